Context: an optimization exercise on an open-source flow, tuned for small area, a short achievable clock period and few clock cycles per item. The choices shown serve that exercise and are no tape-out recipe.
Where RTL was checked, it was by simulation tests only, not by an equivalence proof against the original.
The runs stand in the order in which they began. Some may have run side by side, so a run need not build on the results above it, and the first need not be the original design.
The series may have gaps, and a smaller design here may also do less where the tests do not look.
Function not checked in runs 4 to 10, 12, 15, 16, 24 to 26, 29, 31 and 35: the RTL went through the layout flow alone.

--- design/flow/run.sh ---
#!/bin/bash
# synth_recipe.tcl (not shown) runs the flow's synth.tcl, then flattens the netlist and writes it again
# the make line also repeats each setting of config.mk as NAME=value (left out here)
make -C /OpenROAD-flow-scripts/flow DESIGN_CONFIG=/design/flow/config.mk WORK_HOME=/design/flow/orfs CLKGATE_MAP_FILE= SYNTH_SCRIPT=/design/flow/synth_recipe.tcl finish
--- design/flow/config.mk ---
export PLATFORM = sky130hd
export DESIGN_NAME = mul_unit
export DESIGN_NICKNAME = mul_unit
export VERILOG_FILES = /design/flow/design.v
export SDC_FILE = /design/flow/constraint.sdc
export NUM_CORES = 4
export LEC_CHECK = 0
export CAP_MARGIN = 20
export CORE_MARGIN = 2
export CORE_UTILIZATION = 40
export SLEW_MARGIN = 20
--- design/flow/design.v ---
module mul_unit
(
    input  logic                  clk,
    input  logic                  rst,
    input  logic                  start,
    input  logic [1:0]            mul_type,
    input  logic [31:0]           a,
    input  logic [31:0]           b,
    input  logic [4:0]            arch_reg,
    input  logic [5:0]   phys_reg,
    input  logic [2:0]  rob,
    input  logic                  cdb_mul_ack,
    input  logic                  branch,
    output logic                  cdb_valid,
    output logic [2:0]  cdb_rob,
    output logic [4:0]            cdb_arch_reg,
    output logic [5:0]   cdb_phys_reg,
    output logic [31:0]           cdb_data,
    output logic [31:0]           cdb_ps1_rdata,
    output logic [31:0]           cdb_ps2_rdata,
    output logic                  done
);
    logic [249:0] cdb;
    shift_add_multiplier #(.OPERAND_WIDTH(32)) u_mul (
        .clk            (clk),
        .rst            (rst),
        .start          (start),
        .mul_type       (mul_type),
        .a              (a),
        .b              (b),
        .arch_reg       (arch_reg),
        .phys_reg       (phys_reg),
        .rob            (rob),
        .cdb_mul_ack    (cdb_mul_ack),
        .branch         (branch),
        .mul_cdb_output (cdb),
        .done           (done)
    );
    assign cdb_valid     = cdb[249];
    assign cdb_rob       = cdb[248:246];
    assign cdb_arch_reg  = cdb[245:241];
    assign cdb_phys_reg  = cdb[240:235];
    assign cdb_data      = cdb[234:203];
    assign cdb_ps1_rdata = cdb[202:171];
    assign cdb_ps2_rdata = cdb[170:139];
endmodule

package rv32i_types;
    localparam int PR_WIDTH = 6;                                         
    localparam int ROB_WIDTH = 3;                                        
    localparam int RS_WIDTH = 3;                                         
    localparam int PHYS_REG_NUM = 2**PR_WIDTH;                           
    localparam int RAT_NUM = 32;
    localparam int RRF_NUM = 32;
    localparam int RS_NUM = 2**RS_WIDTH;                                 
    localparam int ROB_NUM = 2**ROB_WIDTH;                               
    localparam logic [RS_WIDTH:0] RS_NUM_LOGIC = 2**RS_WIDTH;       
    localparam logic [ROB_WIDTH:0] ROB_NUM_LOGIC = 2**ROB_WIDTH; 
    localparam logic [ROB_WIDTH-1:0] ROB_IDX_LOGIC = 2**ROB_WIDTH;    
    localparam logic [PR_WIDTH-1:0] PR_NUM_LOGIC = 2**PR_WIDTH;
    localparam int GHR_WIDTH = 32;
    localparam int WEIGHTS_WIDTH = 8;
    localparam int P_TABLE_SIZE = 256;
    typedef enum logic [6:0] {
        op_b_lui    = 7'b0110111,  
        op_b_auipc  = 7'b0010111,  
        op_b_jal    = 7'b1101111,  
        op_b_jalr   = 7'b1100111,  
        op_b_br     = 7'b1100011,  
        op_b_load   = 7'b0000011,  
        op_b_store  = 7'b0100011,  
        op_b_imm    = 7'b0010011,  
        op_b_reg    = 7'b0110011   
    } rv32i_op_b_t;
    typedef enum bit [2:0] {
        mul     = 3'b000,
        mulh    = 3'b001,
        mulhsu  = 3'b010,
        mulhu   = 3'b011, 
        div     = 3'b100,
        divu    = 3'b101, 
        rem     = 3'b110, 
        remu    = 3'b111
    } M_ext_funct3_t;
    typedef enum bit [2:0] {
        beq  = 3'b000,
        bne  = 3'b001,
        blt  = 3'b100,
        bge  = 3'b101,
        bltu = 3'b110,
        bgeu = 3'b111
    } branch_funct3_t;
    typedef enum bit [2:0] {
        lb  = 3'b000,
        lh  = 3'b001,
        lw  = 3'b010,
        lbu = 3'b100,
        lhu = 3'b101
    } load_funct3_t;
    typedef enum bit [2:0] {
        sb = 3'b000,
        sh = 3'b001,
        sw = 3'b010
    } store_funct3_t;
    typedef enum bit [2:0] {
        alu_add = 3'b000,
        alu_sll = 3'b001,
        alu_sra = 3'b010,
        alu_sub = 3'b011,
        alu_xor = 3'b100,
        alu_srl = 3'b101,
        alu_or  = 3'b110,
        alu_and = 3'b111
    } alu_ops;
    typedef enum bit [2:0] {
        add  = 3'b000,  
        sll  = 3'b001,
        slt  = 3'b010,
        sltu = 3'b011,
        axor = 3'b100,
        sr   = 3'b101,  
        aor  = 3'b110,
        aand = 3'b111
    } arith_funct3_t;
    typedef struct packed {
        logic                       valid;
        logic   [31:0]              inst;
        logic   [4:0]               rs1_addr;
        logic   [4:0]               rs2_addr;
        logic   [31:0]              rs1_rdata;
        logic   [31:0]              rs2_rdata;
        logic   [4:0]               rd_addr;
        logic   [31:0]              rd_wdata;
        logic   [31:0]              pc_rdata, pc_wdata;
        logic   [31:0]              mem_addr;
        logic   [3:0]               mem_rmask, mem_wmask;
        logic   [31:0]              mem_rdata, mem_wdata;
    } RVFI;
    typedef struct packed {
        logic   [31:0]  pc;
        logic   [31:0]  pc_next;
        logic   [31:0]  out_inst;
        logic           prediction;
    } if_id_stage_reg_t;
    typedef struct packed {
        logic   [31:0]  pc;
        logic   [31:0]  pc_next;
        logic           valid;
        logic   [31:0]  inst;
        logic           decoded;
        logic   [6:0]   opcode;
        logic   [6:0]   funct7;
        logic   [2:0]   funct3;
        logic   [3:0]   mem_rmask;
        logic   [3:0]   mem_wmask;
        logic           RegWrite;
        logic           MemtoReg;
        logic   [4:0]   rs1_addr;
        logic   [4:0]   rs2_addr;
        logic   [4:0]   rd;
        logic   [31:0]  imm_gen;
        logic           prediction;
        logic   [1:0]   reservation_choice;
        RVFI            rvfi_sig;
    } id_ex_stage_reg_t;
    typedef struct packed {
        logic                   cdb_valid;
        logic   [ROB_WIDTH-1:0] rob;
        logic   [4:0]           arch_reg;
        logic   [PR_WIDTH-1:0]  phys_reg;
        logic   [31:0]          data;            
        logic   [31:0]          ps1_rdata;
        logic   [31:0]          ps2_rdata;
        logic                   is_store;
        logic                   is_branch;
        logic                   is_jalr;
        logic   [31:0]          branch_imm;
        logic   [31:0]          mem_addr;
        logic   [31:0]          mem_wdata;
        logic   [31:0]          mem_rdata;
        logic   [3:0]           mem_rmask;
        logic   [3:0]           mem_wmask;
    } cdb_t;
    typedef struct packed {
        logic                   rob_valid;   
        logic   [ROB_WIDTH-1:0] idx;         
        logic   [PR_WIDTH-1:0]  pReg;       
        logic   [4:0]           archReg;     
        logic                   br;          
        logic   [31:0]          br_imm;      
        logic   [31:0]          pc;          
        logic                   st;          
        logic                   jmp;         
        logic                   prediction;  
        logic                   is_branch;
        RVFI                    rvfi_sig;
    } ROBEntry_t;
    typedef struct packed {
        logic                       valid;                   
        logic   [31:0]              imm_gen;                 
        logic   [6:0]               opcode;                  
        logic   [3:0]               Op;                      
        logic   [PR_WIDTH-1:0]      prs1;                    
        logic   [PR_WIDTH-1:0]      prs2;                    
        logic                       prs1Ready;               
        logic                       prs2Ready;               
        logic   [PR_WIDTH-1:0]      pDest;                   
        logic   [4:0]               archDest;                
        logic   [ROB_WIDTH-1:0]     Wrob;                    
    } ReservationEntry_t;
    typedef struct packed {
        logic                       ls_valid;                
        logic                       operation;               
        logic   [PR_WIDTH-1:0]      addr;                    
        logic                       addrReady;               
        logic   [PR_WIDTH-1:0]      data;                    
        logic                       dataReady;               
        logic   [31:0]              offset;                  
        logic   [PR_WIDTH-1:0]      pDest;                   
        logic   [4:0]               archDest;                
        logic   [ROB_WIDTH-1:0]     Wrob;                    
        logic                       inProgress;              
        logic                       commit;                  
        logic   [2:0]               funct3;                  
    } loadStoreReservationEntry_t;
endpackage
module shift_add_multiplier
#(
    parameter int OPERAND_WIDTH = 32
)
(
    input logic clk,
    input logic rst,
    input logic start,
    input logic [1:0] mul_type,
    input logic [OPERAND_WIDTH-1:0] a,
    input logic [OPERAND_WIDTH-1:0] b,
    input logic [4:0] arch_reg, 
    input logic [rv32i_types::PR_WIDTH-1:0] phys_reg, 
    input logic [rv32i_types::ROB_WIDTH-1:0] rob, 
    input logic cdb_mul_ack, 
    input logic branch,          
    output rv32i_types::cdb_t mul_cdb_output, 
    output logic done
);
    enum int unsigned {IDLE, SHIFT, ADD, DONE} curr_state, next_state;
    localparam int OP_WIDTH_LOG = $clog2(OPERAND_WIDTH);
    logic [OP_WIDTH_LOG-1:0] counter;
    logic [OPERAND_WIDTH-1:0] b_reg;
    logic [2*OPERAND_WIDTH-1:0] accumulator, a_reg;  
    logic neg_result;
    logic   [2*OPERAND_WIDTH-1:0]   p;
    logic                           local_cdb_valid;
    logic   [rv32i_types::ROB_WIDTH-1:0] local_rob;
    logic   [4:0]                   local_arch_reg;
    logic   [rv32i_types::PR_WIDTH-1:0]  local_phys_reg;
    logic   [31:0]                  local_op1;
    logic   [31:0]                  local_op2;
    always_comb
    begin : state_transition
        next_state = curr_state;
        unique case (curr_state)
            IDLE:    next_state = start ? ADD : IDLE;
            ADD:     next_state = SHIFT;
            SHIFT:   next_state = ({27'b0, counter} == OPERAND_WIDTH-1'b1) ? DONE : ADD;
            DONE:    next_state = ((start == 0) && cdb_mul_ack) ? IDLE : DONE;
            default: next_state = curr_state;
        endcase
    end : state_transition
    always_comb
    begin : state_outputs
        p = '0;
        done = '0;
        mul_cdb_output.cdb_valid = '0;
        mul_cdb_output.rob = '0;
        mul_cdb_output.arch_reg = '0;
        mul_cdb_output.phys_reg = '0;
        mul_cdb_output.data = '0;
        mul_cdb_output.ps1_rdata = '0;
        mul_cdb_output.ps2_rdata = '0;
        mul_cdb_output.is_store = '0;
        mul_cdb_output.is_branch = '0;
        mul_cdb_output.is_jalr = '0;
        mul_cdb_output.branch_imm = '0;
        mul_cdb_output.mem_addr = '0;
        mul_cdb_output.mem_wdata = '0;
        mul_cdb_output.mem_rdata = '0;
        mul_cdb_output.mem_rmask = '0;
        mul_cdb_output.mem_wmask = '0;
        unique case (curr_state)
            DONE:
            begin
                unique case (mul_type)
                    2'b11: p = accumulator[2*OPERAND_WIDTH-1:0];
                    2'b00,
                    2'b10: p = neg_result ? (~accumulator[2*OPERAND_WIDTH-1-1:0])+1'b1 : accumulator;
                    default: ;
                endcase
                if ( cdb_mul_ack ) begin
                    done = 1'b1;
                    mul_cdb_output.cdb_valid = local_cdb_valid;
                    mul_cdb_output.rob = local_rob;
                    mul_cdb_output.arch_reg = local_arch_reg;
                    mul_cdb_output.phys_reg = local_phys_reg;
                    mul_cdb_output.data = p;
                    mul_cdb_output.ps1_rdata = local_op1;
                    mul_cdb_output.ps2_rdata = local_op2;
                end
            end
            IDLE: 
            begin
                if ( start ) done = 1'b0;
                else done = 1'b1;
            end
            default: ;
        endcase
    end : state_outputs
    always_ff @ (posedge clk)
    begin
        if (rst || branch)
        begin
            curr_state <= IDLE;
            a_reg <= '0;
            b_reg <= '0;
            accumulator <= '0;
            counter <= '0;
            neg_result <= '0;
            local_cdb_valid <= '0;
            local_rob <= '0;
            local_arch_reg <= '0;
            local_phys_reg <= '0;
            local_op1 <= '0;
            local_op2 <= '0;
        end
        else
        begin
            curr_state <= next_state;
            unique case (curr_state)
                IDLE:
                begin
                    if (start)
                    begin
                        accumulator <= '0;
                        unique case (mul_type)
                            2'b11:
                            begin
                                neg_result <= '0;    
                                a_reg <= {{OPERAND_WIDTH{1'b0}}, a};
                                b_reg <= b;
                            end
                            2'b00:
                            begin
                                neg_result <= (a[OPERAND_WIDTH-1] ^ b[OPERAND_WIDTH-1]) && ((a != '0) && (b != '0));
                                a_reg <= (a[OPERAND_WIDTH-1]) ? {OPERAND_WIDTH*{1'b0}, (~a + 1'b1)} : a;
                                b_reg <= (b[OPERAND_WIDTH-1]) ? {(~b + 1'b1)} : b;
                            end
                            2'b10:
                            begin
                                neg_result <= a[OPERAND_WIDTH-1];
                                a_reg <= (a[OPERAND_WIDTH-1]) ? {OPERAND_WIDTH*{1'b0}, (~a + 1'b1)} : a;
                                b_reg <= b;
                            end
                            default:;
                        endcase
                        local_cdb_valid <= start;
                        local_rob <= rob;
                        local_arch_reg <= arch_reg;
                        local_phys_reg <= phys_reg;
                        local_op1 <= a;
                        local_op2 <= b;
                    end
                end
                ADD:
                begin
                    if (b_reg[0]) accumulator <= accumulator + a_reg;
                    local_cdb_valid <= local_cdb_valid;
                    local_rob <= local_rob;
                    local_arch_reg <= local_arch_reg;
                    local_phys_reg <= local_phys_reg;
                    local_op1 <= local_op1;
                    local_op2 <= local_op2;
                end
                SHIFT:
                begin
                    a_reg <= a_reg<<1;
                    b_reg <= b_reg>>1;
                    counter <= counter + 1'b1;
                    local_cdb_valid <= local_cdb_valid;
                    local_rob <= local_rob;
                    local_arch_reg <= local_arch_reg;
                    local_phys_reg <= local_phys_reg;
                    local_op1 <= local_op1;
                    local_op2 <= local_op2;
                end
                DONE: 
                begin
                    counter <= '0;
                    local_cdb_valid <= local_cdb_valid;
                    local_rob <= local_rob;
                    local_arch_reg <= local_arch_reg;
                    local_phys_reg <= local_phys_reg;
                    local_op1 <= local_op1;
                    local_op2 <= local_op2;
                end
                default: ;
            endcase
        end
    end
endmodule
--- design/flow/constraint.sdc ---
create_clock -name core_clock -period 5.0 [get_ports {clk}]
set_input_delay 1.0000 -clock core_clock [delete_from_list [all_inputs] [get_ports {clk}]]
set_output_delay 1.0000 -clock core_clock [all_outputs]
set_load 0.01 [all_outputs]
==> results of run 1 <==
==> per-layer routing <==
metal  up-vias  share of wire (%)  global-route usage [%]
li1       5775                  -                       -
met1      5342                 49                    34.8
met2       347                 41                    34.0
met3        20                8.2                    6.24
met4         0               0.90                    4.67
met5         -                  0                       0
==> cells by family after synthesis <==
family	Yosys count	share of synthesized area [%]
simple gates	699	28.2
compound gates	432	22.9
flops	183	32.2
buf+inv	129	4.27
xor+xnor	87	6.70
fa+ha+maj	41	4.58
mux	12	1.14
==> layout by cell type, fill, tap and decap left out, types with 33 or more instances in the layout <==
cell type	n
and3_1	83
nor2_1	100
a21oi_1	219
dfxtp_1	183
nand3_1	39
ha_1	38
nand2_1	360
o21ai_0	68
clkdlybuf4s50_1	195
xnor2_1	54
xor2_1	33
==> worst register-to-register path, stage by stage, from the launching register on <==
cell	delay [ns]
dfxtp_1	0.45
ha_1	0.35
a21oi_1	0.17
o21ai_0	0.14
nor2_1	0.17
a21oi_1	0.11
nor4_1	0.56
nor2_1	0.21
o311ai_0	0.62
mux2_2	0.40
a21oi_1	0.13
==> cell type report <==
class	count	area, um^2
clock buffers	18	439
clock inverters	14	161
fillers	2763	13700
inverters	24	90.1
multi-input cells	1271	7250
flip-flops and latches	183	3660
well taps	378	473
repair buffers	213	2110
==> per-stage QoR <==
stage | instance area (um^2) | utilization [%] | hold WS [ns]
floorplan | 11400 | - | 0.432
global placement | 13600 | 48.8 | 0.437
detailed placement | 13600 | 48.8 | 0.443
CTS | 14200 | 50.9 | 0.453
global route | 14200 | 50.9 | 0.466
finish | 14200 | 50.9 | 0.451
==> worst paths after layout <==
kind / cells past startpoint / endpoint / start / slack (ns)
worst max register to register: 10 / u_mul.accumulator[31] / u_mul.accumulator[8] / 1.61
worst max-delay path: 10 / cdb_data[31] / u_mul.accumulator[6] / 0.53
worst min register to register: 2 / u_mul.local_op1[13] / u_mul.local_op1[13] / 0.45
worst min-delay path: 2 / u_mul.local_op1[13] / u_mul.local_op1[13] / 0.45
==> impl_results.md, run 1 <==
* Status: finished clean
* Fin worst setup slack at 0.525 ns
* WL final at 36,000 um
* FMAX at 0.223 GHz
* Crit share post-route at 89.5%
* Boundary pin count at 197
* Synth cell count leaders: nand2_1, a21oi_1, dfxtp_1
* Sequential area share after synthesis at 32.2%
* Setup TNS at 0 ns
* Non-Filler Instances at 2,101
* Placed insts at 2,069
* Netlist cell types at 68
* Average via count per standard cell at 5.47
* All-layer global routing usage at 23.5%
* Layout area overhead at 24.7%
* Crit path DAT at 3.47 ns
* Critical path data required time at 4.00 ns
* Post-CTS setup repair buffer count at 0
* Ordered list of cells on the worst path: or4_4 > nor2_2 > nand3_2 > or2_4 > nor2_4 > nand2_2 > o31ai_1 > mux2_1 > nor2_1 > clkdlybuf4s50_1
* Hold_buf cts at 0
* Grt total ovfl at 0
* Clk Latency, worst-skew pair at 0.43 ns
* CP max FO at 8
* DRT Pass-1 Iters at 5
* Die W at 173 um
* Die height at 173 um
* Normalized max-slew margin at 27.4%
* CTS tree: yes
* Cts repair resizes at 0
* Asr flop ratio synth at 0%
* Via count at 11,500
* WS Path Type: reg2out
* Count leader, synth: nand2_1
* Num CTS Buffers at 17
* Mapped Cells at 1,583
* Reg clk slew, reported paths at 0.08 ns
* Root buf cell: clkbuf_16
* CORE AREA at 27,900 um^2
* Area leader, netlist: dfxtp_1
* Drt drc at 0
* H-tree depth at 4
* Worst-Margin Slew at 1.09 ns
* CP endpoint kind: output pin
* HP Class: reg2reg
* Largest stage delay, worst path at 0.58 ns
* Number of enable flip-flop cells after synthesis at 0
* CTS Buffer Depth at 2
* CP max-delay cell: or4_4
* Top cells by area, synth: dfxtp_1, nand2_1, a21oi_1
* Pin count of the biggest net entering global routing at 153
* RSZ-0062 raised after global routing: false
* Setup crit start kind: flop
* Antenna viol nets, final at 0
* Cell Area, Synth at 11,400 um^2
* Antenna Cells at 0
* Post-DP HPWL at 25,400 um
* Initial antenna violation count at 0
* Slew Viols, Final at 0
* Starting DRT DRC Count at 661
* Mean post-synth cell area at 7.18 um^2
* CP delay by family, top: simple AND/OR/NAND/NOR gates
* Max capacitance violation total at 0
* Fraction of layout cells with a size suffix above 1 at 5.46%
* Clk sinks at 183
* CP Buf/Inv Count at 1
* Dpl ws at 0.633 ns
* Initial Utilization at 40.8%
* First-pass GRT wire length at 57,500 um
* Period minus WS final at 4.47 ns
* Nets at 1,836
* Final Hold Vio Count at 0
* Post-synth top area share at 32.2%
* WL/cell at 17.2 um
* Overall die area at 29,800 um^2
* YS warnings at 1
* Top_reg_cell synth: dfxtp_1
* Row count at 61
* Final Skew at 0.0141 ns
* Final Setup Violations at 0
* GPL Wtd Cong at 0.899
* PortBufs at 196
* #FFs+latches synth at 183
* Vias in the first global route at 10,600
Testbench counts, summed over its fixed seeds: cycles 158,408, ops 2,400.
Power of run 1 is not shown: the default activity estimate is doubtful for this run.
==> inputs of run 2 (changes only) <==
--- a/design/flow/design.v
+++ b/design/flow/design.v
@@ -235,175 +235,1656 @@
     input logic [1:0] mul_type,
     input logic [OPERAND_WIDTH-1:0] a,
     input logic [OPERAND_WIDTH-1:0] b,
-    input logic [4:0] arch_reg, 
-    input logic [rv32i_types::PR_WIDTH-1:0] phys_reg, 
-    input logic [rv32i_types::ROB_WIDTH-1:0] rob, 
-    input logic cdb_mul_ack, 
-    input logic branch,          
-    output rv32i_types::cdb_t mul_cdb_output, 
+    input logic [4:0] arch_reg,
+    input logic [rv32i_types::PR_WIDTH-1:0] phys_reg,
+    input logic [rv32i_types::ROB_WIDTH-1:0] rob,
+    input logic cdb_mul_ack,
+    input logic branch,
+    output rv32i_types::cdb_t mul_cdb_output,
     output logic done
 );
-    enum int unsigned {IDLE, SHIFT, ADD, DONE} curr_state, next_state;
-    localparam int OP_WIDTH_LOG = $clog2(OPERAND_WIDTH);
-    logic [OP_WIDTH_LOG-1:0] counter;
-    logic [OPERAND_WIDTH-1:0] b_reg;
-    logic [2*OPERAND_WIDTH-1:0] accumulator, a_reg;  
-    logic neg_result;
-    logic   [2*OPERAND_WIDTH-1:0]   p;
-    logic                           local_cdb_valid;
-    logic   [rv32i_types::ROB_WIDTH-1:0] local_rob;
-    logic   [4:0]                   local_arch_reg;
-    logic   [rv32i_types::PR_WIDTH-1:0]  local_phys_reg;
-    logic   [31:0]                  local_op1;
-    logic   [31:0]                  local_op2;
-    always_comb
-    begin : state_transition
-        next_state = curr_state;
-        unique case (curr_state)
-            IDLE:    next_state = start ? ADD : IDLE;
-            ADD:     next_state = SHIFT;
-            SHIFT:   next_state = ({27'b0, counter} == OPERAND_WIDTH-1'b1) ? DONE : ADD;
-            DONE:    next_state = ((start == 0) && cdb_mul_ack) ? IDLE : DONE;
-            default: next_state = curr_state;
-        endcase
-    end : state_transition
-    always_comb
-    begin : state_outputs
-        p = '0;
-        done = '0;
-        mul_cdb_output.cdb_valid = '0;
-        mul_cdb_output.rob = '0;
-        mul_cdb_output.arch_reg = '0;
-        mul_cdb_output.phys_reg = '0;
-        mul_cdb_output.data = '0;
-        mul_cdb_output.ps1_rdata = '0;
-        mul_cdb_output.ps2_rdata = '0;
-        mul_cdb_output.is_store = '0;
-        mul_cdb_output.is_branch = '0;
-        mul_cdb_output.is_jalr = '0;
-        mul_cdb_output.branch_imm = '0;
-        mul_cdb_output.mem_addr = '0;
-        mul_cdb_output.mem_wdata = '0;
-        mul_cdb_output.mem_rdata = '0;
-        mul_cdb_output.mem_rmask = '0;
-        mul_cdb_output.mem_wmask = '0;
-        unique case (curr_state)
-            DONE:
-            begin
-                unique case (mul_type)
-                    2'b11: p = accumulator[2*OPERAND_WIDTH-1:0];
-                    2'b00,
-                    2'b10: p = neg_result ? (~accumulator[2*OPERAND_WIDTH-1-1:0])+1'b1 : accumulator;
-                    default: ;
-                endcase
-                if ( cdb_mul_ack ) begin
-                    done = 1'b1;
-                    mul_cdb_output.cdb_valid = local_cdb_valid;
-                    mul_cdb_output.rob = local_rob;
-                    mul_cdb_output.arch_reg = local_arch_reg;
-                    mul_cdb_output.phys_reg = local_phys_reg;
-                    mul_cdb_output.data = p;
-                    mul_cdb_output.ps1_rdata = local_op1;
-                    mul_cdb_output.ps2_rdata = local_op2;
-                end
-            end
-            IDLE: 
-            begin
-                if ( start ) done = 1'b0;
-                else done = 1'b1;
-            end
-            default: ;
-        endcase
-    end : state_outputs
-    always_ff @ (posedge clk)
-    begin
-        if (rst || branch)
-        begin
-            curr_state <= IDLE;
-            a_reg <= '0;
-            b_reg <= '0;
-            accumulator <= '0;
-            counter <= '0;
-            neg_result <= '0;
-            local_cdb_valid <= '0;
-            local_rob <= '0;
-            local_arch_reg <= '0;
-            local_phys_reg <= '0;
-            local_op1 <= '0;
-            local_op2 <= '0;
+    logic busy;       
+    logic rdy;        
+    logic zero_q;     
+    logic [31:0] a_q, b_q;
+    logic [rv32i_types::ROB_WIDTH-1:0] rob_q;
+    logic [4:0] arch_q;
+    logic [rv32i_types::PR_WIDTH-1:0] phys_q;
+    logic deliver;
+    assign deliver = rdy & cdb_mul_ack;
+    always_ff @(posedge clk) begin
+        if (rst || branch) begin
+            busy <= 1'b0;
+            rdy  <= 1'b0;
+        end else begin
+            busy <= busy ? ~deliver : start;
+            rdy  <= busy & ~deliver;
         end
-        else
-        begin
-            curr_state <= next_state;
-            unique case (curr_state)
-                IDLE:
-                begin
-                    if (start)
-                    begin
-                        accumulator <= '0;
-                        unique case (mul_type)
-                            2'b11:
-                            begin
-                                neg_result <= '0;    
-                                a_reg <= {{OPERAND_WIDTH{1'b0}}, a};
-                                b_reg <= b;
-                            end
-                            2'b00:
-                            begin
-                                neg_result <= (a[OPERAND_WIDTH-1] ^ b[OPERAND_WIDTH-1]) && ((a != '0) && (b != '0));
-                                a_reg <= (a[OPERAND_WIDTH-1]) ? {OPERAND_WIDTH*{1'b0}, (~a + 1'b1)} : a;
-                                b_reg <= (b[OPERAND_WIDTH-1]) ? {(~b + 1'b1)} : b;
-                            end
-                            2'b10:
-                            begin
-                                neg_result <= a[OPERAND_WIDTH-1];
-                                a_reg <= (a[OPERAND_WIDTH-1]) ? {OPERAND_WIDTH*{1'b0}, (~a + 1'b1)} : a;
-                                b_reg <= b;
-                            end
-                            default:;
-                        endcase
-                        local_cdb_valid <= start;
-                        local_rob <= rob;
-                        local_arch_reg <= arch_reg;
-                        local_phys_reg <= phys_reg;
-                        local_op1 <= a;
-                        local_op2 <= b;
-                    end
-                end
-                ADD:
-                begin
-                    if (b_reg[0]) accumulator <= accumulator + a_reg;
-                    local_cdb_valid <= local_cdb_valid;
-                    local_rob <= local_rob;
-                    local_arch_reg <= local_arch_reg;
-                    local_phys_reg <= local_phys_reg;
-                    local_op1 <= local_op1;
-                    local_op2 <= local_op2;
-                end
-                SHIFT:
-                begin
-                    a_reg <= a_reg<<1;
-                    b_reg <= b_reg>>1;
-                    counter <= counter + 1'b1;
-                    local_cdb_valid <= local_cdb_valid;
-                    local_rob <= local_rob;
-                    local_arch_reg <= local_arch_reg;
-                    local_phys_reg <= local_phys_reg;
-                    local_op1 <= local_op1;
-                    local_op2 <= local_op2;
-                end
-                DONE: 
-                begin
-                    counter <= '0;
-                    local_cdb_valid <= local_cdb_valid;
-                    local_rob <= local_rob;
-                    local_arch_reg <= local_arch_reg;
-                    local_phys_reg <= local_phys_reg;
-                    local_op1 <= local_op1;
-                    local_op2 <= local_op2;
-                end
-                default: ;
-            endcase
+    end
+    always_ff @(posedge clk) begin
+        if (!busy) begin
+            a_q    <= a[31:0];
+            b_q    <= b[31:0];
+            rob_q  <= rob;
+            arch_q <= arch_reg;
+            phys_q <= phys_reg;
+            zero_q <= (mul_type == 2'b01);
         end
     end
+    logic bo0;
+    logic bt0;
+    logic bn0;
+    logic pp0;
+    logic pp2;
+    logic pp4;
+    logic pp6;
+    logic pp8;
+    logic pp10;
+    logic pp12;
+    logic pp14;
+    logic pp16;
+    logic pp18;
+    logic pp20;
+    logic pp22;
+    logic pp24;
+    logic pp26;
+    logic pp28;
+    logic pp30;
+    logic pp32;
+    logic pp34;
+    logic pp36;
+    logic pp38;
+    logic pp40;
+    logic pp42;
+    logic pp44;
+    logic pp46;
+    logic pp48;
+    logic pp50;
+    logic pp52;
+    logic pp54;
+    logic pp56;
+    logic pp58;
+    logic pp60;
+    logic pp62;
+    logic bo1;
+    logic bt1;
+    logic bn1;
+    logic pp65;
+    logic pp67;
+    logic pp69;
+    logic pp71;
+    logic pp73;
+    logic pp75;
+    logic pp77;
+    logic pp79;
+    logic pp81;
+    logic pp83;
+    logic pp85;
+    logic pp87;
+    logic pp89;
+    logic pp91;
+    logic pp93;
+    logic pp95;
+    logic pp97;
+    logic pp99;
+    logic pp101;
+    logic pp103;
+    logic pp105;
+    logic pp107;
+    logic pp109;
+    logic pp111;
+    logic pp113;
+    logic pp115;
+    logic pp117;
+    logic pp119;
+    logic pp121;
+    logic pp123;
+    logic bo2;
+    logic bt2;
+    logic bn2;
+    logic pp126;
+    logic pp128;
+    logic pp130;
+    logic pp132;
+    logic pp134;
+    logic pp136;
+    logic pp138;
+    logic pp140;
+    logic pp142;
+    logic pp144;
+    logic pp146;
+    logic pp148;
+    logic pp150;
+    logic pp152;
+    logic pp154;
+    logic pp156;
+    logic pp158;
+    logic pp160;
+    logic pp162;
+    logic pp164;
+    logic pp166;
+    logic pp168;
+    logic pp170;
+    logic pp172;
+    logic pp174;
+    logic pp176;
+    logic pp178;
+    logic pp180;
+    logic bo3;
+    logic bt3;
+    logic bn3;
+    logic pp183;
+    logic pp185;
+    logic pp187;
+    logic pp189;
+    logic pp191;
+    logic pp193;
+    logic pp195;
+    logic pp197;
+    logic pp199;
+    logic pp201;
+    logic pp203;
+    logic pp205;
+    logic pp207;
+    logic pp209;
+    logic pp211;
+    logic pp213;
+    logic pp215;
+    logic pp217;
+    logic pp219;
+    logic pp221;
+    logic pp223;
+    logic pp225;
+    logic pp227;
+    logic pp229;
+    logic pp231;
+    logic pp233;
+    logic bo4;
+    logic bt4;
+    logic bn4;
+    logic pp236;
+    logic pp238;
+    logic pp240;
+    logic pp242;
+    logic pp244;
+    logic pp246;
+    logic pp248;
+    logic pp250;
+    logic pp252;
+    logic pp254;
+    logic pp256;
+    logic pp258;
+    logic pp260;
+    logic pp262;
+    logic pp264;
+    logic pp266;
+    logic pp268;
+    logic pp270;
+    logic pp272;
+    logic pp274;
+    logic pp276;
+    logic pp278;
+    logic pp280;
+    logic pp282;
+    logic bo5;
+    logic bt5;
+    logic bn5;
+    logic pp285;
+    logic pp287;
+    logic pp289;
+    logic pp291;
+    logic pp293;
+    logic pp295;
+    logic pp297;
+    logic pp299;
+    logic pp301;
+    logic pp303;
+    logic pp305;
+    logic pp307;
+    logic pp309;
+    logic pp311;
+    logic pp313;
+    logic pp315;
+    logic pp317;
+    logic pp319;
+    logic pp321;
+    logic pp323;
+    logic pp325;
+    logic pp327;
+    logic bo6;
+    logic bt6;
+    logic bn6;
+    logic pp330;
+    logic pp332;
+    logic pp334;
+    logic pp336;
+    logic pp338;
+    logic pp340;
+    logic pp342;
+    logic pp344;
+    logic pp346;
+    logic pp348;
+    logic pp350;
+    logic pp352;
+    logic pp354;
+    logic pp356;
+    logic pp358;
+    logic pp360;
+    logic pp362;
+    logic pp364;
+    logic pp366;
+    logic pp368;
+    logic bo7;
+    logic bt7;
+    logic bn7;
+    logic pp371;
+    logic pp373;
+    logic pp375;
+    logic pp377;
+    logic pp379;
+    logic pp381;
+    logic pp383;
+    logic pp385;
+    logic pp387;
+    logic pp389;
+    logic pp391;
+    logic pp393;
+    logic pp395;
+    logic pp397;
+    logic pp399;
+    logic pp401;
+    logic pp403;
+    logic pp405;
+    logic bo8;
+    logic bt8;
+    logic bn8;
+    logic pp408;
+    logic pp410;
+    logic pp412;
+    logic pp414;
+    logic pp416;
+    logic pp418;
+    logic pp420;
+    logic pp422;
+    logic pp424;
+    logic pp426;
+    logic pp428;
+    logic pp430;
+    logic pp432;
+    logic pp434;
+    logic pp436;
+    logic pp438;
+    logic bo9;
+    logic bt9;
+    logic bn9;
+    logic pp441;
+    logic pp443;
+    logic pp445;
+    logic pp447;
+    logic pp449;
+    logic pp451;
+    logic pp453;
+    logic pp455;
+    logic pp457;
+    logic pp459;
+    logic pp461;
+    logic pp463;
+    logic pp465;
+    logic pp467;
+    logic bo10;
+    logic bt10;
+    logic bn10;
+    logic pp470;
+    logic pp472;
+    logic pp474;
+    logic pp476;
+    logic pp478;
+    logic pp480;
+    logic pp482;
+    logic pp484;
+    logic pp486;
+    logic pp488;
+    logic pp490;
+    logic pp492;
+    logic bo11;
+    logic bt11;
+    logic bn11;
+    logic pp495;
+    logic pp497;
+    logic pp499;
+    logic pp501;
+    logic pp503;
+    logic pp505;
+    logic pp507;
+    logic pp509;
+    logic pp511;
+    logic pp513;
+    logic bo12;
+    logic bt12;
+    logic bn12;
+    logic pp516;
+    logic pp518;
+    logic pp520;
+    logic pp522;
+    logic pp524;
+    logic pp526;
+    logic pp528;
+    logic pp530;
+    logic bo13;
+    logic bt13;
+    logic bn13;
+    logic pp533;
+    logic pp535;
+    logic pp537;
+    logic pp539;
+    logic pp541;
+    logic pp543;
+    logic bo14;
+    logic bt14;
+    logic bn14;
+    logic pp546;
+    logic pp548;
+    logic pp550;
+    logic pp552;
+    logic bo15;
+    logic bt15;
+    logic bn15;
+    logic pp555;
+    logic pp556;
+    logic s559;
+    logic c560;
+    logic s563;
+    logic c564;
+    logic s567;
+    logic c568;
+    logic s571;
+    logic c572;
+    logic s575;
+    logic c576;
+    logic s579;
+    logic c580;
+    logic s583;
+    logic c584;
+    logic s587;
+    logic c588;
+    logic s591;
+    logic c592;
+    logic s595;
+    logic c596;
+    logic s599;
+    logic c600;
+    logic s603;
+    logic c604;
+    logic s607;
+    logic c608;
+    logic s611;
+    logic c612;
+    logic s615;
+    logic c616;
+    logic s619;
+    logic c620;
+    logic s623;
+    logic c624;
+    logic s627;
+    logic c628;
+    logic s631;
+    logic c632;
+    logic s635;
+    logic c636;
+    logic s639;
+    logic c640;
+    logic s643;
+    logic c644;
+    logic s647;
+    logic c648;
+    logic s651;
+    logic c652;
+    logic s655;
+    logic c656;
+    logic s659;
+    logic c660;
+    logic s663;
+    logic c664;
+    logic s667;
+    logic c668;
+    logic s671;
+    logic c672;
+    logic s675;
+    logic c676;
+    logic s679;
+    logic c680;
+    logic s683;
+    logic c684;
+    logic s687;
+    logic c688;
+    logic s691;
+    logic c692;
+    logic s695;
+    logic c696;
+    logic s699;
+    logic c700;
+    logic s703;
+    logic c704;
+    logic s707;
+    logic c708;
+    logic s711;
+    logic c712;
+    logic s715;
+    logic c716;
+    logic s719;
+    logic c720;
+    logic s723;
+    logic c724;
+    logic s727;
+    logic c728;
+    logic s731;
+    logic c732;
+    logic s735;
+    logic c736;
+    logic s739;
+    logic c740;
+    logic s743;
+    logic c744;
+    logic s747;
+    logic c748;
+    logic s751;
+    logic c752;
+    logic s755;
+    logic c756;
+    logic s759;
+    logic c760;
+    logic s763;
+    logic c764;
+    logic s767;
+    logic c768;
+    logic s771;
+    logic c772;
+    logic s775;
+    logic c776;
+    logic s779;
+    logic c780;
+    logic s783;
+    logic c784;
+    logic s787;
+    logic c788;
+    logic s791;
+    logic c792;
+    logic s795;
+    logic c796;
+    logic s799;
+    logic c800;
+    logic s803;
+    logic c804;
+    logic s807;
+    logic c808;
+    logic s811;
+    logic c812;
+    logic s815;
+    logic c816;
+    logic s819;
+    logic c820;
+    logic s823;
+    logic c824;
+    logic s827;
+    logic c828;
+    logic s831;
+    logic c832;
+    logic s835;
+    logic c836;
+    logic s839;
+    logic c840;
+    logic s843;
+    logic c844;
+    logic s847;
+    logic c848;
+    logic s851;
+    logic c852;
+    logic s855;
+    logic c856;
+    logic s859;
+    logic c860;
+    logic s863;
+    logic c864;
+    logic s867;
+    logic c868;
+    logic s871;
+    logic c872;
+    logic s875;
+    logic c876;
+    logic s879;
+    logic c880;
+    logic s883;
+    logic c884;
+    logic s887;
+    logic c888;
+    logic s891;
+    logic c892;
+    logic s895;
+    logic c896;
+    logic s899;
+    logic c900;
+    logic s903;
+    logic c904;
+    logic s907;
+    logic c908;
+    logic s911;
+    logic c912;
+    logic s915;
+    logic c916;
+    logic s919;
+    logic c920;
+    logic s923;
+    logic c924;
+    logic s927;
+    logic c928;
+    logic s931;
+    logic c932;
+    logic s935;
+    logic c936;
+    logic s939;
+    logic c940;
+    logic s943;
+    logic c944;
+    logic s947;
+    logic c948;
+    logic s951;
+    logic c952;
+    logic s955;
+    logic c956;
+    logic s959;
+    logic c960;
+    logic s963;
+    logic c964;
+    logic s967;
+    logic c968;
+    logic s971;
+    logic c972;
+    logic s975;
+    logic c976;
+    logic s979;
+    logic c980;
+    logic s983;
+    logic c984;
+    logic s987;
+    logic c988;
+    logic s991;
+    logic c992;
+    logic s995;
+    logic c996;
+    logic s999;
+    logic c1000;
+    logic s1003;
+    logic c1004;
+    logic s1007;
+    logic c1008;
+    logic s1011;
+    logic c1012;
+    logic s1015;
+    logic c1016;
+    logic s1019;
+    logic c1020;
+    logic s1023;
+    logic c1024;
+    logic s1027;
+    logic c1028;
+    logic s1031;
+    logic c1032;
+    logic s1035;
+    logic c1036;
+    logic s1039;
+    logic c1040;
+    logic s1043;
+    logic c1044;
+    logic s1047;
+    logic c1048;
+    logic s1051;
+    logic c1052;
+    logic s1055;
+    logic c1056;
+    logic s1059;
+    logic c1060;
+    logic s1063;
+    logic c1064;
+    logic s1067;
+    logic c1068;
+    logic s1071;
+    logic c1072;
+    logic s1075;
+    logic c1076;
+    logic s1079;
+    logic c1080;
+    logic s1083;
+    logic c1084;
+    logic s1087;
+    logic c1088;
+    logic s1091;
+    logic c1092;
+    logic s1095;
+    logic c1096;
+    logic s1099;
+    logic c1100;
+    logic s1103;
+    logic c1104;
+    logic s1107;
+    logic c1108;
+    logic s1111;
+    logic c1112;
+    logic s1115;
+    logic c1116;
+    logic s1119;
+    logic c1120;
+    logic s1123;
+    logic c1124;
+    logic s1127;
+    logic c1128;
+    logic s1131;
+    logic c1132;
+    logic s1135;
+    logic c1136;
+    logic s1139;
+    logic c1140;
+    logic s1143;
+    logic c1144;
+    logic s1147;
+    logic c1148;
+    logic s1151;
+    logic c1152;
+    logic s1155;
+    logic c1156;
+    logic s1159;
+    logic c1160;
+    logic s1163;
+    logic c1164;
+    logic s1167;
+    logic c1168;
+    logic s1171;
+    logic c1172;
+    logic s1175;
+    logic c1176;
+    logic s1179;
+    logic c1180;
+    logic s1183;
+    logic c1184;
+    logic s1187;
+    logic c1188;
+    logic s1191;
+    logic c1192;
+    logic s1195;
+    logic c1196;
+    logic s1199;
+    logic c1200;
+    logic s1203;
+    logic c1204;
+    logic s1207;
+    logic c1208;
+    logic s1211;
+    logic c1212;
+    logic s1215;
+    logic c1216;
+    logic s1219;
+    logic c1220;
+    logic s1223;
+    logic c1224;
+    logic s1227;
+    logic c1228;
+    logic s1231;
+    logic c1232;
+    logic s1235;
+    logic c1236;
+    logic s1239;
+    logic c1240;
+    logic s1243;
+    logic c1244;
+    logic s1247;
+    logic c1248;
+    logic s1251;
+    logic c1252;
+    logic s1255;
+    logic c1256;
+    logic s1259;
+    logic c1260;
+    logic s1263;
+    logic c1264;
+    logic s1267;
+    logic c1268;
+    logic s1271;
+    logic c1272;
+    logic s1275;
+    logic c1276;
+    logic s1279;
+    logic c1280;
+    logic s1283;
+    logic c1284;
+    logic s1287;
+    logic c1288;
+    logic s1291;
+    logic c1292;
+    logic s1295;
+    logic c1296;
+    logic s1299;
+    logic c1300;
+    logic s1303;
+    logic c1304;
+    logic s1307;
+    logic c1308;
+    logic s1311;
+    logic c1312;
+    logic s1315;
+    logic c1316;
+    logic s1319;
+    logic c1320;
+    logic s1323;
+    logic c1324;
+    logic s1327;
+    logic c1328;
+    logic s1331;
+    logic c1332;
+    logic s1335;
+    logic c1336;
+    logic s1339;
+    logic c1340;
+    logic s1343;
+    logic c1344;
+    logic s1347;
+    logic c1348;
+    logic s1351;
+    logic c1352;
+    logic s1355;
+    logic c1356;
+    logic s1359;
+    logic c1360;
+    logic s1363;
+    logic c1364;
+    logic s1367;
+    logic c1368;
+    logic s1371;
+    logic c1372;
+    logic s1375;
+    logic c1376;
+    logic s1379;
+    logic c1380;
+    logic s1383;
+    logic c1384;
+    logic s1387;
+    logic c1388;
+    logic s1391;
+    logic c1392;
+    logic s1395;
+    logic c1396;
+    logic s1399;
+    logic c1400;
+    logic s1403;
+    logic c1404;
+    logic s1407;
+    logic c1408;
+    logic s1411;
+    logic c1412;
+    logic s1415;
+    logic c1416;
+    logic s1419;
+    logic c1420;
+    logic s1423;
+    logic c1424;
+    logic s1427;
+    logic c1428;
+    logic s1431;
+    logic c1432;
+    logic s1435;
+    logic c1436;
+    logic s1439;
+    logic c1440;
+    logic s1443;
+    logic c1444;
+    logic s1447;
+    logic c1448;
+    logic s1451;
+    logic c1452;
+    logic s1455;
+    logic c1456;
+    logic s1458;
+    logic c1459;
+    logic s1461;
+    logic c1462;
+    logic s1464;
+    logic c1465;
+    logic s1467;
+    logic c1468;
+    logic s1470;
+    logic c1471;
+    logic s1473;
+    logic c1474;
+    logic s1476;
+    logic c1477;
+    logic s1479;
+    logic c1480;
+    logic s1482;
+    logic c1483;
+    logic s1485;
+    logic c1486;
+    logic s1488;
+    logic c1489;
+    logic s1491;
+    logic c1492;
+    logic s1494;
+    logic c1495;
+    assign bo0 = b_q[0] ^ 1'b0;
+    assign bt0 = (b_q[1] & ~b_q[0] & ~1'b0) | (~b_q[1] & b_q[0] & 1'b0);
+    assign bn0 = b_q[1];
+    assign pp0 = (bo0 & a_q[0]) ^ bn0;
+    assign pp2 = ((bo0 & a_q[1]) | (bt0 & a_q[0])) ^ bn0;
+    assign pp4 = ((bo0 & a_q[2]) | (bt0 & a_q[1])) ^ bn0;
+    assign pp6 = ((bo0 & a_q[3]) | (bt0 & a_q[2])) ^ bn0;
+    assign pp8 = ((bo0 & a_q[4]) | (bt0 & a_q[3])) ^ bn0;
+    assign pp10 = ((bo0 & a_q[5]) | (bt0 & a_q[4])) ^ bn0;
+    assign pp12 = ((bo0 & a_q[6]) | (bt0 & a_q[5])) ^ bn0;
+    assign pp14 = ((bo0 & a_q[7]) | (bt0 & a_q[6])) ^ bn0;
+    assign pp16 = ((bo0 & a_q[8]) | (bt0 & a_q[7])) ^ bn0;
+    assign pp18 = ((bo0 & a_q[9]) | (bt0 & a_q[8])) ^ bn0;
+    assign pp20 = ((bo0 & a_q[10]) | (bt0 & a_q[9])) ^ bn0;
+    assign pp22 = ((bo0 & a_q[11]) | (bt0 & a_q[10])) ^ bn0;
+    assign pp24 = ((bo0 & a_q[12]) | (bt0 & a_q[11])) ^ bn0;
+    assign pp26 = ((bo0 & a_q[13]) | (bt0 & a_q[12])) ^ bn0;
+    assign pp28 = ((bo0 & a_q[14]) | (bt0 & a_q[13])) ^ bn0;
+    assign pp30 = ((bo0 & a_q[15]) | (bt0 & a_q[14])) ^ bn0;
+    assign pp32 = ((bo0 & a_q[16]) | (bt0 & a_q[15])) ^ bn0;
+    assign pp34 = ((bo0 & a_q[17]) | (bt0 & a_q[16])) ^ bn0;
+    assign pp36 = ((bo0 & a_q[18]) | (bt0 & a_q[17])) ^ bn0;
+    assign pp38 = ((bo0 & a_q[19]) | (bt0 & a_q[18])) ^ bn0;
+    assign pp40 = ((bo0 & a_q[20]) | (bt0 & a_q[19])) ^ bn0;
+    assign pp42 = ((bo0 & a_q[21]) | (bt0 & a_q[20])) ^ bn0;
+    assign pp44 = ((bo0 & a_q[22]) | (bt0 & a_q[21])) ^ bn0;
+    assign pp46 = ((bo0 & a_q[23]) | (bt0 & a_q[22])) ^ bn0;
+    assign pp48 = ((bo0 & a_q[24]) | (bt0 & a_q[23])) ^ bn0;
+    assign pp50 = ((bo0 & a_q[25]) | (bt0 & a_q[24])) ^ bn0;
+    assign pp52 = ((bo0 & a_q[26]) | (bt0 & a_q[25])) ^ bn0;
+    assign pp54 = ((bo0 & a_q[27]) | (bt0 & a_q[26])) ^ bn0;
+    assign pp56 = ((bo0 & a_q[28]) | (bt0 & a_q[27])) ^ bn0;
+    assign pp58 = ((bo0 & a_q[29]) | (bt0 & a_q[28])) ^ bn0;
+    assign pp60 = ((bo0 & a_q[30]) | (bt0 & a_q[29])) ^ bn0;
+    assign pp62 = ((bo0 & a_q[31]) | (bt0 & a_q[30])) ^ bn0;
+    assign bo1 = b_q[2] ^ b_q[1];
+    assign bt1 = (b_q[3] & ~b_q[2] & ~b_q[1]) | (~b_q[3] & b_q[2] & b_q[1]);
+    assign bn1 = b_q[3];
+    assign pp65 = (bo1 & a_q[0]) ^ bn1;
+    assign pp67 = ((bo1 & a_q[1]) | (bt1 & a_q[0])) ^ bn1;
+    assign pp69 = ((bo1 & a_q[2]) | (bt1 & a_q[1])) ^ bn1;
+    assign pp71 = ((bo1 & a_q[3]) | (bt1 & a_q[2])) ^ bn1;
+    assign pp73 = ((bo1 & a_q[4]) | (bt1 & a_q[3])) ^ bn1;
+    assign pp75 = ((bo1 & a_q[5]) | (bt1 & a_q[4])) ^ bn1;
+    assign pp77 = ((bo1 & a_q[6]) | (bt1 & a_q[5])) ^ bn1;
+    assign pp79 = ((bo1 & a_q[7]) | (bt1 & a_q[6])) ^ bn1;
+    assign pp81 = ((bo1 & a_q[8]) | (bt1 & a_q[7])) ^ bn1;
+    assign pp83 = ((bo1 & a_q[9]) | (bt1 & a_q[8])) ^ bn1;
+    assign pp85 = ((bo1 & a_q[10]) | (bt1 & a_q[9])) ^ bn1;
+    assign pp87 = ((bo1 & a_q[11]) | (bt1 & a_q[10])) ^ bn1;
+    assign pp89 = ((bo1 & a_q[12]) | (bt1 & a_q[11])) ^ bn1;
+    assign pp91 = ((bo1 & a_q[13]) | (bt1 & a_q[12])) ^ bn1;
+    assign pp93 = ((bo1 & a_q[14]) | (bt1 & a_q[13])) ^ bn1;
+    assign pp95 = ((bo1 & a_q[15]) | (bt1 & a_q[14])) ^ bn1;
+    assign pp97 = ((bo1 & a_q[16]) | (bt1 & a_q[15])) ^ bn1;
+    assign pp99 = ((bo1 & a_q[17]) | (bt1 & a_q[16])) ^ bn1;
+    assign pp101 = ((bo1 & a_q[18]) | (bt1 & a_q[17])) ^ bn1;
+    assign pp103 = ((bo1 & a_q[19]) | (bt1 & a_q[18])) ^ bn1;
+    assign pp105 = ((bo1 & a_q[20]) | (bt1 & a_q[19])) ^ bn1;
+    assign pp107 = ((bo1 & a_q[21]) | (bt1 & a_q[20])) ^ bn1;
+    assign pp109 = ((bo1 & a_q[22]) | (bt1 & a_q[21])) ^ bn1;
+    assign pp111 = ((bo1 & a_q[23]) | (bt1 & a_q[22])) ^ bn1;
+    assign pp113 = ((bo1 & a_q[24]) | (bt1 & a_q[23])) ^ bn1;
+    assign pp115 = ((bo1 & a_q[25]) | (bt1 & a_q[24])) ^ bn1;
+    assign pp117 = ((bo1 & a_q[26]) | (bt1 & a_q[25])) ^ bn1;
+    assign pp119 = ((bo1 & a_q[27]) | (bt1 & a_q[26])) ^ bn1;
+    assign pp121 = ((bo1 & a_q[28]) | (bt1 & a_q[27])) ^ bn1;
+    assign pp123 = ((bo1 & a_q[29]) | (bt1 & a_q[28])) ^ bn1;
+    assign bo2 = b_q[4] ^ b_q[3];
+    assign bt2 = (b_q[5] & ~b_q[4] & ~b_q[3]) | (~b_q[5] & b_q[4] & b_q[3]);
+    assign bn2 = b_q[5];
+    assign pp126 = (bo2 & a_q[0]) ^ bn2;
+    assign pp128 = ((bo2 & a_q[1]) | (bt2 & a_q[0])) ^ bn2;
+    assign pp130 = ((bo2 & a_q[2]) | (bt2 & a_q[1])) ^ bn2;
+    assign pp132 = ((bo2 & a_q[3]) | (bt2 & a_q[2])) ^ bn2;
+    assign pp134 = ((bo2 & a_q[4]) | (bt2 & a_q[3])) ^ bn2;
+    assign pp136 = ((bo2 & a_q[5]) | (bt2 & a_q[4])) ^ bn2;
+    assign pp138 = ((bo2 & a_q[6]) | (bt2 & a_q[5])) ^ bn2;
+    assign pp140 = ((bo2 & a_q[7]) | (bt2 & a_q[6])) ^ bn2;
+    assign pp142 = ((bo2 & a_q[8]) | (bt2 & a_q[7])) ^ bn2;
+    assign pp144 = ((bo2 & a_q[9]) | (bt2 & a_q[8])) ^ bn2;
+    assign pp146 = ((bo2 & a_q[10]) | (bt2 & a_q[9])) ^ bn2;
+    assign pp148 = ((bo2 & a_q[11]) | (bt2 & a_q[10])) ^ bn2;
+    assign pp150 = ((bo2 & a_q[12]) | (bt2 & a_q[11])) ^ bn2;
+    assign pp152 = ((bo2 & a_q[13]) | (bt2 & a_q[12])) ^ bn2;
+    assign pp154 = ((bo2 & a_q[14]) | (bt2 & a_q[13])) ^ bn2;
+    assign pp156 = ((bo2 & a_q[15]) | (bt2 & a_q[14])) ^ bn2;
+    assign pp158 = ((bo2 & a_q[16]) | (bt2 & a_q[15])) ^ bn2;
+    assign pp160 = ((bo2 & a_q[17]) | (bt2 & a_q[16])) ^ bn2;
+    assign pp162 = ((bo2 & a_q[18]) | (bt2 & a_q[17])) ^ bn2;
+    assign pp164 = ((bo2 & a_q[19]) | (bt2 & a_q[18])) ^ bn2;
+    assign pp166 = ((bo2 & a_q[20]) | (bt2 & a_q[19])) ^ bn2;
+    assign pp168 = ((bo2 & a_q[21]) | (bt2 & a_q[20])) ^ bn2;
+    assign pp170 = ((bo2 & a_q[22]) | (bt2 & a_q[21])) ^ bn2;
+    assign pp172 = ((bo2 & a_q[23]) | (bt2 & a_q[22])) ^ bn2;
+    assign pp174 = ((bo2 & a_q[24]) | (bt2 & a_q[23])) ^ bn2;
+    assign pp176 = ((bo2 & a_q[25]) | (bt2 & a_q[24])) ^ bn2;
+    assign pp178 = ((bo2 & a_q[26]) | (bt2 & a_q[25])) ^ bn2;
+    assign pp180 = ((bo2 & a_q[27]) | (bt2 & a_q[26])) ^ bn2;
+    assign bo3 = b_q[6] ^ b_q[5];
+    assign bt3 = (b_q[7] & ~b_q[6] & ~b_q[5]) | (~b_q[7] & b_q[6] & b_q[5]);
+    assign bn3 = b_q[7];
+    assign pp183 = (bo3 & a_q[0]) ^ bn3;
+    assign pp185 = ((bo3 & a_q[1]) | (bt3 & a_q[0])) ^ bn3;
+    assign pp187 = ((bo3 & a_q[2]) | (bt3 & a_q[1])) ^ bn3;
+    assign pp189 = ((bo3 & a_q[3]) | (bt3 & a_q[2])) ^ bn3;
+    assign pp191 = ((bo3 & a_q[4]) | (bt3 & a_q[3])) ^ bn3;
+    assign pp193 = ((bo3 & a_q[5]) | (bt3 & a_q[4])) ^ bn3;
+    assign pp195 = ((bo3 & a_q[6]) | (bt3 & a_q[5])) ^ bn3;
+    assign pp197 = ((bo3 & a_q[7]) | (bt3 & a_q[6])) ^ bn3;
+    assign pp199 = ((bo3 & a_q[8]) | (bt3 & a_q[7])) ^ bn3;
+    assign pp201 = ((bo3 & a_q[9]) | (bt3 & a_q[8])) ^ bn3;
+    assign pp203 = ((bo3 & a_q[10]) | (bt3 & a_q[9])) ^ bn3;
+    assign pp205 = ((bo3 & a_q[11]) | (bt3 & a_q[10])) ^ bn3;
+    assign pp207 = ((bo3 & a_q[12]) | (bt3 & a_q[11])) ^ bn3;
+    assign pp209 = ((bo3 & a_q[13]) | (bt3 & a_q[12])) ^ bn3;
+    assign pp211 = ((bo3 & a_q[14]) | (bt3 & a_q[13])) ^ bn3;
+    assign pp213 = ((bo3 & a_q[15]) | (bt3 & a_q[14])) ^ bn3;
+    assign pp215 = ((bo3 & a_q[16]) | (bt3 & a_q[15])) ^ bn3;
+    assign pp217 = ((bo3 & a_q[17]) | (bt3 & a_q[16])) ^ bn3;
+    assign pp219 = ((bo3 & a_q[18]) | (bt3 & a_q[17])) ^ bn3;
+    assign pp221 = ((bo3 & a_q[19]) | (bt3 & a_q[18])) ^ bn3;
+    assign pp223 = ((bo3 & a_q[20]) | (bt3 & a_q[19])) ^ bn3;
+    assign pp225 = ((bo3 & a_q[21]) | (bt3 & a_q[20])) ^ bn3;
+    assign pp227 = ((bo3 & a_q[22]) | (bt3 & a_q[21])) ^ bn3;
+    assign pp229 = ((bo3 & a_q[23]) | (bt3 & a_q[22])) ^ bn3;
+    assign pp231 = ((bo3 & a_q[24]) | (bt3 & a_q[23])) ^ bn3;
+    assign pp233 = ((bo3 & a_q[25]) | (bt3 & a_q[24])) ^ bn3;
+    assign bo4 = b_q[8] ^ b_q[7];
+    assign bt4 = (b_q[9] & ~b_q[8] & ~b_q[7]) | (~b_q[9] & b_q[8] & b_q[7]);
+    assign bn4 = b_q[9];
+    assign pp236 = (bo4 & a_q[0]) ^ bn4;
+    assign pp238 = ((bo4 & a_q[1]) | (bt4 & a_q[0])) ^ bn4;
+    assign pp240 = ((bo4 & a_q[2]) | (bt4 & a_q[1])) ^ bn4;
+    assign pp242 = ((bo4 & a_q[3]) | (bt4 & a_q[2])) ^ bn4;
+    assign pp244 = ((bo4 & a_q[4]) | (bt4 & a_q[3])) ^ bn4;
+    assign pp246 = ((bo4 & a_q[5]) | (bt4 & a_q[4])) ^ bn4;
+    assign pp248 = ((bo4 & a_q[6]) | (bt4 & a_q[5])) ^ bn4;
+    assign pp250 = ((bo4 & a_q[7]) | (bt4 & a_q[6])) ^ bn4;
+    assign pp252 = ((bo4 & a_q[8]) | (bt4 & a_q[7])) ^ bn4;
+    assign pp254 = ((bo4 & a_q[9]) | (bt4 & a_q[8])) ^ bn4;
+    assign pp256 = ((bo4 & a_q[10]) | (bt4 & a_q[9])) ^ bn4;
+    assign pp258 = ((bo4 & a_q[11]) | (bt4 & a_q[10])) ^ bn4;
+    assign pp260 = ((bo4 & a_q[12]) | (bt4 & a_q[11])) ^ bn4;
+    assign pp262 = ((bo4 & a_q[13]) | (bt4 & a_q[12])) ^ bn4;
+    assign pp264 = ((bo4 & a_q[14]) | (bt4 & a_q[13])) ^ bn4;
+    assign pp266 = ((bo4 & a_q[15]) | (bt4 & a_q[14])) ^ bn4;
+    assign pp268 = ((bo4 & a_q[16]) | (bt4 & a_q[15])) ^ bn4;
+    assign pp270 = ((bo4 & a_q[17]) | (bt4 & a_q[16])) ^ bn4;
+    assign pp272 = ((bo4 & a_q[18]) | (bt4 & a_q[17])) ^ bn4;
+    assign pp274 = ((bo4 & a_q[19]) | (bt4 & a_q[18])) ^ bn4;
+    assign pp276 = ((bo4 & a_q[20]) | (bt4 & a_q[19])) ^ bn4;
+    assign pp278 = ((bo4 & a_q[21]) | (bt4 & a_q[20])) ^ bn4;
+    assign pp280 = ((bo4 & a_q[22]) | (bt4 & a_q[21])) ^ bn4;
+    assign pp282 = ((bo4 & a_q[23]) | (bt4 & a_q[22])) ^ bn4;
+    assign bo5 = b_q[10] ^ b_q[9];
+    assign bt5 = (b_q[11] & ~b_q[10] & ~b_q[9]) | (~b_q[11] & b_q[10] & b_q[9]);
+    assign bn5 = b_q[11];
+    assign pp285 = (bo5 & a_q[0]) ^ bn5;
+    assign pp287 = ((bo5 & a_q[1]) | (bt5 & a_q[0])) ^ bn5;
+    assign pp289 = ((bo5 & a_q[2]) | (bt5 & a_q[1])) ^ bn5;
+    assign pp291 = ((bo5 & a_q[3]) | (bt5 & a_q[2])) ^ bn5;
+    assign pp293 = ((bo5 & a_q[4]) | (bt5 & a_q[3])) ^ bn5;
+    assign pp295 = ((bo5 & a_q[5]) | (bt5 & a_q[4])) ^ bn5;
+    assign pp297 = ((bo5 & a_q[6]) | (bt5 & a_q[5])) ^ bn5;
+    assign pp299 = ((bo5 & a_q[7]) | (bt5 & a_q[6])) ^ bn5;
+    assign pp301 = ((bo5 & a_q[8]) | (bt5 & a_q[7])) ^ bn5;
+    assign pp303 = ((bo5 & a_q[9]) | (bt5 & a_q[8])) ^ bn5;
+    assign pp305 = ((bo5 & a_q[10]) | (bt5 & a_q[9])) ^ bn5;
+    assign pp307 = ((bo5 & a_q[11]) | (bt5 & a_q[10])) ^ bn5;
+    assign pp309 = ((bo5 & a_q[12]) | (bt5 & a_q[11])) ^ bn5;
+    assign pp311 = ((bo5 & a_q[13]) | (bt5 & a_q[12])) ^ bn5;
+    assign pp313 = ((bo5 & a_q[14]) | (bt5 & a_q[13])) ^ bn5;
+    assign pp315 = ((bo5 & a_q[15]) | (bt5 & a_q[14])) ^ bn5;
+    assign pp317 = ((bo5 & a_q[16]) | (bt5 & a_q[15])) ^ bn5;
+    assign pp319 = ((bo5 & a_q[17]) | (bt5 & a_q[16])) ^ bn5;
+    assign pp321 = ((bo5 & a_q[18]) | (bt5 & a_q[17])) ^ bn5;
+    assign pp323 = ((bo5 & a_q[19]) | (bt5 & a_q[18])) ^ bn5;
+    assign pp325 = ((bo5 & a_q[20]) | (bt5 & a_q[19])) ^ bn5;
+    assign pp327 = ((bo5 & a_q[21]) | (bt5 & a_q[20])) ^ bn5;
+    assign bo6 = b_q[12] ^ b_q[11];
+    assign bt6 = (b_q[13] & ~b_q[12] & ~b_q[11]) | (~b_q[13] & b_q[12] & b_q[11]);
+    assign bn6 = b_q[13];
+    assign pp330 = (bo6 & a_q[0]) ^ bn6;
+    assign pp332 = ((bo6 & a_q[1]) | (bt6 & a_q[0])) ^ bn6;
+    assign pp334 = ((bo6 & a_q[2]) | (bt6 & a_q[1])) ^ bn6;
+    assign pp336 = ((bo6 & a_q[3]) | (bt6 & a_q[2])) ^ bn6;
+    assign pp338 = ((bo6 & a_q[4]) | (bt6 & a_q[3])) ^ bn6;
+    assign pp340 = ((bo6 & a_q[5]) | (bt6 & a_q[4])) ^ bn6;
+    assign pp342 = ((bo6 & a_q[6]) | (bt6 & a_q[5])) ^ bn6;
+    assign pp344 = ((bo6 & a_q[7]) | (bt6 & a_q[6])) ^ bn6;
+    assign pp346 = ((bo6 & a_q[8]) | (bt6 & a_q[7])) ^ bn6;
+    assign pp348 = ((bo6 & a_q[9]) | (bt6 & a_q[8])) ^ bn6;
+    assign pp350 = ((bo6 & a_q[10]) | (bt6 & a_q[9])) ^ bn6;
+    assign pp352 = ((bo6 & a_q[11]) | (bt6 & a_q[10])) ^ bn6;
+    assign pp354 = ((bo6 & a_q[12]) | (bt6 & a_q[11])) ^ bn6;
+    assign pp356 = ((bo6 & a_q[13]) | (bt6 & a_q[12])) ^ bn6;
+    assign pp358 = ((bo6 & a_q[14]) | (bt6 & a_q[13])) ^ bn6;
+    assign pp360 = ((bo6 & a_q[15]) | (bt6 & a_q[14])) ^ bn6;
+    assign pp362 = ((bo6 & a_q[16]) | (bt6 & a_q[15])) ^ bn6;
+    assign pp364 = ((bo6 & a_q[17]) | (bt6 & a_q[16])) ^ bn6;
+    assign pp366 = ((bo6 & a_q[18]) | (bt6 & a_q[17])) ^ bn6;
+    assign pp368 = ((bo6 & a_q[19]) | (bt6 & a_q[18])) ^ bn6;
+    assign bo7 = b_q[14] ^ b_q[13];
+    assign bt7 = (b_q[15] & ~b_q[14] & ~b_q[13]) | (~b_q[15] & b_q[14] & b_q[13]);
+    assign bn7 = b_q[15];
+    assign pp371 = (bo7 & a_q[0]) ^ bn7;
+    assign pp373 = ((bo7 & a_q[1]) | (bt7 & a_q[0])) ^ bn7;
+    assign pp375 = ((bo7 & a_q[2]) | (bt7 & a_q[1])) ^ bn7;
+    assign pp377 = ((bo7 & a_q[3]) | (bt7 & a_q[2])) ^ bn7;
+    assign pp379 = ((bo7 & a_q[4]) | (bt7 & a_q[3])) ^ bn7;
+    assign pp381 = ((bo7 & a_q[5]) | (bt7 & a_q[4])) ^ bn7;
+    assign pp383 = ((bo7 & a_q[6]) | (bt7 & a_q[5])) ^ bn7;
+    assign pp385 = ((bo7 & a_q[7]) | (bt7 & a_q[6])) ^ bn7;
+    assign pp387 = ((bo7 & a_q[8]) | (bt7 & a_q[7])) ^ bn7;
+    assign pp389 = ((bo7 & a_q[9]) | (bt7 & a_q[8])) ^ bn7;
+    assign pp391 = ((bo7 & a_q[10]) | (bt7 & a_q[9])) ^ bn7;
+    assign pp393 = ((bo7 & a_q[11]) | (bt7 & a_q[10])) ^ bn7;
+    assign pp395 = ((bo7 & a_q[12]) | (bt7 & a_q[11])) ^ bn7;
+    assign pp397 = ((bo7 & a_q[13]) | (bt7 & a_q[12])) ^ bn7;
+    assign pp399 = ((bo7 & a_q[14]) | (bt7 & a_q[13])) ^ bn7;
+    assign pp401 = ((bo7 & a_q[15]) | (bt7 & a_q[14])) ^ bn7;
+    assign pp403 = ((bo7 & a_q[16]) | (bt7 & a_q[15])) ^ bn7;
+    assign pp405 = ((bo7 & a_q[17]) | (bt7 & a_q[16])) ^ bn7;
+    assign bo8 = b_q[16] ^ b_q[15];
+    assign bt8 = (b_q[17] & ~b_q[16] & ~b_q[15]) | (~b_q[17] & b_q[16] & b_q[15]);
+    assign bn8 = b_q[17];
+    assign pp408 = (bo8 & a_q[0]) ^ bn8;
+    assign pp410 = ((bo8 & a_q[1]) | (bt8 & a_q[0])) ^ bn8;
+    assign pp412 = ((bo8 & a_q[2]) | (bt8 & a_q[1])) ^ bn8;
+    assign pp414 = ((bo8 & a_q[3]) | (bt8 & a_q[2])) ^ bn8;
+    assign pp416 = ((bo8 & a_q[4]) | (bt8 & a_q[3])) ^ bn8;
+    assign pp418 = ((bo8 & a_q[5]) | (bt8 & a_q[4])) ^ bn8;
+    assign pp420 = ((bo8 & a_q[6]) | (bt8 & a_q[5])) ^ bn8;
+    assign pp422 = ((bo8 & a_q[7]) | (bt8 & a_q[6])) ^ bn8;
+    assign pp424 = ((bo8 & a_q[8]) | (bt8 & a_q[7])) ^ bn8;
+    assign pp426 = ((bo8 & a_q[9]) | (bt8 & a_q[8])) ^ bn8;
+    assign pp428 = ((bo8 & a_q[10]) | (bt8 & a_q[9])) ^ bn8;
+    assign pp430 = ((bo8 & a_q[11]) | (bt8 & a_q[10])) ^ bn8;
+    assign pp432 = ((bo8 & a_q[12]) | (bt8 & a_q[11])) ^ bn8;
+    assign pp434 = ((bo8 & a_q[13]) | (bt8 & a_q[12])) ^ bn8;
+    assign pp436 = ((bo8 & a_q[14]) | (bt8 & a_q[13])) ^ bn8;
+    assign pp438 = ((bo8 & a_q[15]) | (bt8 & a_q[14])) ^ bn8;
+    assign bo9 = b_q[18] ^ b_q[17];
+    assign bt9 = (b_q[19] & ~b_q[18] & ~b_q[17]) | (~b_q[19] & b_q[18] & b_q[17]);
+    assign bn9 = b_q[19];
+    assign pp441 = (bo9 & a_q[0]) ^ bn9;
+    assign pp443 = ((bo9 & a_q[1]) | (bt9 & a_q[0])) ^ bn9;
+    assign pp445 = ((bo9 & a_q[2]) | (bt9 & a_q[1])) ^ bn9;
+    assign pp447 = ((bo9 & a_q[3]) | (bt9 & a_q[2])) ^ bn9;
+    assign pp449 = ((bo9 & a_q[4]) | (bt9 & a_q[3])) ^ bn9;
+    assign pp451 = ((bo9 & a_q[5]) | (bt9 & a_q[4])) ^ bn9;
+    assign pp453 = ((bo9 & a_q[6]) | (bt9 & a_q[5])) ^ bn9;
+    assign pp455 = ((bo9 & a_q[7]) | (bt9 & a_q[6])) ^ bn9;
+    assign pp457 = ((bo9 & a_q[8]) | (bt9 & a_q[7])) ^ bn9;
+    assign pp459 = ((bo9 & a_q[9]) | (bt9 & a_q[8])) ^ bn9;
+    assign pp461 = ((bo9 & a_q[10]) | (bt9 & a_q[9])) ^ bn9;
+    assign pp463 = ((bo9 & a_q[11]) | (bt9 & a_q[10])) ^ bn9;
+    assign pp465 = ((bo9 & a_q[12]) | (bt9 & a_q[11])) ^ bn9;
+    assign pp467 = ((bo9 & a_q[13]) | (bt9 & a_q[12])) ^ bn9;
+    assign bo10 = b_q[20] ^ b_q[19];
+    assign bt10 = (b_q[21] & ~b_q[20] & ~b_q[19]) | (~b_q[21] & b_q[20] & b_q[19]);
+    assign bn10 = b_q[21];
+    assign pp470 = (bo10 & a_q[0]) ^ bn10;
+    assign pp472 = ((bo10 & a_q[1]) | (bt10 & a_q[0])) ^ bn10;
+    assign pp474 = ((bo10 & a_q[2]) | (bt10 & a_q[1])) ^ bn10;
+    assign pp476 = ((bo10 & a_q[3]) | (bt10 & a_q[2])) ^ bn10;
+    assign pp478 = ((bo10 & a_q[4]) | (bt10 & a_q[3])) ^ bn10;
+    assign pp480 = ((bo10 & a_q[5]) | (bt10 & a_q[4])) ^ bn10;
+    assign pp482 = ((bo10 & a_q[6]) | (bt10 & a_q[5])) ^ bn10;
+    assign pp484 = ((bo10 & a_q[7]) | (bt10 & a_q[6])) ^ bn10;
+    assign pp486 = ((bo10 & a_q[8]) | (bt10 & a_q[7])) ^ bn10;
+    assign pp488 = ((bo10 & a_q[9]) | (bt10 & a_q[8])) ^ bn10;
+    assign pp490 = ((bo10 & a_q[10]) | (bt10 & a_q[9])) ^ bn10;
+    assign pp492 = ((bo10 & a_q[11]) | (bt10 & a_q[10])) ^ bn10;
+    assign bo11 = b_q[22] ^ b_q[21];
+    assign bt11 = (b_q[23] & ~b_q[22] & ~b_q[21]) | (~b_q[23] & b_q[22] & b_q[21]);
+    assign bn11 = b_q[23];
+    assign pp495 = (bo11 & a_q[0]) ^ bn11;
+    assign pp497 = ((bo11 & a_q[1]) | (bt11 & a_q[0])) ^ bn11;
+    assign pp499 = ((bo11 & a_q[2]) | (bt11 & a_q[1])) ^ bn11;
+    assign pp501 = ((bo11 & a_q[3]) | (bt11 & a_q[2])) ^ bn11;
+    assign pp503 = ((bo11 & a_q[4]) | (bt11 & a_q[3])) ^ bn11;
+    assign pp505 = ((bo11 & a_q[5]) | (bt11 & a_q[4])) ^ bn11;
+    assign pp507 = ((bo11 & a_q[6]) | (bt11 & a_q[5])) ^ bn11;
+    assign pp509 = ((bo11 & a_q[7]) | (bt11 & a_q[6])) ^ bn11;
+    assign pp511 = ((bo11 & a_q[8]) | (bt11 & a_q[7])) ^ bn11;
+    assign pp513 = ((bo11 & a_q[9]) | (bt11 & a_q[8])) ^ bn11;
+    assign bo12 = b_q[24] ^ b_q[23];
+    assign bt12 = (b_q[25] & ~b_q[24] & ~b_q[23]) | (~b_q[25] & b_q[24] & b_q[23]);
+    assign bn12 = b_q[25];
+    assign pp516 = (bo12 & a_q[0]) ^ bn12;
+    assign pp518 = ((bo12 & a_q[1]) | (bt12 & a_q[0])) ^ bn12;
+    assign pp520 = ((bo12 & a_q[2]) | (bt12 & a_q[1])) ^ bn12;
+    assign pp522 = ((bo12 & a_q[3]) | (bt12 & a_q[2])) ^ bn12;
+    assign pp524 = ((bo12 & a_q[4]) | (bt12 & a_q[3])) ^ bn12;
+    assign pp526 = ((bo12 & a_q[5]) | (bt12 & a_q[4])) ^ bn12;
+    assign pp528 = ((bo12 & a_q[6]) | (bt12 & a_q[5])) ^ bn12;
+    assign pp530 = ((bo12 & a_q[7]) | (bt12 & a_q[6])) ^ bn12;
+    assign bo13 = b_q[26] ^ b_q[25];
+    assign bt13 = (b_q[27] & ~b_q[26] & ~b_q[25]) | (~b_q[27] & b_q[26] & b_q[25]);
+    assign bn13 = b_q[27];
+    assign pp533 = (bo13 & a_q[0]) ^ bn13;
+    assign pp535 = ((bo13 & a_q[1]) | (bt13 & a_q[0])) ^ bn13;
+    assign pp537 = ((bo13 & a_q[2]) | (bt13 & a_q[1])) ^ bn13;
+    assign pp539 = ((bo13 & a_q[3]) | (bt13 & a_q[2])) ^ bn13;
+    assign pp541 = ((bo13 & a_q[4]) | (bt13 & a_q[3])) ^ bn13;
+    assign pp543 = ((bo13 & a_q[5]) | (bt13 & a_q[4])) ^ bn13;
+    assign bo14 = b_q[28] ^ b_q[27];
+    assign bt14 = (b_q[29] & ~b_q[28] & ~b_q[27]) | (~b_q[29] & b_q[28] & b_q[27]);
+    assign bn14 = b_q[29];
+    assign pp546 = (bo14 & a_q[0]) ^ bn14;
+    assign pp548 = ((bo14 & a_q[1]) | (bt14 & a_q[0])) ^ bn14;
+    assign pp550 = ((bo14 & a_q[2]) | (bt14 & a_q[1])) ^ bn14;
+    assign pp552 = ((bo14 & a_q[3]) | (bt14 & a_q[2])) ^ bn14;
+    assign bo15 = b_q[30] ^ b_q[29];
+    assign bt15 = (b_q[31] & ~b_q[30] & ~b_q[29]) | (~b_q[31] & b_q[30] & b_q[29]);
+    assign bn15 = b_q[31];
+    assign pp555 = bo15 & a_q[0];
+    assign pp556 = (bo15 & (a_q[1] ^ (bn15 & a_q[0]))) | (bt15 & a_q[0]);
+    assign s559 = bn1 ^ pp4;
+    assign c560 = bn1 & pp4;
+    assign s563 = pp6 ^ pp67;
+    assign c564 = pp6 & pp67;
+    assign s567 = bn2 ^ pp8 ^ pp69;
+    assign c568 = (bn2 & pp8) | (bn2 & pp69) | (pp8 & pp69);
+    assign s571 = pp126 ^ c564;
+    assign c572 = pp126 & c564;
+    assign s575 = pp10 ^ pp71 ^ pp128;
+    assign c576 = (pp10 & pp71) | (pp10 & pp128) | (pp71 & pp128);
+    assign s579 = c568 ^ c572;
+    assign c580 = c568 & c572;
+    assign s583 = bn3 ^ pp12 ^ pp73;
+    assign c584 = (bn3 & pp12) | (bn3 & pp73) | (pp12 & pp73);
+    assign s587 = pp130 ^ pp183 ^ c576;
+    assign c588 = (pp130 & pp183) | (pp130 & c576) | (pp183 & c576);
+    assign s591 = s583 ^ c580;
+    assign c592 = s583 & c580;
+    assign s595 = pp14 ^ pp75 ^ pp132;
+    assign c596 = (pp14 & pp75) | (pp14 & pp132) | (pp75 & pp132);
+    assign s599 = pp185 ^ c584 ^ s595;
+    assign c600 = (pp185 & c584) | (pp185 & s595) | (c584 & s595);
+    assign s603 = c588 ^ c592;
+    assign c604 = c588 & c592;
+    assign s607 = bn4 ^ pp16 ^ pp77;
+    assign c608 = (bn4 & pp16) | (bn4 & pp77) | (pp16 & pp77);
+    assign s611 = pp134 ^ pp187 ^ pp236;
+    assign c612 = (pp134 & pp187) | (pp134 & pp236) | (pp187 & pp236);
+    assign s615 = c596 ^ s607 ^ s611;
+    assign c616 = (c596 & s607) | (c596 & s611) | (s607 & s611);
+    assign s619 = c600 ^ s615;
+    assign c620 = c600 & s615;
+    assign s623 = pp18 ^ pp79 ^ pp136;
+    assign c624 = (pp18 & pp79) | (pp18 & pp136) | (pp79 & pp136);
+    assign s627 = pp189 ^ pp238 ^ c608;
+    assign c628 = (pp189 & pp238) | (pp189 & c608) | (pp238 & c608);
+    assign s631 = c612 ^ s623 ^ s627;
+    assign c632 = (c612 & s623) | (c612 & s627) | (s623 & s627);
+    assign s635 = c616 ^ c620;
+    assign c636 = c616 & c620;
+    assign s639 = bn5 ^ pp20 ^ pp81;
+    assign c640 = (bn5 & pp20) | (bn5 & pp81) | (pp20 & pp81);
+    assign s643 = pp138 ^ pp191 ^ pp240;
+    assign c644 = (pp138 & pp191) | (pp138 & pp240) | (pp191 & pp240);
+    assign s647 = pp285 ^ c624 ^ s639;
+    assign c648 = (pp285 & c624) | (pp285 & s639) | (c624 & s639);
+    assign s651 = s643 ^ c628 ^ s647;
+    assign c652 = (s643 & c628) | (s643 & s647) | (c628 & s647);
+    assign s655 = c632 ^ c636;
+    assign c656 = c632 & c636;
+    assign s659 = pp22 ^ pp83 ^ pp140;
+    assign c660 = (pp22 & pp83) | (pp22 & pp140) | (pp83 & pp140);
+    assign s663 = pp193 ^ pp242 ^ pp287;
+    assign c664 = (pp193 & pp242) | (pp193 & pp287) | (pp242 & pp287);
+    assign s667 = c640 ^ c644 ^ s659;
+    assign c668 = (c640 & c644) | (c640 & s659) | (c644 & s659);
+    assign s671 = s663 ^ c648 ^ s667;
+    assign c672 = (s663 & c648) | (s663 & s667) | (c648 & s667);
+    assign s675 = c652 ^ s671;
+    assign c676 = c652 & s671;
+    assign s679 = bn6 ^ pp24 ^ pp85;
+    assign c680 = (bn6 & pp24) | (bn6 & pp85) | (pp24 & pp85);
+    assign s683 = pp142 ^ pp195 ^ pp244;
+    assign c684 = (pp142 & pp195) | (pp142 & pp244) | (pp195 & pp244);
+    assign s687 = pp289 ^ pp330 ^ c660;
+    assign c688 = (pp289 & pp330) | (pp289 & c660) | (pp330 & c660);
+    assign s691 = c664 ^ s679 ^ s683;
+    assign c692 = (c664 & s679) | (c664 & s683) | (s679 & s683);
+    assign s695 = s687 ^ c668 ^ s691;
+    assign c696 = (s687 & c668) | (s687 & s691) | (c668 & s691);
+    assign s699 = c672 ^ s695;
+    assign c700 = c672 & s695;
+    assign s703 = pp26 ^ pp87 ^ pp144;
+    assign c704 = (pp26 & pp87) | (pp26 & pp144) | (pp87 & pp144);
+    assign s707 = pp197 ^ pp246 ^ pp291;
+    assign c708 = (pp197 & pp246) | (pp197 & pp291) | (pp246 & pp291);
+    assign s711 = pp332 ^ c680 ^ c684;
+    assign c712 = (pp332 & c680) | (pp332 & c684) | (c680 & c684);
+    assign s715 = s703 ^ s707 ^ c688;
+    assign c716 = (s703 & s707) | (s703 & c688) | (s707 & c688);
+    assign s719 = s711 ^ c692 ^ s715;
+    assign c720 = (s711 & c692) | (s711 & s715) | (c692 & s715);
+    assign s723 = c696 ^ c700;
+    assign c724 = c696 & c700;
+    assign s727 = bn7 ^ pp28 ^ pp89;
+    assign c728 = (bn7 & pp28) | (bn7 & pp89) | (pp28 & pp89);
+    assign s731 = pp146 ^ pp199 ^ pp248;
+    assign c732 = (pp146 & pp199) | (pp146 & pp248) | (pp199 & pp248);
+    assign s735 = pp293 ^ pp334 ^ pp371;
+    assign c736 = (pp293 & pp334) | (pp293 & pp371) | (pp334 & pp371);
+    assign s739 = c704 ^ c708 ^ s727;
+    assign c740 = (c704 & c708) | (c704 & s727) | (c708 & s727);
+    assign s743 = s731 ^ s735 ^ c712;
+    assign c744 = (s731 & s735) | (s731 & c712) | (s735 & c712);
+    assign s747 = s739 ^ c716 ^ s743;
+    assign c748 = (s739 & c716) | (s739 & s743) | (c716 & s743);
+    assign s751 = c720 ^ s747;
+    assign c752 = c720 & s747;
+    assign s755 = pp30 ^ pp91 ^ pp148;
+    assign c756 = (pp30 & pp91) | (pp30 & pp148) | (pp91 & pp148);
+    assign s759 = pp201 ^ pp250 ^ pp295;
+    assign c760 = (pp201 & pp250) | (pp201 & pp295) | (pp250 & pp295);
+    assign s763 = pp336 ^ pp373 ^ c728;
+    assign c764 = (pp336 & pp373) | (pp336 & c728) | (pp373 & c728);
+    assign s767 = c732 ^ c736 ^ s755;
+    assign c768 = (c732 & c736) | (c732 & s755) | (c736 & s755);
+    assign s771 = s759 ^ s763 ^ c740;
+    assign c772 = (s759 & s763) | (s759 & c740) | (s763 & c740);
+    assign s775 = s767 ^ c744 ^ s771;
+    assign c776 = (s767 & c744) | (s767 & s771) | (c744 & s771);
+    assign s779 = c748 ^ s775;
+    assign c780 = c748 & s775;
+    assign s783 = bn8 ^ pp32 ^ pp93;
+    assign c784 = (bn8 & pp32) | (bn8 & pp93) | (pp32 & pp93);
+    assign s787 = pp150 ^ pp203 ^ pp252;
+    assign c788 = (pp150 & pp203) | (pp150 & pp252) | (pp203 & pp252);
+    assign s791 = pp297 ^ pp338 ^ pp375;
+    assign c792 = (pp297 & pp338) | (pp297 & pp375) | (pp338 & pp375);
+    assign s795 = pp408 ^ c756 ^ c760;
+    assign c796 = (pp408 & c756) | (pp408 & c760) | (c756 & c760);
+    assign s799 = s783 ^ s787 ^ s791;
+    assign c800 = (s783 & s787) | (s783 & s791) | (s787 & s791);
+    assign s803 = c764 ^ s795 ^ c768;
+    assign c804 = (c764 & s795) | (c764 & c768) | (s795 & c768);
+    assign s807 = s799 ^ c772 ^ s803;
+    assign c808 = (s799 & c772) | (s799 & s803) | (c772 & s803);
+    assign s811 = c776 ^ s807;
+    assign c812 = c776 & s807;
+    assign s815 = pp34 ^ pp95 ^ pp152;
+    assign c816 = (pp34 & pp95) | (pp34 & pp152) | (pp95 & pp152);
+    assign s819 = pp205 ^ pp254 ^ pp299;
+    assign c820 = (pp205 & pp254) | (pp205 & pp299) | (pp254 & pp299);
+    assign s823 = pp340 ^ pp377 ^ pp410;
+    assign c824 = (pp340 & pp377) | (pp340 & pp410) | (pp377 & pp410);
+    assign s827 = c784 ^ c788 ^ c792;
+    assign c828 = (c784 & c788) | (c784 & c792) | (c788 & c792);
+    assign s831 = s815 ^ s819 ^ s823;
+    assign c832 = (s815 & s819) | (s815 & s823) | (s819 & s823);
+    assign s835 = c796 ^ s827 ^ c800;
+    assign c836 = (c796 & s827) | (c796 & c800) | (s827 & c800);
+    assign s839 = s831 ^ c804 ^ s835;
+    assign c840 = (s831 & c804) | (s831 & s835) | (c804 & s835);
+    assign s843 = c808 ^ s839;
+    assign c844 = c808 & s839;
+    assign s847 = bn9 ^ pp36 ^ pp97;
+    assign c848 = (bn9 & pp36) | (bn9 & pp97) | (pp36 & pp97);
+    assign s851 = pp154 ^ pp207 ^ pp256;
+    assign c852 = (pp154 & pp207) | (pp154 & pp256) | (pp207 & pp256);
+    assign s855 = pp301 ^ pp342 ^ pp379;
+    assign c856 = (pp301 & pp342) | (pp301 & pp379) | (pp342 & pp379);
+    assign s859 = pp412 ^ pp441 ^ c816;
+    assign c860 = (pp412 & pp441) | (pp412 & c816) | (pp441 & c816);
+    assign s863 = c820 ^ c824 ^ s847;
+    assign c864 = (c820 & c824) | (c820 & s847) | (c824 & s847);
+    assign s867 = s851 ^ s855 ^ c828;
+    assign c868 = (s851 & s855) | (s851 & c828) | (s855 & c828);
+    assign s871 = s859 ^ c832 ^ s863;
+    assign c872 = (s859 & c832) | (s859 & s863) | (c832 & s863);
+    assign s875 = s867 ^ c836 ^ s871;
+    assign c876 = (s867 & c836) | (s867 & s871) | (c836 & s871);
+    assign s879 = c840 ^ s875;
+    assign c880 = c840 & s875;
+    assign s883 = pp38 ^ pp99 ^ pp156;
+    assign c884 = (pp38 & pp99) | (pp38 & pp156) | (pp99 & pp156);
+    assign s887 = pp209 ^ pp258 ^ pp303;
+    assign c888 = (pp209 & pp258) | (pp209 & pp303) | (pp258 & pp303);
+    assign s891 = pp344 ^ pp381 ^ pp414;
+    assign c892 = (pp344 & pp381) | (pp344 & pp414) | (pp381 & pp414);
+    assign s895 = pp443 ^ c848 ^ c852;
+    assign c896 = (pp443 & c848) | (pp443 & c852) | (c848 & c852);
+    assign s899 = c856 ^ s883 ^ s887;
+    assign c900 = (c856 & s883) | (c856 & s887) | (s883 & s887);
+    assign s903 = s891 ^ c860 ^ s895;
+    assign c904 = (s891 & c860) | (s891 & s895) | (c860 & s895);
+    assign s907 = c864 ^ s899 ^ c868;
+    assign c908 = (c864 & s899) | (c864 & c868) | (s899 & c868);
+    assign s911 = c872 ^ s903 ^ s907;
+    assign c912 = (c872 & s903) | (c872 & s907) | (s903 & s907);
+    assign s915 = c876 ^ c880;
+    assign c916 = c876 & c880;
+    assign s919 = bn10 ^ pp40 ^ pp101;
+    assign c920 = (bn10 & pp40) | (bn10 & pp101) | (pp40 & pp101);
+    assign s923 = pp158 ^ pp211 ^ pp260;
+    assign c924 = (pp158 & pp211) | (pp158 & pp260) | (pp211 & pp260);
+    assign s927 = pp305 ^ pp346 ^ pp383;
+    assign c928 = (pp305 & pp346) | (pp305 & pp383) | (pp346 & pp383);
+    assign s931 = pp416 ^ pp445 ^ pp470;
+    assign c932 = (pp416 & pp445) | (pp416 & pp470) | (pp445 & pp470);
+    assign s935 = c884 ^ c888 ^ c892;
+    assign c936 = (c884 & c888) | (c884 & c892) | (c888 & c892);
+    assign s939 = s919 ^ s923 ^ s927;
+    assign c940 = (s919 & s923) | (s919 & s927) | (s923 & s927);
+    assign s943 = s931 ^ c896 ^ s935;
+    assign c944 = (s931 & c896) | (s931 & s935) | (c896 & s935);
+    assign s947 = c900 ^ s939 ^ c904;
+    assign c948 = (c900 & s939) | (c900 & c904) | (s939 & c904);
+    assign s951 = s943 ^ c908 ^ s947;
+    assign c952 = (s943 & c908) | (s943 & s947) | (c908 & s947);
+    assign s955 = c912 ^ s951;
+    assign c956 = c912 & s951;
+    assign s959 = pp42 ^ pp103 ^ pp160;
+    assign c960 = (pp42 & pp103) | (pp42 & pp160) | (pp103 & pp160);
+    assign s963 = pp213 ^ pp262 ^ pp307;
+    assign c964 = (pp213 & pp262) | (pp213 & pp307) | (pp262 & pp307);
+    assign s967 = pp348 ^ pp385 ^ pp418;
+    assign c968 = (pp348 & pp385) | (pp348 & pp418) | (pp385 & pp418);
+    assign s971 = pp447 ^ pp472 ^ c920;
+    assign c972 = (pp447 & pp472) | (pp447 & c920) | (pp472 & c920);
+    assign s975 = c924 ^ c928 ^ c932;
+    assign c976 = (c924 & c928) | (c924 & c932) | (c928 & c932);
+    assign s979 = s959 ^ s963 ^ s967;
+    assign c980 = (s959 & s963) | (s959 & s967) | (s963 & s967);
+    assign s983 = c936 ^ s971 ^ s975;
+    assign c984 = (c936 & s971) | (c936 & s975) | (s971 & s975);
+    assign s987 = c940 ^ s979 ^ c944;
+    assign c988 = (c940 & s979) | (c940 & c944) | (s979 & c944);
+    assign s991 = s983 ^ c948 ^ s987;
+    assign c992 = (s983 & c948) | (s983 & s987) | (c948 & s987);
+    assign s995 = c952 ^ s991;
+    assign c996 = c952 & s991;
+    assign s999 = bn11 ^ pp44 ^ pp105;
+    assign c1000 = (bn11 & pp44) | (bn11 & pp105) | (pp44 & pp105);
+    assign s1003 = pp162 ^ pp215 ^ pp264;
+    assign c1004 = (pp162 & pp215) | (pp162 & pp264) | (pp215 & pp264);
+    assign s1007 = pp309 ^ pp350 ^ pp387;
+    assign c1008 = (pp309 & pp350) | (pp309 & pp387) | (pp350 & pp387);
+    assign s1011 = pp420 ^ pp449 ^ pp474;
+    assign c1012 = (pp420 & pp449) | (pp420 & pp474) | (pp449 & pp474);
+    assign s1015 = pp495 ^ c960 ^ c964;
+    assign c1016 = (pp495 & c960) | (pp495 & c964) | (c960 & c964);
+    assign s1019 = c968 ^ s999 ^ s1003;
+    assign c1020 = (c968 & s999) | (c968 & s1003) | (s999 & s1003);
+    assign s1023 = s1007 ^ s1011 ^ c972;
+    assign c1024 = (s1007 & s1011) | (s1007 & c972) | (s1011 & c972);
+    assign s1027 = c976 ^ s1015 ^ c980;
+    assign c1028 = (c976 & s1015) | (c976 & c980) | (s1015 & c980);
+    assign s1031 = s1019 ^ s1023 ^ c984;
+    assign c1032 = (s1019 & s1023) | (s1019 & c984) | (s1023 & c984);
+    assign s1035 = s1027 ^ c988 ^ s1031;
+    assign c1036 = (s1027 & c988) | (s1027 & s1031) | (c988 & s1031);
+    assign s1039 = c992 ^ s1035;
+    assign c1040 = c992 & s1035;
+    assign s1043 = pp46 ^ pp107 ^ pp164;
+    assign c1044 = (pp46 & pp107) | (pp46 & pp164) | (pp107 & pp164);
+    assign s1047 = pp217 ^ pp266 ^ pp311;
+    assign c1048 = (pp217 & pp266) | (pp217 & pp311) | (pp266 & pp311);
+    assign s1051 = pp352 ^ pp389 ^ pp422;
+    assign c1052 = (pp352 & pp389) | (pp352 & pp422) | (pp389 & pp422);
+    assign s1055 = pp451 ^ pp476 ^ pp497;
+    assign c1056 = (pp451 & pp476) | (pp451 & pp497) | (pp476 & pp497);
+    assign s1059 = c1000 ^ c1004 ^ c1008;
+    assign c1060 = (c1000 & c1004) | (c1000 & c1008) | (c1004 & c1008);
+    assign s1063 = c1012 ^ s1043 ^ s1047;
+    assign c1064 = (c1012 & s1043) | (c1012 & s1047) | (s1043 & s1047);
+    assign s1067 = s1051 ^ s1055 ^ c1016;
+    assign c1068 = (s1051 & s1055) | (s1051 & c1016) | (s1055 & c1016);
+    assign s1071 = s1059 ^ c1020 ^ s1063;
+    assign c1072 = (s1059 & c1020) | (s1059 & s1063) | (c1020 & s1063);
+    assign s1075 = c1024 ^ s1067 ^ c1028;
+    assign c1076 = (c1024 & s1067) | (c1024 & c1028) | (s1067 & c1028);
+    assign s1079 = s1071 ^ c1032 ^ s1075;
+    assign c1080 = (s1071 & c1032) | (s1071 & s1075) | (c1032 & s1075);
+    assign s1083 = c1036 ^ s1079;
+    assign c1084 = c1036 & s1079;
+    assign s1087 = bn12 ^ pp48 ^ pp109;
+    assign c1088 = (bn12 & pp48) | (bn12 & pp109) | (pp48 & pp109);
+    assign s1091 = pp166 ^ pp219 ^ pp268;
+    assign c1092 = (pp166 & pp219) | (pp166 & pp268) | (pp219 & pp268);
+    assign s1095 = pp313 ^ pp354 ^ pp391;
+    assign c1096 = (pp313 & pp354) | (pp313 & pp391) | (pp354 & pp391);
+    assign s1099 = pp424 ^ pp453 ^ pp478;
+    assign c1100 = (pp424 & pp453) | (pp424 & pp478) | (pp453 & pp478);
+    assign s1103 = pp499 ^ pp516 ^ c1044;
+    assign c1104 = (pp499 & pp516) | (pp499 & c1044) | (pp516 & c1044);
+    assign s1107 = c1048 ^ c1052 ^ c1056;
+    assign c1108 = (c1048 & c1052) | (c1048 & c1056) | (c1052 & c1056);
+    assign s1111 = s1087 ^ s1091 ^ s1095;
+    assign c1112 = (s1087 & s1091) | (s1087 & s1095) | (s1091 & s1095);
+    assign s1115 = s1099 ^ c1060 ^ s1103;
+    assign c1116 = (s1099 & c1060) | (s1099 & s1103) | (c1060 & s1103);
+    assign s1119 = s1107 ^ c1064 ^ s1111;
+    assign c1120 = (s1107 & c1064) | (s1107 & s1111) | (c1064 & s1111);
+    assign s1123 = c1068 ^ c1072 ^ s1115;
+    assign c1124 = (c1068 & c1072) | (c1068 & s1115) | (c1072 & s1115);
+    assign s1127 = s1119 ^ c1076 ^ s1123;
+    assign c1128 = (s1119 & c1076) | (s1119 & s1123) | (c1076 & s1123);
+    assign s1131 = c1080 ^ s1127;
+    assign c1132 = c1080 & s1127;
+    assign s1135 = pp50 ^ pp111 ^ pp168;
+    assign c1136 = (pp50 & pp111) | (pp50 & pp168) | (pp111 & pp168);
+    assign s1139 = pp221 ^ pp270 ^ pp315;
+    assign c1140 = (pp221 & pp270) | (pp221 & pp315) | (pp270 & pp315);
+    assign s1143 = pp356 ^ pp393 ^ pp426;
+    assign c1144 = (pp356 & pp393) | (pp356 & pp426) | (pp393 & pp426);
+    assign s1147 = pp455 ^ pp480 ^ pp501;
+    assign c1148 = (pp455 & pp480) | (pp455 & pp501) | (pp480 & pp501);
+    assign s1151 = pp518 ^ c1088 ^ c1092;
+    assign c1152 = (pp518 & c1088) | (pp518 & c1092) | (c1088 & c1092);
+    assign s1155 = c1096 ^ c1100 ^ s1135;
+    assign c1156 = (c1096 & c1100) | (c1096 & s1135) | (c1100 & s1135);
+    assign s1159 = s1139 ^ s1143 ^ s1147;
+    assign c1160 = (s1139 & s1143) | (s1139 & s1147) | (s1143 & s1147);
+    assign s1163 = c1104 ^ c1108 ^ s1151;
+    assign c1164 = (c1104 & c1108) | (c1104 & s1151) | (c1108 & s1151);
+    assign s1167 = c1112 ^ s1155 ^ s1159;
+    assign c1168 = (c1112 & s1155) | (c1112 & s1159) | (s1155 & s1159);
+    assign s1171 = c1116 ^ c1120 ^ s1163;
+    assign c1172 = (c1116 & c1120) | (c1116 & s1163) | (c1120 & s1163);
+    assign s1175 = s1167 ^ c1124 ^ s1171;
+    assign c1176 = (s1167 & c1124) | (s1167 & s1171) | (c1124 & s1171);
+    assign s1179 = c1128 ^ s1175;
+    assign c1180 = c1128 & s1175;
+    assign s1183 = bn13 ^ pp52 ^ pp113;
+    assign c1184 = (bn13 & pp52) | (bn13 & pp113) | (pp52 & pp113);
+    assign s1187 = pp170 ^ pp223 ^ pp272;
+    assign c1188 = (pp170 & pp223) | (pp170 & pp272) | (pp223 & pp272);
+    assign s1191 = pp317 ^ pp358 ^ pp395;
+    assign c1192 = (pp317 & pp358) | (pp317 & pp395) | (pp358 & pp395);
+    assign s1195 = pp428 ^ pp457 ^ pp482;
+    assign c1196 = (pp428 & pp457) | (pp428 & pp482) | (pp457 & pp482);
+    assign s1199 = pp503 ^ pp520 ^ pp533;
+    assign c1200 = (pp503 & pp520) | (pp503 & pp533) | (pp520 & pp533);
+    assign s1203 = c1136 ^ c1140 ^ c1144;
+    assign c1204 = (c1136 & c1140) | (c1136 & c1144) | (c1140 & c1144);
+    assign s1207 = c1148 ^ s1183 ^ s1187;
+    assign c1208 = (c1148 & s1183) | (c1148 & s1187) | (s1183 & s1187);
+    assign s1211 = s1191 ^ s1195 ^ s1199;
+    assign c1212 = (s1191 & s1195) | (s1191 & s1199) | (s1195 & s1199);
+    assign s1215 = c1152 ^ s1203 ^ c1156;
+    assign c1216 = (c1152 & s1203) | (c1152 & c1156) | (s1203 & c1156);
+    assign s1219 = c1160 ^ s1207 ^ s1211;
+    assign c1220 = (c1160 & s1207) | (c1160 & s1211) | (s1207 & s1211);
+    assign s1223 = c1164 ^ c1168 ^ s1215;
+    assign c1224 = (c1164 & c1168) | (c1164 & s1215) | (c1168 & s1215);
+    assign s1227 = s1219 ^ c1172 ^ s1223;
+    assign c1228 = (s1219 & c1172) | (s1219 & s1223) | (c1172 & s1223);
+    assign s1231 = c1176 ^ s1227;
+    assign c1232 = c1176 & s1227;
+    assign s1235 = pp54 ^ pp115 ^ pp172;
+    assign c1236 = (pp54 & pp115) | (pp54 & pp172) | (pp115 & pp172);
+    assign s1239 = pp225 ^ pp274 ^ pp319;
+    assign c1240 = (pp225 & pp274) | (pp225 & pp319) | (pp274 & pp319);
+    assign s1243 = pp360 ^ pp397 ^ pp430;
+    assign c1244 = (pp360 & pp397) | (pp360 & pp430) | (pp397 & pp430);
+    assign s1247 = pp459 ^ pp484 ^ pp505;
+    assign c1248 = (pp459 & pp484) | (pp459 & pp505) | (pp484 & pp505);
+    assign s1251 = pp522 ^ pp535 ^ c1184;
+    assign c1252 = (pp522 & pp535) | (pp522 & c1184) | (pp535 & c1184);
+    assign s1255 = c1188 ^ c1192 ^ c1196;
+    assign c1256 = (c1188 & c1192) | (c1188 & c1196) | (c1192 & c1196);
+    assign s1259 = c1200 ^ s1235 ^ s1239;
+    assign c1260 = (c1200 & s1235) | (c1200 & s1239) | (s1235 & s1239);
+    assign s1263 = s1243 ^ s1247 ^ c1204;
+    assign c1264 = (s1243 & s1247) | (s1243 & c1204) | (s1247 & c1204);
+    assign s1267 = s1251 ^ s1255 ^ c1208;
+    assign c1268 = (s1251 & s1255) | (s1251 & c1208) | (s1255 & c1208);
+    assign s1271 = c1212 ^ s1259 ^ s1263;
+    assign c1272 = (c1212 & s1259) | (c1212 & s1263) | (s1259 & s1263);
+    assign s1275 = c1216 ^ c1220 ^ s1267;
+    assign c1276 = (c1216 & c1220) | (c1216 & s1267) | (c1220 & s1267);
+    assign s1279 = s1271 ^ c1224 ^ s1275;
+    assign c1280 = (s1271 & c1224) | (s1271 & s1275) | (c1224 & s1275);
+    assign s1283 = c1228 ^ s1279;
+    assign c1284 = c1228 & s1279;
+    assign s1287 = bn14 ^ pp56 ^ pp117;
+    assign c1288 = (bn14 & pp56) | (bn14 & pp117) | (pp56 & pp117);
+    assign s1291 = pp174 ^ pp227 ^ pp276;
+    assign c1292 = (pp174 & pp227) | (pp174 & pp276) | (pp227 & pp276);
+    assign s1295 = pp321 ^ pp362 ^ pp399;
+    assign c1296 = (pp321 & pp362) | (pp321 & pp399) | (pp362 & pp399);
+    assign s1299 = pp432 ^ pp461 ^ pp486;
+    assign c1300 = (pp432 & pp461) | (pp432 & pp486) | (pp461 & pp486);
+    assign s1303 = pp507 ^ pp524 ^ pp537;
+    assign c1304 = (pp507 & pp524) | (pp507 & pp537) | (pp524 & pp537);
+    assign s1307 = pp546 ^ c1236 ^ c1240;
+    assign c1308 = (pp546 & c1236) | (pp546 & c1240) | (c1236 & c1240);
+    assign s1311 = c1244 ^ c1248 ^ s1287;
+    assign c1312 = (c1244 & c1248) | (c1244 & s1287) | (c1248 & s1287);
+    assign s1315 = s1291 ^ s1295 ^ s1299;
+    assign c1316 = (s1291 & s1295) | (s1291 & s1299) | (s1295 & s1299);
+    assign s1319 = s1303 ^ c1252 ^ c1256;
+    assign c1320 = (s1303 & c1252) | (s1303 & c1256) | (c1252 & c1256);
+    assign s1323 = s1307 ^ c1260 ^ s1311;
+    assign c1324 = (s1307 & c1260) | (s1307 & s1311) | (c1260 & s1311);
+    assign s1327 = s1315 ^ c1264 ^ s1319;
+    assign c1328 = (s1315 & c1264) | (s1315 & s1319) | (c1264 & s1319);
+    assign s1331 = c1268 ^ s1323 ^ c1272;
+    assign c1332 = (c1268 & s1323) | (c1268 & c1272) | (s1323 & c1272);
+    assign s1335 = s1327 ^ c1276 ^ s1331;
+    assign c1336 = (s1327 & c1276) | (s1327 & s1331) | (c1276 & s1331);
+    assign s1339 = c1280 ^ c1284;
+    assign c1340 = c1280 & c1284;
+    assign s1343 = pp58 ^ pp119 ^ pp176;
+    assign c1344 = (pp58 & pp119) | (pp58 & pp176) | (pp119 & pp176);
+    assign s1347 = pp229 ^ pp278 ^ pp323;
+    assign c1348 = (pp229 & pp278) | (pp229 & pp323) | (pp278 & pp323);
+    assign s1351 = pp364 ^ pp401 ^ pp434;
+    assign c1352 = (pp364 & pp401) | (pp364 & pp434) | (pp401 & pp434);
+    assign s1355 = pp463 ^ pp488 ^ pp509;
+    assign c1356 = (pp463 & pp488) | (pp463 & pp509) | (pp488 & pp509);
+    assign s1359 = pp526 ^ pp539 ^ pp548;
+    assign c1360 = (pp526 & pp539) | (pp526 & pp548) | (pp539 & pp548);
+    assign s1363 = c1288 ^ c1292 ^ c1296;
+    assign c1364 = (c1288 & c1292) | (c1288 & c1296) | (c1292 & c1296);
+    assign s1367 = c1300 ^ c1304 ^ s1343;
+    assign c1368 = (c1300 & c1304) | (c1300 & s1343) | (c1304 & s1343);
+    assign s1371 = s1347 ^ s1351 ^ s1355;
+    assign c1372 = (s1347 & s1351) | (s1347 & s1355) | (s1351 & s1355);
+    assign s1375 = s1359 ^ c1308 ^ s1363;
+    assign c1376 = (s1359 & c1308) | (s1359 & s1363) | (c1308 & s1363);
+    assign s1379 = c1312 ^ c1316 ^ s1367;
+    assign c1380 = (c1312 & c1316) | (c1312 & s1367) | (c1316 & s1367);
+    assign s1383 = s1371 ^ c1320 ^ c1324;
+    assign c1384 = (s1371 & c1320) | (s1371 & c1324) | (c1320 & c1324);
+    assign s1387 = s1375 ^ s1379 ^ c1328;
+    assign c1388 = (s1375 & s1379) | (s1375 & c1328) | (s1379 & c1328);
+    assign s1391 = s1383 ^ c1332 ^ s1387;
+    assign c1392 = (s1383 & c1332) | (s1383 & s1387) | (c1332 & s1387);
+    assign s1395 = c1336 ^ s1391;
+    assign c1396 = c1336 & s1391;
+    assign s1399 = pp555 ^ pp60 ^ pp121;
+    assign c1400 = (pp555 & pp60) | (pp555 & pp121) | (pp60 & pp121);
+    assign s1403 = pp178 ^ pp231 ^ pp280;
+    assign c1404 = (pp178 & pp231) | (pp178 & pp280) | (pp231 & pp280);
+    assign s1407 = pp325 ^ pp366 ^ pp403;
+    assign c1408 = (pp325 & pp366) | (pp325 & pp403) | (pp366 & pp403);
+    assign s1411 = pp436 ^ pp465 ^ pp490;
+    assign c1412 = (pp436 & pp465) | (pp436 & pp490) | (pp465 & pp490);
+    assign s1415 = pp511 ^ pp528 ^ pp541;
+    assign c1416 = (pp511 & pp528) | (pp511 & pp541) | (pp528 & pp541);
+    assign s1419 = pp550 ^ c1344 ^ c1348;
+    assign c1420 = (pp550 & c1344) | (pp550 & c1348) | (c1344 & c1348);
+    assign s1423 = c1352 ^ c1356 ^ c1360;
+    assign c1424 = (c1352 & c1356) | (c1352 & c1360) | (c1356 & c1360);
+    assign s1427 = s1399 ^ s1403 ^ s1407;
+    assign c1428 = (s1399 & s1403) | (s1399 & s1407) | (s1403 & s1407);
+    assign s1431 = s1411 ^ s1415 ^ c1364;
+    assign c1432 = (s1411 & s1415) | (s1411 & c1364) | (s1415 & c1364);
+    assign s1435 = s1419 ^ s1423 ^ c1368;
+    assign c1436 = (s1419 & s1423) | (s1419 & c1368) | (s1423 & c1368);
+    assign s1439 = c1372 ^ s1427 ^ s1431;
+    assign c1440 = (c1372 & s1427) | (c1372 & s1431) | (s1427 & s1431);
+    assign s1443 = c1376 ^ c1380 ^ s1435;
+    assign c1444 = (c1376 & c1380) | (c1376 & s1435) | (c1380 & s1435);
+    assign s1447 = c1384 ^ s1439 ^ s1443;
+    assign c1448 = (c1384 & s1439) | (c1384 & s1443) | (s1439 & s1443);
+    assign s1451 = c1388 ^ s1447 ^ c1392;
+    assign c1452 = (c1388 & s1447) | (c1388 & c1392) | (s1447 & c1392);
+    assign s1455 = pp556 ^ pp62 ^ pp123;
+    assign c1456 = (pp556 & pp62) | (pp556 & pp123) | (pp62 & pp123);
+    assign s1458 = pp180 ^ pp233 ^ pp282;
+    assign c1459 = (pp180 & pp233) | (pp180 & pp282) | (pp233 & pp282);
+    assign s1461 = pp327 ^ pp368 ^ pp405;
+    assign c1462 = (pp327 & pp368) | (pp327 & pp405) | (pp368 & pp405);
+    assign s1464 = pp438 ^ pp467 ^ pp492;
+    assign c1465 = (pp438 & pp467) | (pp438 & pp492) | (pp467 & pp492);
+    assign s1467 = pp513 ^ pp530 ^ pp543;
+    assign c1468 = (pp513 & pp530) | (pp513 & pp543) | (pp530 & pp543);
+    assign s1470 = pp552 ^ c1400 ^ c1404;
+    assign c1471 = (pp552 & c1400) | (pp552 & c1404) | (c1400 & c1404);
+    assign s1473 = c1408 ^ c1412 ^ c1416;
+    assign c1474 = (c1408 & c1412) | (c1408 & c1416) | (c1412 & c1416);
+    assign s1476 = s1455 ^ s1458 ^ s1461;
+    assign c1477 = (s1455 & s1458) | (s1455 & s1461) | (s1458 & s1461);
+    assign s1479 = s1464 ^ s1467 ^ c1420;
+    assign c1480 = (s1464 & s1467) | (s1464 & c1420) | (s1467 & c1420);
+    assign s1482 = c1424 ^ s1470 ^ s1473;
+    assign c1483 = (c1424 & s1470) | (c1424 & s1473) | (s1470 & s1473);
+    assign s1485 = c1428 ^ s1476 ^ c1432;
+    assign c1486 = (c1428 & s1476) | (c1428 & c1432) | (s1476 & c1432);
+    assign s1488 = s1479 ^ c1436 ^ s1482;
+    assign c1489 = (s1479 & c1436) | (s1479 & s1482) | (c1436 & s1482);
+    assign s1491 = c1440 ^ s1485 ^ c1444;
+    assign c1492 = (c1440 & s1485) | (c1440 & c1444) | (s1485 & c1444);
+    assign s1494 = s1488 ^ c1448 ^ s1491;
+    assign c1495 = (s1488 & c1448) | (s1488 & s1491) | (c1448 & s1491);
+    logic [31:0] cs0_d, cs0_q;
+    assign cs0_d = {s1494, c1396, c1340, s1335, c1232, c1180, c1132, c1084, c1040, c996, c956, c916, s911, c844, c812, c780, c752, c724, s719, c676, c656, s651, s631, c604, s599, s587, s575, s567, c560, pp65, pp2, bn0};
+    logic [31:0] cs1_d, cs1_q;
+    assign cs1_d = {c1452, s1451, s1395, s1339, s1283, s1231, s1179, s1131, s1083, s1039, s995, s955, s915, s879, s843, s811, s779, s751, s723, s699, s675, s655, s635, s619, s603, s591, s579, s571, s563, s559, 1'b0, pp0};
+    always_ff @(posedge clk) begin
+        cs0_q <= cs0_d;
+        cs1_q <= cs1_d;
+    end
+    logic [31:0] prod;
+    assign prod = cs0_q + cs1_q;
+    logic g, gd;
+    assign g  = deliver;
+    assign gd = deliver & ~zero_q;
+    always_comb begin
+        mul_cdb_output = '0;
+        mul_cdb_output.cdb_valid = g;
+        mul_cdb_output.rob       = {rv32i_types::ROB_WIDTH{g}} & rob_q;
+        mul_cdb_output.arch_reg  = {5{g}} & arch_q;
+        mul_cdb_output.phys_reg  = {rv32i_types::PR_WIDTH{g}} & phys_q;
+        mul_cdb_output.data      = {32{gd}} & prod;
+        mul_cdb_output.ps1_rdata = {32{g}} & a_q;
+        mul_cdb_output.ps2_rdata = {32{g}} & b_q;
+    end
+    assign done = ~start & (~busy | deliver);
 endmodule
==> impl_results.md, run 2 <==
* Status: finished clean
* Final Skew at 0.0153 ns
* Boundary pin count at 197
* Count leader, synth: nand2_1
* Placed insts at 3,492
* Worst reg-to-reg path cell count at 15
* Normalized max-slew margin at 43.2%
* Reg clk slew, reported paths at 0.07 ns
* CP max-delay cell: fa_1
* Post-DP HPWL at 59,000 um
* Worst-Margin Slew at 0.849 ns
* Row count at 84
* R2R Path End: u_mul.cs0_q[31]
* #FFs+latches synth at 144
* Commonest non-fill, non-tap cell in the layout: nand2_1
* Min-delay src: u_mul.busy
* WL final at 77,400 um
* Final Hold Vio Count at 0
* Clk Latency, worst-skew pair at 0.49 ns
* Post-synth top area share at 18.3%
* Number of enable flip-flop cells after synthesis at 79
* CTS tree: yes
* Mapped Cells at 2,760
* Biggest registers after layout: u_mul.a_q (32), u_mul.b_q (32), u_mul.cs0_q (32)
* Crit path DAT at 5.22 ns
* Sequential area share after synthesis at 17.1%
* Clk sinks at 144
* Crit share post-route at 96.0%
* Pin count of the biggest net entering global routing at 86
* CP max FO at 6
* Hold_buf cts at 0
* Mean post-synth cell area at 7.77 um^2
* Area leader, netlist: fa_1
* First-pass GRT wire length at 118,000 um
* Cell Area, Synth at 21,400 um^2
* R2R setup slack at 0.20 ns
* Root buf cell: clkbuf_16
* Overall die area at 55,500 um^2
* DRT Pass-1 Iters at 6
* CP endpoint kind: flop
* Fill cells at 5,212
* Top_reg_cell synth: edfxtp_1
* Setup TNS at 0 ns
* WL/cell at 21.9 um
* Via count at 20,800
* CP startpoint: u_mul.b_q[20]
* Layout area overhead at 17.2%
* Die W at 235 um
* Asr flop ratio synth at 0%
* Most frequent CP cell: xnor2_1
* Synth cell count leaders: nand2_1, clkbuf_1, a21oi_1
* Antenna viol nets, final at 0
* Fraction of layout cells with a size suffix above 1 at 8.45%
* Slew Viols, Final at 0
* FMAX at 0.208 GHz
* Initial antenna violation count at 0
* GPL Wtd Cong at 0.928
* Period minus WS final at 4.80 ns
* YS warnings at 1
* H-tree depth at 4
* Average via count per standard cell at 5.90
* WS Path Type: reg2reg
* Fin util at 47.6%
* Antenna Cells at 0
* Largest stage delay, worst path at 0.54 ns
* Critical path data required time at 5.43 ns
* CTS Buffer Depth at 2
* HP Class: reg2reg
* FF-to-FF Start: u_mul.b_q[20]
* Nets at 3,168
* Netlist cell types at 71
* Grt total ovfl at 0
* Drt drc at 0
* Non-Filler Instances at 3,529
* PortBufs at 196
* Vias in the first global route at 19,500
* Most frequent cells in the layout: nand2_1, a21oi_1, inv_1
* Final Setup Violations at 0
* Num CTS Buffers at 17
* All-layer global routing usage at 27.6%
* Max capacitance violation total at 0
* Starting DRT DRC Count at 2,012
* Hold-critical path endpoint: u_mul.busy
* Top cells by area, synth: fa_1, edfxtp_1, nand2_1
* Initial Utilization at 40.6%
* Ordered list of cells on the worst path: xor2_1 > and2_1 > a22oi_1 > o21ai_0 > fa_1 > fa_1 > fa_1 > fa_1 > fa_1 > xnor2_1 > xnor2_1 > xnor2_1 > xnor2_1 > xnor2_1 > xnor2_1
* CORE AREA at 52,800 um^2
* Setup crit start kind: flop
* Die height at 235 um
* Hold Crit Depth at 2
run 2: changes by cell type after synthesis, sizes merged, moves of 42 or more:
cell	before	now
fa	1	196
inv	23	205
clkbuf	97	246
dfxtp	183	65
maj3	0	105
o22ai	0	87
edfxtp	0	79
a22oi	15	91
buf	8	81
nor2b	5	75
o21ai	75	132
a221oi	2	52
o311a	1	43
run 2: layout make-up:
| cell class | instances | area [um^2] | area share [%] |
|---|---|---|---|
| sequential | 144 | 3670 | 14.6 |
| clock inverter | 14 | 203 | 0.807 |
| multi-input combinational | 2083 | 15700 | 62.6 |
| tap | 688 | 861 | 3.43 |
| inverter | 206 | 776 | 3.09 |
| timing repair buffer | 376 | 3460 | 13.8 |
| clock buffer | 18 | 429 | 1.71 |
run 2: logic make-up after synthesis:
| group | synth area share, % |
|---|---|
| flip-flops | 17.1 |
| AND/OR/NAND/NOR | 17.0 |
| adder cells (fa/ha/maj) | 26.7 |
| XOR/XNOR | 3.96 |
| multiplexers | 0.724 |
| buffers and inverters | 9.51 |
| AO/OA/AOI/OAI | 25.0 |
run 2: through the flow:
step / hold WS (ns) / instance area (um^2) / setup slack [ns]
floorplan: 0.425 / 21400 / 0.179
global placement: 0.543 / 24500 / 0.269
detailed placement: 0.584 / 24500 / 0.258
CTS: 0.597 / 25100 / 0.226
global route: 0.648 / 25100 / -0.0123
finish: 0.590 / 25100 / 0.201
run 2: timing repair:
item                       CTS  global route
resized for setup            0             2
setup buffers                0             5
setup endpoints to repair    0             1
run 2: critical path: cells and delay by family (launching register included):
kind / cells / cell delay [ns]
xor gates and xnor gates: 7 / 1.23
AOI/OAI and AO/OA: 2 / 0.38
and+or+nand+nor: 1 / 0.21
adders and majority gates: 5 / 2.42
DFF: 1 / 0.49
run 2: worst max-delay path by stage:
stage	endpoint	slack [ns]	depth (start not counted)
after floorplan	u_mul.cs0_q[31]	0.18	18
after global placement	u_mul.cs1_q[30]	0.27	15
after detailed placement	u_mul.cs1_q[30]	0.26	15
after CTS	u_mul.cs0_q[31]	0.23	17
after global routing	u_mul.cs0_q[31]	-0.01	16
final	u_mul.cs0_q[31]	0.20	15
run 2: routing by layer:
| layer | global-route usage [%] | wire, um | up-vias |
|---|---|---|---|
| li1 | - | - | 9730 |
| met4 | 13.8 | 3870 | 0 |
| met5 | 0 | 0 | - |
| met2 | 44.5 | 35800 | 905 |
| met1 | 36.5 | 33000 | 10000 |
| met3 | 3.51 | 4740 | 149 |
Testbench counts for the RTL of run 2, summed over its fixed seeds: cycles 7,208, ops 2,400.
Power of run 2 is not shown: the default activity estimate is doubtful for this run.
--- run 3: outline of the changes from run 2 ---
design/flow/design.v: 1890 -> 3214 lines; modules unchanged: 1
  shift_add_multiplier: edited, 1664 -> 2988 lines, shown in part
==> module shift_add_multiplier, changes in run 3, first 102 of 4279 lines <==
@@ -45,9 +45,6 @@
             zero_q <= (mul_type == 2'b01);
         end
     end
-    logic bo0;
-    logic bt0;
-    logic bn0;
     logic pp0;
     logic pp2;
     logic pp4;
@@ -80,42 +77,37 @@
     logic pp58;
     logic pp60;
     logic pp62;
-    logic bo1;
-    logic bt1;
-    logic bn1;
-    logic pp65;
-    logic pp67;
-    logic pp69;
-    logic pp71;
-    logic pp73;
-    logic pp75;
-    logic pp77;
-    logic pp79;
-    logic pp81;
-    logic pp83;
-    logic pp85;
-    logic pp87;
-    logic pp89;
-    logic pp91;
-    logic pp93;
-    logic pp95;
-    logic pp97;
-    logic pp99;
-    logic pp101;
-    logic pp103;
-    logic pp105;
-    logic pp107;
-    logic pp109;
-    logic pp111;
-    logic pp113;
-    logic pp115;
-    logic pp117;
-    logic pp119;
-    logic pp121;
-    logic pp123;
-    logic bo2;
-    logic bt2;
-    logic bn2;
+    logic pp64;
+    logic pp66;
+    logic pp68;
+    logic pp70;
+    logic pp72;
+    logic pp74;
+    logic pp76;
+    logic pp78;
+    logic pp80;
+    logic pp82;
+    logic pp84;
+    logic pp86;
+    logic pp88;
+    logic pp90;
+    logic pp92;
+    logic pp94;
+    logic pp96;
+    logic pp98;
+    logic pp100;
+    logic pp102;
+    logic pp104;
+    logic pp106;
+    logic pp108;
+    logic pp110;
+    logic pp112;
+    logic pp114;
+    logic pp116;
+    logic pp118;
+    logic pp120;
+    logic pp122;
+    logic pp124;
     logic pp126;
     logic pp128;
     logic pp130;
@@ -144,38 +136,33 @@
     logic pp176;
     logic pp178;
     logic pp180;
-    logic bo3;
-    logic bt3;
-    logic bn3;
-    logic pp183;
-    logic pp185;
-    logic pp187;
-    logic pp189;
-    logic pp191;
-    logic pp193;
-    logic pp195;
-    logic pp197;
-    logic pp199;
-    logic pp201;
-    logic pp203;
==> impl_results.md, run 3 <==
* Status: finished with violations
* SO Faults: setup timing
* GPL Wtd Cong at 0.957
* Clk sinks at 144
* Starting DRT DRC Count at 910
* Worst reg-to-reg path cell count at 19
* CTS tree: yes
* Non-Filler Instances at 2,911
* WL final at 63,400 um
* Period minus WS final at 5.18 ns
* Critical path data required time at 5.36 ns
* First-pass GRT wire length at 98,700 um
* Post-DP HPWL at 51,500 um
* Synth cell count leaders: fa_1, inv_1, nand2_1
* Initial Utilization at 40.2%
* Crit path depth at 19
* CP delay by family, top: adder cells
* Post-synth top area share at 41.6%
* Hold Crit Depth at 1
* Num CTS Buffers at 17
* Sequential area share after synthesis at 18.8%
* HP Class: reg2reg
* Die W at 225 um
* Netlist cell types at 61
* Cell Area, Synth at 19,600 um^2
* Worst-Margin Slew at 1.17 ns
* Normalized max-slew margin at 21.6%
* PortBufs at 196
* Nets at 2,826
* Asr flop ratio synth at 0%
* DRT Pass-1 Iters at 5
* Final Skew at 0.0151 ns
* Final hold slack at 0.542 ns
* CP max-delay cell: fa_2
* Clk Latency, worst-skew pair at 0.50 ns
* Layout area overhead at 22.2%
* Fin worst setup slack at -0.183 ns
* Final Setup Violations at 1
* Row count at 81
* Top cells by area, synth: fa_1, edfxtp_1, and2_1
* WS Path Type: reg2reg
* Most frequent cells in the layout: inv_1, fa_1, nand2_1
* YS warnings at 1
* Largest stage delay, worst path at 0.57 ns
* Overall die area at 50,700 um^2
* Mean post-synth cell area at 9.76 um^2
* Area leader, netlist: fa_1
* Drt drc at 0
* Via count at 14,600
* H-tree depth at 4
* Count leader, synth: fa_1
* Grt total ovfl at 0
* Average via count per standard cell at 5.01
* CP max FO at 3
* Antenna viol nets, final at 0
* RSZ-0062 raised after global routing: true
* CP Buf/Inv Count at 4
* Biggest registers after layout: u_mul.a_q (32), u_mul.b_q (32), u_mul.cs0_q (32)
* Setup crit start kind: flop
* Max capacitance violation total at 0
* #FFs+latches synth at 144
* Boundary pin count at 197
* Dpl ws at -0.333 ns
* Commonest non-fill, non-tap cell in the layout: inv_1
* Placed insts at 2,861
* Vias in the first global route at 16,400
* CP endpoint kind: flop
* Slew Viols, Final at 0
* Crit path DAT at 5.55 ns
* Most frequent CP cell: xnor2_1
* CORE AREA at 48,600 um^2
* CTS Buffer Depth at 2
* Ordered list of cells on the worst path: buf_4 > and2_1 > fa_1 > inv_2 > fa_2 > fa_1 > inv_1 > fa_2 > inv_2 > fa_2 > fa_2 > fa_2 > xnor2_2 > xnor2_1 > xnor2_1 > xnor2_1 > xnor2_1 > xnor2_1 > xnor2_1
* Initial antenna violation count at 3
* Final Hold Vio Count at 0
* Mapped Cells at 2,006
* Pin count of the biggest net entering global routing at 79
* FMAX at 0.193 GHz
* Root buf cell: clkbuf_16
* Reg clk slew, reported paths at 0.07 ns
* Fraction of layout cells with a size suffix above 1 at 11.6%
* All-layer global routing usage at 26.7%
* Die height at 225 um
* Top_reg_cell synth: edfxtp_1
* Fill cells at 4,569
* WL/cell at 21.8 um
* Crit share post-route at 104%
* Number of enable flip-flop cells after synthesis at 79
==> run 3: cell count changes in the layout (fill, tap and decap cells not counted), sizes merged, moves of 105 or more <==
| cell | change |
|---|---|
| o21ai | -114 |
| nand2 | -114 |
| nor2 | -108 |
| a21oi | -215 |
| inv | +202 |
| fa | +211 |
| maj3 | -105 |
| and2 | +249 |
==> run 3: kinds of logic after synthesis <==
kind of cell,synth area share (%)
xor+xnor,3.53
fa+ha+maj,45.4
buf+inv,10.1
flops,18.8
simple gates,18.4
mux,0.0511
compound gates,3.77
==> run 3: worst register-to-register path: stages, from the launching register on <==
cell and delay (ns):
edfxtp_1 0.44, buf_4 0.18, and2_1 0.15, fa_1 0.56
inv_2 0.06, fa_2 0.37, fa_1 0.48, inv_1 0.06
fa_2 0.57, inv_2 0.04, fa_2 0.38, fa_2 0.36
fa_2 0.38, xnor2_2 0.17, xnor2_1 0.15, xnor2_1 0.15
xnor2_1 0.15, xnor2_1 0.15, xnor2_1 0.15, xnor2_1 0.10
==> run 3: through the flow <==
stage / instance area, um^2 / setup TNS (ns) / util [%]
floorplan: 19700 / -0.0870 / -
global placement: 23000 / -0.352 / 47.4
detailed placement: 23000 / -0.333 / 47.4
CTS: 23800 / -0.220 / 48.9
global route: 23900 / -0.354 / 49.2
finish: 23900 / -0.183 / 49.2
==> run 3: area by class of cell <==
cell class | count | area (um^2) | area share, %
multi-input cells | 1344 | 14000 | 58.6
flip-flops and latches | 144 | 3670 | 15.4
repair buffers | 365 | 3320 | 13.9
inverters | 403 | 1510 | 6.33
well taps | 622 | 778 | 3.25
clock buffers | 17 | 425 | 1.78
clock inverters | 15 | 180 | 0.753
diodes | 1 | 2.50 | 0.0105
==> run 3: layer usage <==
metal | vias to the layer above | GRT usage [%] | routed length [um]
met2 | 565 | 44.6 | 30500
met3 | 149 | 4.71 | 3620
met5 | - | 0 | 0
met4 | 0 | 15.4 | 3820
met1 | 7405 | 32.7 | 25400
li1 | 6472 | - | -
==> run 3: timing repair <==
action	in CTS	in global routing
resized for setup	22	30
buffers inserted	12	5
pin swaps	17	22
hold buffers	0	0
setup endpoints to repair	3	12
==> run 3: final timing paths <==
path | slack (ns) | end | start
setup / recovery | -0.18 | u_mul.cs1_q[31] | u_mul.b_q[2]
hold / removal | 0.54 | u_mul.busy | u_mul.busy
setup reg to reg | -0.18 | u_mul.cs1_q[31] | u_mul.b_q[2]
hold reg to reg | 0.54 | u_mul.busy | u_mul.busy
Testbench counts for the RTL of run 3, summed over its fixed seeds: cycles 7,208, ops 2,400.
Power of run 3 is not shown: the default activity estimate is doubtful for this run.
## Run 4: large edit since run 3, in outline
design/flow/design.v: 3214 -> 1591 lines; modules unchanged: 1
  mul_fa: new, 4 lines
  mul_bsel: new, 3 lines
  mul_x2: new, 3 lines
  mul_ha: new, 4 lines
  shift_add_multiplier: edited, 2988 -> 1351 lines, shown in part
==> module mul_fa as of run 4 <==
module mul_fa (input logic a, input logic b, input logic ci, output logic s, output logic co);
    assign s  = a ^ b ^ ci;
    assign co = (a & b) | (ci & (a ^ b));
endmodule
==> module mul_bsel as of run 4 <==
module mul_bsel (input logic one, input logic two, input logic neg, input logic a0, input logic a1, output logic pp);
    assign pp = ((one & a0) | (two & a1)) ^ neg;
endmodule
==> module mul_x2 as of run 4 <==
module mul_x2 (input logic a, input logic b, output logic s);
    assign s = a ^ b;
endmodule
==> module mul_ha as of run 4 <==
module mul_ha (input logic a, input logic b, output logic s, output logic co);
    assign s  = a ^ b;
    assign co = a & b;
endmodule
==> module shift_add_multiplier, changes in run 4, first 56 of 4009 lines <==
@@ -45,2932 +45,1295 @@
             zero_q <= (mul_type == 2'b01);
         end
     end
+    logic bo0;
+    logic bt0;
+    logic bn0;
     logic pp0;
-    logic pp2;
-    logic pp4;
+    logic pp3;
     logic pp6;
-    logic pp8;
-    logic pp10;
+    logic pp9;
     logic pp12;
-    logic pp14;
-    logic pp16;
+    logic pp15;
     logic pp18;
-    logic pp20;
-    logic pp22;
+    logic pp21;
     logic pp24;
-    logic pp26;
-    logic pp28;
+    logic pp27;
     logic pp30;
-    logic pp32;
-    logic pp34;
+    logic pp33;
     logic pp36;
-    logic pp38;
-    logic pp40;
+    logic pp39;
     logic pp42;
-    logic pp44;
-    logic pp46;
+    logic pp45;
     logic pp48;
-    logic pp50;
-    logic pp52;
+    logic pp51;
     logic pp54;
-    logic pp56;
-    logic pp58;
+    logic pp57;
     logic pp60;
-    logic pp62;
-    logic pp64;
+    logic pp63;
     logic pp66;
-    logic pp68;
-    logic pp70;
+    logic pp69;
     logic pp72;
--- a/design/flow/config.mk
+++ b/design/flow/config.mk
@@ -9,3 +9,5 @@
 export CORE_MARGIN = 2
 export CORE_UTILIZATION = 40
 export SLEW_MARGIN = 20
+export SYNTH_HIERARCHICAL = 1
+export SYNTH_MINIMUM_KEEP_SIZE = 0
==> impl_results.md, run 4 <==
* Overall die area at 45,100 um^2
* Final Hold Vio Count at 0
* Most frequent cells in the layout: xnor2_1, a22oi_2, clkdlybuf4s50_1
* Fill cells at 3,951
* HP Class: reg2reg
* CP max FO at 4
* RSZ-0062 raised after global routing: false
* PortBufs at 196
* Final Skew at 0.0102 ns
* Row count at 76
* WL final at 54,600 um
* Initial Utilization at 40.4%
* Die W at 212 um
* Root buf cell: clkbuf_16
* Area of the multi-input gates at 13,300 um^2
* Crit path DAT at 3.84 ns
* Status: finished clean
* Worst-Margin Slew at 1.04 ns
* Starting DRT DRC Count at 802
* GPL Wtd Cong at 0.877
* Vias in the first global route at 13,600
* All-layer global routing usage at 24.9%
* Nets at 2,058
* Biggest registers after layout: u_mul.a_q (32), u_mul.b_q (32), u_mul.cs0_q (31)
* Fin worst setup slack at 0.157 ns
* Num CTS Buffers at 17
* Initial antenna violation count at 1
* Area occupied by registers at 4260 um^2
* Average via count per standard cell at 5.46
* DRT Pass-1 Iters at 5
* Cell Area, Synth at 17,300 um^2
* Critical path data required time at 4.00 ns
* Slew Viols, Final at 0
* CORE AREA at 43,000 um^2
* Drt drc at 0
* Boundary pin count at 197
* CTS Buffer Depth at 2
* Clk Latency, worst-skew pair at 0.47 ns
* Setup crit start kind: flop
* Mapped Cells at 1,435
* Crit share post-route at 96.9%
* CP endpoint kind: output pin
* FMAX at 0.206 GHz
* Fraction of layout cells with a size suffix above 1 at 26.4%
* Reg clk slew, reported paths at 0.07 ns
* WL/cell at 23.6 um
* Dpl ws at 0.232 ns
* WS Path Type: reg2out
* Pin count of the biggest net entering global routing at 79
* Final Setup Violations at 0
* Layout area overhead at 24.0%
* Die height at 212 um
* Grt total ovfl at 0
* Post-DP HPWL at 41,800 um
* Period minus WS final at 4.84 ns
* CTS tree: yes
* Antenna viol nets, final at 0
* Fin util at 50.0%
* Max capacitance violation total at 0
* Via count at 12,700
* Mean post-synth cell area at 12.1 um^2
* Clk sinks at 173
* Antenna Cells at 0
* YS warnings at 7
* Commonest non-fill, non-tap cell in the layout: xnor2_1
* First-pass GRT wire length at 83,600 um
* Normalized max-slew margin at 30.5%
* H-tree depth at 4
run 4: metal layers:
layer  global-route usage (%)  wire length (um)  up-vias
met1                     31.6             23200     6404
met2                     42.9             27300      367
met5                        0                16        -
li1                         -                 -     5792
met3                     3.62              2310       89
met4                     9.60              1800        2
run 4: worst max-delay path, stage by stage (launching register included):
cell and delay, ns:
dfxtp_1 0.32, fa_1 0.48, ha_1 0.35, and2_1 0.20, a221oi_2 0.35, a21boi_4 0.12, nor3b_2 0.30, o41a_1 0.30
o21ai_1 0.11, mux2i_1 0.26, clkdlybuf4s50_1 0.59
run 4: worst paths after layout:
path         cells after the start            from  slack [ns]         endpoint
max                             10  u_mul.cs0_q[5]        0.16     cdb_data[27]
min                              1      u_mul.busy        0.56       u_mul.busy
max reg2reg                      9    u_mul.b_q[5]        0.67  u_mul.cs2_q[30]
min reg2reg                      1      u_mul.busy        0.56       u_mul.busy
run 4: repair_timing:
action,CTS,global route
hold buffers,0,0
gates resized for setup,5,7
buffers inserted,0,0
endpoints found under the setup margin,1,4
pin swaps,2,2
run 4: layout make-up:
cell class / count / share of cell area [%]
repair buffers: 282 / 12.2
inverters: 16 / 0.285
flip-flops and latches: 173 / 19.8
clock buffers: 17 / 1.98
multi-input cells: 1228 / 61.7
well taps: 585 / 3.40
clock inverters: 15 / 0.721
run 4: per-stage QoR:
step	area, um^2	hold WS, ns	TNS, ns	cells
floorplan	17600	0.471	-1.26	1449
global placement	20900	0.514	0	2284
detailed placement	20900	0.528	0	2284
CTS	21500	0.539	0	2316
global route	21500	0.567	0	2316
finish	21500	0.557	0	2316
Power of run 4 is not shown: the default activity estimate is doubtful for this run.
--- run 5: outline of the changes from run 4 ---
design/flow/design.v: 1591 -> 2699 lines; modules unchanged: 4
  shift_add_multiplier: edited, 1351 -> 2462 lines, shown in part
  removed: mul_bsel
==> module shift_add_multiplier, changes in run 5, first 103 of 3549 lines <==
@@ -45,1292 +45,2403 @@
             zero_q <= (mul_type == 2'b01);
         end
     end
-    logic bo0;
-    logic bt0;
-    logic bn0;
     logic pp0;
-    logic pp3;
+    logic pp2;
+    logic pp4;
     logic pp6;
-    logic pp9;
+    logic pp8;
+    logic pp10;
     logic pp12;
-    logic pp15;
+    logic pp14;
+    logic pp16;
     logic pp18;
-    logic pp21;
+    logic pp20;
+    logic pp22;
     logic pp24;
-    logic pp27;
+    logic pp26;
+    logic pp28;
     logic pp30;
-    logic pp33;
+    logic pp32;
+    logic pp34;
     logic pp36;
-    logic pp39;
+    logic pp38;
+    logic pp40;
     logic pp42;
-    logic pp45;
+    logic pp44;
+    logic pp46;
     logic pp48;
-    logic pp51;
+    logic pp50;
+    logic pp52;
     logic pp54;
-    logic pp57;
+    logic pp56;
+    logic pp58;
     logic pp60;
-    logic pp63;
+    logic pp62;
+    logic pp64;
     logic pp66;
-    logic pp69;
+    logic pp68;
+    logic pp70;
     logic pp72;
-    logic pp75;
+    logic pp74;
+    logic pp76;
     logic pp78;
-    logic pp81;
+    logic pp80;
+    logic pp82;
     logic pp84;
-    logic pp87;
+    logic pp86;
+    logic pp88;
     logic pp90;
-    logic pp93;
-    logic bo1;
-    logic bt1;
-    logic bn1;
-    logic pp97;
+    logic pp92;
+    logic pp94;
+    logic pp96;
+    logic pp98;
     logic pp100;
-    logic pp103;
+    logic pp102;
+    logic pp104;
     logic pp106;
-    logic pp109;
+    logic pp108;
+    logic pp110;
     logic pp112;
-    logic pp115;
+    logic pp114;
+    logic pp116;
     logic pp118;
-    logic pp121;
+    logic pp120;
+    logic pp122;
     logic pp124;
-    logic pp127;
+    logic pp126;
+    logic pp128;
     logic pp130;
-    logic pp133;
+    logic pp132;
+    logic pp134;
     logic pp136;
-    logic pp139;
==> impl_results.md, run 5 <==
* YS warnings at 7
* Hold_buf cts at 0
* Pin count of the biggest net entering global routing at 79
* Critical path data required time at 4.00 ns
* Starting DRT DRC Count at 906
* Ordered list of cells on the worst path: fa_1 > ha_2 > a21oi_4 > nand2_2 > o2111ai_4 > a31oi_1 > o2111a_1 > o31a_1 > nor3_2 > clkdlybuf4s50_1
* CP endpoint kind: output pin
* Largest stage delay, worst path at 0.58 ns
* Row count at 80
* Status: finished clean
* Reg clk slew, reported paths at 0.07 ns
* Setup crit start kind: flop
* First-pass GRT wire length at 92,600 um
* Crit share post-route at 96.7%
* Period minus WS final at 4.84 ns
* Average via count per standard cell at 5.42
* Mapped Cells at 1,663
* Num CTS Buffers at 17
* Post-DP HPWL at 45,000 um
* H-tree depth at 4
* Initial Utilization at 40.5%
* Overall die area at 50,200 um^2
* RSZ-0062 raised after global routing: false
* Initial antenna violation count at 2
* Layout area overhead at 17.4%
* DRT Pass-1 Iters at 7
* GPL Wtd Cong at 0.908
* Normalized max-slew margin at 33.9%
* CP max FO at 5
* Fill cells at 4,313
* Cell Area, Synth at 19,400 um^2
* Root buf cell: clkbuf_16
* Final Skew at 0.0141 ns
* Crit path DAT at 3.84 ns
* Die height at 224 um
* Final Setup Violations at 0
* Commonest non-fill, non-tap cell in the layout: and2_1
* Mean post-synth cell area at 11.6 um^2
* Antenna viol nets, final at 0
* All-layer global routing usage at 25.1%
* CORE AREA at 47,700 um^2
* Clk Latency, worst-skew pair at 0.48 ns
* Slew Viols, Final at 0
* Nets at 2,378
* Area occupied by registers at 4280 um^2
* Fraction of layout cells with a size suffix above 1 at 6.14%
* Biggest registers after layout: u_mul.a_q (32), u_mul.b_q (32), u_mul.cs0_q (31)
* PortBufs at 196
* CP max-delay cell: clkdlybuf4s50_1
* Die W at 224 um
* Clk sinks at 174
* Worst-Margin Slew at 0.991 ns
* WS Path Type: reg2out
* FMAX at 0.207 GHz
* Via count at 13,300
* WL/cell at 24.7 um
* Max capacitance violation total at 0
* Vias in the first global route at 14,900
* CTS tree: yes
* Drt drc at 0
* HP Class: reg2reg
* Final Hold Vio Count at 0
* Area of the multi-input gates at 14,700 um^2
* WL final at 60,600 um
* CTS Buffer Depth at 2
* Boundary pin count at 197
* Setup TNS at 0 ns
* Most frequent cells in the layout: and2_1, fa_1, clkdlybuf4s50_1
* Grt total ovfl at 0
run 5: path summary, 6_finish.rpt:
kind | cells past startpoint | slack (ns) | end | from
hold reg to reg | 2 | 0.57 | u_mul.busy | u_mul.busy
setup / recovery | 10 | 0.16 | cdb_data[29] | u_mul.cs0_q[6]
setup reg to reg | 9 | 0.55 | u_mul.cs2_q[26] | u_mul.b_q[12]
hold / removal | 2 | 0.57 | u_mul.busy | u_mul.busy
run 5: metal layers:
layer | global-route usage, % | vias up | share of wire [%]
li1 | - | 5642 | -
met1 | 34.1 | 6967 | 43
met2 | 41.0 | 610 | 47
met3 | 4.58 | 96 | 6.8
met4 | 7.85 | 2 | 2.5
met5 | 0 | - | 0.016
run 5: final cells by class:
type                            count  area share [%]
Antenna cell                        1          0.0110
Clock buffer                       19            1.95
Clock inverter                     13           0.391
Inverter                           14           0.237
Multi-Input combinational cell   1365            64.6
Sequential cell                   174            18.8
Tap cell                          615            3.39
Timing Repair Buffer              255            10.6
run 5: critical path, delay by kind of cell, from the launching register on:
| family | cells | cell delay [ns] |
|---|---|---|
| AO/OA/AOI/OAI | 5 | 1.25 |
| adder cells (fa/ha/maj) | 2 | 0.87 |
| buffers and inverters | 1 | 0.58 |
| AND/OR/NAND/NOR | 2 | 0.34 |
| flip-flops | 1 | 0.31 |
run 5: what timing repair did:
| action | CTS | global route |
|---|---|---|
| buffers inserted | 2 | 0 |
| gates resized for setup | 8 | 9 |
| pin swaps | 3 | 4 |
| endpoints found under the setup margin | 6 | 8 |
run 5: metrics by stage:
| stage | setup slack [ns] | utilization [%] | cell area, um^2 | hold WS (ns) | std cells |
|---|---|---|---|---|---|
| 2_1_floorplan | 1.16 | - | 19400 | 0.471 | 1663 |
| 3_3_place_gp | 0.307 | 46.3 | 22100 | 0.512 | 2421 |
| 3_5_place_dp | 0.226 | 46.3 | 22100 | 0.564 | 2421 |
| 4_1_cts | 0.00378 | 47.5 | 22700 | 0.574 | 2455 |
| 5_1_grt | 0.00469 | 47.6 | 22700 | 0.583 | 2455 |
| 6_report | 0.164 | 47.6 | 22700 | 0.570 | 2456 |
Power of run 5 is not shown: the default activity estimate is doubtful for this run.
==> inputs of run 6 (changes only) <==
==> design/flow/design.v: back to that of run 4 <==
==> design/flow/flow/run.sh (new file) <==
#!/bin/bash
# Standard ORFS layout (standard.sh), except that the port buffers
# are sky130_fd_sc_hd__buf_2 rather than the cell buffer_ports picks itself.
set -euo pipefail
export BUFFER_PORTS_ARGS="-buffer_cell sky130_fd_sc_hd__buf_2"
bash standard.sh > standard.log 2>&1
==> design/flow/standard.sh (new file) <==
#!/bin/bash
# synth_recipe.tcl (not shown) runs the flow's synth.tcl, then flattens the netlist and writes it again
# the make line also repeats each setting of config.mk as NAME=value (left out here)
make -C /OpenROAD-flow-scripts/flow DESIGN_CONFIG=/design/flow/config.mk WORK_HOME=/design/flow/orfs CLKGATE_MAP_FILE= SYNTH_SCRIPT=/design/flow/synth_recipe.tcl "${@:-finish}"
removed: design/flow/run.sh
==> impl_results.md, run 6 <==
* Status: finished clean
* GPL Wtd Cong at 0.892
* Slew Viols, Final at 0
* First-pass GRT wire length at 83,600 um
* Commonest non-fill, non-tap cell in the layout: xnor2_1
* FMAX at 0.209 GHz
* Die height at 212 um
* YS warnings at 7
* Hold Crit Depth at 1
* Mapped Cells at 1,435
* Layout area overhead at 18.1%
* Row count at 76
* WL final at 55,100 um
* Worst reg-to-reg path cell count at 10
* Reg clk slew, reported paths at 0.08 ns
* Final Setup Violations at 0
* Hold_buf cts at 0
* Area occupied by registers at 4260 um^2
* Area of the multi-input gates at 13,200 um^2
* Critical path data required time at 4.00 ns
* Final Skew at 0.0117 ns
* Clk sinks at 173
* Overall die area at 45,100 um^2
* Cts repair resizes at 0
* CORE AREA at 43,000 um^2
* CP max FO at 6
* R2R Path End: u_mul.cs2_q[29]
* Hold-critical path endpoint: u_mul.busy
* Boundary pin count at 197
* Antenna Cells at 0
* Period minus WS final at 4.79 ns
* Pin count of the biggest net entering global routing at 79
* RSZ-0062 raised after global routing: false
* H-tree depth at 4
* Post-CTS setup repair buffer count at 0
* Average via count per standard cell at 5.52
* CP max-delay cell: o41a_1
* Antenna viol nets, final at 0
* Worst-Margin Slew at 0.966 ns
* Fin area at 20,500 um^2
* WS Path Type: reg2out
* Mean post-synth cell area at 12.1 um^2
* Final Hold Vio Count at 0
* Initial antenna violation count at 0
* Via count at 12,800
* Post-DP HPWL at 42,800 um
* PortBufs at 196
* Clk Latency, worst-skew pair at 0.47 ns
* Nets at 2,058
* Ordered list of cells on the worst path: fa_1 > ha_1 > and2_1 > nand3_1 > a21boi_2 > nor3b_2 > o41a_1 > o41ai_2 > mux2i_1 > buf_2
* Setup TNS at 0 ns
* Grt total ovfl at 0
* R2R setup slack at 0.73 ns
* Largest stage delay, worst path at 0.50 ns
* HP Class: reg2reg
* DRT Pass-1 Iters at 5
* Fill cells at 4,022
* Setup crit start kind: flop
* Initial Utilization at 40.4%
* Crit path DAT at 3.79 ns
* Die W at 212 um
* Biggest registers after layout: u_mul.a_q (32), u_mul.b_q (32), u_mul.cs0_q (31)
* Normalized max-slew margin at 34.9%
* CTS Buffer Depth at 2
* Max capacitance violation total at 0
* Root buf cell: clkbuf_16
* FF-to-FF Start: u_mul.b_q[9]
* DP Area at 19,900 um^2
* All-layer global routing usage at 25.0%
* Vias in the first global route at 13,700
* WL/cell at 23.8 um
* Min-delay src: u_mul.busy
* CTS tree: yes
* Starting DRT DRC Count at 736
* Most frequent cells in the layout: xnor2_1, a22oi_2, buf_2
* Drt drc at 0
* Num CTS Buffers at 17
* Crit share post-route at 95.8%
* Fraction of layout cells with a size suffix above 1 at 37.3%
* Cell Area, Synth at 17,300 um^2
* CP endpoint kind: output pin
==> run 6: worst max-delay path by stage <==
stage,startpoint,to,slack [ns],cells past startpoint
final,u_mul.cs0_q[6],cdb_data[31],0.21,10
after global routing,u_mul.cs0_q[6],cdb_data[31],0.02,10
after CTS,u_mul.cs0_q[6],cdb_data[31],0.17,10
after detailed placement,u_mul.cs0_q[6],cdb_data[31],0.70,10
after global placement,u_mul.cs0_q[6],cdb_data[31],0.72,10
after floorplan,u_mul.b_q[1],u_mul.cs2_q[30],-0.33,8
==> run 6: per-layer routing <==
layer,track usage [%],share of wire [%],vias up
li1,-,-,5785
met1,31.9,43,6544
met2,43.3,50,377
met3,2.98,3.8,89
met4,9.72,3.3,0
met5,0,0,-
==> run 6: critical path, delay by kind of cell (launching register included) <==
kind            cells  cell delay (ns)
mux                 1             0.36
buf+inv             1             0.19
fa+ha+maj           2             0.87
flops               1             0.32
compound gates      3             1.18
simple gates        3             0.41
==> run 6: stage by stage <==
step	setup WS, ns	util, %	instances	hold slack, ns
floorplan	-0.333	-	1449	0.471
global placement	0.719	46.3	2284	0.516
detailed placement	0.695	46.3	2284	0.523
CTS	0.166	47.6	2316	0.534
global route	0.0156	47.7	2316	0.571
finish	0.212	47.7	2316	0.541
==> run 6: area by class of cell <==
cell class / count / share of cell area [%]
Timing Repair Buffer: 282 / 7.94
Sequential cell: 173 / 20.8
Clock inverter: 13 / 0.715
Tap cell: 585 / 3.57
Multi-Input combinational cell: 1228 / 64.5
Inverter: 16 / 0.299
Clock buffer: 19 / 2.21
Power of run 6 is not shown: the default activity estimate is doubtful for this run.
==> inputs of run 7 (changes only) <==
--- a/design/flow/config.mk
+++ b/design/flow/config.mk
@@ -8,6 +8,7 @@
 export CAP_MARGIN = 20
 export CORE_MARGIN = 2
 export CORE_UTILIZATION = 40
+export SETUP_SLACK_MARGIN = 0.8
 export SLEW_MARGIN = 20
 export SYNTH_HIERARCHICAL = 1
 export SYNTH_MINIMUM_KEEP_SIZE = 0
==> impl_results.md, run 7 <==
* CP max FO at 4
* Drt drc at 0
* Final Skew at 0.00815 ns
* FMAX at 0.232 GHz
* Clk sinks at 173
* PortBufs at 196
* Die height at 212 um
* Antenna viol nets, final at 0
* First-pass GRT wire length at 83,000 um
* Antenna Cells at 0
* CTS tree: yes
* Grt total ovfl at 0
* Fin area at 21,400 um^2
* Worst-Margin Slew at 0.867 ns
* Die W at 212 um
* Mean post-synth cell area at 12.1 um^2
* DP Area at 19,900 um^2
* Period minus WS final at 4.30 ns
* Pin count of the biggest net entering global routing at 79
* Crit path DAT at 3.30 ns
* Boundary pin count at 197
* Final hold slack at 0.558 ns
* WS Path Type: reg2out
* Via count at 13,100
* Slew Viols, Final at 0
* Most frequent cells in the layout: xnor2_1, a22oi_2, buf_2
* Mapped Cells at 1,435
* Initial Utilization at 40.4%
* Fill cells at 3,934
* Commonest non-fill, non-tap cell in the layout: xnor2_1
* Crit share post-route at 86.1%
* Layout area overhead at 23.3%
* Vias in the first global route at 13,900
* CORE AREA at 43,000 um^2
* GPL Wtd Cong at 0.918
* Fraction of layout cells with a size suffix above 1 at 46.0%
* YS warnings at 7
* Normalized max-slew margin at 42.2%
* Row count at 76
* Area occupied by registers at 4260 um^2
* All-layer global routing usage at 24.6%
* H-tree depth at 4
* WL final at 54,400 um
* Hold_buf cts at 0
* RSZ-0062 raised after global routing: true
* Biggest registers after layout: u_mul.a_q (32), u_mul.b_q (32), u_mul.cs0_q (31)
* Final Hold Vio Count at 0
* Clk Latency, worst-skew pair at 0.46 ns
* Nets at 2,083
* HP Class: reg2reg
* Status: finished clean
* Post-DP HPWL at 40,500 um
* Average via count per standard cell at 5.61
* Initial antenna violation count at 0
* Area of the multi-input gates at 13,900 um^2
* R2R setup slack at 0.93 ns
* Overall die area at 45,100 um^2
* Num CTS Buffers at 17
* Root buf cell: clkbuf_16
* WL/cell at 23.2 um
* CTS Buffer Depth at 2
* Reg clk slew, reported paths at 0.07 ns
* Final Setup Violations at 0
* Max capacitance violation total at 0
* CP endpoint kind: output pin
* Starting DRT DRC Count at 823
* Setup crit start kind: flop
* Cell Area, Synth at 17,300 um^2
* DRT Pass-1 Iters at 5
* Critical path data required time at 4.00 ns
## run 7: cell types whose count changed in the layout (fill, tap and decap cells not counted), moves of 8 or more
| cell | previous run | this run |
|---|---|---|
| a21oi_1 | 35 | 24 |
| a21oi_2 | 0 | 8 |
| buf_4 | 86 | 103 |
| fa_1 | 163 | 123 |
| fa_2 | 34 | 74 |
| ha_1 | 56 | 17 |
| ha_2 | 1 | 26 |
| ha_4 | 1 | 15 |
| nor3_1 | 10 | 2 |
| o21ai_0 | 26 | 14 |
## run 7: worst paths after layout
path	endpoint	startpoint	depth (start not counted)
setup reg to reg	u_mul.cs2_q[30]	u_mul.b_q[3]	9
hold reg to reg	u_mul.busy	u_mul.busy	2
hold / removal	u_mul.busy	u_mul.busy	2
setup / recovery	cdb_data[27]	u_mul.cs0_q[11]	10
## run 7: per-stage QoR
step | std cells | util (%) | worst slack (ns) | setup TNS [ns]
after floorplan | 1449 | - | -0.320 | -1.21
after global placement | 2271 | 46.4 | 0.500 | 0
after detailed placement | 2271 | 46.4 | 0.567 | 0
after CTS | 2331 | 49.1 | 0.655 | 0
after global routing | 2341 | 49.8 | 0.556 | 0
final | 2341 | 49.8 | 0.696 | 0
## run 7: timing repair
action                                  4_1_cts  5_1_grt
hold endpoints to repair                      0        0
gates resized for setup                      73       58
buffers inserted                             28       10
endpoints found under the setup margin       22       23
pin swaps                                    37       24
## run 7: layout make-up
class                           count  area share [%]
Multi-Input combinational cell   1228            65.1
Sequential cell                   173            19.9
Timing Repair Buffer              307            8.64
Tap cell                          585            3.42
Clock buffer                       17            1.99
Clock inverter                     15           0.684
Inverter                           16           0.287
## run 7: metal layers
metal	GRT usage, %	part of all wire [%]	up-vias
met4	10.3	3.9	0
met2	42.0	50	452
li1	-	-	5846
met3	4.06	4.7	101
met5	0	0	-
met1	31.0	41	6732
## run 7: worst max-delay path, cell delays in order (launching register included)
cell     delay [ns]
dfxtp_2        0.32
fa_1           0.54
ha_4           0.32
o21a_1         0.14
o21ai_2        0.06
o21a_1         0.20
o41a_1         0.49
buf_4          0.18
o21ai_2        0.15
mux2i_2        0.26
buf_2          0.17
Power of run 7 is not shown: the default activity estimate is doubtful for this run.
## Run 8: large edit since run 7, in outline
design/flow/design.v: 1591 -> 1514 lines; modules unchanged: 4
  mul_bsel: edited, 3 -> 5 lines, not shown
  mul_aoi22: new, 3 lines
  mul_xnor2: new, 3 lines
  shift_add_multiplier: edited, 1351 -> 1266 lines, shown in part
==> module mul_aoi22 as of run 8 <==
module mul_aoi22 (input logic a, input logic b, input logic c, input logic d, output logic y);
    assign y = ~((a & b) | (c & d));
endmodule
==> module mul_xnor2 as of run 8 <==
module mul_xnor2 (input logic a, input logic b, output logic y);
    assign y = ~(a ^ b);
endmodule
==> module shift_add_multiplier, changes in run 8, first 14 of 886 lines <==
@@ -45,9 +45,17 @@
             zero_q <= (mul_type == 2'b01);
         end
     end
-    logic bo0;
-    logic bt0;
-    logic bn0;
+    logic [15:0] bo_q, bt_q;
+    logic [32:0] bx;
+    assign bx = {b[31:0], 1'b0};
+    always_ff @(posedge clk) begin
+        if (!busy) begin
+            for (int i = 0; i < 16; i++) begin
+                bo_q[i] <= bx[2*i+1] ^ bx[2*i];
==> design/flow/flow/run.sh (replaced) <==
#!/bin/bash
# The standard ORFS layout (standard.sh) with two changes:
#  - the port buffers are sky130_fd_sc_hd__buf_2 instead of the cell
#    buffer_ports picks by itself (a slow delay cell);
#  - after the standard synthesis every combinational cell is set to its
#    drive-1 variant; floorplan/placement repair sizes up what timing needs.
set -euo pipefail
export BUFFER_PORTS_ARGS="-buffer_cell sky130_fd_sc_hd__buf_2"
RES=orfs/results/${FLOW_PLATFORM}/mul_unit/base
bash standard.sh synth > synth.log 2>&1
DS_ODB=$RES/1_synth.odb openroad -no_init -exit flow/downsize.tcl > downsize.log 2>&1
touch $RES/1_synth.sdc
bash standard.sh > standard.log 2>&1
==> design/flow/flow/downsize.tcl (new file) <==
# Set every combinational cell of the synthesized netlist to its drive-1
# variant; the resizer's repair steps size up what timing needs.
set odb_file $::env(DS_ODB)
read_db $odb_file
set db [ord::get_db]
set n 0
foreach inst [[ord::get_db_block] getInsts] {
  set m [[$inst getMaster] getName]
  if {[regexp {^(sky130_fd_sc_hd__[a-z0-9]+)_([0-9]+)$} $m -> base drive]} {
    if {$drive <= 1} continue
    if {[regexp {df|dl|sdf|edf|clk|conb|buf} $base]} continue
    set new [$db findMaster ${base}_1]
    if {$new == "NULL" || $new == ""} continue
    $inst swapMaster $new
    incr n
  }
}
puts "downsized $n cells"
write_db $odb_file
==> impl_results.md, run 8 <==
* Status: finished clean
* Crit share post-route at 85.8%
* Nets at 2,057
* WL final at 52,900 um
* CP max FO at 4
* Normalized max-slew margin at 34.0%
* Row count at 75
* All-layer global routing usage at 23.6%
* CORE AREA at 41,900 um^2
* GPL Wtd Cong at 0.883
* Final Hold Vio Count at 0
* CTS Buffer Depth at 3
* Biggest registers after layout: u_mul.a_q (32), u_mul.b_q (32), u_mul.cs0_q (31)
* Grt total ovfl at 0
* Wire length on met3 at 3690 um
* CP Buf/Inv Count at 3
* First-pass GRT wire length at 80,000 um
* Top layer in use: met5
* CP delay by family, top: compound AO/OA/AOI/OAI gates
* Worst-Margin Slew at 0.989 ns
* Final hold slack at 0.572 ns
* Boundary pin count at 197
* Reg clk slew, reported paths at 0.06 ns
* CP startpoint: u_mul.cs2_q[4]
* PortBufs at 196
* Average via count per standard cell at 5.79
* Drt drc at 0
* Largest stage delay, worst path at 0.55 ns
* Clk sinks at 204
* Hold_buf cts at 0
* Clk Latency, worst-skew pair at 0.55 ns
* Die height at 210 um
* HP Class: reg2reg
* Crit path DAT at 3.29 ns
* CP max-delay cell: fa_1
* Vias in the first global route at 13,600
* Starting DRT DRC Count at 1,152
* Ordered list of cells on the worst path: inv_2 > fa_1 > inv_2 > ha_4 > nand2_4 > o211ai_1 > o2111ai_2 > a21oi_4 > o2111ai_2 > a21o_1 > a21oi_1 > buf_2
* Root buf cell: clkbuf_16
* Slew Viols, Final at 0
* Antenna viol nets, final at 0
* Mapped Cells at 1,441
* Initial antenna violation count at 1
* Pin count of the biggest net entering global routing at 79
* CTS tree: yes
* FF-to-FF Start: u_mul.bo_q[1]
* Max capacitance violation total at 0
* DRT Pass-1 Iters at 6
* Cell Area, Synth at 16,900 um^2
* Fin worst setup slack at 0.709 ns
* Most frequent cells in the layout: xnor2_1, a22oi_1, fa_1
* Fill cells at 3,794
* Mean post-synth cell area at 11.8 um^2
* Dpl ws at 0.743 ns
* Commonest non-fill, non-tap cell in the layout: xnor2_1
* YS warnings at 7
* Die W at 210 um
* Via count at 13,200
* WL/cell at 23.3 um
* Period minus WS final at 4.29 ns
* Critical path data required time at 4.00 ns
* H-tree depth at 1
* Num CTS Buffers at 25
* CP endpoint kind: output pin
* Setup TNS at 0 ns
* Initial Utilization at 40.5%
* WS Path Type: reg2out
* RSZ-0062 raised after global routing: true
* WL met2 at 24,700 um
* WL met1 at 22,200 um
* Overall die area at 44,000 um^2
* Final Skew at 0.0169 ns
* FMAX at 0.233 GHz
* Antenna Cells at 0
* Layout area overhead at 18.9%
* Post-DP HPWL at 39,200 um
* Setup crit start kind: flop
* Min-delay src: u_mul.busy
* Fraction of layout cells with a size suffix above 1 at 20.5%
* Final Setup Violations at 0
[run 8: cell count changes in the layout (fill, tap and decap cells not counted), sizes merged, moves of 13 or more]
cell    before  now
buf        307  256
edfxtp      79  110
nand2       53   28
nor2        59   37
nand3b       0   15
nand2b       3   16
[run 8: layer usage]
| layer | track usage [%] | vias up |
|---|---|---|
| li1 | - | 5863 |
| met1 | 31.5 | 6565 |
| met2 | 38.4 | 619 |
| met3 | 3.67 | 124 |
| met4 | 10.1 | 2 |
| met5 | 0 | - |
[run 8: repair_timing]
item,4_1_cts,5_1_grt
buffers inserted,4,3
pin swaps,29,20
gates resized for setup,36,26
endpoints found under the setup margin,16,19
[run 8: worst reg2reg max path, cell delays in order, from the launching register on]
cell and delay [ns]:
edfxtp_1 0.79, a22oi_1 0.23, xnor2_1 0.42, fa_1 0.54, fa_1 0.43, fa_1 0.47
fa_1 0.48, ha_1 0.22, ha_1 0.28
[run 8: cell type report]
type	count	area (um^2)	area share, %
clock buffers	29	693	3.44
clock inverters	16	138	0.683
inverters	15	58.8	0.292
multi-input cells	1215	12000	59.4
flip-flops and latches	204	5190	25.8
well taps	539	674	3.35
repair buffers	256	1430	7.11
[run 8: worst paths after layout]
check        cells after the start  slack [ns]              end
min                              1        0.57       u_mul.busy
min reg2reg                      1        0.57       u_mul.busy
max reg2reg                      8        1.02  u_mul.cs2_q[29]
max                             12        0.71     cdb_data[27]
[run 8: metrics by stage]
stage	instances	util, %	instance area (um^2)
3_5_place_dp	2222	45.3	19000
2_1_floorplan	1455	-	17000
6_report	2274	48.1	20100
3_3_place_gp	2222	45.3	19000
4_1_cts	2271	47.8	20000
5_1_grt	2274	48.1	20100
Power of run 8 is not shown: the default activity estimate is doubtful for this run.
--- run 9: outline of the changes from run 8 ---
design/flow/design.v: 1514 -> 1601 lines; modules unchanged: 7
  shift_add_multiplier: edited, 1266 -> 1353 lines, shown in part
==> module shift_add_multiplier, changes in run 9, first 99 of 612 lines <==
@@ -718,32 +718,91 @@
     logic c1795;
     logic s1799;
     logic c1800;
-    logic x1804;
-    logic x1807;
-    logic x1810;
-    logic x1813;
-    logic x1816;
-    logic x1819;
-    logic x1822;
-    logic x1825;
-    logic x1828;
-    logic x1831;
-    logic x1834;
-    logic x1837;
-    logic x1840;
-    logic x1843;
-    logic x1846;
-    logic x1849;
-    logic x1852;
-    logic x1855;
-    logic x1858;
-    logic x1861;
-    logic x1864;
-    logic x1867;
-    logic x1870;
-    logic x1873;
-    logic x1876;
-    logic x1879;
+    logic s1804;
+    logic c1805;
+    logic s1809;
+    logic c1810;
+    logic s1814;
+    logic c1815;
+    logic s1819;
+    logic c1820;
+    logic s1824;
+    logic c1825;
+    logic s1829;
+    logic c1830;
+    logic s1834;
+    logic c1835;
+    logic s1839;
+    logic c1840;
+    logic s1844;
+    logic c1845;
+    logic s1849;
+    logic c1850;
+    logic s1854;
+    logic c1855;
+    logic s1859;
+    logic c1860;
+    logic s1864;
+    logic c1865;
+    logic s1869;
+    logic c1870;
+    logic s1874;
+    logic c1875;
+    logic s1879;
+    logic c1880;
+    logic s1884;
+    logic c1885;
+    logic s1889;
+    logic c1890;
+    logic s1894;
+    logic c1895;
+    logic s1899;
+    logic c1900;
+    logic s1904;
+    logic c1905;
+    logic s1909;
+    logic c1910;
+    logic s1914;
+    logic c1915;
+    logic s1919;
+    logic c1920;
+    logic s1924;
+    logic c1925;
+    logic s1929;
+    logic c1930;
+    logic s1934;
+    logic c1935;
+    logic s1939;
+    logic c1940;
+    logic s1944;
+    logic c1945;
+    logic x1949;
+    logic x1952;
+    logic x1955;
+    logic x1958;
+    logic x1961;
+    logic x1964;
+    logic x1967;
+    logic x1970;
+    logic x1973;
+    logic x1976;
+    logic x1979;
==> impl_results.md, run 9 <==
* Nets at 2,158
* Critical path data required time at 5.34 ns
* WL final at 54,200 um
* Post-DP HPWL at 39,300 um
* Setup TNS at 0 ns
* Mapped Cells at 1,424
* YS warnings at 7
* Normalized max-slew margin at 38.5%
* Final Setup Violations at 0
* CP endpoint kind: flop
* Period minus WS final at 4.11 ns
* Initial antenna violation count at 1
* Die height at 207 um
* First-pass GRT wire length at 80,400 um
* Crit path DAT at 4.45 ns
* Most frequent cells in the layout: xnor2_1, a22oi_1, buf_2
* Worst-Margin Slew at 0.922 ns
* Commonest non-fill, non-tap cell in the layout: xnor2_1
* Crit share post-route at 82.1%
* CP startpoint: u_mul.bo_q[7]
* Vias in the first global route at 13,400
* Hold_buf cts at 0
* Cell Area, Synth at 16,400 um^2
* Die W at 207 um
* Reg clk slew, reported paths at 0.07 ns
* Clk sinks at 176
* WL/cell at 22.9 um
* Starting DRT DRC Count at 1,408
* Slew Viols, Final at 0
* Antenna viol nets, final at 0
* H-tree depth at 4
* Fraction of layout cells with a size suffix above 1 at 24.8%
* Boundary pin count at 197
* Mean post-synth cell area at 11.6 um^2
* RSZ-0062 raised after global routing: false
* CP max FO at 3
* FMAX at 0.244 GHz
* Status: finished clean
* Layout area overhead at 24.5%
* Root buf cell: clkbuf_16
* Final Skew at 0.0119 ns
* Via count at 13,600
* Min-delay src: u_mul.busy
* Initial Utilization at 40.4%
* Final hold slack at 0.564 ns
* CTS Buffer Depth at 2
* WS Path Type: reg2reg
* FF-to-FF Start: u_mul.bo_q[7]
* HP Class: reg2reg
* Overall die area at 42,800 um^2
* Row count at 74
* Drt drc at 0
* CTS tree: yes
* All-layer global routing usage at 25.2%
* CORE AREA at 40,700 um^2
* PortBufs at 196
* Biggest registers after layout: u_mul.a_q (32), u_mul.b_q (32), u_mul.cs0_q (31)
* Clk Latency, worst-skew pair at 0.47 ns
* DRT Pass-1 Iters at 6
* Average via count per standard cell at 5.75
* Num CTS Buffers at 17
* Final Hold Vio Count at 0
* Pin count of the biggest net entering global routing at 79
* Setup crit start kind: flop
* Grt total ovfl at 0
* Max capacitance violation total at 0
* GPL Wtd Cong at 0.906
-- run 9: cell types whose count changed in the layout (fill, tap and decap cells not counted), moves of 7 or more --
cell and change:
buf_4 +105, o21ai_0 +7, o21a_1 +7, nand2_1 +8, xnor2_1 -7, dfxtp_1 -24, buf_12 +22, ha_1 +13
nor3_1 +17, clkbuf_16 -10, ha_4 -9, fa_1 -20, fa_2 +19
-- run 9: repair_timing --
item / 4_1_cts / 5_1_grt
resized for setup: 1 / 21
pin swaps: 0 / 6
endpoints found under the setup margin: 14 / 18
hold endpoints to repair: 0 / 0
buffers inserted: 52 / 79
-- run 9: path summary, 6_finish.rpt --
kind	end	cells past startpoint	slack (ns)
max	u_mul.cs1_q[30]	10	0.89
max reg2reg	u_mul.cs1_q[30]	10	0.89
min	u_mul.busy	2	0.56
min reg2reg	u_mul.busy	2	0.56
-- run 9: metal layers --
layer / share of wire [%] / GRT usage, %
met5: 0 / 0
met4: 4.1 / 11.9
met3: 8.5 / 5.59
met2: 46 / 39.5
met1: 41 / 33.3
-- run 9: stage by stage --
step	util, %	cell area (um^2)	setup WS, ns	instances
floorplan	-	16600	0.612	1438
global placement	45.6	18600	0.595	2200
detailed placement	45.6	18600	0.507	2200
CTS	48.2	19600	0.790	2284
global route	50.3	20500	0.786	2364
finish	50.3	20500	0.893	2364
-- run 9: worst max-delay path: stages, from the launching register on --
cell and delay [ns]:
edfxtp_1 0.45, buf_4 0.16, buf_4 0.13, a22oi_1 0.22, xnor2_1 0.20, fa_1 0.51
fa_2 0.38, fa_1 0.54, fa_1 0.43, fa_1 0.52, fa_1 0.43
-- run 9: area by class of cell --
class | count | area, um^2
clock buffer | 17 | 425
inverter | 11 | 43.8
multi-input combinational | 1226 | 11900
tap | 532 | 666
antenna | 1 | 2.50
clock inverter | 15 | 149
fill | 3750 | 20300
sequential | 176 | 4630
timing repair buffer | 386 | 2690
Power of run 9 is not shown: the default activity estimate is doubtful for this run.
==> inputs of run 10 (changes only) <==
--- a/design/flow/config.mk
+++ b/design/flow/config.mk
@@ -8,7 +8,7 @@
 export CAP_MARGIN = 20
 export CORE_MARGIN = 2
 export CORE_UTILIZATION = 40
-export SETUP_SLACK_MARGIN = 0.8
+export SETUP_SLACK_MARGIN = 1.2
 export SLEW_MARGIN = 20
 export SYNTH_HIERARCHICAL = 1
 export SYNTH_MINIMUM_KEEP_SIZE = 0
==> impl_results.md, run 10 <==
* WS Path Type: reg2reg
* Hold_buf cts at 0
* Initial Utilization at 40.4%
* Starting DRT DRC Count at 1,222
* DRT Pass-1 Iters at 6
* Normalized max-slew margin at 43.2%
* Min-delay src: u_mul.busy
* Commonest non-fill, non-tap cell in the layout: xnor2_1
* Via count at 14,000
* Pin count of the biggest net entering global routing at 79
* Nets at 2,218
* Period minus WS final at 4.03 ns
* CP endpoint kind: flop
* Mapped Cells at 1,424
* Worst-Margin Slew at 0.852 ns
* Reg clk slew, reported paths at 0.08 ns
* Largest stage delay, worst path at 0.66 ns
* Ordered list of cells on the worst path: buf_4 > buf_4 > buf_4 > a22oi_1 > xnor2_1 > fa_1 > fa_1 > fa_1 > fa_1 > fa_1
* YS warnings at 7
* Slew Viols, Final at 0
* Clk sinks at 176
* CTS Buffer Depth at 2
* Critical path data required time at 5.35 ns
* Average via count per standard cell at 5.79
* FF-to-FF Start: u_mul.a_q[20]
* Antenna viol nets, final at 0
* Biggest registers after layout: u_mul.a_q (32), u_mul.b_q (32), u_mul.cs0_q (31)
* PortBufs at 196
* Status: finished clean
* Row count at 74
* FMAX at 0.248 GHz
* CP Buf/Inv Count at 3
* CORE AREA at 40,700 um^2
* H-tree depth at 4
* Final Skew at 0.0257 ns
* Grt total ovfl at 0
* Root buf cell: clkbuf_16
* WL final at 57,600 um
* CP delay by family, top: adder cells
* Cell Area, Synth at 16,400 um^2
* Boundary pin count at 197
* GPL Wtd Cong at 0.911
* Vias in the first global route at 14,300
* Drt drc at 0
* Setup TNS at 0 ns
* HP Class: reg2reg
* Crit share post-route at 80.6%
* Die W at 207 um
* Final Setup Violations at 0
* All-layer global routing usage at 27.0%
* Setup crit start kind: flop
* Post-DP HPWL at 40,900 um
* Most frequent cells in the layout: xnor2_1, a22oi_1, buf_4
* WL/cell at 23.8 um
* Num CTS Buffers at 17
* CP max-delay cell: fa_1
* Die height at 207 um
* Layout area overhead at 33.9%
* First-pass GRT wire length at 85,500 um
* Initial antenna violation count at 1
* Mean post-synth cell area at 11.6 um^2
* Clk Latency, worst-skew pair at 0.48 ns
* Overall die area at 42,800 um^2
* CTS tree: yes
* Max capacitance violation total at 0
* CP startpoint: u_mul.a_q[20]
* Crit path DAT at 4.38 ns
* Fraction of layout cells with a size suffix above 1 at 37.8%
* Most frequent CP cell: fa_1
* CP max FO at 4
* Final Hold Vio Count at 0
* RSZ-0062 raised after global routing: true
[run 10: worst register-to-register path, delay by kind of cell, from the launching register on]
kind                     cells  cell delay, ns
AO/OA/AOI/OAI                1            0.22
buffers and inverters        3            0.46
adder cells (fa/ha/maj)      5            2.58
flip-flops                   1            0.47
XOR/XNOR                     1            0.16
[run 10: final cells by class]
class / count / area, um^2
fillers: 3536 / 18700
flip-flops and latches: 176 / 4630
clock buffers: 17 / 425
inverters: 11 / 43.8
repair buffers: 446 / 3240
well taps: 532 / 666
diodes: 1 / 2.50
multi-input cells: 1226 / 12800
clock inverters: 15 / 186
[run 10: timing repair]
item | CTS | global route
setup buffers | 161 | 22
endpoints found under the setup margin | 45 | 37
resized for setup | 126 | 105
endpoints found under the hold margin | 0 | 0
pin swaps | 61 | 67
[run 10: final timing paths]
| check | endpoint | slack (ns) | depth (start not counted) |
|---|---|---|---|
| worst max-delay path | u_mul.cs1_q[30] | 0.97 | 10 |
| worst min-delay path | u_mul.busy | 0.56 | 2 |
| worst max register to register | u_mul.cs1_q[30] | 0.97 | 10 |
| worst min register to register | u_mul.busy | 0.56 | 2 |
[run 10: per-layer routing]
layer	vias to the layer above	GRT usage (%)	wire, um
met5	-	0	0
met4	0	12.7	2830
met3	123	4.99	4520
met2	716	43.9	27100
met1	6985	34.8	23100
li1	6217	-	-
[run 10: stage by stage]
| stage | worst slack (ns) | hold slack [ns] | cell area [um^2] | util [%] | cells |
|---|---|---|---|---|---|
| after floorplan | 0.613 | 0.471 | 16700 | - | 1438 |
| after global placement | 0.674 | 0.544 | 18700 | 46.0 | 2208 |
| after detailed placement | 0.605 | 0.561 | 18700 | 46.0 | 2208 |
| after CTS | 1.01 | 0.572 | 21400 | 52.4 | 2401 |
| after global routing | 0.929 | 0.602 | 22000 | 54.1 | 2423 |
| final | 0.969 | 0.563 | 22000 | 54.1 | 2424 |
Power of run 10 is not shown: the default activity estimate is doubtful for this run.
==> inputs of run 11 (changes only) <==
--- a/design/flow/design.v
+++ b/design/flow/design.v
@@ -269,6 +269,7 @@
     logic rdy;        
     logic zero_q;     
     logic [31:0] a_q, b_q;
+    logic [15:0] bodd_q;
     logic [rv32i_types::ROB_WIDTH-1:0] rob_q;
     logic [4:0] arch_q;
     logic [rv32i_types::PR_WIDTH-1:0] phys_q;
@@ -286,7 +287,7 @@
     always_ff @(posedge clk) begin
         if (!busy) begin
             a_q    <= a[31:0];
-            b_q    <= b[31:0];
+            for (int i = 0; i < 16; i++) bodd_q[i] <= b[2*i+1];
             rob_q  <= rob;
             arch_q <= arch_reg;
             phys_q <= phys_reg;
@@ -304,6 +305,12 @@
             end
         end
     end
+    always_comb begin
+        for (int i = 0; i < 16; i++) begin
+            b_q[2*i+1] = bodd_q[i];
+            b_q[2*i]   = bo_q[i] ^ ((i == 0) ? 1'b0 : bodd_q[i-1]);
+        end
+    end
     logic pp0;
     logic pp3;
     logic pp6;
--- a/design/flow/config.mk
+++ b/design/flow/config.mk
@@ -8,7 +8,7 @@
 export CAP_MARGIN = 20
 export CORE_MARGIN = 2
 export CORE_UTILIZATION = 40
-export SETUP_SLACK_MARGIN = 1.2
+export SETUP_SLACK_MARGIN = 0.8
 export SLEW_MARGIN = 20
 export SYNTH_HIERARCHICAL = 1
 export SYNTH_MINIMUM_KEEP_SIZE = 0
==> impl_results.md, run 11 <==
* Placed insts at 2,190
* CP delay by family, top: adder cells
* Root buf cell: clkbuf_16
* Crit path DAT at 4.49 ns
* H-tree depth at 4
* Status: finished clean
* Most frequent cells in the layout: xnor2_1, a22oi_1, buf_2
* Max FFs per register at 32
* Max capacitance violation total at 0
* Overall die area at 41,800 um^2
* CTS Buffer Depth at 2
* Met1 GRT Util at 34.7%
* Largest stage delay, worst path at 0.56 ns
* Nets at 2,140
* Period minus WS final at 4.15 ns
* CP Buf/Inv Count at 1
* Initial antenna violation count at 0
* Met2 Use GR at 42.5%
* Die height at 205 um
* Initial Utilization at 40.5%
* Non-Filler Instances at 2,338
* WL final at 55,300 um
* Crit share post-route at 82.9%
* PortBufs at 196
* CORE AREA at 39,700 um^2
* Mean post-synth cell area at 11.3 um^2
* CP max-delay cell: edfxtp_1
* Ordered list of cells on the worst path: buf_4 > a22oi_1 > xnor2_1 > fa_1 > fa_1 > fa_1 > fa_1 > fa_1 > fa_1
* Vias in the first global route at 13,700
* Final Hold Vio Count at 0
* Mapped Cells at 1,423
* Setup TNS at 0 ns
* Critical path data required time at 5.34 ns
* Row count at 73
* YS warnings at 7
* Grt total ovfl at 0
* DRT Pass-1 Iters at 6
* WL/cell at 23.7 um
* Via count at 13,400
* Slew Viols, Final at 0
* Clk sinks at 161
* Antenna Cells at 0
* Met3 usage at 4.15%
* CP endpoint kind: flop
* CP max FO at 7
* Cell Area, Synth at 16,100 um^2
* Fraction of layout cells with a size suffix above 1 at 24.3%
* Drt drc at 0
* Most used routing layer: met2
* Most frequent CP cell: fa_1
* GPL Wtd Cong at 0.927
* Clk Latency, worst-skew pair at 0.46 ns
* Pin count of the biggest net entering global routing at 65
* Final Setup Violations at 0
* FMAX at 0.241 GHz
* Post-DP HPWL at 40,400 um
* RSZ-0062 raised after global routing: true
* Average via count per standard cell at 5.74
* HP Class: reg2reg
* Most flops, register: u_mul.a_q
* Layout area overhead at 24.5%
* Num CTS Buffers at 17
* Reg clk slew, reported paths at 0.07 ns
* CTS tree: yes
* Normalized max-slew margin at 47.9%
* Setup crit start kind: flop
* Final Skew at 0.0123 ns
* Worst-Margin Slew at 0.781 ns
* Commonest non-fill, non-tap cell in the layout: xnor2_1
* Biggest registers after layout: u_mul.a_q (32), u_mul.cs0_q (31), u_mul.cs1_q (30)
* Boundary pin count at 197
* All-layer global routing usage at 26.5%
* Starting DRT DRC Count at 1,205
* First-pass GRT wire length at 83,100 um
* Antenna viol nets, final at 0
* Die W at 205 um
* WS Path Type: reg2reg
-- run 11: path summary, 6_finish.rpt --
kind	cells past startpoint	endpoint	slack, ns	startpoint
max reg2reg	9	u_mul.cs1_q[30]	0.85	u_mul.a_q[10]
min	2	u_mul.busy	0.57	u_mul.busy
min reg2reg	2	u_mul.busy	0.57	u_mul.busy
max	9	u_mul.cs1_q[30]	0.85	u_mul.a_q[10]
-- run 11: worst min-delay path: stages (launching register included) --
cell and delay (ns):
dfxtp_1 0.36, nor2_1 0.11, a2111oi_0 0.06
-- run 11: through the flow --
step | instance area (um^2) | utilization [%] | setup slack, ns | hold WS [ns]
global placement | 18200 | 45.9 | 0.565 | 0.543
finish | 20000 | 50.4 | 0.853 | 0.572
CTS | 19500 | 49.1 | 0.797 | 0.575
global route | 20000 | 50.4 | 0.764 | 0.646
floorplan | 16300 | - | 0.583 | 0.471
detailed placement | 18200 | 45.9 | 0.590 | 0.567
-- run 11: layer usage --
metal,up-vias,share of wire [%]
li1,6020,-
met1,6664,42
met2,614,47
met3,115,6.4
met4,0,4.7
met5,-,0
-- run 11: final cells by class --
class                   instances  area, um^2
fillers                      3602       19700
flip-flops and latches        161        4170
well taps                     525         657
clock buffers                  18         429
multi-input cells            1241       12000
repair buffers                368        2540
clock inverters                14         178
inverters                      11        43.8
-- run 11: what timing repair did --
action	in CTS	in global routing
gates cloned	0	0
hold buffers	0	0
endpoints found under the hold margin	0	0
setup buffers	61	55
setup endpoints to repair	24	19
pin swaps	0	1
gates resized for setup	4	8
Testbench counts for the RTL of run 11, summed over its fixed seeds: cycles 7,208, ops 2,400.
Power of run 11 is not shown: the default activity estimate is doubtful for this run.
## Run 12: large edit since run 11, in outline
design/flow/design.v: 1608 -> 1192 lines; modules unchanged: 7
  mul_bsel8: new, 8 lines
  mul_nand2: new, 3 lines
  mul_xor2: new, 3 lines
  shift_add_multiplier: edited, 1360 -> 930 lines, shown in part
==> module mul_bsel8 as of run 12 <==
module mul_bsel8 (input logic s1, input logic s2, input logic s3, input logic s4, input logic neg,
                  input logic a0, input logic a1, input logic t0, input logic a2, output logic pp);
    logic n0, n1, p;
    mul_aoi22 u_0 (.a(s1), .b(a0), .c(s2), .d(a1), .y(n0));
    mul_aoi22 u_1 (.a(s3), .b(t0), .c(s4), .d(a2), .y(n1));
    mul_nand2 u_n (.a(n0), .b(n1), .y(p));
    mul_xor2 u_x (.a(p), .b(neg), .y(pp));
endmodule
==> module mul_nand2 as of run 12 <==
module mul_nand2 (input logic a, input logic b, output logic y);
    assign y = ~(a & b);
endmodule
==> module mul_xor2 as of run 12 <==
module mul_xor2 (input logic a, input logic b, output logic y);
    assign y = a ^ b;
endmodule
==> module shift_add_multiplier, changes in run 12, first 33 of 1951 lines <==
@@ -21,7 +21,6 @@
     logic rdy;        
     logic zero_q;     
     logic [31:0] a_q, b_q;
-    logic [15:0] bodd_q;
     logic [rv32i_types::ROB_WIDTH-1:0] rob_q;
     logic [4:0] arch_q;
     logic [rv32i_types::PR_WIDTH-1:0] phys_q;
@@ -39,30 +38,31 @@
     always_ff @(posedge clk) begin
         if (!busy) begin
             a_q    <= a[31:0];
-            for (int i = 0; i < 16; i++) bodd_q[i] <= b[2*i+1];
+            b_q    <= b[31:0];
             rob_q  <= rob;
             arch_q <= arch_reg;
             phys_q <= phys_reg;
             zero_q <= (mul_type == 2'b01);
         end
     end
-    logic [15:0] bo_q, bt_q;
-    logic [32:0] bx;
-    assign bx = {b[31:0], 1'b0};
+    logic [31:0] t_q;
+    logic [10:0] s1_q, s2_q, s3_q, s4_q;
+    logic [34:0] bx;
+    assign bx = {2'b00, b[31:0], 1'b0};
     always_ff @(posedge clk) begin
         if (!busy) begin
-            for (int i = 0; i < 16; i++) begin
-                bo_q[i] <= bx[2*i+1] ^ bx[2*i];
-                bt_q[i] <= (bx[2*i+2] & ~bx[2*i+1] & ~bx[2*i]) | (~bx[2*i+2] & bx[2*i+1] & bx[2*i]);
+            t_q <= a[31:0] + {a[30:0], 1'b0};
==> impl_results.md, run 12 <==
* YS warnings at 7
* WL/cell at 22.5 um
* Worst reg-to-reg path cell count at 10
* Grt total ovfl at 0
* Clk sinks at 219
* Status: finished clean
* Initial Utilization at 40.6%
* WL final at 61,000 um
* Die height at 219 um
* Most frequent cells in the layout: a22oi_1, nand2_1, xor2_1
* Setup TNS at 0 ns
* Antenna Cells at 0
* Post-DP HPWL at 46,700 um
* Initial antenna violation count at 1
* Starting DRT DRC Count at 1,814
* DRT Pass-1 Iters at 7
* Period minus WS final at 4.10 ns
* Mapped Cells at 1,825
* Worst-Margin Slew at 1.16 ns
* Pin count of the biggest net entering global routing at 156
* FF-to-FF Start: u_mul.s1_q[1]
* Final Hold Vio Count at 0
* All-layer global routing usage at 25.0%
* CTS Buffer Depth at 3
* Fraction of layout cells with a size suffix above 1 at 14.2%
* First-pass GRT wire length at 93,000 um
* CP endpoint kind: output pin
* Non-Filler Instances at 2,708
* Max capacitance violation total at 0
* CP max-delay cell: or4_4
* GPL Wtd Cong at 0.980
* Crit share post-route at 81.9%
* Final Setup Violations at 0
* Biggest registers after layout: u_mul.a_q (32), u_mul.b_q (32)
* PortBufs at 196
* Area occupied by registers at 5930 um^2
* Hold_buf cts at 0
* HP Class: reg2reg
* DP Area at 20,500 um^2
* Num CTS Buffers at 25
* Placed insts at 2,661
* Commonest non-fill, non-tap cell in the layout: a22oi_1
* Mean post-synth cell area at 10.1 um^2
* Slew Viols, Final at 0
* R2R setup slack at 0.97 ns
* Reg clk slew, reported paths at 0.06 ns
* R2R Path End: u_mul.cs1_q[30]
* CORE AREA at 45,500 um^2
* Clk Latency, worst-skew pair at 0.55 ns
* Root buf cell: clkbuf_16
* Area of the multi-input gates at 12,500 um^2
* Vias in the first global route at 15,500
* Hold-critical path endpoint: u_mul.busy
* Drt drc at 0
* Row count at 78
* Ordered list of cells on the worst path: ha_1 > and4_2 > and2_1 > nand2_1 > or4_4 > a211o_1 > nand3_1 > nor3b_2 > buf_2
* CTS tree: yes
* RSZ-0062 raised after global routing: false
* Boundary pin count at 197
* Min-delay src: u_mul.busy
* Fill cells at 4,331
* Overall die area at 47,900 um^2
* Largest stage delay, worst path at 0.46 ns
* CP max FO at 8
* Final Skew at 0.0155 ns
* Nets at 2,380
* Antenna viol nets, final at 0
* Crit path DAT at 3.10 ns
* Die W at 219 um
* Cell Area, Synth at 18,500 um^2
* Critical path data required time at 4.00 ns
* Normalized max-slew margin at 22.9%
* Average via count per standard cell at 5.92
* H-tree depth at 1
* Via count at 16,000
* WS Path Type: reg2out
* FMAX at 0.244 GHz
* Setup crit start kind: flop
* Layout area overhead at 16.6%
* Hold Crit Depth at 2
* Fin area at 21,500 um^2
-- run 12: metrics by stage --
step / setup slack (ns) / utilization, % / hold WS (ns)
after floorplan: 0.930 / - / 0.471
after global placement: 1.05 / 45.1 / 0.560
after detailed placement: 0.977 / 45.1 / 0.593
after CTS: 0.819 / 47.2 / 0.598
after global routing: 0.805 / 47.3 / 0.597
final: 0.903 / 47.3 / 0.591
-- run 12: cell type report --
class / count / area share, %
Multi-Input combinational cell: 1587 / 58.3
Sequential cell: 219 / 27.5
Timing Repair Buffer: 242 / 6.25
Clock buffer: 35 / 3.87
Tap cell: 600 / 3.49
Clock inverter: 10 / 0.296
Inverter: 15 / 0.285
-- run 12: critical path: cells and delay by family (launching register included) --
kind                       cells  cell delay, ns
buffers and inverters          1            0.16
AOI/OAI and AO/OA              1            0.33
and+or+nand+nor                6            1.33
adders and majority gates      1            0.43
DFF                            1            0.30
-- run 12: repair_timing --
| item | 4_1_cts | 5_1_grt |
|---|---|---|
| setup endpoints to repair | 9 | 12 |
| setup buffers | 0 | 2 |
| pin swaps | 1 | 1 |
| gates resized for setup | 6 | 10 |
-- run 12: how the worst max path moves through the flow --
| stage | startpoint | end | cells after the start |
|---|---|---|---|
| after floorplan | u_mul.b_q[2] | u_mul.cs1_q[30] | 7 |
| after global placement | u_mul.s3_q[3] | u_mul.cs1_q[30] | 9 |
| after detailed placement | u_mul.s1_q[1] | u_mul.cs1_q[30] | 10 |
| after CTS | u_mul.cs0_q[4] | cdb_data[25] | 9 |
| after global routing | u_mul.s3_q[1] | u_mul.cs1_q[30] | 10 |
| final | u_mul.cs0_q[14] | cdb_data[31] | 9 |
-- run 12: metal layers --
layer / vias to the layer above / wire (um) / GRT usage [%]
li1: 7407 / - / -
met1: 7790 / 26200 / 33.5
met2: 692 / 27800 / 40.5
met3: 142 / 4030 / 3.24
met4: 0 / 2970 / 11.3
met5: - / 0 / 0
Power of run 12 is not shown: the default activity estimate is doubtful for this run.
==> inputs of run 13 (changes only) <==
==> design/flow/design.v: back to that of run 11 <==
==> design/flow/flow/run.sh (replaced) <==
#!/bin/bash
# The standard ORFS layout (standard.sh) with two changes:
#  - the port buffers are sky130_fd_sc_hd__buf_1 instead of the cell
#    buffer_ports picks by itself (a slow delay cell);
#  - after the standard synthesis every combinational cell is set to its
#    drive-1 variant; floorplan/placement repair sizes up what timing needs.
set -euo pipefail
export BUFFER_PORTS_ARGS="-buffer_cell sky130_fd_sc_hd__buf_1"
RES=orfs/results/${FLOW_PLATFORM}/mul_unit/base
bash standard.sh synth > synth.log 2>&1
DS_ODB=$RES/1_synth.odb openroad -no_init -exit flow/downsize.tcl > downsize.log 2>&1
touch $RES/1_synth.sdc
bash standard.sh > standard.log 2>&1
--- a/design/flow/config.mk
+++ b/design/flow/config.mk
@@ -7,8 +7,8 @@
 export LEC_CHECK = 0
 export CAP_MARGIN = 20
 export CORE_MARGIN = 2
-export CORE_UTILIZATION = 40
-export SETUP_SLACK_MARGIN = 0.8
+export CORE_UTILIZATION = 60
+export SETUP_SLACK_MARGIN = 0.65
 export SLEW_MARGIN = 20
 export SYNTH_HIERARCHICAL = 1
 export SYNTH_MINIMUM_KEEP_SIZE = 0
==> impl_results.md, run 13 <==
* FMAX at 0.233 GHz
* Worst reg-to-reg path cell count at 10
* Hold_buf cts at 0
* Slew Viols, Final at 0
* Fraction of layout cells with a size suffix above 1 at 10.1%
* Mean post-synth cell area at 11.3 um^2
* Vias in the first global route at 13,600
* Min-delay src: u_mul.busy
* Setup TNS at 0 ns
* H-tree depth at 4
* Antenna viol nets, final at 0
* Final Setup Violations at 0
* Worst-Margin Slew at 1.01 ns
* Final Skew at 0.0218 ns
* YS warnings at 7
* CP endpoint kind: flop
* Critical path data required time at 5.31 ns
* Drt drc at 0
* CP max FO at 13
* Initial Utilization at 61.4%
* WL final at 51,800 um
* Commonest non-fill, non-tap cell in the layout: xnor2_1
* FF-to-FF Start: u_mul.a_q[14]
* Boundary pin count at 197
* First-pass GRT wire length at 78,200 um
* Final Hold Vio Count at 0
* Hold Crit Depth at 1
* Ordered list of cells on the worst path: buf_4 > a22oi_1 > xnor2_1 > fa_1 > fa_1 > fa_1 > fa_1 > fa_2 > fa_2 > fa_1
* RSZ-0062 raised after global routing: true
* WS Path Type: reg2reg
* Period minus WS final at 4.30 ns
* HP Class: reg2reg
* Post-DP HPWL at 37,700 um
* Biggest registers after layout: u_mul.a_q (32), u_mul.cs0_q (31), u_mul.cs1_q (30)
* Pin count of the biggest net entering global routing at 65
* CTS Buffer Depth at 2
* Initial antenna violation count at 0
* Overall die area at 28,100 um^2
* Clk sinks at 161
* Setup crit start kind: flop
* CORE AREA at 26,200 um^2
* Grt total ovfl at 0
* Nets at 2,089
* Starting DRT DRC Count at 1,606
* Root buf cell: clkbuf_16
* Layout area overhead at 17.4%
* Most flops, register: u_mul.a_q
* Most frequent CP cell: fa_1
* Average via count per standard cell at 6.57
* Hold-critical path endpoint: u_mul.busy
* Largest stage delay, worst path at 0.58 ns
* All-layer global routing usage at 36.5%
* Status: finished clean
* Max FFs per register at 32
* Clk Latency, worst-skew pair at 0.44 ns
* CP max-delay cell: edfxtp_1
* CTS tree: yes
* Via count at 13,800
* WL/cell at 24.7 um
* Die W at 168 um
* Max capacitance violation total at 0
* Crit path DAT at 4.61 ns
* Crit share post-route at 86.0%
* DRT Pass-1 Iters at 6
* R2R setup slack at 0.70 ns
* Mapped Cells at 1,423
* Row count at 59
* Die height at 168 um
* Antenna Cells at 0
* Reg clk slew, reported paths at 0.08 ns
* Normalized max-slew margin at 32.6%
* R2R Path End: u_mul.cs1_q[30]
* Cell Area, Synth at 16,100 um^2
* GPL Wtd Cong at 0.951
* PortBufs at 196
* Most frequent cells in the layout: xnor2_1, a22oi_1, buf_1
* Num CTS Buffers at 17
==> run 13: worst max path at each step <==
stage                          from              end  slack [ns]  cells after the start
CTS                   u_mul.a_q[15]  u_mul.cs1_q[30]        0.62                      9
detailed placement    u_mul.bo_q[6]  u_mul.cs1_q[30]        0.63                      9
floorplan           u_mul.bodd_q[2]  u_mul.cs1_q[30]        0.58                      8
global placement      u_mul.a_q[16]  u_mul.cs1_q[30]        0.60                      9
finish                u_mul.a_q[14]  u_mul.cs1_q[30]        0.70                     10
global route          u_mul.a_q[19]  u_mul.cs1_q[30]        0.63                     10
==> run 13: cell type report <==
type                    count  area, um^2
multi-input cells        1241       11900
fillers                  1966        7310
flip-flops and latches    161        4170
repair buffers            317        1750
clock buffers              18         439
well taps                 335         419
clock inverters            14         140
inverters                  11        42.5
==> run 13: through the flow <==
stage               std cells  util [%]  hold WS (ns)  cell area (um^2)  setup WS (ns)
floorplan                1437         -         0.471             16200          0.583
global placement         2014      68.0         0.524             17800          0.601
detailed placement       2014      68.0         0.536             17800          0.626
CTS                      2050      70.4         0.546             18500          0.619
global route             2097      72.1         0.576             18900          0.632
finish                   2097      72.1         0.551             18900          0.701
==> run 13: what timing repair did <==
| item | CTS | global route |
|---|---|---|
| buffers inserted | 4 | 47 |
| endpoints found under the setup margin | 4 | 14 |
| gates resized for setup | 2 | 1 |
==> run 13: per-layer routing <==
| layer | GRT usage [%] | vias to the layer above | share of wire (%) |
|---|---|---|---|
| met4 | 15.1 | 0 | 3.9 |
| met2 | 60.9 | 895 | 49 |
| li1 | - | 5926 | - |
| met5 | 0 | - | 0 |
| met1 | 47.1 | 6803 | 38 |
| met3 | 7.00 | 144 | 9.6 |
==> run 13: worst max-delay path: cells and delay by family (launching register included) <==
kind	cells	cell delay [ns]
flops	1	0.58
buf+inv	1	0.31
fa+ha+maj	7	2.88
xor+xnor	1	0.26
compound gates	1	0.13
Testbench counts for the RTL of run 13, summed over its fixed seeds: cycles 7,208, ops 2,400.
Power of run 13 is not shown: the default activity estimate is doubtful for this run.
==> inputs of run 14 (changes only) <==
==> design/flow/flow/run.sh (replaced) <==
#!/bin/bash
# The standard ORFS layout (standard.sh) with two changes:
#  - the port buffers are sky130_fd_sc_hd__buf_2 instead of the cell
#    buffer_ports picks by itself (a slow delay cell);
#  - after the standard synthesis every combinational cell is set to its
#    drive-1 variant; floorplan/placement repair sizes up what timing needs.
set -euo pipefail
export BUFFER_PORTS_ARGS="-buffer_cell sky130_fd_sc_hd__buf_2"
RES=orfs/results/${FLOW_PLATFORM}/mul_unit/base
bash standard.sh synth > synth.log 2>&1
DS_ODB=$RES/1_synth.odb openroad -no_init -exit flow/downsize.tcl > downsize.log 2>&1
touch $RES/1_synth.sdc
bash standard.sh > standard.log 2>&1
--- a/design/flow/config.mk
+++ b/design/flow/config.mk
@@ -7,8 +7,8 @@
 export LEC_CHECK = 0
 export CAP_MARGIN = 20
 export CORE_MARGIN = 2
-export CORE_UTILIZATION = 60
-export SETUP_SLACK_MARGIN = 0.65
+export CORE_UTILIZATION = 40
+export SETUP_SLACK_MARGIN = 0.5
 export SLEW_MARGIN = 20
 export SYNTH_HIERARCHICAL = 1
 export SYNTH_MINIMUM_KEEP_SIZE = 0
==> impl_results.md, run 14 <==
* HP Class: reg2reg
* Post-CTS setup repair buffer count at 0
* Hold_buf cts at 0
* Setup TNS at 0 ns
* Grt total ovfl at 0
* Worst reg-to-reg path cell count at 10
* CP max FO at 20
* Clk Latency, worst-skew pair at 0.46 ns
* Layout area overhead at 17.7%
* Met3 usage at 4.12%
* Biggest registers after layout: u_mul.a_q (32), u_mul.cs0_q (31), u_mul.cs1_q (30)
* Boundary pin count at 197
* CP endpoint kind: flop
* First-pass GRT wire length at 80,900 um
* Met1 GRT Util at 32.5%
* H-tree depth at 4
* Crit path depth at 10
* Drt drc at 0
* Die W at 205 um
* Average via count per standard cell at 5.84
* Vias in the first global route at 13,500
* Max capacitance violation total at 0
* RSZ-0062 raised after global routing: false
* Final Skew at 0.0142 ns
* Most frequent CP cell: fa_1
* WL/cell at 23.8 um
* Max FFs per register at 32
* YS warnings at 7
* CP delay by family, top: adder cells
* Critical path data required time at 5.33 ns
* Pin count of the biggest net entering global routing at 65
* Initial antenna violation count at 0
* Via count at 13,100
* Normalized max-slew margin at 42.4%
* Fraction of layout cells with a size suffix above 1 at 18.1%
* Reg clk slew, reported paths at 0.07 ns
* Most used routing layer: met2
* FMAX at 0.228 GHz
* Antenna viol nets, final at 0
* Clk sinks at 161
* Antenna Cells at 0
* Crit share post-route at 87.8%
* Status: finished clean
* Final Setup Violations at 0
* Overall die area at 41,800 um^2
* CP max-delay cell: edfxtp_1
* Initial Utilization at 40.5%
* Mean post-synth cell area at 11.3 um^2
* Row count at 73
* Nets at 2,041
* GPL Wtd Cong at 0.932
* WS Path Type: reg2reg
* WL final at 53,300 um
* Num CTS Buffers at 17
* Commonest non-fill, non-tap cell in the layout: xnor2_1
* Crit path DAT at 4.72 ns
* Ordered list of cells on the worst path: buf_4 > a22oi_1 > xnor2_1 > fa_1 > fa_1 > fa_1 > fa_1 > fa_2 > fa_2 > fa_1
* Worst-Margin Slew at 0.864 ns
* Met2 Use GR at 42.6%
* DRT Pass-1 Iters at 6
* CP Buf/Inv Count at 1
* Die height at 205 um
* Root buf cell: clkbuf_16
* PortBufs at 196
* Most frequent cells in the layout: xnor2_1, a22oi_1, buf_2
* Cell Area, Synth at 16,100 um^2
* All-layer global routing usage at 25.7%
* Post-DP HPWL at 39,800 um
* Most flops, register: u_mul.a_q
* Mapped Cells at 1,423
* Starting DRT DRC Count at 1,228
* Period minus WS final at 4.39 ns
* Final Hold Vio Count at 0
* CTS tree: yes
* CORE AREA at 39,700 um^2
* CTS Buffer Depth at 2
* Setup crit start kind: flop
* Largest stage delay, worst path at 0.66 ns
* Slew Viols, Final at 0
* Cts repair resizes at 0
* Hold Crit Depth at 1
## run 14: routing by layer
layer / wire (um) / vias up
met3: 3540 / 104
met5: 0 / -
li1: - / 5819
met1: 21700 / 6502
met2: 25600 / 645
met4: 2520 / 0
## run 14: per-stage QoR
| step | std cells | hold slack [ns] | cell area [um^2] | worst slack [ns] | utilization [%] |
|---|---|---|---|---|---|
| after global placement | 2197 | 0.542 | 18200 | 0.624 | 45.8 |
| after CTS | 2229 | 0.578 | 18900 | 0.560 | 47.4 |
| after detailed placement | 2197 | 0.569 | 18200 | 0.567 | 45.8 |
| final | 2239 | 0.585 | 18900 | 0.608 | 47.7 |
| after floorplan | 1437 | 0.471 | 16200 | 0.507 | - |
| after global routing | 2239 | 0.640 | 18900 | 0.502 | 47.7 |
## run 14: final timing paths
check,start,endpoint,slack (ns)
max,u_mul.a_q[5],u_mul.cs1_q[30],0.61
min,u_mul.busy,u_mul.busy,0.58
max reg2reg,u_mul.a_q[5],u_mul.cs1_q[30],0.61
min reg2reg,u_mul.busy,u_mul.busy,0.58
## run 14: area by class of cell
type                       instances  area (um^2)
sequential                       161         4170
inverter                          11         43.8
tap                              525          657
timing repair buffer             269         1550
multi-input combinational       1241        11900
clock buffer                      17          425
clock inverter                    15          220
fill                            3736        20800
Power of run 14 is not shown: the default activity estimate is doubtful for this run.
==> run 15: too many edits to list; what changed since run 14 <==
design/flow/design.v: 1608 -> 1821 lines; modules unchanged: 7
  mul_bsel8: new, 8 lines, not shown
  mul_nand2: new, 3 lines
  mul_xor2: new, 3 lines
  mul_x3: new, 3 lines
  mul_mj: new, 3 lines, not shown
  shift_add_multiplier: edited, 1360 -> 1553 lines, shown in part
==> module mul_nand2 as of run 15 <==
module mul_nand2 (input logic a, input logic b, output logic y);
    assign y = ~(a & b);
endmodule
==> module mul_xor2 as of run 15 <==
module mul_xor2 (input logic a, input logic b, output logic y);
    assign y = a ^ b;
endmodule
==> module mul_x3 as of run 15 <==
module mul_x3 (input logic a, input logic b, input logic c, output logic s);
    assign s = a ^ b ^ c;
endmodule
==> module shift_add_multiplier, changes in run 15, first 28 of 2484 lines <==
@@ -64,67 +64,68 @@
         end
     end
     logic pp0;
-    logic pp3;
-    logic pp6;
-    logic pp9;
-    logic pp12;
-    logic pp15;
-    logic pp18;
-    logic pp21;
-    logic pp24;
-    logic pp27;
-    logic pp30;
-    logic pp33;
-    logic pp36;
-    logic pp39;
-    logic pp42;
-    logic pp45;
-    logic pp48;
-    logic pp51;
-    logic pp54;
-    logic pp57;
-    logic pp60;
-    logic pp63;
-    logic pp66;
-    logic pp69;
-    logic pp72;
==> design/flow/flow/run.sh (replaced) <==
#!/bin/bash
# The standard ORFS layout (standard.sh) with two changes:
#  - the port buffers are sky130_fd_sc_hd__buf_1 instead of the cell
#    buffer_ports picks by itself (a slow delay cell);
#  - after the standard synthesis every combinational cell is set to its
#    drive-1 variant; floorplan/placement repair sizes up what timing needs.
set -euo pipefail
export BUFFER_PORTS_ARGS="-buffer_cell sky130_fd_sc_hd__buf_1"
RES=orfs/results/${FLOW_PLATFORM}/mul_unit/base
bash standard.sh synth > synth.log 2>&1
DS_ODB=$RES/1_synth.odb openroad -no_init -exit flow/downsize.tcl > downsize.log 2>&1
touch $RES/1_synth.sdc
bash standard.sh > standard.log 2>&1
--- a/design/flow/config.mk
+++ b/design/flow/config.mk
@@ -7,8 +7,8 @@
 export LEC_CHECK = 0
 export CAP_MARGIN = 20
 export CORE_MARGIN = 2
-export CORE_UTILIZATION = 40
-export SETUP_SLACK_MARGIN = 0.5
+export CORE_UTILIZATION = 60
+export SETUP_SLACK_MARGIN = 1.0
 export SLEW_MARGIN = 20
 export SYNTH_HIERARCHICAL = 1
 export SYNTH_MINIMUM_KEEP_SIZE = 0
==> impl_results.md, run 15 <==
* FMAX at 0.248 GHz
* Area occupied by registers at 4190 um^2
* First-pass GRT wire length at 81,500 um
* Mapped Cells at 1,569
* YS warnings at 7
* Worst-Margin Slew at 0.893 ns
* CP delay by family, top: XOR/XNOR gates
* Vias in the first global route at 14,300
* Largest stage delay, worst path at 0.63 ns
* Antenna viol nets, final at 0
* Fill cells at 1,962
* CP max FO at 8
* Via count at 14,900
* Overall die area at 29,100 um^2
* Biggest registers after layout: u_mul.a_q (32), u_mul.cs0_q (31), u_mul.cs1_q (30)
* Pin count of the biggest net entering global routing at 65
* Cell Area, Synth at 16,700 um^2
* Max capacitance violation total at 0
* Die height at 171 um
* All-layer global routing usage at 36.9%
* Period minus WS final at 4.04 ns
* FF-to-FF Start: u_mul.a_q[18]
* CP max-delay cell: edfxtp_1
* Final Hold Vio Count at 0
* Status: finished clean
* H-tree depth at 4
* Final Skew at 0.0275 ns
* Fin util at 74.3%
* Reg clk slew, reported paths at 0.10 ns
* Area of the multi-input gates at 12,500 um^2
* Setup crit start kind: flop
* Post-DP HPWL at 39,000 um
* Clk sinks at 162
* Initial Utilization at 61.5%
* Min-delay src: u_mul.busy
* Hold Crit Depth at 1
* Crit path DAT at 4.41 ns
* PortBufs at 196
* Most flops, register: u_mul.a_q
* Boundary pin count at 197
* WL/cell at 24.1 um
* Normalized max-slew margin at 40.4%
* CP endpoint kind: flop
* Crit share post-route at 80.8%
* CTS tree: yes
* Ordered list of cells on the worst path: buf_6 > a22oi_1 > xnor2_1 > fa_1 > fa_1 > xor2_1 > xor2_1 > xor2_1 > xor2_2 > xor2_1 > xor2_1 > xor2_1
* WS Path Type: reg2reg
* Fraction of layout cells with a size suffix above 1 at 12.3%
* HP Class: reg2reg
* Average via count per standard cell at 6.45
* Hold-critical path endpoint: u_mul.busy
* Worst reg-to-reg path cell count at 12
* Max FFs per register at 32
* Nets at 2,199
* CORE AREA at 27,100 um^2
* R2R Path End: u_mul.cs1_q[30]
* Final Setup Violations at 0
* Setup TNS at 0 ns
* Slew Viols, Final at 0
* Drt drc at 0
* Commonest non-fill, non-tap cell in the layout: xnor2_1
* R2R setup slack at 0.96 ns
* CTS Buffer Depth at 2
* Num CTS Buffers at 17
* RSZ-0062 raised after global routing: true
* WL final at 55,600 um
* Critical path data required time at 5.37 ns
* Non-Filler Instances at 2,310
* Grt total ovfl at 0
* Initial antenna violation count at 1
* Die W at 171 um
* Mean post-synth cell area at 10.6 um^2
* Placed insts at 2,182
* Starting DRT DRC Count at 1,882
* Most frequent cells in the layout: xnor2_1, a22oi_1, buf_1
* GPL Wtd Cong at 1.01
* Layout area overhead at 20.8%
* CP Buf/Inv Count at 1
* DRT Pass-1 Iters at 7
* Most frequent CP cell: xor2_1
* Root buf cell: clkbuf_16
* Clk Latency, worst-skew pair at 0.46 ns
* Row count at 60
==> run 15: changes by cell type in the layout (fill, tap and decap cells not counted), sizes merged, moves of 7 or more <==
cell / before / now
a21o: 9 / 20
a22oi: 270 / 256
buf: 269 / 365
conb: 15 / 0
fa: 196 / 131
maj3: 0 / 65
nand3: 5 / 19
o21ai: 36 / 29
xor2: 48 / 177
==> run 15: how the worst max path moves through the flow <==
stage	startpoint	to	slack [ns]	cells past startpoint
floorplan	u_mul.bodd_q[0]	u_mul.cs1_q[27]	0.96	7
global placement	u_mul.a_q[10]	u_mul.top_q[3]	1.07	8
detailed placement	u_mul.a_q[9]	u_mul.cs1_q[29]	0.98	12
CTS	u_mul.cs0_q[18]	cdb_data[23]	0.97	8
global route	u_mul.a_q[18]	u_mul.cs1_q[29]	0.87	13
finish	u_mul.a_q[18]	u_mul.cs1_q[30]	0.96	12
==> run 15: final cells by class <==
class / count / area share, %
Clock inverter: 14 / 0.814
Multi-Input combinational cell: 1369 / 62.0
Antenna cell: 1 / 0.0124
Inverter: 8 / 0.155
Clock buffer: 18 / 2.13
Tap cell: 372 / 2.31
Timing Repair Buffer: 366 / 11.7
Sequential cell: 162 / 20.8
==> run 15: routing by layer <==
metal	up-vias	track usage [%]	routed length, um
met5	-	0	0
met4	0	20.5	3100
met3	245	7.68	5510
met2	1077	59.8	26100
met1	7076	46.1	21000
li1	6501	-	-
==> run 15: repair_timing <==
item | 4_1_cts | 5_1_grt
hold buffers | 0 | 0
setup buffers | 12 | 83
endpoints found under the hold margin | 0 | 0
endpoints found under the setup margin | 10 | 24
resized for setup | 11 | 18
pin swaps | 0 | 11
==> run 15: metrics by stage <==
stage	worst slack [ns]	cell area (um^2)	hold slack, ns
2_1_floorplan	0.962	16700	0.471
3_3_place_gp	1.07	18400	0.523
3_5_place_dp	0.981	18400	0.530
4_1_cts	0.974	19100	0.539
5_1_grt	0.874	20100	0.580
6_report	0.962	20100	0.541
==> run 15: worst reg2reg max path: cells and delay by family, from the launching register on <==
kind | cells | cell delay (ns)
flip-flops | 1 | 0.63
adder cells (fa/ha/maj) | 2 | 1.00
XOR/XNOR | 8 | 1.82
buffers and inverters | 1 | 0.26
AO/OA/AOI/OAI | 1 | 0.25
Power of run 15 is not shown: the default activity estimate is doubtful for this run.
--- run 16: outline of the changes from run 15 ---
design/flow/design.v: 1821 -> 2214 lines; modules unchanged: 12
  shift_add_multiplier: edited, 1553 -> 1946 lines, shown in part
==> module shift_add_multiplier, changes in run 16, first 105 of 2172 lines <==
@@ -341,131 +341,126 @@
     logic c820;
     logic s824;
     logic c825;
-    logic s829;
-    logic c830;
-    logic s834;
-    logic c835;
-    logic s839;
-    logic c840;
-    logic s844;
-    logic c845;
-    logic s849;
-    logic c850;
-    logic s854;
-    logic c855;
-    logic s859;
-    logic c860;
-    logic s864;
-    logic c865;
-    logic s869;
-    logic c870;
-    logic s874;
-    logic c875;
+    logic p826;
+    logic s832;
+    logic c833;
+    logic s837;
+    logic c838;
+    logic p839;
+    logic s845;
+    logic c846;
+    logic s850;
+    logic c851;
+    logic p852;
+    logic s858;
+    logic c859;
+    logic p860;
+    logic s866;
+    logic c867;
+    logic s871;
+    logic c872;
+    logic p873;
     logic s879;
     logic c880;
-    logic s884;
-    logic c885;
-    logic s889;
-    logic c890;
-    logic s894;
-    logic c895;
-    logic s899;
-    logic c900;
-    logic s904;
-    logic c905;
-    logic p906;
-    logic s912;
-    logic c913;
-    logic s917;
-    logic c918;
-    logic s922;
-    logic c923;
-    logic s927;
-    logic c928;
-    logic s932;
-    logic c933;
-    logic p934;
-    logic s940;
-    logic c941;
+    logic p881;
+    logic s887;
+    logic c888;
+    logic s892;
+    logic c893;
+    logic p894;
+    logic s900;
+    logic c901;
+    logic p902;
+    logic s908;
+    logic c909;
+    logic p910;
+    logic s916;
+    logic c917;
+    logic s921;
+    logic c922;
+    logic p923;
+    logic s929;
+    logic c930;
+    logic p931;
+    logic s937;
+    logic c938;
+    logic p939;
     logic s945;
     logic c946;
     logic s950;
     logic c951;
-    logic s955;
-    logic c956;
-    logic s960;
-    logic c961;
-    logic p962;
-    logic s968;
-    logic c969;
-    logic s973;
-    logic c974;
==> impl_results.md, run 16 <==
* Dpl ws at 0.987 ns
* Fin util at 73.5%
* Fin worst setup slack at 1.06 ns
* Slew Viols, Final at 0
* Root buf cell: clkbuf_16
* Fin area at 21,200 um^2
* Normalized max-slew margin at 42.1%
* Max capacitance violation total at 0
* Overall die area at 30,800 um^2
* Critical path data required time at 4.00 ns
* Grt total ovfl at 0
* DRT Pass-1 Iters at 8
* Hold Crit Depth at 2
* CORE AREA at 28,900 um^2
* CTS tree: yes
* PortBufs at 196
* Hold_buf cts at 0
* Setup crit start kind: flop
* Row count at 62
* Fraction of layout cells with a size suffix above 1 at 11.2%
* Setup TNS at 0 ns
* First-pass GRT wire length at 87,000 um
* Vias in the first global route at 15,500
* Crit path DAT at 2.94 ns
* Most frequent cells in the layout: xor2_1, xnor2_1, a22oi_1
* Period minus WS final at 3.94 ns
* Mapped Cells at 1,831
* Cell Area, Synth at 17,600 um^2
* CTS Buffer Depth at 2
* Pin count of the biggest net entering global routing at 65
* Worst-Margin Slew at 0.868 ns
* CP max FO at 5
* HP Class: reg2reg
* H-tree depth at 4
* Final Setup Violations at 0
* Layout area overhead at 20.3%
* Antenna Cells at 0
* Reg clk slew, reported paths at 0.07 ns
* Nets at 2,347
* Most flops, register: u_mul.a_q
* Via count at 16,400
* Boundary pin count at 197
* Max FFs per register at 32
* CP endpoint kind: output pin
* Initial Utilization at 61.1%
* Biggest registers after layout: u_mul.a_q (32), u_mul.cs0_q (31), u_mul.cs1_q (30)
* Final Skew at 0.0198 ns
* DP Area at 19,200 um^2
* WL final at 58,900 um
* GPL Wtd Cong at 0.992
* FMAX at 0.254 GHz
* Die height at 175 um
* Worst reg-to-reg path cell count at 12
* WS Path Type: reg2out
* Die W at 175 um
* WL/cell at 22.7 um
* Average via count per standard cell at 6.31
* Status: finished clean
* RSZ-0062 raised after global routing: true
* Initial antenna violation count at 0
* Crit share post-route at 78.8%
* Num CTS Buffers at 17
* Antenna viol nets, final at 0
* Clk Latency, worst-skew pair at 0.46 ns
* Clk sinks at 162
* Mean post-synth cell area at 9.63 um^2
* Drt drc at 0
* Starting DRT DRC Count at 1,728
* YS warnings at 7
* Final Hold Vio Count at 0
* Post-DP HPWL at 42,100 um
* All-layer global routing usage at 36.4%
* Commonest non-fill, non-tap cell in the layout: xor2_1
[run 16: cell types whose count changed in the layout (fill, tap and decap cells not counted), moves of 6 or more]
cell    change
xor2_1    +259
maj3_1    +132
fa_1      -125
buf_4      +19
fa_2        -6
[run 16: metal layers]
layer,track usage (%),vias up,part of all wire (%)
met5,0,-,0
met4,17.9,0,4.7
met3,5.95,156,8.9
met2,61.1,916,47
met1,45.5,7896,40
li1,-,7450,-
[run 16: worst max-delay path: stages (launching register included)]
cell      delay, ns
dfxtp_1        0.31
ha_1           0.37
nand2_1        0.20
nor4_2         0.52
a211oi_4       0.15
buf_4          0.17
a211o_1        0.31
a21o_1         0.17
a21oi_1        0.13
buf_1          0.18
[run 16: cell type report]
| class | count | area, um^2 |
|---|---|---|
| multi-input combinational | 1631 | 13400 |
| sequential | 162 | 4190 |
| clock inverter | 15 | 184 |
| inverter | 8 | 32.5 |
| fill | 2197 | 7640 |
| clock buffer | 17 | 425 |
| timing repair buffer | 383 | 2460 |
| tap | 384 | 480 |
[run 16: path summary, 6_finish.rpt]
check	from	end	slack (ns)
min	u_mul.busy	u_mul.busy	0.58
max	u_mul.cs0_q[12]	cdb_data[26]	1.06
min reg2reg	u_mul.busy	u_mul.busy	0.58
max reg2reg	u_mul.bodd_q[3]	u_mul.cs1_q[27]	1.08
[run 16: timing repair]
item | CTS | global route
setup buffers | 3 | 122
pin swaps | 0 | 7
gates resized for setup | 3 | 30
setup endpoints to repair | 5 | 20
[run 16: through the flow]
step | hold WS (ns) | instances
after floorplan | 0.471 | 1831
after global placement | 0.547 | 2443
after detailed placement | 0.570 | 2443
after CTS | 0.579 | 2478
after global routing | 0.634 | 2600
final | 0.575 | 2600
Power of run 16 is not shown: the default activity estimate is doubtful for this run.
==> inputs of run 17 (changes only) <==
==> design/flow/design.v: back to that of run 11 <==
--- a/design/flow/config.mk
+++ b/design/flow/config.mk
@@ -7,8 +7,9 @@
 export LEC_CHECK = 0
 export CAP_MARGIN = 20
 export CORE_MARGIN = 2
-export CORE_UTILIZATION = 60
-export SETUP_SLACK_MARGIN = 1.0
+export CORE_UTILIZATION = 70
+export PLACE_DENSITY = 0.85
+export SETUP_SLACK_MARGIN = 0.65
 export SLEW_MARGIN = 20
 export SYNTH_HIERARCHICAL = 1
 export SYNTH_MINIMUM_KEEP_SIZE = 0
==> impl_results.md, run 17 <==
* Cell Area, Synth at 16,100 um^2
* WS Path Type: reg2reg
* Setup crit start kind: flop
* Setup TNS at 0 ns
* Final Setup Violations at 0
* Slew Viols, Final at 0
* RSZ-0062 raised after global routing: true
* Clk Latency, worst-skew pair at 0.45 ns
* Overall die area at 24,200 um^2
* Nets at 2,088
* R2R setup slack at 0.36 ns
* DRT Pass-1 Iters at 7
* Crit share post-route at 92.9%
* GPL Wtd Cong at 0.982
* Starting DRT DRC Count at 2,747
* Biggest registers after layout: u_mul.a_q (32), u_mul.cs0_q (31), u_mul.cs1_q (30)
* Max FFs per register at 32
* Mean post-synth cell area at 11.3 um^2
* CP startpoint: u_mul.bt_q[8]
* Worst reg-to-reg path cell count at 9
* Status: finished clean
* Initial Utilization at 71.3%
* Post-DP HPWL at 37,100 um
* Drt drc at 0
* Die height at 156 um
* Initial antenna violation count at 3
* Critical path capture point: u_mul.cs1_q[30]
* Pin count of the biggest net entering global routing at 65
* R2R Path End: u_mul.cs1_q[30]
* Reg clk slew, reported paths at 0.07 ns
* Final Hold Vio Count at 0
* Average via count per standard cell at 7.21
* CTS tree: yes
* Clk sinks at 161
* HP Class: reg2reg
* Max capacitance violation total at 0
* First-pass GRT wire length at 80,300 um
* Root buf cell: clkbuf_16
* CORE AREA at 22,600 um^2
* CP endpoint kind: flop
* Via count at 14,700
* WL/cell at 27.9 um
* FF-to-FF Start: u_mul.bt_q[8]
* Crit path DAT at 4.95 ns
* CTS Buffer Depth at 2
* PortBufs at 196
* Antenna viol nets, final at 0
* Fraction of layout cells with a size suffix above 1 at 9.94%
* All-layer global routing usage at 44.4%
* H-tree depth at 4
* Hold_buf cts at 0
* FMAX at 0.215 GHz
* Worst-Margin Slew at 0.907 ns
* CP max FO at 16
* Die W at 156 um
* Commonest non-fill, non-tap cell in the layout: xnor2_1
* Grt total ovfl at 0
* Boundary pin count at 197
* Layout area overhead at 17.4%
* Antenna Cells at 0
* Vias in the first global route at 14,200
* Final Skew at 0.0204 ns
* Most flops, register: u_mul.a_q
* Mapped Cells at 1,423
* Num CTS Buffers at 17
* YS warnings at 7
* Critical path data required time at 5.31 ns
* Most frequent cells in the layout: xnor2_1, a22oi_1, buf_1
* Row count at 55
* Normalized max-slew margin at 39.6%
* WL final at 57,000 um
* Period minus WS final at 4.64 ns
## run 17: area by class of cell
cell class / instances / area [um^2]
inverters: 11 / 42.5
multi-input cells: 1241 / 11900
well taps: 285 / 357
flip-flops and latches: 161 / 4170
fillers: 1299 / 3690
repair buffers: 316 / 1800
clock inverters: 14 / 141
clock buffers: 18 / 429
## run 17: timing repair
item / 4_1_cts / 5_1_grt
resized for setup: 1 / 3
endpoints found under the setup margin: 5 / 13
setup buffers: 8 / 53
## run 17: how the worst min path moves through the flow
stage	from	to	slack, ns	depth (start not counted)
after global routing	u_mul.busy	u_mul.busy	0.61	1
after CTS	u_mul.busy	u_mul.busy	0.57	1
after floorplan	u_mul.busy	u_mul.busy	0.47	1
after global placement	u_mul.busy	u_mul.busy	0.52	1
final	u_mul.busy	u_mul.busy	0.58	1
after detailed placement	u_mul.busy	u_mul.busy	0.56	1
## run 17: worst max-delay path: stages (launching register included)
cell,delay [ns]
edfxtp_1,0.87
a22oi_1,0.23
xnor2_1,0.24
fa_1,0.51
fa_1,0.55
fa_1,0.46
fa_1,0.44
fa_2,0.37
fa_2,0.38
fa_1,0.44
## run 17: stage by stage
step                setup WS, ns  cell area [um^2]  cells  hold WS, ns  util, %
CTS                        0.659             18300   1993        0.575     81.3
detailed placement         0.648             17700   1953        0.565     78.4
floorplan                  0.583             16200   1437        0.471        -
finish                     0.357             18900   2046        0.582     83.7
global route               0.370             18900   2046        0.612     83.7
global placement           0.746             17700   1953        0.519     78.4
## run 17: metal layers
| layer | part of all wire (%) | vias to the layer above | track usage [%] |
|---|---|---|---|
| li1 | - | 5923 | - |
| met1 | 33 | 6949 | 53.8 |
| met2 | 45 | 1450 | 71.0 |
| met3 | 13 | 419 | 11.7 |
| met4 | 8.4 | 6 | 28.0 |
| met5 | 0.072 | - | 0 |
Testbench counts for the RTL of run 17, summed over its fixed seeds: cycles 7,208, ops 2,400.
Power of run 17 is not shown: the default activity estimate is doubtful for this run.
==> inputs of run 18 (changes only) <==
--- a/design/flow/config.mk
+++ b/design/flow/config.mk
@@ -7,9 +7,9 @@
 export LEC_CHECK = 0
 export CAP_MARGIN = 20
 export CORE_MARGIN = 2
-export CORE_UTILIZATION = 70
-export PLACE_DENSITY = 0.85
-export SETUP_SLACK_MARGIN = 0.65
+export CORE_UTILIZATION = 60
+export PLACE_DENSITY = 0.75
+export SETUP_SLACK_MARGIN = 0.8
 export SLEW_MARGIN = 20
 export SYNTH_HIERARCHICAL = 1
 export SYNTH_MINIMUM_KEEP_SIZE = 0
==> impl_results.md, run 18 <==
* Initial antenna violation count at 1
* CP max FO at 17
* Crit share post-route at 83.1%
* Starting DRT DRC Count at 1,796
* Critical path data required time at 5.31 ns
* Fraction of layout cells with a size suffix above 1 at 14.6%
* Overall die area at 28,100 um^2
* FMAX at 0.241 GHz
* Final Skew at 0.0263 ns
* DRT Pass-1 Iters at 7
* Status: finished clean
* Die W at 168 um
* Commonest non-fill, non-tap cell in the layout: xnor2_1
* Worst reg-to-reg path cell count at 9
* Reg clk slew, reported paths at 0.08 ns
* Antenna viol nets, final at 0
* Most flops, register: u_mul.a_q
* Cell Area, Synth at 16,100 um^2
* WL final at 55,300 um
* WL/cell at 25.6 um
* Mapped Cells at 1,423
* GPL Wtd Cong at 0.970
* R2R setup slack at 0.84 ns
* Slew Viols, Final at 0
* Worst-Margin Slew at 0.715 ns
* Max FFs per register at 32
* YS warnings at 7
* Final Setup Violations at 0
* FF-to-FF Start: u_mul.a_q[7]
* Pin count of the biggest net entering global routing at 65
* Ordered list of cells on the worst path: buf_4 > a22oi_1 > xnor2_1 > fa_1 > fa_1 > fa_1 > fa_1 > fa_1 > ha_1
* Max capacitance violation total at 0
* All-layer global routing usage at 38.2%
* Hold_buf cts at 0
* RSZ-0062 raised after global routing: false
* Final Hold Vio Count at 0
* Antenna Cells at 0
* Fill cells at 1,832
* Crit path DAT at 4.47 ns
* Root buf cell: clkbuf_16
* Biggest registers after layout: u_mul.a_q (32), u_mul.cs0_q (31), u_mul.cs1_q (30)
* Average via count per standard cell at 6.54
* CTS tree: yes
* Period minus WS final at 4.16 ns
* CP endpoint kind: flop
* Setup TNS at 0 ns
* Normalized max-slew margin at 52.4%
* Via count at 14,200
* Mean post-synth cell area at 11.3 um^2
* Nets at 2,155
* Vias in the first global route at 14,200
* Hold Crit Depth at 1
* H-tree depth at 4
* Clk Latency, worst-skew pair at 0.44 ns
* Drt drc at 0
* Grt total ovfl at 0
* CORE AREA at 26,200 um^2
* Most frequent cells in the layout: xnor2_1, a22oi_1, buf_1
* CP max-delay cell: fa_1
* Clk sinks at 161
* Boundary pin count at 197
* HP Class: reg2reg
* First-pass GRT wire length at 81,900 um
* Row count at 59
* Most frequent CP cell: fa_1
* Largest stage delay, worst path at 0.56 ns
* R2R Path End: u_mul.cs1_q[22]
* WS Path Type: reg2reg
* Critical path capture point: u_mul.cs1_q[22]
* CP startpoint: u_mul.a_q[7]
* CTS Buffer Depth at 2
* Num CTS Buffers at 17
* Setup crit start kind: flop
* Die height at 168 um
* Layout area overhead at 22.2%
* PortBufs at 196
* Post-DP HPWL at 37,900 um
* Initial Utilization at 61.4%
[run 18: layer usage]
| layer | routed length (um) | GRT usage, % |
|---|---|---|
| met4 | 3470 | 22.1 |
| met2 | 25800 | 61.4 |
| met5 | 13 | 0 |
| met3 | 5510 | 7.71 |
| met1 | 20500 | 48.4 |
[run 18: timing repair]
action,CTS,global route
hold endpoints to repair,0,0
setup endpoints to repair,21,24
gates resized for setup,5,18
pin swaps,0,6
gates cloned,0,1
setup buffers,42,83
[run 18: critical path: cells and delay by family (launching register included)]
| kind | cells | cell delay (ns) |
|---|---|---|
| buf+inv | 1 | 0.28 |
| fa+ha+maj | 6 | 2.73 |
| flops | 1 | 0.52 |
| xor+xnor | 1 | 0.17 |
| compound gates | 1 | 0.32 |
[run 18: area by class of cell]
cell class | instances | area (um^2) | share of cell area [%]
clock buffer | 18 | 429 | 2.18
inverter | 11 | 43.8 | 0.223
clock inverter | 14 | 149 | 0.757
multi-input combinational | 1241 | 12100 | 61.3
sequential | 161 | 4170 | 21.2
tap | 335 | 419 | 2.13
timing repair buffer | 383 | 2390 | 12.2
[run 18: worst min-delay path by stage]
stage,startpoint,endpoint
2_1_floorplan,u_mul.busy,u_mul.busy
3_3_place_gp,u_mul.busy,u_mul.busy
3_5_place_dp,u_mul.busy,u_mul.busy
4_1_cts,u_mul.busy,u_mul.busy
5_1_grt,u_mul.busy,u_mul.busy
6_report,u_mul.busy,u_mul.busy
[run 18: stage by stage]
step | utilization (%) | setup WS [ns] | area, um^2 | hold WS, ns | std cells
3_3_place_gp | 67.9 | 0.668 | 17800 | 0.543 | 2005
3_5_place_dp | 67.9 | 0.584 | 17800 | 0.568 | 2005
2_1_floorplan | - | 0.583 | 16300 | 0.471 | 1437
4_1_cts | 71.9 | 0.765 | 18800 | 0.578 | 2079
6_report | 75.0 | 0.843 | 19700 | 0.602 | 2163
5_1_grt | 75.0 | 0.752 | 19700 | 0.632 | 2163
Power of run 18 is not shown: the default activity estimate is doubtful for this run.
## Run 19: large edit since run 18, in outline
design/flow/design.v: 1608 -> 1918 lines; modules unchanged: 7
  mul_bsel8: new, 8 lines, not shown
  mul_nand2: new, 3 lines
  mul_xor2: new, 3 lines
  mul_x3: new, 3 lines
  mul_mj: new, 3 lines
  mul_and2: new, 3 lines
  mul_ao21: new, 3 lines
  shift_add_multiplier: edited, 1360 -> 1644 lines, shown in part
==> module mul_nand2 as of run 19 <==
module mul_nand2 (input logic a, input logic b, output logic y);
    assign y = ~(a & b);
endmodule
==> module mul_xor2 as of run 19 <==
module mul_xor2 (input logic a, input logic b, output logic y);
    assign y = a ^ b;
endmodule
==> module mul_x3 as of run 19 <==
module mul_x3 (input logic a, input logic b, input logic c, output logic s);
    assign s = a ^ b ^ c;
endmodule
==> module mul_mj as of run 19 <==
module mul_mj (input logic a, input logic b, input logic c, output logic s);
    assign s = (a & b) | (c & (a | b));
endmodule
==> module mul_and2 as of run 19 <==
module mul_and2 (input logic a, input logic b, output logic y);
    assign y = a & b;
endmodule
==> module mul_ao21 as of run 19 <==
module mul_ao21 (input logic a, input logic b, input logic c, output logic y);
    assign y = (a & b) | c;
endmodule
==> module shift_add_multiplier, changes in run 19, first 39 of 1832 lines <==
@@ -64,67 +64,68 @@
         end
     end
     logic pp0;
-    logic pp3;
-    logic pp6;
-    logic pp9;
-    logic pp12;
-    logic pp15;
-    logic pp18;
-    logic pp21;
-    logic pp24;
-    logic pp27;
-    logic pp30;
-    logic pp33;
-    logic pp36;
-    logic pp39;
-    logic pp42;
-    logic pp45;
-    logic pp48;
-    logic pp51;
-    logic pp54;
-    logic pp57;
-    logic pp60;
-    logic pp63;
-    logic pp66;
-    logic pp69;
-    logic pp72;
-    logic pp75;
-    logic pp78;
-    logic pp81;
-    logic pp84;
-    logic pp87;
-    logic pp90;
-    logic pp93;
-    logic pp97;
-    logic pp100;
-    logic pp103;
-    logic pp106;
--- a/design/flow/config.mk
+++ b/design/flow/config.mk
@@ -8,8 +8,7 @@
 export CAP_MARGIN = 20
 export CORE_MARGIN = 2
 export CORE_UTILIZATION = 60
-export PLACE_DENSITY = 0.75
-export SETUP_SLACK_MARGIN = 0.8
+export SETUP_SLACK_MARGIN = 0.65
 export SLEW_MARGIN = 20
 export SYNTH_HIERARCHICAL = 1
 export SYNTH_MINIMUM_KEEP_SIZE = 0
==> impl_results.md, run 19 <==
* Most flops, register: u_mul.a_q
* Normalized max-slew margin at 32.8%
* Die W at 167 um
* Drt drc at 0
* WS Path Type: reg2reg
* Boundary pin count at 197
* Fraction of layout cells with a size suffix above 1 at 8.86%
* Clk Latency, worst-skew pair at 0.45 ns
* Most frequent cells in the layout: xnor2_1, a22oi_1, buf_1
* Critical path capture point: u_mul.cs1_q[30]
* WL/cell at 23.6 um
* Layout area overhead at 16.0%
* Period minus WS final at 4.22 ns
* Row count at 59
* Status: finished clean
* HP Class: reg2reg
* Overall die area at 27,800 um^2
* Worst-Margin Slew at 1.01 ns
* Commonest non-fill, non-tap cell in the layout: xnor2_1
* RSZ-0062 raised after global routing: false
* Average via count per standard cell at 6.24
* Initial antenna violation count at 1
* Slew Viols, Final at 0
* Placed insts at 1,925
* Max FFs per register at 32
* WL final at 46,700 um
* Vias in the first global route at 12,700
* Antenna viol nets, final at 0
* CTS Buffer Depth at 2
* Cell Area, Synth at 15,900 um^2
* FMAX at 0.237 GHz
* Grt total ovfl at 0
* CP max FO at 14
* R2R Path End: u_mul.cs1_q[30]
* Critical path data required time at 5.32 ns
* FF-to-FF Start: u_mul.bo_q[6]
* R2R setup slack at 0.78 ns
* Biggest registers after layout: u_mul.a_q (32), u_mul.cs0_q (31), u_mul.cs1_q (30)
* Final Hold Vio Count at 0
* First-pass GRT wire length at 72,000 um
* Max capacitance violation total at 0
* Pin count of the biggest net entering global routing at 79
* CP endpoint kind: flop
* Mean post-synth cell area at 11.9 um^2
* Crit share post-route at 84.5%
* DP Area at 17,600 um^2
* GPL Wtd Cong at 0.967
* Hold_buf cts at 0
* PortBufs at 196
* Worst reg-to-reg path cell count at 9
* Non-Filler Instances at 1,984
* Root buf cell: clkbuf_16
* Starting DRT DRC Count at 1,146
* Via count at 12,400
* CTS tree: yes
* CORE AREA at 26,100 um^2
* Fin area at 18,400 um^2
* Initial Utilization at 61.0%
* Clk sinks at 161
* Hold Crit Depth at 1
* Final hold slack at 0.579 ns
* Setup TNS at 0 ns
* CP startpoint: u_mul.bo_q[6]
* Final Skew at 0.0149 ns
* All-layer global routing usage at 33.8%
* DRT Pass-1 Iters at 8
* Final Setup Violations at 0
* H-tree depth at 4
* YS warnings at 7
* Die height at 167 um
* Setup crit start kind: flop
* Mapped Cells at 1,341
* Crit path DAT at 4.54 ns
* Reg clk slew, reported paths at 0.08 ns
* Post-DP HPWL at 33,900 um
* Num CTS Buffers at 17
* Nets at 1,975
[run 19: routing by layer]
| layer | track usage, % | up-vias | wire (um) |
|---|---|---|---|
| li1 | - | 5427 | - |
| met1 | 44.2 | 6085 | 18000 |
| met2 | 55.1 | 747 | 22600 |
| met3 | 7.30 | 112 | 4420 |
| met4 | 13.6 | 0 | 1650 |
| met5 | 0 | - | 0 |
[run 19: through the flow]
stage / setup slack, ns / util (%)
floorplan: 0.626 / -
global placement: 0.724 / 67.5
detailed placement: 0.676 / 67.5
CTS: 0.677 / 69.8
global route: 0.681 / 70.7
finish: 0.777 / 70.7
[run 19: cell type report]
cell class | instances | area [um^2]
Antenna cell | 1 | 2.50
Sequential cell | 161 | 4170
Timing Repair Buffer | 278 | 1400
Clock buffer | 17 | 425
Clock inverter | 15 | 171
Fill cell | 1949 | 7630
Inverter | 2 | 10.0
Tap cell | 335 | 419
Multi-Input combinational cell | 1175 | 11800
[run 19: worst max-delay path, stage by stage, from the launching register on]
cell and delay, ns:
edfxtp_1 0.73, a22oi_1 0.20, xnor2_1 0.19, fa_1 0.46, fa_1 0.43, fa_1 0.47
fa_2 0.36, fa_1 0.46, fa_2 0.35, fa_1 0.43
[run 19: how the worst min path moves through the flow]
stage | from | endpoint
final | u_mul.busy | u_mul.busy
after global routing | u_mul.busy | u_mul.busy
after global placement | u_mul.busy | u_mul.busy
after floorplan | u_mul.busy | u_mul.busy
after detailed placement | u_mul.busy | u_mul.busy
after CTS | u_mul.busy | u_mul.busy
[run 19: repair_timing]
| item | 4_1_cts | 5_1_grt |
|---|---|---|
| endpoints found under the hold margin | 0 | 0 |
| resized for setup | 0 | 1 |
| setup endpoints to repair | 0 | 8 |
| setup buffers | 0 | 26 |
Testbench counts for the RTL of run 19, summed over its fixed seeds: cycles 7,208, ops 2,400.
Power of run 19 is not shown: the default activity estimate is doubtful for this run.
==> inputs of run 20 (changes only) <==
--- a/design/flow/config.mk
+++ b/design/flow/config.mk
@@ -8,7 +8,7 @@
 export CAP_MARGIN = 20
 export CORE_MARGIN = 2
 export CORE_UTILIZATION = 60
-export SETUP_SLACK_MARGIN = 0.65
+export SETUP_SLACK_MARGIN = 0.9
 export SLEW_MARGIN = 20
 export SYNTH_HIERARCHICAL = 1
 export SYNTH_MINIMUM_KEEP_SIZE = 0
==> impl_results.md, run 20 <==
* YS warnings at 7
* WL/cell at 23.5 um
* Root buf cell: clkbuf_16
* R2R Path End: u_mul.cs1_q[28]
* CP max-delay cell: edfxtp_1
* Post-DP HPWL at 34,100 um
* CTS Buffer Depth at 2
* Slew Viols, Final at 0
* Max capacitance violation total at 0
* Period minus WS final at 4.08 ns
* Ordered list of cells on the worst path: a22oi_1 > xnor2_1 > fa_1 > fa_2 > fa_2 > fa_2 > fa_2 > fa_1 > ha_2
* Worst reg-to-reg path cell count at 9
* Mean post-synth cell area at 11.9 um^2
* Antenna Cells at 0
* Drt drc at 0
* Status: finished clean
* Final Skew at 0.0204 ns
* CP max FO at 9
* Hold Crit Depth at 1
* Hold_buf cts at 0
* CTS tree: yes
* R2R setup slack at 0.92 ns
* Die W at 167 um
* DRT Pass-1 Iters at 8
* Num CTS Buffers at 17
* Initial Utilization at 61.0%
* PortBufs at 196
* First-pass GRT wire length at 73,000 um
* Via count at 13,100
* H-tree depth at 4
* WS Path Type: reg2reg
* Boundary pin count at 197
* HP Class: reg2reg
* Row count at 59
* Die height at 167 um
* Min-delay src: u_mul.busy
* Clk Latency, worst-skew pair at 0.45 ns
* Final Hold Vio Count at 0
* CP delay by family, top: adder cells
* Mapped Cells at 1,341
* Crit path DAT at 4.47 ns
* Worst-Margin Slew at 0.945 ns
* Nets at 2,066
* Critical path data required time at 5.39 ns
* Most frequent cells in the layout: xnor2_1, a22oi_1, buf_1
* Grt total ovfl at 0
* Clk sinks at 161
* CP Buf/Inv Count at 0
* GPL Wtd Cong at 0.921
* Overall die area at 27,800 um^2
* Crit share post-route at 81.5%
* Hold-critical path endpoint: u_mul.busy
* Antenna viol nets, final at 0
* WL final at 48,700 um
* Normalized max-slew margin at 37.0%
* Most flops, register: u_mul.a_q
* Reg clk slew, reported paths at 0.08 ns
* Cell Area, Synth at 15,900 um^2
* All-layer global routing usage at 34.0%
* FMAX at 0.245 GHz
* Final Setup Violations at 0
* Biggest registers after layout: u_mul.a_q (32), u_mul.cs0_q (31), u_mul.cs1_q (30)
* Layout area overhead at 22.2%
* RSZ-0062 raised after global routing: true
* Starting DRT DRC Count at 1,516
* Largest stage delay, worst path at 0.65 ns
* Most frequent CP cell: fa_2
* Commonest non-fill, non-tap cell in the layout: xnor2_1
* Setup TNS at 0 ns
* Fraction of layout cells with a size suffix above 1 at 16.0%
* Pin count of the biggest net entering global routing at 82
* Average via count per standard cell at 6.29
* FF-to-FF Start: u_mul.a_q[11]
* Setup crit start kind: flop
* CP endpoint kind: flop
* Max FFs per register at 32
* Initial antenna violation count at 0
* Vias in the first global route at 13,200
* CORE AREA at 26,100 um^2
-- run 20: area by class of cell --
type	count	area (um^2)
multi-input cells	1175	12000
fillers	1872	6640
flip-flops and latches	161	4170
repair buffers	369	2210
clock buffers	17	425
well taps	335	419
clock inverters	15	199
inverters	2	10.0
-- run 20: worst max-delay path by stage --
stage               startpoint               to  cells past startpoint
2_1_floorplan  u_mul.bodd_q[1]  u_mul.cs1_q[30]                      7
5_1_grt          u_mul.bo_q[6]  u_mul.cs1_q[30]                      9
3_3_place_gp     u_mul.bo_q[4]  u_mul.cs1_q[28]                     10
6_report         u_mul.a_q[11]  u_mul.cs1_q[28]                      9
3_5_place_dp     u_mul.bo_q[4]  u_mul.cs1_q[28]                     10
4_1_cts         u_mul.bo_q[10]  u_mul.cs1_q[30]                      9
-- run 20: metal layers --
| layer | part of all wire [%] | GRT usage [%] | routed length, um | vias up |
|---|---|---|---|---|
| met3 | 8.3 | 5.68 | 4020 | 155 |
| met2 | 48 | 56.0 | 23400 | 786 |
| li1 | - | - | - | 5609 |
| met1 | 39 | 44.3 | 18900 | 6504 |
| met5 | 0 | 0 | 0 | - |
| met4 | 4.8 | 15.8 | 2320 | 0 |
-- run 20: per-stage QoR --
step	instances	hold slack [ns]	setup WS [ns]	util [%]	cell area [um^2]
2_1_floorplan	1341	0.461	0.627	-	16100
3_3_place_gp	1930	0.511	0.819	67.9	17700
3_5_place_dp	1930	0.561	0.807	67.9	17700
4_1_cts	2002	0.572	0.874	71.8	18700
5_1_grt	2074	0.587	0.787	74.5	19400
6_report	2074	0.571	0.924	74.5	19400
-- run 20: timing repair --
item,4_1_cts,5_1_grt
gates resized for setup,1,28
pin swaps,0,4
buffers inserted,40,72
endpoints found under the setup margin,18,23
Power of run 20 is not shown: the default activity estimate is doubtful for this run.
==> inputs of run 21 (changes only) <==
--- a/design/flow/config.mk
+++ b/design/flow/config.mk
@@ -8,7 +8,7 @@
 export CAP_MARGIN = 20
 export CORE_MARGIN = 2
 export CORE_UTILIZATION = 60
-export SETUP_SLACK_MARGIN = 0.9
+export SETUP_SLACK_MARGIN = 0.45
 export SLEW_MARGIN = 20
 export SYNTH_HIERARCHICAL = 1
 export SYNTH_MINIMUM_KEEP_SIZE = 0
==> impl_results.md, run 21 <==
* PortBufs at 196
* Nets at 1,947
* Overall die area at 27,800 um^2
* Hold_buf cts at 0
* WS Path Type: reg2reg
* CORE AREA at 26,100 um^2
* Critical path data required time at 5.31 ns
* CP delay by family, top: adder cells
* Setup TNS at 0 ns
* First-pass GRT wire length at 71,800 um
* Grt total ovfl at 0
* Slew Viols, Final at 0
* Commonest non-fill, non-tap cell in the layout: xnor2_1
* Fill cells at 2,039
* GPL Wtd Cong at 1.01
* Most flops, register: u_mul.a_q
* Pin count of the biggest net entering global routing at 82
* H-tree depth at 4
* Initial Utilization at 61.0%
* Normalized max-slew margin at 30.7%
* Post-DP HPWL at 34,300 um
* Clk Latency, worst-skew pair at 0.44 ns
* Mapped Cells at 1,341
* Ordered list of cells on the worst path: a22oi_1 > xnor2_1 > fa_1 > fa_1 > fa_1 > fa_1 > fa_1 > fa_1 > fa_1
* Biggest registers after layout: u_mul.a_q (32), u_mul.cs0_q (31), u_mul.cs1_q (30)
* Max capacitance violation total at 0
* Antenna viol nets, final at 0
* CP endpoint kind: flop
* Largest stage delay, worst path at 0.81 ns
* WL final at 46,500 um
* Num CTS Buffers at 17
* WL/cell at 23.8 um
* Fraction of layout cells with a size suffix above 1 at 5.62%
* Die W at 167 um
* Setup crit start kind: flop
* CP max-delay cell: edfxtp_1
* YS warnings at 7
* Most frequent CP cell: fa_1
* Crit share post-route at 87.9%
* Layout area overhead at 13.7%
* Worst-Margin Slew at 1.04 ns
* Vias in the first global route at 12,500
* Reg clk slew, reported paths at 0.08 ns
* HP Class: reg2reg
* CTS tree: yes
* RSZ-0062 raised after global routing: false
* Cell Area, Synth at 15,900 um^2
* R2R setup slack at 0.61 ns
* FMAX at 0.228 GHz
* Mean post-synth cell area at 11.9 um^2
* Period minus WS final at 4.39 ns
* Crit path DAT at 4.71 ns
* Area occupied by registers at 4170 um^2
* Boundary pin count at 197
* Root buf cell: clkbuf_16
* Drt drc at 0
* DRT Pass-1 Iters at 7
* Row count at 59
* Final Setup Violations at 0
* Initial antenna violation count at 1
* Most frequent cells in the layout: xnor2_1, a22oi_1, fa_1, buf_1, and2_1
* Die height at 167 um
* Max FFs per register at 32
* Average via count per standard cell at 6.25
* Final Skew at 0.0178 ns
* Final Hold Vio Count at 0
* Status: finished clean
* CTS Buffer Depth at 2
* Starting DRT DRC Count at 1,323
* CP max FO at 16
* Via count at 12,200
* Clk sinks at 161
* CP Buf/Inv Count at 0
* All-layer global routing usage at 33.9%
* Area of the multi-input gates at 11,700 um^2
run 21: worst reg2reg max path, delay by kind of cell (launching register included):
kind / cells / cell delay, ns
adders and majority gates: 7 / 3.06
DFF: 1 / 0.81
AOI/OAI and AO/OA: 1 / 0.23
xor gates and xnor gates: 1 / 0.19
run 21: worst paths after layout:
check                                  endpoint  cells past startpoint     startpoint
worst min register to register       u_mul.busy                      1     u_mul.busy
worst min-delay path                 u_mul.busy                      1     u_mul.busy
worst max-delay path            u_mul.cs1_q[30]                      9  u_mul.bo_q[3]
worst max register to register  u_mul.cs1_q[30]                      9  u_mul.bo_q[3]
run 21: stage by stage:
stage | hold slack (ns) | cells | worst slack [ns] | util, % | instance area [um^2]
finish | 0.558 | 1956 | 0.606 | 69.4 | 18100
CTS | 0.557 | 1952 | 0.515 | 69.2 | 18000
global route | 0.622 | 1955 | 0.482 | 69.3 | 18100
global placement | 0.539 | 1920 | 0.736 | 66.9 | 17400
floorplan | 0.461 | 1341 | 0.463 | - | 15900
detailed placement | 0.546 | 1920 | 0.652 | 66.9 | 17400
run 21: routing by layer:
layer | GRT usage, % | up-vias | wire length (um) | part of all wire, %
met3 | 7.77 | 113 | 4470 | 9.6
met5 | 0 | - | 13 | 0.028
met1 | 45.8 | 6035 | 18600 | 40
met4 | 13.0 | 2 | 1560 | 3.4
li1 | - | 5356 | - | -
met2 | 53.6 | 726 | 21900 | 47
run 21: layout make-up:
cell class / count / share of cell area, %
clock buffers: 17 / 2.35
repair buffers: 250 / 6.31
clock inverters: 15 / 1.07
diodes: 1 / 0.0138
multi-input cells: 1175 / 64.8
inverters: 2 / 0.0554
flip-flops and latches: 161 / 23.1
well taps: 335 / 2.32
run 21: repair_timing:
item | CTS | global route
setup endpoints to repair | 0 | 2
setup buffers | 0 | 3
resized for setup | 0 | 1
Power of run 21 is not shown: the default activity estimate is doubtful for this run.
==> inputs of run 22 (changes only) <==
--- a/design/flow/config.mk
+++ b/design/flow/config.mk
@@ -8,7 +8,8 @@
 export CAP_MARGIN = 20
 export CORE_MARGIN = 2
 export CORE_UTILIZATION = 60
-export SETUP_SLACK_MARGIN = 0.45
+export CTS_BUF_LIST = sky130_fd_sc_hd__clkbuf_4 sky130_fd_sc_hd__clkbuf_8
+export SETUP_SLACK_MARGIN = 0.65
 export SLEW_MARGIN = 20
 export SYNTH_HIERARCHICAL = 1
 export SYNTH_MINIMUM_KEEP_SIZE = 0
==> impl_results.md, run 22 <==
* Status: finished clean
* YS warnings at 7
* Drt drc at 0
* HP Class: reg2reg
* H-tree depth at 4
* First-pass GRT wire length at 71,500 um
* FMAX at 0.236 GHz
* Vias in the first global route at 12,600
* FF-to-FF Start: u_mul.a_q[6]
* Min-delay src: u_mul.busy
* Largest stage delay, worst path at 0.57 ns
* R2R Path End: u_mul.cs1_q[26]
* Worst reg-to-reg path cell count at 9
* Final Setup Violations at 0
* All-layer global routing usage at 33.5%
* Row count at 59
* Clk Latency, worst-skew pair at 0.49 ns
* CP max-delay cell: edfxtp_1
* WL/cell at 23.5 um
* WS Path Type: reg2reg
* CTS Buffer Depth at 2
* Antenna viol nets, final at 0
* Mean post-synth cell area at 11.9 um^2
* Most flops, register: u_mul.a_q
* Pin count of the biggest net entering global routing at 79
* Die W at 167 um
* Post-DP HPWL at 33,900 um
* Slew Viols, Final at 0
* Normalized max-slew margin at 32.9%
* Fraction of layout cells with a size suffix above 1 at 8.75%
* Crit share post-route at 84.6%
* CORE AREA at 26,100 um^2
* Commonest non-fill, non-tap cell in the layout: xnor2_1
* Worst-Margin Slew at 1.01 ns
* RSZ-0062 raised after global routing: true
* Setup crit start kind: flop
* CTS tree: yes
* Most frequent CP cell: fa_1
* Hold_buf cts at 0
* Grt total ovfl at 0
* Reg clk slew, reported paths at 0.12 ns
* Final Skew at 0.0267 ns
* Average via count per standard cell at 6.27
* CP max FO at 21
* Fill cells at 1,995
* Boundary pin count at 197
* Clk sinks at 161
* Initial Utilization at 61.0%
* Max capacitance violation total at 0
* Cell Area, Synth at 15,900 um^2
* Setup TNS at 0 ns
* GPL Wtd Cong at 0.967
* Layout area overhead at 14.7%
* R2R setup slack at 0.77 ns
* Crit path DAT at 4.61 ns
* Mapped Cells at 1,341
* WL final at 46,600 um
* Hold-critical path endpoint: u_mul.busy
* PortBufs at 196
* Period minus WS final at 4.23 ns
* Most frequent cells in the layout: xnor2_1, a22oi_1, buf_1
* Num CTS Buffers at 17
* Die height at 167 um
* Root buf cell: clkbuf_8
* Nets at 1,973
* Critical path data required time at 5.38 ns
* Via count at 12,400
* Starting DRT DRC Count at 1,333
* Max FFs per register at 32
* Initial antenna violation count at 1
* Ordered list of cells on the worst path: buf_4 > a22oi_1 > xnor2_1 > fa_1 > fa_1 > fa_1 > fa_1 > fa_1 > ha_1
* Final Hold Vio Count at 0
* Overall die area at 27,800 um^2
* DRT Pass-1 Iters at 9
* Hold Crit Depth at 1
* CP startpoint: u_mul.a_q[6]
* Biggest registers after layout: u_mul.a_q (32), u_mul.cs0_q (31), u_mul.cs1_q (30)
* CP endpoint kind: flop
run 22: cell types whose count changed in the layout (fill, tap and decap cells not counted), moves of 10 or more:
cell | before | now
buf_4 | 54 | 75
clkbuf_16 | 17 | 0
clkbuf_8 | 0 | 17
fa_1 | 196 | 180
fa_2 | 0 | 16
xnor2_1 | 270 | 260
xnor2_2 | 2 | 12
run 22: routing by layer:
metal	vias to the layer above	global-route usage, %	routed length, um
li1	5416	-	-
met1	6098	44.9	18000
met2	773	53.5	22200
met3	140	6.63	4550
met4	0	14.7	1790
met5	-	0	0
run 22: how the worst max path moves through the flow:
stage / end / slack [ns] / cells past startpoint
2_1_floorplan: u_mul.cs1_q[30] / 0.63 / 7
3_3_place_gp: u_mul.cs1_q[30] / 0.72 / 9
3_5_place_dp: u_mul.cs1_q[30] / 0.68 / 9
4_1_cts: cdb_data[31] / 0.65 / 10
5_1_grt: cdb_data[31] / 0.64 / 10
6_report: u_mul.cs1_q[26] / 0.77 / 9
run 22: stage by stage:
step	cell area (um^2)	setup slack, ns	util, %	hold WS [ns]	std cells
finish	18200	0.768	70.0	0.586	1982
global route	18200	0.635	70.0	0.626	1982
CTS	18000	0.653	69.1	0.578	1957
detailed placement	17600	0.676	67.5	0.560	1925
global placement	17600	0.724	67.5	0.540	1925
floorplan	16000	0.626	-	0.461	1341
run 22: critical path, delay by kind of cell, from the launching register on:
kind / cells / cell delay [ns]
fa+ha+maj: 6 / 2.71
flops: 1 / 0.57
buf+inv: 1 / 0.41
xor+xnor: 1 / 0.29
compound gates: 1 / 0.15
run 22: area by class of cell:
type	count	area [um^2]	area share [%]
Multi-Input combinational cell	1175	11800	64.8
Sequential cell	161	4170	22.9
Timing Repair Buffer	276	1400	7.67
Tap cell	335	419	2.30
Clock buffer	17	234	1.28
Clock inverter	15	171	0.940
Inverter	2	10.0	0.0549
Antenna cell	1	2.50	0.0137
run 22: repair_timing:
item | in CTS | in global routing
setup endpoints to repair | 0 | 9
gates resized for setup | 0 | 1
setup buffers | 0 | 24
Power of run 22 is not shown: the default activity estimate is doubtful for this run.
==> inputs of run 23 (changes only) <==
--- a/design/flow/config.mk
+++ b/design/flow/config.mk
@@ -8,7 +8,7 @@
 export CAP_MARGIN = 20
 export CORE_MARGIN = 2
 export CORE_UTILIZATION = 60
-export CTS_BUF_LIST = sky130_fd_sc_hd__clkbuf_4 sky130_fd_sc_hd__clkbuf_8
+export CTS_BUF_LIST = sky130_fd_sc_hd__clkbuf_8
 export SETUP_SLACK_MARGIN = 0.65
 export SLEW_MARGIN = 20
 export SYNTH_HIERARCHICAL = 1
==> impl_results.md, run 23 <==
* First-pass GRT wire length at 71,500 um
* FF-to-FF Start: u_mul.a_q[6]
* Biggest registers after layout: u_mul.a_q (32), u_mul.cs0_q (31), u_mul.cs1_q (30)
* Drt drc at 0
* CTS tree: yes
* CORE AREA at 26,100 um^2
* Max capacitance violation total at 0
* WL final at 46,600 um
* H-tree depth at 4
* Slew Viols, Final at 0
* GPL Wtd Cong at 0.967
* Fill cells at 1,995
* Post-DP HPWL at 33,900 um
* Mean post-synth cell area at 11.9 um^2
* Setup TNS at 0 ns
* Worst-Margin Slew at 1.01 ns
* DRT Pass-1 Iters at 9
* Period minus WS final at 4.23 ns
* WS Path Type: reg2reg
* Die height at 167 um
* Initial antenna violation count at 1
* Grt total ovfl at 0
* Antenna viol nets, final at 0
* Average via count per standard cell at 6.27
* Nets at 1,973
* Initial Utilization at 61.0%
* Most flops, register: u_mul.a_q
* HP Class: reg2reg
* Critical path capture point: u_mul.cs1_q[26]
* Final Setup Violations at 0
* CP endpoint kind: flop
* Cell Area, Synth at 15,900 um^2
* Num CTS Buffers at 17
* Mapped Cells at 1,341
* Final Hold Vio Count at 0
* Top layer in use: met4
* WL/cell at 23.5 um
* Reg clk slew, reported paths at 0.12 ns
* Clk sinks at 161
* Pin count of the biggest net entering global routing at 79
* Status: finished clean
* Most frequent cells in the layout: xnor2_1, a22oi_1, buf_1
* Worst reg-to-reg path cell count at 9
* Critical path data required time at 5.38 ns
* Boundary pin count at 197
* PortBufs at 196
* Row count at 59
* R2R Path End: u_mul.cs1_q[26]
* Crit share post-route at 84.6%
* WL met2 at 22,200 um
* Wire length on met3 at 4550 um
* Clk Latency, worst-skew pair at 0.49 ns
* Fraction of layout cells with a size suffix above 1 at 8.75%
* Via count at 12,400
* RSZ-0062 raised after global routing: true
* Starting DRT DRC Count at 1,333
* Vias in the first global route at 12,600
* Die W at 167 um
* Normalized max-slew margin at 32.9%
* WL met1 at 18,000 um
* Setup crit start kind: flop
* R2R setup slack at 0.77 ns
* All-layer global routing usage at 33.5%
* Final Skew at 0.0267 ns
* Crit path DAT at 4.61 ns
* Max FFs per register at 32
* CP max FO at 21
* Overall die area at 27,800 um^2
* Commonest non-fill, non-tap cell in the layout: xnor2_1
* Root buf cell: clkbuf_8
* YS warnings at 7
* Hold_buf cts at 0
* FMAX at 0.236 GHz
* CP startpoint: u_mul.a_q[6]
* CTS Buffer Depth at 2
* Layout area overhead at 14.7%
==> run 23: worst min-delay path by stage <==
stage	to	from	depth (start not counted)	slack, ns
2_1_floorplan	u_mul.busy	u_mul.busy	1	0.46
3_3_place_gp	u_mul.busy	u_mul.busy	1	0.54
3_5_place_dp	u_mul.busy	u_mul.busy	1	0.56
4_1_cts	u_mul.busy	u_mul.busy	1	0.58
5_1_grt	u_mul.busy	u_mul.busy	1	0.63
6_report	u_mul.busy	u_mul.busy	1	0.59
==> run 23: per-stage QoR <==
| step | hold slack (ns) | instances | cell area [um^2] | setup slack [ns] | utilization (%) |
|---|---|---|---|---|---|
| floorplan | 0.461 | 1341 | 16000 | 0.626 | - |
| global placement | 0.540 | 1925 | 17600 | 0.724 | 67.5 |
| detailed placement | 0.560 | 1925 | 17600 | 0.676 | 67.5 |
| CTS | 0.578 | 1957 | 18000 | 0.653 | 69.1 |
| global route | 0.626 | 1982 | 18200 | 0.635 | 70.0 |
| finish | 0.586 | 1982 | 18200 | 0.768 | 70.0 |
==> run 23: what timing repair did <==
action	CTS	global route
setup buffers	0	24
gates resized for setup	0	1
setup endpoints to repair	0	9
==> run 23: final cells by class <==
type / count / area [um^2] / share of cell area [%]
Antenna cell: 1 / 2.50 / 0.0137
Clock buffer: 17 / 234 / 1.28
Clock inverter: 15 / 171 / 0.940
Inverter: 2 / 10.0 / 0.0549
Multi-Input combinational cell: 1175 / 11800 / 64.8
Sequential cell: 161 / 4170 / 22.9
Tap cell: 335 / 419 / 2.30
Timing Repair Buffer: 276 / 1400 / 7.67
==> run 23: metal layers <==
layer / vias to the layer above / track usage (%)
met5: - / 0
met4: 0 / 14.7
met3: 140 / 6.63
met2: 773 / 53.5
met1: 6098 / 44.9
li1: 5416 / -
==> run 23: critical path, cell delays in order, from the launching register on <==
cell	delay (ns)
edfxtp_1	0.57
buf_4	0.41
a22oi_1	0.15
xnor2_1	0.29
fa_1	0.50
fa_1	0.42
fa_1	0.47
fa_1	0.57
fa_1	0.45
ha_1	0.30
Power of run 23 is not shown: the default activity estimate is doubtful for this run.
## Run 24: large edit since run 23, in outline
design/flow/design.v: 1918 -> 1893 lines; modules unchanged: 14
  shift_add_multiplier: edited, 1644 -> 1619 lines, shown in part
==> module shift_add_multiplier, changes in run 24, first 80 of 417 lines <==
@@ -761,55 +761,32 @@
     logic c1870;
     logic s1874;
     logic c1875;
-    logic s1879;
-    logic c1880;
-    logic s1884;
-    logic c1885;
-    logic s1889;
-    logic c1890;
-    logic s1894;
-    logic c1895;
-    logic s1899;
-    logic c1900;
-    logic s1904;
-    logic c1905;
-    logic s1909;
-    logic c1910;
-    logic s1914;
-    logic c1915;
-    logic s1919;
-    logic c1920;
-    logic s1924;
-    logic c1925;
-    logic s1929;
-    logic c1930;
-    logic x1934;
-    logic x1937;
-    logic x1940;
-    logic x1943;
-    logic x1946;
-    logic x1949;
-    logic x1952;
-    logic x1955;
-    logic x1958;
-    logic x1961;
-    logic x1964;
-    logic x1967;
-    logic x1970;
-    logic x1973;
-    logic x1976;
-    logic x1979;
-    logic x1982;
-    logic x1985;
-    logic x1988;
-    logic x1991;
-    logic x1994;
-    logic x1997;
-    logic x2000;
-    logic x2003;
-    logic x2006;
-    logic x2009;
-    logic x2012;
+    logic x1879;
+    logic x1882;
+    logic x1885;
+    logic x1888;
+    logic x1891;
+    logic x1894;
+    logic x1897;
+    logic x1900;
+    logic x1903;
+    logic x1906;
+    logic x1909;
+    logic x1912;
+    logic x1915;
+    logic x1918;
+    logic x1921;
+    logic x1924;
+    logic x1927;
+    logic x1930;
+    logic x1933;
+    logic x1936;
+    logic x1939;
+    logic x1942;
+    logic x1945;
+    logic x1948;
+    logic x1951;
+    logic x1954;
     assign pp0 = (bo_q[0] & a_q[0]) ^ b_q[1];
--- a/design/flow/config.mk
+++ b/design/flow/config.mk
@@ -8,7 +8,6 @@
 export CAP_MARGIN = 20
 export CORE_MARGIN = 2
 export CORE_UTILIZATION = 60
-export CTS_BUF_LIST = sky130_fd_sc_hd__clkbuf_8
 export SETUP_SLACK_MARGIN = 0.65
 export SLEW_MARGIN = 20
 export SYNTH_HIERARCHICAL = 1
==> impl_results.md, run 24 <==
* Status: finished clean
* Final Setup Violations at 0
* Antenna Cells at 0
* Critical path capture point: cdb_data[31]
* Clk sinks at 172
* GPL Wtd Cong at 0.890
* CTS Buffer Depth at 2
* YS warnings at 7
* R2R setup slack at 1.12 ns
* Most used routing layer: met2
* WS Path Type: reg2out
* Most frequent cells in the layout: xnor2_1, a22oi_1, fa_1
* Root buf cell: clkbuf_16
* CP startpoint: u_mul.cs2_q[25]
* Critical path data required time at 4.00 ns
* FF-to-FF Start: u_mul.a_q[3]
* Mapped Cells at 1,352
* WL final at 46,300 um
* Grt total ovfl at 0
* Drt drc at 0
* Antenna viol nets, final at 0
* Pin count of the biggest net entering global routing at 82
* Ordered list of cells on the worst path: fa_1 > ha_4 > a21o_1 > a21o_1 > a21o_1 > a21o_1 > a21o_1 > xnor2_2 > xnor2_1 > xnor2_1 > and2_1 > buf_2
* Overall die area at 28,200 um^2
* Num CTS Buffers at 17
* Layout area overhead at 15.7%
* Final Skew at 0.0143 ns
* R2R Path End: u_mul.cs2_q[30]
* All-layer global routing usage at 33.7%
* FMAX at 0.235 GHz
* CP max FO at 4
* Nets at 1,984
* Commonest non-fill, non-tap cell in the layout: xnor2_1
* Initial Utilization at 61.5%
* Worst reg-to-reg path cell count at 7
* Max FFs per register at 32
* Setup crit start kind: flop
* WL/cell at 23.2 um
* Vias in the first global route at 12,900
* Initial antenna violation count at 0
* Fill cells at 2,020
* CP max-delay cell: fa_1
* DRT Pass-1 Iters at 7
* Met3 usage at 5.83%
* Starting DRT DRC Count at 1,096
* Via count at 12,500
* Hold Crit Depth at 1
* Row count at 59
* Normalized max-slew margin at 34.4%
* CP endpoint kind: output pin
* PortBufs at 196
* Biggest registers after layout: u_mul.a_q (32), u_mul.cs0_q (31), u_mul.cs1_q (30)
* Die height at 168 um
* Crit path DAT at 3.25 ns
* Clk Latency, worst-skew pair at 0.45 ns
* Die W at 168 um
* Reg clk slew, reported paths at 0.08 ns
* RSZ-0062 raised after global routing: true
* Slew Viols, Final at 0
* Fraction of layout cells with a size suffix above 1 at 7.91%
* H-tree depth at 4
* Met1 GRT Util at 45.0%
* CTS tree: yes
* Most frequent CP cell: a21o_1
* Worst-Margin Slew at 0.985 ns
* Max capacitance violation total at 0
* First-pass GRT wire length at 72,500 um
* Mean post-synth cell area at 11.9 um^2
* CORE AREA at 26,200 um^2
* Period minus WS final at 4.25 ns
* Largest stage delay, worst path at 0.59 ns
* HP Class: reg2reg
* Setup TNS at 0 ns
* Average via count per standard cell at 6.27
* Cell Area, Synth at 16,100 um^2
* Post-DP HPWL at 33,100 um
* Met2 Use GR at 54.1%
* Most flops, register: u_mul.a_q
* Final Hold Vio Count at 0
* Boundary pin count at 197
* Crit share post-route at 85.1%
[run 24: final cells by class]
cell class | count | area, um^2 | share of cell area (%)
Clock buffer | 17 | 425 | 2.28
Tap cell | 335 | 419 | 2.25
Multi-Input combinational cell | 1176 | 11800 | 63.5
Timing Repair Buffer | 275 | 1370 | 7.34
Clock inverter | 15 | 183 | 0.980
Inverter | 2 | 11.3 | 0.0604
Sequential cell | 172 | 4390 | 23.6
[run 24: timing repair]
item                                    CTS  global route
setup buffers                             0             4
hold buffers                              0             0
pin swaps                                 2            11
resized for setup                         5            15
endpoints found under the setup margin    1             1
[run 24: worst max-delay path, delay by kind of cell (launching register included)]
family                     cells  cell delay, ns
AOI/OAI and AO/OA              5            0.95
adders and majority gates      2            0.81
and+or+nand+nor                1            0.14
xor gates and xnor gates       3            0.45
DFF                            1            0.32
buffers and inverters          1            0.14
[run 24: through the flow]
| step | hold WS [ns] | util, % | area (um^2) | instances | worst slack (ns) |
|---|---|---|---|---|---|
| final | 0.579 | 71.1 | 18600 | 1992 | 0.747 |
| after global routing | 0.616 | 71.1 | 18600 | 1992 | 0.591 |
| after CTS | 0.580 | 70.5 | 18500 | 1988 | 0.654 |
| after detailed placement | 0.568 | 68.1 | 17900 | 1956 | 1.06 |
| after global placement | 0.542 | 68.1 | 17900 | 1956 | 1.10 |
| after floorplan | 0.461 | - | 16100 | 1353 | 1.00 |
[run 24: worst min path at each step]
stage                          start          to  slack [ns]
after floorplan           u_mul.busy  u_mul.busy        0.46
after global placement    u_mul.busy  u_mul.busy        0.54
after detailed placement  u_mul.busy  u_mul.busy        0.57
after CTS                 u_mul.busy  u_mul.busy        0.58
after global routing      u_mul.busy  u_mul.busy        0.62
final                     u_mul.busy  u_mul.busy        0.58
[run 24: metal layers]
metal	routed length (um)	vias to the layer above
met3	3970	144
li1	-	5453
met4	2120	0
met2	21700	696
met1	18500	6198
met5	0	-
Power of run 24 is not shown: the default activity estimate is doubtful for this run.
==> inputs of run 25 (changes only) <==
--- a/design/flow/config.mk
+++ b/design/flow/config.mk
@@ -8,7 +8,7 @@
 export CAP_MARGIN = 20
 export CORE_MARGIN = 2
 export CORE_UTILIZATION = 60
-export SETUP_SLACK_MARGIN = 0.65
+export SETUP_SLACK_MARGIN = 0.9
 export SLEW_MARGIN = 20
 export SYNTH_HIERARCHICAL = 1
 export SYNTH_MINIMUM_KEEP_SIZE = 0
==> impl_results.md, run 25 <==
* Period minus WS final at 4.23 ns
* Most flops, register: u_mul.a_q
* PortBufs at 196
* CP endpoint kind: output pin
* Root buf cell: clkbuf_16
* Layout area overhead at 16.0%
* CTS tree: yes
* Crit path DAT at 3.23 ns
* Final Setup Violations at 0
* Commonest non-fill, non-tap cell in the layout: xnor2_1
* FF-to-FF Start: u_mul.a_q[3]
* Setup TNS at 0 ns
* Biggest registers after layout: u_mul.a_q (32), u_mul.cs0_q (31), u_mul.cs1_q (30)
* Average via count per standard cell at 6.23
* Overall die area at 28,200 um^2
* Reg clk slew, reported paths at 0.08 ns
* Status: finished clean
* Initial Utilization at 61.5%
* Fraction of layout cells with a size suffix above 1 at 8.80%
* Row count at 59
* Nets at 1,987
* GPL Wtd Cong at 0.890
* Min-delay src: u_mul.busy
* Crit share post-route at 84.6%
* Critical path data required time at 4.00 ns
* CORE AREA at 26,200 um^2
* HP Class: reg2reg
* R2R setup slack at 1.07 ns
* RSZ-0062 raised after global routing: true
* WL final at 46,500 um
* Worst-Margin Slew at 0.992 ns
* Hold Crit Depth at 1
* Vias in the first global route at 13,000
* Die height at 168 um
* Cell Area, Synth at 16,100 um^2
* Grt total ovfl at 0
* H-tree depth at 4
* Most frequent cells in the layout: xnor2_1, a22oi_1, fa_1
* Boundary pin count at 197
* Clk sinks at 172
* R2R Path End: u_mul.cs2_q[30]
* Antenna Cells at 0
* Normalized max-slew margin at 33.9%
* Drt drc at 0
* Pin count of the biggest net entering global routing at 82
* Final Hold Vio Count at 0
* Slew Viols, Final at 0
* YS warnings at 7
* Fin worst setup slack at 0.771 ns
* DRT Pass-1 Iters at 6
* Hold_buf cts at 0
* Fin util at 71.3%
* Via count at 12,400
* Setup crit start kind: flop
* Max FFs per register at 32
* Mapped Cells at 1,352
* Initial antenna violation count at 0
* Mean post-synth cell area at 11.9 um^2
* FMAX at 0.236 GHz
* Post-DP HPWL at 33,100 um
* Antenna viol nets, final at 0
* Hold-critical path endpoint: u_mul.busy
* CP max FO at 3
* Max capacitance violation total at 0
* WS Path Type: reg2out
* All-layer global routing usage at 33.9%
* CTS Buffer Depth at 2
* Die W at 168 um
* Num CTS Buffers at 17
* Final Skew at 0.0138 ns
* Starting DRT DRC Count at 1,141
* First-pass GRT wire length at 72,900 um
* Clk Latency, worst-skew pair at 0.45 ns
* WL/cell at 23.3 um
* Dpl ws at 1.06 ns
* Worst reg-to-reg path cell count at 7
## run 25: worst max-delay path by stage
stage               startpoint              end  slack [ns]  cells past startpoint
6_report       u_mul.cs2_q[23]     cdb_data[31]        0.77                     12
3_3_place_gp   u_mul.cs0_q[20]     cdb_data[31]        1.10                     12
5_1_grt        u_mul.cs0_q[24]     cdb_data[31]        0.65                     12
4_1_cts        u_mul.cs2_q[25]     cdb_data[31]        0.80                     12
3_5_place_dp   u_mul.cs0_q[21]     cdb_data[31]        1.06                     12
2_1_floorplan  u_mul.bodd_q[0]  u_mul.cs2_q[29]        1.00                      7
## run 25: metrics by stage
step | hold slack, ns | cell area (um^2) | cells
after floorplan | 0.461 | 16100 | 1353
after global placement | 0.542 | 17900 | 1956
after detailed placement | 0.568 | 17900 | 1956
after CTS | 0.580 | 18700 | 1995
after global routing | 0.616 | 18700 | 1995
final | 0.579 | 18700 | 1995
## run 25: what timing repair did
action / 4_1_cts / 5_1_grt
pin swaps: 17 / 4
setup endpoints to repair: 1 / 7
setup buffers: 7 / 0
gates resized for setup: 26 / 10
## run 25: per-layer routing
layer	vias up	wire length (um)	track usage [%]
met1	6194	18800	45.0
met2	663	22200	55.1
met3	120	3720	6.06
li1	5443	-	-
met4	0	1760	15.0
met5	-	0	0
## run 25: cell type report
cell class,count,area (um^2)
fillers,2013,7520
flip-flops and latches,172,4400
clock inverters,15,183
repair buffers,278,1400
multi-input cells,1176,11900
inverters,2,11.3
well taps,335,419
clock buffers,17,425
## run 25: worst max-delay path, stage by stage, from the launching register on
cell	delay, ns
dfxtp_2	0.32
fa_1	0.60
ha_4	0.22
a21o_1	0.18
a21o_1	0.17
a21o_4	0.19
a21o_1	0.15
a21o_1	0.20
xnor2_2	0.15
xnor2_1	0.18
xnor2_1	0.13
and2_1	0.14
buf_2	0.14
Power of run 25 is not shown: the default activity estimate is doubtful for this run.
==> inputs of run 26 (changes only) <==
--- a/design/flow/design.v
+++ b/design/flow/design.v
@@ -1035,32 +1035,40 @@
     logic c1870;
     logic s1874;
     logic c1875;
-    logic x1879;
-    logic x1882;
-    logic x1885;
-    logic x1888;
-    logic x1891;
-    logic x1894;
-    logic x1897;
-    logic x1900;
-    logic x1903;
-    logic x1906;
-    logic x1909;
-    logic x1912;
-    logic x1915;
-    logic x1918;
-    logic x1921;
-    logic x1924;
-    logic x1927;
-    logic x1930;
-    logic x1933;
-    logic x1936;
-    logic x1939;
-    logic x1942;
-    logic x1945;
-    logic x1948;
-    logic x1951;
-    logic x1954;
+    logic s1879;
+    logic c1880;
+    logic s1884;
+    logic c1885;
+    logic s1889;
+    logic c1890;
+    logic s1894;
+    logic c1895;
+    logic x1899;
+    logic x1902;
+    logic x1905;
+    logic x1908;
+    logic x1911;
+    logic x1914;
+    logic x1917;
+    logic x1920;
+    logic x1923;
+    logic x1926;
+    logic x1929;
+    logic x1932;
+    logic x1935;
+    logic x1938;
+    logic x1941;
+    logic x1944;
+    logic x1947;
+    logic x1950;
+    logic x1953;
+    logic x1956;
+    logic x1959;
+    logic x1962;
+    logic x1965;
+    logic x1968;
+    logic x1971;
+    logic x1974;
     assign pp0 = (bo_q[0] & a_q[0]) ^ b_q[1];
     mul_bsel u3 (.one(bo_q[0]), .two(bt_q[0]), .neg(b_q[1]), .a0(a_q[1]), .a1(a_q[0]), .pp(pp2));
     mul_bsel u6 (.one(bo_q[0]), .two(bt_q[0]), .neg(b_q[1]), .a0(a_q[2]), .a1(a_q[1]), .pp(pp5));
@@ -1432,166 +1440,170 @@
     mul_fa u1296 (.a(s1279), .b(c1235), .ci(c1240), .s(s1294), .co(c1295));
     mul_fa u1301 (.a(s1284), .b(s1289), .ci(c1245), .s(s1299), .co(c1300));
     mul_fa u1306 (.a(s1294), .b(c1250), .ci(s1299), .s(s1304), .co(c1305));
-    mul_fa u1311 (.a(pp62), .b(pp152), .ci(pp236), .s(s1309), .co(c1310));
-    mul_fa u1316 (.a(pp314), .b(pp386), .ci(pp452), .s(s1314), .co(c1315));
-    mul_fa u1321 (.a(pp512), .b(pp566), .ci(pp614), .s(s1319), .co(c1320));
-    mul_fa u1326 (.a(pp656), .b(pp692), .ci(c1265), .s(s1324), .co(c1325));
-    mul_fa u1331 (.a(c1270), .b(c1275), .ci(c1280), .s(s1329), .co(c1330));
-    mul_fa u1336 (.a(s1309), .b(s1314), .ci(s1319), .s(s1334), .co(c1335));
-    mul_fa u1341 (.a(c1285), .b(s1324), .ci(c1290), .s(s1339), .co(c1340));
-    mul_fa u1346 (.a(s1329), .b(s1334), .ci(c1295), .s(s1344), .co(c1345));
-    mul_ha u1351 (.a(s1339), .b(c1300), .s(s1349), .co(c1350));
-    mul_fa u1356 (.a(b_q[23]), .b(pp65), .ci(pp155), .s(s1354), .co(c1355));
-    mul_fa u1361 (.a(pp239), .b(pp317), .ci(pp389), .s(s1359), .co(c1360));
-    mul_fa u1366 (.a(pp455), .b(pp515), .ci(pp569), .s(s1364), .co(c1365));
-    mul_fa u1371 (.a(pp617), .b(pp659), .ci(pp695), .s(s1369), .co(c1370));
-    mul_fa u1376 (.a(pp726), .b(c1310), .ci(c1315), .s(s1374), .co(c1375));
-    mul_fa u1381 (.a(c1320), .b(s1354), .ci(s1359), .s(s1379), .co(c1380));
-    mul_fa u1386 (.a(s1364), .b(s1369), .ci(c1325), .s(s1384), .co(c1385));
-    mul_fa u1391 (.a(c1330), .b(s1374), .ci(c1335), .s(s1389), .co(c1390));
-    mul_fa u1396 (.a(s1379), .b(s1384), .ci(c1340), .s(s1394), .co(c1395));
-    mul_ha u1401 (.a(s1389), .b(c1345), .s(s1399), .co(c1400));
-    mul_fa u1406 (.a(pp68), .b(pp158), .ci(pp242), .s(s1404), .co(c1405));
-    mul_fa u1411 (.a(pp320), .b(pp392), .ci(pp458), .s(s1409), .co(c1410));
-    mul_fa u1416 (.a(pp518), .b(pp572), .ci(pp620), .s(s1414), .co(c1415));
-    mul_fa u1421 (.a(pp662), .b(pp698), .ci(pp728), .s(s1419), .co(c1420));
-    mul_fa u1426 (.a(c1355), .b(c1360), .ci(c1365), .s(s1424), .co(c1425));
-    mul_fa u1431 (.a(c1370), .b(s1404), .ci(s1409), .s(s1429), .co(c1430));
-    mul_fa u1436 (.a(s1414), .b(s1419), .ci(c1375), .s(s1434), .co(c1435));
-    mul_fa u1441 (.a(c1380), .b(s1424), .ci(s1429), .s(s1439), .co(c1440));
-    mul_fa u1446 (.a(c1385), .b(s1434), .ci(c1390), .s(s1444), .co(c1445));
-    mul_ha u1451 (.a(s1439), .b(c1395), .s(s1449), .co(c1450));
-    mul_fa u1456 (.a(b_q[25]), .b(pp71), .ci(pp161), .s(s1454), .co(c1455));
-    mul_fa u1461 (.a(pp245), .b(pp323), .ci(pp395), .s(s1459), .co(c1460));
-    mul_fa u1466 (.a(pp461), .b(pp521), .ci(pp575), .s(s1464), .co(c1465));
-    mul_fa u1471 (.a(pp623), .b(pp665), .ci(pp701), .s(s1469), .co(c1470));
-    mul_fa u1476 (.a(pp731), .b(pp756), .ci(c1405), .s(s1474), .co(c1475));
-    mul_fa u1481 (.a(c1410), .b(c1415), .ci(c1420), .s(s1479), .co(c1480));
-    mul_fa u1486 (.a(s1454), .b(s1459), .ci(s1464), .s(s1484), .co(c1485));
-    mul_fa u1491 (.a(s1469), .b(c1425), .ci(s1474), .s(s1489), .co(c1490));
-    mul_fa u1496 (.a(c1430), .b(s1479), .ci(s1484), .s(s1494), .co(c1495));
-    mul_fa u1501 (.a(c1435), .b(s1489), .ci(c1440), .s(s1499), .co(c1500));
-    mul_ha u1506 (.a(s1494), .b(c1445), .s(s1504), .co(c1505));
-    mul_fa u1511 (.a(pp74), .b(pp164), .ci(pp248), .s(s1509), .co(c1510));
-    mul_fa u1516 (.a(pp326), .b(pp398), .ci(pp464), .s(s1514), .co(c1515));
-    mul_fa u1521 (.a(pp524), .b(pp578), .ci(pp626), .s(s1519), .co(c1520));
-    mul_fa u1526 (.a(pp668), .b(pp704), .ci(pp734), .s(s1524), .co(c1525));
-    mul_fa u1531 (.a(pp758), .b(c1455), .ci(c1460), .s(s1529), .co(c1530));
-    mul_fa u1536 (.a(c1465), .b(c1470), .ci(s1509), .s(s1534), .co(c1535));
-    mul_fa u1541 (.a(s1514), .b(s1519), .ci(s1524), .s(s1539), .co(c1540));
-    mul_fa u1546 (.a(c1475), .b(c1480), .ci(s1529), .s(s1544), .co(c1545));
-    mul_fa u1551 (.a(c1485), .b(s1534), .ci(s1539), .s(s1549), .co(c1550));
-    mul_fa u1556 (.a(c1490), .b(s1544), .ci(c1495), .s(s1554), .co(c1555));
-    mul_ha u1561 (.a(s1549), .b(c1500), .s(s1559), .co(c1560));
-    mul_fa u1566 (.a(b_q[27]), .b(pp77), .ci(pp167), .s(s1564), .co(c1565));
-    mul_fa u1571 (.a(pp251), .b(pp329), .ci(pp401), .s(s1569), .co(c1570));
-    mul_fa u1576 (.a(pp467), .b(pp527), .ci(pp581), .s(s1574), .co(c1575));
-    mul_fa u1581 (.a(pp629), .b(pp671), .ci(pp707), .s(s1579), .co(c1580));
-    mul_fa u1586 (.a(pp737), .b(pp761), .ci(pp780), .s(s1584), .co(c1585));
-    mul_fa u1591 (.a(c1510), .b(c1515), .ci(c1520), .s(s1589), .co(c1590));
-    mul_fa u1596 (.a(c1525), .b(s1564), .ci(s1569), .s(s1594), .co(c1595));
-    mul_fa u1601 (.a(s1574), .b(s1579), .ci(s1584), .s(s1599), .co(c1600));
-    mul_fa u1606 (.a(c1530), .b(c1535), .ci(c1540), .s(s1604), .co(c1605));
-    mul_fa u1611 (.a(s1589), .b(s1594), .ci(s1599), .s(s1609), .co(c1610));
-    mul_fa u1616 (.a(c1545), .b(s1604), .ci(c1550), .s(s1614), .co(c1615));
-    mul_ha u1621 (.a(s1609), .b(c1555), .s(s1619), .co(c1620));
-    mul_fa u1626 (.a(pp80), .b(pp170), .ci(pp254), .s(s1624), .co(c1625));
-    mul_fa u1631 (.a(pp332), .b(pp404), .ci(pp470), .s(s1629), .co(c1630));
-    mul_fa u1636 (.a(pp530), .b(pp584), .ci(pp632), .s(s1634), .co(c1635));
-    mul_fa u1641 (.a(pp674), .b(pp710), .ci(pp740), .s(s1639), .co(c1640));
-    mul_fa u1646 (.a(pp764), .b(pp782), .ci(c1565), .s(s1644), .co(c1645));
-    mul_fa u1651 (.a(c1570), .b(c1575), .ci(c1580), .s(s1649), .co(c1650));
-    mul_fa u1656 (.a(c1585), .b(s1624), .ci(s1629), .s(s1654), .co(c1655));
-    mul_fa u1661 (.a(s1634), .b(s1639), .ci(c1590), .s(s1659), .co(c1660));
-    mul_fa u1666 (.a(s1644), .b(c1595), .ci(c1600), .s(s1664), .co(c1665));
-    mul_fa u1671 (.a(s1649), .b(s1654), .ci(s1659), .s(s1669), .co(c1670));
-    mul_fa u1676 (.a(c1605), .b(c1610), .ci(s1664), .s(s1674), .co(c1675));
-    mul_ha u1681 (.a(s1669), .b(c1615), .s(s1679), .co(c1680));
-    mul_fa u1686 (.a(b_q[29]), .b(pp83), .ci(pp173), .s(s1684), .co(c1685));
-    mul_fa u1691 (.a(pp257), .b(pp335), .ci(pp407), .s(s1689), .co(c1690));
-    mul_fa u1696 (.a(pp473), .b(pp533), .ci(pp587), .s(s1694), .co(c1695));
-    mul_fa u1701 (.a(pp635), .b(pp677), .ci(pp713), .s(s1699), .co(c1700));
-    mul_fa u1706 (.a(pp743), .b(pp767), .ci(pp785), .s(s1704), .co(c1705));
-    mul_fa u1711 (.a(pp798), .b(c1625), .ci(c1630), .s(s1709), .co(c1710));
-    mul_fa u1716 (.a(c1635), .b(c1640), .ci(s1684), .s(s1714), .co(c1715));
-    mul_fa u1721 (.a(s1689), .b(s1694), .ci(s1699), .s(s1719), .co(c1720));
-    mul_fa u1726 (.a(s1704), .b(c1645), .ci(c1650), .s(s1724), .co(c1725));
-    mul_fa u1731 (.a(s1709), .b(c1655), .ci(s1714), .s(s1729), .co(c1730));
-    mul_fa u1736 (.a(s1719), .b(c1660), .ci(s1724), .s(s1734), .co(c1735));
-    mul_fa u1741 (.a(c1665), .b(s1729), .ci(c1670), .s(s1739), .co(c1740));
-    mul_ha u1746 (.a(s1734), .b(c1675), .s(s1744), .co(c1745));
-    mul_fa u1751 (.a(pp86), .b(pp176), .ci(pp260), .s(s1749), .co(c1750));
-    mul_fa u1756 (.a(pp338), .b(pp410), .ci(pp476), .s(s1754), .co(c1755));
-    mul_fa u1761 (.a(pp536), .b(pp590), .ci(pp638), .s(s1759), .co(c1760));
-    mul_fa u1766 (.a(pp680), .b(pp716), .ci(pp746), .s(s1764), .co(c1765));
-    mul_fa u1771 (.a(pp770), .b(pp788), .ci(pp800), .s(s1769), .co(c1770));
-    mul_fa u1776 (.a(c1685), .b(c1690), .ci(c1695), .s(s1774), .co(c1775));
-    mul_fa u1781 (.a(c1700), .b(c1705), .ci(s1749), .s(s1779), .co(c1780));
-    mul_fa u1786 (.a(s1754), .b(s1759), .ci(s1764), .s(s1784), .co(c1785));
-    mul_fa u1791 (.a(s1769), .b(c1710), .ci(c1715), .s(s1789), .co(c1790));
-    mul_fa u1796 (.a(c1720), .b(s1774), .ci(s1779), .s(s1794), .co(c1795));
-    mul_fa u1801 (.a(s1784), .b(c1725), .ci(c1730), .s(s1799), .co(c1800));
-    mul_fa u1806 (.a(s1789), .b(s1794), .ci(c1735), .s(s1804), .co(c1805));
-    mul_ha u1811 (.a(s1799), .b(c1740), .s(s1809), .co(c1810));
-    mul_fa u1816 (.a(pp810), .b(pp89), .ci(pp179), .s(s1814), .co(c1815));
-    mul_fa u1821 (.a(pp263), .b(pp341), .ci(pp413), .s(s1819), .co(c1820));
-    mul_fa u1826 (.a(pp479), .b(pp539), .ci(pp593), .s(s1824), .co(c1825));
-    mul_fa u1831 (.a(pp641), .b(pp683), .ci(pp719), .s(s1829), .co(c1830));
-    mul_fa u1836 (.a(pp749), .b(pp773), .ci(pp791), .s(s1834), .co(c1835));
-    mul_fa u1841 (.a(pp803), .b(c1750), .ci(c1755), .s(s1839), .co(c1840));
-    mul_fa u1846 (.a(c1760), .b(c1765), .ci(c1770), .s(s1844), .co(c1845));
-    mul_fa u1851 (.a(s1814), .b(s1819), .ci(s1824), .s(s1849), .co(c1850));
-    mul_fa u1856 (.a(s1829), .b(s1834), .ci(c1775), .s(s1854), .co(c1855));
-    mul_fa u1861 (.a(c1780), .b(s1839), .ci(c1785), .s(s1859), .co(c1860));
-    mul_fa u1866 (.a(s1844), .b(s1849), .ci(c1790), .s(s1864), .co(c1865));
-    mul_fa u1871 (.a(s1854), .b(c1795), .ci(s1859), .s(s1869), .co(c1870));
-    mul_fa u1876 (.a(c1800), .b(s1864), .ci(s1869), .s(s1874), .co(c1875));
-    mul_x2 u1880 (.a(pp811), .b(pp92), .s(x1879));
-    mul_x2 u1883 (.a(pp182), .b(pp266), .s(x1882));
-    mul_x2 u1886 (.a(pp344), .b(pp416), .s(x1885));
-    mul_x2 u1889 (.a(pp482), .b(pp542), .s(x1888));
-    mul_x2 u1892 (.a(pp596), .b(pp644), .s(x1891));
-    mul_x2 u1895 (.a(pp686), .b(pp722), .s(x1894));
-    mul_x2 u1898 (.a(pp752), .b(pp776), .s(x1897));
-    mul_x2 u1901 (.a(pp794), .b(pp806), .s(x1900));
-    mul_x2 u1904 (.a(x1879), .b(x1882), .s(x1903));
-    mul_x2 u1907 (.a(x1885), .b(x1888), .s(x1906));
-    mul_x2 u1910 (.a(x1891), .b(x1894), .s(x1909));
-    mul_x2 u1913 (.a(x1897), .b(x1900), .s(x1912));
-    mul_x2 u1916 (.a(x1903), .b(x1906), .s(x1915));
-    mul_x2 u1919 (.a(x1909), .b(x1912), .s(x1918));
-    mul_x2 u1922 (.a(c1815), .b(c1820), .s(x1921));
-    mul_x2 u1925 (.a(c1825), .b(c1830), .s(x1924));
-    mul_x2 u1928 (.a(c1835), .b(x1915), .s(x1927));
-    mul_x2 u1931 (.a(x1918), .b(x1921), .s(x1930));
-    mul_x2 u1934 (.a(x1924), .b(x1927), .s(x1933));
-    mul_x2 u1937 (.a(x1930), .b(c1840), .s(x1936));
-    mul_x2 u1940 (.a(c1845), .b(c1850), .s(x1939));
-    mul_x2 u1943 (.a(x1933), .b(x1936), .s(x1942));
-    mul_x2 u1946 (.a(x1939), .b(x1942), .s(x1945));
-    mul_x2 u1949 (.a(c1855), .b(c1860), .s(x1948));
-    mul_x2 u1952 (.a(x1945), .b(x1948), .s(x1951));
-    mul_x2 u1955 (.a(c1865), .b(x1951), .s(x1954));
+    mul_ha u1311 (.a(c1255), .b(s1304), .s(s1309), .co(c1310));
+    mul_fa u1316 (.a(pp62), .b(pp152), .ci(pp236), .s(s1314), .co(c1315));
+    mul_fa u1321 (.a(pp314), .b(pp386), .ci(pp452), .s(s1319), .co(c1320));
+    mul_fa u1326 (.a(pp512), .b(pp566), .ci(pp614), .s(s1324), .co(c1325));
+    mul_fa u1331 (.a(pp656), .b(pp692), .ci(c1265), .s(s1329), .co(c1330));
+    mul_fa u1336 (.a(c1270), .b(c1275), .ci(c1280), .s(s1334), .co(c1335));
+    mul_fa u1341 (.a(s1314), .b(s1319), .ci(s1324), .s(s1339), .co(c1340));
+    mul_fa u1346 (.a(c1285), .b(s1329), .ci(c1290), .s(s1344), .co(c1345));
+    mul_fa u1351 (.a(s1334), .b(s1339), .ci(c1295), .s(s1349), .co(c1350));
+    mul_fa u1356 (.a(s1344), .b(c1300), .ci(s1349), .s(s1354), .co(c1355));
+    mul_ha u1361 (.a(c1305), .b(s1354), .s(s1359), .co(c1360));
+    mul_fa u1366 (.a(b_q[23]), .b(pp65), .ci(pp155), .s(s1364), .co(c1365));
+    mul_fa u1371 (.a(pp239), .b(pp317), .ci(pp389), .s(s1369), .co(c1370));
+    mul_fa u1376 (.a(pp455), .b(pp515), .ci(pp569), .s(s1374), .co(c1375));
+    mul_fa u1381 (.a(pp617), .b(pp659), .ci(pp695), .s(s1379), .co(c1380));
+    mul_fa u1386 (.a(pp726), .b(c1315), .ci(c1320), .s(s1384), .co(c1385));
+    mul_fa u1391 (.a(c1325), .b(s1364), .ci(s1369), .s(s1389), .co(c1390));
+    mul_fa u1396 (.a(s1374), .b(s1379), .ci(c1330), .s(s1394), .co(c1395));
+    mul_fa u1401 (.a(c1335), .b(s1384), .ci(c1340), .s(s1399), .co(c1400));
+    mul_fa u1406 (.a(s1389), .b(s1394), .ci(c1345), .s(s1404), .co(c1405));
+    mul_fa u1411 (.a(s1399), .b(c1350), .ci(s1404), .s(s1409), .co(c1410));
+    mul_ha u1416 (.a(c1355), .b(s1409), .s(s1414), .co(c1415));
+    mul_fa u1421 (.a(pp68), .b(pp158), .ci(pp242), .s(s1419), .co(c1420));
+    mul_fa u1426 (.a(pp320), .b(pp392), .ci(pp458), .s(s1424), .co(c1425));
+    mul_fa u1431 (.a(pp518), .b(pp572), .ci(pp620), .s(s1429), .co(c1430));
+    mul_fa u1436 (.a(pp662), .b(pp698), .ci(pp728), .s(s1434), .co(c1435));
+    mul_fa u1441 (.a(c1365), .b(c1370), .ci(c1375), .s(s1439), .co(c1440));
+    mul_fa u1446 (.a(c1380), .b(s1419), .ci(s1424), .s(s1444), .co(c1445));
+    mul_fa u1451 (.a(s1429), .b(s1434), .ci(c1385), .s(s1449), .co(c1450));
+    mul_fa u1456 (.a(c1390), .b(s1439), .ci(s1444), .s(s1454), .co(c1455));
+    mul_fa u1461 (.a(c1395), .b(s1449), .ci(c1400), .s(s1459), .co(c1460));
+    mul_fa u1466 (.a(s1454), .b(c1405), .ci(s1459), .s(s1464), .co(c1465));
+    mul_ha u1471 (.a(c1410), .b(s1464), .s(s1469), .co(c1470));
+    mul_fa u1476 (.a(b_q[25]), .b(pp71), .ci(pp161), .s(s1474), .co(c1475));
+    mul_fa u1481 (.a(pp245), .b(pp323), .ci(pp395), .s(s1479), .co(c1480));
+    mul_fa u1486 (.a(pp461), .b(pp521), .ci(pp575), .s(s1484), .co(c1485));
+    mul_fa u1491 (.a(pp623), .b(pp665), .ci(pp701), .s(s1489), .co(c1490));
+    mul_fa u1496 (.a(pp731), .b(pp756), .ci(c1420), .s(s1494), .co(c1495));
+    mul_fa u1501 (.a(c1425), .b(c1430), .ci(c1435), .s(s1499), .co(c1500));
+    mul_fa u1506 (.a(s1474), .b(s1479), .ci(s1484), .s(s1504), .co(c1505));
+    mul_fa u1511 (.a(s1489), .b(c1440), .ci(s1494), .s(s1509), .co(c1510));
+    mul_fa u1516 (.a(c1445), .b(s1499), .ci(s1504), .s(s1514), .co(c1515));
+    mul_fa u1521 (.a(c1450), .b(s1509), .ci(c1455), .s(s1519), .co(c1520));
+    mul_fa u1526 (.a(s1514), .b(c1460), .ci(s1519), .s(s1524), .co(c1525));
+    mul_fa u1531 (.a(pp74), .b(pp164), .ci(pp248), .s(s1529), .co(c1530));
+    mul_fa u1536 (.a(pp326), .b(pp398), .ci(pp464), .s(s1534), .co(c1535));
+    mul_fa u1541 (.a(pp524), .b(pp578), .ci(pp626), .s(s1539), .co(c1540));
+    mul_fa u1546 (.a(pp668), .b(pp704), .ci(pp734), .s(s1544), .co(c1545));
+    mul_fa u1551 (.a(pp758), .b(c1475), .ci(c1480), .s(s1549), .co(c1550));
+    mul_fa u1556 (.a(c1485), .b(c1490), .ci(s1529), .s(s1554), .co(c1555));
+    mul_fa u1561 (.a(s1534), .b(s1539), .ci(s1544), .s(s1559), .co(c1560));
+    mul_fa u1566 (.a(c1495), .b(c1500), .ci(s1549), .s(s1564), .co(c1565));
+    mul_fa u1571 (.a(c1505), .b(s1554), .ci(s1559), .s(s1569), .co(c1570));
+    mul_fa u1576 (.a(c1510), .b(s1564), .ci(c1515), .s(s1574), .co(c1575));
+    mul_ha u1581 (.a(s1569), .b(c1520), .s(s1579), .co(c1580));
+    mul_fa u1586 (.a(b_q[27]), .b(pp77), .ci(pp167), .s(s1584), .co(c1585));
+    mul_fa u1591 (.a(pp251), .b(pp329), .ci(pp401), .s(s1589), .co(c1590));
+    mul_fa u1596 (.a(pp467), .b(pp527), .ci(pp581), .s(s1594), .co(c1595));
+    mul_fa u1601 (.a(pp629), .b(pp671), .ci(pp707), .s(s1599), .co(c1600));
+    mul_fa u1606 (.a(pp737), .b(pp761), .ci(pp780), .s(s1604), .co(c1605));
+    mul_fa u1611 (.a(c1530), .b(c1535), .ci(c1540), .s(s1609), .co(c1610));
+    mul_fa u1616 (.a(c1545), .b(s1584), .ci(s1589), .s(s1614), .co(c1615));
+    mul_fa u1621 (.a(s1594), .b(s1599), .ci(s1604), .s(s1619), .co(c1620));
+    mul_fa u1626 (.a(c1550), .b(c1555), .ci(c1560), .s(s1624), .co(c1625));
+    mul_fa u1631 (.a(s1609), .b(s1614), .ci(s1619), .s(s1629), .co(c1630));
+    mul_fa u1636 (.a(c1565), .b(s1624), .ci(c1570), .s(s1634), .co(c1635));
+    mul_ha u1641 (.a(s1629), .b(c1575), .s(s1639), .co(c1640));
+    mul_fa u1646 (.a(pp80), .b(pp170), .ci(pp254), .s(s1644), .co(c1645));
+    mul_fa u1651 (.a(pp332), .b(pp404), .ci(pp470), .s(s1649), .co(c1650));
+    mul_fa u1656 (.a(pp530), .b(pp584), .ci(pp632), .s(s1654), .co(c1655));
+    mul_fa u1661 (.a(pp674), .b(pp710), .ci(pp740), .s(s1659), .co(c1660));
+    mul_fa u1666 (.a(pp764), .b(pp782), .ci(c1585), .s(s1664), .co(c1665));
+    mul_fa u1671 (.a(c1590), .b(c1595), .ci(c1600), .s(s1669), .co(c1670));
+    mul_fa u1676 (.a(c1605), .b(s1644), .ci(s1649), .s(s1674), .co(c1675));
+    mul_fa u1681 (.a(s1654), .b(s1659), .ci(c1610), .s(s1679), .co(c1680));
+    mul_fa u1686 (.a(s1664), .b(c1615), .ci(c1620), .s(s1684), .co(c1685));
+    mul_fa u1691 (.a(s1669), .b(s1674), .ci(s1679), .s(s1689), .co(c1690));
+    mul_fa u1696 (.a(c1625), .b(c1630), .ci(s1684), .s(s1694), .co(c1695));
+    mul_ha u1701 (.a(s1689), .b(c1635), .s(s1699), .co(c1700));
+    mul_fa u1706 (.a(b_q[29]), .b(pp83), .ci(pp173), .s(s1704), .co(c1705));
+    mul_fa u1711 (.a(pp257), .b(pp335), .ci(pp407), .s(s1709), .co(c1710));
+    mul_fa u1716 (.a(pp473), .b(pp533), .ci(pp587), .s(s1714), .co(c1715));
+    mul_fa u1721 (.a(pp635), .b(pp677), .ci(pp713), .s(s1719), .co(c1720));
+    mul_fa u1726 (.a(pp743), .b(pp767), .ci(pp785), .s(s1724), .co(c1725));
+    mul_fa u1731 (.a(pp798), .b(c1645), .ci(c1650), .s(s1729), .co(c1730));
+    mul_fa u1736 (.a(c1655), .b(c1660), .ci(s1704), .s(s1734), .co(c1735));
+    mul_fa u1741 (.a(s1709), .b(s1714), .ci(s1719), .s(s1739), .co(c1740));
+    mul_fa u1746 (.a(s1724), .b(c1665), .ci(c1670), .s(s1744), .co(c1745));
+    mul_fa u1751 (.a(s1729), .b(c1675), .ci(s1734), .s(s1749), .co(c1750));
+    mul_fa u1756 (.a(s1739), .b(c1680), .ci(s1744), .s(s1754), .co(c1755));
+    mul_fa u1761 (.a(c1685), .b(s1749), .ci(c1690), .s(s1759), .co(c1760));
+    mul_ha u1766 (.a(s1754), .b(c1695), .s(s1764), .co(c1765));
+    mul_fa u1771 (.a(pp86), .b(pp176), .ci(pp260), .s(s1769), .co(c1770));
+    mul_fa u1776 (.a(pp338), .b(pp410), .ci(pp476), .s(s1774), .co(c1775));
+    mul_fa u1781 (.a(pp536), .b(pp590), .ci(pp638), .s(s1779), .co(c1780));
+    mul_fa u1786 (.a(pp680), .b(pp716), .ci(pp746), .s(s1784), .co(c1785));
+    mul_fa u1791 (.a(pp770), .b(pp788), .ci(pp800), .s(s1789), .co(c1790));
+    mul_fa u1796 (.a(c1705), .b(c1710), .ci(c1715), .s(s1794), .co(c1795));
+    mul_fa u1801 (.a(c1720), .b(c1725), .ci(s1769), .s(s1799), .co(c1800));
+    mul_fa u1806 (.a(s1774), .b(s1779), .ci(s1784), .s(s1804), .co(c1805));
+    mul_fa u1811 (.a(s1789), .b(c1730), .ci(c1735), .s(s1809), .co(c1810));
+    mul_fa u1816 (.a(c1740), .b(s1794), .ci(s1799), .s(s1814), .co(c1815));
+    mul_fa u1821 (.a(s1804), .b(c1745), .ci(c1750), .s(s1819), .co(c1820));
+    mul_fa u1826 (.a(s1809), .b(s1814), .ci(c1755), .s(s1824), .co(c1825));
+    mul_ha u1831 (.a(s1819), .b(c1760), .s(s1829), .co(c1830));
+    mul_fa u1836 (.a(pp810), .b(pp89), .ci(pp179), .s(s1834), .co(c1835));
+    mul_fa u1841 (.a(pp263), .b(pp341), .ci(pp413), .s(s1839), .co(c1840));
+    mul_fa u1846 (.a(pp479), .b(pp539), .ci(pp593), .s(s1844), .co(c1845));
+    mul_fa u1851 (.a(pp641), .b(pp683), .ci(pp719), .s(s1849), .co(c1850));
+    mul_fa u1856 (.a(pp749), .b(pp773), .ci(pp791), .s(s1854), .co(c1855));
+    mul_fa u1861 (.a(pp803), .b(c1770), .ci(c1775), .s(s1859), .co(c1860));
+    mul_fa u1866 (.a(c1780), .b(c1785), .ci(c1790), .s(s1864), .co(c1865));
+    mul_fa u1871 (.a(s1834), .b(s1839), .ci(s1844), .s(s1869), .co(c1870));
+    mul_fa u1876 (.a(s1849), .b(s1854), .ci(c1795), .s(s1874), .co(c1875));
+    mul_fa u1881 (.a(c1800), .b(s1859), .ci(c1805), .s(s1879), .co(c1880));
+    mul_fa u1886 (.a(s1864), .b(s1869), .ci(c1810), .s(s1884), .co(c1885));
+    mul_fa u1891 (.a(s1874), .b(c1815), .ci(s1879), .s(s1889), .co(c1890));
+    mul_fa u1896 (.a(c1820), .b(s1884), .ci(s1889), .s(s1894), .co(c1895));
+    mul_x2 u1900 (.a(pp811), .b(pp92), .s(x1899));
+    mul_x2 u1903 (.a(pp182), .b(pp266), .s(x1902));
+    mul_x2 u1906 (.a(pp344), .b(pp416), .s(x1905));
+    mul_x2 u1909 (.a(pp482), .b(pp542), .s(x1908));
+    mul_x2 u1912 (.a(pp596), .b(pp644), .s(x1911));
+    mul_x2 u1915 (.a(pp686), .b(pp722), .s(x1914));
+    mul_x2 u1918 (.a(pp752), .b(pp776), .s(x1917));
+    mul_x2 u1921 (.a(pp794), .b(pp806), .s(x1920));
+    mul_x2 u1924 (.a(x1899), .b(x1902), .s(x1923));
+    mul_x2 u1927 (.a(x1905), .b(x1908), .s(x1926));
+    mul_x2 u1930 (.a(x1911), .b(x1914), .s(x1929));
+    mul_x2 u1933 (.a(x1917), .b(x1920), .s(x1932));
+    mul_x2 u1936 (.a(x1923), .b(x1926), .s(x1935));
+    mul_x2 u1939 (.a(x1929), .b(x1932), .s(x1938));
+    mul_x2 u1942 (.a(c1835), .b(c1840), .s(x1941));
+    mul_x2 u1945 (.a(c1845), .b(c1850), .s(x1944));
+    mul_x2 u1948 (.a(c1855), .b(x1935), .s(x1947));
+    mul_x2 u1951 (.a(x1938), .b(x1941), .s(x1950));
+    mul_x2 u1954 (.a(x1944), .b(x1947), .s(x1953));
+    mul_x2 u1957 (.a(x1950), .b(c1860), .s(x1956));
+    mul_x2 u1960 (.a(c1865), .b(c1870), .s(x1959));
+    mul_x2 u1963 (.a(x1953), .b(x1956), .s(x1962));
+    mul_x2 u1966 (.a(x1959), .b(x1962), .s(x1965));
+    mul_x2 u1969 (.a(c1875), .b(c1880), .s(x1968));
+    mul_x2 u1972 (.a(x1965), .b(x1968), .s(x1971));
+    mul_x2 u1975 (.a(c1885), .b(x1971), .s(x1974));
     logic [30:0] cs0_q;
     logic [30:0] cs1_q;
-    logic [30:20] cs2_q;
+    logic [30:24] cs2_q;
     logic [2:0] top_q;
     always_ff @(posedge clk) begin
-        cs0_q <= {c1805, c1745, c1680, s1674, s1614, s1554, s1499, s1444, s1394, s1344, c1255, s1254, c1170, c1130, c1090, c1055, c1020, s1014, c960, c935, c910, s904, c870, s864, s849, s834, s824, c815, pp96, pp2, b_q[1]};
-        cs1_q <= {c1810, s1804, s1739, c1620, c1560, c1505, c1450, c1400, c1350, s1349, s1304, s1259, s1214, s1169, s1129, s1089, s1054, s1019, s989, s959, s934, s909, s889, s869, s854, s839, s829, s819, s814, 1'b0, pp0};
-        cs2_q <= {s1874, s1809, s1744, s1679, s1619, s1559, s1504, s1449, s1399, c1305, c1260};
-        top_q <= {c1875, x1954, c1870};
+        cs0_q <= {c1825, c1765, c1700, s1694, s1634, s1574, c1465, c1415, c1360, c1310, c1260, s1254, c1170, c1130, c1090, c1055, c1020, s1014, c960, c935, c910, s904, c870, s864, s849, s834, s824, c815, pp96, pp2, b_q[1]};
+        cs1_q <= {c1830, s1824, s1759, c1640, c1580, s1579, s1524, s1469, s1414, s1359, s1309, s1259, s1214, s1169, s1129, s1089, s1054, s1019, s989, s959, s934, s909, s889, s869, s854, s839, s829, s819, s814, 1'b0, pp0};
+        cs2_q <= {s1894, s1829, s1764, s1699, s1639, c1525, c1470};
+        top_q <= {c1895, x1974, c1890};
     end
     logic [31:0] prod;
     logic [30:0] pg_g, pg_p, ad_x, ad_y;
-    logic [31:20] o3_c;
-    assign o3_c[20] = 1'b0;
-    for (genvar i = 20; i < 31; i++) begin : g_o3
+    logic [31:24] o3_c;
+    assign o3_c[24] = 1'b0;
+    for (genvar i = 24; i < 31; i++) begin : g_o3
         mul_fa u (.a(cs0_q[i]), .b(cs1_q[i]), .ci(cs2_q[i]), .s(ad_x[i]), .co(o3_c[i+1]));
     end
-    assign ad_y[30:20] = o3_c[30:20];
-    assign ad_x[19:0] = cs0_q[19:0];
-    assign ad_y[19:0] = cs1_q[19:0];
+    assign ad_y[30:24] = o3_c[30:24];
+    assign ad_x[23:0] = cs0_q[23:0];
+    assign ad_y[23:0] = cs1_q[23:0];
     for (genvar i = 0; i < 31; i++) begin : g_pg
         mul_ha u (.a(ad_x[i]), .b(ad_y[i]), .s(pg_p[i]), .co(pg_g[i]));
     end
--- a/design/flow/config.mk
+++ b/design/flow/config.mk
@@ -8,7 +8,7 @@
 export CAP_MARGIN = 20
 export CORE_MARGIN = 2
 export CORE_UTILIZATION = 60
-export SETUP_SLACK_MARGIN = 0.9
+export SETUP_SLACK_MARGIN = 0.8
 export SLEW_MARGIN = 20
 export SYNTH_HIERARCHICAL = 1
 export SYNTH_MINIMUM_KEEP_SIZE = 0
==> impl_results.md, run 26 <==
* Setup TNS at 0 ns
* Mapped Cells at 1,348
* Boundary pin count at 197
* CTS tree: yes
* Reg clk slew, reported paths at 0.09 ns
* Biggest registers after layout: u_mul.a_q (32), u_mul.cs0_q (31), u_mul.cs1_q (30)
* Vias in the first global route at 13,100
* Fraction of layout cells with a size suffix above 1 at 8.20%
* FMAX at 0.236 GHz
* Hold Crit Depth at 1
* H-tree depth at 4
* Area of the multi-input gates at 11,800 um^2
* R2R setup slack at 0.92 ns
* Slew Viols, Final at 0
* WL/cell at 24.2 um
* Via count at 12,600
* YS warnings at 7
* Antenna viol nets, final at 0
* CP max FO at 3
* Crit share post-route at 84.9%
* CP endpoint kind: output pin
* Worst reg-to-reg path cell count at 8
* Root buf cell: clkbuf_16
* Pin count of the biggest net entering global routing at 82
* WL final at 48,300 um
* Average via count per standard cell at 6.32
* Area occupied by registers at 4320 um^2
* Clk sinks at 168
* Nets at 1,986
* Num CTS Buffers at 17
* GPL Wtd Cong at 0.881
* Normalized max-slew margin at 32.3%
* All-layer global routing usage at 35.1%
* Setup crit start kind: flop
* Final Hold Vio Count at 0
* CTS Buffer Depth at 2
* Die W at 167 um
* Initial Utilization at 61.4%
* DRT Pass-1 Iters at 18
* Post-DP HPWL at 34,700 um
* HP Class: reg2reg
* Most flops, register: u_mul.a_q
* First-pass GRT wire length at 74,900 um
* Cell Area, Synth at 16,000 um^2
* Grt total ovfl at 0
* Initial antenna violation count at 0
* Status: finished clean
* Clk Latency, worst-skew pair at 0.44 ns
* Antenna Cells at 0
* Starting DRT DRC Count at 1,306
* RSZ-0062 raised after global routing: true
* Period minus WS final at 4.24 ns
* Most frequent cells in the layout: xnor2_1, a22oi_1, fa_1
* Commonest non-fill, non-tap cell in the layout: xnor2_1
* Row count at 59
* Critical path data required time at 4.00 ns
* Drt drc at 0
* Die height at 167 um
* WS Path Type: reg2out
* Fill cells at 2,023
* Final Skew at 0.0184 ns
* Crit path DAT at 3.24 ns
* CORE AREA at 26,100 um^2
* Final Setup Violations at 0
* Max FFs per register at 32
* Layout area overhead at 15.8%
* Max capacitance violation total at 0
* Worst-Margin Slew at 1.01 ns
* PortBufs at 196
* Overall die area at 28,100 um^2
* Mean post-synth cell area at 11.9 um^2
## run 26: cell count changes in the layout (fill, tap and decap cells not counted), sizes merged
cell / change
clkinv: +2
dfxtp: -4
inv: -1
buf: +4
clkinvlp: -1
clkbuf: -1
## run 26: worst paths after layout
kind / startpoint / to
worst min register to register: u_mul.busy / u_mul.busy
worst max register to register: u_mul.bo_q[6] / u_mul.cs1_q[22]
worst max-delay path: u_mul.cs0_q[27] / cdb_data[31]
worst min-delay path: u_mul.busy / u_mul.busy
## run 26: layer usage
metal	global-route usage [%]	wire length, um	vias to the layer above
li1	-	-	5436
met2	56.0	22500	782
met5	0	0	-
met4	15.3	2020	0
met3	6.81	4510	121
met1	47.3	19200	6258
## run 26: metrics by stage
stage                     hold slack (ns)  util (%)  cells  setup WS [ns]  instance area (um^2)
final                               0.557      71.1   1994          0.756                 18600
after global routing                0.615      71.1   1994          0.658                 18600
after detailed placement            0.546      68.0   1955           1.02                 17800
after global placement              0.550      68.0   1955           1.01                 17800
after floorplan                     0.461         -   1349          0.834                 16000
after CTS                           0.560      70.7   1988          0.804                 18500
## run 26: area by class of cell
class / instances / area share, %
Tap cell: 335 / 2.26
Sequential cell: 168 / 23.2
Clock buffer: 17 / 2.29
Multi-Input combinational cell: 1176 / 63.5
Clock inverter: 15 / 1.13
Timing Repair Buffer: 281 / 7.57
Inverter: 2 / 0.0606
## run 26: timing repair
item	in CTS	in global routing
hold buffers	0	0
buffers inserted	1	6
pin swaps	8	7
cloned	0	0
setup endpoints to repair	1	8
gates resized for setup	9	9
## run 26: critical path: stages, from the launching register on
cell and delay [ns]:
dfxtp_2 0.33, fa_2 0.61, ha_4 0.22, and2_4 0.16
a21o_1 0.19, a21o_1 0.16, a21o_1 0.14, a21o_1 0.24
xnor2_2 0.18, xnor2_1 0.20, xnor2_1 0.13, and2_1 0.13
buf_2 0.12
Power of run 26 is not shown: the default activity estimate is doubtful for this run.
## Run 27: large edit since run 26, in outline
design/flow/design.v: 1905 -> 1899 lines; modules unchanged: 14
  shift_add_multiplier: edited, 1631 -> 1625 lines, shown in part
==> module shift_add_multiplier, changes in run 27, first 69 of 404 lines <==
@@ -761,40 +761,32 @@
     logic c1870;
     logic s1874;
     logic c1875;
-    logic s1879;
-    logic c1880;
-    logic s1884;
-    logic c1885;
-    logic s1889;
-    logic c1890;
-    logic s1894;
-    logic c1895;
-    logic x1899;
-    logic x1902;
-    logic x1905;
-    logic x1908;
-    logic x1911;
-    logic x1914;
-    logic x1917;
-    logic x1920;
-    logic x1923;
-    logic x1926;
-    logic x1929;
-    logic x1932;
-    logic x1935;
-    logic x1938;
-    logic x1941;
-    logic x1944;
-    logic x1947;
-    logic x1950;
-    logic x1953;
-    logic x1956;
-    logic x1959;
-    logic x1962;
-    logic x1965;
-    logic x1968;
-    logic x1971;
-    logic x1974;
+    logic x1879;
+    logic x1882;
+    logic x1885;
+    logic x1888;
+    logic x1891;
+    logic x1894;
+    logic x1897;
+    logic x1900;
+    logic x1903;
+    logic x1906;
+    logic x1909;
+    logic x1912;
+    logic x1915;
+    logic x1918;
+    logic x1921;
+    logic x1924;
+    logic x1927;
+    logic x1930;
+    logic x1933;
+    logic x1936;
+    logic x1939;
+    logic x1942;
+    logic x1945;
+    logic x1948;
+    logic x1951;
+    logic x1954;
     assign pp0 = (bo_q[0] & a_q[0]) ^ b_q[1];
     mul_bsel u3 (.one(bo_q[0]), .two(bt_q[0]), .neg(b_q[1]), .a0(a_q[1]), .a1(a_q[0]), .pp(pp2));
     mul_bsel u6 (.one(bo_q[0]), .two(bt_q[0]), .neg(b_q[1]), .a0(a_q[2]), .a1(a_q[1]), .pp(pp5));
@@ -1166,170 +1158,166 @@
     mul_fa u1296 (.a(s1279), .b(c1235), .ci(c1240), .s(s1294), .co(c1295));
--- a/design/flow/config.mk
+++ b/design/flow/config.mk
@@ -8,7 +8,7 @@
 export CAP_MARGIN = 20
 export CORE_MARGIN = 2
 export CORE_UTILIZATION = 60
-export SETUP_SLACK_MARGIN = 0.8
+export SETUP_SLACK_MARGIN = 0.9
 export SLEW_MARGIN = 20
 export SYNTH_HIERARCHICAL = 1
 export SYNTH_MINIMUM_KEEP_SIZE = 0
==> impl_results.md, run 27 <==
* First-pass GRT wire length at 70,200 um
* Die height at 168 um
* Met1 GRT Util at 41.8%
* Starting DRT DRC Count at 1,272
* HP Class: reg2reg
* PortBufs at 196
* R2R setup slack at 0.95 ns
* Slew Viols, Final at 0
* Drt drc at 0
* Mean post-synth cell area at 11.9 um^2
* Biggest registers after layout: u_mul.a_q (32), u_mul.cs0_q (31), u_mul.cs1_q (30)
* Num CTS Buffers at 17
* Worst reg-to-reg path cell count at 9
* Post-DP HPWL at 32,300 um
* Met2 Use GR at 53.1%
* Pin count of the biggest net entering global routing at 57
* Period minus WS final at 4.05 ns
* Boundary pin count at 197
* Reg clk slew, reported paths at 0.08 ns
* Antenna viol nets, final at 0
* Initial Utilization at 61.5%
* Most frequent cells in the layout: xnor2_1, a22oi_1, fa_1
* Overall die area at 28,200 um^2
* YS warnings at 7
* Average via count per standard cell at 6.12
* Layout area overhead at 14.9%
* Setup crit start kind: flop
* Final Setup Violations at 0
* Met3 usage at 8.16%
* Area of the multi-input gates at 11,800 um^2
* Area occupied by registers at 4400 um^2
* WS Path Type: reg2reg
* Mapped Cells at 1,352
* Crit share post-route at 81.0%
* Clk sinks at 172
* Max FFs per register at 32
* All-layer global routing usage at 32.5%
* CP endpoint kind: flop
* Initial antenna violation count at 0
* Die W at 168 um
* WL/cell at 22.5 um
* FF-to-FF Start: u_mul.a_q[8]
* CTS tree: yes
* Cell Area, Synth at 16,100 um^2
* Most flops, register: u_mul.a_q
* Ordered list of cells on the worst path: buf_4 > a22oi_1 > xnor2_1 > fa_1 > fa_1 > fa_1 > fa_1 > fa_1 > ha_1
* Fraction of layout cells with a size suffix above 1 at 7.59%
* Placed insts at 1,948
* Antenna Cells at 0
* DRT Pass-1 Iters at 6
* Nets at 1,974
* Vias in the first global route at 12,600
* WL final at 44,700 um
* Crit path DAT at 4.38 ns
* CP max FO at 13
* Grt total ovfl at 0
* Normalized max-slew margin at 22.1%
* Critical path data required time at 5.33 ns
* Setup TNS at 0 ns
* Via count at 12,100
* RSZ-0062 raised after global routing: false
* Largest stage delay, worst path at 0.93 ns
* Critical path capture point: u_mul.cs2_q[29]
* Non-Filler Instances at 1,982
* CP max-delay cell: edfxtp_1
* Commonest non-fill, non-tap cell in the layout: xnor2_1
* Hold_buf cts at 0
* CP startpoint: u_mul.a_q[8]
* R2R Path End: u_mul.cs2_q[29]
* Clk Latency, worst-skew pair at 0.45 ns
* Worst-Margin Slew at 1.17 ns
* Final Hold Vio Count at 0
* Most frequent CP cell: fa_1
* Status: finished clean
* Fill cells at 2,027
* Most used routing layer: met2
* GPL Wtd Cong at 0.964
* Final Skew at 0.0183 ns
* H-tree depth at 4
* Max capacitance violation total at 0
* CTS Buffer Depth at 2
* CORE AREA at 26,200 um^2
* FMAX at 0.247 GHz
* Row count at 59
* Root buf cell: clkbuf_16
[run 27: layout make-up]
type                            count  share of cell area (%)
Multi-Input combinational cell   1176                    63.8
Clock inverter                     15                    1.02
Sequential cell                   172                    23.7
Clock buffer                       17                    2.30
Inverter                            2                  0.0540
Tap cell                          335                    2.26
Timing Repair Buffer              265                    6.80
[run 27: layer usage]
layer  vias to the layer above  share of wire [%]
li1                       5418                  -
met1                      5917                 39
met2                       669                 47
met3                       128                9.3
met4                         0                4.0
met5                         -                  0
[run 27: what timing repair did]
item | 4_1_cts | 5_1_grt
endpoints found under the setup margin | 3 | 15
resized for setup | 2 | 21
setup buffers | 2 | 0
pin swaps | 1 | 5
[run 27: worst min-delay path by stage]
stage	slack, ns	to	from	cells past startpoint
floorplan	0.46	u_mul.busy	u_mul.busy	1
global placement	0.55	u_mul.busy	u_mul.busy	1
detailed placement	0.55	u_mul.busy	u_mul.busy	1
CTS	0.56	u_mul.busy	u_mul.busy	1
global route	0.61	u_mul.busy	u_mul.busy	1
finish	0.56	u_mul.busy	u_mul.busy	1
[run 27: critical path: cells and delay by family (launching register included)]
family,cells,cell delay (ns)
fa+ha+maj,6,2.36
flops,1,0.93
buf+inv,1,0.32
xor+xnor,1,0.20
compound gates,1,0.10
[run 27: through the flow]
| stage | worst slack, ns | cell area [um^2] | hold slack [ns] | utilization (%) |
|---|---|---|---|---|
| 3_5_place_dp | 1.02 | 17800 | 0.554 | 67.8 |
| 5_1_grt | 0.903 | 18500 | 0.611 | 70.7 |
| 3_3_place_gp | 1.10 | 17800 | 0.546 | 67.8 |
| 4_1_cts | 0.901 | 18400 | 0.563 | 70.2 |
| 2_1_floorplan | 1.00 | 16100 | 0.461 | - |
| 6_report | 0.950 | 18500 | 0.559 | 70.7 |
Testbench counts for the RTL of run 27, summed over its fixed seeds: cycles 7,208, ops 2,400.
Power of run 27 is not shown: the default activity estimate is doubtful for this run.
==> inputs of run 28 (changes only) <==
--- a/design/flow/config.mk
+++ b/design/flow/config.mk
@@ -8,7 +8,7 @@
 export CAP_MARGIN = 20
 export CORE_MARGIN = 2
 export CORE_UTILIZATION = 60
-export SETUP_SLACK_MARGIN = 0.9
+export SETUP_SLACK_MARGIN = 1.35
 export SLEW_MARGIN = 20
 export SYNTH_HIERARCHICAL = 1
 export SYNTH_MINIMUM_KEEP_SIZE = 0
==> impl_results.md, run 28 <==
* Status: finished clean
* DRT Pass-1 Iters at 6
* Largest stage delay, worst path at 0.58 ns
* Biggest registers after layout: u_mul.a_q (32), u_mul.cs0_q (31), u_mul.cs1_q (30)
* Worst reg-to-reg path cell count at 8
* Initial Utilization at 61.5%
* All-layer global routing usage at 36.2%
* Fill cells at 1,669
* H-tree depth at 4
* Final Setup Violations at 0
* Fin area at 20,500 um^2
* Antenna Cells at 0
* Vias in the first global route at 13,800
* Hold Crit Depth at 1
* Most frequent cells in the layout: xnor2_1, a22oi_1, buf_4
* Crit path DAT at 2.87 ns
* CP delay by family, top: adder cells
* HP Class: reg2reg
* Final Skew at 0.0156 ns
* Period minus WS final at 3.87 ns
* CP Buf/Inv Count at 1
* Dpl ws at 1.14 ns
* Crit path depth at 10
* YS warnings at 7
* Clk sinks at 172
* Mean post-synth cell area at 11.9 um^2
* Via count at 13,400
* CP max-delay cell: fa_1
* Critical path data required time at 4.00 ns
* Mapped Cells at 1,352
* Antenna viol nets, final at 0
* Post-DP HPWL at 33,000 um
* CORE AREA at 26,200 um^2
* Row count at 59
* Root buf cell: clkbuf_16
* Overall die area at 28,200 um^2
* Layout area overhead at 27.0%
* First-pass GRT wire length at 77,600 um
* Cell Area, Synth at 16,100 um^2
* Nets at 2,133
* Num CTS Buffers at 17
* Hold_buf cts at 0
* Drt drc at 0
* Fraction of layout cells with a size suffix above 1 at 20.1%
* Initial antenna violation count at 0
* Max capacitance violation total at 0
* Setup TNS at 0 ns
* Final hold slack at 0.556 ns
* CP endpoint kind: output pin
* CTS Buffer Depth at 2
* Clk Latency, worst-skew pair at 0.46 ns
* PortBufs at 196
* GPL Wtd Cong at 0.896
* Slew Viols, Final at 0
* Max FFs per register at 32
* FMAX at 0.258 GHz
* Pin count of the biggest net entering global routing at 57
* WL/cell at 23.8 um
* Die W at 168 um
* WS Path Type: reg2out
* DP Area at 17,800 um^2
* Normalized max-slew margin at 53.6%
* CTS tree: yes
* RSZ-0062 raised after global routing: true
* Grt total ovfl at 0
* Boundary pin count at 197
* Most flops, register: u_mul.a_q
* CP max FO at 8
* Ordered list of cells on the worst path: fa_1 > ha_4 > and2_4 > and2_4 > a21o_4 > a21o_1 > a21o_1 > xor2_1 > and2_1 > buf_2
* Commonest non-fill, non-tap cell in the layout: xnor2_1
* Average via count per standard cell at 6.28
* Final Hold Vio Count at 0
* Die height at 168 um
* Reg clk slew, reported paths at 0.09 ns
* Fin worst setup slack at 1.13 ns
* Starting DRT DRC Count at 1,806
* Setup crit start kind: flop
* Worst-Margin Slew at 0.696 ns
* WL final at 51,000 um
* Crit share post-route at 77.4%
-- run 28: cell count changes in the layout (fill, tap and decap cells not counted), moves of 12 or more --
cell / before / now
and2_1: 156 / 144
and2_4: 0 / 13
buf_1: 191 / 179
buf_12: 0 / 28
buf_4: 69 / 190
fa_1: 194 / 171
fa_2: 3 / 26
ha_1: 50 / 38
-- run 28: area by class of cell --
class	instances	area [um^2]	share of cell area, %
multi-input cells	1177	12100	59.3
flip-flops and latches	172	4410	21.5
repair buffers	423	2850	13.9
clock buffers	17	425	2.08
well taps	335	419	2.05
clock inverters	15	225	1.10
inverters	2	11.3	0.0550
-- run 28: what timing repair did --
action	4_1_cts	5_1_grt
cloned	1	0
buffers inserted	125	35
setup endpoints to repair	87	34
pin swaps	36	33
gates resized for setup	42	50
-- run 28: path summary, 6_finish.rpt --
check                   from         endpoint  slack (ns)
max          u_mul.cs0_q[21]     cdb_data[31]        1.13
max reg2reg    u_mul.bo_q[5]  u_mul.cs2_q[30]        1.40
min reg2reg       u_mul.busy       u_mul.busy        0.56
min               u_mul.busy       u_mul.busy        0.56
-- run 28: through the flow --
| step | utilization [%] | instances |
|---|---|---|
| 6_report | 78.1 | 2141 |
| 5_1_grt | 78.1 | 2141 |
| 4_1_cts | 76.2 | 2106 |
| 3_5_place_dp | 68.1 | 1948 |
| 3_3_place_gp | 68.1 | 1948 |
| 2_1_floorplan | - | 1353 |
-- run 28: routing by layer --
layer	global-route usage, %	share of wire (%)	vias to the layer above
met1	46.7	38	6513
li1	-	-	5753
met5	0	0	-
met4	17.1	4.9	0
met3	7.57	10	224
met2	58.9	47	953
Power of run 28 is not shown: the default activity estimate is doubtful for this run.
==> run 29: too many edits to list; what changed since run 28 <==
design/flow/design.v: 1899 -> 1887 lines; modules unchanged: 14
  shift_add_multiplier: edited, 1625 -> 1613 lines, shown in part
==> module shift_add_multiplier, changes in run 29, first 69 of 453 lines <==
@@ -753,40 +753,32 @@
     logic c1850;
     logic s1854;
     logic c1855;
-    logic s1859;
-    logic c1860;
-    logic s1864;
-    logic c1865;
-    logic s1869;
-    logic c1870;
-    logic s1874;
-    logic c1875;
-    logic x1879;
-    logic x1882;
-    logic x1885;
-    logic x1888;
-    logic x1891;
-    logic x1894;
-    logic x1897;
-    logic x1900;
-    logic x1903;
-    logic x1906;
-    logic x1909;
-    logic x1912;
-    logic x1915;
-    logic x1918;
-    logic x1921;
-    logic x1924;
-    logic x1927;
-    logic x1930;
-    logic x1933;
-    logic x1936;
-    logic x1939;
-    logic x1942;
-    logic x1945;
-    logic x1948;
-    logic x1951;
-    logic x1954;
+    logic x1859;
+    logic x1862;
+    logic x1865;
+    logic x1868;
+    logic x1871;
+    logic x1874;
+    logic x1877;
+    logic x1880;
+    logic x1883;
+    logic x1886;
+    logic x1889;
+    logic x1892;
+    logic x1895;
+    logic x1898;
+    logic x1901;
+    logic x1904;
+    logic x1907;
+    logic x1910;
+    logic x1913;
+    logic x1916;
+    logic x1919;
+    logic x1922;
+    logic x1925;
+    logic x1928;
+    logic x1931;
+    logic x1934;
     assign pp0 = (bo_q[0] & a_q[0]) ^ b_q[1];
     mul_bsel u3 (.one(bo_q[0]), .two(bt_q[0]), .neg(b_q[1]), .a0(a_q[1]), .a1(a_q[0]), .pp(pp2));
     mul_bsel u6 (.one(bo_q[0]), .two(bt_q[0]), .neg(b_q[1]), .a0(a_q[2]), .a1(a_q[1]), .pp(pp5));
@@ -1122,202 +1114,198 @@
     mul_fa u1116 (.a(s1094), .b(s1099), .ci(s1104), .s(s1114), .co(c1115));
--- a/design/flow/config.mk
+++ b/design/flow/config.mk
@@ -8,7 +8,7 @@
 export CAP_MARGIN = 20
 export CORE_MARGIN = 2
 export CORE_UTILIZATION = 60
-export SETUP_SLACK_MARGIN = 1.35
+export SETUP_SLACK_MARGIN = 1.1
 export SLEW_MARGIN = 20
 export SYNTH_HIERARCHICAL = 1
 export SYNTH_MINIMUM_KEEP_SIZE = 0
==> impl_results.md, run 29 <==
* CTS tree: yes
* CP delay by family, top: adder cells
* Fill cells at 2,026
* DRT Pass-1 Iters at 8
* Most frequent cells in the layout: xnor2_1, a22oi_1, fa_1
* Hold_buf cts at 0
* Antenna viol nets, final at 0
* CP max FO at 8
* Pin count of the biggest net entering global routing at 82
* DP Area at 17,800 um^2
* Die height at 168 um
* CP Buf/Inv Count at 1
* Clk Latency, worst-skew pair at 0.45 ns
* Final Hold Vio Count at 0
* Period minus WS final at 3.93 ns
* Largest stage delay, worst path at 0.58 ns
* H-tree depth at 4
* Non-Filler Instances at 1,986
* Worst-Margin Slew at 0.954 ns
* Biggest registers after layout: u_mul.a_q (32), u_mul.cs0_q (31), u_mul.cs1_q (30)
* Crit share post-route at 78.6%
* Initial Utilization at 60.6%
* Grt total ovfl at 0
* CP max-delay cell: fa_1
* Final Setup Violations at 0
* Boundary pin count at 197
* Post-DP HPWL at 33,300 um
* Mean post-synth cell area at 11.9 um^2
* Status: finished clean
* Clk sinks at 176
* PortBufs at 196
* Setup TNS at 0 ns
* Via count at 12,400
* Drt drc at 0
* FMAX at 0.254 GHz
* Nets at 1,972
* CORE AREA at 26,700 um^2
* RSZ-0062 raised after global routing: true
* Fin area at 18,700 um^2
* Vias in the first global route at 12,600
* Row count at 60
* Mapped Cells at 1,356
* Layout area overhead at 15.5%
* HP Class: reg2reg
* CTS Buffer Depth at 2
* YS warnings at 7
* Critical path data required time at 4.00 ns
* WL/cell at 23.3 um
* Final hold slack at 0.563 ns
* Commonest non-fill, non-tap cell in the layout: xnor2_1
* WL final at 46,200 um
* Final Skew at 0.0168 ns
* Overall die area at 28,300 um^2
* Max capacitance violation total at 0
* Root buf cell: clkbuf_16
* Average via count per standard cell at 6.25
* CP endpoint kind: output pin
* Starting DRT DRC Count at 1,281
* Die W at 168 um
* Placed insts at 1,944
* Initial antenna violation count at 0
* Cell Area, Synth at 16,200 um^2
* Max FFs per register at 32
* Crit path DAT at 2.93 ns
* Num CTS Buffers at 17
* Antenna Cells at 0
* Fraction of layout cells with a size suffix above 1 at 8.45%
* GPL Wtd Cong at 0.910
* Setup crit start kind: flop
* Slew Viols, Final at 0
* Normalized max-slew margin at 36.4%
* Ordered list of cells on the worst path: fa_1 > ha_4 > and2_4 > a21o_4 > a21o_4 > a21o_1 > a21o_1 > xor2_1 > and2_1 > buf_2
* Reg clk slew, reported paths at 0.08 ns
* First-pass GRT wire length at 70,900 um
* Most flops, register: u_mul.a_q
* WS Path Type: reg2out
* All-layer global routing usage at 32.8%
## run 29: cell types whose count changed in the layout (fill, tap and decap cells not counted), moves of 10 or more
cell | previous run | this run
buf_4 | 190 | 61
buf_12 | 28 | 2
fa_1 | 171 | 193
fa_2 | 26 | 4
dfxtp_1 | 66 | 77
buf_1 | 179 | 189
## run 29: cell type report
| cell class | instances | area, um^2 | share of cell area (%) |
|---|---|---|---|
| multi-input cells | 1176 | 11900 | 63.8 |
| flip-flops and latches | 176 | 4480 | 23.9 |
| well taps | 341 | 427 | 2.28 |
| clock buffers | 18 | 439 | 2.35 |
| inverters | 2 | 11.3 | 0.0602 |
| repair buffers | 259 | 1240 | 6.64 |
| clock inverters | 14 | 180 | 0.963 |
## run 29: worst paths after layout
check | from | endpoint | slack [ns] | cells past startpoint
setup / recovery | u_mul.cs0_q[18] | cdb_data[31] | 1.07 | 10
hold / removal | u_mul.busy | u_mul.busy | 0.56 | 1
setup reg to reg | u_mul.a_q[2] | u_mul.cs2_q[30] | 1.19 | 7
hold reg to reg | u_mul.busy | u_mul.busy | 0.56 | 1
## run 29: metrics by stage
step	setup slack [ns]	util (%)
2_1_floorplan	1.10	-
3_3_place_gp	1.26	66.6
3_5_place_dp	1.20	66.6
4_1_cts	1.05	69.3
5_1_grt	1.02	70.0
6_report	1.07	70.0
## run 29: what timing repair did
action,in CTS,in global routing
setup buffers,2,8
pin swaps,23,12
gates resized for setup,20,17
endpoints found under the setup margin,16,17
hold endpoints to repair,0,0
gates cloned,0,0
## run 29: per-layer routing
metal	global-route usage [%]	vias up	wire length [um]
li1	-	5434	-
met1	43.2	6120	18400
met2	52.2	732	21700
met3	8.23	123	4580
met4	13.4	0	1550
met5	0.174	-	0
Power of run 29 is not shown: the default activity estimate is doubtful for this run.
==> inputs of run 30 (changes only) <==
==> design/flow/design.v: back to that of run 27 <==
==> impl_results.md, run 30 <==
* Crit path DAT at 2.88 ns
* WS Path Type: reg2out
* Dpl ws at 1.15 ns
* Reg clk slew, reported paths at 0.08 ns
* Initial Utilization at 61.5%
* Commonest non-fill, non-tap cell in the layout: xnor2_1
* Grt total ovfl at 0
* Antenna viol nets, final at 0
* Max FFs per register at 32
* All-layer global routing usage at 31.9%
* Final Hold Vio Count at 0
* Via count at 12,300
* Row count at 59
* Fin util at 72.0%
* Pin count of the biggest net entering global routing at 82
* RSZ-0062 raised after global routing: true
* Drt drc at 0
* PortBufs at 196
* YS warnings at 7
* Boundary pin count at 197
* Setup crit start kind: flop
* Cell Area, Synth at 16,100 um^2
* WL final at 44,900 um
* Die height at 168 um
* Clk sinks at 172
* Fin worst setup slack at 1.12 ns
* Hold_buf cts at 0
* Slew Viols, Final at 0
* HP Class: reg2reg
* Fraction of layout cells with a size suffix above 1 at 9.75%
* CP delay by family, top: adder cells
* Most flops, register: u_mul.a_q
* CORE AREA at 26,200 um^2
* Overall die area at 28,200 um^2
* Num CTS Buffers at 17
* CP max-delay cell: fa_1
* Max capacitance violation total at 0
* Root buf cell: clkbuf_16
* H-tree depth at 4
* Clk Latency, worst-skew pair at 0.44 ns
* FMAX at 0.257 GHz
* CTS Buffer Depth at 2
* CP endpoint kind: output pin
* Average via count per standard cell at 6.13
* DRT Pass-1 Iters at 8
* DP Area at 17,800 um^2
* Status: finished clean
* Period minus WS final at 3.88 ns
* Ordered list of cells on the worst path: fa_1 > ha_4 > and2_4 > and2_4 > a21o_4 > a21o_1 > a21o_1 > xor2_1 > and2_1 > clkbuf_2
* Post-DP HPWL at 32,100 um
* Fin area at 18,900 um^2
* Crit share post-route at 77.7%
* Die W at 168 um
* Biggest registers after layout: u_mul.a_q (32), u_mul.cs0_q (31), u_mul.cs1_q (30)
* CP Buf/Inv Count at 1
* R2R setup slack at 1.17 ns
* Normalized max-slew margin at 38.1%
* Antenna Cells at 0
* GPL Wtd Cong at 0.970
* Worst-Margin Slew at 0.928 ns
* CP max FO at 8
* Fill cells at 2,006
* Layout area overhead at 17.0%
* Starting DRT DRC Count at 1,182
* CTS tree: yes
* Setup TNS at 0 ns
* Initial antenna violation count at 0
* Vias in the first global route at 12,400
* WL/cell at 22.4 um
* Largest stage delay, worst path at 0.59 ns
* Nets at 1,998
* Critical path data required time at 4.00 ns
* Mapped Cells at 1,352
* First-pass GRT wire length at 69,000 um
* Most frequent cells in the layout: xnor2_1, a22oi_1, fa_1
* Final Setup Violations at 0
* Mean post-synth cell area at 11.9 um^2
* Final Skew at 0.0132 ns
==> run 30: per-layer routing <==
metal | up-vias | global-route usage, % | share of wire (%)
met5 | - | 0 | 0
li1 | 5476 | - | -
met4 | 0 | 13.1 | 4.1
met2 | 701 | 53.3 | 48
met1 | 6012 | 41.7 | 39
met3 | 116 | 5.50 | 8.8
==> run 30: metrics by stage <==
stage                     hold slack (ns)  std cells
after floorplan                     0.461       1353
after global placement              0.542       1946
after detailed placement            0.552       1946
after CTS                           0.563       1978
after global routing                0.628       2006
final                               0.603       2006
==> run 30: what timing repair did <==
action	in CTS	in global routing
setup endpoints to repair	13	26
pin swaps	7	15
buffers inserted	0	27
gates resized for setup	13	20
==> run 30: path summary, 6_finish.rpt <==
path,start,to,cells past startpoint
max,u_mul.cs2_q[23],cdb_data[31],10
min,u_mul.busy,u_mul.busy,2
max reg2reg,u_mul.a_q[6],u_mul.cs2_q[30],7
min reg2reg,u_mul.busy,u_mul.busy,2
==> run 30: layout make-up <==
class	instances	area (um^2)	share of cell area, %
clock inverter	15	165	0.876
inverter	2	10.0	0.0531
clock buffer	17	425	2.26
tap	335	419	2.22
multi-input combinational	1176	11900	63.0
sequential	172	4400	23.3
timing repair buffer	289	1560	8.29
==> run 30: worst reg2reg max path, delay by kind of cell, from the launching register on <==
family	cells	cell delay [ns]
fa+ha+maj	5	2.32
compound gates	1	0.25
flops	1	0.91
xor+xnor	1	0.22
Testbench counts for the RTL of run 30, summed over its fixed seeds: cycles 7,208, ops 2,400.
Power of run 30 is not shown: the default activity estimate is doubtful for this run.
==> inputs of run 31 (changes only) <==
--- a/design/flow/design.v
+++ b/design/flow/design.v
@@ -1035,32 +1035,40 @@
     logic c1870;
     logic s1874;
     logic c1875;
-    logic x1879;
-    logic x1882;
-    logic x1885;
-    logic x1888;
-    logic x1891;
-    logic x1894;
-    logic x1897;
-    logic x1900;
-    logic x1903;
-    logic x1906;
-    logic x1909;
-    logic x1912;
-    logic x1915;
-    logic x1918;
-    logic x1921;
-    logic x1924;
-    logic x1927;
-    logic x1930;
-    logic x1933;
-    logic x1936;
-    logic x1939;
-    logic x1942;
-    logic x1945;
-    logic x1948;
-    logic x1951;
-    logic x1954;
+    logic s1879;
+    logic c1880;
+    logic s1884;
+    logic c1885;
+    logic s1889;
+    logic c1890;
+    logic s1894;
+    logic c1895;
+    logic x1899;
+    logic x1902;
+    logic x1905;
+    logic x1908;
+    logic x1911;
+    logic x1914;
+    logic x1917;
+    logic x1920;
+    logic x1923;
+    logic x1926;
+    logic x1929;
+    logic x1932;
+    logic x1935;
+    logic x1938;
+    logic x1941;
+    logic x1944;
+    logic x1947;
+    logic x1950;
+    logic x1953;
+    logic x1956;
+    logic x1959;
+    logic x1962;
+    logic x1965;
+    logic x1968;
+    logic x1971;
+    logic x1974;
     assign pp0 = (bo_q[0] & a_q[0]) ^ b_q[1];
     mul_bsel u3 (.one(bo_q[0]), .two(bt_q[0]), .neg(b_q[1]), .a0(a_q[1]), .a1(a_q[0]), .pp(pp2));
     mul_bsel u6 (.one(bo_q[0]), .two(bt_q[0]), .neg(b_q[1]), .a0(a_q[2]), .a1(a_q[1]), .pp(pp5));
@@ -1432,166 +1440,170 @@
     mul_fa u1296 (.a(s1279), .b(c1235), .ci(c1240), .s(s1294), .co(c1295));
     mul_fa u1301 (.a(s1284), .b(s1289), .ci(c1245), .s(s1299), .co(c1300));
     mul_fa u1306 (.a(s1294), .b(c1250), .ci(s1299), .s(s1304), .co(c1305));
-    mul_fa u1311 (.a(pp62), .b(pp152), .ci(pp236), .s(s1309), .co(c1310));
-    mul_fa u1316 (.a(pp314), .b(pp386), .ci(pp452), .s(s1314), .co(c1315));
-    mul_fa u1321 (.a(pp512), .b(pp566), .ci(pp614), .s(s1319), .co(c1320));
-    mul_fa u1326 (.a(pp656), .b(pp692), .ci(c1265), .s(s1324), .co(c1325));
-    mul_fa u1331 (.a(c1270), .b(c1275), .ci(c1280), .s(s1329), .co(c1330));
-    mul_fa u1336 (.a(s1309), .b(s1314), .ci(s1319), .s(s1334), .co(c1335));
-    mul_fa u1341 (.a(c1285), .b(s1324), .ci(c1290), .s(s1339), .co(c1340));
-    mul_fa u1346 (.a(s1329), .b(s1334), .ci(c1295), .s(s1344), .co(c1345));
-    mul_ha u1351 (.a(s1339), .b(c1300), .s(s1349), .co(c1350));
-    mul_fa u1356 (.a(b_q[23]), .b(pp65), .ci(pp155), .s(s1354), .co(c1355));
-    mul_fa u1361 (.a(pp239), .b(pp317), .ci(pp389), .s(s1359), .co(c1360));
-    mul_fa u1366 (.a(pp455), .b(pp515), .ci(pp569), .s(s1364), .co(c1365));
-    mul_fa u1371 (.a(pp617), .b(pp659), .ci(pp695), .s(s1369), .co(c1370));
-    mul_fa u1376 (.a(pp726), .b(c1310), .ci(c1315), .s(s1374), .co(c1375));
-    mul_fa u1381 (.a(c1320), .b(s1354), .ci(s1359), .s(s1379), .co(c1380));
-    mul_fa u1386 (.a(s1364), .b(s1369), .ci(c1325), .s(s1384), .co(c1385));
-    mul_fa u1391 (.a(c1330), .b(s1374), .ci(c1335), .s(s1389), .co(c1390));
-    mul_fa u1396 (.a(s1379), .b(s1384), .ci(c1340), .s(s1394), .co(c1395));
-    mul_ha u1401 (.a(s1389), .b(c1345), .s(s1399), .co(c1400));
-    mul_fa u1406 (.a(pp68), .b(pp158), .ci(pp242), .s(s1404), .co(c1405));
-    mul_fa u1411 (.a(pp320), .b(pp392), .ci(pp458), .s(s1409), .co(c1410));
-    mul_fa u1416 (.a(pp518), .b(pp572), .ci(pp620), .s(s1414), .co(c1415));
-    mul_fa u1421 (.a(pp662), .b(pp698), .ci(pp728), .s(s1419), .co(c1420));
-    mul_fa u1426 (.a(c1355), .b(c1360), .ci(c1365), .s(s1424), .co(c1425));
-    mul_fa u1431 (.a(c1370), .b(s1404), .ci(s1409), .s(s1429), .co(c1430));
-    mul_fa u1436 (.a(s1414), .b(s1419), .ci(c1375), .s(s1434), .co(c1435));
-    mul_fa u1441 (.a(c1380), .b(s1424), .ci(s1429), .s(s1439), .co(c1440));
-    mul_fa u1446 (.a(c1385), .b(s1434), .ci(c1390), .s(s1444), .co(c1445));
-    mul_ha u1451 (.a(s1439), .b(c1395), .s(s1449), .co(c1450));
-    mul_fa u1456 (.a(b_q[25]), .b(pp71), .ci(pp161), .s(s1454), .co(c1455));
-    mul_fa u1461 (.a(pp245), .b(pp323), .ci(pp395), .s(s1459), .co(c1460));
-    mul_fa u1466 (.a(pp461), .b(pp521), .ci(pp575), .s(s1464), .co(c1465));
-    mul_fa u1471 (.a(pp623), .b(pp665), .ci(pp701), .s(s1469), .co(c1470));
-    mul_fa u1476 (.a(pp731), .b(pp756), .ci(c1405), .s(s1474), .co(c1475));
-    mul_fa u1481 (.a(c1410), .b(c1415), .ci(c1420), .s(s1479), .co(c1480));
-    mul_fa u1486 (.a(s1454), .b(s1459), .ci(s1464), .s(s1484), .co(c1485));
-    mul_fa u1491 (.a(s1469), .b(c1425), .ci(s1474), .s(s1489), .co(c1490));
-    mul_fa u1496 (.a(c1430), .b(s1479), .ci(s1484), .s(s1494), .co(c1495));
-    mul_fa u1501 (.a(c1435), .b(s1489), .ci(c1440), .s(s1499), .co(c1500));
-    mul_ha u1506 (.a(s1494), .b(c1445), .s(s1504), .co(c1505));
-    mul_fa u1511 (.a(pp74), .b(pp164), .ci(pp248), .s(s1509), .co(c1510));
-    mul_fa u1516 (.a(pp326), .b(pp398), .ci(pp464), .s(s1514), .co(c1515));
-    mul_fa u1521 (.a(pp524), .b(pp578), .ci(pp626), .s(s1519), .co(c1520));
-    mul_fa u1526 (.a(pp668), .b(pp704), .ci(pp734), .s(s1524), .co(c1525));
-    mul_fa u1531 (.a(pp758), .b(c1455), .ci(c1460), .s(s1529), .co(c1530));
-    mul_fa u1536 (.a(c1465), .b(c1470), .ci(s1509), .s(s1534), .co(c1535));
-    mul_fa u1541 (.a(s1514), .b(s1519), .ci(s1524), .s(s1539), .co(c1540));
-    mul_fa u1546 (.a(c1475), .b(c1480), .ci(s1529), .s(s1544), .co(c1545));
-    mul_fa u1551 (.a(c1485), .b(s1534), .ci(s1539), .s(s1549), .co(c1550));
-    mul_fa u1556 (.a(c1490), .b(s1544), .ci(c1495), .s(s1554), .co(c1555));
-    mul_ha u1561 (.a(s1549), .b(c1500), .s(s1559), .co(c1560));
-    mul_fa u1566 (.a(b_q[27]), .b(pp77), .ci(pp167), .s(s1564), .co(c1565));
-    mul_fa u1571 (.a(pp251), .b(pp329), .ci(pp401), .s(s1569), .co(c1570));
-    mul_fa u1576 (.a(pp467), .b(pp527), .ci(pp581), .s(s1574), .co(c1575));
-    mul_fa u1581 (.a(pp629), .b(pp671), .ci(pp707), .s(s1579), .co(c1580));
-    mul_fa u1586 (.a(pp737), .b(pp761), .ci(pp780), .s(s1584), .co(c1585));
-    mul_fa u1591 (.a(c1510), .b(c1515), .ci(c1520), .s(s1589), .co(c1590));
-    mul_fa u1596 (.a(c1525), .b(s1564), .ci(s1569), .s(s1594), .co(c1595));
-    mul_fa u1601 (.a(s1574), .b(s1579), .ci(s1584), .s(s1599), .co(c1600));
-    mul_fa u1606 (.a(c1530), .b(c1535), .ci(c1540), .s(s1604), .co(c1605));
-    mul_fa u1611 (.a(s1589), .b(s1594), .ci(s1599), .s(s1609), .co(c1610));
-    mul_fa u1616 (.a(c1545), .b(s1604), .ci(c1550), .s(s1614), .co(c1615));
-    mul_ha u1621 (.a(s1609), .b(c1555), .s(s1619), .co(c1620));
-    mul_fa u1626 (.a(pp80), .b(pp170), .ci(pp254), .s(s1624), .co(c1625));
-    mul_fa u1631 (.a(pp332), .b(pp404), .ci(pp470), .s(s1629), .co(c1630));
-    mul_fa u1636 (.a(pp530), .b(pp584), .ci(pp632), .s(s1634), .co(c1635));
-    mul_fa u1641 (.a(pp674), .b(pp710), .ci(pp740), .s(s1639), .co(c1640));
-    mul_fa u1646 (.a(pp764), .b(pp782), .ci(c1565), .s(s1644), .co(c1645));
-    mul_fa u1651 (.a(c1570), .b(c1575), .ci(c1580), .s(s1649), .co(c1650));
-    mul_fa u1656 (.a(c1585), .b(s1624), .ci(s1629), .s(s1654), .co(c1655));
-    mul_fa u1661 (.a(s1634), .b(s1639), .ci(c1590), .s(s1659), .co(c1660));
-    mul_fa u1666 (.a(s1644), .b(c1595), .ci(c1600), .s(s1664), .co(c1665));
-    mul_fa u1671 (.a(s1649), .b(s1654), .ci(s1659), .s(s1669), .co(c1670));
-    mul_fa u1676 (.a(c1605), .b(c1610), .ci(s1664), .s(s1674), .co(c1675));
-    mul_ha u1681 (.a(s1669), .b(c1615), .s(s1679), .co(c1680));
-    mul_fa u1686 (.a(b_q[29]), .b(pp83), .ci(pp173), .s(s1684), .co(c1685));
-    mul_fa u1691 (.a(pp257), .b(pp335), .ci(pp407), .s(s1689), .co(c1690));
-    mul_fa u1696 (.a(pp473), .b(pp533), .ci(pp587), .s(s1694), .co(c1695));
-    mul_fa u1701 (.a(pp635), .b(pp677), .ci(pp713), .s(s1699), .co(c1700));
-    mul_fa u1706 (.a(pp743), .b(pp767), .ci(pp785), .s(s1704), .co(c1705));
-    mul_fa u1711 (.a(pp798), .b(c1625), .ci(c1630), .s(s1709), .co(c1710));
-    mul_fa u1716 (.a(c1635), .b(c1640), .ci(s1684), .s(s1714), .co(c1715));
-    mul_fa u1721 (.a(s1689), .b(s1694), .ci(s1699), .s(s1719), .co(c1720));
-    mul_fa u1726 (.a(s1704), .b(c1645), .ci(c1650), .s(s1724), .co(c1725));
-    mul_fa u1731 (.a(s1709), .b(c1655), .ci(s1714), .s(s1729), .co(c1730));
-    mul_fa u1736 (.a(s1719), .b(c1660), .ci(s1724), .s(s1734), .co(c1735));
-    mul_fa u1741 (.a(c1665), .b(s1729), .ci(c1670), .s(s1739), .co(c1740));
-    mul_ha u1746 (.a(s1734), .b(c1675), .s(s1744), .co(c1745));
-    mul_fa u1751 (.a(pp86), .b(pp176), .ci(pp260), .s(s1749), .co(c1750));
-    mul_fa u1756 (.a(pp338), .b(pp410), .ci(pp476), .s(s1754), .co(c1755));
-    mul_fa u1761 (.a(pp536), .b(pp590), .ci(pp638), .s(s1759), .co(c1760));
-    mul_fa u1766 (.a(pp680), .b(pp716), .ci(pp746), .s(s1764), .co(c1765));
-    mul_fa u1771 (.a(pp770), .b(pp788), .ci(pp800), .s(s1769), .co(c1770));
-    mul_fa u1776 (.a(c1685), .b(c1690), .ci(c1695), .s(s1774), .co(c1775));
-    mul_fa u1781 (.a(c1700), .b(c1705), .ci(s1749), .s(s1779), .co(c1780));
-    mul_fa u1786 (.a(s1754), .b(s1759), .ci(s1764), .s(s1784), .co(c1785));
-    mul_fa u1791 (.a(s1769), .b(c1710), .ci(c1715), .s(s1789), .co(c1790));
-    mul_fa u1796 (.a(c1720), .b(s1774), .ci(s1779), .s(s1794), .co(c1795));
-    mul_fa u1801 (.a(s1784), .b(c1725), .ci(c1730), .s(s1799), .co(c1800));
-    mul_fa u1806 (.a(s1789), .b(s1794), .ci(c1735), .s(s1804), .co(c1805));
-    mul_ha u1811 (.a(s1799), .b(c1740), .s(s1809), .co(c1810));
-    mul_fa u1816 (.a(pp810), .b(pp89), .ci(pp179), .s(s1814), .co(c1815));
-    mul_fa u1821 (.a(pp263), .b(pp341), .ci(pp413), .s(s1819), .co(c1820));
-    mul_fa u1826 (.a(pp479), .b(pp539), .ci(pp593), .s(s1824), .co(c1825));
-    mul_fa u1831 (.a(pp641), .b(pp683), .ci(pp719), .s(s1829), .co(c1830));
-    mul_fa u1836 (.a(pp749), .b(pp773), .ci(pp791), .s(s1834), .co(c1835));
-    mul_fa u1841 (.a(pp803), .b(c1750), .ci(c1755), .s(s1839), .co(c1840));
-    mul_fa u1846 (.a(c1760), .b(c1765), .ci(c1770), .s(s1844), .co(c1845));
-    mul_fa u1851 (.a(s1814), .b(s1819), .ci(s1824), .s(s1849), .co(c1850));
-    mul_fa u1856 (.a(s1829), .b(s1834), .ci(c1775), .s(s1854), .co(c1855));
-    mul_fa u1861 (.a(c1780), .b(s1839), .ci(c1785), .s(s1859), .co(c1860));
-    mul_fa u1866 (.a(s1844), .b(s1849), .ci(c1790), .s(s1864), .co(c1865));
-    mul_fa u1871 (.a(s1854), .b(c1795), .ci(s1859), .s(s1869), .co(c1870));
-    mul_fa u1876 (.a(c1800), .b(s1864), .ci(s1869), .s(s1874), .co(c1875));
-    mul_x2 u1880 (.a(pp811), .b(pp92), .s(x1879));
-    mul_x2 u1883 (.a(pp182), .b(pp266), .s(x1882));
-    mul_x2 u1886 (.a(pp344), .b(pp416), .s(x1885));
-    mul_x2 u1889 (.a(pp482), .b(pp542), .s(x1888));
-    mul_x2 u1892 (.a(pp596), .b(pp644), .s(x1891));
-    mul_x2 u1895 (.a(pp686), .b(pp722), .s(x1894));
-    mul_x2 u1898 (.a(pp752), .b(pp776), .s(x1897));
-    mul_x2 u1901 (.a(pp794), .b(pp806), .s(x1900));
-    mul_x2 u1904 (.a(x1879), .b(x1882), .s(x1903));
-    mul_x2 u1907 (.a(x1885), .b(x1888), .s(x1906));
-    mul_x2 u1910 (.a(x1891), .b(x1894), .s(x1909));
-    mul_x2 u1913 (.a(x1897), .b(x1900), .s(x1912));
-    mul_x2 u1916 (.a(x1903), .b(x1906), .s(x1915));
-    mul_x2 u1919 (.a(x1909), .b(x1912), .s(x1918));
-    mul_x2 u1922 (.a(c1815), .b(c1820), .s(x1921));
-    mul_x2 u1925 (.a(c1825), .b(c1830), .s(x1924));
-    mul_x2 u1928 (.a(c1835), .b(x1915), .s(x1927));
-    mul_x2 u1931 (.a(x1918), .b(x1921), .s(x1930));
-    mul_x2 u1934 (.a(x1924), .b(x1927), .s(x1933));
-    mul_x2 u1937 (.a(x1930), .b(c1840), .s(x1936));
-    mul_x2 u1940 (.a(c1845), .b(c1850), .s(x1939));
-    mul_x2 u1943 (.a(x1933), .b(x1936), .s(x1942));
-    mul_x2 u1946 (.a(x1939), .b(x1942), .s(x1945));
-    mul_x2 u1949 (.a(c1855), .b(c1860), .s(x1948));
-    mul_x2 u1952 (.a(x1945), .b(x1948), .s(x1951));
-    mul_x2 u1955 (.a(c1865), .b(x1951), .s(x1954));
+    mul_ha u1311 (.a(c1255), .b(s1304), .s(s1309), .co(c1310));
+    mul_fa u1316 (.a(pp62), .b(pp152), .ci(pp236), .s(s1314), .co(c1315));
+    mul_fa u1321 (.a(pp314), .b(pp386), .ci(pp452), .s(s1319), .co(c1320));
+    mul_fa u1326 (.a(pp512), .b(pp566), .ci(pp614), .s(s1324), .co(c1325));
+    mul_fa u1331 (.a(pp656), .b(pp692), .ci(c1265), .s(s1329), .co(c1330));
+    mul_fa u1336 (.a(c1270), .b(c1275), .ci(c1280), .s(s1334), .co(c1335));
+    mul_fa u1341 (.a(s1314), .b(s1319), .ci(s1324), .s(s1339), .co(c1340));
+    mul_fa u1346 (.a(c1285), .b(s1329), .ci(c1290), .s(s1344), .co(c1345));
+    mul_fa u1351 (.a(s1334), .b(s1339), .ci(c1295), .s(s1349), .co(c1350));
+    mul_fa u1356 (.a(s1344), .b(c1300), .ci(s1349), .s(s1354), .co(c1355));
+    mul_ha u1361 (.a(c1305), .b(s1354), .s(s1359), .co(c1360));
+    mul_fa u1366 (.a(b_q[23]), .b(pp65), .ci(pp155), .s(s1364), .co(c1365));
+    mul_fa u1371 (.a(pp239), .b(pp317), .ci(pp389), .s(s1369), .co(c1370));
+    mul_fa u1376 (.a(pp455), .b(pp515), .ci(pp569), .s(s1374), .co(c1375));
+    mul_fa u1381 (.a(pp617), .b(pp659), .ci(pp695), .s(s1379), .co(c1380));
+    mul_fa u1386 (.a(pp726), .b(c1315), .ci(c1320), .s(s1384), .co(c1385));
+    mul_fa u1391 (.a(c1325), .b(s1364), .ci(s1369), .s(s1389), .co(c1390));
+    mul_fa u1396 (.a(s1374), .b(s1379), .ci(c1330), .s(s1394), .co(c1395));
+    mul_fa u1401 (.a(c1335), .b(s1384), .ci(c1340), .s(s1399), .co(c1400));
+    mul_fa u1406 (.a(s1389), .b(s1394), .ci(c1345), .s(s1404), .co(c1405));
+    mul_fa u1411 (.a(s1399), .b(c1350), .ci(s1404), .s(s1409), .co(c1410));
+    mul_ha u1416 (.a(c1355), .b(s1409), .s(s1414), .co(c1415));
+    mul_fa u1421 (.a(pp68), .b(pp158), .ci(pp242), .s(s1419), .co(c1420));
+    mul_fa u1426 (.a(pp320), .b(pp392), .ci(pp458), .s(s1424), .co(c1425));
+    mul_fa u1431 (.a(pp518), .b(pp572), .ci(pp620), .s(s1429), .co(c1430));
+    mul_fa u1436 (.a(pp662), .b(pp698), .ci(pp728), .s(s1434), .co(c1435));
+    mul_fa u1441 (.a(c1365), .b(c1370), .ci(c1375), .s(s1439), .co(c1440));
+    mul_fa u1446 (.a(c1380), .b(s1419), .ci(s1424), .s(s1444), .co(c1445));
+    mul_fa u1451 (.a(s1429), .b(s1434), .ci(c1385), .s(s1449), .co(c1450));
+    mul_fa u1456 (.a(c1390), .b(s1439), .ci(s1444), .s(s1454), .co(c1455));
+    mul_fa u1461 (.a(c1395), .b(s1449), .ci(c1400), .s(s1459), .co(c1460));
+    mul_fa u1466 (.a(s1454), .b(c1405), .ci(s1459), .s(s1464), .co(c1465));
+    mul_ha u1471 (.a(c1410), .b(s1464), .s(s1469), .co(c1470));
+    mul_fa u1476 (.a(b_q[25]), .b(pp71), .ci(pp161), .s(s1474), .co(c1475));
+    mul_fa u1481 (.a(pp245), .b(pp323), .ci(pp395), .s(s1479), .co(c1480));
+    mul_fa u1486 (.a(pp461), .b(pp521), .ci(pp575), .s(s1484), .co(c1485));
+    mul_fa u1491 (.a(pp623), .b(pp665), .ci(pp701), .s(s1489), .co(c1490));
+    mul_fa u1496 (.a(pp731), .b(pp756), .ci(c1420), .s(s1494), .co(c1495));
+    mul_fa u1501 (.a(c1425), .b(c1430), .ci(c1435), .s(s1499), .co(c1500));
+    mul_fa u1506 (.a(s1474), .b(s1479), .ci(s1484), .s(s1504), .co(c1505));
+    mul_fa u1511 (.a(s1489), .b(c1440), .ci(s1494), .s(s1509), .co(c1510));
+    mul_fa u1516 (.a(c1445), .b(s1499), .ci(s1504), .s(s1514), .co(c1515));
+    mul_fa u1521 (.a(c1450), .b(s1509), .ci(c1455), .s(s1519), .co(c1520));
+    mul_fa u1526 (.a(s1514), .b(c1460), .ci(s1519), .s(s1524), .co(c1525));
+    mul_fa u1531 (.a(pp74), .b(pp164), .ci(pp248), .s(s1529), .co(c1530));
+    mul_fa u1536 (.a(pp326), .b(pp398), .ci(pp464), .s(s1534), .co(c1535));
+    mul_fa u1541 (.a(pp524), .b(pp578), .ci(pp626), .s(s1539), .co(c1540));
+    mul_fa u1546 (.a(pp668), .b(pp704), .ci(pp734), .s(s1544), .co(c1545));
+    mul_fa u1551 (.a(pp758), .b(c1475), .ci(c1480), .s(s1549), .co(c1550));
+    mul_fa u1556 (.a(c1485), .b(c1490), .ci(s1529), .s(s1554), .co(c1555));
+    mul_fa u1561 (.a(s1534), .b(s1539), .ci(s1544), .s(s1559), .co(c1560));
+    mul_fa u1566 (.a(c1495), .b(c1500), .ci(s1549), .s(s1564), .co(c1565));
+    mul_fa u1571 (.a(c1505), .b(s1554), .ci(s1559), .s(s1569), .co(c1570));
+    mul_fa u1576 (.a(c1510), .b(s1564), .ci(c1515), .s(s1574), .co(c1575));
+    mul_ha u1581 (.a(s1569), .b(c1520), .s(s1579), .co(c1580));
+    mul_fa u1586 (.a(b_q[27]), .b(pp77), .ci(pp167), .s(s1584), .co(c1585));
+    mul_fa u1591 (.a(pp251), .b(pp329), .ci(pp401), .s(s1589), .co(c1590));
+    mul_fa u1596 (.a(pp467), .b(pp527), .ci(pp581), .s(s1594), .co(c1595));
+    mul_fa u1601 (.a(pp629), .b(pp671), .ci(pp707), .s(s1599), .co(c1600));
+    mul_fa u1606 (.a(pp737), .b(pp761), .ci(pp780), .s(s1604), .co(c1605));
+    mul_fa u1611 (.a(c1530), .b(c1535), .ci(c1540), .s(s1609), .co(c1610));
+    mul_fa u1616 (.a(c1545), .b(s1584), .ci(s1589), .s(s1614), .co(c1615));
+    mul_fa u1621 (.a(s1594), .b(s1599), .ci(s1604), .s(s1619), .co(c1620));
+    mul_fa u1626 (.a(c1550), .b(c1555), .ci(c1560), .s(s1624), .co(c1625));
+    mul_fa u1631 (.a(s1609), .b(s1614), .ci(s1619), .s(s1629), .co(c1630));
+    mul_fa u1636 (.a(c1565), .b(s1624), .ci(c1570), .s(s1634), .co(c1635));
+    mul_ha u1641 (.a(s1629), .b(c1575), .s(s1639), .co(c1640));
+    mul_fa u1646 (.a(pp80), .b(pp170), .ci(pp254), .s(s1644), .co(c1645));
+    mul_fa u1651 (.a(pp332), .b(pp404), .ci(pp470), .s(s1649), .co(c1650));
+    mul_fa u1656 (.a(pp530), .b(pp584), .ci(pp632), .s(s1654), .co(c1655));
+    mul_fa u1661 (.a(pp674), .b(pp710), .ci(pp740), .s(s1659), .co(c1660));
+    mul_fa u1666 (.a(pp764), .b(pp782), .ci(c1585), .s(s1664), .co(c1665));
+    mul_fa u1671 (.a(c1590), .b(c1595), .ci(c1600), .s(s1669), .co(c1670));
+    mul_fa u1676 (.a(c1605), .b(s1644), .ci(s1649), .s(s1674), .co(c1675));
+    mul_fa u1681 (.a(s1654), .b(s1659), .ci(c1610), .s(s1679), .co(c1680));
+    mul_fa u1686 (.a(s1664), .b(c1615), .ci(c1620), .s(s1684), .co(c1685));
+    mul_fa u1691 (.a(s1669), .b(s1674), .ci(s1679), .s(s1689), .co(c1690));
+    mul_fa u1696 (.a(c1625), .b(c1630), .ci(s1684), .s(s1694), .co(c1695));
+    mul_ha u1701 (.a(s1689), .b(c1635), .s(s1699), .co(c1700));
+    mul_fa u1706 (.a(b_q[29]), .b(pp83), .ci(pp173), .s(s1704), .co(c1705));
+    mul_fa u1711 (.a(pp257), .b(pp335), .ci(pp407), .s(s1709), .co(c1710));
+    mul_fa u1716 (.a(pp473), .b(pp533), .ci(pp587), .s(s1714), .co(c1715));
+    mul_fa u1721 (.a(pp635), .b(pp677), .ci(pp713), .s(s1719), .co(c1720));
+    mul_fa u1726 (.a(pp743), .b(pp767), .ci(pp785), .s(s1724), .co(c1725));
+    mul_fa u1731 (.a(pp798), .b(c1645), .ci(c1650), .s(s1729), .co(c1730));
+    mul_fa u1736 (.a(c1655), .b(c1660), .ci(s1704), .s(s1734), .co(c1735));
+    mul_fa u1741 (.a(s1709), .b(s1714), .ci(s1719), .s(s1739), .co(c1740));
+    mul_fa u1746 (.a(s1724), .b(c1665), .ci(c1670), .s(s1744), .co(c1745));
+    mul_fa u1751 (.a(s1729), .b(c1675), .ci(s1734), .s(s1749), .co(c1750));
+    mul_fa u1756 (.a(s1739), .b(c1680), .ci(s1744), .s(s1754), .co(c1755));
+    mul_fa u1761 (.a(c1685), .b(s1749), .ci(c1690), .s(s1759), .co(c1760));
+    mul_ha u1766 (.a(s1754), .b(c1695), .s(s1764), .co(c1765));
+    mul_fa u1771 (.a(pp86), .b(pp176), .ci(pp260), .s(s1769), .co(c1770));
+    mul_fa u1776 (.a(pp338), .b(pp410), .ci(pp476), .s(s1774), .co(c1775));
+    mul_fa u1781 (.a(pp536), .b(pp590), .ci(pp638), .s(s1779), .co(c1780));
+    mul_fa u1786 (.a(pp680), .b(pp716), .ci(pp746), .s(s1784), .co(c1785));
+    mul_fa u1791 (.a(pp770), .b(pp788), .ci(pp800), .s(s1789), .co(c1790));
+    mul_fa u1796 (.a(c1705), .b(c1710), .ci(c1715), .s(s1794), .co(c1795));
+    mul_fa u1801 (.a(c1720), .b(c1725), .ci(s1769), .s(s1799), .co(c1800));
+    mul_fa u1806 (.a(s1774), .b(s1779), .ci(s1784), .s(s1804), .co(c1805));
+    mul_fa u1811 (.a(s1789), .b(c1730), .ci(c1735), .s(s1809), .co(c1810));
+    mul_fa u1816 (.a(c1740), .b(s1794), .ci(s1799), .s(s1814), .co(c1815));
+    mul_fa u1821 (.a(s1804), .b(c1745), .ci(c1750), .s(s1819), .co(c1820));
+    mul_fa u1826 (.a(s1809), .b(s1814), .ci(c1755), .s(s1824), .co(c1825));
+    mul_ha u1831 (.a(s1819), .b(c1760), .s(s1829), .co(c1830));
+    mul_fa u1836 (.a(pp810), .b(pp89), .ci(pp179), .s(s1834), .co(c1835));
+    mul_fa u1841 (.a(pp263), .b(pp341), .ci(pp413), .s(s1839), .co(c1840));
+    mul_fa u1846 (.a(pp479), .b(pp539), .ci(pp593), .s(s1844), .co(c1845));
+    mul_fa u1851 (.a(pp641), .b(pp683), .ci(pp719), .s(s1849), .co(c1850));
+    mul_fa u1856 (.a(pp749), .b(pp773), .ci(pp791), .s(s1854), .co(c1855));
+    mul_fa u1861 (.a(pp803), .b(c1770), .ci(c1775), .s(s1859), .co(c1860));
+    mul_fa u1866 (.a(c1780), .b(c1785), .ci(c1790), .s(s1864), .co(c1865));
+    mul_fa u1871 (.a(s1834), .b(s1839), .ci(s1844), .s(s1869), .co(c1870));
+    mul_fa u1876 (.a(s1849), .b(s1854), .ci(c1795), .s(s1874), .co(c1875));
+    mul_fa u1881 (.a(c1800), .b(s1859), .ci(c1805), .s(s1879), .co(c1880));
+    mul_fa u1886 (.a(s1864), .b(s1869), .ci(c1810), .s(s1884), .co(c1885));
+    mul_fa u1891 (.a(s1874), .b(c1815), .ci(s1879), .s(s1889), .co(c1890));
+    mul_fa u1896 (.a(c1820), .b(s1884), .ci(s1889), .s(s1894), .co(c1895));
+    mul_x2 u1900 (.a(pp811), .b(pp92), .s(x1899));
+    mul_x2 u1903 (.a(pp182), .b(pp266), .s(x1902));
+    mul_x2 u1906 (.a(pp344), .b(pp416), .s(x1905));
+    mul_x2 u1909 (.a(pp482), .b(pp542), .s(x1908));
+    mul_x2 u1912 (.a(pp596), .b(pp644), .s(x1911));
+    mul_x2 u1915 (.a(pp686), .b(pp722), .s(x1914));
+    mul_x2 u1918 (.a(pp752), .b(pp776), .s(x1917));
+    mul_x2 u1921 (.a(pp794), .b(pp806), .s(x1920));
+    mul_x2 u1924 (.a(x1899), .b(x1902), .s(x1923));
+    mul_x2 u1927 (.a(x1905), .b(x1908), .s(x1926));
+    mul_x2 u1930 (.a(x1911), .b(x1914), .s(x1929));
+    mul_x2 u1933 (.a(x1917), .b(x1920), .s(x1932));
+    mul_x2 u1936 (.a(x1923), .b(x1926), .s(x1935));
+    mul_x2 u1939 (.a(x1929), .b(x1932), .s(x1938));
+    mul_x2 u1942 (.a(c1835), .b(c1840), .s(x1941));
+    mul_x2 u1945 (.a(c1845), .b(c1850), .s(x1944));
+    mul_x2 u1948 (.a(c1855), .b(x1935), .s(x1947));
+    mul_x2 u1951 (.a(x1938), .b(x1941), .s(x1950));
+    mul_x2 u1954 (.a(x1944), .b(x1947), .s(x1953));
+    mul_x2 u1957 (.a(x1950), .b(c1860), .s(x1956));
+    mul_x2 u1960 (.a(c1865), .b(c1870), .s(x1959));
+    mul_x2 u1963 (.a(x1953), .b(x1956), .s(x1962));
+    mul_x2 u1966 (.a(x1959), .b(x1962), .s(x1965));
+    mul_x2 u1969 (.a(c1875), .b(c1880), .s(x1968));
+    mul_x2 u1972 (.a(x1965), .b(x1968), .s(x1971));
+    mul_x2 u1975 (.a(c1885), .b(x1971), .s(x1974));
     logic [30:0] cs0_q;
     logic [30:0] cs1_q;
-    logic [30:20] cs2_q;
+    logic [30:24] cs2_q;
     logic [2:0] top_q;
     always_ff @(posedge clk) begin
-        cs0_q <= {c1805, c1745, c1680, s1674, s1614, s1554, s1499, s1444, s1394, s1344, c1255, s1254, c1170, c1130, c1090, c1055, c1020, s1014, c960, c935, c910, s904, c870, s864, s849, s834, s824, c815, pp96, pp2, b_q[1]};
-        cs1_q <= {c1810, s1804, s1739, c1620, c1560, c1505, c1450, c1400, c1350, s1349, s1304, s1259, s1214, s1169, s1129, s1089, s1054, s1019, s989, s959, s934, s909, s889, s869, s854, s839, s829, s819, s814, 1'b0, pp0};
-        cs2_q <= {s1874, s1809, s1744, s1679, s1619, s1559, s1504, s1449, s1399, c1305, c1260};
-        top_q <= {c1875, x1954, c1870};
+        cs0_q <= {c1825, c1765, c1700, s1694, s1634, s1574, c1465, c1415, c1360, c1310, c1260, s1254, c1170, c1130, c1090, c1055, c1020, s1014, c960, c935, c910, s904, c870, s864, s849, s834, s824, c815, pp96, pp2, b_q[1]};
+        cs1_q <= {c1830, s1824, s1759, c1640, c1580, s1579, s1524, s1469, s1414, s1359, s1309, s1259, s1214, s1169, s1129, s1089, s1054, s1019, s989, s959, s934, s909, s889, s869, s854, s839, s829, s819, s814, 1'b0, pp0};
+        cs2_q <= {s1894, s1829, s1764, s1699, s1639, c1525, c1470};
+        top_q <= {c1895, x1974, c1890};
     end
     logic [31:0] prod;
     logic [30:0] pg_g, pg_p, ad_x, ad_y;
-    logic [31:20] o3_c;
-    assign o3_c[20] = 1'b0;
-    for (genvar i = 20; i < 31; i++) begin : g_o3
+    logic [31:24] o3_c;
+    assign o3_c[24] = 1'b0;
+    for (genvar i = 24; i < 31; i++) begin : g_o3
         mul_fa u (.a(cs0_q[i]), .b(cs1_q[i]), .ci(cs2_q[i]), .s(ad_x[i]), .co(o3_c[i+1]));
     end
-    assign ad_y[30:20] = o3_c[30:20];
-    assign ad_x[19:0] = cs0_q[19:0];
-    assign ad_y[19:0] = cs1_q[19:0];
+    assign ad_y[30:24] = o3_c[30:24];
+    assign ad_x[23:0] = cs0_q[23:0];
+    assign ad_y[23:0] = cs1_q[23:0];
     for (genvar i = 0; i < 31; i++) begin : g_pg
         mul_ha u (.a(ad_x[i]), .b(ad_y[i]), .s(pg_p[i]), .co(pg_g[i]));
     end
==> impl_results.md, run 31 <==
* Status: finished clean
* WL/cell at 23.5 um
* Layout area overhead at 22.4%
* Setup TNS at 0 ns
* Die height at 168 um
* WS Path Type: reg2out
* Commonest non-fill, non-tap cell in the layout: xnor2_1
* RSZ-0062 raised after global routing: true
* Max capacitance violation total at 0
* GPL Wtd Cong at 0.916
* Worst-Margin Slew at 0.876 ns
* Average via count per standard cell at 6.27
* First-pass GRT wire length at 74,200 um
* Reg clk slew, reported paths at 0.08 ns
* Critical path capture point: cdb_data[31]
* Row count at 59
* All-layer global routing usage at 34.6%
* Final Skew at 0.0263 ns
* Clk Latency, worst-skew pair at 0.46 ns
* Setup crit start kind: flop
* CTS Buffer Depth at 2
* Initial antenna violation count at 0
* Ordered list of cells on the worst path: fa_2 > ha_4 > and2_4 > a21o_1 > a21o_1 > a21o_1 > a21o_1 > xor2_1 > and2_1 > buf_2
* Root buf cell: clkbuf_16
* Final Hold Vio Count at 0
* Vias in the first global route at 12,800
* Most frequent cells in the layout: xnor2_1, a22oi_1, buf_1
* CP startpoint: u_mul.cs2_q[27]
* Hold_buf cts at 0
* Num CTS Buffers at 17
* Max FFs per register at 32
* Die W at 168 um
* FF-to-FF Start: u_mul.a_q[21]
* Mapped Cells at 1,348
* Overall die area at 28,100 um^2
* Crit path DAT at 2.93 ns
* Via count at 13,000
* Fill cells at 1,850
* CP max FO at 4
* Grt total ovfl at 0
* Initial Utilization at 61.4%
* Worst reg-to-reg path cell count at 8
* R2R Path End: u_mul.cs1_q[23]
* HP Class: reg2reg
* CP max-delay cell: fa_2
* Pin count of the biggest net entering global routing at 82
* Drt drc at 0
* DRT Pass-1 Iters at 19
* Antenna viol nets, final at 0
* CORE AREA at 26,100 um^2
* Final Setup Violations at 0
* Normalized max-slew margin at 41.6%
* Largest stage delay, worst path at 0.60 ns
* Period minus WS final at 3.93 ns
* FMAX at 0.254 GHz
* CP endpoint kind: output pin
* CTS tree: yes
* Hold Crit Depth at 1
* Crit share post-route at 78.6%
* Most flops, register: u_mul.a_q
* YS warnings at 7
* Critical path data required time at 4.00 ns
* Fraction of layout cells with a size suffix above 1 at 15.1%
* Nets at 2,061
* Boundary pin count at 197
* Starting DRT DRC Count at 1,362
* PortBufs at 196
* Post-DP HPWL at 34,600 um
* R2R setup slack at 1.15 ns
* H-tree depth at 4
* Slew Viols, Final at 0
* Cell Area, Synth at 16,000 um^2
* Antenna Cells at 0
* Biggest registers after layout: u_mul.a_q (32), u_mul.cs0_q (31), u_mul.cs1_q (30)
* Clk sinks at 168
* Mean post-synth cell area at 11.9 um^2
* WL final at 48,700 um
* Most frequent CP cell: a21o_1
## run 31: layout make-up
class                   count  area [um^2]  area share [%]
inverters                   2         11.3          0.0574
clock buffers              17          425            2.17
flip-flops and latches    168         4320            22.0
well taps                 335          419            2.13
repair buffers            355         2240            11.4
multi-input cells        1177        12000            61.2
clock inverters            15          209            1.06
## run 31: repair_timing
| item | CTS | global route |
|---|---|---|
| endpoints found under the setup margin | 19 | 30 |
| pin swaps | 2 | 10 |
| resized for setup | 8 | 21 |
| cloned | 0 | 1 |
| buffers inserted | 9 | 72 |
## run 31: layer usage
metal	share of wire, %	vias to the layer above	track usage [%]
li1	-	5600	-
met1	39	6455	46.6
met2	47	809	55.4
met3	9.4	116	6.33
met4	3.9	0	14.9
met5	0	-	0
## run 31: worst min path at each step
stage | start | endpoint
after floorplan | u_mul.busy | u_mul.busy
after global placement | u_mul.busy | u_mul.busy
after detailed placement | u_mul.busy | u_mul.busy
after CTS | u_mul.busy | u_mul.busy
after global routing | u_mul.busy | u_mul.busy
final | u_mul.busy | u_mul.busy
## run 31: critical path: cells and delay by family (launching register included)
| kind | cells | cell delay (ns) |
|---|---|---|
| AO/OA/AOI/OAI | 4 | 0.74 |
| XOR/XNOR | 1 | 0.18 |
| adder cells (fa/ha/maj) | 2 | 0.82 |
| buffers and inverters | 1 | 0.13 |
| flip-flops | 1 | 0.33 |
| AND/OR/NAND/NOR | 2 | 0.29 |
## run 31: metrics by stage
step,instance area (um^2),hold slack [ns],util [%],std cells,worst slack (ns)
after global placement,18000,0.554,68.8,1955,1.11
final,19600,0.561,75.1,2069,1.07
after detailed placement,18000,0.550,68.8,1955,1.05
after global routing,19600,0.602,75.1,2069,0.948
after CTS,18800,0.564,71.8,1996,1.07
after floorplan,16200,0.461,-,1349,0.990
Power of run 31 is not shown: the default activity estimate is doubtful for this run.
==> inputs of run 32 (changes only) <==
==> design/flow/design.v: back to that of run 27 <==
--- a/design/flow/config.mk
+++ b/design/flow/config.mk
@@ -8,6 +8,7 @@
 export CAP_MARGIN = 20
 export CORE_MARGIN = 2
 export CORE_UTILIZATION = 60
+export GPL_ROUTABILITY_DRIVEN = 0
 export SETUP_SLACK_MARGIN = 1.1
 export SLEW_MARGIN = 20
 export SYNTH_HIERARCHICAL = 1
==> impl_results.md, run 32 <==
* Final hold slack at 0.564 ns
* DP Area at 17,800 um^2
* Clk Latency, worst-skew pair at 0.44 ns
* Grt total ovfl at 0
* Fin util at 72.0%
* CORE AREA at 26,200 um^2
* Hold_buf cts at 0
* Initial antenna violation count at 0
* Final Hold Vio Count at 0
* Most frequent cells in the layout: xnor2_1, a22oi_1, fa_1
* Biggest registers after layout: u_mul.a_q (32), u_mul.cs0_q (31), u_mul.cs1_q (30)
* Pin count of the biggest net entering global routing at 82
* Num CTS Buffers at 17
* Crit share post-route at 78.2%
* RSZ-0062 raised after global routing: true
* WS Path Type: reg2reg
* Via count at 12,400
* Normalized max-slew margin at 33.3%
* Most flops, register: u_mul.a_q
* CP endpoint kind: flop
* Row count at 59
* Vias in the first global route at 12,500
* Period minus WS final at 3.91 ns
* Nets at 1,996
* HP Class: reg2reg
* Clk sinks at 172
* Max capacitance violation total at 0
* Setup crit start kind: flop
* Mapped Cells at 1,352
* Critical path data required time at 5.33 ns
* DRT Pass-1 Iters at 6
* Final Skew at 0.0153 ns
* H-tree depth at 4
* Cell Area, Synth at 16,100 um^2
* Slew Viols, Final at 0
* Max FFs per register at 32
* All-layer global routing usage at 32.1%
* Worst-Margin Slew at 1.00 ns
* Starting DRT DRC Count at 1,248
* Boundary pin count at 197
* Antenna viol nets, final at 0
* Reg clk slew, reported paths at 0.08 ns
* CP max FO at 18
* Root buf cell: clkbuf_16
* Crit path DAT at 4.24 ns
* Fin area at 18,900 um^2
* Layout area overhead at 17.0%
* FMAX at 0.256 GHz
* Status: finished clean
* Final Setup Violations at 0
* Die W at 168 um
* CTS Buffer Depth at 2
* Commonest non-fill, non-tap cell in the layout: xnor2_1
* CTS tree: yes
* Mean post-synth cell area at 11.9 um^2
* First-pass GRT wire length at 69,700 um
* Fraction of layout cells with a size suffix above 1 at 9.65%
* Initial Utilization at 61.5%
* Drt drc at 0
* Overall die area at 28,200 um^2
* WL final at 45,200 um
* Antenna Cells at 0
* PortBufs at 196
* YS warnings at 7
* Die height at 168 um
* Average via count per standard cell at 6.21
* Setup TNS at 0 ns
* Post-DP HPWL at 32,200 um
* WL/cell at 22.6 um
-- run 32: what timing repair did --
action / 4_1_cts / 5_1_grt
endpoints found under the setup margin: 10 / 32
resized for setup: 13 / 18
pin swaps: 7 / 10
buffers inserted: 0 / 28
-- run 32: per-stage QoR --
step | setup slack [ns] | std cells
2_1_floorplan | 1.08 | 1353
3_3_place_gp | 1.19 | 1944
3_5_place_dp | 1.13 | 1944
4_1_cts | 1.10 | 1976
5_1_grt | 1.03 | 2004
6_report | 1.09 | 2004
-- run 32: path summary, 6_finish.rpt --
kind	start	to	depth (start not counted)	slack [ns]
setup / recovery	u_mul.a_q[9]	u_mul.cs1_q[19]	8	1.09
hold / removal	u_mul.busy	u_mul.busy	1	0.56
setup reg to reg	u_mul.a_q[9]	u_mul.cs1_q[19]	8	1.09
hold reg to reg	u_mul.busy	u_mul.busy	1	0.56
-- run 32: worst max-delay path, stage by stage, from the launching register on --
cell      delay, ns
edfxtp_1       0.96
a22oi_1        0.24
xnor2_1        0.20
fa_1           0.47
fa_1           0.58
fa_1           0.45
fa_1           0.45
ha_2           0.18
ha_1           0.26
-- run 32: layout make-up --
class                           count  area (um^2)
Multi-Input combinational cell   1176        11900
Fill cell                        1926         7350
Sequential cell                   172         4400
Timing Repair Buffer              287         1530
Clock buffer                       17          425
Tap cell                          335          419
Clock inverter                     15          195
Inverter                            2         10.0
-- run 32: metal layers --
layer / wire (um) / up-vias / share of wire (%) / global-route usage (%)
met5: 0 / - / 0 / 0
met1: 17700 / 6114 / 39 / 41.7
met3: 4120 / 120 / 9.1 / 6.84
met4: 1630 / 0 / 3.6 / 12.1
li1: - / 5470 / - / -
met2: 21700 / 737 / 48 / 53.2
Testbench counts for the RTL of run 32, summed over its fixed seeds: cycles 7,208, ops 2,400.
Power of run 32 is not shown: the default activity estimate is doubtful for this run.
==> inputs of run 33 (changes only) <==
--- a/design/flow/config.mk
+++ b/design/flow/config.mk
@@ -8,8 +8,7 @@
 export CAP_MARGIN = 20
 export CORE_MARGIN = 2
 export CORE_UTILIZATION = 60
-export GPL_ROUTABILITY_DRIVEN = 0
-export SETUP_SLACK_MARGIN = 1.1
+export SETUP_SLACK_MARGIN = 1.2
 export SLEW_MARGIN = 20
 export SYNTH_HIERARCHICAL = 1
 export SYNTH_MINIMUM_KEEP_SIZE = 0
==> impl_results.md, run 33 <==
* Clk Latency, worst-skew pair at 0.44 ns
* Most flops, register: u_mul.a_q
* CP max FO at 3
* Commonest non-fill, non-tap cell in the layout: xnor2_1
* Final Hold Vio Count at 0
* H-tree depth at 4
* Grt total ovfl at 0
* Cell Area, Synth at 16,100 um^2
* Status: finished clean
* FMAX at 0.253 GHz
* WL final at 46,400 um
* Normalized max-slew margin at 31.8%
* Final Setup Violations at 0
* Slew Viols, Final at 0
* GPL Wtd Cong at 0.967
* CP delay by family, top: adder cells
* HP Class: reg2reg
* Setup crit start kind: flop
* Crit share post-route at 78.9%
* Setup TNS at 0 ns
* Num CTS Buffers at 17
* Antenna viol nets, final at 0
* Die W at 168 um
* Critical path data required time at 4.00 ns
* Row count at 59
* Reg clk slew, reported paths at 0.08 ns
* Boundary pin count at 197
* Overall die area at 28,200 um^2
* CTS tree: yes
* Post-DP HPWL at 32,300 um
* WS Path Type: reg2out
* CP endpoint kind: output pin
* Vias in the first global route at 13,100
* Via count at 12,600
* Max FFs per register at 32
* All-layer global routing usage at 33.1%
* Starting DRT DRC Count at 1,425
* Crit path DAT at 2.95 ns
* Layout area overhead at 20.3%
* Largest stage delay, worst path at 0.65 ns
* DRT Pass-1 Iters at 6
* CP max-delay cell: fa_2
* Fraction of layout cells with a size suffix above 1 at 12.8%
* Drt drc at 0
* Clk sinks at 172
* Most frequent cells in the layout: xnor2_1, a22oi_1, fa_1, buf_1, and2_1
* PortBufs at 196
* WL/cell at 22.6 um
* Worst-Margin Slew at 1.02 ns
* Most frequent CP cell: and2_1
* Pin count of the biggest net entering global routing at 82
* Max capacitance violation total at 0
* First-pass GRT wire length at 71,800 um
* YS warnings at 7
* Average via count per standard cell at 6.16
* CP Buf/Inv Count at 1
* Initial antenna violation count at 1
* Die height at 168 um
* Nets at 2,043
* Mean post-synth cell area at 11.9 um^2
* Ordered list of cells on the worst path: fa_2 > ha_4 > and2_4 > and2_1 > and2_1 > and2_1 > a21o_1 > xor2_1 > and2_1 > buf_2
* CORE AREA at 26,200 um^2
* Biggest registers after layout: u_mul.a_q (32), u_mul.cs0_q (31), u_mul.cs1_q (30)
* Root buf cell: clkbuf_16
* Final Skew at 0.0167 ns
* Hold_buf cts at 0
* CTS Buffer Depth at 2
* Mapped Cells at 1,352
* Period minus WS final at 3.95 ns
* RSZ-0062 raised after global routing: true
* Initial Utilization at 61.5%
[run 33: layout make-up]
cell class | instances | area [um^2]
multi-input combinational | 1177 | 12000
fill | 1863 | 6820
sequential | 172 | 4400
timing repair buffer | 333 | 2000
clock buffer | 18 | 429
tap | 335 | 419
clock inverter | 14 | 173
inverter | 2 | 10.0
antenna | 1 | 2.50
[run 33: through the flow]
step	cells	area, um^2	utilization, %	setup WS, ns	hold WS, ns
after floorplan	1353	16200	-	1.08	0.461
after CTS	2020	19000	72.5	1.06	0.563
after global placement	1943	17800	67.8	1.20	0.542
after detailed placement	1943	17800	67.8	1.10	0.553
final	2052	19400	74.0	1.05	0.564
after global routing	2051	19400	74.0	0.989	0.598
[run 33: worst register-to-register path, stage by stage (launching register included)]
cell	delay [ns]
edfxtp_1	0.95
buf_4	0.32
xnor2_1	0.15
fa_1	0.45
fa_1	0.40
fa_1	0.45
fa_1	0.48
ha_2	0.18
ha_1	0.26
[run 33: path summary, 6_finish.rpt]
kind                                       from         endpoint  slack [ns]  cells after the start
worst max-delay path            u_mul.cs1_q[29]     cdb_data[31]        1.05                     10
worst min-delay path                 u_mul.busy       u_mul.busy        0.56                      1
worst max register to register  u_mul.bodd_q[7]  u_mul.cs1_q[19]        1.23                      8
worst min register to register       u_mul.busy       u_mul.busy        0.56                      1
[run 33: metal layers]
metal  routed length [um]  GRT usage, %  up-vias
li1                     -             -     5574
met1                17800          41.7     6240
met2                22900          56.3      721
met3                 3940          6.44      113
met4                 1700          13.8        0
met5                    0             0        -
[run 33: repair_timing]
action                                  4_1_cts  5_1_grt
cloned                                        0        1
buffers inserted                             45       30
pin swaps                                    21        3
endpoints found under the setup margin       21       29
gates resized for setup                      34        8
Power of run 33 is not shown: the default activity estimate is doubtful for this run.
==> inputs of run 34 (changes only) <==
--- a/design/flow/config.mk
+++ b/design/flow/config.mk
@@ -7,8 +7,8 @@
 export LEC_CHECK = 0
 export CAP_MARGIN = 20
 export CORE_MARGIN = 2
-export CORE_UTILIZATION = 60
-export SETUP_SLACK_MARGIN = 1.2
+export CORE_UTILIZATION = 50
+export SETUP_SLACK_MARGIN = 1.1
 export SLEW_MARGIN = 20
 export SYNTH_HIERARCHICAL = 1
 export SYNTH_MINIMUM_KEEP_SIZE = 0
==> impl_results.md, run 34 <==
* Mapped Cells at 1,352
* Biggest registers after layout: u_mul.a_q (32), u_mul.cs0_q (31), u_mul.cs1_q (30)
* Final hold slack at 0.571 ns
* HP Class: reg2reg
* R2R setup slack at 1.19 ns
* Slew Viols, Final at 0
* Pin count of the biggest net entering global routing at 82
* GPL Wtd Cong at 0.931
* CP endpoint kind: output pin
* Initial Utilization at 51.0%
* Max capacitance violation total at 0
* Antenna viol nets, final at 0
* Commonest non-fill, non-tap cell in the layout: xnor2_1
* Grt total ovfl at 0
* Die height at 184 um
* All-layer global routing usage at 28.2%
* Non-Filler Instances at 2,064
* Max FFs per register at 32
* Post-DP HPWL at 34,200 um
* Overall die area at 33,700 um^2
* YS warnings at 7
* RSZ-0062 raised after global routing: true
* Status: finished clean
* Die W at 184 um
* Fill cells at 2,742
* DP Area at 17,900 um^2
* Ordered list of cells on the worst path: fa_2 > ha_4 > and2_1 > and2_1 > and2_1 > and2_1 > a21o_1 > xor2_1 > and2_1 > clkbuf_2
* First-pass GRT wire length at 71,900 um
* Reg clk slew, reported paths at 0.08 ns
* Num CTS Buffers at 17
* Crit path DAT at 2.90 ns
* Period minus WS final at 3.90 ns
* Worst-Margin Slew at 0.930 ns
* Placed insts at 2,014
* H-tree depth at 4
* Average via count per standard cell at 5.84
* WS Path Type: reg2out
* Most flops, register: u_mul.a_q
* Drt drc at 0
* Final Hold Vio Count at 0
* WL final at 46,600 um
* WL/cell at 22.6 um
* Mean post-synth cell area at 11.9 um^2
* Root buf cell: clkbuf_16
* DRT Pass-1 Iters at 6
* Initial antenna violation count at 1
* Final Skew at 0.0136 ns
* CTS Buffer Depth at 2
* Area of the multi-input gates at 11,900 um^2
* CORE AREA at 31,600 um^2
* Final Setup Violations at 0
* Layout area overhead at 16.8%
* Setup crit start kind: flop
* Normalized max-slew margin at 38.0%
* Area occupied by registers at 4400 um^2
* Clk sinks at 172
* Cell Area, Synth at 16,100 um^2
* CTS tree: yes
* Starting DRT DRC Count at 1,087
* Nets at 1,988
* Largest stage delay, worst path at 0.64 ns
* Boundary pin count at 197
* Crit share post-route at 77.9%
* Fraction of layout cells with a size suffix above 1 at 9.39%
* CP max-delay cell: fa_2
* Row count at 65
* Critical path data required time at 4.00 ns
* FMAX at 0.257 GHz
* Most frequent CP cell: and2_1
* Fin area at 18,800 um^2
* Setup TNS at 0 ns
* Via count at 12,100
* CP max FO at 3
* Clk Latency, worst-skew pair at 0.45 ns
* Vias in the first global route at 12,400
* Most frequent cells in the layout: xnor2_1, a22oi_1, fa_1
* PortBufs at 196
## run 34: cell count changes in the layout (fill, tap and decap cells not counted), sizes merged
cell	previous run	this run
a21o	76	75
buf	331	274
bufinv	1	0
clkbuf	20	22
clkinv	5	7
## run 34: repair_timing
item | 4_1_cts | 5_1_grt
gates cloned | 0 | 0
hold endpoints to repair | 0 | 0
endpoints found under the setup margin | 12 | 20
pin swaps | 7 | 18
gates resized for setup | 15 | 20
buffers inserted | 1 | 16
hold buffers | 0 | 0
## run 34: cell type report
class                           instances  area share, %
Inverter                                2         0.0598
Antenna cell                            1         0.0133
Tap cell                              402           2.67
Clock buffer                           17           2.26
Sequential cell                       172           23.4
Timing Repair Buffer                  279           7.73
Clock inverter                         15          0.877
Multi-Input combinational cell       1176           63.0
## run 34: stage by stage
stage                     utilization, %  setup WS [ns]
after CTS                           58.9           1.06
after detailed placement            56.7           1.16
after floorplan                        -           1.08
final                               59.5           1.10
after global placement              56.7           1.21
after global routing                59.5          0.986
## run 34: path summary, 6_finish.rpt
check | to | cells past startpoint | from
max | cdb_data[31] | 10 | u_mul.cs0_q[29]
min | u_mul.busy | 1 | u_mul.busy
max reg2reg | u_mul.cs2_q[29] | 8 | u_mul.a_q[11]
min reg2reg | u_mul.busy | 1 | u_mul.busy
## run 34: per-layer routing
| layer | vias to the layer above | GRT usage, % | share of wire, % |
|---|---|---|---|
| li1 | 5446 | - | - |
| met1 | 6020 | 37.5 | 42 |
| met4 | 0 | 9.86 | 2.7 |
| met2 | 529 | 47.5 | 50 |
| met5 | - | 0 | 0 |
| met3 | 67 | 3.66 | 6.1 |
## run 34: critical path, delay by kind of cell (launching register included)
family	cells	cell delay (ns)
adders and majority gates	2	0.87
and+or+nand+nor	5	0.79
DFF	1	0.32
AOI/OAI and AO/OA	1	0.19
xor gates and xnor gates	1	0.16
buffers and inverters	1	0.12
Power of run 34 is not shown: the default activity estimate is doubtful for this run.
==> inputs of run 35 (changes only) <==
--- a/design/flow/design.v
+++ b/design/flow/design.v
@@ -1061,6 +1061,7 @@
     logic x1948;
     logic x1951;
     logic x1954;
+    logic x1957;
     assign pp0 = (bo_q[0] & a_q[0]) ^ b_q[1];
     mul_bsel u3 (.one(bo_q[0]), .two(bt_q[0]), .neg(b_q[1]), .a0(a_q[1]), .a1(a_q[0]), .pp(pp2));
     mul_bsel u6 (.one(bo_q[0]), .two(bt_q[0]), .neg(b_q[1]), .a0(a_q[2]), .a1(a_q[1]), .pp(pp5));
@@ -1572,15 +1573,16 @@
     mul_x2 u1949 (.a(c1855), .b(c1860), .s(x1948));
     mul_x2 u1952 (.a(x1945), .b(x1948), .s(x1951));
     mul_x2 u1955 (.a(c1865), .b(x1951), .s(x1954));
+    mul_x2 u1958 (.a(c1870), .b(x1954), .s(x1957));
     logic [30:0] cs0_q;
     logic [30:0] cs1_q;
     logic [30:20] cs2_q;
-    logic [2:0] top_q;
+    logic [1:0] top_q;
     always_ff @(posedge clk) begin
         cs0_q <= {c1805, c1745, c1680, s1674, s1614, s1554, s1499, s1444, s1394, s1344, c1255, s1254, c1170, c1130, c1090, c1055, c1020, s1014, c960, c935, c910, s904, c870, s864, s849, s834, s824, c815, pp96, pp2, b_q[1]};
         cs1_q <= {c1810, s1804, s1739, c1620, c1560, c1505, c1450, c1400, c1350, s1349, s1304, s1259, s1214, s1169, s1129, s1089, s1054, s1019, s989, s959, s934, s909, s889, s869, s854, s839, s829, s819, s814, 1'b0, pp0};
         cs2_q <= {s1874, s1809, s1744, s1679, s1619, s1559, s1504, s1449, s1399, c1305, c1260};
-        top_q <= {c1875, x1954, c1870};
+        top_q <= {c1875, x1957};
     end
     logic [31:0] prod;
     logic [30:0] pg_g, pg_p, ad_x, ad_y;
@@ -1866,12 +1868,10 @@
     mul_x2 u_sum28 (.a(pg_p[28]), .b(sk4_g27), .s(prod[28]));
     mul_x2 u_sum29 (.a(pg_p[29]), .b(sk4_g28), .s(prod[29]));
     mul_x2 u_sum30 (.a(pg_p[30]), .b(sk4_g29), .s(prod[30]));
-    logic p31_2;
-    mul_x2 u_p31_2 (.a(top_q[0]), .b(top_q[1]), .s(p31_2));
     logic p31_1;
-    mul_x2 u_p31_1 (.a(top_q[2]), .b(o3_c[31]), .s(p31_1));
+    mul_x2 u_p31_1 (.a(top_q[0]), .b(top_q[1]), .s(p31_1));
     logic p31_0;
-    mul_x2 u_p31_0 (.a(p31_2), .b(p31_1), .s(p31_0));
+    mul_x2 u_p31_0 (.a(o3_c[31]), .b(p31_1), .s(p31_0));
     mul_x2 u_sum31 (.a(p31_0), .b(sk4_g30), .s(prod[31]));
     logic g, gd;
     assign g  = deliver;
==> impl_results.md, run 35 <==
* Status: finished clean
* Mapped Cells at 1,351
* Most frequent cells in the layout: xnor2_1, a22oi_1, fa_1
* Max FFs per register at 32
* Reg clk slew, reported paths at 0.08 ns
* Overall die area at 33,700 um^2
* Hold_buf cts at 0
* WL final at 46,200 um
* Initial antenna violation count at 0
* Fin util at 60.9%
* Min-delay src: u_mul.busy
* Hold Crit Depth at 1
* WS Path Type: reg2out
* Boundary pin count at 197
* Met1 GRT Util at 37.1%
* R2R setup slack at 1.19 ns
* Normalized max-slew margin at 41.6%
* RSZ-0062 raised after global routing: true
* Biggest registers after layout: u_mul.a_q (32), u_mul.cs0_q (31), u_mul.cs1_q (30)
* All-layer global routing usage at 28.1%
* Most flops, register: u_mul.a_q
* R2R Path End: u_mul.cs1_q[19]
* Row count at 65
* Fraction of layout cells with a size suffix above 1 at 11.9%
* PortBufs at 196
* Grt total ovfl at 0
* Mean post-synth cell area at 11.9 um^2
* Via count at 12,200
* Layout area overhead at 19.8%
* FMAX at 0.256 GHz
* CP max FO at 3
* Most used routing layer: met2
* Final Hold Vio Count at 0
* Met2 Use GR at 46.3%
* Setup TNS at 0 ns
* H-tree depth at 4
* Final Setup Violations at 0
* Starting DRT DRC Count at 995
* Final hold slack at 0.569 ns
* WL/cell at 22.1 um
* Setup crit start kind: flop
* FF-to-FF Start: u_mul.bodd_q[5]
* Crit path DAT at 2.91 ns
* DP Area at 17,800 um^2
* CP endpoint kind: output pin
* Slew Viols, Final at 0
* Die W at 183 um
* Nets at 2,020
* Vias in the first global route at 12,400
* Initial Utilization at 50.9%
* Most frequent CP cell: and2_1
* Root buf cell: clkbuf_16
* Ordered list of cells on the worst path: fa_1 > ha_1 > and2_1 > and2_1 > and2_1 > a21o_1 > xor2_1 > and2_1 > clkbuf_2
* CP max-delay cell: fa_1
* Clk sinks at 171
* Met3 usage at 4.48%
* Num CTS Buffers at 17
* HP Class: reg2reg
* Pin count of the biggest net entering global routing at 82
* DRT Pass-1 Iters at 6
* First-pass GRT wire length at 71,400 um
* Worst reg-to-reg path cell count at 8
* Crit share post-route at 78.1%
* Antenna Cells at 0
* Cell Area, Synth at 16,100 um^2
* Final Skew at 0.0165 ns
* Max capacitance violation total at 0
* Period minus WS final at 3.91 ns
* CTS Buffer Depth at 2
* Clk Latency, worst-skew pair at 0.45 ns
* Fin area at 19,300 um^2
* Die height at 183 um
* Post-DP HPWL at 33,300 um
* Drt drc at 0
* Average via count per standard cell at 5.81
* Hold-critical path endpoint: u_mul.busy
* GPL Wtd Cong at 0.896
* Largest stage delay, worst path at 0.68 ns
* Worst-Margin Slew at 0.877 ns
* CORE AREA at 31,600 um^2
* Antenna viol nets, final at 0
* CTS tree: yes
* YS warnings at 7
* Commonest non-fill, non-tap cell in the layout: xnor2_1
* Fill cells at 2,696
* Critical path data required time at 4.00 ns
==> run 35: layout make-up <==
cell class              count  area, um^2  area share, %
clock inverters            15         195           1.01
inverters                   2        11.3         0.0584
repair buffers            312        1840           9.55
multi-input cells        1176       11900           61.8
flip-flops and latches    171        4390           22.8
clock buffers              17         425           2.21
well taps                 402         503           2.61
==> run 35: per-stage QoR <==
stage / setup WS, ns / cells
6_report: 1.09 / 2095
4_1_cts: 1.04 / 2044
3_3_place_gp: 1.18 / 2007
3_5_place_dp: 1.13 / 2007
5_1_grt: 0.998 / 2095
2_1_floorplan: 1.08 / 1352
==> run 35: what timing repair did <==
action,CTS,global route
pin swaps,18,14
setup buffers,5,51
gates cloned,0,0
setup endpoints to repair,15,23
resized for setup,31,14
==> run 35: worst max-delay path by stage <==
stage,to,cells past startpoint,startpoint
floorplan,u_mul.cs1_q[19],7,u_mul.bodd_q[0]
global placement,u_mul.cs2_q[29],8,u_mul.bo_q[6]
detailed placement,u_mul.cs2_q[30],7,u_mul.bo_q[6]
CTS,cdb_data[30],10,u_mul.cs2_q[25]
global route,cdb_data[31],9,u_mul.cs0_q[30]
finish,cdb_data[31],9,u_mul.cs0_q[30]
==> run 35: metal layers <==
layer	vias to the layer above	share of wire (%)
met4	0	3.6
met1	5968	41
met5	-	0
met2	573	49
met3	101	6.6
li1	5527	-
==> run 35: worst max-delay path: cells and delay by family, from the launching register on <==
kind / cells / cell delay (ns)
AND/OR/NAND/NOR: 4 / 0.66
flip-flops: 1 / 0.32
XOR/XNOR: 1 / 0.15
AO/OA/AOI/OAI: 1 / 0.19
adder cells (fa/ha/maj): 2 / 1.00
buffers and inverters: 1 / 0.12
Power of run 35 is not shown: the default activity estimate is doubtful for this run.

==> port drivers added, routing unchanged <==
No port has a modelled driver above. Below, the same layouts with a new extraction and two added sets of constraints.
Step 1 (the two cells are an assumption about what drives the block):
set clk [get_ports {clk}]
set_driving_cell -lib_cell sky130_fd_sc_hd__clkbuf_16 $clk
set_driving_cell -lib_cell sky130_fd_sc_hd__buf_2 [delete_from_list [all_inputs] $clk]
Step 2 also shifts input and output timing later by t, the mid clock arrival at the registers, as if the neighbouring blocks saw the same clock.
Three values: ideal ports, drivers, drivers and shift; two values: the first two.
run | t, ns | setup slack, ns | cell pins on the clock port's net
run 1 | 0.473 | 0.525 / 0.476 / 0.628 | 1
run 2 | 0.542 | 0.201 / 0.201 / 0.201 | 1
run 3 | 0.548 | -0.183 / -0.183 / -0.183 | 1
run 4 | 0.515 | 0.157 / 0.102 / 0.617 | 1
run 5 | 0.528 | 0.164 / 0.108 / 0.547 | 1
run 6 | 0.519 | 0.212 / 0.161 / 0.680 | 1
run 7 | 0.513 | 0.696 / 0.645 / 0.931 | 1
run 8 | 0.587 | 0.709 / 0.658 / 1.019 | 1
run 9 | 0.512 | 0.893 / 0.876 / 0.893 | 1
run 10 | 0.524 | 0.969 / 0.969 / 0.969 | 1
run 11 | 0.506 | 0.853 / 0.853 / 0.853 | 1
run 12 | 0.595 | 0.903 / 0.850 / 0.975 | 1
run 13 | 0.484 | 0.701 / 0.701 / 0.701 | 1
run 14 | 0.508 | 0.608 / 0.608 / 0.608 | 1
run 15 | 0.498 | 0.962 / 0.962 / 0.962 | 1
run 16 | 0.502 | 1.059 / 1.004 / 1.079 | 1
run 17 | 0.488 | 0.357 / 0.357 / 0.357 | 1
run 18 | 0.485 | 0.843 / 0.817 / 0.843 | 1
run 19 | 0.494 | 0.777 / 0.777 / 0.777 | 1
run 20 | 0.494 | 0.924 / 0.924 / 0.924 | 1
run 21 | 0.486 | 0.606 / 0.569 / 0.606 | 1
run 22 | 0.518 | 0.768 / 0.768 / 0.768 | 1
run 23 | 0.518 | 0.768 / 0.768 / 0.768 | 1
run 24 | 0.498 | 0.747 / 0.693 / 1.120 | 1
run 25 | 0.500 | 0.771 / 0.719 / 1.070 | 1
run 26 | 0.486 | 0.756 / 0.705 / 0.916 | 1
run 27 | 0.490 | 0.950 / 0.944 / 0.950 | 1
run 28 | 0.506 | 1.128 / 1.076 / 1.396 | 1
run 29 | 0.490 | 1.071 / 1.020 / 1.191 | 1
run 30 | 0.489 | 1.116 / 1.065 / 1.166 | 1
run 31 | 0.497 | 1.071 / 1.022 / 1.150 | 1
run 32 | 0.482 | 1.091 / 1.091 / 1.091 | 1
run 33 | 0.486 | 1.053 / 0.999 / 1.229 | 1
run 34 | 0.490 | 1.103 / 1.052 / 1.192 | 1
run 35 | 0.499 | 1.093 / 1.039 / 1.194 | 1
